Context: an optimization exercise on an open-source flow, tuned for small area and a short achievable clock period. The choices shown serve that exercise and are no tape-out recipe. At most, simulation tests tie the RTL to the original design; equivalence was not proved. The runs stand in the order in which they began. Some may have run side by side, so a run need not build on the results above it, and the first need not be the original design. Not every run is shown, and edits may drop behaviour that the tests do not exercise. For runs 2 to 9, 11, 13, 15 to 18, 21, 22, 36, 41 and 42, only the layout was checked, not whether the RTL still works.

--- run.sh ---
#!/bin/bash
# synth_recipe.tcl (not shown) runs the flow's synth.tcl, then flattens the netlist and writes it again
# the make line also repeats each setting of config.mk as NAME=value (left out here)
make -C /OpenROAD-flow-scripts/flow DESIGN_CONFIG=/design/flow/config.mk WORK_HOME=/design/flow/orfs CLKGATE_MAP_FILE= SYNTH_SCRIPT=/design/flow/synth_recipe.tcl finish
--- config.mk ---
export PLATFORM = sky130hd
export DESIGN_NAME = top
export DESIGN_NICKNAME = top
export VERILOG_FILES = /design/flow/design.v
export SDC_FILE = /design/flow/constraint.sdc
export NUM_CORES = 4
export LEC_CHECK = 0
export CAP_MARGIN = 20
export CORE_MARGIN = 2
export CORE_UTILIZATION = 40
export SLEW_MARGIN = 20
--- constraint.sdc ---
create_clock -name core_clock -period 10.0 [get_ports {clk}]
set_input_delay 2.0000 -clock core_clock [delete_from_list [all_inputs] [get_ports {clk}]]
set_output_delay 2.0000 -clock core_clock [all_outputs]
set_load 0.01 [all_outputs]
--- design.v ---
module top#(parameter m = 7)(
    input clk,
    input signed [m-1:0]noise_in,
    output reg signed [2*m-1:0]filter_out
);
    localparam signed [m-1:0] tap0 = 5;
    localparam signed [m-1:0] tap1 = 8;
    localparam signed [m-1:0] tap2 = 11;
    localparam signed [m-1:0] tap3 = 15;
    localparam signed [m-1:0] tap4 = 17;
    localparam signed [m-1:0] tap5 = 18;
    localparam signed [m-1:0] tap6 = 17;
    localparam signed [m-1:0] tap7 = 15;
    localparam signed [m-1:0] tap8 = 11;
    localparam signed [m-1:0] tap9 = 8;
    localparam signed [m-1:0] tap10 = 5;
    reg signed [m-1:0] register_0;
    reg signed [m-1:0] register_1;
    reg signed [m-1:0] register_2;
    reg signed [m-1:0] register_3;
    reg signed [m-1:0] register_4;
    reg signed [m-1:0] register_5;
    reg signed [m-1:0] register_6;
    reg signed [m-1:0] register_7;
    reg signed [m-1:0] register_8;
    reg signed [m-1:0] register_9;
    always@(posedge clk) begin
        register_0 <= noise_in;
        register_1 <= register_0;
        register_2 <= register_1;
        register_3 <= register_2;
        register_4 <= register_3;
        register_5 <= register_4;
        register_6 <= register_5;
        register_7 <= register_6;
        register_8 <= register_7;
        register_9 <= register_8;  
        filter_out <=  noise_in * tap0 +
                            register_0 * tap1 +
                            register_1 * tap2 +
                            register_2 * tap3 +
                            register_3 * tap4 +
                            register_4 * tap5 +
                            register_5 * tap6 +
                            register_6 * tap7 +
                            register_7 * tap8 +
                            register_8 * tap9 +
                            register_9 * tap10;
    end
endmodule
==> results of run 1 <==
-- synth_stat cells (all sizes together) --
master   number
nand3b        2
o21bai        1
inv         311
a211oi        2
nor2          8
and2          4
nand3         1
o21a          2
or2           4
nor2b         2
dfxtp        84
a2111o        1
o211ai        1
xnor2        25
a21o          3
fa          186
a2111oi       1
o21ai         9
ha          163
nand2         4
a21oi        11
a31oi         1
xnor3         1
xor2          7
o2111ai       1
clkbuf        2
-- sequential cells by signal (all words and copies together) (netlist names) --
register / flops
register_2: 7
register_4: 7
register_7: 7
filter_out: 14
register_1: 7
register_0: 7
register_8: 7
register_5: 7
register_9: 7
register_3: 7
register_6: 7
-- area by class of cell --
type                            count  area [um^2]
Fill cell                        2137        12500
Multi-Input combinational cell    440         6400
Sequential cell                    84         1680
Inverter                          311         1170
Tap cell                          285          357
Clock buffer                       12          246
Timing Repair Buffer               21          210
Clock inverter                      4         72.6
-- through the flow --
| stage | util | cells | worst slack (ns) | hold WS, ns | instance area (um^2) |
|---|---|---|---|---|---|
| global placement | 0.433 | 1141 | 1.15 | 0.336 | 9810 |
| floorplan | - | 837 | 2.11 | 0.331 | 9250 |
| detailed placement | 0.433 | 1141 | 1.06 | 0.338 | 9810 |
| CTS | 0.447 | 1157 | 1.40 | 0.352 | 10100 |
| global route | 0.447 | 1157 | 1.10 | 0.359 | 10100 |
| finish | 0.447 | 1157 | 1.46 | 0.350 | 10100 |
-- logic make-up after synthesis --
group,Yosys count
xor gates and xnor gates,33
adders and majority gates,349
buffers and inverters,313
DFF,84
AOI/OAI and AO/OA,33
and+or+nand+nor,25
-- worst max-delay path, stage by stage --
cell	delay [ns]
clkdlybuf4s50_1	0.58
inv_1	0.17
fa_1	0.56
inv_1	0.04
ha_1	0.29
fa_1	0.48
fa_1	0.51
inv_1	0.05
fa_1	0.47
inv_1	0.05
fa_1	0.53
fa_1	0.45
fa_1	0.59
inv_1	0.07
fa_1	0.52
inv_1	0.04
ha_1	0.33
and2_1	0.17
o21ai_0	0.24
nand3b_1	0.15
a21o_1	0.20
a21oi_1	0.18
xnor2_1	0.13
-- worst min-delay path by stage --
| stage | start | end | slack, ns | depth (start not counted) |
|---|---|---|---|---|
| 6_report | register_8[5]$_DFF_P_ | register_9[5]$_DFF_P_ | 0.35 | 0 |
| 5_1_grt | register_8[3]$_DFF_P_ | register_9[3]$_DFF_P_ | 0.36 | 0 |
| 4_1_cts | register_8[5]$_DFF_P_ | register_9[5]$_DFF_P_ | 0.35 | 0 |
| 3_5_place_dp | register_8[5]$_DFF_P_ | register_9[5]$_DFF_P_ | 0.34 | 0 |
| 3_3_place_gp | register_8[4]$_DFF_P_ | register_9[4]$_DFF_P_ | 0.34 | 0 |
| 2_1_floorplan | register_0[1]$_DFF_P_ | register_1[1]$_DFF_P_ | 0.33 | 0 |
-- per-layer routing --
metal  vias up  track usage  routed length (um)
met5         -            0                   0
met4         0       0.0467                 330
met3        21       0.0208                 304
met2        44        0.268                8180
met1      2479        0.204                7370
li1       2474            -                   -
-- placed cells by master (no fill, tap or decap), types with 2 or more instances in the layout --
| cell type | count |
|---|---|
| nor2_1 | 8 |
| nor2b_1 | 2 |
| inv_1 | 311 |
| dfxtp_1 | 84 |
| a211oi_1 | 2 |
| ha_1 | 163 |
| a21oi_1 | 11 |
| bufinv_16 | 2 |
| nand3b_1 | 2 |
| clkbuf_1 | 2 |
| o21ai_0 | 9 |
| xor2_1 | 7 |
| o21a_1 | 2 |
| xnor2_1 | 25 |
| fa_1 | 186 |
| or2_2 | 4 |
| and2_1 | 4 |
| clkdlybuf4s50_1 | 21 |
| a21o_1 | 3 |
| clkbuf_16 | 9 |
| nand2_1 | 4 |
==> out/summary.txt, run 1 <==
STATUS
---------------------------------------------------------------------------------
Status .............................................................  timing/DRC/antenna clean

CRITICAL PATH
---------------------------------------------------------------------------------
Class of the most critical setup path .............................. input port to register
Req. time, crit path ...............................................     10.28 ns
Source of the critical timing path .................................  noise_in[6]
Critical Path Source Type ..........................................   input port
Arrival time at the worst endpoint .................................      8.82 ns
Worst r2r path cells ...............................................           20
Critical Path Fanout Max ...........................................            5
Worst reg2reg path endpoint ........................................ filter_out[11]$_DFF_P_
Worst reg2reg path startpoint ...................................... register_2[6]$_DFF_P_
Type of element capturing the critical path ........................     register
Worst-case register-to-register setup slack ........................      3.06 ns
End point of the critical path ..................................... filter_out[11]$_DFF_P_

DETAILED ROUTING
---------------------------------------------------------------------------------
Routed wire per std cell ...........................................      14.0 um
Initial DRT Pass Iterations ........................................            4
Remaining DRCs .....................................................            0
Total via count after detailed routing .............................         5018
Via density ........................................................         4.34
Post-detailed-routing wire length ..................................      16.2 mm
DR iter-0 viols ....................................................          123
Final ANT Viol Nets ................................................            0

CLOCKING
---------------------------------------------------------------------------------
Hold buffer count at CTS ...........................................            0
Clock buffer count from CTS ........................................            9
Clock Pin Slew Worst Setup and Hold Paths ..........................      0.06 ns
Post-cts resize count ..............................................            0
CTS root buffer ....................................................    clkbuf_16
Post-CTS Setup Bufs ................................................            0
TritonCTS Sinks ....................................................           84
CTS tree ...........................................................         done
Number of buffers on the longest clock path ........................            2
Source-to-sink clock delay at the later pin of the worst-skew pair .      0.35 ns
Number of H-tree branching levels ..................................            3

CELLS AND AREA
---------------------------------------------------------------------------------
Count of nets after finishing ......................................         1224
Proportion of layout cells with a drive suffix above 1 .............       0.0206
Inserted Diodes ....................................................            0
Area growth from synthesis to layout ...............................        9.49%

SYNTH
---------------------------------------------------------------------------------
Cells after synthesis ..............................................          837
Fraction of the mapped netlist area in compound gates ..............       0.0219
Share of cell area taken by muxes after synthesis ..................            0
Fraction of synthesized cell area taken by the top area cell type ..        0.402
Portion of the post-synthesis area used by sequential elements .....        0.182
Synth top area cells ............................................... fa_1 (40%), ha_1 (22%), dfxtp_1 (18%), inv_1 (13%), xnor2_1 (2.4%)
Post-synthesis adder-cell area fraction ............................        0.623
Post-synthesis cell area ...........................................    9250 um^2
Total number of yosys warnings .....................................            1
Dominant combinational cell family by area after synthesis .........  adder cells
Total of flip-flops plus latches after synthesis ...................           84
Synth area leader ..................................................         fa_1
Avg Cell Area, Syn .................................................    11.1 um^2
Synth Area in XOR/XNOR .............................................       0.0327
Distinct cell type count after synthesis ...........................           26
Simple-gate share of the synthesized area ..........................       0.0138

STA
---------------------------------------------------------------------------------
Largest clock skew in the final design .............................   0.00951 ns
Actual transition at the worst max-transition pin ..................     0.521 ns
Number of failing setup endpoints in the final timing report .......            0
Count of endpoints failing hold in the final timing report .........            0
Minimum clock period after layout ..................................      8.54 ns
Post-route clock period utilization ................................        0.854
F_max ..............................................................      117 MHz
Setup TNS ..........................................................         0 ns
Number of pins with negative max-slew slack in the final report ....            0
Unrepaired setup endpoints after global routing ....................           no
Rel. slew slack ....................................................        0.650

GRT
---------------------------------------------------------------------------------
Antenna violations before repair ...................................            0
First-pass GRT wire length .........................................      28.9 mm
GRT overflow .......................................................            0
Pin count of the biggest net entering global routing ...............           14
Tot GR Track Use ...................................................        0.155
Vias in the first global route .....................................         5794

DIE
---------------------------------------------------------------------------------
Full die area ......................................................   24400 um^2
Top-Level Pins .....................................................           22
Die Span X .........................................................       156 um
Chip Height ........................................................       156 um
Effective utilization at floorplan .................................        0.409
Floorplan Core Area ................................................   22600 um^2
Row count ..........................................................           55

HOLD PATH
---------------------------------------------------------------------------------
Worst hold path type ............................................... register to register

PLACED DESIGN
---------------------------------------------------------------------------------
Half-perimeter wire length of the detailed placement result ........      14.4 mm
Number of port buffers .............................................           21
Placer congestion estimate .........................................        0.821

FLOW RUN
---------------------------------------------------------------------------------
Max-capacitance violation count ....................................            0

Power of run 1 is left out: the tool's default activity adds up to more than one toggle a clock period on the data nets, which glitch-free logic cannot reach.
==> inputs of run 2 (changes only) <==
==> design.v (replaced) <==
module fa (input a, input b, input c, output s, output co);
    assign s = a ^ b ^ c;
    assign co = (a & b) | (c & (a ^ b));
endmodule
module ha (input a, input b, output s, output co);
    assign s = a ^ b;
    assign co = a & b;
endmodule
module top #(parameter m = 7) (
    input clk,
    input signed [m-1:0] noise_in,
    output reg signed [2*m-1:0] filter_out
);
    reg [6:0] d0, d1, d2, d3, d4, d5, d6, d7, d8;
    reg [12:0] ps;
    reg [12:0] pc;
    wire n1, n2, n3, n4, n5, n6, n7, n8, n9, n10, n11, n12;
    wire n13, n14, n15, n16, n17, n18, n19, n20, n21, n22, n23, n24;
    wire n25, n26, n27, n28, n29, n30, n31, n32, n33, n34, n35, n36;
    wire n37, n38, n39, n40, n41, n42, n43, n44, n45, n46, n47, n48;
    wire n49, n50, n51, n52, n53, n54, n55, n56, n57, n58, n59, n60;
    wire n61, n62, n63, n64, n65, n66, n67, n68, n69, n70, n71, n72;
    wire n73, n74, n75, n76, n77, n78, n79, n80, n81, n82, n83, n84;
    wire n85, n86, n87, n88, n89, n90, n91, n92, n93, n94, n95, n96;
    wire n97, n98, n99, n100, n101, n102, n103, n104, n105, n106, n107, n108;
    wire n109, n110, n111, n112, n113, n114, n115, n116, n117, n118, n119, n120;
    wire n121, n122, n123, n124, n125, n126, n127, n128, n129, n130, n131, n132;
    wire n133, n134, n135, n136, n137, n138, n139, n140, n141, n142, n143, n144;
    wire n145, n146, n147, n148, n149, n150, n151, n152, n153, n154, n155, n156;
    wire n157, n158, n159, n160, n161, n162, n163, n164, n165, n166, n167, n168;
    wire n169, n170, n171, n172, n173, n174, n175, n176, n177, n178, n179, n180;
    wire n181, n182, n183, n184, n185, n186, n187, n188, n189, n190, n191, n192;
    wire n193, n194, n195, n196, n197, n198, n199, n200, n201, n202, n203, n204;
    wire n205, n206, n207, n208, n209, n210, n211, n212, n213, n214, n215, n216;
    wire n217, n218, n219, n220, n221, n222, n223, n224, n225, n226, n227, n228;
    wire n229, n230, n231, n232, n233, n234, n235, n236, n237, n238, n239, n240;
    wire n241, n242, n243, n244, n245, n246, n247, n248, n249, n250, n251, n252;
    wire n253, n254, n255, n256, n257, n258, n259, n260, n261, n262, n263, n264;
    wire n265, n266, n267, n268, n269, n270, n271, n272, n273, n274, n275, n276;
    wire n277, n278, n279, n280, n281, n282, n283, n284, n285, n286, n287, n288;
    wire n289, n290, n291, n292;
    ha u2 (d0[0], d0[2], n1, n2);
    fa u4 (d0[1], d0[3], d0[4], n3, n4);
    fa u6 (d1[0], ~d1[4], d2[0], n5, n6);
    fa u8 (d2[4], d3[0], d3[3], n7, n8);
    ha u10 (d4[0], d4[4], n9, n10);
    fa u12 (d0[2], d0[4], d0[5], n11, n12);
    fa u14 (d1[1], ~d1[5], d2[1], n13, n14);
    fa u16 (d2[5], d3[1], d3[4], n15, n16);
    fa u18 (d4[1], d4[5], d5[1], n17, n18);
    fa u20 (~d5[5], d6[2], d6[4], n19, n20);
    fa u22 (d0[3], d0[5], ~d0[6], n21, n22);
    fa u24 (d1[2], d1[6], d2[2], n23, n24);
    fa u26 (~d2[6], d3[2], d3[5], n25, n26);
    fa u28 (d4[2], ~d4[6], d5[2], n27, n28);
    fa u30 (d5[6], d6[3], d6[5], n29, n30);
    ha u32 (~d6[6], d7[3], n31, n32);
    fa u34 (d0[4], ~d0[6], d1[3], n33, n34);
    fa u36 (d2[3], d3[3], ~d3[6], n35, n36);
    ha u38 (d4[3], d5[3], n37, n38);
    ha u40 (d0[0], d0[1], n39, n40);
    fa u42 (d0[1], d0[2], ~d1[2], n41, n42);
    ha u44 (d2[2], d3[1], n43, n44);
    fa u46 (d0[3], ~d1[3], d2[3], n45, n46);
    fa u48 (d3[2], d4[3], ~d5[3], n47, n48);
    fa u50 (d6[0], d6[2], d6[3], n49, n50);
    fa u52 (d5[0], ~d5[4], d6[1], n51, n52);
    fa u54 (d6[3], d6[4], d7[1], n53, n54);
    fa u56 (d8[2], d8[4], n2, n55, n56);
    ha u58 (n9, n3, n57, n58);
    fa u60 (d6[5], d7[2], d8[3], n59, n60);
    fa u62 (d8[5], n10, n4, n61, n62);
    fa u64 (n6, n8, n11, n63, n64);
    fa u66 (n13, n15, n17, n65, n66);
    fa u68 (d8[4], ~d8[6], n31, n67, n68);
    fa u70 (n12, n14, n16, n69, n70);
    fa u72 (n18, n20, n21, n71, n72);
    fa u74 (n23, n25, n27, n73, n74);
    fa u76 (d6[4], ~d6[6], d7[4], n75, n76);
    fa u78 (d8[5], n32, n37, n77, n78);
    fa u80 (n22, n24, n26, n79, n80);
    fa u82 (n28, n30, n33, n81, n82);
    fa u84 (d0[5], d1[4], d2[4], n83, n84);
    fa u86 (d3[4], d4[4], d5[4], n85, n86);
    fa u88 (d6[5], d7[5], ~d8[6], n87, n88);
    ha u90 (n38, n34, n89, n90);
    fa u92 (~d0[6], d1[5], d2[5], n91, n92);
    ha u94 (d3[5], d4[5], n93, n94);
    ha u96 (d0[0], ~d1[0], n95, n96);
    fa u98 (~d1[1], d2[1], d3[0], n97, n98);
    fa u100 (d4[1], ~d5[1], d6[0], n99, n100);
    fa u102 (d4[2], ~d5[2], d6[1], n101, n102);
    fa u104 (d6[2], d8[0], d8[2], n103, n104);
    ha u106 (n40, n43, n105, n106);
    fa u108 (d7[0], d8[1], d8[3], n107, n108);
    fa u110 (n44, n1, n42, n109, n110);
    fa u112 (n45, n47, n49, n111, n112);
    fa u114 (n46, n48, n50, n113, n114);
    fa u116 (n5, n7, n51, n115, n116);
    fa u118 (n53, n55, n57, n117, n118);
    fa u120 (n52, n54, n19, n119, n120);
    fa u122 (n59, n56, n58, n121, n122);
    fa u124 (n61, n63, n65, n123, n124);
    fa u126 (n60, n29, n67, n125, n126);
    fa u128 (n62, n64, n66, n127, n128);
    fa u130 (n69, n71, n73, n129, n130);
    fa u132 (n35, n75, n68, n131, n132);
    fa u134 (n77, n70, n72, n133, n134);
    fa u136 (n74, n79, n81, n135, n136);
    fa u138 (n76, n36, n83, n137, n138);
    fa u140 (n85, n87, n78, n139, n140);
    fa u142 (n89, n80, n82, n141, n142);
    fa u144 (d5[5], ~d6[6], ~d7[6], n143, n144);
    fa u146 (n93, n84, n86, n145, n146);
    fa u148 (n88, n91, n90, n147, n148);
    fa u150 (~d1[6], ~d2[6], ~d3[6], n149, n150);
    fa u152 (~d4[6], ~d5[6], n94, n151, n152);
    fa u154 (d2[0], d4[0], ~d5[0], n153, n154);
    fa u156 (d6[1], d8[1], n96, n155, n156);
    ha u158 (n39, n97, n157, n158);
    fa u160 (n98, n100, n41, n159, n160);
    fa u162 (n101, n103, n105, n161, n162);
    fa u164 (n102, n104, n106, n163, n164);
    fa u166 (n107, n109, n111, n165, n166);
    fa u168 (n108, n110, n112, n167, n168);
    fa u170 (n113, n115, n117, n169, n170);
    fa u172 (n114, n116, n119, n171, n172);
    fa u174 (n118, n121, n123, n173, n174);
    fa u176 (n120, n122, n125, n175, n176);
    fa u178 (n124, n127, n129, n177, n178);
    fa u180 (n126, n131, n128, n179, n180);
    fa u182 (n130, n133, n135, n181, n182);
    fa u184 (n137, n132, n139, n183, n184);
    fa u186 (n134, n136, n141, n185, n186);
    fa u188 (n143, n138, n145, n187, n188);
    fa u190 (n140, n147, n142, n189, n190);
    fa u192 (n144, n92, n149, n191, n192);
    fa u194 (n151, n146, n148, n193, n194);
    ha u196 (d6[0], d8[0], n195, n196);
    fa u198 (n154, n99, n155, n197, n198);
    fa u200 (n156, n158, n159, n199, n200);
    fa u202 (n160, n162, n163, n201, n202);
    fa u204 (n164, n166, n167, n203, n204);
    fa u206 (n168, n171, n170, n205, n206);
    fa u208 (n172, n175, n174, n207, n208);
    fa u210 (n176, n179, n178, n209, n210);
    fa u212 (n183, n180, n182, n211, n212);
    fa u214 (n187, n184, n189, n213, n214);
    fa u216 (n191, n188, n193, n215, n216);
    fa u218 (n150, n152, n192, n217, n218);
    ha u220 (n95, n195, n219, n220);
    fa u222 (n196, n157, n197, n221, n222);
    fa u224 (n161, n198, n199, n223, n224);
    fa u226 (n200, n201, n165, n225, n226);
    fa u228 (n202, n169, n203, n227, n228);
    fa u230 (n204, n173, n205, n229, n230);
    fa u232 (n177, n206, n207, n231, n232);
    fa u234 (n181, n208, n209, n233, n234);
    fa u236 (n185, n210, n211, n235, n236);
    fa u238 (n186, n213, n212, n237, n238);
    fa u240 (n190, n215, n214, n239, n240);
    fa u242 (n217, n194, n216, n241, n242);
    ha u244 (ps[7], pc[7], n243, n244);
    ha u246 (ps[8], pc[8], n245, n246);
    fa u248 (ps[9], pc[9], ~d0[6], n247, n248);
    ha u250 (ps[10], pc[10], n249, n250);
    ha u252 (ps[11], pc[11], n251, n252);
    ha u254 (ps[12], pc[12], n253, n254);
    ha u256 (ps[1], pc[1], n255, n256);
    ha u258 (ps[2], pc[2], n257, n258);
    fa u260 (ps[3], pc[3], d0[0], n259, n260);
    fa u262 (ps[4], pc[4], d0[1], n261, n262);
    fa u264 (ps[5], pc[5], d0[2], n263, n264);
    fa u266 (ps[6], pc[6], d0[3], n265, n266);
    fa u268 (d0[4], n243, 1'b1, n267, n268);
    fa u270 (d0[5], n244, n245, n269, n270);
    fa u272 (n246, n247, 1'b1, n271, n272);
    fa u274 (n249, n248, 1'b1, n273, n274);
    fa u276 (n250, n251, 1'b1, n275, n276);
    fa u278 (n252, n253, 1'b1, n277, n278);
    wire [13:0] ea = {n278, n276, n274, n272, n270, n268, n266, n264, n262, n260, n258, n256, n255, ps[0]};
    wire [13:0] eb = {n254, n277, n275, n273, n271, n269, n267, n265, n263, n261, n259, n257, 1'b0, pc[0]};
    wire [13:0] pb = ea + eb + 14'd2;
    wire [6:0] xi = {~noise_in[6], noise_in[5:0]};
    ha u280 (pb[2], xi[0], n279, n280);
    fa u282 (pb[3], xi[1], xi[3], n281, n282);
    fa u284 (pb[4], xi[2], xi[4], n283, n284);
    fa u286 (pb[5], xi[3], xi[5], n285, n286);
    fa u288 (pb[6], xi[4], xi[6], n287, n288);
    ha u290 (pb[7], xi[5], n289, n290);
    ha u292 (pb[8], xi[6], n291, n292);
    wire [13:0] la = {pb[13], pb[12], pb[11], pb[10], n292, n290, n288, n286, n284, n282, n280, xi[2], pb[1], pb[0]};
    wire [13:0] lb = {1'b0, 1'b0, 1'b0, 1'b0, pb[9], n291, n289, n287, n285, n283, n281, n279, xi[1], xi[0]};
    always @(posedge clk) begin
        d0 <= noise_in; d1 <= d0; d2 <= d1; d3 <= d2; d4 <= d3;
        d5 <= d4; d6 <= d5; d7 <= d6; d8 <= d7;
        ps <= {n242, n240, n238, n236, n234, n232, n230, n228, n226, n224, n222, n220, n153};
        pc <= {n218, n241, n239, n237, n235, n233, n231, n229, n227, n225, n223, n221, n219};
        filter_out <= la + lb;
    end
endmodule
--- a/config.mk
+++ b/config.mk
@@ -9,3 +9,4 @@
 export CORE_MARGIN = 2
 export CORE_UTILIZATION = 40
 export SLEW_MARGIN = 20
+export SYNTH_HIERARCHICAL = 1
==> run 2 against run 1 <==
Still clean; critical path depth down 14; worst hold slack gained 0.0012 ns; clock-buffer cell count fell by 2; global-route usage down 0.35 points; cell area is 34% lower; clock skew down 0.0020 ns; cell count decreased by 44%; sequential cell count is 19 higher; routed wire length decreased by 34%; core utilization rose by 1.5 points; critical endpoint is now filter_out[12]$_DFF_P_; highest routed layer unchanged.
==> out/summary.txt, run 2 <==
STATUS
-------------------------------------------------------------------------------------
Status .................................................................  timing/DRC/antenna clean

CELLS AND AREA
-------------------------------------------------------------------------------------
Proportion of layout cells with a drive suffix above 1 .................       0.0436   +0.0229
Area growth from synthesis to layout ...................................        12.6%
Count of nets after finishing ..........................................          633   -48%
Highest-count cells in the layout ignoring fill and taps ............... fa_1 (123), dfxtp_1 (103), ha_1 (48)
Core utilization of the finished layout ................................        0.462   +0.0150
Post-layout instance area ..............................................    6720 um^2   -34%
Number of fill cells in the layout .....................................         1321   -38%
Sequential standard cell area ..........................................    2060 um^2   +23%
Most frequent standard cell in the layout excluding fill and tap cells .         fa_1
Number of flip-flops in the largest register ...........................           14   unchanged
Biggest registers after layout ......................................... filter_out (14), pc (13), ps (13)
Inserted Diodes ........................................................            0   unchanged
Multi-input logic area .................................................    3810 um^2   -40%
Most flop-heavy register ...............................................   filter_out

SYNTH
-------------------------------------------------------------------------------------
Cells after synthesis ..................................................          418   -50%
Total number of yosys warnings .........................................            7   +6
Portion of the post-synthesis area used by sequential elements .........        0.346   +0.164
Distinct cell type count after synthesis ...............................           39   +50%
Fraction of synthesized cell area taken by the top area cell type ......        0.413   +0.0102
Prevailing post-synth register cell ....................................      dfxtp_1
Most frequent cells after synthesis .................................... fa_1 (123), dfxtp_1 (103), ha_1 (48)
Avg Cell Area, Syn .....................................................    14.3 um^2   +29%
Most frequently used cell type in the post-synthesis netlist ...........         fa_1
Synth area leader ......................................................         fa_1
Post-synthesis cell area ...............................................    5970 um^2   -36%
Synth top area cells ................................................... fa_1 (41%), dfxtp_1 (35%), ha_1 (10%), inv_1 (1.8%), xnor2_1 (1.8%)
Number of flops mapped to enable cells by yosys ........................            0   unchanged
Total of flip-flops plus latches after synthesis .......................          103   +23%
Share of async-settable or async-resettable flops after synthesis ......            0   unchanged

DETAILED ROUTING
-------------------------------------------------------------------------------------
Remaining DRCs .........................................................            0   unchanged
Total via count after detailed routing .................................         3092   -38%
Via density ............................................................         4.81   +11%
Initial DRT Pass Iterations ............................................            4   unchanged
Routed wire per std cell ...............................................      16.5 um   +18%
DR iter-0 viols ........................................................          158   +28%
Final ANT Viol Nets ....................................................            0   unchanged
Post-detailed-routing wire length ......................................      10.6 mm   -34%

CRITICAL PATH
-------------------------------------------------------------------------------------
Class of the most critical setup path .................................. input port to register
Critical Path Source Type ..............................................   input port
Type of element capturing the critical path ............................     register
Arrival time at the worst endpoint .....................................      4.67 ns   -4.15 ns
Critical Path Fanout Max ...............................................            4   -1
Req. time, crit path ...................................................     10.23 ns   -0.05 ns

CLOCKING
-------------------------------------------------------------------------------------
CTS root buffer ........................................................    clkbuf_16
Clock buffer count from CTS ............................................            9   unchanged
Source-to-sink clock delay at the later pin of the worst-skew pair .....      0.35 ns   about the same
Clock Pin Slew Worst Setup and Hold Paths ..............................      0.07 ns   about the same
Post-CTS Setup Bufs ....................................................            0   unchanged
Number of H-tree branching levels ......................................            3   unchanged
Hold buffer count at CTS ...............................................            0   unchanged
Number of buffers on the longest clock path ............................            2   unchanged
Post-cts resize count ..................................................            0   unchanged
TritonCTS Sinks ........................................................          103   +23%
CTS tree ...............................................................         done

FLOW RUN
-------------------------------------------------------------------------------------
Max-capacitance violation count ........................................            0   unchanged

PLACED DESIGN
-------------------------------------------------------------------------------------
Placer congestion estimate .............................................        0.862   +5.0%
Post-Place Cell Area ...................................................    6420 um^2   -35%
Pre-CTS setup slack ....................................................      5.17 ns   +4.11 ns
Half-perimeter wire length of the detailed placement result ............      9.15 mm   -36%
Number of port buffers .................................................           21   unchanged

STA
-------------------------------------------------------------------------------------
Count of endpoints failing hold in the final timing report .............            0   unchanged
F_max ..................................................................      225 MHz   +92%
Rel. slew slack ........................................................        0.629   -0.0212
Number of failing setup endpoints in the final timing report ...........            0   unchanged
Number of pins with negative max-slew slack in the final report ........            0   unchanged
Largest clock skew in the final design .................................   0.00749 ns   -0.00202 ns
Setup TNS ..............................................................         0 ns   unchanged
Post-route setup slack .................................................      5.56 ns   +4.10 ns
Actual transition at the worst max-transition pin ......................     0.549 ns   +0.0283 ns
Unrepaired setup endpoints after global routing ........................           no
Post-route clock period utilization ....................................        0.444   -0.410
Minimum clock period after layout ......................................      4.44 ns   -4.10 ns

GRT
-------------------------------------------------------------------------------------
GRT overflow ...........................................................            0   unchanged
Pin count of the biggest net entering global routing ...................           18   +4
Tot GR Track Use .......................................................        0.152   -0.00346
First-pass GRT wire length .............................................      18.2 mm   -37%
Vias in the first global route .........................................         3424   -41%
Antenna violations before repair .......................................            0   unchanged

DIE
-------------------------------------------------------------------------------------
Full die area ..........................................................   15900 um^2   -35%
Die Span X .............................................................       126 um   -19%
Row count ..............................................................           44   -20%
Effective utilization at floorplan .....................................        0.411   +0.00188
Chip Height ............................................................       126 um   -19%
Top-Level Pins .........................................................           22   unchanged
Floorplan Core Area ....................................................   14500 um^2   -36%

HOLD PATH
-------------------------------------------------------------------------------------
Worst hold path type ................................................... register to register

run 2: changes by cell type after synthesis, sizes merged, moves of 6 or more:
cell / change
nor2: +7
nor3: +6
ha: -115
dfxtp: +19
inv: -282
fa: -63
xnor2: -13
a21oi: +6
run 2: final cells by class:
class                   count  area share
clock buffers              10      0.0341
well taps                 184      0.0343
clock inverters             6      0.0104
repair buffers             21      0.0313
flip-flops and latches    103       0.307
multi-input cells         290       0.567
inverters                  29      0.0162
run 2: worst paths after layout:
kind | start | endpoint | slack, ns | depth (start not counted)
worst min register to register | d4[6]$_DFF_P_ | d5[6]$_DFF_P_ | 0.35 | 0
worst max register to register | d0[1]$_DFF_P_ | filter_out[12]$_DFF_P_ | 5.72 | 14
worst max-delay path | noise_in[1] | filter_out[12]$_DFF_P_ | 5.56 | 9
worst min-delay path | d4[6]$_DFF_P_ | d5[6]$_DFF_P_ | 0.35 | 0
run 2: layer usage:
metal  track usage  share of wire  vias up
met5             0              0        -
met4        0.0368         0.0090        0
met3        0.0433          0.041        6
met2         0.233           0.49       52
met1         0.215           0.46     1596
li1              -              -     1438
run 2: modules after synthesis, one instance, submodules excluded:
module | flip-flops and latches | cells | copies in the design
top | 103 | 272 | 1
fa | 0 | 1 | 122
ha | 0 | 1 | 24
run 2: cells by family after synthesis:
logic type | count (synthesis) | share of synthesized area
simple gates | 49 | 0.0463
buf+inv | 29 | 0.0182
xor+xnor | 19 | 0.0279
flops | 103 | 0.346
compound gates | 46 | 0.0480
fa+ha+maj | 171 | 0.513
other cells | 1 | 0.000628
run 2: worst max-delay path, cell delays in order:
cell	delay, ns
clkdlybuf4s50_1	0.58
fa_1	0.45
ha_1	0.34
a21oi_1	0.11
nor2b_1	0.17
o31ai_1	0.12
a21boi_0	0.34
or3b_1	0.41
xor2_1	0.15
run 2: metrics by stage:
stage,hold slack (ns),cells
2_1_floorplan,0.331,422
3_3_place_gp,0.336,627
3_5_place_dp,0.336,627
4_1_cts,0.351,643
5_1_grt,0.359,643
6_report,0.351,643
Power of run 2 is left out for the same reason.
==> inputs of run 3 (changes only) <==
==> design.v (replaced) <==
module fa (input a, input b, input c, output s, output co);
    assign s = a ^ b ^ c;
    assign co = (a & b) | (c & (a ^ b));
endmodule
module ha (input a, input b, output s, output co);
    assign s = a ^ b;
    assign co = a & b;
endmodule
module g_inv (input a, output y);
    assign y = ~a;
endmodule
module g_nand2 (input a, input b, output y);
    assign y = ~(a & b);
endmodule
module g_nor2 (input a, input b, output y);
    assign y = ~(a | b);
endmodule
module g_xor2 (input a, input b, output y);
    assign y = a ^ b;
endmodule
module g_xnor2 (input a, input b, output y);
    assign y = ~(a ^ b);
endmodule
module g_o21ai (input a1, input a2, input b1, output y);
    assign y = ~((a1 | a2) & b1);
endmodule
module g_a21oi (input a1, input a2, input b1, output y);
    assign y = ~((a1 & a2) | b1);
endmodule
module late (input [13:0] pb, input [6:0] xi, output [13:0] y);
    wire w1, w2, w3, w4, w5, w6, w7, w8, w9, w10, w11, w12;
    wire w13, w14, w15, w16, w17, w18, w19, w20, w21, w22, w23, w24;
    wire w25, w26, w27, w28, w29, w30, w31, w32, w33, w34, w35, w36;
    wire w37, w38, w39, w40, w41, w42, w43, w44, w45, w46, w47, w48;
    wire w49, w50, w51, w52, w53, w54, w55, w56, w57, w58, w59, w60;
    wire w61, w62, w63, w64, w65, w66, w67, w68, w69, w70, w71, w72;
    wire w73, w74, w75, w76, w77, w78, w79, w80, w81, w82, w83, w84;
    wire w85, w86, w87, w88, w89, w90, w91, w92, w93, w94, w95, w96;
    wire w97, w98, w99, w100, w101, w102, w103, w104, w105, w106, w107, w108;
    wire w109, w110, w111, w112, w113, w114, w115, w116, w117, w118, w119, w120;
    wire w121, w122, w123, w124, w125, w126, w127, w128, w129, w130, w131, w132;
    wire w133, w134, w135, w136, w137, w138, w139, w140, w141, w142, w143, w144;
    wire w145, w146, w147, w148, w149;
    g_xor2 i1 (xi[2], xi[0], w1);
    g_xor2 i2 (pb[2], w1, w2);
    g_nand2 i3 (xi[2], xi[0], w3);
    g_nor2 i4 (xi[2], xi[0], w4);
    g_inv i5 (pb[2], w5);
    g_o21ai i6 (w5, w4, w3, w6);
    g_xor2 i7 (xi[3], xi[1], w7);
    g_xor2 i8 (pb[3], w7, w8);
    g_nand2 i9 (xi[3], xi[1], w9);
    g_nor2 i10 (xi[3], xi[1], w10);
    g_inv i11 (pb[3], w11);
    g_o21ai i12 (w11, w10, w9, w12);
    g_xor2 i13 (xi[4], xi[2], w13);
    g_xor2 i14 (pb[4], w13, w14);
    g_nand2 i15 (xi[4], xi[2], w15);
    g_nor2 i16 (xi[4], xi[2], w16);
    g_inv i17 (pb[4], w17);
    g_o21ai i18 (w17, w16, w15, w18);
    g_xor2 i19 (xi[5], xi[3], w19);
    g_xor2 i20 (pb[5], w19, w20);
    g_nand2 i21 (xi[5], xi[3], w21);
    g_nor2 i22 (xi[5], xi[3], w22);
    g_inv i23 (pb[5], w23);
    g_o21ai i24 (w23, w22, w21, w24);
    g_xor2 i25 (xi[6], xi[4], w25);
    g_xor2 i26 (pb[6], w25, w26);
    g_nand2 i27 (xi[6], xi[4], w27);
    g_nor2 i28 (xi[6], xi[4], w28);
    g_inv i29 (pb[6], w29);
    g_o21ai i30 (w29, w28, w27, w30);
    g_xor2 i31 (pb[7], xi[5], w31);
    g_xor2 i32 (pb[8], xi[6], w32);
    g_nand2 i33 (pb[7], xi[5], w33);
    g_nand2 i34 (pb[8], xi[6], w34);
    g_nand2 i35 (pb[0], xi[0], w35);
    g_nand2 i36 (pb[1], xi[1], w36);
    g_nand2 i37 (w8, w6, w37);
    g_nand2 i38 (w14, w12, w38);
    g_nand2 i39 (w20, w18, w39);
    g_nand2 i40 (w26, w24, w40);
    g_nand2 i41 (w31, w30, w41);
    g_inv i42 (w32, w42);
    g_nor2 i43 (w42, w33, w43);
    g_inv i44 (pb[9], w44);
    g_nor2 i45 (w44, w34, w45);
    g_nor2 i46 (pb[0], xi[0], w46);
    g_nor2 i47 (pb[1], xi[1], w47);
    g_nor2 i48 (w8, w6, w48);
    g_nor2 i49 (w14, w12, w49);
    g_nor2 i50 (w20, w18, w50);
    g_nor2 i51 (w26, w24, w51);
    g_nor2 i52 (w31, w30, w52);
    g_inv i53 (w32, w53);
    g_nand2 i54 (w53, w33, w54);
    g_inv i55 (pb[9], w55);
    g_nand2 i56 (w55, w34, w56);
    g_xor2 i57 (pb[0], xi[0], w57);
    g_xor2 i58 (pb[1], xi[1], w58);
    g_xor2 i59 (w8, w6, w59);
    g_xor2 i60 (w14, w12, w60);
    g_xor2 i61 (w20, w18, w61);
    g_xor2 i62 (w26, w24, w62);
    g_xor2 i63 (w31, w30, w63);
    g_xnor2 i64 (w32, w33, w64);
    g_xnor2 i65 (pb[9], w34, w65);
    g_xnor2 i66 (pb[2], w1, w66);
    g_inv i67 (w54, w67);
    g_inv i68 (w56, w68);
    g_inv i69 (pb[10], w69);
    g_inv i70 (pb[11], w70);
    g_inv i71 (pb[12], w71);
    g_inv i72 (pb[13], w72);
    g_o21ai i73 (w47, w35, w36, w73);
    g_nor2 i74 (w66, w36, w74);
    g_nor2 i75 (w66, w47, w75);
    g_nor2 i76 (w48, w66, w76);
    g_o21ai i77 (w49, w37, w38, w77);
    g_nor2 i78 (w49, w48, w78);
    g_o21ai i79 (w50, w38, w39, w79);
    g_nor2 i80 (w50, w49, w80);
    g_o21ai i81 (w51, w39, w40, w81);
    g_nor2 i82 (w51, w50, w82);
    g_o21ai i83 (w52, w40, w41, w83);
    g_nor2 i84 (w52, w51, w84);
    g_inv i85 (w43, w85);
    g_o21ai i86 (w67, w41, w85, w86);
    g_nor2 i87 (w67, w52, w87);
    g_inv i88 (w68, w88);
    g_a21oi i89 (w88, w43, w45, w89);
    g_nor2 i90 (w68, w67, w90);
    g_inv i91 (w45, w91);
    g_nor2 i92 (w69, w91, w92);
    g_nor2 i93 (w69, w68, w93);
    g_nor2 i94 (w70, w69, w94);
    g_nor2 i95 (w71, w70, w95);
    g_nor2 i96 (w72, w71, w96);
    g_inv i97 (w35, w97);
    g_a21oi i98 (w75, w97, w74, w98);
    g_inv i99 (w37, w99);
    g_a21oi i100 (w76, w73, w99, w100);
    g_a21oi i101 (w78, w74, w77, w101);
    g_nand2 i102 (w78, w75, w102);
    g_inv i103 (w37, w103);
    g_a21oi i104 (w80, w103, w79, w104);
    g_nand2 i105 (w80, w76, w105);
    g_a21oi i106 (w82, w77, w81, w106);
    g_nand2 i107 (w82, w78, w107);
    g_a21oi i108 (w84, w79, w83, w108);
    g_nand2 i109 (w84, w80, w109);
    g_a21oi i110 (w87, w81, w86, w110);
    g_nand2 i111 (w87, w82, w111);
    g_inv i112 (w89, w112);
    g_a21oi i113 (w90, w83, w112, w113);
    g_nand2 i114 (w90, w84, w114);
    g_a21oi i115 (w93, w86, w92, w115);
    g_nand2 i116 (w93, w87, w116);
    g_inv i117 (w94, w117);
    g_nor2 i118 (w117, w89, w118);
    g_nand2 i119 (w94, w90, w119);
    g_nand2 i120 (w95, w92, w120);
    g_nand2 i121 (w95, w93, w121);
    g_nand2 i122 (w96, w94, w122);
    g_o21ai i123 (w102, w35, w101, w123);
    g_inv i124 (w73, w124);
    g_o21ai i125 (w105, w124, w104, w125);
    g_o21ai i126 (w107, w98, w106, w126);
    g_o21ai i127 (w109, w100, w108, w127);
    g_o21ai i128 (w111, w101, w110, w128);
    g_nor2 i129 (w111, w102, w129);
    g_o21ai i130 (w114, w104, w113, w130);
    g_nor2 i131 (w114, w105, w131);
    g_o21ai i132 (w116, w106, w115, w132);
    g_nor2 i133 (w116, w107, w133);
    g_inv i134 (w118, w134);
    g_o21ai i135 (w119, w108, w134, w135);
    g_nor2 i136 (w119, w109, w136);
    g_o21ai i137 (w121, w110, w120, w137);
    g_nor2 i138 (w121, w111, w138);
    g_nor2 i139 (w122, w113, w139);
    g_nor2 i140 (w122, w114, w140);
    g_inv i141 (w35, w141);
    g_a21oi i142 (w129, w141, w128, w142);
    g_a21oi i143 (w131, w73, w130, w143);
    g_inv i144 (w98, w144);
    g_a21oi i145 (w133, w144, w132, w145);
    g_inv i146 (w100, w146);
    g_a21oi i147 (w136, w146, w135, w147);
    g_a21oi i148 (w138, w123, w137, w148);
    g_a21oi i149 (w140, w125, w139, w149);
    g_xor2 o0 (w57, 1'b0, y[0]);
    g_xnor2 o1 (w58, w35, y[1]);
    g_xor2 o2 (w2, w73, y[2]);
    g_xnor2 o3 (w59, w98, y[3]);
    g_xnor2 o4 (w60, w100, y[4]);
    g_xor2 o5 (w61, w123, y[5]);
    g_xor2 o6 (w62, w125, y[6]);
    g_xor2 o7 (w63, w126, y[7]);
    g_xor2 o8 (w64, w127, y[8]);
    g_xnor2 o9 (w65, w142, y[9]);
    g_xnor2 o10 (pb[10], w143, y[10]);
    g_xnor2 o11 (pb[11], w145, y[11]);
    g_xnor2 o12 (pb[12], w147, y[12]);
    g_xnor2 o13 (pb[13], w148, y[13]);
endmodule
module top #(parameter m = 7) (
    input clk,
    input signed [m-1:0] noise_in,
    output reg signed [2*m-1:0] filter_out
);
    reg [6:0] d0, d1, d2, d3, d4, d5, d6, d7;
    reg [13:0] s2;
    reg [12:0] c2;
    reg [13:0] s1;
    reg [12:0] c1;
    wire n1, n2, n3, n4, n5, n6, n7, n8, n9, n10, n11, n12;
    wire n13, n14, n15, n16, n17, n18, n19, n20, n21, n22, n23, n24;
    wire n25, n26, n27, n28, n29, n30, n31, n32, n33, n34, n35, n36;
    wire n37, n38, n39, n40, n41, n42, n43, n44, n45, n46, n47, n48;
    wire n49, n50, n51, n52, n53, n54, n55, n56, n57, n58, n59, n60;
    wire n61, n62, n63, n64, n65, n66, n67, n68, n69, n70, n71, n72;
    wire n73, n74, n75, n76, n77, n78, n79, n80, n81, n82, n83, n84;
    wire n85, n86, n87, n88, n89, n90, n91, n92, n93, n94, n95, n96;
    wire n97, n98, n99, n100, n101, n102, n103, n104, n105, n106, n107, n108;
    wire n109, n110, n111, n112, n113, n114, n115, n116, n117, n118, n119, n120;
    wire n121, n122, n123, n124, n125, n126, n127, n128, n129, n130, n131, n132;
    wire n133, n134, n135, n136, n137, n138, n139, n140, n141, n142, n143, n144;
    wire n145, n146, n147, n148, n149, n150, n151, n152, n153, n154, n155, n156;
    wire n157, n158, n159, n160, n161, n162, n163, n164, n165, n166, n167, n168;
    wire n169, n170, n171, n172, n173, n174, n175, n176, n177, n178, n179, n180;
    wire n181, n182, n183, n184, n185, n186, n187, n188, n189, n190, n191, n192;
    wire n193, n194, n195, n196, n197, n198, n199, n200, n201, n202, n203, n204;
    wire n205, n206, n207, n208, n209, n210, n211, n212, n213, n214, n215, n216;
    wire n217, n218, n219, n220, n221, n222, n223, n224, n225, n226, n227, n228;
    wire n229, n230, n231, n232, n233, n234, n235, n236, n237, n238, n239, n240;
    wire n241, n242, n243, n244, n245, n246, n247, n248, n249, n250, n251, n252;
    wire n253, n254, n255, n256, n257, n258, n259, n260, n261, n262, n263, n264;
    wire n265, n266, n267, n268, n269, n270, n271, n272, n273, n274, n275, n276;
    wire n277, n278, n279, n280, n281, n282, n283, n284, n285, n286;
    fa u1 (d2[0], d2[3], d3[0], n1, n2);
    ha u2 (d3[4], d4[0], n3, n4);
    fa u3 (d2[1], d2[4], d3[1], n5, n6);
    fa u4 (d3[5], d4[1], ~d4[5], n7, n8);
    ha u5 (d5[2], d5[4], n9, n10);
    fa u6 (d2[2], d2[5], d3[2], n11, n12);
    fa u7 (~d3[6], d4[2], d4[6], n13, n14);
    fa u8 (d5[3], d5[5], ~d5[6], n15, n16);
    fa u9 (d2[3], ~d2[6], d3[3], n17, n18);
    ha u10 (d4[3], d5[4], n19, n20);
    ha u11 (d2[0], d3[1], n21, n22);
    fa u12 (d2[1], d3[2], ~d4[2], n23, n24);
    fa u13 (d2[2], d3[3], ~d4[3], n25, n26);
    fa u14 (d5[0], d5[2], d5[3], n27, n28);
    fa u15 (~d4[4], d5[1], d5[3], n29, n30);
    fa u16 (d5[4], d6[1], d7[2], n31, n32);
    ha u17 (d7[4], n3, n33, n34);
    fa u18 (d5[5], d6[2], d7[3], n35, n36);
    fa u19 (d7[5], n4, n9, n37, n38);
    fa u20 (n2, n5, n7, n39, n40);
    fa u21 (d6[3], d7[4], ~d7[6], n41, n42);
    fa u22 (n10, n6, n8, n43, n44);
    fa u23 (n11, n13, n15, n45, n46);
    fa u24 (~d5[6], d6[4], d7[5], n47, n48);
    fa u25 (n19, n12, n14, n49, n50);
    fa u26 (n16, n17, 1'b1, n51, n52);
    fa u27 (d2[4], d3[4], d4[4], n53, n54);
    fa u28 (d5[5], d6[5], ~d7[6], n55, n56);
    ha u29 (n20, n18, n57, n58);
    fa u30 (d2[5], d3[5], d4[5], n59, n60);
    ha u31 (~d5[6], ~d6[6], n61, n62);
    fa u32 (~d4[1], d5[0], d5[1], n63, n64);
    fa u33 (d5[1], d5[2], d7[0], n65, n66);
    ha u34 (d7[2], n22, n67, n68);
    fa u35 (d6[0], d7[1], d7[3], n69, n70);
    fa u36 (n24, n25, n27, n71, n72);
    fa u37 (n26, n28, n1, n73, n74);
    fa u38 (n29, n31, n33, n75, n76);
    fa u39 (n30, n32, n35, n77, n78);
    fa u40 (n34, n37, n39, n79, n80);
    fa u41 (n36, n41, n38, n81, n82);
    fa u42 (n40, n43, n45, n83, n84);
    fa u43 (n42, n47, n44, n85, n86);
    fa u44 (n46, n49, n51, n87, n88);
    fa u45 (n48, n53, n55, n89, n90);
    fa u46 (n57, n50, n52, n91, n92);
    fa u47 (n61, n54, n56, n93, n94);
    fa u48 (n59, n58, 1'b1, n95, n96);
    fa u49 (~d2[6], ~d3[6], ~d4[6], n97, n98);
    fa u50 (n62, n60, 1'b1, n99, n100);
    ha u51 (d3[0], ~d4[0], n101, n102);
    fa u52 (d7[1], n21, n63, n103, n104);
    fa u53 (n64, n23, n65, n105, n106);
    fa u54 (n66, n68, n69, n107, n108);
    fa u55 (n70, n72, n73, n109, n110);
    fa u56 (n74, n77, n76, n111, n112);
    fa u57 (n78, n81, n80, n113, n114);
    fa u58 (n82, n85, n84, n115, n116);
    fa u59 (n89, n86, n88, n117, n118);
    fa u60 (n90, n93, n95, n119, n120);
    fa u61 (n97, n94, n99, n121, n122);
    ha u62 (n98, n100, n123, n124);
    ha u63 (d5[0], d7[0], n125, n126);
    fa u64 (n102, n103, 1'b1, n127, n128);
    fa u65 (n67, n104, n105, n129, n130);
    fa u66 (n106, n71, n107, n131, n132);
    fa u67 (n108, n75, n109, n133, n134);
    fa u68 (n110, n79, n111, n135, n136);
    fa u69 (n112, n83, n113, n137, n138);
    fa u70 (n87, n114, n115, n139, n140);
    fa u71 (n91, n116, n117, n141, n142);
    fa u72 (n92, n119, n118, n143, n144);
    fa u73 (n96, n121, n120, n145, n146);
    fa u74 (n123, n122, 1'b1, n147, n148);
    ha u75 (n124, 1'b1, n149, n150);
    ha u76 (s2[3], c2[3], n151, n152);
    fa u77 (s2[4], c2[4], d0[1], n153, n154);
    fa u78 (d0[3], d0[4], d1[0], n155, n156);
    fa u79 (s2[5], c2[5], d0[2], n157, n158);
    fa u80 (d0[4], d0[5], d1[1], n159, n160);
    ha u81 (~d1[5], d2[1], n161, n162);
    fa u82 (s2[6], c2[6], d0[3], n163, n164);
    fa u83 (d0[5], ~d0[6], d1[2], n165, n166);
    fa u84 (d1[6], d2[2], ~d2[6], n167, n168);
    fa u85 (s2[7], c2[7], d0[4], n169, n170);
    ha u86 (~d0[6], d1[3], n171, n172);
    ha u87 (s2[8], c2[8], n173, n174);
    ha u88 (s2[0], c2[0], n175, n176);
    fa u89 (s2[1], c2[1], d0[0], n177, n178);
    ha u90 (d0[1], ~d1[1], n179, n180);
    fa u91 (s2[2], c2[2], d0[1], n181, n182);
    fa u92 (d0[2], ~d1[2], d2[2], n183, n184);
    fa u93 (d0[0], d0[2], d0[3], n185, n186);
    fa u94 (~d1[3], d2[3], n151, n187, n188);
    fa u95 (~d1[4], d2[0], d2[4], n189, n190);
    fa u96 (n152, n153, n155, n191, n192);
    fa u97 (d2[5], n161, n154, n193, n194);
    fa u98 (n156, n157, n159, n195, n196);
    fa u99 (n162, n158, n160, n197, n198);
    fa u100 (n163, n165, n167, n199, n200);
    fa u101 (d2[3], n171, n164, n201, n202);
    fa u102 (n166, n168, n169, n203, n204);
    fa u103 (d0[5], d1[4], d2[4], n205, n206);
    fa u104 (n172, n173, n170, n207, n208);
    fa u105 (s2[9], c2[9], ~d0[6], n209, n210);
    fa u106 (d1[5], d2[5], n174, n211, n212);
    fa u107 (s2[10], c2[10], ~d1[6], n213, n214);
    ha u108 (d0[0], ~d1[0], n215, n216);
    fa u109 (d2[1], n176, n179, n217, n218);
    fa u110 (n180, n178, n181, n219, n220);
    fa u111 (n182, n184, n185, n221, n222);
    fa u112 (n186, n189, n188, n223, n224);
    fa u113 (n190, n192, n193, n225, n226);
    fa u114 (n194, n196, n197, n227, n228);
    fa u115 (n198, n200, n201, n229, n230);
    fa u116 (n205, n202, n204, n231, n232);
    fa u117 (n206, n209, n211, n233, n234);
    fa u118 (~d2[6], n210, n213, n235, n236);
    ha u119 (s2[11], c2[11], n237, n238);
    ha u120 (d2[0], n175, n239, n240);
    fa u121 (n216, n177, n217, n241, n242);
    fa u122 (n183, n218, n219, n243, n244);
    fa u123 (n187, n220, n221, n245, n246);
    fa u124 (n222, n191, n223, n247, n248);
    fa u125 (n195, n224, n225, n249, n250);
    fa u126 (n199, n226, n227, n251, n252);
    fa u127 (n203, n228, n229, n253, n254);
    fa u128 (n207, n230, n231, n255, n256);
    fa u129 (n208, n233, n232, n257, n258);
    fa u130 (n212, n235, n234, n259, n260);
    fa u131 (n237, n214, n236, n261, n262);
    fa u132 (s2[12], c2[12], n238, n263, n264);
    fa u133 (n244, n245, noise_in[0], n265, n266);
    fa u134 (n246, n247, noise_in[1], n267, n268);
    fa u135 (n248, noise_in[2], n249, n269, n270);
    fa u136 (n250, noise_in[3], n251, n271, n272);
    fa u137 (n252, noise_in[4], n253, n273, n274);
    fa u138 (n254, noise_in[5], n255, n275, n276);
    fa u139 (n257, n256, ~noise_in[6], n277, n278);
    ha u140 (n259, n258, n279, n280);
    ha u141 (n261, n260, n281, n282);
    ha u142 (n263, n262, n283, n284);
    ha u143 (s2[13], n264, n285, n286);
    wire [13:0] ea = {s1[13], s1[12], s1[11], s1[10], s1[9], s1[8], s1[7], s1[6], s1[5], s1[4], s1[3], s1[2], s1[1], s1[0]};
    wire [13:0] eb = {c1[12], c1[11], c1[10], c1[9], c1[8], c1[7], c1[6], c1[5], c1[4], c1[3], 1'b0, c1[2], c1[1], c1[0]};
    wire [13:0] pb = ea + eb + 14'd0;
    wire [13:0] y;
    late u_late (pb, {~noise_in[6], noise_in[5:0]}, y);
    always @(posedge clk) begin
        d0 <= noise_in;
        d1 <= d0;
        d2 <= d1;
        d3 <= d2;
        d4 <= d3;
        d5 <= d4;
        d6 <= d5;
        d7 <= d6;
        s2 <= {n150, n148, n146, n144, n142, n140, n138, n136, n134, n132, n130, n128, n126, n101};
        c2 <= {n149, n147, n145, n143, n141, n139, n137, n135, n133, n131, n129, n127, n125};
        s1 <= {n284, n282, n280, n278, n276, n274, n272, n270, n268, n266, n265, n242, n240, n215};
        c1 <= {n285, n283, n281, n279, n277, n275, n273, n271, n269, n267, n243, n241, n239};
        filter_out <= y;
    end
endmodule
==> flow/run.sh (new file) <==
#!/bin/bash
# The standard ORFS layout, with one change: the port buffers are buf_4
# cells instead of the delay buffer that buffer_ports picks by default, which
# puts about half a nanosecond on every path from an input.
set -euo pipefail
export BUFFER_PORTS_ARGS="-buffer_cell sky130_fd_sc_hd__buf_4"
bash standard.sh finish > standard.log 2>&1
==> standard.sh (new file) <==
#!/bin/bash
# synth_recipe.tcl (not shown) runs the flow's synth.tcl, then flattens the netlist and writes it again
# the make line also repeats each setting of config.mk as NAME=value (left out here)
make -C /OpenROAD-flow-scripts/flow DESIGN_CONFIG=/design/flow/config.mk WORK_HOME=/design/flow/orfs CLKGATE_MAP_FILE= SYNTH_SCRIPT=/design/flow/synth_recipe.tcl "${@:-finish}"
removed: run.sh
==> run 3 against run 2 <==
Critical path depth increased by 1; non-clock buffer count unchanged; via count increased by 22%; highest routed layer unchanged.
==> out/summary.txt, run 3 <==
STATUS
-------------------------------------------------------------------------------------
Status .................................................................  timing/DRC/antenna clean

GRT
-------------------------------------------------------------------------------------
Pin count of the biggest net entering global routing ...................           17   -1
Vias in the first global route .........................................         4103   +20%
Met2 demand-to-capacity share in global routing ........................        0.253   +0.0198
Antenna violations before repair .......................................            0   unchanged
GRT overflow ...........................................................            0   unchanged
Global-route met3 utilization ..........................................       0.0393   -0.00403
First-pass GRT wire length .............................................      20.1 mm   +11%
Tot GR Track Use .......................................................        0.149   -0.00332
Met1 Usage GRT .........................................................        0.182   -0.0330
Most heavily used metal layer in global routing ........................         met2

STA
-------------------------------------------------------------------------------------
Number of pins with negative max-slew slack in the final report ........            0   unchanged
F_max ..................................................................      301 MHz   +33%
Post-route clock period utilization ....................................        0.333   -0.111
Largest clock skew in the final design .................................   0.00957 ns   +0.00208 ns
Unrepaired setup endpoints after global routing ........................           no
Setup TNS ..............................................................         0 ns   unchanged
Minimum clock period after layout ......................................      3.33 ns   -1.11 ns
Count of endpoints failing hold in the final timing report .............            0   unchanged
Number of failing setup endpoints in the final timing report ...........            0   unchanged

SYNTH
-------------------------------------------------------------------------------------
Distinct cell type count after synthesis ...............................           37   -5.1%
Prevailing post-synth register cell ....................................      dfxtp_1
Synth top area cells ................................................... dfxtp_1 (37%), fa_1 (35%), ha_1 (6.8%), xor2_1 (3.7%), inv_1 (3.1%)
Post-synthesis cell area ...............................................    6800 um^2   +14%
Total of flip-flops plus latches after synthesis .......................          124   +20%
Fraction of synthesized cell area taken by the top area cell type ......        0.365   -0.0475
Total number of yosys warnings .........................................            7   unchanged
Share of async-settable or async-resettable flops after synthesis ......            0   unchanged
Synth area leader ......................................................      dfxtp_1
Portion of the post-synthesis area used by sequential elements .........        0.365   +0.0196
Number of flops mapped to enable cells by yosys ........................            0   unchanged
Most frequently used cell type in the post-synthesis netlist ...........      dfxtp_1
Avg Cell Area, Syn .....................................................    12.7 um^2   -11%
Cells after synthesis ..................................................          536   +28%
Most frequent cells after synthesis .................................... dfxtp_1 (124), fa_1 (119), inv_1 (56)

CRITICAL PATH
-------------------------------------------------------------------------------------
Req. time, crit path ...................................................     10.30 ns   +0.07 ns
Maximum cell stage delay along the critical path .......................      0.28 ns   -0.30 ns
Critical Path Fanout Max ...............................................            6   +2
Worst r2r path cells ...................................................           16   +2
Cell with the largest stage delay on the worst path ....................       xor2_1
Arrival time at the worst endpoint .....................................      3.63 ns   -1.04 ns
Cell mode on critical path .............................................       nor2_1
Worst reg2reg path startpoint .......................................... c1[0]$_DFF_P_
Worst reg2reg path endpoint ............................................ filter_out[10]$_DFF_P_
Critical Path Source Type ..............................................   input port
Type of element capturing the critical path ............................     register
Worst-case register-to-register setup slack ............................      6.92 ns   +1.20 ns
Class of the most critical setup path .................................. input port to register
Crit-path cells ........................................................ buf_4 > inv_1 > xor2_1 > xor2_1 > nor2_1 > nor2_1 > nand2_1 > nor2_1 > a21oi_2 > xnor2_1

CELLS AND AREA
-------------------------------------------------------------------------------------
Inserted Diodes ........................................................            0   unchanged
Number of fill cells in the layout .....................................         1502   +14%
Sequential standard cell area ..........................................    2480 um^2   +20%
Multi-input logic area .................................................    4110 um^2   +7.9%
Highest-count cells in the layout ignoring fill and taps ............... dfxtp_1 (124), fa_1 (119), inv_1 (56)
Count of nets after finishing ..........................................          743   +17%
Most frequent standard cell in the layout excluding fill and tap cells .      dfxtp_1
Post-layout instance area ..............................................    7850 um^2   +17%
Biggest registers after layout ......................................... filter_out (14), s1 (14), s2 (14)
Proportion of layout cells with a drive suffix above 1 .................        0.127   +0.0831
Area growth from synthesis to layout ...................................        15.5%

DETAILED ROUTING
-------------------------------------------------------------------------------------
Post-detailed-routing wire length ......................................      11.9 mm   +13%
Final ANT Viol Nets ....................................................            0   unchanged
Via density ............................................................         4.63   -3.6%
Routed wire per std cell ...............................................      14.7 um   -11%
Total via count after detailed routing .................................         3763   +22%
Initial DRT Pass Iterations ............................................            4   unchanged
DR iter-0 viols ........................................................          144   -8.9%
Remaining DRCs .........................................................            0   unchanged

CLOCKING
-------------------------------------------------------------------------------------
Clock Pin Slew Worst Setup and Hold Paths ..............................      0.06 ns   about the same
Post-CTS Setup Bufs ....................................................            0   unchanged
CTS root buffer ........................................................    clkbuf_16
Hold buffer count at CTS ...............................................            0   unchanged
Clock buffer count from CTS ............................................           17   +8
Source-to-sink clock delay at the later pin of the worst-skew pair .....      0.42 ns   +0.07 ns
CTS tree ...............................................................         done
Number of buffers on the longest clock path ............................            2   unchanged
TritonCTS Sinks ........................................................          124   +20%
Post-cts resize count ..................................................            0   unchanged
Number of H-tree branching levels ......................................            4   +1

DIE
-------------------------------------------------------------------------------------
Effective utilization at floorplan .....................................        0.410   -0.000640
Chip Height ............................................................       134 um   +6.5%
Top-Level Pins .........................................................           22   unchanged
Die Span X .............................................................       134 um   +6.5%
Row count ..............................................................           47   +6.8%
Floorplan Core Area ....................................................   16600 um^2   +14%
Full die area ..........................................................   18100 um^2   +13%

PLACED DESIGN
-------------------------------------------------------------------------------------
Number of port buffers .................................................           21   unchanged
Post-Place Cell Area ...................................................    7240 um^2   +13%
Placer congestion estimate .............................................        0.809   -6.1%
Half-perimeter wire length of the detailed placement result ............      9.83 mm   +7.5%

HOLD PATH
-------------------------------------------------------------------------------------
Worst hold path type ................................................... register to register
Sink of the worst hold path ............................................ d1[6]$_DFF_P_
Min-Delay Startpoint ................................................... d0[6]$_DFF_P_
Hold path cells ........................................................            0   unchanged

FLOW RUN
-------------------------------------------------------------------------------------
Max-capacitance violation count ........................................            0   unchanged

==> run 3: logic make-up (layout without fill, tap and decap cells) <==
logic type,after synthesis,after routing,share of synthesized area
adder cells (fa/ha/maj),156,156,0.419
buffers and inverters,58,109,0.0324
other,2,7,0.00110
multiplexers,1,1,0.00147
AO/OA/AOI/OAI,64,64,0.0674
XOR/XNOR,46,46,0.0593
flip-flops,124,124,0.365
AND/OR/NAND/NOR,85,85,0.0547
==> run 3: per-module statistics from Yosys, one instance, submodules excluded, excerpt <==
module / times used / area (um^2)
g_xnor2: 11 / 8.76
g_xor2: 25 / 8.76
late: 1 / 3.75
g_nor2: 32 / 3.75
g_nand2: 26 / 3.75
fa: 118 / 20.0
g_a21oi: 15 / 8.76
ha: 25 / 12.5
g_inv: 27 / 3.75
==> run 3: critical path: cells and delay by family <==
family          cells  cell delay [ns]
simple gates        4             0.60
xor+xnor            3             0.61
compound gates      1             0.08
buf+inv             2             0.34
==> run 3: area by class of cell <==
| cell class | instances | area share |
|---|---|---|
| tap | 220 | 0.0351 |
| clock buffer | 19 | 0.0564 |
| sequential | 124 | 0.316 |
| timing repair buffer | 21 | 0.0201 |
| inverter | 56 | 0.0268 |
| clock inverter | 13 | 0.0212 |
| multi-input combinational | 359 | 0.524 |
==> run 3: metal layers <==
metal | up-vias | part of all wire | wire length (um)
met3 | 17 | 0.030 | 358
met4 | 0 | 0.014 | 166
met1 | 1901 | 0.45 | 5370
met2 | 52 | 0.51 | 6050
li1 | 1793 | - | -
met5 | - | 0 | 0
==> run 3: worst max-delay path by stage <==
stage	slack (ns)	cells after the start	endpoint	from
floorplan	6.61	9	filter_out[13]$_DFF_P_	noise_in[6]
global placement	6.28	10	filter_out[10]$_DFF_P_	noise_in[6]
detailed placement	6.25	10	filter_out[10]$_DFF_P_	noise_in[6]
CTS	6.70	10	filter_out[10]$_DFF_P_	noise_in[6]
global route	6.48	10	filter_out[12]$_DFF_P_	noise_in[6]
finish	6.67	10	filter_out[13]$_DFF_P_	noise_in[6]
==> run 3: per-stage QoR <==
step | hold WS [ns] | util | setup WS [ns] | instances
finish | 0.351 | 0.473 | 6.67 | 812
global route | 0.360 | 0.473 | 6.48 | 812
CTS | 0.352 | 0.473 | 6.70 | 812
detailed placement | 0.340 | 0.437 | 6.25 | 780
global placement | 0.337 | 0.437 | 6.28 | 780
floorplan | 0.331 | - | 6.61 | 541
Power of run 3 is left out for the same reason.
==> inputs of run 4 (changes only) <==
==> run.sh (new file) <==
#!/bin/bash
# synth_recipe.tcl (not shown) runs the flow's synth.tcl, then flattens the netlist and writes it again
# the make line also repeats each setting of config.mk as NAME=value (left out here)
make -C /OpenROAD-flow-scripts/flow DESIGN_CONFIG=/design/flow/config.mk WORK_HOME=/design/flow/orfs CLKGATE_MAP_FILE= SYNTH_SCRIPT=/design/flow/synth_recipe.tcl finish
removed: flow/run.sh
removed: standard.sh
==> run 4 against run 3 <==
Sequential share of layout area increased by 0.081 points; global-route usage rose by 0.12 points; routed wire length is 0.23% lower; critical path depth down 1.
==> out/summary.txt, run 4 <==
STA
-------------------------------------------------------------------------------------
Minimum clock period after layout ......................................      3.77 ns   +0.445 ns
Actual transition at the worst max-transition pin ......................     0.529 ns
Hold slack final .......................................................     0.350 ns   -0.000704 ns
Largest clock skew in the final design .................................   0.00889 ns   -0.000679 ns
Rel. slew slack ........................................................        0.645
Post-route clock period utilization ....................................        0.377   +0.0445
Number of failing setup endpoints in the final timing report ...........            0   unchanged
Number of pins with negative max-slew slack in the final report ........            0   unchanged
Setup TNS ..............................................................         0 ns   unchanged
Unrepaired setup endpoints after global routing ........................           no
Count of endpoints failing hold in the final timing report .............            0   unchanged
F_max ..................................................................      265 MHz   -12%

DETAILED ROUTING
-------------------------------------------------------------------------------------
Post-detailed-routing wire length ......................................      11.9 mm   -0.23%
Via density ............................................................         4.61   -0.43%
Remaining DRCs .........................................................            0   unchanged
Initial DRT Pass Iterations ............................................            4   unchanged
Total via count after detailed routing .................................         3747   -0.43%
Final ANT Viol Nets ....................................................            0   unchanged
Routed wire per std cell ...............................................      14.7 um   -0.23%
DR iter-0 viols ........................................................          117   -19%

CLOCKING
-------------------------------------------------------------------------------------
TritonCTS Sinks ........................................................          124   unchanged
Post-CTS Setup Bufs ....................................................            0   unchanged
Post-cts resize count ..................................................            0   unchanged
Source-to-sink clock delay at the later pin of the worst-skew pair .....      0.41 ns   about the same
CTS root buffer ........................................................    clkbuf_16
Number of H-tree branching levels ......................................            4   unchanged
Clock buffer count from CTS ............................................           17   unchanged
Number of buffers on the longest clock path ............................            2   unchanged
Clock Pin Slew Worst Setup and Hold Paths ..............................      0.05 ns   about the same
Hold buffer count at CTS ...............................................            0   unchanged
CTS tree ...............................................................         done

FLOW RUN
-------------------------------------------------------------------------------------
Max-capacitance violation count ........................................            0   unchanged

SYNTH
-------------------------------------------------------------------------------------
Share of async-settable or async-resettable flops after synthesis ......            0   unchanged
Prevailing post-synth register cell ....................................      dfxtp_1
Distinct cell type count after synthesis ...............................           37   unchanged
Cells after synthesis ..................................................          536   unchanged
Total number of yosys warnings .........................................            7   unchanged
Post-synthesis cell area ...............................................    6800 um^2   unchanged
Fraction of synthesized cell area taken by the top area cell type ......        0.365   unchanged
Portion of the post-synthesis area used by sequential elements .........        0.365   unchanged
Most frequent cells after synthesis .................................... dfxtp_1 (124), fa_1 (119), inv_1 (56)
Avg Cell Area, Syn .....................................................    12.7 um^2   unchanged
Number of flops mapped to enable cells by yosys ........................            0   unchanged
Most frequently used cell type in the post-synthesis netlist ...........      dfxtp_1
Total of flip-flops plus latches after synthesis .......................          124   unchanged
Synth area leader ......................................................      dfxtp_1
Synth top area cells ................................................... dfxtp_1 (37%), fa_1 (35%), ha_1 (6.8%), xor2_1 (3.7%), inv_1 (3.1%)

GRT
-------------------------------------------------------------------------------------
Vias in the first global route .........................................         4305   +4.9%
Pin count of the biggest net entering global routing ...................           17   unchanged
GRT overflow ...........................................................            0   unchanged
First-pass GRT wire length .............................................      20.5 mm   +1.9%
Tot GR Track Use .......................................................        0.150   +0.00123
Antenna violations before repair .......................................            0   unchanged

CELLS AND AREA
-------------------------------------------------------------------------------------
Most frequent standard cell in the layout excluding fill and tap cells .      dfxtp_1
Highest-count cells in the layout ignoring fill and taps ............... dfxtp_1 (124), fa_1 (119), inv_1 (56)
Core utilization of the finished layout ................................        0.472   -0.00121
Proportion of layout cells with a drive suffix above 1 .................       0.0878   -0.0389
Final cell count without fillers .......................................          812   unchanged
Biggest registers after layout ......................................... filter_out (14), s1 (14), s2 (14)
Count of nets after finishing ..........................................          743   unchanged
Inserted Diodes ........................................................            0   unchanged
Area growth from synthesis to layout ...................................        15.2%

DIE
-------------------------------------------------------------------------------------
Die Span X .............................................................       134 um   unchanged
Top-Level Pins .........................................................           22   unchanged
Full die area ..........................................................   18100 um^2   unchanged
Floorplan Core Area ....................................................   16600 um^2   unchanged
Row count ..............................................................           47   unchanged
Effective utilization at floorplan .....................................        0.410   unchanged
Chip Height ............................................................       134 um   unchanged

CRITICAL PATH
-------------------------------------------------------------------------------------
Req. time, crit path ...................................................     10.29 ns   about the same
Critical Path Source Type ..............................................   input port
Arrival time at the worst endpoint .....................................      4.06 ns   +0.43 ns
Class of the most critical setup path .................................. input port to register
Critical Path Fanout Max ...............................................            8   +2
Type of element capturing the critical path ............................     register

PLACED DESIGN
-------------------------------------------------------------------------------------
Placer congestion estimate .............................................        0.873   +7.9%
Number of port buffers .................................................           21   unchanged
Half-perimeter wire length of the detailed placement result ............      9.89 mm   +0.60%
Placed instance count ..................................................          780   unchanged

HOLD PATH
-------------------------------------------------------------------------------------
Worst hold path type ................................................... register to register

STATUS
-------------------------------------------------------------------------------------
Status .................................................................  timing/DRC/antenna clean

run 4: cell counts after synthesis:
No cell type changed its count.
run 4: Yosys stat by module, one instance, submodules excluded, a selection:
module   times used  cell area, um^2
ha               25             12.5
g_a21oi          15             8.76
g_inv            27             3.75
g_nand2          26             3.75
late              1             3.75
g_xor2           25             8.76
g_o21ai          20             5.00
g_xnor2          11             8.76
g_nor2           32             3.75
top               1             3250
run 4: worst paths after layout:
path	depth (start not counted)	startpoint	end	slack, ns
hold reg to reg	0	d0[6]$_DFF_P_	d1[6]$_DFF_P_	0.35
hold / removal	0	d0[6]$_DFF_P_	d1[6]$_DFF_P_	0.35
setup / recovery	9	noise_in[4]	filter_out[13]$_DFF_P_	6.23
setup reg to reg	16	c1[0]$_DFF_P_	filter_out[13]$_DFF_P_	6.83
run 4: routing by layer:
layer	part of all wire	wire length, um	track usage
met5	0	0	0
met4	0.013	153	0.0509
met3	0.036	428	0.0461
met2	0.51	6020	0.248
met1	0.45	5310	0.187
run 4: worst max-delay path: stages:
cell             delay, ns
clkdlybuf4s50_1       0.71
xor2_1                0.21
xor2_1                0.27
nor2_1                0.11
nor2_1                0.21
nand2_1               0.11
o21ai_1               0.23
a21oi_2               0.09
xnor2_1               0.13
run 4: metrics by stage:
| stage | worst slack (ns) | instance area, um^2 |
|---|---|---|
| floorplan | 6.61 | 6820 |
| global placement | 5.86 | 7290 |
| detailed placement | 5.81 | 7290 |
| CTS | 6.24 | 7830 |
| global route | 6.02 | 7830 |
| finish | 6.23 | 7830 |
run 4: cell type report:
type	count	area [um^2]
clock inverter	12	100
tap	220	275
fill	1482	8750
clock buffer	20	437
timing repair buffer	21	210
sequential	124	2480
inverter	56	210
multi-input combinational	359	4110
run 4: kinds of logic after synthesis:
family / count (synthesis) / synth area share
muxes: 1 / 0.00147
AOI/OAI and AO/OA: 64 / 0.0674
xor gates and xnor gates: 46 / 0.0593
DFF: 124 / 0.365
buffers and inverters: 58 / 0.0324
and+or+nand+nor: 85 / 0.0547
other: 2 / 0.00110
adders and majority gates: 156 / 0.419
Power of run 4 is left out for the same reason.
--- run 5: outline of the changes from run 4 ---
design.v: 405 -> 398 lines; modules unchanged: 9
  g_nand2b: new, 3 lines, not shown
  g_nor2b: new, 3 lines
  late: edited, 178 -> 165 lines, shown in part
  top: edited, 198 -> 198 lines, not shown
==> module g_nor2b as of run 5 <==
module g_nor2b (input a, input bn, output y);
    assign y = ~(a | ~bn);
endmodule
==> module late, changes in run 5, first 3 of 308 lines <==
@@ -1,4 +1,4 @@
-module late (input [13:0] pb, input [6:0] xi, output [13:0] y);
+module late (input [13:0] pb, input [6:0] xr, output [13:0] y);
removed: run.sh
==> flow/run.sh (new file) <==
#!/bin/bash
# The standard ORFS layout, with one change: the port buffers are buf_4
# cells instead of the delay buffer that buffer_ports picks by default, which
# puts about half a nanosecond on every path from an input.
set -euo pipefail
export BUFFER_PORTS_ARGS="-buffer_cell sky130_fd_sc_hd__buf_4"
export SETUP_SLACK_MARGIN=7.0
bash standard.sh finish > standard.log 2>&1
==> standard.sh (new file) <==
#!/bin/bash
# synth_recipe.tcl (not shown) runs the flow's synth.tcl, then flattens the netlist and writes it again
# the make line also repeats each setting of config.mk as NAME=value (left out here)
make -C /OpenROAD-flow-scripts/flow DESIGN_CONFIG=/design/flow/config.mk WORK_HOME=/design/flow/orfs CLKGATE_MAP_FILE= SYNTH_SCRIPT=/design/flow/synth_recipe.tcl "${@:-finish}"
--- a/config.mk
+++ b/config.mk
@@ -7,6 +7,7 @@
 export LEC_CHECK = 0
 export CAP_MARGIN = 20
 export CORE_MARGIN = 2
-export CORE_UTILIZATION = 40
+export CORE_UTILIZATION = 60
+export CTS_BUF_LIST = sky130_fd_sc_hd__clkbuf_4
 export SLEW_MARGIN = 20
 export SYNTH_HIERARCHICAL = 1
==> run 5 against run 4 <==
Synthesized cell count is 2.2% lower; still clean on timing, DRC and antenna; critical path depth stayed put; die area down 33%; clock skew grew 0.0080 ns; worst hold slack improved by 0.0097 ns.
==> out/summary.txt, run 5 <==
GRT
-------------------------------------------------------------------------------------
Tot GR Track Use .......................................................        0.227   +0.0771
Antenna violations before repair .......................................            0   unchanged
Vias in the first global route .........................................         4124   -4.2%
GRT overflow ...........................................................            0   unchanged
First-pass GRT wire length .............................................      19.8 mm   -3.7%
Pin count of the biggest net entering global routing ...................           17   unchanged

DIE
-------------------------------------------------------------------------------------
Top-Level Pins .........................................................           22   unchanged
Row count ..............................................................           38   -19%
Effective utilization at floorplan .....................................        0.621   +0.211
Chip Height ............................................................       110 um   -18%
Floorplan Core Area ....................................................   10900 um^2   -34%
Die Span X .............................................................       110 um   -18%
Full die area ..........................................................   12200 um^2   -33%

STA
-------------------------------------------------------------------------------------
Number of pins with negative max-slew slack in the final report ........            0   unchanged
Number of failing setup endpoints in the final timing report ...........            0   unchanged
Post-route setup slack .................................................      7.00 ns   +0.773 ns
Minimum clock period after layout ......................................      3.00 ns   -0.773 ns
Unrepaired setup endpoints after global routing ........................          yes
Setup TNS ..............................................................         0 ns   unchanged
Largest clock skew in the final design .................................    0.0169 ns   +0.00798 ns
Post-route clock period utilization ....................................        0.300   -0.0773
Count of endpoints failing hold in the final timing report .............            0   unchanged
F_max ..................................................................      334 MHz   +26%

CELLS AND AREA
-------------------------------------------------------------------------------------
Post-layout instance area ..............................................    7670 um^2   -2.0%
Area growth from synthesis to layout ...................................        13.0%
Inserted Diodes ........................................................            0   unchanged
Highest-count cells in the layout ignoring fill and taps ............... fa_1 (118), dfxtp_1 (99), inv_1 (42)
Multi-input logic area .................................................    4280 um^2   +4.1%
Sequential standard cell area ..........................................    2510 um^2   +1.3%
Number of fill cells in the layout .....................................          810   -45%
Proportion of layout cells with a drive suffix above 1 .................        0.229   +0.141
Biggest registers after layout ......................................... filter_out (14), s1 (14), s2 (14)
Count of nets after finishing ..........................................          737   -0.81%
Most frequent standard cell in the layout excluding fill and tap cells .         fa_1

SYNTH
-------------------------------------------------------------------------------------
Portion of the post-synthesis area used by sequential elements .........        0.366   +0.000471
Prevailing post-synth register cell ....................................      dfxtp_1
Synth area leader ......................................................      dfxtp_1
Post-synthesis cell area ...............................................    6790 um^2   -0.13%
Synth top area cells ................................................... dfxtp_1 (37%), fa_1 (35%), ha_1 (6.8%), xor2_1 (3.5%), xnor2_1 (2.5%)
Distinct cell type count after synthesis ...............................           38   +2.7%
Avg Cell Area, Syn .....................................................    13.0 um^2   +2.2%
Most frequently used cell type in the post-synthesis netlist ...........      dfxtp_1
Number of flops mapped to enable cells by yosys ........................            0   unchanged
Fraction of synthesized cell area taken by the top area cell type ......        0.366   +0.000471
Cells after synthesis ..................................................          524   -2.2%
Total number of yosys warnings .........................................            7   unchanged
Total of flip-flops plus latches after synthesis .......................          124   unchanged
Share of async-settable or async-resettable flops after synthesis ......            0   unchanged
Most frequent cells after synthesis .................................... dfxtp_1 (124), fa_1 (119), inv_1 (44)

CLOCKING
-------------------------------------------------------------------------------------
Source-to-sink clock delay at the later pin of the worst-skew pair .....      0.53 ns   +0.12 ns
CTS tree ...............................................................         done
TritonCTS Sinks ........................................................          124   unchanged
Number of buffers on the longest clock path ............................            2   unchanged
Clock Pin Slew Worst Setup and Hold Paths ..............................      0.11 ns   +0.06 ns
Number of H-tree branching levels ......................................            4   unchanged
Clock buffer count from CTS ............................................           17   unchanged
CTS root buffer ........................................................     clkbuf_4

CRITICAL PATH
-------------------------------------------------------------------------------------
Worst r2r path cells ...................................................            5   -11
Worst-case register-to-register setup slack ............................      7.10 ns   +0.27 ns
Worst reg2reg path endpoint ............................................ c2[8]$_DFF_P_
Critical Path Source Type ..............................................   input port
Class of the most critical setup path .................................. input port to register
Arrival time at the worst endpoint .....................................      3.41 ns   -0.65 ns
Critical Path Fanout Max ...............................................            8   unchanged
Req. time, crit path ...................................................     10.42 ns   +0.13 ns
Worst reg2reg path startpoint .......................................... d5[3]$_DFF_P_
Type of element capturing the critical path ............................     register

HOLD PATH
-------------------------------------------------------------------------------------
Sink of the worst hold path ............................................ d6[6]$_DFF_P_
Worst hold path type ................................................... register to register
Min-Delay Startpoint ................................................... d5[6]$_DFF_P_
Hold path cells ........................................................            0   unchanged

PLACED DESIGN
-------------------------------------------------------------------------------------
Placer congestion estimate .............................................        0.844   -3.3%
Post-Place Cell Area ...................................................    7160 um^2   -1.8%
Half-perimeter wire length of the detailed placement result ............      9.89 mm   about the same
Pre-CTS setup slack ....................................................      6.38 ns   +0.572 ns
Number of port buffers .................................................           21   unchanged

STATUS
-------------------------------------------------------------------------------------
Status .................................................................  timing/DRC/antenna clean

DETAILED ROUTING
-------------------------------------------------------------------------------------
Routed wire per std cell ...............................................      16.4 um   +12%
Total via count after detailed routing .................................         3779   +0.85%
Post-detailed-routing wire length ......................................      11.9 mm   about the same
Initial DRT Pass Iterations ............................................            4   unchanged
DR iter-0 viols ........................................................          149   +27%
Final ANT Viol Nets ....................................................            0   unchanged
Remaining DRCs .........................................................            0   unchanged
Via density ............................................................         5.21   +13%

FLOW RUN
-------------------------------------------------------------------------------------
Max-capacitance violation count ........................................            0   unchanged

[run 5: changes by cell type after synthesis, sizes merged, moves of 2 or more]
| cell | previous run | this run |
|---|---|---|
| inv | 56 | 44 |
| nor2b | 1 | 4 |
| nand2 | 33 | 30 |
| xnor2 | 17 | 19 |
| nand2b | 1 | 5 |
| nor2 | 35 | 31 |
| xor2 | 29 | 27 |
[run 5: per-module statistics from Yosys (local to each module, per instance), excerpt]
module / copies in the design / area [um^2]
g_inv: 15 / 3.75
g_nand2: 23 / 3.75
g_nand2b: 4 / 6.26
g_nor2: 28 / 3.75
g_nor2b: 3 / 13.8
g_o21ai: 21 / 5.00
g_xor2: 23 / 8.76
ha: 25 / 12.5
late: 1 / 3.75
top: 1 / 3250
[run 5: cell type report]
cell class	count	area share
Multi-Input combinational cell	359	0.558
Sequential cell	124	0.328
Timing Repair Buffer	27	0.0342
Tap cell	140	0.0228
Inverter	44	0.0215
Clock inverter	15	0.0191
Clock buffer	17	0.0166
[run 5: worst max path at each step]
| stage | startpoint | end | slack [ns] | depth (start not counted) |
|---|---|---|---|---|
| finish | noise_in[2] | filter_out[13]$_DFF_P_ | 7.00 | 9 |
| CTS | filter_out[13]$_DFF_P_ | filter_out[13] | 6.95 | 1 |
| global route | c1[0]$_DFF_P_ | filter_out[12]$_DFF_P_ | 6.95 | 15 |
| global placement | noise_in[4] | filter_out[10]$_DFF_P_ | 6.43 | 9 |
| floorplan | noise_in[2] | filter_out[13]$_DFF_P_ | 6.77 | 8 |
| detailed placement | noise_in[4] | filter_out[13]$_DFF_P_ | 6.38 | 9 |
[run 5: per-stage QoR]
step           hold slack [ns]   util  cells
2_1_floorplan            0.331      -    529
3_3_place_gp             0.338  0.655    688
3_5_place_dp             0.338  0.655    688
4_1_cts                  0.362  0.689    722
5_1_grt                  0.368  0.702    726
6_report                 0.360  0.702    726
[run 5: logic make-up after synthesis]
group,share of synthesized area
buffers and inverters,0.0258
adder cells (fa/ha/maj),0.419
AO/OA/AOI/OAI,0.0669
flip-flops,0.366
AND/OR/NAND/NOR,0.0606
XOR/XNOR,0.0593
multiplexers,0.00147
other,0.00111
[run 5: timing repair]
action                                  4_1_cts  5_1_grt
endpoints found under the hold margin         0        0
pin swaps                                     0       14
buffers inserted                              2        4
endpoints found under the setup margin       22       30
hold buffers                                  0        0
gates resized for setup                      26       36
[run 5: critical path: stages]
cell and delay (ns):
buf_4 0.16, xor2_2 0.19, xor2_2 0.20, nor2_2 0.21, o21ai_2 0.12, a21oi_2 0.20, o21ai_4 0.10, a21oi_2 0.15
xnor2_1 0.08
[run 5: per-layer routing]
layer | up-vias | track usage | share of wire
li1 | 1786 | - | -
met1 | 1927 | 0.276 | 0.42
met2 | 48 | 0.397 | 0.54
met3 | 18 | 0.0441 | 0.025
met4 | 0 | 0.0920 | 0.018
met5 | - | 0 | 0
Power of run 5 is left out for the same reason.
==> inputs of run 6 (changes only) <==
--- a/flow/run.sh
+++ b/flow/run.sh
@@ -4,5 +4,4 @@
 # puts about half a nanosecond on every path from an input.
 set -euo pipefail
 export BUFFER_PORTS_ARGS="-buffer_cell sky130_fd_sc_hd__buf_4"
-export SETUP_SLACK_MARGIN=7.0
 bash standard.sh finish > standard.log 2>&1
==> run 6 against run 5 <==
Cell count down 0.69%; area after synthesis stayed put; clock skew barely moved; first-iteration DRC count up 28%; highest routed layer unchanged.
==> out/summary.txt, run 6 <==
DIE
-------------------------------------------------------------------------------------
Effective utilization at floorplan .....................................        0.621   unchanged
Die Span X .............................................................       110 um   unchanged
Chip Height ............................................................       110 um   unchanged
Floorplan Core Area ....................................................   10900 um^2   unchanged
Top-Level Pins .........................................................           22   unchanged
Row count ..............................................................           38   unchanged
Full die area ..........................................................   12200 um^2   unchanged

CRITICAL PATH
-------------------------------------------------------------------------------------
Worst r2r path cells ...................................................            5   unchanged
Cell with the largest stage delay on the worst path ....................       xor2_1
Critical Path Source Type ..............................................   input port
Arrival time at the worst endpoint .....................................      3.52 ns   +0.11 ns
Req. time, crit path ...................................................     10.43 ns   about the same
Worst-case register-to-register setup slack ............................      6.97 ns   -0.13 ns
Type of element capturing the critical path ............................     register
Depth of the critical timing path with buffers and inverters included ..            9   unchanged
Critical Path Fanout Max ...............................................            8   unchanged
Worst reg2reg path startpoint .......................................... d2[5]$_DFF_P_
Maximum cell stage delay along the critical path .......................      0.30 ns   +0.09 ns
Family with the most delay on the worst path ........................... XOR/XNOR gates
Worst reg2reg path endpoint ............................................ c2[7]$_DFF_P_
Class of the most critical setup path .................................. input port to register
Crit-path cells ........................................................ buf_4 > xor2_1 > xor2_1 > nor2_1 > nor2_1 > nand2_1 > o21ai_1 > a21oi_2 > xnor2_1
Critical path buffer and inverter count ................................            1   unchanged

CELLS AND AREA
-------------------------------------------------------------------------------------
Count of nets after finishing ..........................................          731   -0.81%
Proportion of layout cells with a drive suffix above 1 .................        0.133   -0.0959
Most frequent standard cell in the layout excluding fill and tap cells .      dfxtp_1
Highest-count cells in the layout ignoring fill and taps ............... dfxtp_1 (124), fa_1 (119), inv_1 (44)
Core utilization of the finished layout ................................        0.680   -0.0214
Number of fill cells in the layout .....................................          820   +1.2%
Area growth from synthesis to layout ...................................        9.60%
Biggest registers after layout ......................................... filter_out (14), s1 (14), s2 (14)

STA
-------------------------------------------------------------------------------------
Setup TNS ..............................................................         0 ns   unchanged
Number of failing setup endpoints in the final timing report ...........            0   unchanged
Unrepaired setup endpoints after global routing ........................           no
Post-route clock period utilization ....................................        0.308   +0.00864
Minimum clock period after layout ......................................      3.08 ns   +0.0864 ns
Largest clock skew in the final design .................................    0.0167 ns   -0.000181 ns
Rel. slew slack ........................................................        0.650
Number of pins with negative max-slew slack in the final report ........            0   unchanged
Actual transition at the worst max-transition pin ......................     0.522 ns
F_max ..................................................................      324 MHz   -2.8%
Count of endpoints failing hold in the final timing report .............            0   unchanged

SYNTH
-------------------------------------------------------------------------------------
Total of flip-flops plus latches after synthesis .......................          124   unchanged
Distinct cell type count after synthesis ...............................           38   unchanged
Total number of yosys warnings .........................................            7   unchanged
Synth area leader ......................................................      dfxtp_1
Post-synthesis cell area ...............................................    6790 um^2   unchanged
Most frequently used cell type in the post-synthesis netlist ...........      dfxtp_1
Avg Cell Area, Syn .....................................................    13.0 um^2   unchanged
Number of flops mapped to enable cells by yosys ........................            0   unchanged
Synth top area cells ................................................... dfxtp_1 (37%), fa_1 (35%), ha_1 (6.8%), xor2_1 (3.5%), xnor2_1 (2.5%)
Share of async-settable or async-resettable flops after synthesis ......            0   unchanged
Most frequent cells after synthesis .................................... dfxtp_1 (124), fa_1 (119), inv_1 (44)
Cells after synthesis ..................................................          524   unchanged
Fraction of synthesized cell area taken by the top area cell type ......        0.366   unchanged
Portion of the post-synthesis area used by sequential elements .........        0.366   unchanged
Prevailing post-synth register cell ....................................      dfxtp_1

PLACED DESIGN
-------------------------------------------------------------------------------------
Half-perimeter wire length of the detailed placement result ............      9.68 mm   -2.0%
Number of port buffers .................................................           21   unchanged
Placer congestion estimate .............................................        0.842   -0.23%

GRT
-------------------------------------------------------------------------------------
GRT overflow ...........................................................            0   unchanged
Pin count of the biggest net entering global routing ...................           17   unchanged
Met1 Usage GRT .........................................................        0.287   +0.0104
Global-route met3 utilization ..........................................       0.0511   +0.00705
Met2 demand-to-capacity share in global routing ........................        0.389   -0.00833
Tot GR Track Use .......................................................        0.228   +0.00115
First-pass GRT wire length .............................................      19.7 mm   -0.35%
Antenna violations before repair .......................................            1   +1
Most heavily used metal layer in global routing ........................         met2
Vias in the first global route .........................................         4023   -2.4%

CLOCKING
-------------------------------------------------------------------------------------
Post-CTS Setup Bufs ....................................................            0   -2
Number of H-tree branching levels ......................................            4   unchanged
CTS root buffer ........................................................     clkbuf_4
Source-to-sink clock delay at the later pin of the worst-skew pair .....      0.55 ns   +0.02 ns
Number of buffers on the longest clock path ............................            2   unchanged
TritonCTS Sinks ........................................................          124   unchanged
Clock Pin Slew Worst Setup and Hold Paths ..............................      0.11 ns   about the same
Clock buffer count from CTS ............................................           17   unchanged
Hold buffer count at CTS ...............................................            0   unchanged
Post-cts resize count ..................................................            0   -100%
CTS tree ...............................................................         done

HOLD PATH
-------------------------------------------------------------------------------------
Hold path cells ........................................................            0   unchanged
Worst hold path type ................................................... register to register
Sink of the worst hold path ............................................ d6[6]$_DFF_P_
Min-Delay Startpoint ................................................... d5[6]$_DFF_P_

STATUS
-------------------------------------------------------------------------------------
Status .................................................................  timing/DRC/antenna clean

DETAILED ROUTING
-------------------------------------------------------------------------------------
Via density ............................................................         5.19   -0.21%
Final ANT Viol Nets ....................................................            0   unchanged
Remaining DRCs .........................................................            0   unchanged
Initial DRT Pass Iterations ............................................            4   unchanged
Routed wire per std cell ...............................................      16.2 um   -1.1%
Total via count after detailed routing .................................         3745   -0.90%
Post-detailed-routing wire length ......................................      11.7 mm   -1.8%
DR iter-0 viols ........................................................          190   +28%

FLOW RUN
-------------------------------------------------------------------------------------
Max-capacitance violation count ........................................            0   unchanged

run 6: layout make-up:
cell class	count	area, um^2	area share
Antenna cell	1	2.50	0.000336
Sequential cell	124	2480	0.334
Clock inverter	13	165	0.0222
Multi-Input combinational cell	359	4150	0.558
Timing Repair Buffer	21	158	0.0212
Inverter	44	165	0.0222
Clock buffer	19	143	0.0192
Tap cell	140	175	0.0235
run 6: worst max-delay path by stage:
stage / from / to
after floorplan: noise_in[2] / filter_out[13]$_DFF_P_
after global placement: noise_in[4] / filter_out[13]$_DFF_P_
after detailed placement: noise_in[3] / filter_out[13]$_DFF_P_
after CTS: filter_out[13]$_DFF_P_ / filter_out[13]
after global routing: c1[0]$_DFF_P_ / filter_out[10]$_DFF_P_
final: noise_in[3] / filter_out[13]$_DFF_P_
run 6: modules after synthesis (local to each module, per instance):
module	cell area, um^2	flops+latches	times used
g_nor2	3.75	0	28
g_nand2	3.75	0	23
fa	20.0	0	118
ha	12.5	0	25
late	3.75	0	1
top	3250	124	1
g_o21ai	5.00	0	21
g_inv	3.75	0	15
g_nand2b	6.26	0	4
g_xnor2	8.76	0	13
g_nor2b	13.8	0	3
g_xor2	8.76	0	23
g_a21oi	8.76	0	14
run 6: stage by stage:
stage          hold WS, ns  setup slack (ns)  std cells  cell area (um^2)
6_report             0.362              6.92        721              7440
5_1_grt              0.371              6.72        721              7440
4_1_cts              0.364              6.93        720              7440
3_5_place_dp         0.337              6.35        688              7130
3_3_place_gp         0.337              6.41        688              7130
2_1_floorplan        0.331              6.72        529              6810
run 6: layer usage:
| layer | share of wire | wire length [um] | vias to the layer above |
|---|---|---|---|
| li1 | - | - | 1778 |
| met1 | 0.43 | 4990 | 1893 |
| met2 | 0.53 | 6140 | 58 |
| met3 | 0.030 | 345 | 16 |
| met4 | 0.018 | 206 | 0 |
| met5 | 0 | 0 | - |
run 6: cells by family (layout without fill, tap and decap cells):
kind of cell             after synthesis  count (layout)  share of synthesized area
adder cells (fa/ha/maj)              156             156                      0.419
buffers and inverters                 46              97                     0.0258
multiplexers                           1               1                    0.00147
XOR/XNOR                              46              46                     0.0593
other                                  2               8                    0.00111
AO/OA/AOI/OAI                         64              64                     0.0669
AND/OR/NAND/NOR                       85              85                     0.0606
flip-flops                           124             124                      0.366
Power of run 6 is left out for the same reason.
==> inputs of run 7 (changes only) <==
--- a/config.mk
+++ b/config.mk
@@ -8,6 +8,6 @@
 export CAP_MARGIN = 20
 export CORE_MARGIN = 2
 export CORE_UTILIZATION = 60
-export CTS_BUF_LIST = sky130_fd_sc_hd__clkbuf_4
+export CTS_BUF_LIST = sky130_fd_sc_hd__clkbuf_8
 export SLEW_MARGIN = 20
 export SYNTH_HIERARCHICAL = 1
==> run 7 against run 6 <==
Cell area up 1.4%; largest cell class unchanged; first-iteration DRC count up 11%; core utilization up 0.97 points; clock-buffer cell count down 1; critical endpoint unchanged.
==> out/summary.txt, run 7 <==
DETAILED ROUTING
-------------------------------------------------------------------------------------
Routed wire per std cell ...............................................      16.7 um   +2.9%
Post-detailed-routing wire length ......................................      12.0 mm   +2.7%
Initial DRT Pass Iterations ............................................            5   +1
Final ANT Viol Nets ....................................................            0   unchanged
DR iter-0 viols ........................................................          211   +11%
Remaining DRCs .........................................................            0   unchanged
DRT met1 WL ............................................................      5.05 mm   +1.1%
Via density ............................................................         5.23   +0.59%
Total via count after detailed routing .................................         3762   +0.45%
Highest metal layer used by the detailed router ........................         met4
Routed length on met2 ..................................................      6.37 mm   +3.6%
Total length of routed met3 wires ......................................       418 um   +21%

GRT
-------------------------------------------------------------------------------------
Antenna violations before repair .......................................            0   -1
First-pass GRT wire length .............................................      20.1 mm   +2.0%
GRT overflow ...........................................................            0   unchanged
Vias in the first global route .........................................         4082   +1.5%
Tot GR Track Use .......................................................        0.233   +0.00503
Pin count of the biggest net entering global routing ...................           17   unchanged

DIE
-------------------------------------------------------------------------------------
Die Span X .............................................................       110 um   unchanged
Chip Height ............................................................       110 um   unchanged
Effective utilization at floorplan .....................................        0.621   unchanged
Floorplan Core Area ....................................................   10900 um^2   unchanged
Full die area ..........................................................   12200 um^2   unchanged
Row count ..............................................................           38   unchanged
Top-Level Pins .........................................................           22   unchanged

SYNTH
-------------------------------------------------------------------------------------
Prevailing post-synth register cell ....................................      dfxtp_1
Share of async-settable or async-resettable flops after synthesis ......            0   unchanged
Synth area leader ......................................................      dfxtp_1
Number of flops mapped to enable cells by yosys ........................            0   unchanged
Portion of the post-synthesis area used by sequential elements .........        0.366   unchanged
Total of flip-flops plus latches after synthesis .......................          124   unchanged
Post-synthesis cell area ...............................................    6790 um^2   unchanged
Most frequently used cell type in the post-synthesis netlist ...........      dfxtp_1
Distinct cell type count after synthesis ...............................           38   unchanged
Most frequent cells after synthesis .................................... dfxtp_1 (124), fa_1 (119), inv_1 (44)
Cells after synthesis ..................................................          524   unchanged
Fraction of synthesized cell area taken by the top area cell type ......        0.366   unchanged
Avg Cell Area, Syn .....................................................    13.0 um^2   unchanged
Total number of yosys warnings .........................................            7   unchanged
Synth top area cells ................................................... dfxtp_1 (37%), fa_1 (35%), ha_1 (6.8%), xor2_1 (3.5%), xnor2_1 (2.5%)

CELLS AND AREA
-------------------------------------------------------------------------------------
Area growth from synthesis to layout ...................................        11.2%
Highest-count cells in the layout ignoring fill and taps ............... dfxtp_1 (124), fa_1 (119), inv_1 (46)
Number of fill cells in the layout .....................................          810   -1.2%
Biggest registers after layout ......................................... filter_out (14), s1 (14), s2 (14)
Sequential standard cell area ..........................................    2480 um^2   unchanged
Multi-input logic area .................................................    4150 um^2   unchanged
Core utilization of the finished layout ................................        0.690   +0.00972
Inserted Diodes ........................................................            0   -1
Most frequent standard cell in the layout excluding fill and tap cells .      dfxtp_1
Count of nets after finishing ..........................................          731   unchanged
Proportion of layout cells with a drive suffix above 1 .................        0.131   -0.00172

STA
-------------------------------------------------------------------------------------
Minimum clock period after layout ......................................      3.17 ns   +0.0905 ns
Hold slack final .......................................................     0.358 ns   -0.00334 ns
Setup TNS ..............................................................         0 ns   unchanged
Rel. slew slack ........................................................        0.640   -0.0101
F_max ..................................................................      315 MHz   -2.9%
Number of failing setup endpoints in the final timing report ...........            0   unchanged
Number of pins with negative max-slew slack in the final report ........            0   unchanged
Unrepaired setup endpoints after global routing ........................           no
Count of endpoints failing hold in the final timing report .............            0   unchanged
Post-route clock period utilization ....................................        0.317   +0.00905
Largest clock skew in the final design .................................   0.00693 ns   -0.00975 ns
Actual transition at the worst max-transition pin ......................     0.537 ns   +0.0151 ns

CRITICAL PATH
-------------------------------------------------------------------------------------
Critical Path Fanout Max ...............................................            8   unchanged
Arrival time at the worst endpoint .....................................      3.50 ns   -0.02 ns
Class of the most critical setup path .................................. input port to register
Type of element capturing the critical path ............................     register
Critical Path Source Type ..............................................   input port
Req. time, crit path ...................................................     10.33 ns   -0.10 ns

STATUS
-------------------------------------------------------------------------------------
Status .................................................................  timing/DRC/antenna clean

HOLD PATH
-------------------------------------------------------------------------------------
Worst hold path type ................................................... register to register

PLACED DESIGN
-------------------------------------------------------------------------------------
Half-perimeter wire length of the detailed placement result ............      9.68 mm   unchanged
Placer congestion estimate .............................................        0.842   unchanged
Number of port buffers .................................................           21   unchanged

CLOCKING
-------------------------------------------------------------------------------------
Post-cts resize count ..................................................            0   unchanged
Number of buffers on the longest clock path ............................            2   unchanged
Number of H-tree branching levels ......................................            4   unchanged
Hold buffer count at CTS ...............................................            0   unchanged
Clock buffer count from CTS ............................................           17   unchanged
TritonCTS Sinks ........................................................          124   unchanged
Post-CTS Setup Bufs ....................................................            0   unchanged
CTS tree ...............................................................         done
CTS root buffer ........................................................     clkbuf_8
Clock Pin Slew Worst Setup and Hold Paths ..............................      0.07 ns   -0.04 ns
Source-to-sink clock delay at the later pin of the worst-skew pair .....      0.45 ns   -0.10 ns

FLOW RUN
-------------------------------------------------------------------------------------
Max-capacitance violation count ........................................            0   unchanged

-- run 7: final timing paths --
kind	startpoint	end	slack, ns	depth (start not counted)
setup / recovery	noise_in[3]	filter_out[13]$_DFF_P_	6.83	9
hold / removal	d0[6]$_DFF_P_	d1[6]$_DFF_P_	0.36	0
setup reg to reg	d2[5]$_DFF_P_	c2[7]$_DFF_P_	6.96	5
hold reg to reg	d0[6]$_DFF_P_	d1[6]$_DFF_P_	0.36	0
-- run 7: cell type report --
cell class	count	area share
Inverter	44	0.0219
Timing Repair Buffer	21	0.0209
Sequential cell	124	0.329
Clock buffer	18	0.0328
Tap cell	140	0.0232
Multi-Input combinational cell	359	0.550
Clock inverter	14	0.0224
-- run 7: stage by stage --
step	setup WS, ns	instances	area (um^2)
after CTS	6.85	720	7550
after global placement	6.41	688	7130
after floorplan	6.72	529	6810
after global routing	6.67	720	7550
final	6.83	720	7550
after detailed placement	6.35	688	7130
-- run 7: Yosys stat by module, one instance, submodules excluded, a selection --
module / flip-flops and latches / cell area [um^2] / cells inside / times used
g_nand2: 0 / 3.75 / 1 / 23
g_nand2b: 0 / 6.26 / 1 / 4
g_nor2: 0 / 3.75 / 1 / 28
g_nor2b: 0 / 13.8 / 1 / 3
g_o21ai: 0 / 5.00 / 1 / 21
g_xnor2: 0 / 8.76 / 1 / 13
late: 0 / 3.75 / 1 / 1
top: 124 / 3250 / 236 / 1
-- run 7: cells by family after synthesis --
family,share of synthesized area
AO/OA/AOI/OAI,0.0669
XOR/XNOR,0.0593
adder cells (fa/ha/maj),0.419
buffers and inverters,0.0258
flip-flops,0.366
multiplexers,0.00147
other,0.00111
AND/OR/NAND/NOR,0.0606
-- run 7: per-layer routing --
layer / vias to the layer above / track usage
li1: 1773 / -
met1: 1906 / 0.285
met2: 66 / 0.408
met3: 17 / 0.0529
met4: 0 / 0.0804
met5: - / 0
-- run 7: worst max-delay path: stages --
cell and delay (ns):
buf_4 0.15, xor2_1 0.18, xor2_1 0.30, nor2_1 0.10
nor2_1 0.23, nand2_1 0.10, o21ai_1 0.23, a21oi_2 0.09
xnor2_1 0.13
Power of run 7 is left out for the same reason.
## Run 8: large edit since run 7, in outline
design.v: 398 -> 502 lines; modules unchanged: 11
  early: new, 104 lines, not shown
  late: edited, 165 -> 167 lines, shown in part
  top: edited, 198 -> 196 lines, not shown
==> module late as of run 8, first 12 of 167 lines <==
module late (input [13:0] pb, input [6:0] xr, output [13:0] y);
    wire w1, w2, w3, w4, w5, w6, w7, w8, w9, w10, w11, w12;
    wire w13, w14, w15, w16, w17, w18, w19, w20, w21, w22, w23, w24;
    wire w25, w26, w27, w28, w29, w30, w31, w32, w33, w34, w35, w36;
    wire w37, w38, w39, w40, w41, w42, w43, w44, w45, w46, w47, w48;
    wire w49, w50, w51, w52, w53, w54, w55, w56, w57, w58, w59, w60;
    wire w61, w62, w63, w64, w65, w66, w67, w68, w69, w70, w71, w72;
    wire w73, w74, w75, w76, w77, w78, w79, w80, w81, w82, w83, w84;
    wire w85, w86, w87, w88, w89, w90, w91, w92, w93, w94, w95, w96;
    wire w97, w98, w99, w100, w101, w102, w103, w104, w105, w106, w107, w108;
    wire w109, w110, w111, w112, w113, w114, w115, w116, w117, w118, w119, w120;
    wire w121, w122, w123, w124, w125, w126, w127, w128, w129, w130, w131, w132;
--- a/config.mk
+++ b/config.mk
@@ -8,6 +8,6 @@
 export CAP_MARGIN = 20
 export CORE_MARGIN = 2
 export CORE_UTILIZATION = 60
-export CTS_BUF_LIST = sky130_fd_sc_hd__clkbuf_8
+export CTS_BUF_LIST = sky130_fd_sc_hd__clkbuf_4
 export SLEW_MARGIN = 20
 export SYNTH_HIERARCHICAL = 1
==> run 8 against run 7 <==
Largest cell class unchanged; critical path depth did not move; setup slack worse by 0.036 ns; cell count grew 0.14%; sequential share of layout area rose by 1.2 points; sequential cell count is the same; register-to-register slack lost 0.12 ns; still clean; area after synthesis fell by 2.0%; via count decreased by 5.5%.
==> out/summary.txt, run 8 <==
SYNTH
-------------------------------------------------------------------------------------
Synth area leader ......................................................      dfxtp_1
Most frequently used cell type in the post-synthesis netlist ...........      dfxtp_1
Most frequent cells after synthesis .................................... dfxtp_1 (124), fa_1 (118), inv_1 (51)
Distinct cell type count after synthesis ...............................           13   -66%
Synth Area in XOR/XNOR .................................................       0.0817   +0.0223
Total number of yosys warnings .........................................            7   unchanged
Synth top area cells ................................................... dfxtp_1 (37%), fa_1 (36%), xor2_1 (5.9%), ha_1 (4.7%), inv_1 (2.9%)
Avg Cell Area, Syn .....................................................    12.7 um^2   -2.2%
Simple-gate share of the synthesized area ..............................       0.0611   +0.000514
Post-synthesis adder-cell area fraction ................................        0.402   -0.0168
Dominant combinational cell family by area after synthesis .............  adder cells
Share of cell area taken by muxes after synthesis ......................            0   -0.00147
Share of async-settable or async-resettable flops after synthesis ......            0   unchanged
Prevailing post-synth register cell ....................................      dfxtp_1
Cells after synthesis ..................................................          525   +0.19%
Fraction of the mapped netlist area in compound gates ..................       0.0512   -0.0157
Fraction of synthesized cell area taken by the top area cell type ......        0.373   +0.00764
Post-synthesis cell area ...............................................    6650 um^2   -2.0%
Number of flops mapped to enable cells by yosys ........................            0   unchanged
Portion of the post-synthesis area used by sequential elements .........        0.373   +0.00764
Total of flip-flops plus latches after synthesis .......................          124   unchanged

CLOCKING
-------------------------------------------------------------------------------------
Post-CTS Setup Bufs ....................................................            0   unchanged
Source-to-sink clock delay at the later pin of the worst-skew pair .....      0.52 ns   +0.07 ns
Number of buffers on the longest clock path ............................            2   unchanged
CTS tree ...............................................................         done
TritonCTS Sinks ........................................................          124   unchanged
Number of H-tree branching levels ......................................            4   unchanged
Post-cts resize count ..................................................            0   unchanged
Clock Pin Slew Worst Setup and Hold Paths ..............................      0.09 ns   +0.02 ns
Clock buffer count from CTS ............................................           17   unchanged
Hold buffer count at CTS ...............................................            0   unchanged
CTS root buffer ........................................................     clkbuf_4

DIE
-------------------------------------------------------------------------------------
Effective utilization at floorplan .....................................        0.613   -0.00737
Full die area ..........................................................   11900 um^2   -2.0%
Chip Height ............................................................       109 um   -0.99%
Top-Level Pins .........................................................           22   unchanged
Floorplan Core Area ....................................................   10800 um^2   -0.87%
Die Span X .............................................................       109 um   -0.99%
Row count ..............................................................           38   unchanged

STA
-------------------------------------------------------------------------------------
Largest clock skew in the final design .................................    0.0157 ns   +0.00877 ns
Number of failing setup endpoints in the final timing report ...........            0   unchanged
Setup TNS ..............................................................         0 ns   unchanged
Hold slack final .......................................................     0.359 ns   +0.000439 ns
Number of pins with negative max-slew slack in the final report ........            0   unchanged
Actual transition at the worst max-transition pin ......................     0.504 ns   -0.0323 ns
Minimum clock period after layout ......................................      3.21 ns   +0.0363 ns
F_max ..................................................................      311 MHz   -1.1%
Count of endpoints failing hold in the final timing report .............            0   unchanged
Unrepaired setup endpoints after global routing ........................           no
Post-route clock period utilization ....................................        0.321   +0.00363
Rel. slew slack ........................................................        0.661   +0.0217

CRITICAL PATH
-------------------------------------------------------------------------------------
Critical Path Fanout Max ...............................................            8   unchanged
Req. time, crit path ...................................................     10.40 ns   +0.07 ns
Worst r2r path cells ...................................................           15   +10
Critical Path Source Type ..............................................   input port
Type of element capturing the critical path ............................     register
Worst-case register-to-register setup slack ............................      6.84 ns   -0.12 ns
Worst reg2reg path endpoint ............................................ filter_out[13]$_DFF_P_
Arrival time at the worst endpoint .....................................      3.61 ns   +0.11 ns
Worst reg2reg path startpoint .......................................... c1[0]$_DFF_P_
Class of the most critical setup path .................................. input port to register

CELLS AND AREA
-------------------------------------------------------------------------------------
Highest-count cells in the layout ignoring fill and taps ............... dfxtp_1 (124), fa_1 (118), inv_1 (51)
Biggest registers after layout ......................................... filter_out (14), s1 (14), s2 (14)
Inserted Diodes ........................................................            0   unchanged
Most frequent standard cell in the layout excluding fill and tap cells .      dfxtp_1
Sequential standard cell area ..........................................    2480 um^2   unchanged
Core utilization of the finished layout ................................        0.671   -0.0193
Area growth from synthesis to layout ...................................        9.35%
Multi-input logic area .................................................    4000 um^2   -3.7%
Count of nets after finishing ..........................................          721   -1.4%
Number of fill cells in the layout .....................................          822   +1.5%
Proportion of layout cells with a drive suffix above 1 .................        0.120   -0.0106

PLACED DESIGN
-------------------------------------------------------------------------------------
Number of port buffers .................................................           21   unchanged
Placer congestion estimate .............................................        0.839   -0.30%
Half-perimeter wire length of the detailed placement result ............      9.56 mm   -1.2%

DETAILED ROUTING
-------------------------------------------------------------------------------------
Via density ............................................................         4.93   -5.7%
Routed wire per std cell ...............................................      15.8 um   -5.1%
Final ANT Viol Nets ....................................................            0   unchanged
Remaining DRCs .........................................................            0   unchanged
DR iter-0 viols ........................................................          146   -31%
Initial DRT Pass Iterations ............................................            5   unchanged
Post-detailed-routing wire length ......................................      11.4 mm   -4.9%
Total via count after detailed routing .................................         3554   -5.5%

HOLD PATH
-------------------------------------------------------------------------------------
Hold path cells ........................................................            0   unchanged
Min-Delay Startpoint ................................................... d2[6]$_DFF_P_
Worst hold path type ................................................... register to register
Sink of the worst hold path ............................................ d3[6]$_DFF_P_

GRT
-------------------------------------------------------------------------------------
Pin count of the biggest net entering global routing ...................           17   unchanged
Tot GR Track Use .......................................................        0.223   -0.0104
First-pass GRT wire length .............................................      19.0 mm   -5.5%
Vias in the first global route .........................................         3988   -2.3%
GRT overflow ...........................................................            0   unchanged
Antenna violations before repair .......................................            0   unchanged

FLOW RUN
-------------------------------------------------------------------------------------
Max-capacitance violation count ........................................            0   unchanged

STATUS
-------------------------------------------------------------------------------------
Status .................................................................  timing/DRC/antenna clean

==> run 8: cell families (layout without fill, tap and decap cells) <==
kind of cell,after synthesis,after routing
AO/OA/AOI/OAI,53,53
XOR/XNOR,62,62
adder cells (fa/ha/maj),143,143
buffers and inverters,51,102
flip-flops,124,124
other,3,8
AND/OR/NAND/NOR,89,89
==> run 8: Yosys stat by module, one instance, submodules excluded, a selection <==
module	cells	cell area (um^2)
g_nor2	1	3.75
fa	1	20.0
late	1	3.75
g_xnor2	1	8.76
g_o21ai	1	5.00
g_nor2b	1	13.8
g_nand2b	1	6.26
ha	1	12.5
early	1	3.75
g_nand2	1	3.75
==> run 8: layer usage <==
layer,wire length (um),global-route usage
met1,4890,0.264
met2,5980,0.395
met3,386,0.0604
met4,169,0.0696
met5,0,0
==> run 8: area by class of cell <==
type	instances	area share
Clock inverter	11	0.0175
Clock buffer	19	0.0196
Sequential cell	124	0.341
Multi-Input combinational cell	355	0.549
Tap cell	140	0.0241
Inverter	51	0.0263
Timing Repair Buffer	21	0.0217
==> run 8: worst max-delay path, stage by stage <==
cell      delay (ns)
buf_4           0.15
xor2_1          0.18
xor2_1          0.29
nor2_1          0.13
nor2_1          0.22
nand2b_1        0.12
o21ai_1         0.26
a21oi_2         0.09
xnor2_1         0.14
==> run 8: worst max path at each step <==
stage                       start                     end  slack, ns  cells after the start
finish                noise_in[4]  filter_out[13]$_DFF_P_       6.79                      9
global route        c1[0]$_DFF_P_  filter_out[13]$_DFF_P_       6.61                     15
CTS                   noise_in[4]  filter_out[13]$_DFF_P_       6.84                      9
detailed placement    noise_in[4]  filter_out[13]$_DFF_P_       6.31                      9
global placement      noise_in[0]   filter_out[8]$_DFF_P_       6.40                      8
floorplan             noise_in[2]  filter_out[13]$_DFF_P_       6.72                      8
==> run 8: stage by stage <==
step / setup WS (ns) / cell area (um^2) / cells
2_1_floorplan: 6.72 / 6670 / 530
3_3_place_gp: 6.40 / 7000 / 691
3_5_place_dp: 6.31 / 7000 / 691
4_1_cts: 6.84 / 7270 / 721
5_1_grt: 6.61 / 7270 / 721
6_report: 6.79 / 7270 / 721
Power of run 8 is left out for the same reason.
==> inputs of run 9 (changes only) <==
--- a/config.mk
+++ b/config.mk
@@ -9,5 +9,6 @@
 export CORE_MARGIN = 2
 export CORE_UTILIZATION = 60
 export CTS_BUF_LIST = sky130_fd_sc_hd__clkbuf_4
+export CTS_CLUSTER_SIZE = 8
 export SLEW_MARGIN = 20
 export SYNTH_HIERARCHICAL = 1
==> run 9 against run 8 <==
Worst hold slack unchanged; cell count unchanged; largest cell class unchanged; core utilization stayed put; sequential cell count is the same; routed wire length unchanged.
==> out/summary.txt, run 9 <==
STATUS
-------------------------------------------------------------------------------------
Status .................................................................  timing/DRC/antenna clean

STA
-------------------------------------------------------------------------------------
Minimum clock period after layout ......................................      3.21 ns   unchanged
Setup TNS ..............................................................         0 ns   unchanged
Largest clock skew in the final design .................................    0.0157 ns   unchanged
Number of pins with negative max-slew slack in the final report ........            0   unchanged
Post-route setup slack .................................................      6.79 ns   unchanged
F_max ..................................................................      311 MHz   unchanged
Count of endpoints failing hold in the final timing report .............            0   unchanged
Actual transition at the worst max-transition pin ......................     0.504 ns   unchanged
Unrepaired setup endpoints after global routing ........................           no
Rel. slew slack ........................................................        0.661   unchanged
Post-route clock period utilization ....................................        0.321   unchanged
Number of failing setup endpoints in the final timing report ...........            0   unchanged

CLOCKING
-------------------------------------------------------------------------------------
Number of H-tree branching levels ......................................            4   unchanged
Clock buffer count from CTS ............................................           17   unchanged
CTS root buffer ........................................................     clkbuf_4
Clock Pin Slew Worst Setup and Hold Paths ..............................      0.09 ns   about the same
Number of buffers on the longest clock path ............................            2   unchanged
TritonCTS Sinks ........................................................          124   unchanged
Post-CTS Setup Bufs ....................................................            0   unchanged
Source-to-sink clock delay at the later pin of the worst-skew pair .....      0.52 ns   about the same
CTS tree ...............................................................         done
Post-cts resize count ..................................................            0   unchanged
Hold buffer count at CTS ...............................................            0   unchanged

PLACED DESIGN
-------------------------------------------------------------------------------------
Number of port buffers .................................................           21   unchanged
Placed instance count ..................................................          691   unchanged
Pre-CTS setup slack ....................................................      6.31 ns   unchanged
Placer congestion estimate .............................................        0.839   unchanged
Half-perimeter wire length of the detailed placement result ............      9.56 mm   unchanged

SYNTH
-------------------------------------------------------------------------------------
Synth top area cells ................................................... dfxtp_1 (37%), fa_1 (36%), xor2_1 (5.9%), ha_1 (4.7%), inv_1 (2.9%)
Fraction of synthesized cell area taken by the top area cell type ......        0.373   unchanged
Distinct cell type count after synthesis ...............................           13   unchanged
Total number of yosys warnings .........................................            7   unchanged
Cells after synthesis ..................................................          525   unchanged
Prevailing post-synth register cell ....................................      dfxtp_1
Total of flip-flops plus latches after synthesis .......................          124   unchanged
Post-synthesis cell area ...............................................    6650 um^2   unchanged
Synth area leader ......................................................      dfxtp_1
Share of async-settable or async-resettable flops after synthesis ......            0   unchanged
Avg Cell Area, Syn .....................................................    12.7 um^2   unchanged
Number of flops mapped to enable cells by yosys ........................            0   unchanged
Most frequent cells after synthesis .................................... dfxtp_1 (124), fa_1 (118), inv_1 (51)
Most frequently used cell type in the post-synthesis netlist ...........      dfxtp_1
Portion of the post-synthesis area used by sequential elements .........        0.373   unchanged

CRITICAL PATH
-------------------------------------------------------------------------------------
Critical Path Fanout Max ...............................................            8   unchanged
Family with the most delay on the worst path ........................... XOR/XNOR gates
Crit-path cells ........................................................ buf_4 > xor2_1 > xor2_1 > nor2_1 > nor2_1 > nand2b_1 > o21ai_1 > a21oi_2 > xnor2_1
Req. time, crit path ...................................................     10.40 ns   about the same
Class of the most critical setup path .................................. input port to register
Maximum cell stage delay along the critical path .......................      0.29 ns   about the same
Type of element capturing the critical path ............................     register
Critical path buffer and inverter count ................................            1   unchanged
Cell with the largest stage delay on the worst path ....................       xor2_1
Arrival time at the worst endpoint .....................................      3.61 ns   about the same
Critical Path Source Type ..............................................   input port

DETAILED ROUTING
-------------------------------------------------------------------------------------
Remaining DRCs .........................................................            0   unchanged
Highest metal layer used by the detailed router ........................         met4
Final ANT Viol Nets ....................................................            0   unchanged
Routed wire per std cell ...............................................      15.8 um   unchanged
DR iter-0 viols ........................................................          146   unchanged
Routed length on met2 ..................................................      5.98 mm   unchanged
Via density ............................................................         4.93   unchanged
DRT met1 WL ............................................................      4.89 mm   unchanged
Initial DRT Pass Iterations ............................................            5   unchanged
Post-detailed-routing wire length ......................................      11.4 mm   unchanged
Total via count after detailed routing .................................         3554   unchanged
Total length of routed met3 wires ......................................       386 um   unchanged

CELLS AND AREA
-------------------------------------------------------------------------------------
Most frequent standard cell in the layout excluding fill and tap cells .      dfxtp_1
Core utilization of the finished layout ................................        0.671   unchanged
Number of fill cells in the layout .....................................          822   unchanged
Area growth from synthesis to layout ...................................        9.35%   unchanged
Count of nets after finishing ..........................................          721   unchanged
Final cell count without fillers .......................................          721   unchanged
Inserted Diodes ........................................................            0   unchanged
Proportion of layout cells with a drive suffix above 1 .................        0.120   unchanged
Highest-count cells in the layout ignoring fill and taps ............... dfxtp_1 (124), fa_1 (118), inv_1 (51)
Biggest registers after layout ......................................... filter_out (14), s1 (14), s2 (14)

GRT
-------------------------------------------------------------------------------------
Pin count of the biggest net entering global routing ...................           17   unchanged
Vias in the first global route .........................................         3988   unchanged
First-pass GRT wire length .............................................      19.0 mm   unchanged
Tot GR Track Use .......................................................        0.223   unchanged
GRT overflow ...........................................................            0   unchanged
Antenna violations before repair .......................................            0   unchanged

DIE
-------------------------------------------------------------------------------------
Die Span X .............................................................       109 um   unchanged
Floorplan Core Area ....................................................   10800 um^2   unchanged
Full die area ..........................................................   11900 um^2   unchanged
Top-Level Pins .........................................................           22   unchanged
Chip Height ............................................................       109 um   unchanged
Row count ..............................................................           38   unchanged
Effective utilization at floorplan .....................................        0.613   unchanged

HOLD PATH
-------------------------------------------------------------------------------------
Worst hold path type ................................................... register to register

FLOW RUN
-------------------------------------------------------------------------------------
Max-capacitance violation count ........................................            0   unchanged

==> run 9: cell counts in the layout (fill, tap and decap cells not counted) <==
Identical to the previous run, type by type.
==> run 9: through the flow <==
stage / instance area (um^2) / hold WS [ns]
6_report: 7270 / 0.359
5_1_grt: 7270 / 0.368
4_1_cts: 7270 / 0.361
3_5_place_dp: 7000 / 0.344
3_3_place_gp: 7000 / 0.334
2_1_floorplan: 6670 / 0.331
==> run 9: cells by family (layout without fill, tap and decap cells) <==
family	count (synthesis)	after routing	synth area share
other	3	8	0.00169
DFF	124	124	0.373
AOI/OAI and AO/OA	53	53	0.0512
adders and majority gates	143	143	0.402
buffers and inverters	51	102	0.0288
xor gates and xnor gates	62	62	0.0817
and+or+nand+nor	89	89	0.0611
==> run 9: area by class of cell <==
class | instances | area [um^2] | share of cell area
tap | 140 | 175 | 0.0241
multi-input combinational | 355 | 4000 | 0.549
clock inverter | 11 | 128 | 0.0175
inverter | 51 | 191 | 0.0263
timing repair buffer | 21 | 158 | 0.0217
clock buffer | 19 | 143 | 0.0196
sequential | 124 | 2480 | 0.341
==> run 9: modules after synthesis, one instance, submodules excluded, excerpt <==
module   cells  times used
g_xnor2      1          17
g_nor2b      1           3
early        1           1
g_a21oi      1          20
g_xor2       1          45
top        146           1
g_nand2      1          32
g_o21ai      1          33
fa           1         118
ha           1          25
==> run 9: final timing paths <==
| check | start | slack (ns) | endpoint | cells past startpoint |
|---|---|---|---|---|
| worst min register to register | d2[6]$_DFF_P_ | 0.36 | d3[6]$_DFF_P_ | 0 |
| worst max-delay path | noise_in[4] | 6.79 | filter_out[13]$_DFF_P_ | 9 |
| worst max register to register | c1[0]$_DFF_P_ | 6.84 | filter_out[13]$_DFF_P_ | 15 |
| worst min-delay path | d2[6]$_DFF_P_ | 0.36 | d3[6]$_DFF_P_ | 0 |
==> run 9: per-layer routing <==
layer  track usage  vias up
met1         0.264     1767
met3        0.0604       16
met5             0        -
li1              -     1710
met2         0.395       61
met4        0.0696        0
Power of run 9 is left out for the same reason.
==> run 10: too many edits to list; what changed since run 9 <==
design.v: 502 -> 484 lines; modules unchanged: 12
  early: edited, 104 -> 76 lines, not shown
  late: edited, 167 -> 177 lines, shown in part
==> module late as of run 10, first 14 of 177 lines <==
module late (input [13:0] pb, input [6:0] xr, output [13:0] y);
    wire w1, w2, w3, w4, w5, w6, w7, w8, w9, w10, w11, w12;
    wire w13, w14, w15, w16, w17, w18, w19, w20, w21, w22, w23, w24;
    wire w25, w26, w27, w28, w29, w30, w31, w32, w33, w34, w35, w36;
    wire w37, w38, w39, w40, w41, w42, w43, w44, w45, w46, w47, w48;
    wire w49, w50, w51, w52, w53, w54, w55, w56, w57, w58, w59, w60;
    wire w61, w62, w63, w64, w65, w66, w67, w68, w69, w70, w71, w72;
    wire w73, w74, w75, w76, w77, w78, w79, w80, w81, w82, w83, w84;
    wire w85, w86, w87, w88, w89, w90, w91, w92, w93, w94, w95, w96;
    wire w97, w98, w99, w100, w101, w102, w103, w104, w105, w106, w107, w108;
    wire w109, w110, w111, w112, w113, w114, w115, w116, w117, w118, w119, w120;
    wire w121, w122, w123, w124, w125, w126, w127, w128, w129, w130, w131, w132;
    wire w133, w134, w135, w136, w137, w138, w139, w140, w141, w142, w143, w144;
    wire w145, w146, w147, w148;
--- a/config.mk
+++ b/config.mk
@@ -9,6 +9,5 @@
 export CORE_MARGIN = 2
 export CORE_UTILIZATION = 60
 export CTS_BUF_LIST = sky130_fd_sc_hd__clkbuf_4
-export CTS_CLUSTER_SIZE = 8
 export SLEW_MARGIN = 20
 export SYNTH_HIERARCHICAL = 1
==> run 10 against run 9 <==
Cell count down 2.1%; via count down 3.3%; still clean; fmax up 1.3%; cell area down 0.33%.
==> out/summary.txt, run 10 <==
CELLS AND AREA
-------------------------------------------------------------------------------------
Area growth from synthesis to layout ...................................        9.49%
Biggest registers after layout ......................................... filter_out (14), s1 (14), s2 (14)
Count of nets after finishing ..........................................          717   -0.55%
Sequential standard cell area ..........................................    2480 um^2   unchanged
Inserted Diodes ........................................................            0   unchanged
Number of fill cells in the layout .....................................          811   -1.3%
Most frequent standard cell in the layout excluding fill and tap cells .      dfxtp_1
Multi-input logic area .................................................    3940 um^2   -1.3%
Highest-count cells in the layout ignoring fill and taps ............... dfxtp_1 (124), fa_1 (118), inv_1 (57)
Proportion of layout cells with a drive suffix above 1 .................        0.131   +0.0103
Final cell count without fillers .......................................          706   -2.1%
Post-layout instance area ..............................................    7250 um^2   -0.33%

SYNTH
-------------------------------------------------------------------------------------
Synth top area cells ................................................... dfxtp_1 (37%), fa_1 (36%), ha_1 (7.2%), xor2_1 (4.4%), inv_1 (3.2%)
Fraction of synthesized cell area taken by the top area cell type ......        0.375   +0.00169
Avg Cell Area, Syn .....................................................    13.0 um^2   +2.9%
Synth area leader ......................................................      dfxtp_1
Prevailing post-synth register cell ....................................      dfxtp_1
Portion of the post-synthesis area used by sequential elements .........        0.375   +0.00169
Cells after synthesis ..................................................          508   -3.2%
Most frequent cells after synthesis .................................... dfxtp_1 (124), fa_1 (118), inv_1 (57)
Post-synthesis cell area ...............................................    6620 um^2   -0.45%
Most frequently used cell type in the post-synthesis netlist ...........      dfxtp_1
Distinct cell type count after synthesis ...............................           12   -1
Share of async-settable or async-resettable flops after synthesis ......            0   unchanged
Total number of yosys warnings .........................................            7   unchanged
Total of flip-flops plus latches after synthesis .......................          124   unchanged
Number of flops mapped to enable cells by yosys ........................            0   unchanged

CRITICAL PATH
-------------------------------------------------------------------------------------
Req. time, crit path ...................................................     10.42 ns   +0.02 ns
Critical Path Source Type ..............................................   input port
Type of element capturing the critical path ............................     register
Arrival time at the worst endpoint .....................................      3.59 ns   -0.02 ns
Class of the most critical setup path .................................. input port to register
Critical Path Fanout Max ...............................................            8   unchanged

PLACED DESIGN
-------------------------------------------------------------------------------------
Post-Place Cell Area ...................................................    6970 um^2   -0.43%
Half-perimeter wire length of the detailed placement result ............      9.01 mm   -5.8%
Placer congestion estimate .............................................        0.825   -1.7%
Number of port buffers .................................................           21   unchanged
Placed instance count ..................................................          674   -2.5%

DIE
-------------------------------------------------------------------------------------
Floorplan Core Area ....................................................   10800 um^2   -0.44%
Row count ..............................................................           38   unchanged
Chip Height ............................................................       109 um   -0.22%
Effective utilization at floorplan .....................................        0.613   about the same
Full die area ..........................................................   11900 um^2   -0.44%
Die Span X .............................................................       109 um   -0.22%
Top-Level Pins .........................................................           22   unchanged

DETAILED ROUTING
-------------------------------------------------------------------------------------
Remaining DRCs .........................................................            0   unchanged
DR iter-0 viols ........................................................          149   +2.1%
Final ANT Viol Nets ....................................................            0   unchanged
Via density ............................................................         4.87   -1.3%
Routed wire per std cell ...............................................      15.5 um   -2.4%
Post-detailed-routing wire length ......................................      10.9 mm   -4.4%
Initial DRT Pass Iterations ............................................            4   -1
Total via count after detailed routing .................................         3436   -3.3%

GRT
-------------------------------------------------------------------------------------
Most heavily used metal layer in global routing ........................         met2
Global-route met3 utilization ..........................................       0.0634   +0.00299
Met2 demand-to-capacity share in global routing ........................        0.382   -0.0129
First-pass GRT wire length .............................................      18.5 mm   -2.7%
Met1 Usage GRT .........................................................        0.255   -0.00832
GRT overflow ...........................................................            0   unchanged
Vias in the first global route .........................................         3888   -2.5%
Tot GR Track Use .......................................................        0.217   -0.00575
Antenna violations before repair .......................................            0   unchanged
Pin count of the biggest net entering global routing ...................           17   unchanged

CLOCKING
-------------------------------------------------------------------------------------
Clock Pin Slew Worst Setup and Hold Paths ..............................      0.11 ns   +0.02 ns
Number of H-tree branching levels ......................................            4   unchanged
Hold buffer count at CTS ...............................................            0   unchanged
CTS tree ...............................................................         done
CTS root buffer ........................................................     clkbuf_4
Post-cts resize count ..................................................            0   unchanged
Number of buffers on the longest clock path ............................            2   unchanged
Clock buffer count from CTS ............................................           17   unchanged
TritonCTS Sinks ........................................................          124   unchanged
Source-to-sink clock delay at the later pin of the worst-skew pair .....      0.53 ns   about the same
Post-CTS Setup Bufs ....................................................            0   unchanged

HOLD PATH
-------------------------------------------------------------------------------------
Worst hold path type ................................................... register to register

STA
-------------------------------------------------------------------------------------
Unrepaired setup endpoints after global routing ........................           no
F_max ..................................................................      315 MHz   +1.3%
Number of pins with negative max-slew slack in the final report ........            0   unchanged
Hold slack final .......................................................     0.358 ns   -0.000186 ns
Number of failing setup endpoints in the final timing report ...........            0   unchanged
Setup TNS ..............................................................         0 ns   unchanged
Post-route clock period utilization ....................................        0.317   -0.00405
Count of endpoints failing hold in the final timing report .............            0   unchanged
Largest clock skew in the final design .................................   0.00968 ns   -0.00602 ns
Minimum clock period after layout ......................................      3.17 ns   -0.0405 ns

STATUS
-------------------------------------------------------------------------------------
Status .................................................................  timing/DRC/antenna clean

FLOW RUN
-------------------------------------------------------------------------------------
Max-capacitance violation count ........................................            0   unchanged

## run 10: cell types whose count changed after synthesis, sizes merged, moves of 3 or more
cell / change
ha: +13
inv: +6
nand2: -8
nand2b: +3
nor2: -15
nor2b: -3
xor2: -12
## run 10: per-module statistics from Yosys (local to each module, per instance), a selection
module | area [um^2] | flops+latches | cells
g_xor2 | 8.76 | 0 | 1
g_xnor2 | 8.76 | 0 | 1
top | 2560 | 124 | 146
late | 3.75 | 0 | 1
g_o21ai | 5.00 | 0 | 1
g_nand2 | 3.75 | 0 | 1
g_a21oi | 8.76 | 0 | 1
early | 3.75 | 0 | 1
fa | 20.0 | 0 | 1
g_nor2 | 3.75 | 0 | 1
ha | 12.5 | 0 | 1
## run 10: per-layer routing
layer / wire, um / part of all wire / vias to the layer above
li1: - / - / 1671
met1: 4710 / 0.43 / 1712
met2: 5740 / 0.53 / 43
met3: 343 / 0.031 / 10
met4: 125 / 0.011 / 0
met5: 0 / 0 / -
## run 10: stage by stage
stage	setup WS [ns]	utilization
finish	6.83	0.672
floorplan	6.72	-
global placement	6.40	0.646
detailed placement	6.36	0.646
CTS	6.91	0.672
global route	6.70	0.672
## run 10: logic make-up (layout without fill, tap and decap cells)
family,after synthesis,in the layout,synth area share
AND/OR/NAND/NOR,66,66,0.0450
buffers and inverters,57,110,0.0323
AO/OA/AOI/OAI,53,53,0.0525
flip-flops,124,124,0.375
other,3,8,0.00170
adder cells (fa/ha/maj),156,156,0.429
XOR/XNOR,49,49,0.0648
## run 10: final timing paths
kind                 start                     end  slack, ns  cells past startpoint
max            noise_in[4]  filter_out[13]$_DFF_P_       6.83                      9
min          d0[6]$_DFF_P_           d1[6]$_DFF_P_       0.36                      0
min reg2reg  d0[6]$_DFF_P_           d1[6]$_DFF_P_       0.36                      0
max reg2reg  s1[1]$_DFF_P_  filter_out[13]$_DFF_P_       6.96                     14
## run 10: critical path, cell delays in order
cell and delay [ns]:
buf_4 0.14, xor2_1 0.18, xor2_1 0.28, nor2_1 0.12, nor2_1 0.24, nand2b_1 0.14
o21ai_1 0.26, a21oi_2 0.10, xnor2_1 0.13
## run 10: cell type report
type	count	area share
flip-flops and latches	124	0.342
repair buffers	21	0.0218
multi-input cells	332	0.544
well taps	140	0.0242
clock buffers	17	0.0176
clock inverters	15	0.0205
inverters	57	0.0295
Power of run 10 is left out for the same reason.
==> inputs of run 11 (changes only) <==
--- a/design.v
+++ b/design.v
@@ -119,10 +119,7 @@
     wire w73, w74, w75, w76, w77, w78, w79, w80, w81, w82, w83, w84;
     wire w85, w86, w87, w88, w89, w90, w91, w92, w93, w94, w95, w96;
     wire w97, w98, w99, w100, w101, w102, w103, w104, w105, w106, w107, w108;
-    wire w109, w110, w111, w112, w113, w114, w115, w116, w117, w118, w119, w120;
-    wire w121, w122, w123, w124, w125, w126, w127, w128, w129, w130, w131, w132;
-    wire w133, w134, w135, w136, w137, w138, w139, w140, w141, w142, w143, w144;
-    wire w145, w146, w147, w148;
+    wire w109, w110, w111, w112, w113, w125, w127, w128, w130, w131, w133;
     g_xor2 i1 (xr[2], xr[0], w1);
     g_xor2 i2 (pb[2], w1, w2);
     g_nand2 i3 (xr[2], xr[0], w3);
@@ -203,88 +200,59 @@
     g_inv i78 (w61, w78);
     g_o21ai i79 (w78, w57, w60, w79);
     g_nand2 i80 (w61, w58, w80);
-    g_nand2b i81 (w60, pb[10], w81);
-    g_nand2 i82 (pb[10], w61, w82);
-    g_nand2 i83 (pb[11], pb[10], w83);
-    g_nand2 i84 (pb[12], pb[11], w84);
-    g_nand2 i85 (pb[13], pb[12], w85);
-    g_o21ai i86 (w65, w36, w64, w86);
-    g_inv i87 (w63, w87);
-    g_o21ai i88 (w66, w87, w42, w88);
-    g_inv i89 (w64, w89);
-    g_a21oi i90 (w68, w89, w67, w90);
-    g_nand2b i91 (w65, w68, w91);
-    g_inv i92 (w42, w92);
-    g_a21oi i93 (w70, w92, w69, w93);
-    g_nand2b i94 (w66, w70, w94);
-    g_a21oi i95 (w72, w67, w71, w95);
-    g_nand2 i96 (w72, w68, w96);
-    g_a21oi i97 (w74, w69, w73, w97);
-    g_nand2 i98 (w74, w70, w98);
-    g_inv i99 (w77, w99);
-    g_a21oi i100 (w99, w71, w76, w100);
-    g_nand2b i101 (w77, w72, w101);
-    g_inv i102 (w80, w102);
-    g_a21oi i103 (w102, w73, w79, w103);
-    g_nand2b i104 (w80, w74, w104);
-    g_inv i105 (w82, w105);
-    g_inv i106 (w81, w106);
-    g_a21oi i107 (w105, w76, w106, w107);
-    g_nor2 i108 (w82, w77, w108);
-    g_nand2b i109 (w83, w79, w109);
-    g_nor2 i110 (w83, w80, w110);
-    g_nor2 i111 (w84, w81, w111);
-    g_nor2 i112 (w84, w82, w112);
-    g_nor2 i113 (w85, w83, w113);
-    g_o21ai i114 (w91, w36, w90, w114);
-    g_inv i115 (w63, w115);
-    g_o21ai i116 (w94, w115, w93, w116);
-    g_inv i117 (w86, w117);
-    g_o21ai i118 (w96, w117, w95, w118);
-    g_inv i119 (w88, w119);
-    g_o21ai i120 (w98, w119, w97, w120);
-    g_o21ai i121 (w101, w90, w100, w121);
-    g_nor2 i122 (w101, w91, w122);
-    g_o21ai i123 (w104, w93, w103, w123);
-    g_nor2 i124 (w104, w94, w124);
-    g_inv i125 (w108, w125);
-    g_o21ai i126 (w125, w95, w107, w126);
-    g_nand2b i127 (w96, w108, w127);
-    g_inv i128 (w110, w128);
-    g_o21ai i129 (w128, w97, w109, w129);
-    g_nand2b i130 (w98, w110, w130);
-    g_inv i131 (w112, w131);
-    g_inv i132 (w111, w132);
-    g_o21ai i133 (w131, w100, w132, w133);
-    g_nand2b i134 (w101, w112, w134);
-    g_nand2b i135 (w103, w113, w135);
-    g_nand2b i136 (w104, w113, w136);
-    g_inv i137 (w36, w137);
-    g_a21oi i138 (w122, w137, w121, w138);
-    g_a21oi i139 (w124, w63, w123, w139);
-    g_inv i140 (w127, w140);
-    g_a21oi i141 (w140, w86, w126, w141);
-    g_inv i142 (w130, w142);
-    g_a21oi i143 (w142, w88, w129, w143);
-    g_inv i144 (w134, w144);
-    g_a21oi i145 (w144, w114, w133, w145);
-    g_inv i146 (w136, w146);
-    g_inv i147 (w135, w147);
-    g_a21oi i148 (w146, w116, w147, w148);
-    g_xor2 i149 (w38, 1'b0, y[0]);
-    g_xnor2 i150 (w41, w36, y[1]);
-    g_xor2 i151 (w2, w63, y[2]);
-    g_xor2 i152 (w44, w86, y[3]);
-    g_xor2 i153 (w47, w88, y[4]);
-    g_xor2 i154 (w50, w114, y[5]);
-    g_xor2 i155 (w53, w116, y[6]);
-    g_xor2 i156 (w56, w118, y[7]);
-    g_xor2 i157 (w59, w120, y[8]);
-    g_xnor2 i158 (w62, w138, y[9]);
-    g_xnor2 i159 (pb[10], w139, y[10]);
-    g_xnor2 i160 (pb[11], w141, y[11]);
-    g_xnor2 i161 (pb[12], w143, y[12]);
-    g_xnor2 i162 (pb[13], w145, y[13]);
+    g_o21ai i81 (w65, w36, w64, w81);
+    g_inv i82 (w63, w82);
+    g_o21ai i83 (w66, w82, w42, w83);
+    g_inv i84 (w64, w84);
+    g_a21oi i85 (w68, w84, w67, w85);
+    g_nand2b i86 (w65, w68, w86);
+    g_inv i87 (w42, w87);
+    g_a21oi i88 (w70, w87, w69, w88);
+    g_nand2b i89 (w66, w70, w89);
+    g_a21oi i90 (w72, w67, w71, w90);
+    g_nand2 i91 (w72, w68, w91);
+    g_a21oi i92 (w74, w69, w73, w92);
+    g_nand2 i93 (w74, w70, w93);
+    g_inv i94 (w77, w94);
+    g_a21oi i95 (w94, w71, w76, w95);
+    g_nand2b i96 (w77, w72, w96);
+    g_inv i97 (w80, w97);
+    g_a21oi i98 (w97, w73, w79, w98);
+    g_nand2b i99 (w80, w74, w99);
+    g_o21ai i100 (w86, w36, w85, w100);
+    g_inv i101 (w63, w101);
+    g_o21ai i102 (w89, w101, w88, w102);
+    g_inv i103 (w81, w103);
+    g_o21ai i104 (w91, w103, w90, w104);
+    g_inv i105 (w83, w105);
+    g_o21ai i106 (w93, w105, w92, w106);
+    g_o21ai i107 (w96, w85, w95, w107);
+    g_nor2 i108 (w96, w86, w108);
+    g_o21ai i109 (w99, w88, w98, w109);
+    g_nor2 i110 (w99, w89, w110);
+    g_inv i111 (w36, w111);
+    g_a21oi i112 (w108, w111, w107, w112);
+    g_a21oi i113 (w110, w63, w109, w113);
+    g_xor2 i114 (w38, 1'b0, y[0]);
+    g_xnor2 i115 (w41, w36, y[1]);
+    g_xor2 i116 (w2, w63, y[2]);
+    g_xor2 i117 (w44, w81, y[3]);
+    g_xor2 i118 (w47, w83, y[4]);
+    g_xor2 i119 (w50, w100, y[5]);
+    g_xor2 i120 (w53, w102, y[6]);
+    g_xor2 i121 (w56, w104, y[7]);
+    g_xor2 i122 (w59, w106, y[8]);
+    g_xnor2 i123 (w62, w112, y[9]);
+    g_xnor2 i124 (pb[10], w113, y[10]);
+    g_nand2b i125 (w113, pb[10], w125);
+    g_xnor2 i126 (pb[11], w125, y[11]);
+    g_nand2 i127 (pb[10], pb[11], w127);
+    g_nor2 i128 (w113, w127, w128);
+    g_xor2 i129 (pb[12], w128, y[12]);
+    g_nand2b i130 (w127, pb[12], w130);
+    g_nor2 i131 (w113, w130, w131);
+    g_xor2 i132 (pb[13], w131, y[13]);
+    g_nand2b i133 (w130, pb[13], w133);
 endmodule
 module top #(parameter m = 7) (
     input clk,
==> run 11 against run 10 <==
Critical path depth is 1 higher; worst hold slack about the same; die area down 1.7%; global-route usage is 0.14 points lower; cell area down 0.95%; largest cell class unchanged; cell count shrank 3.3%; first-iteration DRC count shrank 23%.
==> out/summary.txt, run 11 <==
SYNTH
-------------------------------------------------------------------------------------
Prevailing post-synth register cell ....................................      dfxtp_1
Synth area leader ......................................................      dfxtp_1
Most frequent cells after synthesis .................................... dfxtp_1 (124), fa_1 (118), inv_1 (48)
Post-synthesis cell area ...............................................    6500 um^2   -1.8%
Cells after synthesis ..................................................          485   -4.5%
Avg Cell Area, Syn .....................................................    13.4 um^2   +2.9%
Number of flops mapped to enable cells by yosys ........................            0   unchanged
Total number of yosys warnings .........................................            7   unchanged
Most frequently used cell type in the post-synthesis netlist ...........      dfxtp_1
Total of flip-flops plus latches after synthesis .......................          124   unchanged
Synth top area cells ................................................... dfxtp_1 (38%), fa_1 (36%), ha_1 (7.3%), xor2_1 (4.7%), inv_1 (2.8%)
Fraction of synthesized cell area taken by the top area cell type ......        0.382   +0.00678
Portion of the post-synthesis area used by sequential elements .........        0.382   +0.00678
Distinct cell type count after synthesis ...............................           12   unchanged
Share of async-settable or async-resettable flops after synthesis ......            0   unchanged

DIE
-------------------------------------------------------------------------------------
Effective utilization at floorplan .....................................        0.608   -0.00554
Die Span X .............................................................       108 um   -0.86%
Chip Height ............................................................       108 um   -0.86%
Floorplan Core Area ....................................................   10700 um^2   -0.88%
Top-Level Pins .........................................................           22   unchanged
Row count ..............................................................           38   unchanged
Full die area ..........................................................   11700 um^2   -1.7%

CELLS AND AREA
-------------------------------------------------------------------------------------
Most frequent standard cell in the layout excluding fill and tap cells .      dfxtp_1
Proportion of layout cells with a drive suffix above 1 .................        0.129   -0.00183
Count of nets after finishing ..........................................          694   -3.2%
Biggest registers after layout ......................................... filter_out (14), s1 (14), s2 (14)
Inserted Diodes ........................................................            0   unchanged
Core utilization of the finished layout ................................        0.671   about the same
Area growth from synthesis to layout ...................................        10.4%
Post-layout instance area ..............................................    7180 um^2   -0.95%
Highest-count cells in the layout ignoring fill and taps ............... dfxtp_1 (124), fa_1 (118), inv_1 (48)

CLOCKING
-------------------------------------------------------------------------------------
CTS tree ...............................................................         done
Hold buffer count at CTS ...............................................            0   unchanged
Number of H-tree branching levels ......................................            4   unchanged
Post-CTS Setup Bufs ....................................................            0   unchanged
Post-cts resize count ..................................................            0   unchanged
Number of buffers on the longest clock path ............................            2   unchanged
CTS root buffer ........................................................     clkbuf_4
Clock buffer count from CTS ............................................           17   unchanged
TritonCTS Sinks ........................................................          124   unchanged
Source-to-sink clock delay at the later pin of the worst-skew pair .....      0.53 ns   about the same
Clock Pin Slew Worst Setup and Hold Paths ..............................      0.10 ns   about the same

FLOW RUN
-------------------------------------------------------------------------------------
Max-capacitance violation count ........................................            0   unchanged

DETAILED ROUTING
-------------------------------------------------------------------------------------
Post-detailed-routing wire length ......................................      10.6 mm   -2.5%
Initial DRT Pass Iterations ............................................            4   unchanged
Remaining DRCs .........................................................            0   unchanged
Final ANT Viol Nets ....................................................            0   unchanged
Via density ............................................................         5.00   +2.8%
Total via count after detailed routing .................................         3416   -0.58%
Routed wire per std cell ...............................................      15.6 um   +0.78%
DR iter-0 viols ........................................................          115   -23%

STA
-------------------------------------------------------------------------------------
Largest clock skew in the final design .................................    0.0155 ns   +0.00583 ns
F_max ..................................................................      305 MHz   -3.3%
Number of failing setup endpoints in the final timing report ...........            0   unchanged
Count of endpoints failing hold in the final timing report .............            0   unchanged
Rel. slew slack ........................................................        0.644
Minimum clock period after layout ......................................      3.28 ns   +0.108 ns
Actual transition at the worst max-transition pin ......................     0.530 ns
Unrepaired setup endpoints after global routing ........................           no
Post-route clock period utilization ....................................        0.328   +0.0108
Number of pins with negative max-slew slack in the final report ........            0   unchanged
Setup TNS ..............................................................         0 ns   unchanged

GRT
-------------------------------------------------------------------------------------
Pin count of the biggest net entering global routing ...................           17   unchanged
Tot GR Track Use .......................................................        0.215   -0.00138
Vias in the first global route .........................................         3747   -3.6%
First-pass GRT wire length .............................................      18.0 mm   -2.6%
Antenna violations before repair .......................................            0   unchanged
GRT overflow ...........................................................            0   unchanged

CRITICAL PATH
-------------------------------------------------------------------------------------
Arrival time at the worst endpoint .....................................      3.70 ns   +0.11 ns
Critical Path Fanout Max ...............................................            8   unchanged
Crit-path cells ........................................................ buf_4 > xor2_1 > xor2_1 > nand2_1 > o21ai_1 > a21oi_2 > o21ai_1 > a21oi_2 > nand2b_1 > xnor2_1
Class of the most critical setup path .................................. input port to register
Req. time, crit path ...................................................     10.42 ns   about the same
Family with the most delay on the worst path ........................... compound AO/OA/AOI/OAI gates
Maximum cell stage delay along the critical path .......................      0.29 ns   about the same
Critical Path Source Type ..............................................   input port
Type of element capturing the critical path ............................     register
Critical path buffer and inverter count ................................            1   unchanged
Cell with the largest stage delay on the worst path ....................      o21ai_1

PLACED DESIGN
-------------------------------------------------------------------------------------
Placer congestion estimate .............................................        0.832   +0.91%
Number of port buffers .................................................           21   unchanged
Half-perimeter wire length of the detailed placement result ............      8.83 mm   -1.9%
Post-Place Cell Area ...................................................    6850 um^2   -1.7%

STATUS
-------------------------------------------------------------------------------------
Status .................................................................  timing/DRC/antenna clean

HOLD PATH
-------------------------------------------------------------------------------------
Worst hold path type ................................................... register to register

[run 11: changes by cell type after synthesis]
cell      previous run  this run
a21oi_2             22        18
inv_1               57        48
nand2_1             24        22
nand2b_1            20        17
nor2_1              22        20
o21ai_1             31        28
xnor2_1             16        14
xor2_1              33        35
[run 11: per-layer routing]
layer | GRT usage | part of all wire | vias to the layer above
met2 | 0.374 | 0.54 | 48
met3 | 0.0615 | 0.031 | 15
li1 | - | - | 1605
met4 | 0.0687 | 0.015 | 0
met5 | 0 | 0 | -
met1 | 0.261 | 0.41 | 1748
[run 11: stage by stage]
stage,worst slack (ns),std cells,hold WS (ns)
2_1_floorplan,6.60,490,0.331
3_3_place_gp,6.30,651,0.338
3_5_place_dp,6.25,651,0.345
4_1_cts,6.79,683,0.359
5_1_grt,6.50,683,0.372
6_report,6.72,683,0.359
[run 11: cell families (layout without fill, tap and decap cells)]
group	Yosys count	count (layout)	share of synthesized area
AOI/OAI and AO/OA	46	46	0.0458
xor gates and xnor gates	49	49	0.0660
adders and majority gates	156	156	0.436
buffers and inverters	48	101	0.0277
DFF	124	124	0.382
other	3	8	0.00173
and+or+nand+nor	59	59	0.0406
[run 11: path summary, 6_finish.rpt]
path                            depth (start not counted)     startpoint                     end  slack (ns)
worst min register to register                          0  d2[6]$_DFF_P_           d3[6]$_DFF_P_        0.36
worst min-delay path                                    0  d2[6]$_DFF_P_           d3[6]$_DFF_P_        0.36
worst max register to register                         14  s1[1]$_DFF_P_  filter_out[11]$_DFF_P_        6.76
worst max-delay path                                   10    noise_in[2]  filter_out[11]$_DFF_P_        6.72
[run 11: cell type report]
| class | count | area (um^2) |
|---|---|---|
| Multi-Input combinational cell | 318 | 3860 |
| Fill cell | 819 | 3520 |
| Sequential cell | 124 | 2480 |
| Clock inverter | 15 | 198 |
| Inverter | 48 | 180 |
| Tap cell | 140 | 175 |
| Timing Repair Buffer | 21 | 158 |
| Clock buffer | 17 | 128 |
[run 11: worst reg2reg max path, stage by stage, from the launching register on]
cell	delay (ns)
dfxtp_1	0.32
ha_1	0.32
a21oi_2	0.09
o21ai_1	0.45
a21oi_2	0.14
o21ai_1	0.21
xor2_1	0.32
xor2_1	0.29
nor2_1	0.11
nor2_1	0.20
nand2b_1	0.10
o21ai_1	0.17
a21oi_2	0.10
nand2b_1	0.20
xnor2_1	0.13
[run 11: Yosys stat by module (local to each module, per instance), a selection]
module / area, um^2 / cells / flops+latches
g_o21ai: 5.00 / 1 / 0
g_nand2b: 6.26 / 1 / 0
g_nand2: 3.75 / 1 / 0
g_xor2: 8.76 / 1 / 0
top: 2560 / 146 / 124
g_xnor2: 8.76 / 1 / 0
g_inv: 3.75 / 1 / 0
fa: 20.0 / 1 / 0
late: 3.75 / 1 / 0
ha: 12.5 / 1 / 0
early: 3.75 / 1 / 0
g_a21oi: 8.76 / 1 / 0
Power of run 11 is left out for the same reason.
==> inputs of run 12 (changes only) <==
==> design.v: back to that of run 10 <==
--- a/flow/run.sh
+++ b/flow/run.sh
@@ -4,4 +4,6 @@
 # puts about half a nanosecond on every path from an input.
 set -euo pipefail
 export BUFFER_PORTS_ARGS="-buffer_cell sky130_fd_sc_hd__buf_4"
+export SETUP_SLACK_MARGIN=6.9
+export SETUP_MOVE_SEQUENCE=sizeup,swap
 bash standard.sh finish > standard.log 2>&1
==> run 12 against run 11 <==
Core utilization is 1.4 points higher; cell area rose by 2.9%; clock skew increased by 0.0049 ns; still clean on timing, DRC and antenna; fmax is 7.6% higher; largest cell class unchanged; synthesized cell count increased by 4.7%.
==> out/summary.txt, run 12 <==
DETAILED ROUTING
-------------------------------------------------------------------------------------
Final ANT Viol Nets ....................................................            0   unchanged
DR iter-0 viols ........................................................          168   +46%
Post-detailed-routing wire length ......................................      11.0 mm   +3.6%
Remaining DRCs .........................................................            0   unchanged
Initial DRT Pass Iterations ............................................            4   unchanged
Total via count after detailed routing .................................         3469   +1.6%
Routed wire per std cell ...............................................      15.6 um   +0.18%
Via density ............................................................         4.91   -1.8%

STA
-------------------------------------------------------------------------------------
Setup TNS ..............................................................         0 ns   unchanged
Number of failing setup endpoints in the final timing report ...........            0   unchanged
Largest clock skew in the final design .................................    0.0204 ns   +0.00494 ns
F_max ..................................................................      328 MHz   +7.6%
Post-route clock period utilization ....................................        0.305   -0.0232
Unrepaired setup endpoints after global routing ........................           no
Number of pins with negative max-slew slack in the final report ........            0   unchanged
Count of endpoints failing hold in the final timing report .............            0   unchanged
Minimum clock period after layout ......................................      3.05 ns   -0.232 ns

SYNTH
-------------------------------------------------------------------------------------
Dominant combinational cell family by area after synthesis .............  adder cells
Portion of the post-synthesis area used by sequential elements .........        0.375   -0.00678
Total of flip-flops plus latches after synthesis .......................          124   unchanged
Synth area leader ......................................................      dfxtp_1
Most frequently used cell type in the post-synthesis netlist ...........      dfxtp_1
Simple-gate share of the synthesized area ..............................       0.0450   +0.00438
Post-synthesis cell area ...............................................    6620 um^2   +1.8%
Most frequent cells after synthesis .................................... dfxtp_1 (124), fa_1 (118), inv_1 (57)
Fraction of synthesized cell area taken by the top area cell type ......        0.375   -0.00678
Share of async-settable or async-resettable flops after synthesis ......            0   unchanged
Synth top area cells ................................................... dfxtp_1 (37%), fa_1 (36%), ha_1 (7.2%), xor2_1 (4.4%), inv_1 (3.2%)
Cells after synthesis ..................................................          508   +4.7%
Number of flops mapped to enable cells by yosys ........................            0   unchanged
Fraction of the mapped netlist area in compound gates ..................       0.0525   +0.00675
Share of cell area taken by muxes after synthesis ......................            0   unchanged
Distinct cell type count after synthesis ...............................           12   unchanged
Post-synthesis adder-cell area fraction ................................        0.429   -0.00775
Avg Cell Area, Syn .....................................................    13.0 um^2   -2.8%
Prevailing post-synth register cell ....................................      dfxtp_1
Synth Area in XOR/XNOR .................................................       0.0648   -0.00117
Total number of yosys warnings .........................................            7   unchanged

CRITICAL PATH
-------------------------------------------------------------------------------------
Arrival time at the worst endpoint .....................................      3.53 ns   -0.17 ns
Critical Path Source Type ..............................................   input port
Req. time, crit path ...................................................     10.48 ns   +0.06 ns
Class of the most critical setup path .................................. input port to register
Critical Path Fanout Max ...............................................            8   unchanged
Worst-case register-to-register setup slack ............................      7.00 ns   +0.24 ns
Type of element capturing the critical path ............................     register

CLOCKING
-------------------------------------------------------------------------------------
Clock buffer count from CTS ............................................           17   unchanged
CTS tree ...............................................................         done
Number of buffers on the longest clock path ............................            2   unchanged
Number of H-tree branching levels ......................................            4   unchanged
Hold buffer count at CTS ...............................................            0   unchanged
CTS root buffer ........................................................     clkbuf_4
TritonCTS Sinks ........................................................          124   unchanged
Clock Pin Slew Worst Setup and Hold Paths ..............................      0.12 ns   +0.02 ns
Source-to-sink clock delay at the later pin of the worst-skew pair .....      0.54 ns   about the same

DIE
-------------------------------------------------------------------------------------
Full die area ..........................................................   11900 um^2   +1.7%
Effective utilization at floorplan .....................................        0.613   +0.00554
Die Span X .............................................................       109 um   +0.86%
Row count ..............................................................           38   unchanged
Top-Level Pins .........................................................           22   unchanged
Chip Height ............................................................       109 um   +0.86%
Floorplan Core Area ....................................................   10800 um^2   +0.89%

CELLS AND AREA
-------------------------------------------------------------------------------------
Proportion of layout cells with a drive suffix above 1 .................        0.177   +0.0478
Number of fill cells in the layout .....................................          809   -1.2%
Count of nets after finishing ..........................................          717   +3.3%
Biggest registers after layout ......................................... filter_out (14), s1 (14), s2 (14)
Core utilization of the finished layout ................................        0.685   +0.0137
Inserted Diodes ........................................................            0   unchanged
Area growth from synthesis to layout ...................................        11.6%
Highest-count cells in the layout ignoring fill and taps ............... dfxtp_1 (120), fa_1 (118), inv_1 (56)
Most frequent standard cell in the layout excluding fill and tap cells .      dfxtp_1

STATUS
-------------------------------------------------------------------------------------
Status .................................................................  timing/DRC/antenna clean

GRT
-------------------------------------------------------------------------------------
Antenna violations before repair .......................................            0   unchanged
First-pass GRT wire length .............................................      18.8 mm   +4.8%
GRT overflow ...........................................................            0   unchanged
Vias in the first global route .........................................         3905   +4.2%
Pin count of the biggest net entering global routing ...................           17   unchanged
Tot GR Track Use .......................................................        0.222   +0.00639

PLACED DESIGN
-------------------------------------------------------------------------------------
Placer congestion estimate .............................................        0.843   +1.2%
Number of port buffers .................................................           21   unchanged
Half-perimeter wire length of the detailed placement result ............      9.12 mm   +3.2%

FLOW RUN
-------------------------------------------------------------------------------------
Max-capacitance violation count ........................................            0   unchanged

HOLD PATH
-------------------------------------------------------------------------------------
Worst hold path type ................................................... register to register

-- run 12: changes by cell type in the layout (fill, tap and decap cells not counted), moves of 4 or more --
cell     change
a21oi_2      +4
dfxtp_1      -4
dfxtp_2      +4
inv_1        +8
nor2_1       -6
nor2_2       +6
o21ai_1      -7
o21ai_2      +9
-- run 12: worst paths after layout --
check                start                    end  cells after the start
max            noise_in[3]  filter_out[8]$_DFF_P_                      9
min          d5[6]$_DFF_P_          d6[6]$_DFF_P_                      0
max reg2reg  d2[3]$_DFF_P_          c2[8]$_DFF_P_                      5
min reg2reg  d5[6]$_DFF_P_          d6[6]$_DFF_P_                      0
-- run 12: logic make-up after synthesis --
group,after synthesis
AOI/OAI and AO/OA,53
xor gates and xnor gates,49
adders and majority gates,156
buffers and inverters,57
DFF,124
other,3
and+or+nand+nor,66
-- run 12: area by class of cell --
cell class              instances  area (um^2)  share of cell area
inverters                      57          214              0.0289
flip-flops and latches        124         2490               0.337
well taps                     140          175              0.0237
clock buffers                  19          143              0.0193
multi-input cells             332         4060               0.550
repair buffers                 21          161              0.0218
clock inverters                13          149              0.0201
-- run 12: worst max-delay path, cell delays in order --
cell and delay (ns):
buf_4 0.15, xor2_1 0.18, xor2_1 0.29, nor2_1 0.15, nand2b_4 0.18, o21ai_4 0.18, inv_1 0.06, o21ai_1 0.18
xor2_1 0.15
-- run 12: modules after synthesis, one instance, submodules excluded, a selection --
module | flops+latches | copies in the design | cell area, um^2 | cells
late | 0 | 1 | 3.75 | 1
g_a21oi | 0 | 22 | 8.76 | 1
g_o21ai | 0 | 31 | 5.00 | 1
g_xor2 | 0 | 33 | 8.76 | 1
g_xnor2 | 0 | 16 | 8.76 | 1
g_nand2 | 0 | 24 | 3.75 | 1
early | 0 | 1 | 3.75 | 1
-- run 12: per-layer routing --
metal,global-route usage,vias up,share of wire
met5,0,-,0
met4,0.0815,0,0.013
met1,0.278,1751,0.43
met3,0.0550,14,0.028
met2,0.375,44,0.53
li1,-,1660,-
-- run 12: timing repair --
action                                  in CTS  in global routing
resized for setup                            0                 15
endpoints found under the setup margin       0                  9
setup buffers                                0                  0
-- run 12: metrics by stage --
stage	worst slack [ns]	std cells	cell area [um^2]	hold WS [ns]
2_1_floorplan	6.76	513	6710	0.331
3_3_place_gp	6.41	674	7040	0.339
3_5_place_dp	6.36	674	7040	0.335
4_1_cts	6.92	706	7330	0.361
5_1_grt	6.90	706	7390	0.367
6_report	6.95	706	7390	0.358
Power of run 12 is left out for the same reason.
## Run 13: large edit since run 12, in outline
design.v: 484 -> 477 lines; modules unchanged: 13
  late: edited, 177 -> 170 lines, shown in part
==> module late as of run 13, first 23 of 170 lines <==
module late (input [13:0] pb, input [6:0] xr, output [13:0] y);
    wire w1, w2, w3, w4, w5, w6, w7, w8, w9, w10, w11, w12;
    wire w13, w14, w15, w16, w17, w18, w19, w20, w21, w22, w23, w24;
    wire w25, w26, w27, w28, w29, w30, w31, w32, w33, w34, w35, w36;
    wire w37, w38, w39, w40, w41, w42, w43, w44, w45, w46, w47, w48;
    wire w49, w50, w51, w52, w53, w54, w55, w56, w57, w58, w59, w60;
    wire w61, w62, w63, w64, w65, w66, w67, w68, w69, w70, w71, w72;
    wire w73, w74, w75, w76, w77, w78, w79, w80, w81, w82, w83, w84;
    wire w85, w86, w87, w88, w89, w90, w91, w92, w93, w94, w95, w96;
    wire w97, w98, w99, w100, w101, w102, w103, w104, w105, w106, w107, w108;
    wire w109, w110, w111, w112, w113, w114, w115, w116, w117, w118, w119, w120;
    wire w121, w122, w123, w124, w125, w126, w127, w128, w129, w130, w131, w132;
    wire w133, w134, w135, w136, w137, w138, w139, w140, w141, w142;
    g_xnor2 i1 (xr[2], xr[0], w1);
    g_xnor2 i2 (pb[2], w1, w2);
    g_nand2 i3 (xr[2], xr[0], w3);
    g_inv i4 (pb[2], w4);
    g_o21ai i5 (w4, w1, w3, w5);
    g_xnor2 i6 (xr[3], xr[1], w6);
    g_xnor2 i7 (pb[3], w6, w7);
    g_nand2 i8 (xr[3], xr[1], w8);
    g_inv i9 (pb[3], w9);
    g_o21ai i10 (w9, w6, w8, w10);
==> run 13 against run 12 <==
Still clean; core utilization up 0.058 points; via count down 0.40%; synthesized cell count down 1.2%; critical path type unchanged; highest routed layer unchanged.
==> out/summary.txt, run 13 <==
STA
-------------------------------------------------------------------------------------
F_max ..................................................................      331 MHz   +0.91%
Post-route clock period utilization ....................................        0.302   -0.00276
Setup TNS ..............................................................         0 ns   unchanged
Number of pins with negative max-slew slack in the final report ........            0   unchanged
Number of failing setup endpoints in the final timing report ...........            0   unchanged
Unrepaired setup endpoints after global routing ........................           no
Count of endpoints failing hold in the final timing report .............            0   unchanged
Minimum clock period after layout ......................................      3.02 ns   -0.0276 ns
Largest clock skew in the final design .................................   0.00975 ns   -0.0107 ns

CLOCKING
-------------------------------------------------------------------------------------
Post-cts resize count ..................................................            0   unchanged
Post-CTS Setup Bufs ....................................................            0   unchanged
TritonCTS Sinks ........................................................          124   unchanged
Clock buffer count from CTS ............................................           17   unchanged
Number of buffers on the longest clock path ............................            2   unchanged
Source-to-sink clock delay at the later pin of the worst-skew pair .....      0.53 ns   about the same
CTS root buffer ........................................................     clkbuf_4
Number of H-tree branching levels ......................................            4   unchanged
CTS tree ...............................................................         done
Hold buffer count at CTS ...............................................            0   unchanged
Clock Pin Slew Worst Setup and Hold Paths ..............................      0.10 ns   -0.02 ns

SYNTH
-------------------------------------------------------------------------------------
Prevailing post-synth register cell ....................................      dfxtp_1
Share of async-settable or async-resettable flops after synthesis ......            0   unchanged
Total of flip-flops plus latches after synthesis .......................          124   unchanged
Avg Cell Area, Syn .....................................................    13.1 um^2   +0.81%
Synth top area cells ................................................... dfxtp_1 (38%), fa_1 (36%), ha_1 (7.2%), xor2_1 (3.3%), inv_1 (3.2%)
Fraction of synthesized cell area taken by the top area cell type ......        0.376   +0.00142
Distinct cell type count after synthesis ...............................           12   unchanged
Synth area leader ......................................................      dfxtp_1
Most frequent cells after synthesis .................................... dfxtp_1 (124), fa_1 (118), inv_1 (56)
Post-synthesis cell area ...............................................    6600 um^2   -0.38%
Total number of yosys warnings .........................................            7   unchanged
Number of flops mapped to enable cells by yosys ........................            0   unchanged
Portion of the post-synthesis area used by sequential elements .........        0.376   +0.00142
Cells after synthesis ..................................................          502   -1.2%
Most frequently used cell type in the post-synthesis netlist ...........      dfxtp_1

PLACED DESIGN
-------------------------------------------------------------------------------------
Number of port buffers .................................................           21   unchanged
Placer congestion estimate .............................................        0.917   +8.9%
Half-perimeter wire length of the detailed placement result ............      9.29 mm   +1.9%

DETAILED ROUTING
-------------------------------------------------------------------------------------
Post-detailed-routing wire length ......................................      11.2 mm   +1.2%
Routed length on met2 ..................................................      5.93 mm   +0.99%
Routed wire per std cell ...............................................      15.9 um   +2.1%
Via density ............................................................         4.94   +0.45%
Remaining DRCs .........................................................            0   unchanged
Total length of routed met3 wires ......................................       346 um   +11%
Highest metal layer used by the detailed router ........................         met4
DR iter-0 viols ........................................................          118   -30%
Initial DRT Pass Iterations ............................................            4   unchanged
Total via count after detailed routing .................................         3455   -0.40%
DRT met1 WL ............................................................      4.68 mm   -0.32%
Final ANT Viol Nets ....................................................            0   unchanged

CELLS AND AREA
-------------------------------------------------------------------------------------
Most frequent standard cell in the layout excluding fill and tap cells .      dfxtp_1
Biggest registers after layout ......................................... filter_out (14), s1 (14), s2 (14)
Area growth from synthesis to layout ...................................        12.2%
Multi-input logic area .................................................    4160 um^2   +2.3%
Count of nets after finishing ..........................................          711   -0.84%
Highest-count cells in the layout ignoring fill and taps ............... dfxtp_1 (121), fa_1 (118), inv_1 (55)
Sequential standard cell area ..........................................    2490 um^2   about the same
Inserted Diodes ........................................................            0   unchanged
Proportion of layout cells with a drive suffix above 1 .................        0.195   +0.0180
Number of fill cells in the layout .....................................          779   -3.7%

CRITICAL PATH
-------------------------------------------------------------------------------------
Worst reg2reg path endpoint ............................................ c2[7]$_DFF_P_
Type of element capturing the critical path ............................     register
Worst-case register-to-register setup slack ............................      7.01 ns   about the same
Worst reg2reg path startpoint .......................................... d2[1]$_DFF_P_
Worst r2r path cells ...................................................            5   unchanged
Arrival time at the worst endpoint .....................................      3.48 ns   -0.05 ns
Class of the most critical setup path .................................. input port to register
Critical Path Source Type ..............................................   input port
Req. time, crit path ...................................................     10.46 ns   -0.02 ns
Critical Path Fanout Max ...............................................            6   -2

DIE
-------------------------------------------------------------------------------------
Top-Level Pins .........................................................           22   unchanged
Die Span X .............................................................       109 um   -0.18%
Effective utilization at floorplan .....................................        0.611   -0.00232
Floorplan Core Area ....................................................   10800 um^2   unchanged
Full die area ..........................................................   11800 um^2   -0.37%
Chip Height ............................................................       109 um   -0.18%
Row count ..............................................................           38   unchanged

GRT
-------------------------------------------------------------------------------------
Tot GR Track Use .......................................................        0.227   +0.00554
Vias in the first global route .........................................         3954   +1.3%
First-pass GRT wire length .............................................      19.2 mm   +1.8%
Pin count of the biggest net entering global routing ...................           17   unchanged
GRT overflow ...........................................................            0   unchanged
Antenna violations before repair .......................................            0   unchanged

STATUS
-------------------------------------------------------------------------------------
Status .................................................................  timing/DRC/antenna clean

HOLD PATH
-------------------------------------------------------------------------------------
Hold path cells ........................................................            0   unchanged
Sink of the worst hold path ............................................ d1[6]$_DFF_P_
Worst hold path type ................................................... register to register
Min-Delay Startpoint ................................................... d0[6]$_DFF_P_

FLOW RUN
-------------------------------------------------------------------------------------
Max-capacitance violation count ........................................            0   unchanged

==> run 13: cell type report <==
class                           count  share of cell area
Multi-Input combinational cell    327               0.562
Clock buffer                       21              0.0213
Inverter                           56              0.0284
Tap cell                          140              0.0237
Timing Repair Buffer               21              0.0213
Sequential cell                   124               0.336
Clock inverter                     11             0.00727
==> run 13: stage by stage <==
step	std cells	setup slack (ns)	utilization	hold WS, ns	cell area (um^2)
after floorplan	507	6.81	-	0.331	6850
after global placement	668	6.49	0.665	0.333	7180
after detailed placement	668	6.45	0.665	0.340	7180
after CTS	700	6.93	0.685	0.354	7390
after global routing	700	6.90	0.685	0.365	7400
final	700	6.98	0.685	0.353	7400
==> run 13: how the worst max path moves through the flow <==
stage                             start                      to  slack (ns)  cells after the start
after floorplan             noise_in[4]  filter_out[11]$_DFF_P_        6.81                      9
final                       noise_in[2]   filter_out[7]$_DFF_P_        6.98                      8
after global placement      noise_in[2]   filter_out[7]$_DFF_P_        6.49                      8
after global routing      d2[1]$_DFF_P_           c2[7]$_DFF_P_        6.90                      5
after CTS                 d2[5]$_DFF_P_           c2[8]$_DFF_P_        6.93                      5
after detailed placement    noise_in[2]   filter_out[7]$_DFF_P_        6.45                      8
==> run 13: worst max-delay path, stage by stage <==
cell      delay, ns
buf_4          0.16
xnor2_2        0.18
xnor2_2        0.31
nand2b_1       0.14
o21ai_2        0.25
inv_1          0.08
o21ai_1        0.20
xor2_1         0.17
==> run 13: per-module statistics from Yosys, one instance, submodules excluded <==
module,area [um^2],flops+latches,cells inside,times used
g_nor2,3.75,0,1,18
g_nand2,3.75,0,1,24
late,3.75,0,1,1
g_xor2,8.76,0,1,25
early,3.75,0,1,1
ha,12.5,0,1,38
g_nand2b,6.26,0,1,19
g_xnor2,8.76,0,1,24
top,2560,124,146,1
fa,20.0,0,1,118
g_inv,3.75,0,1,35
g_o21ai,5.00,0,1,31
g_a21oi,8.76,0,1,22
==> run 13: cell families after synthesis <==
group,share of synthesized area
AO/OA/AOI/OAI,0.0527
XOR/XNOR,0.0651
adder cells (fa/ha/maj),0.430
buffers and inverters,0.0319
flip-flops,0.376
other,0.00171
AND/OR/NAND/NOR,0.0419
==> run 13: metal layers <==
layer | GRT usage | vias to the layer above
li1 | - | 1653
met1 | 0.272 | 1732
met2 | 0.397 | 49
met3 | 0.0616 | 21
met4 | 0.0806 | 0
met5 | 0 | -
Power of run 13 is left out for the same reason.
==> inputs of run 14 (changes only) <==
==> design.v: back to that of run 10 <==
--- a/flow/run.sh
+++ b/flow/run.sh
@@ -4,6 +4,6 @@
 # puts about half a nanosecond on every path from an input.
 set -euo pipefail
 export BUFFER_PORTS_ARGS="-buffer_cell sky130_fd_sc_hd__buf_4"
-export SETUP_SLACK_MARGIN=6.9
+export SETUP_SLACK_MARGIN=7.1
 export SETUP_MOVE_SEQUENCE=sizeup,swap
 bash standard.sh finish > standard.log 2>&1
==> run 14 against run 13 <==
Still clean; via count increased by 3.7%; cell count grew 0.86%; area after synthesis up 0.38%; register-to-register slack improved by 0.14 ns; first-iteration DRC count is 3.4% higher; critical path depth rose by 1; synthesized cell count rose by 1.2%; fmax up 0.39%; setup slack better by 0.012 ns; core utilization is 5.0 points higher; routed wire length rose by 4.2%; clock skew rose by 0.0049 ns.
==> out/summary.txt, run 14 <==
STA
-------------------------------------------------------------------------------------
Count of endpoints failing hold in the final timing report .............            0   unchanged
Actual transition at the worst max-transition pin ......................     0.511 ns
Number of failing setup endpoints in the final timing report ...........            0   unchanged
Largest clock skew in the final design .................................    0.0146 ns   +0.00489 ns
Unrepaired setup endpoints after global routing ........................          yes
Hold slack final .......................................................     0.363 ns   +0.00995 ns
Number of pins with negative max-slew slack in the final report ........            0   unchanged
Rel. slew slack ........................................................        0.657
F_max ..................................................................      333 MHz   +0.39%
Minimum clock period after layout ......................................      3.01 ns   -0.0118 ns
Post-route clock period utilization ....................................        0.301   -0.00118
Setup TNS ..............................................................         0 ns   unchanged

DETAILED ROUTING
-------------------------------------------------------------------------------------
Post-detailed-routing wire length ......................................      11.6 mm   +4.2%
Remaining DRCs .........................................................            0   unchanged
Final ANT Viol Nets ....................................................            0   unchanged
DR iter-0 viols ........................................................          122   +3.4%
Via density ............................................................         5.08   +2.8%
Total via count after detailed routing .................................         3583   +3.7%
Initial DRT Pass Iterations ............................................            4   unchanged
Routed wire per std cell ...............................................      16.5 um   +3.3%

CLOCKING
-------------------------------------------------------------------------------------
CTS root buffer ........................................................     clkbuf_4
Clock Pin Slew Worst Setup and Hold Paths ..............................      0.09 ns   about the same
Number of H-tree branching levels ......................................            4   unchanged
CTS tree ...............................................................         done
Number of buffers on the longest clock path ............................            2   unchanged
Post-CTS Setup Bufs ....................................................            0   unchanged
Hold buffer count at CTS ...............................................            0   unchanged
Source-to-sink clock delay at the later pin of the worst-skew pair .....      0.53 ns   about the same
TritonCTS Sinks ........................................................          124   unchanged
Clock buffer count from CTS ............................................           17   unchanged

SYNTH
-------------------------------------------------------------------------------------
Post-synthesis cell area ...............................................    6620 um^2   +0.38%
Synth area leader ......................................................      dfxtp_1
Most frequently used cell type in the post-synthesis netlist ...........      dfxtp_1
Dominant combinational cell family by area after synthesis .............  adder cells
Distinct cell type count after synthesis ...............................           12   unchanged
Fraction of the mapped netlist area in compound gates ..................       0.0525   -0.000199
Share of async-settable or async-resettable flops after synthesis ......            0   unchanged
Simple-gate share of the synthesized area ..............................       0.0450   +0.00305
Fraction of synthesized cell area taken by the top area cell type ......        0.375   -0.00142
Synth Area in XOR/XNOR .................................................       0.0648   -0.000246
Total of flip-flops plus latches after synthesis .......................          124   unchanged
Total number of yosys warnings .........................................            7   unchanged
Number of flops mapped to enable cells by yosys ........................            0   unchanged
Share of cell area taken by muxes after synthesis ......................            0   unchanged
Prevailing post-synth register cell ....................................      dfxtp_1
Most frequent cells after synthesis .................................... dfxtp_1 (124), fa_1 (118), inv_1 (57)
Avg Cell Area, Syn .....................................................    13.0 um^2   -0.81%
Synth top area cells ................................................... dfxtp_1 (37%), fa_1 (36%), ha_1 (7.2%), xor2_1 (4.4%), inv_1 (3.2%)
Portion of the post-synthesis area used by sequential elements .........        0.375   -0.00142
Cells after synthesis ..................................................          508   +1.2%
Post-synthesis adder-cell area fraction ................................        0.429   -0.00163

DIE
-------------------------------------------------------------------------------------
Top-Level Pins .........................................................           22   unchanged
Chip Height ............................................................       109 um   +0.18%
Full die area ..........................................................   11900 um^2   +0.37%
Row count ..............................................................           38   unchanged
Effective utilization at floorplan .....................................        0.613   +0.00232
Die Span X .............................................................       109 um   +0.18%
Floorplan Core Area ....................................................   10800 um^2   unchanged

GRT
-------------------------------------------------------------------------------------
Pin count of the biggest net entering global routing ...................           17   unchanged
Antenna violations before repair .......................................            0   unchanged
GRT overflow ...........................................................            0   unchanged
Vias in the first global route .........................................         3988   +0.86%
First-pass GRT wire length .............................................      18.9 mm   -1.4%
Tot GR Track Use .......................................................        0.224   -0.00380

CRITICAL PATH
-------------------------------------------------------------------------------------
Class of the most critical setup path .................................. input port to register
Worst-case register-to-register setup slack ............................      7.15 ns   +0.14 ns
Type of element capturing the critical path ............................     register
Req. time, crit path ...................................................     10.46 ns   about the same
Critical Path Fanout Max ...............................................            8   +2
Arrival time at the worst endpoint .....................................      3.46 ns   -0.02 ns
Critical Path Source Type ..............................................   input port

STATUS
-------------------------------------------------------------------------------------
Status .................................................................  timing/DRC/antenna clean

CELLS AND AREA
-------------------------------------------------------------------------------------
Proportion of layout cells with a drive suffix above 1 .................        0.295   +0.100
Final cell count without fillers .......................................          706   +0.86%
Area growth from synthesis to layout ...................................        19.8%
Most frequent standard cell in the layout excluding fill and tap cells .         fa_1
Highest-count cells in the layout ignoring fill and taps ............... fa_1 (113), dfxtp_1 (94), inv_1 (53)
Count of nets after finishing ..........................................          717   +0.84%
Inserted Diodes ........................................................            0   unchanged
Core utilization of the finished layout ................................        0.735   +0.0497
Biggest registers after layout ......................................... filter_out (14), s1 (14), s2 (14)

PLACED DESIGN
-------------------------------------------------------------------------------------
Placed instance count ..................................................          674   +0.90%
Number of port buffers .................................................           21   unchanged
Half-perimeter wire length of the detailed placement result ............      9.33 mm   +0.40%
Placer congestion estimate .............................................        0.867   -5.4%

FLOW RUN
-------------------------------------------------------------------------------------
Max-capacitance violation count ........................................            0   unchanged

HOLD PATH
-------------------------------------------------------------------------------------
Worst hold path type ................................................... register to register

## run 14: changes by cell type after synthesis, sizes merged
cell	before	now
xor2	25	33
xnor2	24	16
nor2	18	22
inv	56	57
nand2b	19	20
## run 14: cell families after synthesis
group,count (synthesis)
simple gates,66
flops,124
xor+xnor,49
other cells,3
compound gates,53
fa+ha+maj,156
buf+inv,57
## run 14: final timing paths
path                      start                endpoint  depth (start not counted)
hold reg to reg   d6[6]$_DFF_P_           d7[6]$_DFF_P_                          0
hold / removal    d6[6]$_DFF_P_           d7[6]$_DFF_P_                          0
setup / recovery    noise_in[4]  filter_out[13]$_DFF_P_                          9
setup reg to reg  d2[1]$_DFF_P_           c2[6]$_DFF_P_                          5
## run 14: metal layers
metal | GRT usage | share of wire | vias to the layer above
met5 | 0 | 0 | -
met3 | 0.0574 | 0.033 | 24
met1 | 0.270 | 0.40 | 1852
li1 | - | - | 1654
met2 | 0.388 | 0.54 | 53
met4 | 0.0806 | 0.018 | 0
## run 14: cell type report
cell class,count,area (um^2)
clock buffers,24,180
clock inverters,8,141
fillers,722,2860
inverters,57,216
multi-input cells,332,4410
flip-flops and latches,124,2530
well taps,140,175
repair buffers,21,273
## run 14: worst max-delay path, cell delays in order
cell,delay (ns)
buf_12,0.13
xor2_4,0.19
xor2_4,0.21
nor2_4,0.22
nor2_4,0.08
a21oi_2,0.22
o21ai_2,0.12
a21oi_2,0.16
xnor2_1,0.12
## run 14: metrics by stage
| step | instance area (um^2) | worst slack, ns |
|---|---|---|
| final | 7930 | 6.99 |
| after detailed placement | 7040 | 6.40 |
| after global routing | 7930 | 6.95 |
| after global placement | 7040 | 6.42 |
| after floorplan | 6710 | 6.76 |
| after CTS | 7540 | 6.97 |
## run 14: timing repair
item                       in CTS  in global routing
pin swaps                      17                 29
gates resized for setup        53                 84
setup endpoints to repair      38                 29
gates cloned                    0                  0
## run 14: modules after synthesis (local to each module, per instance)
module,cell area (um^2),copies in the design,flip-flops and latches
early,3.75,1,0
fa,20.0,118,0
g_a21oi,8.76,22,0
g_inv,3.75,36,0
g_nand2,3.75,24,0
g_nand2b,6.26,20,0
g_nor2,3.75,22,0
g_o21ai,5.00,31,0
g_xnor2,8.76,16,0
g_xor2,8.76,33,0
ha,12.5,38,0
late,3.75,1,0
top,2560,1,124
Power of run 14 is left out for the same reason.
## Run 15: large edit since run 14, in outline
design.v: 484 -> 474 lines; modules unchanged: 12
  g_or2: new, 3 lines
  late: edited, 177 -> 164 lines, not shown
  top: edited, 196 -> 196 lines, shown in part
==> module g_or2 as of run 15 <==
module g_or2 (input a, input b, output y);
    assign y = a | b;
endmodule
==> module top, changes in run 15, first 21 of 227 lines <==
@@ -4,8 +4,8 @@
     output reg signed [2*m-1:0] filter_out
 );
     reg [6:0] d0, d1, d2, d3, d4, d5, d6, d7;
-    reg [13:0] s2;
-    reg [12:0] c2;
+    reg [12:0] s2;
+    reg [11:0] c2;
     reg [13:0] s1;
     reg [12:0] c1;
     wire n1, n2, n3, n4, n5, n6, n7, n8, n9, n10, n11, n12;
@@ -31,7 +31,7 @@
     wire n241, n242, n243, n244, n245, n246, n247, n248, n249, n250, n251, n252;
     wire n253, n254, n255, n256, n257, n258, n259, n260, n261, n262, n263, n264;
     wire n265, n266, n267, n268, n269, n270, n271, n272, n273, n274, n275, n276;
-    wire n277, n278, n279, n280, n281, n282, n283, n284, n285, n286;
+    wire n277, n278, n279, n280;
     fa u1 (d2[0], d2[3], d3[0], n1, n2);
     ha u2 (d3[4], d4[0], n3, n4);
     fa u3 (d2[1], d2[4], d3[1], n5, n6);
@@ -57,7 +57,8 @@
--- a/flow/run.sh
+++ b/flow/run.sh
@@ -4,6 +4,4 @@
 # puts about half a nanosecond on every path from an input.
 set -euo pipefail
 export BUFFER_PORTS_ARGS="-buffer_cell sky130_fd_sc_hd__buf_4"
-export SETUP_SLACK_MARGIN=7.1
-export SETUP_MOVE_SEQUENCE=sizeup,swap
 bash standard.sh finish > standard.log 2>&1
==> run 15 against run 14 <==
Via count shrank 6.2%; first-iteration DRC count decreased by 22%; sequential cell count down 2; worst hold slack lost 0.0026 ns; still clean on timing, DRC and antenna; area after synthesis shrank 2.5%; setup slack got worse by 0.16 ns; cell count down 3.5%; routed wire length fell by 7.9%.
==> out/summary.txt, run 15 <==
DETAILED ROUTING
-------------------------------------------------------------------------------------
Post-detailed-routing wire length ......................................      10.7 mm   -7.9%
Via density ............................................................         4.93   -2.8%
Remaining DRCs .........................................................            0   unchanged
Initial DRT Pass Iterations ............................................            4   unchanged
Routed wire per std cell ...............................................      15.7 um   -4.5%
DR iter-0 viols ........................................................           95   -22%
Final ANT Viol Nets ....................................................            0   unchanged
Total via count after detailed routing .................................         3360   -6.2%

SYNTH
-------------------------------------------------------------------------------------
Post-synthesis cell area ...............................................    6450 um^2   -2.5%
Synth area leader ......................................................      dfxtp_1
Cells after synthesis ..................................................          491   -3.3%
Most frequent cells after synthesis .................................... dfxtp_1 (122), fa_1 (113), inv_1 (51)
Most frequently used cell type in the post-synthesis netlist ...........      dfxtp_1
Synth top area cells ................................................... dfxtp_1 (38%), fa_1 (35%), ha_1 (7.2%), xor2_1 (3.8%), xnor2_1 (3.3%)
Fraction of synthesized cell area taken by the top area cell type ......        0.378   +0.00346
Number of flops mapped to enable cells by yosys ........................            0   unchanged
Portion of the post-synthesis area used by sequential elements .........        0.378   +0.00346
Total number of yosys warnings .........................................            7   unchanged
Prevailing post-synth register cell ....................................      dfxtp_1
Total of flip-flops plus latches after synthesis .......................          122   -1.6%
Avg Cell Area, Syn .....................................................    13.1 um^2   +0.86%
Distinct cell type count after synthesis ...............................           13   +1
Share of async-settable or async-resettable flops after synthesis ......            0   unchanged

GRT
-------------------------------------------------------------------------------------
Tot GR Track Use .......................................................        0.222   -0.00200
Antenna violations before repair .......................................            1   +1
Pin count of the biggest net entering global routing ...................           17   unchanged
GRT overflow ...........................................................            0   unchanged
Vias in the first global route .........................................         3890   -2.5%
First-pass GRT wire length .............................................      18.5 mm   -2.2%

CLOCKING
-------------------------------------------------------------------------------------
Clock buffer count from CTS ............................................           17   unchanged
Post-CTS Setup Bufs ....................................................            0   unchanged
Clock Pin Slew Worst Setup and Hold Paths ..............................      0.11 ns   +0.02 ns
Number of H-tree branching levels ......................................            4   unchanged
Source-to-sink clock delay at the later pin of the worst-skew pair .....      0.52 ns   about the same
Number of buffers on the longest clock path ............................            2   unchanged
Post-cts resize count ..................................................            0   -100%
CTS tree ...............................................................         done
TritonCTS Sinks ........................................................          122   -1.6%
CTS root buffer ........................................................     clkbuf_4
Hold buffer count at CTS ...............................................            0   unchanged

CRITICAL PATH
-------------------------------------------------------------------------------------
Req. time, crit path ...................................................     10.42 ns   -0.04 ns
Type of element capturing the critical path ............................     register
Critical Path Source Type ..............................................   input port
Class of the most critical setup path .................................. input port to register
Arrival time at the worst endpoint .....................................      3.59 ns   +0.13 ns
Critical Path Fanout Max ...............................................            6   -2

DIE
-------------------------------------------------------------------------------------
Effective utilization at floorplan .....................................        0.622   +0.00897
Die Span X .............................................................       108 um   -1.2%
Floorplan Core Area ....................................................   10400 um^2   -3.9%
Top-Level Pins .........................................................           22   unchanged
Chip Height ............................................................       108 um   -1.2%
Row count ..............................................................           37   -2.6%
Full die area ..........................................................   11600 um^2   -2.4%

CELLS AND AREA
-------------------------------------------------------------------------------------
Proportion of layout cells with a drive suffix above 1 .................        0.134   -0.161
Biggest registers after layout ......................................... filter_out (14), s1 (14)
Area growth from synthesis to layout ...................................        9.44%
Post-layout instance area ..............................................    7060 um^2   -11%
Core utilization of the finished layout ................................        0.681   -0.0540
Final cell count without fillers .......................................          681   -3.5%
Count of nets after finishing ..........................................          689   -3.9%
Number of fill cells in the layout .....................................          805   +11%
Sequential standard cell area ..........................................    2440 um^2   -3.7%
Multi-input logic area .................................................    3820 um^2   -13%
Highest-count cells in the layout ignoring fill and taps ............... dfxtp_1 (122), fa_1 (113), inv_1 (51)
Most frequent standard cell in the layout excluding fill and tap cells .      dfxtp_1

STATUS
-------------------------------------------------------------------------------------
Status .................................................................  timing/DRC/antenna clean

PLACED DESIGN
-------------------------------------------------------------------------------------
Placed instance count ..................................................          648   -3.9%
Post-Place Cell Area ...................................................    6780 um^2   -3.7%
Placer congestion estimate .............................................        0.892   +2.8%
Number of port buffers .................................................           21   unchanged
Half-perimeter wire length of the detailed placement result ............      8.92 mm   -4.4%

STA
-------------------------------------------------------------------------------------
Setup TNS ..............................................................         0 ns   unchanged
Minimum clock period after layout ......................................      3.17 ns   +0.161 ns
Unrepaired setup endpoints after global routing ........................           no
Actual transition at the worst max-transition pin ......................     0.490 ns   -0.0209 ns
Largest clock skew in the final design .................................   0.00663 ns   -0.00800 ns
Rel. slew slack ........................................................        0.671   +0.0140
Number of failing setup endpoints in the final timing report ...........            0   unchanged
F_max ..................................................................      316 MHz   -5.1%
Post-route clock period utilization ....................................        0.317   +0.0161
Count of endpoints failing hold in the final timing report .............            0   unchanged
Number of pins with negative max-slew slack in the final report ........            0   unchanged

FLOW RUN
-------------------------------------------------------------------------------------
Max-capacitance violation count ........................................            0   unchanged

HOLD PATH
-------------------------------------------------------------------------------------
Worst hold path type ................................................... register to register

-- run 15: cell types whose count changed after synthesis --
cell	previous run	this run
nand2_1	24	21
inv_1	57	51
nand2b_1	20	19
ha_1	38	37
conb_1	3	2
dfxtp_1	124	122
fa_1	118	113
xor2_1	33	28
or2_1	0	3
xnor2_1	16	24
nor2_1	22	18
-- run 15: path summary, 6_finish.rpt --
check / depth (start not counted) / end / slack (ns) / start
hold / removal: 0 / d4[6]$_DFF_P_ / 0.36 / d3[6]$_DFF_P_
hold reg to reg: 0 / d4[6]$_DFF_P_ / 0.36 / d3[6]$_DFF_P_
setup reg to reg: 5 / c2[7]$_DFF_P_ / 6.93 / d2[5]$_DFF_P_
setup / recovery: 9 / filter_out[13]$_DFF_P_ / 6.83 / noise_in[2]
-- run 15: per-module statistics from Yosys (local to each module, per instance) --
module | cells inside | times used | flip-flops and latches
early | 1 | 1 | 0
fa | 1 | 113 | 0
g_a21oi | 1 | 22 | 0
g_inv | 1 | 30 | 0
g_nand2 | 1 | 21 | 0
g_nand2b | 1 | 19 | 0
g_nor2 | 1 | 18 | 0
g_o21ai | 1 | 31 | 0
g_or2 | 1 | 3 | 0
g_xnor2 | 1 | 24 | 0
g_xor2 | 1 | 28 | 0
ha | 1 | 37 | 0
late | 1 | 1 | 0
top | 143 | 1 | 122
-- run 15: critical path, cell delays in order --
cell	delay, ns
buf_4	0.14
xnor2_1	0.23
xnor2_1	0.21
nor2_1	0.12
nor2_1	0.23
nand2b_1	0.15
o21ai_1	0.26
a21oi_2	0.11
xnor2_1	0.14
-- run 15: cells by family after synthesis --
logic type	after synthesis	synth area share
AOI/OAI and AO/OA	53	0.0539
buffers and inverters	51	0.0297
other	2	0.00116
xor gates and xnor gates	52	0.0706
and+or+nand+nor	61	0.0440
DFF	122	0.378
adders and majority gates	150	0.422
-- run 15: metal layers --
layer	global-route usage	routed length (um)
met5	0	0
met3	0.0630	298
met4	0.0797	121
met1	0.263	4550
met2	0.385	5730
-- run 15: stage by stage --
stage | worst slack, ns | hold WS [ns]
floorplan | 6.71 | 0.331
global placement | 6.31 | 0.336
detailed placement | 6.29 | 0.338
CTS | 6.90 | 0.362
global route | 6.70 | 0.369
finish | 6.83 | 0.360
-- run 15: layout make-up --
class                           count  area share
Multi-Input combinational cell    318       0.541
Sequential cell                   122       0.346
Inverter                           51      0.0271
Tap cell                          136      0.0241
Timing Repair Buffer               21      0.0223
Clock inverter                     15      0.0214
Clock buffer                       17      0.0181
Antenna cell                        1    0.000354
Power of run 15 is left out for the same reason.
==> inputs of run 16 (changes only) <==
--- a/flow/run.sh
+++ b/flow/run.sh
@@ -4,4 +4,6 @@
 # puts about half a nanosecond on every path from an input.
 set -euo pipefail
 export BUFFER_PORTS_ARGS="-buffer_cell sky130_fd_sc_hd__buf_4"
+export SETUP_SLACK_MARGIN=6.9
+export SETUP_MOVE_SEQUENCE=sizeup,swap
 bash standard.sh finish > standard.log 2>&1
==> run 16 against run 15 <==
Still clean; synthesized cell count unchanged; cell area increased by 4.4%; sequential share of layout area decreased by 1.4 points; routed wire length increased by 2.6%; sequential cell count unchanged; worst hold slack got worse by 0.0033 ns; non-clock buffer count unchanged; first-iteration DRC count increased by 3.2%; cell count decreased by 0.29%; global-route usage increased by 0.46 points; via count increased by 0.71%.
==> out/summary.txt, run 16 <==
CRITICAL PATH
-------------------------------------------------------------------------------------
Maximum cell stage delay along the critical path .......................      0.27 ns   about the same
Family with the most delay on the worst path ........................... XOR/XNOR gates
Critical path buffer and inverter count ................................            1   unchanged
Req. time, crit path ...................................................     10.39 ns   -0.03 ns
Type of element capturing the critical path ............................     register
Arrival time at the worst endpoint .....................................      3.45 ns   -0.14 ns
Cell with the largest stage delay on the worst path ....................      xnor2_4
Cell mode on critical path .............................................      xnor2_4
Critical Path Fanout Max ...............................................            6   unchanged
Critical Path Source Type ..............................................   input port
Crit-path cells ........................................................ buf_4 > xnor2_4 > xnor2_4 > nor2_4 > nor2_2 > nand2b_1 > o21ai_2 > a21oi_2 > xnor2_1
Class of the most critical setup path .................................. input port to register

CELLS AND AREA
-------------------------------------------------------------------------------------
Count of nets after finishing ..........................................          689   unchanged
Multi-input logic area .................................................    4130 um^2   +8.1%
Highest-count cells in the layout ignoring fill and taps ............... dfxtp_1 (119), fa_1 (113), inv_1 (50)
Core utilization of the finished layout ................................        0.711   +0.0298
Most frequent standard cell in the layout excluding fill and tap cells .      dfxtp_1
Inserted Diodes ........................................................            0   -1
Number of fill cells in the layout .....................................          749   -7.0%
Biggest registers after layout ......................................... filter_out (14), s1 (14)
Area growth from synthesis to layout ...................................        14.2%
Proportion of layout cells with a drive suffix above 1 .................        0.215   +0.0813
Final cell count without fillers .......................................          679   -0.29%
Sequential standard cell area ..........................................    2450 um^2   +0.15%

SYNTH
-------------------------------------------------------------------------------------
Post-synthesis cell area ...............................................    6450 um^2   unchanged
Most frequently used cell type in the post-synthesis netlist ...........      dfxtp_1
Synth top area cells ................................................... dfxtp_1 (38%), fa_1 (35%), ha_1 (7.2%), xor2_1 (3.8%), xnor2_1 (3.3%)
Fraction of synthesized cell area taken by the top area cell type ......        0.378   unchanged
Portion of the post-synthesis area used by sequential elements .........        0.378   unchanged
Most frequent cells after synthesis .................................... dfxtp_1 (122), fa_1 (113), inv_1 (51)
Number of flops mapped to enable cells by yosys ........................            0   unchanged
Share of async-settable or async-resettable flops after synthesis ......            0   unchanged
Synth area leader ......................................................      dfxtp_1
Prevailing post-synth register cell ....................................      dfxtp_1
Total of flip-flops plus latches after synthesis .......................          122   unchanged
Distinct cell type count after synthesis ...............................           13   unchanged
Cells after synthesis ..................................................          491   unchanged
Total number of yosys warnings .........................................            7   unchanged
Avg Cell Area, Syn .....................................................    13.1 um^2   unchanged

DETAILED ROUTING
-------------------------------------------------------------------------------------
Via density ............................................................         4.98   +1.0%
Post-detailed-routing wire length ......................................      11.0 mm   +2.6%
Final ANT Viol Nets ....................................................            0   unchanged
Initial DRT Pass Iterations ............................................            6   +2
DR iter-0 viols ........................................................           98   +3.2%
Routed wire per std cell ...............................................      16.2 um   +2.9%
Total via count after detailed routing .................................         3384   +0.71%
Remaining DRCs .........................................................            0   unchanged

STATUS
-------------------------------------------------------------------------------------
Status .................................................................  timing/DRC/antenna clean

DIE
-------------------------------------------------------------------------------------
Floorplan Core Area ....................................................   10400 um^2   unchanged
Effective utilization at floorplan .....................................        0.622   unchanged
Row count ..............................................................           37   unchanged
Chip Height ............................................................       108 um   unchanged
Top-Level Pins .........................................................           22   unchanged
Die Span X .............................................................       108 um   unchanged
Full die area ..........................................................   11600 um^2   unchanged

GRT
-------------------------------------------------------------------------------------
Pin count of the biggest net entering global routing ...................           17   unchanged
Vias in the first global route .........................................         4042   +3.9%
GRT overflow ...........................................................            0   unchanged
First-pass GRT wire length .............................................      19.2 mm   +4.1%
Tot GR Track Use .......................................................        0.226   +0.00455
Antenna violations before repair .......................................            0   -1

FLOW RUN
-------------------------------------------------------------------------------------
Max-capacitance violation count ........................................            0   unchanged

STA
-------------------------------------------------------------------------------------
Post-route clock period utilization ....................................        0.306   -0.0111
Number of failing setup endpoints in the final timing report ...........            0   unchanged
Unrepaired setup endpoints after global routing ........................           no
Number of pins with negative max-slew slack in the final report ........            0   unchanged
Count of endpoints failing hold in the final timing report .............            0   unchanged
Minimum clock period after layout ......................................      3.06 ns   -0.111 ns
Largest clock skew in the final design .................................    0.0181 ns   +0.0115 ns
F_max ..................................................................      327 MHz   +3.6%
Setup TNS ..............................................................         0 ns   unchanged

CLOCKING
-------------------------------------------------------------------------------------
TritonCTS Sinks ........................................................          122   unchanged
CTS root buffer ........................................................     clkbuf_4
Number of H-tree branching levels ......................................            4   unchanged
Number of buffers on the longest clock path ............................            2   unchanged
Clock Pin Slew Worst Setup and Hold Paths ..............................      0.10 ns   about the same
Clock buffer count from CTS ............................................           17   unchanged
Source-to-sink clock delay at the later pin of the worst-skew pair .....      0.50 ns   -0.02 ns
CTS tree ...............................................................         done
Hold buffer count at CTS ...............................................            0   unchanged

HOLD PATH
-------------------------------------------------------------------------------------
Worst hold path type ................................................... register to register

PLACED DESIGN
-------------------------------------------------------------------------------------
Number of port buffers .................................................           21   unchanged
Half-perimeter wire length of the detailed placement result ............      9.05 mm   +1.5%
Placed instance count ..................................................          648   unchanged
Placer congestion estimate .............................................        0.858   -3.7%

[run 16: metrics by stage]
step | area [um^2] | worst slack (ns) | hold WS (ns)
2_1_floorplan | 6700 | 6.83 | 0.331
3_3_place_gp | 7030 | 6.41 | 0.337
3_5_place_dp | 7030 | 6.38 | 0.337
4_1_cts | 7300 | 6.92 | 0.354
5_1_grt | 7370 | 6.90 | 0.356
6_report | 7370 | 6.94 | 0.357
[run 16: cell type report]
| type | count | area share |
|---|---|---|
| Sequential cell | 122 | 0.332 |
| Timing Repair Buffer | 21 | 0.0214 |
| Multi-Input combinational cell | 318 | 0.560 |
| Clock buffer | 17 | 0.0173 |
| Inverter | 51 | 0.0260 |
| Clock inverter | 14 | 0.0202 |
| Tap cell | 136 | 0.0231 |
[run 16: modules after synthesis, one instance, submodules excluded, excerpt]
module,cells,area [um^2],flip-flops and latches
top,143,2520,122
g_xor2,1,8.76,0
g_a21oi,1,8.76,0
g_o21ai,1,5.00,0
early,1,3.75,0
late,1,3.75,0
g_inv,1,3.75,0
[run 16: worst register-to-register path: stages (launching register included)]
cell	delay [ns]
dfxtp_1	0.33
inv_1	0.23
fa_1	0.50
fa_1	0.40
fa_1	0.48
fa_1	0.51
fa_1	0.40
[run 16: path summary, 6_finish.rpt]
path | start | endpoint | slack (ns) | cells after the start
hold / removal | d0[6]$_DFF_P_ | d1[6]$_DFF_P_ | 0.36 | 0
setup reg to reg | d2[6]$_DFF_P_ | c1[6]$_DFF_P_ | 7.04 | 6
setup / recovery | noise_in[2] | filter_out[13]$_DFF_P_ | 6.94 | 9
hold reg to reg | d0[6]$_DFF_P_ | d1[6]$_DFF_P_ | 0.36 | 0
[run 16: cell families after synthesis]
family / count (synthesis) / synth area share
AOI/OAI and AO/OA: 53 / 0.0539
xor gates and xnor gates: 52 / 0.0706
adders and majority gates: 150 / 0.422
buffers and inverters: 51 / 0.0297
DFF: 122 / 0.378
other: 2 / 0.00116
and+or+nand+nor: 61 / 0.0440
[run 16: timing repair]
item / CTS / global route
resized for setup: 0 / 13
setup endpoints to repair: 0 / 7
buffers inserted: 0 / 0
[run 16: per-layer routing]
layer  vias to the layer above  share of wire  track usage
li1                       1623              -            -
met1                      1717           0.42        0.266
met2                        34           0.55        0.413
met3                        10          0.023       0.0466
met4                         0          0.011       0.0733
met5                         -              0            0
Power of run 16 is left out for the same reason.
--- run 17: outline of the changes from run 16 ---
design.v: 474 -> 468 lines; modules unchanged: 12
  early: edited, 76 -> 76 lines, not shown
  late: edited, 164 -> 158 lines, shown in part
  top: edited, 196 -> 196 lines, not shown
==> module late as of run 17, first 13 of 158 lines <==
module late (input [13:0] pb, input [6:0] xr, output [13:0] y);
    wire w1, w2, w3, w4, w5, w6, w7, w8, w9, w10, w11, w12;
    wire w13, w14, w15, w16, w17, w18, w19, w20, w21, w22, w23, w24;
    wire w25, w26, w27, w28, w29, w30, w31, w32, w33, w34, w35, w36;
    wire w37, w38, w39, w40, w41, w42, w43, w44, w45, w46, w47, w48;
    wire w49, w50, w51, w52, w53, w54, w55, w56, w57, w58, w59, w60;
    wire w61, w62, w63, w64, w65, w66, w67, w68, w69, w70, w71, w72;
    wire w73, w74, w75, w76, w77, w78, w79, w80, w81, w82, w83, w84;
    wire w85, w86, w87, w88, w89, w90, w91, w92, w93, w94, w95, w96;
    wire w97, w98, w99, w100, w101, w102, w103, w104, w105, w106, w107, w108;
    wire w109, w110, w111, w112, w113, w114, w115, w116, w117, w118, w119, w120;
    wire w121, w122, w123, w124, w125, w126, w127, w128, w129, w130, w131;
    g_xnor2 i1 (xr[2], xr[0], w1);
--- a/flow/run.sh
+++ b/flow/run.sh
@@ -4,6 +4,4 @@
 # puts about half a nanosecond on every path from an input.
 set -euo pipefail
 export BUFFER_PORTS_ARGS="-buffer_cell sky130_fd_sc_hd__buf_4"
-export SETUP_SLACK_MARGIN=6.9
-export SETUP_MOVE_SEQUENCE=sizeup,swap
 bash standard.sh finish > standard.log 2>&1
==> run 17 against run 16 <==
Register-to-register slack lost 0.09 ns; global-route usage decreased by 2.0 points; largest cell class unchanged; core utilization fell by 3.6 points; sequential share of layout area is 1.7 points higher; routed wire length is 5.4% lower; critical path type unchanged; cell count decreased by 1.6%; first-iteration DRC count is 16% lower.
==> out/summary.txt, run 17 <==
STA
-------------------------------------------------------------------------------------
Count of endpoints failing hold in the final timing report .............            0   unchanged
Actual transition at the worst max-transition pin ......................     0.514 ns
Largest clock skew in the final design .................................    0.0216 ns   +0.00350 ns
F_max ..................................................................      308 MHz   -5.9%
Unrepaired setup endpoints after global routing ........................           no
Rel. slew slack ........................................................        0.655
Setup TNS ..............................................................         0 ns   unchanged
Minimum clock period after layout ......................................      3.25 ns   +0.192 ns
Number of pins with negative max-slew slack in the final report ........            0   unchanged
Number of failing setup endpoints in the final timing report ...........            0   unchanged
Post-route clock period utilization ....................................        0.325   +0.0192

SYNTH
-------------------------------------------------------------------------------------
Cells after synthesis ..................................................          480   -2.2%
Most frequently used cell type in the post-synthesis netlist ...........      dfxtp_1
Synth top area cells ................................................... dfxtp_1 (38%), fa_1 (35%), ha_1 (7.2%), xor2_1 (4.6%), a21oi_2 (3.0%)
Avg Cell Area, Syn .....................................................    13.4 um^2   +1.6%
Most frequent cells after synthesis .................................... dfxtp_1 (122), fa_1 (113), inv_1 (40)
Share of async-settable or async-resettable flops after synthesis ......            0   unchanged
Portion of the post-synthesis area used by sequential elements .........        0.381   +0.00244
Synth area leader ......................................................      dfxtp_1
Post-synthesis cell area ...............................................    6410 um^2   -0.64%
Prevailing post-synth register cell ....................................      dfxtp_1
Distinct cell type count after synthesis ...............................           13   unchanged
Total of flip-flops plus latches after synthesis .......................          122   unchanged
Total number of yosys warnings .........................................            7   unchanged
Fraction of synthesized cell area taken by the top area cell type ......        0.381   +0.00244
Number of flops mapped to enable cells by yosys ........................            0   unchanged

CLOCKING
-------------------------------------------------------------------------------------
Source-to-sink clock delay at the later pin of the worst-skew pair .....      0.49 ns   about the same
Post-CTS Setup Bufs ....................................................            0   unchanged
Number of buffers on the longest clock path ............................            2   unchanged
CTS root buffer ........................................................     clkbuf_4
Post-cts resize count ..................................................            0   unchanged
Hold buffer count at CTS ...............................................            0   unchanged
Clock Pin Slew Worst Setup and Hold Paths ..............................      0.12 ns   +0.02 ns
Clock buffer count from CTS ............................................           17   unchanged
TritonCTS Sinks ........................................................          122   unchanged
Number of H-tree branching levels ......................................            4   unchanged
CTS tree ...............................................................         done

CRITICAL PATH
-------------------------------------------------------------------------------------
Critical Path Source Type ..............................................   input port
Worst reg2reg path startpoint .......................................... c1[1]$_DFF_P_
Arrival time at the worst endpoint .....................................      3.63 ns   +0.18 ns
Worst r2r path cells ...................................................           14   +8
Worst reg2reg path endpoint ............................................ filter_out[13]$_DFF_P_
Req. time, crit path ...................................................     10.38 ns   about the same
Critical path buffer and inverter count ................................            1   unchanged
Type of element capturing the critical path ............................     register
Cell with the largest stage delay on the worst path ....................       xor2_1
Critical Path Fanout Max ...............................................            7   +1
Family with the most delay on the worst path ........................... XOR/XNOR gates
Crit-path cells ........................................................ buf_4 > xnor2_1 > xor2_1 > nor2_1 > nor2_1 > nand2b_1 > o21ai_1 > a21oi_2 > xnor2_1
Depth of the critical timing path with buffers and inverters included ..            9   unchanged
Worst-case register-to-register setup slack ............................      6.95 ns   -0.09 ns
Class of the most critical setup path .................................. input port to register
Maximum cell stage delay along the critical path .......................      0.29 ns   +0.02 ns

CELLS AND AREA
-------------------------------------------------------------------------------------
Proportion of layout cells with a drive suffix above 1 .................        0.137   -0.0780
Post-layout instance area ..............................................    6990 um^2   -5.1%
Final cell count without fillers .......................................          668   -1.6%
Most frequent standard cell in the layout excluding fill and tap cells .      dfxtp_1
Count of nets after finishing ..........................................          678   -1.6%
Highest-count cells in the layout ignoring fill and taps ............... dfxtp_1 (122), fa_1 (113), inv_1 (40)
Area growth from synthesis to layout ...................................        9.07%
Biggest registers after layout ......................................... filter_out (14), s1 (14)
Number of fill cells in the layout .....................................          795   +6.1%

PLACED DESIGN
-------------------------------------------------------------------------------------
Half-perimeter wire length of the detailed placement result ............      8.64 mm   -4.5%
Placed instance count ..................................................          637   -1.7%
Placer congestion estimate .............................................        0.862   +0.43%
Number of port buffers .................................................           21   unchanged
Post-Place Cell Area ...................................................    6740 um^2   -4.1%

GRT
-------------------------------------------------------------------------------------
Vias in the first global route .........................................         3750   -7.2%
Pin count of the biggest net entering global routing ...................           17   unchanged
First-pass GRT wire length .............................................      17.6 mm   -8.5%
GRT overflow ...........................................................            0   unchanged
Tot GR Track Use .......................................................        0.207   -0.0197
Antenna violations before repair .......................................            1   +1

FLOW RUN
-------------------------------------------------------------------------------------
Max-capacitance violation count ........................................            0   unchanged

DETAILED ROUTING
-------------------------------------------------------------------------------------
Routed wire per std cell ...............................................      15.6 um   -3.8%
Remaining DRCs .........................................................            0   unchanged
Total via count after detailed routing .................................         3317   -2.0%
Final ANT Viol Nets ....................................................            0   unchanged
DR iter-0 viols ........................................................           82   -16%
Via density ............................................................         4.97   -0.37%
Post-detailed-routing wire length ......................................      10.4 mm   -5.4%
Initial DRT Pass Iterations ............................................            4   -2

HOLD PATH
-------------------------------------------------------------------------------------
Hold path cells ........................................................            0   unchanged
Min-Delay Startpoint ................................................... d6[4]$_DFF_P_
Sink of the worst hold path ............................................ d7[4]$_DFF_P_
Worst hold path type ................................................... register to register

DIE
-------------------------------------------------------------------------------------
Effective utilization at floorplan .....................................        0.618   -0.00398
Die Span X .............................................................       107 um   -0.31%
Chip Height ............................................................       107 um   -0.31%
Top-Level Pins .........................................................           22   unchanged
Row count ..............................................................           37   unchanged
Full die area ..........................................................   11500 um^2   -0.61%
Floorplan Core Area ....................................................   10400 um^2   unchanged

STATUS
-------------------------------------------------------------------------------------
Status .................................................................  timing/DRC/antenna clean

-- run 17: changes by cell type in the layout (fill, tap and decap cells not counted), moves of 4 or more --
| cell | change |
|---|---|
| inv_1 | -10 |
| nand2b_1 | +7 |
| nand2b_4 | -6 |
| nor2_1 | +9 |
| nor2_4 | -6 |
| o21ai_1 | +13 |
| o21ai_2 | -11 |
| xnor2_2 | -5 |
| xnor2_4 | -4 |
| xor2_1 | +8 |
-- run 17: how the worst max path moves through the flow --
stage                 from                endpoint  slack (ns)
6_report       noise_in[1]  filter_out[13]$_DFF_P_        6.75
5_1_grt        noise_in[2]  filter_out[13]$_DFF_P_        6.66
4_1_cts        noise_in[2]  filter_out[13]$_DFF_P_        6.81
3_5_place_dp   noise_in[2]  filter_out[13]$_DFF_P_        6.26
3_3_place_gp   noise_in[2]  filter_out[13]$_DFF_P_        6.32
2_1_floorplan  noise_in[1]  filter_out[11]$_DFF_P_        6.65
-- run 17: final cells by class --
class	instances	area [um^2]	area share
multi-input cells	318	3820	0.546
well taps	136	170	0.0243
clock buffers	17	128	0.0182
inverters	40	150	0.0215
diodes	1	2.50	0.000358
repair buffers	21	158	0.0225
flip-flops and latches	122	2440	0.349
clock inverters	13	124	0.0177
-- run 17: kinds of logic after synthesis --
family / Yosys count / synth area share
other cells: 2 / 0.00117
xor+xnor: 52 / 0.0710
compound gates: 53 / 0.0542
fa+ha+maj: 150 / 0.425
simple gates: 61 / 0.0443
buf+inv: 40 / 0.0234
flops: 122 / 0.381
-- run 17: metal layers --
metal | vias to the layer above | track usage | routed length, um
li1 | 1596 | - | -
met1 | 1667 | 0.263 | 4640
met2 | 41 | 0.349 | 5360
met3 | 13 | 0.0502 | 256
met4 | 0 | 0.0705 | 142
met5 | - | 0 | 0
-- run 17: per-stage QoR --
| step | worst slack [ns] | hold WS, ns | util |
|---|---|---|---|
| after global placement | 6.32 | 0.354 | 0.650 |
| final | 6.75 | 0.380 | 0.674 |
| after CTS | 6.81 | 0.374 | 0.674 |
| after floorplan | 6.65 | 0.334 | - |
| after detailed placement | 6.26 | 0.347 | 0.650 |
| after global routing | 6.66 | 0.393 | 0.674 |
-- run 17: Yosys stat by module (local to each module, per instance), a selection --
module / area, um^2 / copies in the design
g_nor2: 3.75 / 18
g_or2: 6.26 / 3
g_o21ai: 5.00 / 31
ha: 12.5 / 37
g_xnor2: 8.76 / 18
g_nand2b: 6.26 / 19
g_a21oi: 8.76 / 22
Power of run 17 is left out for the same reason.
==> inputs of run 18 (changes only) <==
--- a/config.mk
+++ b/config.mk
@@ -8,6 +8,6 @@
 export CAP_MARGIN = 20
 export CORE_MARGIN = 2
 export CORE_UTILIZATION = 60
-export CTS_BUF_LIST = sky130_fd_sc_hd__clkbuf_4
+export CTS_BUF_LIST = sky130_fd_sc_hd__clkbuf_4 sky130_fd_sc_hd__clkbuf_8
 export SLEW_MARGIN = 20
 export SYNTH_HIERARCHICAL = 1
==> run 18 against run 17 <==
Largest cell class unchanged; routed wire length up 0.82%; sequential share of layout area down 0.51 points; setup slack worse by 0.087 ns.
==> out/summary.txt, run 18 <==
DETAILED ROUTING
-------------------------------------------------------------------------------------
Initial DRT Pass Iterations ............................................            4   unchanged
Remaining DRCs .........................................................            0   unchanged
DR iter-0 viols ........................................................           84   +2.4%
Routed wire per std cell ...............................................      15.7 um   +0.97%
Total via count after detailed routing .................................         3329   +0.36%
Post-detailed-routing wire length ......................................      10.5 mm   +0.82%
Via density ............................................................         4.99   +0.51%
Final ANT Viol Nets ....................................................            0   unchanged

CELLS AND AREA
-------------------------------------------------------------------------------------
Biggest registers after layout ......................................... filter_out (14), s1 (14)
Area growth from synthesis to layout ...................................        10.7%
Multi-input logic area .................................................    3820 um^2   unchanged
Sequential standard cell area ..........................................    2440 um^2   unchanged
Number of fill cells in the layout .....................................          768   -3.4%
Count of nets after finishing ..........................................          678   unchanged
Inserted Diodes ........................................................            0   -1
Highest-count cells in the layout ignoring fill and taps ............... dfxtp_1 (122), fa_1 (113), inv_1 (40)
Most frequent standard cell in the layout excluding fill and tap cells .      dfxtp_1
Proportion of layout cells with a drive suffix above 1 .................        0.137   unchanged

DIE
-------------------------------------------------------------------------------------
Effective utilization at floorplan .....................................        0.618   unchanged
Die Span X .............................................................       107 um   unchanged
Floorplan Core Area ....................................................   10400 um^2   unchanged
Chip Height ............................................................       107 um   unchanged
Top-Level Pins .........................................................           22   unchanged
Full die area ..........................................................   11500 um^2   unchanged
Row count ..............................................................           37   unchanged

STA
-------------------------------------------------------------------------------------
Largest clock skew in the final design .................................    0.0143 ns   -0.00732 ns
Count of endpoints failing hold in the final timing report .............            0   unchanged
Setup TNS ..............................................................         0 ns   unchanged
Minimum clock period after layout ......................................      3.34 ns   +0.0870 ns
Number of pins with negative max-slew slack in the final report ........            0   unchanged
Rel. slew slack ........................................................        0.651   -0.00363
Unrepaired setup endpoints after global routing ........................           no
Post-route clock period utilization ....................................        0.334   +0.00870
Actual transition at the worst max-transition pin ......................     0.520 ns   +0.00541 ns
Number of failing setup endpoints in the final timing report ...........            0   unchanged
F_max ..................................................................      300 MHz   -2.6%

PLACED DESIGN
-------------------------------------------------------------------------------------
Number of port buffers .................................................           21   unchanged
Half-perimeter wire length of the detailed placement result ............      8.64 mm   unchanged
Placer congestion estimate .............................................        0.862   unchanged

GRT
-------------------------------------------------------------------------------------
Vias in the first global route .........................................         3774   +0.64%
Pin count of the biggest net entering global routing ...................           17   unchanged
Antenna violations before repair .......................................            0   -1
First-pass GRT wire length .............................................      17.7 mm   +0.63%
Tot GR Track Use .......................................................        0.208   +0.00174
GRT overflow ...........................................................            0   unchanged

CRITICAL PATH
-------------------------------------------------------------------------------------
Crit-path cells ........................................................ buf_4 > xnor2_1 > xor2_1 > nor2_1 > nor2_1 > nand2b_1 > o21ai_1 > a21oi_2 > xnor2_1
Cell with the largest stage delay on the worst path ....................       xor2_1
Maximum cell stage delay along the critical path .......................      0.29 ns   about the same
Class of the most critical setup path .................................. input port to register
Critical Path Fanout Max ...............................................            7   unchanged
Critical Path Source Type ..............................................   input port
Arrival time at the worst endpoint .....................................      3.64 ns   about the same
Req. time, crit path ...................................................     10.31 ns   -0.07 ns
Type of element capturing the critical path ............................     register

SYNTH
-------------------------------------------------------------------------------------
Most frequent cells after synthesis .................................... dfxtp_1 (122), fa_1 (113), inv_1 (40)
Post-synthesis cell area ...............................................    6410 um^2   unchanged
Distinct cell type count after synthesis ...............................           13   unchanged
Total of flip-flops plus latches after synthesis .......................          122   unchanged
Cells after synthesis ..................................................          480   unchanged
Total number of yosys warnings .........................................            7   unchanged
Prevailing post-synth register cell ....................................      dfxtp_1
Fraction of synthesized cell area taken by the top area cell type ......        0.381   unchanged
Number of flops mapped to enable cells by yosys ........................            0   unchanged
Avg Cell Area, Syn .....................................................    13.4 um^2   unchanged
Synth top area cells ................................................... dfxtp_1 (38%), fa_1 (35%), ha_1 (7.2%), xor2_1 (4.6%), a21oi_2 (3.0%)
Synth area leader ......................................................      dfxtp_1
Most frequently used cell type in the post-synthesis netlist ...........      dfxtp_1
Portion of the post-synthesis area used by sequential elements .........        0.381   unchanged
Share of async-settable or async-resettable flops after synthesis ......            0   unchanged

CLOCKING
-------------------------------------------------------------------------------------
Hold buffer count at CTS ...............................................            0   unchanged
Source-to-sink clock delay at the later pin of the worst-skew pair .....      0.42 ns   -0.07 ns
Post-cts resize count ..................................................            0   unchanged
CTS tree ...............................................................         done
Clock buffer count from CTS ............................................           17   unchanged
Number of H-tree branching levels ......................................            4   unchanged
Number of buffers on the longest clock path ............................            2   unchanged
TritonCTS Sinks ........................................................          122   unchanged
Clock Pin Slew Worst Setup and Hold Paths ..............................      0.07 ns   -0.05 ns
Post-CTS Setup Bufs ....................................................            0   unchanged
CTS root buffer ........................................................     clkbuf_8

FLOW RUN
-------------------------------------------------------------------------------------
Max-capacitance violation count ........................................            0   unchanged

HOLD PATH
-------------------------------------------------------------------------------------
Worst hold path type ................................................... register to register

STATUS
-------------------------------------------------------------------------------------
Status .................................................................  timing/DRC/antenna clean

==> run 18: final timing paths <==
kind	start	to	slack [ns]	cells after the start
hold / removal	d6[6]$_DFF_P_	d7[6]$_DFF_P_	0.36	0
setup reg to reg	d2[5]$_DFF_P_	c2[8]$_DFF_P_	6.95	5
setup / recovery	noise_in[1]	filter_out[13]$_DFF_P_	6.66	9
hold reg to reg	d6[6]$_DFF_P_	d7[6]$_DFF_P_	0.36	0
==> run 18: worst max-delay path, delay by kind of cell <==
family                    cells  cell delay, ns
buffers and inverters         1            0.14
and+or+nand+nor               3            0.44
xor gates and xnor gates      3            0.67
AOI/OAI and AO/OA             2            0.39
==> run 18: per-layer routing <==
metal  track usage  share of wire  vias to the layer above
met1         0.264           0.44                     1691
met4        0.0668          0.010                        0
met5             0              0                        -
met3        0.0478          0.026                        9
li1              -              -                     1589
met2         0.357           0.53                       40
==> run 18: metrics by stage <==
step	area, um^2	hold slack [ns]	setup WS (ns)	instances	utilization
6_report	7100	0.363	6.66	667	0.684
5_1_grt	7100	0.382	6.57	667	0.684
4_1_cts	7100	0.365	6.71	667	0.684
3_5_place_dp	6740	0.347	6.26	637	0.650
3_3_place_gp	6740	0.354	6.32	637	0.650
2_1_floorplan	6410	0.334	6.65	480	-
==> run 18: area by class of cell <==
class | count | share of cell area
Clock buffer | 17 | 0.0330
Clock inverter | 13 | 0.0175
Inverter | 40 | 0.0212
Multi-Input combinational cell | 318 | 0.538
Sequential cell | 122 | 0.344
Tap cell | 136 | 0.0240
Timing Repair Buffer | 21 | 0.0222
==> run 18: logic make-up (layout without fill, tap and decap cells) <==
logic type               Yosys count  in the layout  synth area share
other                              2              2           0.00117
adder cells (fa/ha/maj)          150            150             0.425
AND/OR/NAND/NOR                   61             61            0.0443
flip-flops                       122            122             0.381
buffers and inverters             40             91            0.0234
AO/OA/AOI/OAI                     53             53            0.0542
XOR/XNOR                          52             52            0.0710
==> run 18: Yosys stat by module, one instance, submodules excluded, excerpt <==
module | times used | flops+latches | cells inside
fa | 113 | 0 | 1
g_xor2 | 34 | 0 | 1
g_nand2b | 19 | 0 | 1
g_inv | 25 | 0 | 1
g_nand2 | 21 | 0 | 1
g_a21oi | 22 | 0 | 1
early | 1 | 0 | 1
late | 1 | 0 | 1
g_o21ai | 31 | 0 | 1
ha | 37 | 0 | 1
Power of run 18 is left out for the same reason.
--- run 19: outline of the changes from run 18 ---
design.v: 468 -> 445 lines; modules unchanged: 13
  early: edited, 76 -> 69 lines, not shown
  top: edited, 196 -> 180 lines, shown in part
==> module top as of run 19, first 18 of 180 lines <==
module top #(parameter m = 7) (
    input clk,
    input signed [m-1:0] noise_in,
    output reg signed [2*m-1:0] filter_out
);
    reg [6:0] d0, d1, d2, d3, d4, d5, d6, d7;
    reg [21:0] r2;
    reg [13:0] s1;
    reg [11:0] c1;
    wire n1, n2, n3, n4, n5, n6, n7, n8, n9, n10, n11, n12;
    wire n13, n14, n15, n16, n17, n18, n19, n20, n21, n22, n23, n24;
    wire n25, n26, n27, n28, n29, n30, n31, n32, n33, n34, n35, n36;
    wire n37, n38, n39, n40, n41, n42, n43, n44, n45, n46, n47, n48;
    wire n49, n50, n51, n52, n53, n54, n55, n56, n57, n58, n59, n60;
    wire n61, n62, n63, n64, n65, n66, n67, n68, n69, n70, n71, n72;
    wire n73, n74, n75, n76, n77, n78, n79, n80, n81, n82, n83, n84;
    wire n85, n86, n87, n88, n89, n90, n91, n92, n93, n94, n95, n96;
    wire n97, n98, n99, n100, n101, n102, n103, n104, n105, n106, n107, n108;
--- a/config.mk
+++ b/config.mk
@@ -8,6 +8,7 @@
 export CAP_MARGIN = 20
 export CORE_MARGIN = 2
 export CORE_UTILIZATION = 60
-export CTS_BUF_LIST = sky130_fd_sc_hd__clkbuf_4 sky130_fd_sc_hd__clkbuf_8
+export CTS_BUF_LIST = sky130_fd_sc_hd__clkbuf_4
+export CTS_CLUSTER_DIAMETER = 20
 export SLEW_MARGIN = 20
 export SYNTH_HIERARCHICAL = 1
==> run 19 against run 18 <==
Still clean on timing, DRC and antenna; sequential cell count is 4 lower; first-iteration DRC count is 33% higher; area after synthesis is 3.7% lower; critical path depth stayed put; cell area is 4.2% lower; critical endpoint unchanged.
==> out/summary.txt, run 19 <==
SYNTH
-------------------------------------------------------------------------------------
Fraction of the mapped netlist area in compound gates ..................       0.0563   +0.00207
Synth top area cells ................................................... dfxtp_1 (38%), fa_1 (37%), xor2_1 (4.8%), ha_1 (4.7%), a21oi_2 (3.1%)
Cells after synthesis ..................................................          463   -3.5%
Dominant combinational cell family by area after synthesis .............  adder cells
Simple-gate share of the synthesized area ..............................       0.0460   +0.00169
Post-synthesis cell area ...............................................    6180 um^2   -3.7%
Prevailing post-synth register cell ....................................      dfxtp_1
Most frequently used cell type in the post-synthesis netlist ...........      dfxtp_1
Total number of yosys warnings .........................................            7   unchanged
Total of flip-flops plus latches after synthesis .......................          118   -3.3%
Portion of the post-synthesis area used by sequential elements .........        0.382   +0.00154
Share of cell area taken by muxes after synthesis ......................            0   unchanged
Synth area leader ......................................................      dfxtp_1
Distinct cell type count after synthesis ...............................           13   unchanged
Avg Cell Area, Syn .....................................................    13.3 um^2   -0.13%
Share of async-settable or async-resettable flops after synthesis ......            0   unchanged
Most frequent cells after synthesis .................................... dfxtp_1 (118), fa_1 (114), inv_1 (40)
Synth Area in XOR/XNOR .................................................       0.0737   +0.00270
Post-synthesis adder-cell area fraction ................................        0.416   -0.00893
Fraction of synthesized cell area taken by the top area cell type ......        0.382   +0.00154
Number of flops mapped to enable cells by yosys ........................            0   unchanged

CLOCKING
-------------------------------------------------------------------------------------
Clock Pin Slew Worst Setup and Hold Paths ..............................      0.11 ns   +0.04 ns
TritonCTS Sinks ........................................................          118   -3.3%
Post-CTS Setup Bufs ....................................................            0   unchanged
Post-cts resize count ..................................................            0   unchanged
CTS root buffer ........................................................     clkbuf_4
Number of H-tree branching levels ......................................            4   unchanged
Clock buffer count from CTS ............................................           17   unchanged
Number of buffers on the longest clock path ............................            2   unchanged
CTS tree ...............................................................         done
Source-to-sink clock delay at the later pin of the worst-skew pair .....      0.52 ns   +0.10 ns
Hold buffer count at CTS ...............................................            0   unchanged

DETAILED ROUTING
-------------------------------------------------------------------------------------
DR iter-0 viols ........................................................          112   +33%
Total via count after detailed routing .................................         3265   -1.9%
Post-detailed-routing wire length ......................................      10.3 mm   -1.3%
Via density ............................................................         5.00   +0.18%
Routed wire per std cell ...............................................      15.8 um   +0.84%
Initial DRT Pass Iterations ............................................            4   unchanged
Final ANT Viol Nets ....................................................            0   unchanged
Remaining DRCs .........................................................            0   unchanged

CRITICAL PATH
-------------------------------------------------------------------------------------
Maximum cell stage delay along the critical path .......................      0.27 ns   -0.02 ns
Critical Path Source Type ..............................................   input port
Cell with the largest stage delay on the worst path ....................       xor2_1
Crit-path cells ........................................................ buf_4 > xnor2_1 > xor2_1 > nor2_1 > nor2_1 > nand2b_1 > o21ai_1 > a21oi_2 > xnor2_1
Type of element capturing the critical path ............................     register
Critical Path Fanout Max ...............................................            7   unchanged
Arrival time at the worst endpoint .....................................      3.62 ns   -0.02 ns
Class of the most critical setup path .................................. input port to register
Req. time, crit path ...................................................     10.41 ns   +0.10 ns

CELLS AND AREA
-------------------------------------------------------------------------------------
Area growth from synthesis to layout ...................................        10.0%
Number of flip-flops in the largest register ...........................           22
Count of nets after finishing ..........................................          648   -4.4%
Highest-count cells in the layout ignoring fill and taps ............... dfxtp_1 (118), fa_1 (114), inv_1 (40)
Proportion of layout cells with a drive suffix above 1 .................        0.145   +0.00787
Biggest registers after layout ......................................... r2 (22), filter_out (14), s1 (14)
Post-layout instance area ..............................................    6800 um^2   -4.2%
Most frequent standard cell in the layout excluding fill and tap cells .      dfxtp_1
Most flop-heavy register ...............................................           r2

HOLD PATH
-------------------------------------------------------------------------------------
Worst hold path type ................................................... register to register

STA
-------------------------------------------------------------------------------------
Minimum clock period after layout ......................................      3.20 ns   -0.131 ns
Post-route clock period utilization ....................................        0.320   -0.0131
Unrepaired setup endpoints after global routing ........................           no
Number of pins with negative max-slew slack in the final report ........            0   unchanged
Number of failing setup endpoints in the final timing report ...........            0   unchanged
F_max ..................................................................      312 MHz   +4.1%
Setup TNS ..............................................................         0 ns   unchanged
Largest clock skew in the final design .................................    0.0166 ns   +0.00235 ns
Count of endpoints failing hold in the final timing report .............            0   unchanged

GRT
-------------------------------------------------------------------------------------
Pin count of the biggest net entering global routing ...................           17   unchanged
Antenna violations before repair .......................................            1   +1
Tot GR Track Use .......................................................        0.219   +0.0104
First-pass GRT wire length .............................................      17.8 mm   +0.58%
Vias in the first global route .........................................         3753   -0.56%
GRT overflow ...........................................................            0   unchanged

DIE
-------------------------------------------------------------------------------------
Row count ..............................................................           37   unchanged
Top-Level Pins .........................................................           22   unchanged
Die Span X .............................................................       105 um   -1.8%
Chip Height ............................................................       105 um   -1.8%
Full die area ..........................................................   11100 um^2   -3.5%
Effective utilization at floorplan .....................................        0.609   -0.00908
Floorplan Core Area ....................................................   10100 um^2   -2.2%

PLACED DESIGN
-------------------------------------------------------------------------------------
Number of port buffers .................................................           21   unchanged
Post-Place Cell Area ...................................................    6500 um^2   -3.5%
Placer congestion estimate .............................................        0.828   -4.0%
Half-perimeter wire length of the detailed placement result ............      8.53 mm   -1.3%

FLOW RUN
-------------------------------------------------------------------------------------
Max-capacitance violation count ........................................            0   unchanged

STATUS
-------------------------------------------------------------------------------------
Status .................................................................  timing/DRC/antenna clean

## run 19: cell count changes after synthesis
cell     previous run  this run
dfxtp_1           122       118
ha_1               37        23
fa_1              113       114
## run 19: path summary, 6_finish.rpt
path | startpoint | end | slack, ns | cells after the start
setup reg to reg | d2[3]$_DFF_P_ | r2[10]$_DFF_P_ | 6.91 | 5
hold / removal | d7[0]$_DFF_P_ | r2[0]$_DFF_P_ | 0.38 | 0
setup / recovery | noise_in[1] | filter_out[13]$_DFF_P_ | 6.80 | 9
hold reg to reg | d7[0]$_DFF_P_ | r2[0]$_DFF_P_ | 0.38 | 0
## run 19: area by class of cell
cell class,instances,area (um^2)
timing repair buffer,21,158
inverter,40,150
antenna,1,2.50
clock inverter,14,155
tap,136,170
fill,751,3340
sequential,118,2360
clock buffer,18,135
multi-input combinational,305,3660
## run 19: Yosys stat by module (local to each module, per instance), a selection
module	flip-flops and latches	times used
g_xnor2	0	18
top	118	1
early	0	1
g_nand2b	0	19
late	0	1
g_a21oi	0	22
## run 19: critical path: cells and delay by family
kind                   cells  cell delay [ns]
XOR/XNOR                   3             0.63
AND/OR/NAND/NOR            3             0.45
buffers and inverters      1             0.14
AO/OA/AOI/OAI              2             0.38
## run 19: through the flow
stage               hold slack (ns)  worst slack (ns)  instances  utilization
finish                        0.381              6.80        653        0.670
global route                  0.388              6.69        653        0.670
CTS                           0.382              6.85        652        0.670
detailed placement            0.366              6.27        620        0.642
global placement              0.363              6.27        620        0.642
floorplan                     0.349              6.65        463            -
## run 19: logic make-up (layout without fill, tap and decap cells)
family,Yosys count,in the layout
flops,118,118
xor+xnor,52,52
simple gates,61,61
other cells,2,3
fa+ha+maj,137,137
buf+inv,40,93
compound gates,53,53
## run 19: per-layer routing
layer / track usage / part of all wire
met4: 0.0743 / 0.017
met3: 0.0668 / 0.035
met1: 0.247 / 0.40
met2: 0.392 / 0.54
met5: 0 / 0
Power of run 19 is left out for the same reason.
==> inputs of run 20 (changes only) <==
--- a/config.mk
+++ b/config.mk
@@ -9,6 +9,5 @@
 export CORE_MARGIN = 2
 export CORE_UTILIZATION = 60
 export CTS_BUF_LIST = sky130_fd_sc_hd__clkbuf_4
-export CTS_CLUSTER_DIAMETER = 20
 export SLEW_MARGIN = 20
 export SYNTH_HIERARCHICAL = 1
==> run 20 against run 19 <==
Clock-buffer cell count unchanged; first-iteration DRC count unchanged; non-clock buffer count unchanged; die area unchanged; cell count unchanged; global-route usage unchanged; synthesized cell count unchanged; core utilization unchanged.
==> out/summary.txt, run 20 <==
STATUS
-------------------------------------------------------------------------------------
Status .................................................................  timing/DRC/antenna clean

CELLS AND AREA
-------------------------------------------------------------------------------------
Count of nets after finishing ..........................................          648   unchanged
Most frequent standard cell in the layout excluding fill and tap cells .      dfxtp_1
Most flop-heavy register ...............................................           r2
Area growth from synthesis to layout ...................................        10.0%   unchanged
Biggest registers after layout ......................................... r2 (22), filter_out (14), s1 (14)
Highest-count cells in the layout ignoring fill and taps ............... dfxtp_1 (118), fa_1 (114), inv_1 (40)
Number of fill cells in the layout .....................................          751   unchanged
Post-layout instance area ..............................................    6800 um^2   unchanged
Number of flip-flops in the largest register ...........................           22   unchanged
Proportion of layout cells with a drive suffix above 1 .................        0.145   unchanged

SYNTH
-------------------------------------------------------------------------------------
Distinct cell type count after synthesis ...............................           13   unchanged
Number of flops mapped to enable cells by yosys ........................            0   unchanged
Synth area leader ......................................................      dfxtp_1
Most frequently used cell type in the post-synthesis netlist ...........      dfxtp_1
Total of flip-flops plus latches after synthesis .......................          118   unchanged
Post-synthesis cell area ...............................................    6180 um^2   unchanged
Fraction of synthesized cell area taken by the top area cell type ......        0.382   unchanged
Total number of yosys warnings .........................................            7   unchanged
Share of async-settable or async-resettable flops after synthesis ......            0   unchanged
Portion of the post-synthesis area used by sequential elements .........        0.382   unchanged
Synth top area cells ................................................... dfxtp_1 (38%), fa_1 (37%), xor2_1 (4.8%), ha_1 (4.7%), a21oi_2 (3.1%)
Cells after synthesis ..................................................          463   unchanged
Avg Cell Area, Syn .....................................................    13.3 um^2   unchanged
Most frequent cells after synthesis .................................... dfxtp_1 (118), fa_1 (114), inv_1 (40)
Prevailing post-synth register cell ....................................      dfxtp_1

DETAILED ROUTING
-------------------------------------------------------------------------------------
Post-detailed-routing wire length ......................................      10.3 mm   unchanged
Routed wire per std cell ...............................................      15.8 um   unchanged
Final ANT Viol Nets ....................................................            0   unchanged
DR iter-0 viols ........................................................          112   unchanged
Total via count after detailed routing .................................         3265   unchanged
Via density ............................................................         5.00   unchanged
Remaining DRCs .........................................................            0   unchanged
Initial DRT Pass Iterations ............................................            4   unchanged

GRT
-------------------------------------------------------------------------------------
First-pass GRT wire length .............................................      17.8 mm   unchanged
Vias in the first global route .........................................         3753   unchanged
Tot GR Track Use .......................................................        0.219   unchanged
Pin count of the biggest net entering global routing ...................           17   unchanged
GRT overflow ...........................................................            0   unchanged
Antenna violations before repair .......................................            1   unchanged

DIE
-------------------------------------------------------------------------------------
Full die area ..........................................................   11100 um^2   unchanged
Top-Level Pins .........................................................           22   unchanged
Row count ..............................................................           37   unchanged
Die Span X .............................................................       105 um   unchanged
Chip Height ............................................................       105 um   unchanged
Floorplan Core Area ....................................................   10100 um^2   unchanged
Effective utilization at floorplan .....................................        0.609   unchanged

CRITICAL PATH
-------------------------------------------------------------------------------------
Critical Path Fanout Max ...............................................            7   unchanged
Worst reg2reg path startpoint .......................................... d2[3]$_DFF_P_
Source of the critical timing path .....................................  noise_in[1]
Type of element capturing the critical path ............................     register
Critical Path Source Type ..............................................   input port
Maximum cell stage delay along the critical path .......................      0.27 ns   about the same
Crit-path cells ........................................................ buf_4 > xnor2_1 > xor2_1 > nor2_1 > nor2_1 > nand2b_1 > o21ai_1 > a21oi_2 > xnor2_1
Arrival time at the worst endpoint .....................................      3.62 ns   about the same
Cell with the largest stage delay on the worst path ....................       xor2_1
Critical path buffer and inverter count ................................            1   unchanged
Class of the most critical setup path .................................. input port to register
Family with the most delay on the worst path ........................... XOR/XNOR gates
Req. time, crit path ...................................................     10.41 ns   about the same

PLACED DESIGN
-------------------------------------------------------------------------------------
Pre-CTS setup slack ....................................................      6.27 ns   unchanged
Number of port buffers .................................................           21   unchanged
Half-perimeter wire length of the detailed placement result ............      8.53 mm   unchanged
Placer congestion estimate .............................................        0.828   unchanged
Post-Place Cell Area ...................................................    6500 um^2   unchanged

STA
-------------------------------------------------------------------------------------
Minimum clock period after layout ......................................      3.20 ns   unchanged
Setup TNS ..............................................................         0 ns   unchanged
Unrepaired setup endpoints after global routing ........................           no
Count of endpoints failing hold in the final timing report .............            0   unchanged
F_max ..................................................................      312 MHz   unchanged
Number of pins with negative max-slew slack in the final report ........            0   unchanged
Post-route clock period utilization ....................................        0.320   unchanged
Number of failing setup endpoints in the final timing report ...........            0   unchanged
Largest clock skew in the final design .................................    0.0166 ns   unchanged
Post-route setup slack .................................................      6.80 ns   unchanged
Hold slack final .......................................................     0.381 ns   unchanged

FLOW RUN
-------------------------------------------------------------------------------------
Max-capacitance violation count ........................................            0   unchanged

HOLD PATH
-------------------------------------------------------------------------------------
Min-Delay Startpoint ................................................... d7[0]$_DFF_P_
Worst hold path type ................................................... register to register

CLOCKING
-------------------------------------------------------------------------------------
CTS tree ...............................................................         done
TritonCTS Sinks ........................................................          118   unchanged
CTS root buffer ........................................................     clkbuf_4
Number of H-tree branching levels ......................................            4   unchanged
Post-CTS Setup Bufs ....................................................            0   unchanged
Clock buffer count from CTS ............................................           17   unchanged
Number of buffers on the longest clock path ............................            2   unchanged
Source-to-sink clock delay at the later pin of the worst-skew pair .....      0.52 ns   about the same
Clock Pin Slew Worst Setup and Hold Paths ..............................      0.11 ns   about the same
Hold buffer count at CTS ...............................................            0   unchanged
Post-cts resize count ..................................................            0   unchanged

-- run 20: cell counts after synthesis --
No cell type changed its count.
-- run 20: modules after synthesis (local to each module, per instance), a selection --
module	cells	area, um^2	flip-flops and latches
fa	1	20.0	0
g_inv	1	3.75	0
g_nand2	1	3.75	0
g_nand2b	1	6.26	0
g_nor2	1	3.75	0
g_o21ai	1	5.00	0
g_or2	1	6.26	0
g_xnor2	1	8.76	0
g_xor2	1	8.76	0
late	1	3.75	0
top	133	2420	118
-- run 20: per-stage QoR --
step / std cells / util
final: 653 / 0.670
after global routing: 653 / 0.670
after CTS: 652 / 0.670
after detailed placement: 620 / 0.642
after global placement: 620 / 0.642
after floorplan: 463 / -
-- run 20: area by class of cell --
class | count | area [um^2] | share of cell area
Tap cell | 136 | 170 | 0.0250
Clock inverter | 14 | 155 | 0.0228
Sequential cell | 118 | 2360 | 0.348
Antenna cell | 1 | 2.50 | 0.000368
Inverter | 40 | 150 | 0.0221
Multi-Input combinational cell | 305 | 3660 | 0.539
Timing Repair Buffer | 21 | 158 | 0.0232
Clock buffer | 18 | 135 | 0.0199
-- run 20: kinds of logic (layout without fill, tap and decap cells) --
logic type | after synthesis | in the layout | synth area share
buffers and inverters | 40 | 93 | 0.0243
XOR/XNOR | 52 | 52 | 0.0737
AND/OR/NAND/NOR | 61 | 61 | 0.0460
AO/OA/AOI/OAI | 53 | 53 | 0.0563
other | 2 | 3 | 0.00122
flip-flops | 118 | 118 | 0.382
adder cells (fa/ha/maj) | 137 | 137 | 0.416
-- run 20: path summary, 6_finish.rpt --
| kind | cells past startpoint | slack [ns] | end |
|---|---|---|---|
| worst max-delay path | 9 | 6.80 | filter_out[13]$_DFF_P_ |
| worst min register to register | 0 | 0.38 | r2[0]$_DFF_P_ |
| worst min-delay path | 0 | 0.38 | r2[0]$_DFF_P_ |
| worst max register to register | 5 | 6.91 | r2[10]$_DFF_P_ |
-- run 20: metal layers --
metal	GRT usage	wire length, um	up-vias
met4	0.0743	176	0
met1	0.247	4180	1664
met3	0.0668	366	13
met5	0	0	-
met2	0.392	5620	55
li1	-	-	1533
Power of run 20 is left out for the same reason.
==> inputs of run 21 (changes only) <==
--- a/design.v
+++ b/design.v
@@ -100,9 +100,9 @@
     g_xor2 i56 (e7s, e43, pb[7]);
     g_xnor2 i57 (e8s, e29, pb[8]);
     g_xor2 i58 (e9s, e46, pb[9]);
-    g_xor2 i59 (e10s, e36, pb[10]);
-    g_xnor2 i60 (e11s, e47, pb[11]);
-    g_xor2 i61 (e12s, e32, pb[12]);
+    g_xnor2 i59 (e10s, e36, pb[10]);
+    g_xor2 i60 (e11s, e47, pb[11]);
+    g_xnor2 i61 (e12s, e32, pb[12]);
     g_xnor2 i62 (s[13], e48, pb[13]);
 endmodule
 module late (input [13:0] pb, input [6:0] xr, output [13:0] y);
@@ -116,9 +116,9 @@
     wire w85, w86, w87, w88, w89, w90, w91, w92, w93, w94, w95, w96;
     wire w97, w98, w99, w100, w101, w102, w103, w104, w105, w106, w107, w108;
     wire w109, w110, w111, w112, w113, w114, w115, w116, w117, w118, w119, w120;
-    wire w121, w122, w123, w124, w125, w126, w127, w128, w129, w130, w131;
+    wire w121, w122, w123, w124, w125, w126;
     g_xnor2 i1 (xr[2], xr[0], w1);
-    g_xor2 i2 (pb[2], w1, w2);
+    g_xnor2 i2 (pb[2], w1, w2);
     g_nand2 i3 (xr[2], xr[0], w3);
     g_o21ai i4 (pb[2], w1, w3, w4);
     g_xnor2 i5 (xr[3], xr[1], w5);
@@ -169,9 +169,9 @@
     g_nand2b i50 (pb[9], w24, w50);
     g_xnor2 i51 (pb[9], w24, w51);
     g_o21ai i52 (w29, w25, w28, w52);
-    g_nand2b i53 (w28, w2, w53);
-    g_nand2b i54 (w29, w2, w54);
-    g_nand2b i55 (w32, w2, w55);
+    g_nor2 i53 (w2, w28, w53);
+    g_nor2 i54 (w2, w29, w54);
+    g_nor2 i55 (w32, w2, w55);
     g_o21ai i56 (w35, w31, w34, w56);
     g_nor2 i57 (w35, w32, w57);
     g_o21ai i58 (w38, w34, w37, w58);
@@ -186,82 +186,77 @@
     g_inv i67 (w50, w67);
     g_o21ai i68 (w67, w46, w49, w68);
     g_nand2 i69 (w50, w47, w69);
-    g_nand2b i70 (pb[10], w49, w70);
-    g_nor2 i71 (pb[11], pb[10], w71);
-    g_nor2 i72 (pb[12], pb[11], w72);
-    g_nand2 i73 (pb[13], pb[12], w73);
-    g_o21ai i74 (w54, w25, w53, w74);
-    g_inv i75 (w52, w75);
-    g_o21ai i76 (w55, w75, w31, w76);
-    g_inv i77 (w53, w77);
-    g_a21oi i78 (w57, w77, w56, w78);
-    g_nand2b i79 (w54, w57, w79);
-    g_inv i80 (w31, w80);
-    g_a21oi i81 (w59, w80, w58, w81);
-    g_nand2b i82 (w55, w59, w82);
-    g_a21oi i83 (w61, w56, w60, w83);
-    g_nand2 i84 (w61, w57, w84);
-    g_a21oi i85 (w63, w58, w62, w85);
-    g_nand2 i86 (w63, w59, w86);
-    g_inv i87 (w66, w87);
-    g_a21oi i88 (w87, w60, w65, w88);
-    g_nand2b i89 (w66, w61, w89);
-    g_inv i90 (w69, w90);
-    g_a21oi i91 (w90, w62, w68, w91);
-    g_nand2b i92 (w69, w63, w92);
-    g_a21oi i93 (w50, w65, w70, w93);
-    g_nand2b i94 (w66, w50, w94);
-    g_nand2b i95 (w68, w71, w95);
-    g_nand2b i96 (w70, w72, w96);
-    g_inv i97 (pb[13], w97);
-    g_o21ai i98 (w97, w71, w73, w98);
+    g_nand2 i70 (pb[10], w49, w70);
+    g_nand2 i71 (pb[11], pb[10], w71);
+    g_nand2 i72 (pb[12], pb[11], w72);
+    g_nand2b i73 (pb[12], pb[13], w73);
+    g_inv i74 (w25, w74);
+    g_a21oi i75 (w54, w74, w53, w75);
+    g_inv i76 (w31, w76);
+    g_a21oi i77 (w55, w52, w76, w77);
+    g_a21oi i78 (w57, w53, w56, w78);
+    g_nand2 i79 (w57, w54, w79);
+    g_a21oi i80 (w59, w76, w58, w80);
+    g_nand2 i81 (w59, w55, w81);
+    g_a21oi i82 (w61, w56, w60, w82);
+    g_nand2 i83 (w61, w57, w83);
+    g_a21oi i84 (w63, w58, w62, w84);
+    g_nand2 i85 (w63, w59, w85);
+    g_inv i86 (w66, w86);
+    g_a21oi i87 (w86, w60, w65, w87);
+    g_nand2b i88 (w66, w61, w88);
+    g_inv i89 (w69, w89);
+    g_a21oi i90 (w89, w62, w68, w90);
+    g_nand2b i91 (w69, w63, w91);
+    g_a21oi i92 (w50, w65, w70, w92);
+    g_nand2b i93 (w66, w50, w93);
+    g_nor2 i94 (w71, w68, w94);
+    g_nor2 i95 (w72, w70, w95);
+    g_inv i96 (pb[13], w96);
+    g_inv i97 (w71, w97);
+    g_o21ai i98 (w96, w97, w73, w98);
     g_o21ai i99 (w79, w25, w78, w99);
     g_inv i100 (w52, w100);
-    g_o21ai i101 (w82, w100, w81, w101);
-    g_inv i102 (w74, w102);
-    g_o21ai i103 (w84, w102, w83, w103);
-    g_inv i104 (w76, w104);
-    g_o21ai i105 (w86, w104, w85, w105);
-    g_o21ai i106 (w89, w78, w88, w106);
-    g_nor2 i107 (w89, w79, w107);
-    g_o21ai i108 (w92, w81, w91, w108);
-    g_nor2 i109 (w92, w82, w109);
-    g_o21ai i110 (w94, w83, w93, w110);
-    g_nor2 i111 (w94, w84, w111);
-    g_inv i112 (w95, w112);
-    g_o21ai i113 (w69, w85, w112, w113);
-    g_nor2 i114 (w69, w86, w114);
-    g_inv i115 (w50, w115);
-    g_inv i116 (w96, w116);
-    g_o21ai i117 (w115, w88, w116, w117);
-    g_nand2b i118 (w89, w50, w118);
-    g_inv i119 (pb[13], w119);
-    g_inv i120 (w98, w120);
-    g_o21ai i121 (w119, w91, w120, w121);
-    g_nand2b i122 (w92, pb[13], w122);
-    g_inv i123 (w25, w123);
-    g_a21oi i124 (w107, w123, w106, w124);
-    g_a21oi i125 (w109, w52, w108, w125);
-    g_a21oi i126 (w111, w74, w110, w126);
-    g_a21oi i127 (w114, w76, w113, w127);
-    g_inv i128 (w118, w128);
-    g_a21oi i129 (w128, w99, w117, w129);
-    g_inv i130 (w122, w130);
-    g_a21oi i131 (w130, w101, w121, w131);
-    g_xor2 i132 (w27, 1'b0, y[0]);
-    g_xnor2 i133 (w30, w25, y[1]);
-    g_xor2 i134 (w2, w52, y[2]);
-    g_xor2 i135 (w33, w74, y[3]);
-    g_xor2 i136 (w36, w76, y[4]);
-    g_xor2 i137 (w39, w99, y[5]);
-    g_xor2 i138 (w42, w101, y[6]);
-    g_xor2 i139 (w45, w103, y[7]);
-    g_xor2 i140 (w48, w105, y[8]);
-    g_xnor2 i141 (w51, w124, y[9]);
-    g_xor2 i142 (pb[10], w125, y[10]);
-    g_xor2 i143 (pb[11], w126, y[11]);
-    g_xor2 i144 (pb[12], w127, y[12]);
-    g_xnor2 i145 (pb[13], w129, y[13]);
+    g_o21ai i101 (w81, w100, w80, w101);
+    g_o21ai i102 (w83, w75, w82, w102);
+    g_o21ai i103 (w85, w77, w84, w103);
+    g_o21ai i104 (w88, w78, w87, w104);
+    g_nor2 i105 (w88, w79, w105);
+    g_o21ai i106 (w91, w80, w90, w106);
+    g_nor2 i107 (w91, w81, w107);
+    g_o21ai i108 (w93, w82, w92, w108);
+    g_nor2 i109 (w93, w83, w109);
+    g_o21ai i110 (w69, w84, w94, w110);
+    g_nor2 i111 (w69, w85, w111);
+    g_o21ai i112 (w67, w87, w95, w112);
+    g_nand2b i113 (w88, w50, w113);
+    g_inv i114 (w98, w114);
+    g_o21ai i115 (w96, w90, w114, w115);
+    g_nand2b i116 (w91, pb[13], w116);
+    g_a21oi i117 (w105, w74, w104, w117);
+    g_a21oi i118 (w107, w52, w106, w118);
+    g_inv i119 (w75, w119);
+    g_a21oi i120 (w109, w119, w108, w120);
+    g_inv i121 (w77, w121);
+    g_a21oi i122 (w111, w121, w110, w122);
+    g_inv i123 (w113, w123);
+    g_a21oi i124 (w123, w99, w112, w124);
+    g_inv i125 (w116, w125);
+    g_a21oi i126 (w125, w101, w115, w126);
+    g_xor2 i127 (w27, 1'b0, y[0]);
+    g_xnor2 i128 (w30, w25, y[1]);
+    g_xnor2 i129 (w2, w52, y[2]);
+    g_xnor2 i130 (w33, w75, y[3]);
+    g_xnor2 i131 (w36, w77, y[4]);
+    g_xor2 i132 (w39, w99, y[5]);
+    g_xor2 i133 (w42, w101, y[6]);
+    g_xor2 i134 (w45, w102, y[7]);
+    g_xor2 i135 (w48, w103, y[8]);
+    g_xnor2 i136 (w51, w117, y[9]);
+    g_xnor2 i137 (pb[10], w118, y[10]);
+    g_xnor2 i138 (pb[11], w120, y[11]);
+    g_xnor2 i139 (pb[12], w122, y[12]);
+    g_xnor2 i140 (pb[13], w124, y[13]);
 endmodule
 module top #(parameter m = 7) (
     input clk,
==> run 21 against run 20 <==
Clock skew rose by 0.0050 ns; setup slack worse by 0.0071 ns; sequential cell count unchanged; clock-buffer cell count down 1; cell count shrank 1.4%; fmax decreased by 0.22%; critical path depth stayed put; highest routed layer unchanged.
==> out/summary.txt, run 21 <==
FLOW RUN
-------------------------------------------------------------------------------------
Max-capacitance violation count ........................................            0   unchanged

SYNTH
-------------------------------------------------------------------------------------
Most frequently used cell type in the post-synthesis netlist ...........      dfxtp_1
Total number of yosys warnings .........................................            7   unchanged
Post-synthesis cell area ...............................................    6150 um^2   -0.51%
Share of async-settable or async-resettable flops after synthesis ......            0   unchanged
Most frequent cells after synthesis .................................... dfxtp_1 (118), fa_1 (114), inv_1 (35)
Distinct cell type count after synthesis ...............................           13   unchanged
Cells after synthesis ..................................................          458   -1.1%
Synth area leader ......................................................      dfxtp_1
Number of flops mapped to enable cells by yosys ........................            0   unchanged
Prevailing post-synth register cell ....................................      dfxtp_1
Synth top area cells ................................................... dfxtp_1 (38%), fa_1 (37%), ha_1 (4.7%), xnor2_1 (3.7%), xor2_1 (3.7%)
Avg Cell Area, Syn .....................................................    13.4 um^2   +0.58%
Fraction of synthesized cell area taken by the top area cell type ......        0.384   +0.00195
Portion of the post-synthesis area used by sequential elements .........        0.384   +0.00195
Total of flip-flops plus latches after synthesis .......................          118   unchanged

DETAILED ROUTING
-------------------------------------------------------------------------------------
Post-detailed-routing wire length ......................................      10.8 mm   +4.4%
Initial DRT Pass Iterations ............................................            4   unchanged
Total via count after detailed routing .................................         3224   -1.3%
Remaining DRCs .........................................................            0   unchanged
Routed wire per std cell ...............................................      16.8 um   +5.9%
Via density ............................................................         5.01   +0.12%
Final ANT Viol Nets ....................................................            0   unchanged
DR iter-0 viols ........................................................           85   -24%

CRITICAL PATH
-------------------------------------------------------------------------------------
Source of the critical timing path .....................................  noise_in[2]
End point of the critical path ......................................... filter_out[12]$_DFF_P_
Class of the most critical setup path .................................. input port to register
Maximum cell stage delay along the critical path .......................      0.35 ns   +0.08 ns
Crit-path cells ........................................................ buf_4 > xnor2_1 > xor2_1 > nand2_1 > o21ai_1 > a21oi_2 > o21ai_1 > a21oi_2 > xnor2_1
Worst reg2reg path endpoint ............................................ r2[10]$_DFF_P_
Type of element capturing the critical path ............................     register
Arrival time at the worst endpoint .....................................      3.62 ns   about the same
Worst-case register-to-register setup slack ............................      6.89 ns   -0.02 ns
Critical Path Source Type ..............................................   input port
Cell with the largest stage delay on the worst path ....................      o21ai_1
Worst reg2reg path startpoint .......................................... d2[3]$_DFF_P_
Req. time, crit path ...................................................     10.41 ns   about the same
Critical Path Fanout Max ...............................................            6   -1
Worst r2r path cells ...................................................            5   unchanged

STA
-------------------------------------------------------------------------------------
Number of pins with negative max-slew slack in the final report ........            0   unchanged
Minimum clock period after layout ......................................      3.21 ns   +0.00709 ns
Setup TNS ..............................................................         0 ns   unchanged
F_max ..................................................................      311 MHz   -0.22%
Hold slack final .......................................................     0.373 ns   -0.00747 ns
Post-route clock period utilization ....................................        0.321   +0.000709
Number of failing setup endpoints in the final timing report ...........            0   unchanged
Count of endpoints failing hold in the final timing report .............            0   unchanged
Unrepaired setup endpoints after global routing ........................           no
Largest clock skew in the final design .................................    0.0217 ns   +0.00501 ns

CLOCKING
-------------------------------------------------------------------------------------
Clock Pin Slew Worst Setup and Hold Paths ..............................      0.12 ns   about the same
Post-CTS Setup Bufs ....................................................            0   unchanged
CTS root buffer ........................................................     clkbuf_4
Clock buffer count from CTS ............................................           17   unchanged
CTS tree ...............................................................         done
Number of buffers on the longest clock path ............................            2   unchanged
TritonCTS Sinks ........................................................          118   unchanged
Post-cts resize count ..................................................            0   unchanged
Source-to-sink clock delay at the later pin of the worst-skew pair .....      0.51 ns   about the same
Hold buffer count at CTS ...............................................            0   unchanged
Number of H-tree branching levels ......................................            4   unchanged

CELLS AND AREA
-------------------------------------------------------------------------------------
Sequential standard cell area ..........................................    2360 um^2   unchanged
Most flop-heavy register ...............................................           r2
Area growth from synthesis to layout ...................................        10.2%
Count of nets after finishing ..........................................          643   -0.77%
Most frequent standard cell in the layout excluding fill and tap cells .      dfxtp_1
Inserted Diodes ........................................................            0   -1
Multi-input logic area .................................................    3650 um^2   -0.34%
Highest-count cells in the layout ignoring fill and taps ............... dfxtp_1 (118), fa_1 (114), inv_1 (35)
Number of flip-flops in the largest register ...........................           22   unchanged
Biggest registers after layout ......................................... r2 (22), filter_out (14), s1 (14)
Number of fill cells in the layout .....................................          705   -6.1%
Proportion of layout cells with a drive suffix above 1 .................        0.149   +0.00338
Post-layout instance area ..............................................    6780 um^2   -0.33%

PLACED DESIGN
-------------------------------------------------------------------------------------
Post-Place Cell Area ...................................................    6470 um^2   -0.54%
Number of port buffers .................................................           21   unchanged
Half-perimeter wire length of the detailed placement result ............      8.65 mm   +1.4%
Placer congestion estimate .............................................        0.890   +7.5%

DIE
-------------------------------------------------------------------------------------
Full die area ..........................................................   11100 um^2   -0.48%
Die Span X .............................................................       105 um   -0.24%
Top-Level Pins .........................................................           22   unchanged
Chip Height ............................................................       105 um   -0.24%
Row count ..............................................................           36   -2.7%
Effective utilization at floorplan .....................................        0.623   +0.0138
Floorplan Core Area ....................................................    9860 um^2   -2.7%

STATUS
-------------------------------------------------------------------------------------
Status .................................................................  timing/DRC/antenna clean

GRT
-------------------------------------------------------------------------------------
Pin count of the biggest net entering global routing ...................           17   unchanged
Tot GR Track Use .......................................................        0.227   +0.00844
Vias in the first global route .........................................         3822   +1.8%
GRT overflow ...........................................................            0   unchanged
First-pass GRT wire length .............................................      18.7 mm   +4.8%
Antenna violations before repair .......................................            0   -1

HOLD PATH
-------------------------------------------------------------------------------------
Worst hold path type ................................................... register to register

[run 21: changes by cell type after synthesis]
cell,previous run,this run
nand2b_1,19,11
xnor2_1,18,26
xor2_1,34,26
inv_1,40,35
nand2_1,21,26
nor2_1,18,21
a21oi_2,22,24
o21ai_1,31,29
[run 21: worst min-delay path by stage]
stage,start,endpoint,slack [ns],cells past startpoint
floorplan,d7[0]$_DFF_P_,r2[0]$_DFF_P_,0.35,0
global placement,d6[5]$_DFF_P_,d7[5]$_DFF_P_,0.36,0
detailed placement,d7[0]$_DFF_P_,r2[0]$_DFF_P_,0.36,0
CTS,d7[0]$_DFF_P_,r2[0]$_DFF_P_,0.38,0
global route,d4[4]$_DFF_P_,d5[4]$_DFF_P_,0.38,0
finish,d7[0]$_DFF_P_,r2[0]$_DFF_P_,0.37,0
[run 21: cell type report]
class,instances,area share
multi-input cells,305,0.539
flip-flops and latches,118,0.349
repair buffers,21,0.0233
clock inverters,15,0.0262
well taps,133,0.0246
inverters,35,0.0194
clock buffers,17,0.0188
[run 21: critical path: cells and delay by family]
kind	cells	cell delay, ns
xor gates and xnor gates	3	0.64
buffers and inverters	1	0.14
AOI/OAI and AO/OA	4	0.69
and+or+nand+nor	1	0.14
[run 21: layer usage]
metal  global-route usage  part of all wire  vias to the layer above
met5                    0                 0                        -
met4               0.0495            0.0084                        0
met3               0.0550             0.028                       11
met2                0.422              0.55                       53
met1                0.265              0.42                     1647
li1                     -                 -                     1513
[run 21: Yosys stat by module, one instance, submodules excluded]
module,cells inside,times used,flops+latches,cell area (um^2)
g_xnor2,1,26,0,8.76
g_o21ai,1,29,0,5.00
g_nor2,1,21,0,3.75
g_nand2b,1,11,0,6.26
g_a21oi,1,24,0,8.76
ha,1,23,0,12.5
early,1,1,0,3.75
top,133,1,118,2420
fa,1,114,0,20.0
g_or2,1,3,0,6.26
late,1,1,0,3.75
g_xor2,1,26,0,8.76
g_nand2,1,26,0,3.75
g_inv,1,20,0,3.75
[run 21: per-stage QoR]
| stage | worst slack [ns] | cells | utilization |
|---|---|---|---|
| 2_1_floorplan | 6.67 | 458 | - |
| 3_3_place_gp | 6.41 | 612 | 0.656 |
| 3_5_place_dp | 6.33 | 612 | 0.656 |
| 6_report | 6.79 | 644 | 0.687 |
| 4_1_cts | 6.85 | 644 | 0.687 |
| 5_1_grt | 6.67 | 644 | 0.687 |
[run 21: kinds of logic (layout without fill, tap and decap cells)]
| kind of cell | after synthesis | after routing | share of synthesized area |
|---|---|---|---|
| adder cells (fa/ha/maj) | 137 | 137 | 0.418 |
| flip-flops | 118 | 118 | 0.384 |
| AND/OR/NAND/NOR | 61 | 61 | 0.0430 |
| AO/OA/AOI/OAI | 53 | 53 | 0.0578 |
| XOR/XNOR | 52 | 52 | 0.0741 |
| buffers and inverters | 35 | 88 | 0.0214 |
| other | 2 | 2 | 0.00122 |
Power of run 21 is left out for the same reason.
==> inputs of run 22 (changes only) <==
==> flow/run.sh (replaced) <==
#!/bin/bash
# The standard ORFS layout with two changes:
# * the port buffers are buf_4 cells instead of the delay buffer that
#   buffer_ports picks by default (about half a nanosecond on every input);
# * from clock-tree synthesis on, the standard repair_timing steps aim for
#   6.95 ns of setup slack, resizing and swapping pins only, so that the few
#   paths from the input port get larger gates; the constraints (10 ns clock,
#   2 ns input and output delays) are unchanged.
set -euo pipefail
export BUFFER_PORTS_ARGS="-buffer_cell sky130_fd_sc_hd__buf_4"
bash standard.sh place > standard_place.log 2>&1
export SETUP_SLACK_MARGIN=6.95
export SETUP_MOVE_SEQUENCE=sizeup,swap
bash standard.sh finish > standard_finish.log 2>&1
==> run 22 against run 21 <==
Clock skew about the same; still clean on timing, DRC and antenna; global-route usage shrank 0.054 points; first-iteration DRC count is the same; setup slack better by 0.15 ns; critical endpoint is now filter_out[13]$_DFF_P_; critical path type unchanged; routed wire length is 2.6% higher.
==> out/summary.txt, run 22 <==
SYNTH
-------------------------------------------------------------------------------------
Fraction of synthesized cell area taken by the top area cell type ......        0.384   unchanged
Total of flip-flops plus latches after synthesis .......................          118   unchanged
Most frequent cells after synthesis .................................... dfxtp_1 (118), fa_1 (114), inv_1 (35)
Portion of the post-synthesis area used by sequential elements .........        0.384   unchanged
Most frequently used cell type in the post-synthesis netlist ...........      dfxtp_1
Synth top area cells ................................................... dfxtp_1 (38%), fa_1 (37%), ha_1 (4.7%), xnor2_1 (3.7%), xor2_1 (3.7%)
Synth area leader ......................................................      dfxtp_1
Cells after synthesis ..................................................          458   unchanged
Avg Cell Area, Syn .....................................................    13.4 um^2   unchanged
Distinct cell type count after synthesis ...............................           13   unchanged
Share of async-settable or async-resettable flops after synthesis ......            0   unchanged
Post-synthesis cell area ...............................................    6150 um^2   unchanged
Number of flops mapped to enable cells by yosys ........................            0   unchanged
Total number of yosys warnings .........................................            7   unchanged
Prevailing post-synth register cell ....................................      dfxtp_1

DETAILED ROUTING
-------------------------------------------------------------------------------------
Total via count after detailed routing .................................         3256   +0.99%
Via density ............................................................         5.06   +0.99%
DR iter-0 viols ........................................................           85   unchanged
Remaining DRCs .........................................................            0   unchanged
Routed wire per std cell ...............................................      17.2 um   +2.6%
Initial DRT Pass Iterations ............................................            4   unchanged
Post-detailed-routing wire length ......................................      11.1 mm   +2.6%
Final ANT Viol Nets ....................................................            0   unchanged

STA
-------------------------------------------------------------------------------------
Count of endpoints failing hold in the final timing report .............            0   unchanged
Actual transition at the worst max-transition pin ......................     0.511 ns
Post-route clock period utilization ....................................        0.306   -0.0148
Number of pins with negative max-slew slack in the final report ........            0   unchanged
Number of failing setup endpoints in the final timing report ...........            0   unchanged
Hold slack final .......................................................     0.373 ns   -0.00000800 ns
Unrepaired setup endpoints after global routing ........................          yes
Setup TNS ..............................................................         0 ns   unchanged
Largest clock skew in the final design .................................    0.0215 ns   -0.000169 ns
Rel. slew slack ........................................................        0.657
Minimum clock period after layout ......................................      3.06 ns   -0.148 ns
F_max ..................................................................      326 MHz   +4.8%

PLACED DESIGN
-------------------------------------------------------------------------------------
Placer congestion estimate .............................................        0.890   unchanged
Number of port buffers .................................................           21   unchanged
Half-perimeter wire length of the detailed placement result ............      8.65 mm   unchanged

CRITICAL PATH
-------------------------------------------------------------------------------------
Worst r2r path cells ...................................................            5   unchanged
Type of element capturing the critical path ............................     register
Critical path buffer and inverter count ................................            2   +1
Cell mode on critical path .............................................     nand2b_1
Critical Path Fanout Max ...............................................            6   unchanged
Cell with the largest stage delay on the worst path ....................      o21ai_2
Req. time, crit path ...................................................     10.39 ns   -0.02 ns
Critical Path Source Type ..............................................   input port
Arrival time at the worst endpoint .....................................      3.45 ns   -0.17 ns
Worst reg2reg path startpoint .......................................... d0[2]$_DFF_P_
Crit-path cells ........................................................ buf_4 > xor2_4 > o21ai_2 > nor2_2 > nand2b_1 > nand2b_1 > nand2b_1 > inv_1 > a21oi_2 > xnor2_1
Worst reg2reg path endpoint ............................................ c1[5]$_DFF_P_
Worst-case register-to-register setup slack ............................      7.05 ns   +0.16 ns
Maximum cell stage delay along the critical path .......................      0.23 ns   -0.12 ns
Class of the most critical setup path .................................. input port to register
Family with the most delay on the worst path ........................... simple AND/OR/NAND/NOR gates

CELLS AND AREA
-------------------------------------------------------------------------------------
Most flop-heavy register ...............................................           r2
Biggest registers after layout ......................................... r2 (22), filter_out (14), s1 (14)
Proportion of layout cells with a drive suffix above 1 .................        0.229   +0.0802
Most frequent standard cell in the layout excluding fill and tap cells .         fa_1
Number of flip-flops in the largest register ...........................           22   unchanged
Core utilization of the finished layout ................................        0.708   +0.0214
Inserted Diodes ........................................................            0   unchanged
Area growth from synthesis to layout ...................................        13.7%
Count of nets after finishing ..........................................          643   unchanged
Highest-count cells in the layout ignoring fill and taps ............... fa_1 (114), dfxtp_1 (111), inv_1 (35)

HOLD PATH
-------------------------------------------------------------------------------------
Min-Delay Startpoint ................................................... d7[0]$_DFF_P_
Worst hold path type ................................................... register to register
Sink of the worst hold path ............................................ r2[0]$_DFF_P_
Hold path cells ........................................................            0   unchanged

DIE
-------------------------------------------------------------------------------------
Chip Height ............................................................       105 um   unchanged
Die Span X .............................................................       105 um   unchanged
Effective utilization at floorplan .....................................        0.623   unchanged
Row count ..............................................................           36   unchanged
Top-Level Pins .........................................................           22   unchanged
Full die area ..........................................................   11100 um^2   unchanged
Floorplan Core Area ....................................................    9860 um^2   unchanged

STATUS
-------------------------------------------------------------------------------------
Status .................................................................  timing/DRC/antenna clean

CLOCKING
-------------------------------------------------------------------------------------
CTS tree ...............................................................         done
Number of H-tree branching levels ......................................            4   unchanged
Number of buffers on the longest clock path ............................            2   unchanged
CTS root buffer ........................................................     clkbuf_4
Clock buffer count from CTS ............................................           17   unchanged
TritonCTS Sinks ........................................................          118   unchanged
Post-CTS Setup Bufs ....................................................            0   unchanged
Source-to-sink clock delay at the later pin of the worst-skew pair .....      0.51 ns   about the same
Hold buffer count at CTS ...............................................            0   unchanged
Clock Pin Slew Worst Setup and Hold Paths ..............................      0.11 ns   about the same

GRT
-------------------------------------------------------------------------------------
Antenna violations before repair .......................................            0   unchanged
GRT overflow ...........................................................            0   unchanged
First-pass GRT wire length .............................................      18.6 mm   -0.22%
Tot GR Track Use .......................................................        0.227   -0.000542
Vias in the first global route .........................................         3811   -0.29%
Pin count of the biggest net entering global routing ...................           17   unchanged

FLOW RUN
-------------------------------------------------------------------------------------
Max-capacitance violation count ........................................            0   unchanged

-- run 22: per-layer routing --
metal  vias to the layer above  GRT usage  share of wire
li1                       1507          -              -
met4                         0     0.0495          0.012
met3                        15     0.0550          0.026
met1                      1677      0.265           0.41
met5                         -          0              0
met2                        57      0.420           0.56
-- run 22: what timing repair did --
action,in CTS,in global routing
pin swaps,0,5
resized for setup,7,39
endpoints found under the setup margin,9,13
-- run 22: cell type report --
class | instances | area, um^2
Multi-Input combinational cell | 305 | 3850
Fill cell | 681 | 2880
Sequential cell | 118 | 2370
Clock inverter | 15 | 178
Tap cell | 133 | 166
Timing Repair Buffer | 21 | 161
Inverter | 35 | 131
Clock buffer | 17 | 128
-- run 22: worst max-delay path by stage --
| stage | startpoint | to | slack [ns] | cells past startpoint |
|---|---|---|---|---|
| floorplan | noise_in[3] | filter_out[13]$_DFF_P_ | 6.67 | 9 |
| global placement | noise_in[1] | filter_out[13]$_DFF_P_ | 6.41 | 9 |
| detailed placement | noise_in[1] | filter_out[13]$_DFF_P_ | 6.33 | 9 |
| CTS | filter_out[13]$_DFF_P_ | filter_out[13] | 6.92 | 1 |
| global route | noise_in[3] | filter_out[13]$_DFF_P_ | 6.90 | 10 |
| finish | noise_in[4] | filter_out[13]$_DFF_P_ | 6.94 | 10 |
-- run 22: worst register-to-register path, cell delays in order, from the launching register on --
cell	delay, ns
dfxtp_1	0.50
fa_1	0.50
fa_1	0.43
fa_1	0.48
fa_1	0.53
fa_1	0.41
-- run 22: stage by stage --
step / setup slack [ns] / cell area (um^2) / std cells
after floorplan: 6.67 / 6150 / 458
after global placement: 6.41 / 6470 / 612
after detailed placement: 6.33 / 6470 / 612
after CTS: 6.92 / 6790 / 644
after global routing: 6.90 / 6990 / 644
final: 6.94 / 6990 / 644
-- run 22: per-module statistics from Yosys (local to each module, per instance), a selection --
module | area (um^2) | flip-flops and latches | times used
top | 2420 | 118 | 1
fa | 20.0 | 0 | 114
ha | 12.5 | 0 | 23
g_a21oi | 8.76 | 0 | 24
g_xnor2 | 8.76 | 0 | 26
g_or2 | 6.26 | 0 | 3
g_nand2b | 6.26 | 0 | 11
late | 3.75 | 0 | 1
g_inv | 3.75 | 0 | 20
g_nor2 | 3.75 | 0 | 21
g_nand2 | 3.75 | 0 | 26
early | 3.75 | 0 | 1
-- run 22: kinds of logic (layout without fill, tap and decap cells) --
kind of cell,Yosys count,after routing,share of synthesized area
xor+xnor,52,52,0.0741
compound gates,53,53,0.0578
other cells,2,2,0.00122
flops,118,118,0.384
buf+inv,35,88,0.0214
fa+ha+maj,137,137,0.418
simple gates,61,61,0.0430
Power of run 22 is left out for the same reason.
==> inputs of run 23 (changes only) <==
--- a/design.v
+++ b/design.v
@@ -18,6 +18,12 @@
 module g_or2 (input a, input b, output y);
     assign y = a | b;
 endmodule
+module g_and2 (input a, input b, output y);
+    assign y = a & b;
+endmodule
+module g_and2b (input an, input b, output y);
+    assign y = ~an & b;
+endmodule
 module g_nand2b (input an, input b, output y);
     assign y = ~(~an & b);
 endmodule
@@ -103,7 +109,7 @@
     g_xnor2 i59 (e10s, e36, pb[10]);
     g_xor2 i60 (e11s, e47, pb[11]);
     g_xnor2 i61 (e12s, e32, pb[12]);
-    g_xnor2 i62 (s[13], e48, pb[13]);
+    g_xor2 i62 (s[13], e48, pb[13]);
 endmodule
 module late (input [13:0] pb, input [6:0] xr, output [13:0] y);
     wire w1, w2, w3, w4, w5, w6, w7, w8, w9, w10, w11, w12;
@@ -116,7 +122,7 @@
     wire w85, w86, w87, w88, w89, w90, w91, w92, w93, w94, w95, w96;
     wire w97, w98, w99, w100, w101, w102, w103, w104, w105, w106, w107, w108;
     wire w109, w110, w111, w112, w113, w114, w115, w116, w117, w118, w119, w120;
-    wire w121, w122, w123, w124, w125, w126;
+    wire w121;
     g_xnor2 i1 (xr[2], xr[0], w1);
     g_xnor2 i2 (pb[2], w1, w2);
     g_nand2 i3 (xr[2], xr[0], w3);
@@ -139,8 +145,8 @@
     g_o21ai i20 (pb[6], w17, w19, w20);
     g_xor2 i21 (pb[7], xr[5], w21);
     g_xnor2 i22 (pb[8], xr[6], w22);
-    g_nand2 i23 (pb[7], xr[5], w23);
-    g_nand2b i24 (xr[6], pb[8], w24);
+    g_and2 i23 (pb[7], xr[5], w23);
+    g_and2b i24 (xr[6], pb[8], w24);
     g_nand2 i25 (pb[0], xr[0], w25);
     g_nor2 i26 (pb[0], xr[0], w26);
     g_xor2 i27 (pb[0], xr[0], w27);
@@ -162,12 +168,12 @@
     g_nand2 i43 (w21, w20, w43);
     g_nor2 i44 (w21, w20, w44);
     g_xor2 i45 (w21, w20, w45);
-    g_nand2b i46 (w23, w22, w46);
-    g_nand2b i47 (w22, w23, w47);
-    g_xnor2 i48 (w22, w23, w48);
-    g_nand2b i49 (w24, pb[9], w49);
-    g_nand2b i50 (pb[9], w24, w50);
-    g_xnor2 i51 (pb[9], w24, w51);
+    g_nand2 i46 (w22, w23, w46);
+    g_nor2 i47 (w22, w23, w47);
+    g_xor2 i48 (w22, w23, w48);
+    g_nand2 i49 (pb[9], w24, w49);
+    g_nor2 i50 (pb[9], w24, w50);
+    g_xor2 i51 (pb[9], w24, w51);
     g_o21ai i52 (w29, w25, w28, w52);
     g_nor2 i53 (w2, w28, w53);
     g_nor2 i54 (w2, w29, w54);
@@ -180,83 +186,78 @@
     g_nor2 i61 (w41, w38, w61);
     g_o21ai i62 (w44, w40, w43, w62);
     g_nor2 i63 (w44, w41, w63);
-    g_inv i64 (w47, w64);
-    g_o21ai i65 (w64, w43, w46, w65);
-    g_nand2b i66 (w44, w47, w66);
-    g_inv i67 (w50, w67);
-    g_o21ai i68 (w67, w46, w49, w68);
-    g_nand2 i69 (w50, w47, w69);
-    g_nand2 i70 (pb[10], w49, w70);
-    g_nand2 i71 (pb[11], pb[10], w71);
-    g_nand2 i72 (pb[12], pb[11], w72);
-    g_nand2b i73 (pb[12], pb[13], w73);
-    g_inv i74 (w25, w74);
-    g_a21oi i75 (w54, w74, w53, w75);
-    g_inv i76 (w31, w76);
-    g_a21oi i77 (w55, w52, w76, w77);
-    g_a21oi i78 (w57, w53, w56, w78);
-    g_nand2 i79 (w57, w54, w79);
-    g_a21oi i80 (w59, w76, w58, w80);
-    g_nand2 i81 (w59, w55, w81);
-    g_a21oi i82 (w61, w56, w60, w82);
-    g_nand2 i83 (w61, w57, w83);
-    g_a21oi i84 (w63, w58, w62, w84);
-    g_nand2 i85 (w63, w59, w85);
-    g_inv i86 (w66, w86);
-    g_a21oi i87 (w86, w60, w65, w87);
-    g_nand2b i88 (w66, w61, w88);
-    g_inv i89 (w69, w89);
-    g_a21oi i90 (w89, w62, w68, w90);
-    g_nand2b i91 (w69, w63, w91);
-    g_a21oi i92 (w50, w65, w70, w92);
-    g_nand2b i93 (w66, w50, w93);
-    g_nor2 i94 (w71, w68, w94);
-    g_nor2 i95 (w72, w70, w95);
-    g_inv i96 (pb[13], w96);
-    g_inv i97 (w71, w97);
-    g_o21ai i98 (w96, w97, w73, w98);
-    g_o21ai i99 (w79, w25, w78, w99);
-    g_inv i100 (w52, w100);
-    g_o21ai i101 (w81, w100, w80, w101);
-    g_o21ai i102 (w83, w75, w82, w102);
-    g_o21ai i103 (w85, w77, w84, w103);
-    g_o21ai i104 (w88, w78, w87, w104);
-    g_nor2 i105 (w88, w79, w105);
-    g_o21ai i106 (w91, w80, w90, w106);
-    g_nor2 i107 (w91, w81, w107);
-    g_o21ai i108 (w93, w82, w92, w108);
-    g_nor2 i109 (w93, w83, w109);
-    g_o21ai i110 (w69, w84, w94, w110);
-    g_nor2 i111 (w69, w85, w111);
-    g_o21ai i112 (w67, w87, w95, w112);
-    g_nand2b i113 (w88, w50, w113);
-    g_inv i114 (w98, w114);
-    g_o21ai i115 (w96, w90, w114, w115);
-    g_nand2b i116 (w91, pb[13], w116);
-    g_a21oi i117 (w105, w74, w104, w117);
-    g_a21oi i118 (w107, w52, w106, w118);
-    g_inv i119 (w75, w119);
-    g_a21oi i120 (w109, w119, w108, w120);
-    g_inv i121 (w77, w121);
-    g_a21oi i122 (w111, w121, w110, w122);
-    g_inv i123 (w113, w123);
-    g_a21oi i124 (w123, w99, w112, w124);
-    g_inv i125 (w116, w125);
-    g_a21oi i126 (w125, w101, w115, w126);
-    g_xor2 i127 (w27, 1'b0, y[0]);
-    g_xnor2 i128 (w30, w25, y[1]);
-    g_xnor2 i129 (w2, w52, y[2]);
-    g_xnor2 i130 (w33, w75, y[3]);
-    g_xnor2 i131 (w36, w77, y[4]);
-    g_xor2 i132 (w39, w99, y[5]);
-    g_xor2 i133 (w42, w101, y[6]);
-    g_xor2 i134 (w45, w102, y[7]);
-    g_xor2 i135 (w48, w103, y[8]);
-    g_xnor2 i136 (w51, w117, y[9]);
-    g_xnor2 i137 (pb[10], w118, y[10]);
-    g_xnor2 i138 (pb[11], w120, y[11]);
-    g_xnor2 i139 (pb[12], w122, y[12]);
-    g_xnor2 i140 (pb[13], w124, y[13]);
+    g_o21ai i64 (w47, w43, w46, w64);
+    g_nor2 i65 (w47, w44, w65);
+    g_o21ai i66 (w50, w46, w49, w66);
+    g_nor2 i67 (w50, w47, w67);
+    g_nand2 i68 (pb[10], w49, w68);
+    g_nand2 i69 (pb[11], pb[10], w69);
+    g_nand2 i70 (pb[12], pb[11], w70);
+    g_nor2 i71 (pb[13], pb[12], w71);
+    g_inv i72 (w25, w72);
+    g_a21oi i73 (w54, w72, w53, w73);
+    g_inv i74 (w31, w74);
+    g_a21oi i75 (w55, w52, w74, w75);
+    g_a21oi i76 (w57, w53, w56, w76);
+    g_nand2 i77 (w57, w54, w77);
+    g_a21oi i78 (w59, w74, w58, w78);
+    g_nand2 i79 (w59, w55, w79);
+    g_a21oi i80 (w61, w56, w60, w80);
+    g_nand2 i81 (w61, w57, w81);
+    g_a21oi i82 (w63, w58, w62, w82);
+    g_nand2 i83 (w63, w59, w83);
+    g_a21oi i84 (w65, w60, w64, w84);
+    g_nand2 i85 (w65, w61, w85);
+    g_a21oi i86 (w67, w62, w66, w86);
+    g_nand2 i87 (w67, w63, w87);
+    g_inv i88 (w50, w88);
+    g_a21oi i89 (w88, w64, w68, w89);
+    g_nand2b i90 (w50, w65, w90);
+    g_nor2 i91 (w69, w66, w91);
+    g_nor2 i92 (w70, w68, w92);
+    g_inv i93 (pb[13], w93);
+    g_a21oi i94 (w93, w69, w71, w94);
+    g_o21ai i95 (w77, w25, w76, w95);
+    g_inv i96 (w52, w96);
+    g_o21ai i97 (w79, w96, w78, w97);
+    g_o21ai i98 (w81, w73, w80, w98);
+    g_o21ai i99 (w83, w75, w82, w99);
+    g_o21ai i100 (w85, w76, w84, w100);
+    g_nor2 i101 (w85, w77, w101);
+    g_o21ai i102 (w87, w78, w86, w102);
+    g_nor2 i103 (w87, w79, w103);
+    g_o21ai i104 (w90, w80, w89, w104);
+    g_nor2 i105 (w90, w81, w105);
+    g_inv i106 (w67, w106);
+    g_o21ai i107 (w106, w82, w91, w107);
+    g_nand2b i108 (w83, w67, w108);
+    g_o21ai i109 (w50, w84, w92, w109);
+    g_nor2 i110 (w50, w85, w110);
+    g_o21ai i111 (pb[13], w86, w94, w111);
+    g_nor2 i112 (pb[13], w87, w112);
+    g_a21oi i113 (w101, w72, w100, w113);
+    g_a21oi i114 (w103, w52, w102, w114);
+    g_inv i115 (w73, w115);
+    g_a21oi i116 (w105, w115, w104, w116);
+    g_inv i117 (w108, w117);
+    g_inv i118 (w75, w118);
+    g_a21oi i119 (w117, w118, w107, w119);
+    g_a21oi i120 (w110, w95, w109, w120);
+    g_a21oi i121 (w112, w97, w111, w121);
+    g_xor2 i122 (w27, 1'b0, y[0]);
+    g_xnor2 i123 (w30, w25, y[1]);
+    g_xnor2 i124 (w2, w52, y[2]);
+    g_xnor2 i125 (w33, w73, y[3]);
+    g_xnor2 i126 (w36, w75, y[4]);
+    g_xor2 i127 (w39, w95, y[5]);
+    g_xor2 i128 (w42, w97, y[6]);
+    g_xor2 i129 (w45, w98, y[7]);
+    g_xor2 i130 (w48, w99, y[8]);
+    g_xnor2 i131 (w51, w113, y[9]);
+    g_xnor2 i132 (pb[10], w114, y[10]);
+    g_xnor2 i133 (pb[11], w116, y[11]);
+    g_xnor2 i134 (pb[12], w119, y[12]);
+    g_xor2 i135 (pb[13], w120, y[13]);
 endmodule
 module top #(parameter m = 7) (
     input clk,
==> flow/run.sh (replaced) <==
#!/bin/bash
# The standard ORFS layout with two changes:
# * the port buffers are buf_4 cells instead of the delay buffer that
#   buffer_ports picks by default (about half a nanosecond on every input);
# * from clock-tree synthesis on, the standard repair_timing steps aim for
#   7.05 ns of setup slack, resizing and swapping pins only, so that the few
#   paths from the input port get larger gates; the constraints (10 ns clock,
#   2 ns input and output delays) are unchanged.
set -euo pipefail
export BUFFER_PORTS_ARGS="-buffer_cell sky130_fd_sc_hd__buf_4"
bash standard.sh place > standard_place.log 2>&1
export SETUP_SLACK_MARGIN=7.05
export SETUP_MOVE_SEQUENCE=sizeup,swap
bash standard.sh finish > standard_finish.log 2>&1
==> run 23 against run 22 <==
Register-to-register slack improved by 0.07 ns; still clean on timing, DRC and antenna; routed wire length decreased by 1.7%; global-route usage decreased by 0.15 points; via count increased by 0.71%; die area decreased by 0.24%; sequential cell count unchanged; synthesized cell count decreased by 0.44%.
==> out/summary.txt, run 23 <==
DIE
-------------------------------------------------------------------------------------
Chip Height ............................................................       105 um   -0.12%
Full die area ..........................................................   11000 um^2   -0.24%
Die Span X .............................................................       105 um   -0.12%
Effective utilization at floorplan .....................................        0.622   -0.00152
Floorplan Core Area ....................................................    9860 um^2   unchanged
Row count ..............................................................           36   unchanged
Top-Level Pins .........................................................           22   unchanged

SYNTH
-------------------------------------------------------------------------------------
Prevailing post-synth register cell ....................................      dfxtp_1
Portion of the post-synthesis area used by sequential elements .........        0.385   +0.000941
Share of async-settable or async-resettable flops after synthesis ......            0   unchanged
Synth top area cells ................................................... dfxtp_1 (39%), fa_1 (37%), ha_1 (4.7%), xor2_1 (4.3%), a21oi_2 (3.4%)
Synth area leader ......................................................      dfxtp_1
Fraction of synthesized cell area taken by the top area cell type ......        0.385   +0.000941
Number of flops mapped to enable cells by yosys ........................            0   unchanged
Post-synthesis cell area ...............................................    6130 um^2   -0.24%
Total of flip-flops plus latches after synthesis .......................          118   unchanged
Most frequent cells after synthesis .................................... dfxtp_1 (118), fa_1 (114), inv_1 (33)
Total number of yosys warnings .........................................            7   unchanged
Avg Cell Area, Syn .....................................................    13.4 um^2   +0.19%
Cells after synthesis ..................................................          456   -0.44%
Most frequently used cell type in the post-synthesis netlist ...........      dfxtp_1
Distinct cell type count after synthesis ...............................           15   +2

CELLS AND AREA
-------------------------------------------------------------------------------------
Post-layout instance area ..............................................    7120 um^2   +1.8%
Number of fill cells in the layout .....................................          694   +1.9%
Most frequent standard cell in the layout excluding fill and tap cells .         fa_1
Proportion of layout cells with a drive suffix above 1 .................        0.281   +0.0520
Count of nets after finishing ..........................................          641   -0.31%
Highest-count cells in the layout ignoring fill and taps ............... fa_1 (114), dfxtp_1 (85), inv_1 (33)
Inserted Diodes ........................................................            0   unchanged
Biggest registers after layout ......................................... r2 (22), filter_out (14), s1 (14)
Area growth from synthesis to layout ...................................        16.1%
Most flop-heavy register ...............................................           r2
Final cell count without fillers .......................................          642   -0.31%
Number of flip-flops in the largest register ...........................           22   unchanged

CLOCKING
-------------------------------------------------------------------------------------
Clock Pin Slew Worst Setup and Hold Paths ..............................      0.11 ns   about the same
TritonCTS Sinks ........................................................          118   unchanged
Source-to-sink clock delay at the later pin of the worst-skew pair .....      0.53 ns   +0.02 ns
Clock buffer count from CTS ............................................           17   unchanged
CTS tree ...............................................................         done
CTS root buffer ........................................................     clkbuf_4
Hold buffer count at CTS ...............................................            0   unchanged
Post-CTS Setup Bufs ....................................................            0   unchanged
Number of H-tree branching levels ......................................            4   unchanged
Number of buffers on the longest clock path ............................            2   unchanged

DETAILED ROUTING
-------------------------------------------------------------------------------------
Post-detailed-routing wire length ......................................      10.9 mm   -1.7%
Remaining DRCs .........................................................            0   unchanged
DR iter-0 viols ........................................................          104   +22%
Initial DRT Pass Iterations ............................................            4   unchanged
Total via count after detailed routing .................................         3279   +0.71%
Via density ............................................................         5.11   +1.0%
Final ANT Viol Nets ....................................................            0   unchanged
Routed wire per std cell ...............................................      17.0 um   -1.4%

CRITICAL PATH
-------------------------------------------------------------------------------------
Maximum cell stage delay along the critical path .......................      0.24 ns   about the same
Req. time, crit path ...................................................     10.41 ns   +0.02 ns
Type of element capturing the critical path ............................     register
Class of the most critical setup path .................................. input port to register
Cell mode on critical path .............................................      a21oi_2
Crit-path cells ........................................................ buf_4 > xnor2_4 > xor2_2 > nand2_1 > o21ai_2 > a21oi_2 > o21ai_1 > a21oi_2 > xor2_1
Critical Path Fanout Max ...............................................            6   unchanged
Cell with the largest stage delay on the worst path ....................       xor2_2
Arrival time at the worst endpoint .....................................      3.44 ns   about the same
Critical Path Source Type ..............................................   input port

STA
-------------------------------------------------------------------------------------
F_max ..................................................................      330 MHz   +1.1%
Unrepaired setup endpoints after global routing ........................          yes
Number of failing setup endpoints in the final timing report ...........            0   unchanged
Count of endpoints failing hold in the final timing report .............            0   unchanged
Largest clock skew in the final design .................................    0.0182 ns   -0.00326 ns
Actual transition at the worst max-transition pin ......................     0.532 ns   +0.0209 ns
Setup TNS ..............................................................         0 ns   unchanged
Number of pins with negative max-slew slack in the final report ........            0   unchanged
Post-route clock period utilization ....................................        0.303   -0.00325
Rel. slew slack ........................................................        0.643   -0.0142
Hold slack final .......................................................     0.381 ns   +0.00804 ns
Minimum clock period after layout ......................................      3.03 ns   -0.0325 ns

GRT
-------------------------------------------------------------------------------------
Pin count of the biggest net entering global routing ...................           17   unchanged
Tot GR Track Use .......................................................        0.225   -0.00148
Vias in the first global route .........................................         3749   -1.6%
First-pass GRT wire length .............................................      18.1 mm   -3.0%
GRT overflow ...........................................................            0   unchanged
Antenna violations before repair .......................................            0   unchanged

PLACED DESIGN
-------------------------------------------------------------------------------------
Number of port buffers .................................................           21   unchanged
Half-perimeter wire length of the detailed placement result ............      8.64 mm   -0.11%
Placer congestion estimate .............................................        0.865   -2.9%
Placed instance count ..................................................          610   -0.33%
Post-Place Cell Area ...................................................    6450 um^2   -0.23%

HOLD PATH
-------------------------------------------------------------------------------------
Worst hold path type ................................................... register to register

FLOW RUN
-------------------------------------------------------------------------------------
Max-capacitance violation count ........................................            0   unchanged

STATUS
-------------------------------------------------------------------------------------
Status .................................................................  timing/DRC/antenna clean

-- run 23: cell type report --
type                       instances  area (um^2)  share of cell area
tap                              133          166              0.0234
inverter                          33          124              0.0174
multi-input combinational        305         3870               0.544
clock buffer                      17          128              0.0179
sequential                       118         2420               0.340
timing repair buffer              21          210              0.0295
clock inverter                    15          203              0.0285
-- run 23: cells by family (layout without fill, tap and decap cells) --
family / after synthesis / count (layout) / share of synthesized area
XOR/XNOR: 52 / 52 / 0.0743
buffers and inverters: 33 / 86 / 0.0202
AO/OA/AOI/OAI: 53 / 53 / 0.0580
flip-flops: 118 / 118 / 0.385
adder cells (fa/ha/maj): 137 / 137 / 0.419
AND/OR/NAND/NOR: 61 / 61 / 0.0418
other: 2 / 2 / 0.00122
-- run 23: Yosys stat by module (local to each module, per instance), excerpt --
| module | cell area [um^2] | flip-flops and latches | cells inside |
|---|---|---|---|
| g_nor2 | 3.75 | 0 | 1 |
| g_xor2 | 8.76 | 0 | 1 |
| g_xnor2 | 8.76 | 0 | 1 |
| g_or2 | 6.26 | 0 | 1 |
| g_nand2 | 3.75 | 0 | 1 |
| g_inv | 3.75 | 0 | 1 |
| top | 2420 | 118 | 133 |
| early | 3.75 | 0 | 1 |
-- run 23: critical path: cells and delay by family --
| family | cells | cell delay (ns) |
|---|---|---|
| XOR/XNOR | 3 | 0.60 |
| buffers and inverters | 1 | 0.17 |
| AND/OR/NAND/NOR | 1 | 0.17 |
| AO/OA/AOI/OAI | 4 | 0.50 |
-- run 23: routing by layer --
metal  wire (um)  up-vias  GRT usage
li1            -     1516          -
met3         353       28     0.0605
met2        5770       65      0.393
met5           0        -          0
met1        4430     1670      0.259
met4         329        0      0.101
-- run 23: path summary, 6_finish.rpt --
check	startpoint	to	slack, ns	depth (start not counted)
max	noise_in[3]	filter_out[13]$_DFF_P_	6.97	9
min	d4[4]$_DFF_P_	d5[4]$_DFF_P_	0.38	0
max reg2reg	d0[1]$_DFF_P_	c1[4]$_DFF_P_	7.12	5
min reg2reg	d4[4]$_DFF_P_	d5[4]$_DFF_P_	0.38	0
-- run 23: through the flow --
| step | util | setup slack [ns] |
|---|---|---|
| final | 0.721 | 6.97 |
| after global routing | 0.721 | 6.88 |
| after CTS | 0.703 | 6.93 |
| after detailed placement | 0.654 | 6.32 |
| after global placement | 0.654 | 6.37 |
| after floorplan | - | 6.63 |
-- run 23: timing repair --
item,CTS,global route
resized for setup,43,51
setup endpoints to repair,25,30
gates cloned,0,0
pin swaps,2,8
Power of run 23 is left out for the same reason.
==> inputs of run 24 (changes only) <==
==> flow/run.sh (replaced) <==
#!/bin/bash
# The standard ORFS layout with two changes:
# * the port buffers are buf_4 cells instead of the delay buffer that
#   buffer_ports picks by default (about half a nanosecond on every input);
# * from clock-tree synthesis on, the standard repair_timing steps aim for
#   6.95 ns of setup slack, resizing and swapping pins only, so that the few
#   paths from the input port get larger gates; the constraints (10 ns clock,
#   2 ns input and output delays) are unchanged.
set -euo pipefail
export BUFFER_PORTS_ARGS="-buffer_cell sky130_fd_sc_hd__buf_4"
bash standard.sh place > standard_place.log 2>&1
export SETUP_SLACK_MARGIN=6.95
export SETUP_MOVE_SEQUENCE=sizeup,swap
bash standard.sh finish > standard_finish.log 2>&1
==> run 24 against run 23 <==
Fmax shrank 1.2%; global-route usage shrank 0.57 points; worst hold slack lost 0.00067 ns; setup slack lost 0.037 ns; synthesized cell count is the same; non-clock buffer count is the same; core utilization shrank 1.6 points; first-iteration DRC count shrank 16%; routed wire length shrank 1.7%; clock skew is essentially flat; cell count is the same; register-to-register slack lost 0.04 ns.
==> out/summary.txt, run 24 <==
STATUS
-------------------------------------------------------------------------------------
Status .................................................................  timing/DRC/antenna clean

CRITICAL PATH
-------------------------------------------------------------------------------------
Class of the most critical setup path .................................. input port to register
Worst reg2reg path endpoint ............................................ c1[5]$_DFF_P_
Critical Path Fanout Max ...............................................            6   unchanged
Type of element capturing the critical path ............................     register
Req. time, crit path ...................................................     10.45 ns   +0.04 ns
Arrival time at the worst endpoint .....................................      3.52 ns   +0.08 ns
Worst reg2reg path startpoint .......................................... d0[2]$_DFF_P_
Critical Path Source Type ..............................................   input port
Worst-case register-to-register setup slack ............................      7.08 ns   -0.04 ns
Source of the critical timing path .....................................  noise_in[2]
Worst r2r path cells ...................................................            5   unchanged

DETAILED ROUTING
-------------------------------------------------------------------------------------
Remaining DRCs .........................................................            0   unchanged
DR iter-0 viols ........................................................           87   -16%
Routed wire per std cell ...............................................      16.7 um   -1.7%
Final ANT Viol Nets ....................................................            0   unchanged
Via density ............................................................         5.10   -0.18%
Post-detailed-routing wire length ......................................      10.7 mm   -1.7%
Total via count after detailed routing .................................         3273   -0.18%
Initial DRT Pass Iterations ............................................            4   unchanged

STA
-------------------------------------------------------------------------------------
Unrepaired setup endpoints after global routing ........................          yes
Setup TNS ..............................................................         0 ns   unchanged
F_max ..................................................................      326 MHz   -1.2%
Number of failing setup endpoints in the final timing report ...........            0   unchanged
Number of pins with negative max-slew slack in the final report ........            0   unchanged
Hold slack final .......................................................     0.380 ns   -0.000671 ns
Count of endpoints failing hold in the final timing report .............            0   unchanged
Post-route clock period utilization ....................................        0.307   +0.00374
Largest clock skew in the final design .................................    0.0182 ns   -0.0000377 ns
Minimum clock period after layout ......................................      3.07 ns   +0.0374 ns

CELLS AND AREA
-------------------------------------------------------------------------------------
Most frequent standard cell in the layout excluding fill and tap cells .         fa_1
Number of flip-flops in the largest register ...........................           22   unchanged
Proportion of layout cells with a drive suffix above 1 .................        0.220   -0.0609
Count of nets after finishing ..........................................          641   unchanged
Highest-count cells in the layout ignoring fill and taps ............... fa_1 (114), dfxtp_1 (109), inv_1 (33)
Inserted Diodes ........................................................            0   unchanged
Biggest registers after layout ......................................... r2 (22), filter_out (14), s1 (14)
Most flop-heavy register ...............................................           r2
Area growth from synthesis to layout ...................................        13.4%

DIE
-------------------------------------------------------------------------------------
Row count ..............................................................           36   unchanged
Die Span X .............................................................       105 um   unchanged
Full die area ..........................................................   11000 um^2   unchanged
Effective utilization at floorplan .....................................        0.622   unchanged
Top-Level Pins .........................................................           22   unchanged
Floorplan Core Area ....................................................    9860 um^2   unchanged
Chip Height ............................................................       105 um   unchanged

GRT
-------------------------------------------------------------------------------------
First-pass GRT wire length .............................................      17.6 mm   -2.8%
Pin count of the biggest net entering global routing ...................           17   unchanged
Antenna violations before repair .......................................            0   unchanged
GRT overflow ...........................................................            0   unchanged
Tot GR Track Use .......................................................        0.219   -0.00575
Vias in the first global route .........................................         3666   -2.2%

SYNTH
-------------------------------------------------------------------------------------
Prevailing post-synth register cell ....................................      dfxtp_1
Cells after synthesis ..................................................          456   unchanged
Portion of the post-synthesis area used by sequential elements .........        0.385   unchanged
Synth top area cells ................................................... dfxtp_1 (39%), fa_1 (37%), ha_1 (4.7%), xor2_1 (4.3%), a21oi_2 (3.4%)
Total number of yosys warnings .........................................            7   unchanged
Total of flip-flops plus latches after synthesis .......................          118   unchanged
Fraction of synthesized cell area taken by the top area cell type ......        0.385   unchanged
Most frequently used cell type in the post-synthesis netlist ...........      dfxtp_1
Distinct cell type count after synthesis ...............................           15   unchanged
Most frequent cells after synthesis .................................... dfxtp_1 (118), fa_1 (114), inv_1 (33)
Synth area leader ......................................................      dfxtp_1
Avg Cell Area, Syn .....................................................    13.4 um^2   unchanged
Number of flops mapped to enable cells by yosys ........................            0   unchanged
Share of async-settable or async-resettable flops after synthesis ......            0   unchanged
Post-synthesis cell area ...............................................    6130 um^2   unchanged

FLOW RUN
-------------------------------------------------------------------------------------
Max-capacitance violation count ........................................            0   unchanged

CLOCKING
-------------------------------------------------------------------------------------
Number of buffers on the longest clock path ............................            2   unchanged
Hold buffer count at CTS ...............................................            0   unchanged
Clock buffer count from CTS ............................................           17   unchanged
Post-CTS Setup Bufs ....................................................            0   unchanged
TritonCTS Sinks ........................................................          118   unchanged
CTS root buffer ........................................................     clkbuf_4
Number of H-tree branching levels ......................................            4   unchanged
Clock Pin Slew Worst Setup and Hold Paths ..............................      0.11 ns   about the same
CTS tree ...............................................................         done
Source-to-sink clock delay at the later pin of the worst-skew pair .....      0.53 ns   about the same

HOLD PATH
-------------------------------------------------------------------------------------
Hold path cells ........................................................            0   unchanged
Min-Delay Startpoint ................................................... d6[5]$_DFF_P_
Worst hold path type ................................................... register to register
Sink of the worst hold path ............................................ d7[5]$_DFF_P_

PLACED DESIGN
-------------------------------------------------------------------------------------
Number of port buffers .................................................           21   unchanged
Placer congestion estimate .............................................        0.865   unchanged
Half-perimeter wire length of the detailed placement result ............      8.64 mm   unchanged

-- run 24: cell type report --
cell class              count  area [um^2]
inverters                  33          124
repair buffers             21          169
multi-input cells         305         3790
flip-flops and latches    118         2370
well taps                 133          166
fillers                   728         2910
clock inverters            15          203
clock buffers              17          128
-- run 24: timing repair --
action / in CTS / in global routing
endpoints found under the setup margin: 4 / 15
pin swaps: 0 / 8
resized for setup: 5 / 37
-- run 24: modules after synthesis (local to each module, per instance), a selection --
module / times used / cell area, um^2 / cells inside / flops+latches
top: 1 / 2420 / 133 / 118
fa: 114 / 20.0 / 1 / 0
ha: 23 / 12.5 / 1 / 0
g_xnor2: 22 / 8.76 / 1 / 0
g_xor2: 30 / 8.76 / 1 / 0
g_a21oi: 24 / 8.76 / 1 / 0
g_nand2b: 3 / 6.26 / 1 / 0
g_or2: 3 / 6.26 / 1 / 0
g_and2: 1 / 6.26 / 1 / 0
g_o21ai: 29 / 5.00 / 1 / 0
early: 1 / 3.75 / 1 / 0
late: 1 / 3.75 / 1 / 0
g_nand2: 28 / 3.75 / 1 / 0
-- run 24: worst max path at each step --
stage	end	slack, ns	cells past startpoint
after floorplan	filter_out[13]$_DFF_P_	6.63	8
after global placement	filter_out[13]$_DFF_P_	6.37	9
after detailed placement	filter_out[13]$_DFF_P_	6.32	9
after CTS	filter_out[13]	6.92	1
after global routing	filter_out[12]$_DFF_P_	6.85	9
final	filter_out[12]$_DFF_P_	6.93	9
-- run 24: logic make-up (layout without fill, tap and decap cells) --
| family | count (synthesis) | after routing | synth area share |
|---|---|---|---|
| AOI/OAI and AO/OA | 53 | 53 | 0.0580 |
| xor gates and xnor gates | 52 | 52 | 0.0743 |
| adders and majority gates | 137 | 137 | 0.419 |
| buffers and inverters | 33 | 86 | 0.0202 |
| DFF | 118 | 118 | 0.385 |
| other | 2 | 2 | 0.00122 |
| and+or+nand+nor | 61 | 61 | 0.0418 |
-- run 24: worst max-delay path, stage by stage --
cell     delay [ns]
buf_4          0.15
xnor2_2        0.25
xor2_2         0.24
nand2_1        0.14
o21ai_2        0.25
a21oi_2        0.09
o21ai_1        0.17
a21oi_2        0.05
xnor2_1        0.17
-- run 24: per-stage QoR --
step           worst slack (ns)  instance area, um^2  cells   util
4_1_cts                    6.92                 6800    642  0.689
6_report                   6.93                 6960    642  0.705
3_3_place_gp               6.37                 6450    610  0.654
5_1_grt                    6.85                 6960    642  0.705
2_1_floorplan              6.63                 6130    456      -
3_5_place_dp               6.32                 6450    610  0.654
-- run 24: metal layers --
layer	vias to the layer above	routed length, um	track usage
met3	27	314	0.0605
met2	58	5650	0.380
met5	-	0	0
met4	0	314	0.101
met1	1673	4420	0.253
li1	1515	-	-
Power of run 24 is left out for the same reason.
==> inputs of run 25 (changes only) <==
--- a/flow/run.sh
+++ b/flow/run.sh
@@ -5,9 +5,12 @@
 # * from clock-tree synthesis on, the standard repair_timing steps aim for
 #   6.95 ns of setup slack, resizing and swapping pins only, so that the few
 #   paths from the input port get larger gates; the constraints (10 ns clock,
-#   2 ns input and output delays) are unchanged.
+#   2 ns input and output delays) are unchanged;
+# * clock-tree synthesis inserts no dummy loads (cells that only add load to
+#   balance the tree: about 200 um2 of this small design's area).
 set -euo pipefail
 export BUFFER_PORTS_ARGS="-buffer_cell sky130_fd_sc_hd__buf_4"
+export CTS_ARGS="-sink_clustering_enable -repair_clock_nets -buf_list sky130_fd_sc_hd__clkbuf_4 -dont_use_dummy_load"
 bash standard.sh place > standard_place.log 2>&1
 export SETUP_SLACK_MARGIN=6.95
 export SETUP_MOVE_SEQUENCE=sizeup,swap
==> run 25 against run 24 <==
Global-route usage fell by 0.22 points; fmax is 1.6% higher; core utilization fell by 1.7 points; still clean on timing, DRC and antenna; setup slack gained 0.050 ns; area after synthesis unchanged; sequential cell count unchanged; largest cell class unchanged.
==> out/summary.txt, run 25 <==
PLACED DESIGN
-------------------------------------------------------------------------------------
Half-perimeter wire length of the detailed placement result ............      8.64 mm   unchanged
Number of port buffers .................................................           21   unchanged
Placer congestion estimate .............................................        0.865   unchanged
Placed instance count ..................................................          610   unchanged

CELLS AND AREA
-------------------------------------------------------------------------------------
Count of nets after finishing ..........................................          641   unchanged
Final cell count without fillers .......................................          627   -2.3%
Multi-input logic area .................................................    3840 um^2   +1.2%
Number of fill cells in the layout .....................................          747   +2.6%
Proportion of layout cells with a drive suffix above 1 .................        0.202   -0.0176
Most frequent standard cell in the layout excluding fill and tap cells .         fa_1
Most flop-heavy register ...............................................           r2
Biggest registers after layout ......................................... r2 (22), filter_out (14), s1 (14)
Highest-count cells in the layout ignoring fill and taps ............... fa_1 (114), dfxtp_1 (113), inv_1 (33)
Area growth from synthesis to layout ...................................        10.7%
Sequential standard cell area ..........................................    2370 um^2   -0.21%
Number of flip-flops in the largest register ...........................           22   unchanged
Inserted Diodes ........................................................            0   unchanged

SYNTH
-------------------------------------------------------------------------------------
Post-synthesis cell area ...............................................    6130 um^2   unchanged
Total of flip-flops plus latches after synthesis .......................          118   unchanged
Avg Cell Area, Syn .....................................................    13.4 um^2   unchanged
Fraction of synthesized cell area taken by the top area cell type ......        0.385   unchanged
Most frequently used cell type in the post-synthesis netlist ...........      dfxtp_1
Cells after synthesis ..................................................          456   unchanged
Total number of yosys warnings .........................................            7   unchanged
Synth top area cells ................................................... dfxtp_1 (39%), fa_1 (37%), ha_1 (4.7%), xor2_1 (4.3%), a21oi_2 (3.4%)
Synth area leader ......................................................      dfxtp_1
Most frequent cells after synthesis .................................... dfxtp_1 (118), fa_1 (114), inv_1 (33)
Distinct cell type count after synthesis ...............................           15   unchanged
Share of async-settable or async-resettable flops after synthesis ......            0   unchanged
Prevailing post-synth register cell ....................................      dfxtp_1
Portion of the post-synthesis area used by sequential elements .........        0.385   unchanged
Number of flops mapped to enable cells by yosys ........................            0   unchanged

GRT
-------------------------------------------------------------------------------------
Antenna violations before repair .......................................            0   unchanged
Global-route met3 utilization ..........................................       0.0580   -0.00250
Tot GR Track Use .......................................................        0.217   -0.00222
First-pass GRT wire length .............................................      17.5 mm   -0.28%
Met1 Usage GRT .........................................................        0.251   -0.00181
Met2 demand-to-capacity share in global routing ........................        0.382   +0.00186
Vias in the first global route .........................................         3661   -0.14%
GRT overflow ...........................................................            0   unchanged
Pin count of the biggest net entering global routing ...................           17   unchanged
Most heavily used metal layer in global routing ........................         met2

HOLD PATH
-------------------------------------------------------------------------------------
Worst hold path type ................................................... register to register

CRITICAL PATH
-------------------------------------------------------------------------------------
Depth of the critical timing path with buffers and inverters included ..            9   unchanged
Family with the most delay on the worst path ........................... compound AO/OA/AOI/OAI gates
Req. time, crit path ...................................................     10.37 ns   -0.08 ns
Arrival time at the worst endpoint .....................................      3.39 ns   -0.13 ns
Worst-case register-to-register setup slack ............................      7.07 ns   about the same
Worst reg2reg path endpoint ............................................ r2[10]$_DFF_P_
Critical Path Fanout Max ...............................................            6   unchanged
Critical path buffer and inverter count ................................            1   unchanged
Critical Path Source Type ..............................................   input port
Worst r2r path cells ...................................................            5   unchanged
Class of the most critical setup path .................................. input port to register
Crit-path cells ........................................................ buf_4 > xnor2_2 > o21ai_1 > nand2_1 > o21ai_2 > a21oi_2 > o21ai_1 > a21oi_2 > xnor2_1
Worst reg2reg path startpoint .......................................... d2[1]$_DFF_P_
Type of element capturing the critical path ............................     register
Cell with the largest stage delay on the worst path ....................      o21ai_1
Source of the critical timing path .....................................  noise_in[2]
Maximum cell stage delay along the critical path .......................      0.28 ns   +0.03 ns
End point of the critical path ......................................... filter_out[11]$_DFF_P_

DETAILED ROUTING
-------------------------------------------------------------------------------------
Remaining DRCs .........................................................            0   unchanged
Final ANT Viol Nets ....................................................            0   unchanged
Via density ............................................................         5.11   +0.17%
Routed wire per std cell ...............................................      16.6 um   -0.46%
DR iter-0 viols ........................................................           80   -8.0%
Post-detailed-routing wire length ......................................      10.4 mm   -2.8%
Initial DRT Pass Iterations ............................................            4   unchanged
Total via count after detailed routing .................................         3202   -2.2%

CLOCKING
-------------------------------------------------------------------------------------
Clock buffer count from CTS ............................................           17   unchanged
TritonCTS Sinks ........................................................          118   unchanged
Number of H-tree branching levels ......................................            4   unchanged
Clock Pin Slew Worst Setup and Hold Paths ..............................      0.11 ns   about the same
CTS root buffer ........................................................     clkbuf_4
Source-to-sink clock delay at the later pin of the worst-skew pair .....      0.52 ns   about the same
CTS tree ...............................................................         done
Hold buffer count at CTS ...............................................            0   unchanged
Number of buffers on the longest clock path ............................            2   unchanged
Post-CTS Setup Bufs ....................................................            0   unchanged

STA
-------------------------------------------------------------------------------------
Count of endpoints failing hold in the final timing report .............            0   unchanged
Setup TNS ..............................................................         0 ns   unchanged
Number of failing setup endpoints in the final timing report ...........            0   unchanged
Hold slack final .......................................................     0.379 ns   -0.00158 ns
Number of pins with negative max-slew slack in the final report ........            0   unchanged
Minimum clock period after layout ......................................      3.02 ns   -0.0495 ns
Largest clock skew in the final design .................................    0.0354 ns   +0.0173 ns
F_max ..................................................................      331 MHz   +1.6%
Unrepaired setup endpoints after global routing ........................          yes
Post-route clock period utilization ....................................        0.302   -0.00495

DIE
-------------------------------------------------------------------------------------
Floorplan Core Area ....................................................    9860 um^2   unchanged
Row count ..............................................................           36   unchanged
Effective utilization at floorplan .....................................        0.622   unchanged
Chip Height ............................................................       105 um   unchanged
Die Span X .............................................................       105 um   unchanged
Top-Level Pins .........................................................           22   unchanged
Full die area ..........................................................   11000 um^2   unchanged

STATUS
-------------------------------------------------------------------------------------
Status .................................................................  timing/DRC/antenna clean

FLOW RUN
-------------------------------------------------------------------------------------
Max-capacitance violation count ........................................            0   unchanged

[run 25: metal layers]
metal	vias to the layer above	share of wire	wire [um]
met1	1628	0.41	4260
met2	49	0.54	5570
met3	22	0.030	313
met4	0	0.024	254
li1	1503	-	-
met5	-	0	0
[run 25: how the worst min path moves through the flow]
stage                             start             to  slack [ns]  depth (start not counted)
after detailed placement  d6[6]$_DFF_P_  d7[6]$_DFF_P_        0.37                          0
after global routing      d4[6]$_DFF_P_  d5[6]$_DFF_P_        0.38                          0
after global placement    d6[5]$_DFF_P_  d7[5]$_DFF_P_        0.36                          0
after CTS                 d6[2]$_DFF_P_  d7[2]$_DFF_P_        0.38                          0
after floorplan           d7[0]$_DFF_P_  r2[0]$_DFF_P_        0.35                          0
final                     d6[5]$_DFF_P_  d7[5]$_DFF_P_        0.38                          0
[run 25: worst register-to-register path: stages, from the launching register on]
cell	delay, ns
dfxtp_1	0.54
fa_1	0.48
fa_1	0.48
fa_1	0.40
fa_1	0.51
fa_1	0.41
[run 25: area by class of cell]
class | count | area share
Inverter | 33 | 0.0183
Clock buffer | 17 | 0.0188
Timing Repair Buffer | 21 | 0.0238
Tap cell | 133 | 0.0245
Multi-Input combinational cell | 305 | 0.566
Sequential cell | 118 | 0.349
[run 25: what timing repair did]
action                                 CTS  global route
endpoints found under the hold margin    0             0
setup endpoints to repair                6            12
pin swaps                                0             7
gates resized for setup                  8            34
[run 25: stage by stage]
step	setup WS, ns	utilization	instance area [um^2]
after CTS	6.93	0.669	6600
after global placement	6.37	0.654	6450
after detailed placement	6.32	0.654	6450
after floorplan	6.63	-	6130
after global routing	6.92	0.688	6790
final	6.98	0.688	6790
[run 25: Yosys stat by module, one instance, submodules excluded, excerpt]
| module | cell area [um^2] | cells inside | times used |
|---|---|---|---|
| late | 3.75 | 1 | 1 |
| g_inv | 3.75 | 1 | 18 |
| g_or2 | 6.26 | 1 | 3 |
| ha | 12.5 | 1 | 23 |
| g_nand2 | 3.75 | 1 | 28 |
| g_and2 | 6.26 | 1 | 1 |
| fa | 20.0 | 1 | 114 |
[run 25: kinds of logic (layout without fill, tap and decap cells)]
family                     count (synthesis)  in the layout  synth area share
AOI/OAI and AO/OA                         53             53            0.0580
xor gates and xnor gates                  52             52            0.0743
adders and majority gates                137            137             0.419
buffers and inverters                     33             71            0.0202
DFF                                      118            118             0.385
other                                      2              2           0.00122
and+or+nand+nor                           61             61            0.0418
Power of run 25 is left out for the same reason.
==> inputs of run 26 (changes only) <==
==> flow/run.sh (replaced) <==
#!/bin/bash
# The standard ORFS layout with two changes:
# * the port buffers are buf_4 cells instead of the delay buffer that
#   buffer_ports picks by default (about half a nanosecond on every input);
# * from clock-tree synthesis on, the standard repair_timing steps aim for
#   6.9 ns of setup slack, resizing and swapping pins only, so that the few
#   paths from the input port get larger gates; the constraints (10 ns clock,
#   2 ns input and output delays) are unchanged;
# * clock-tree synthesis inserts no dummy loads (cells that only add load to
#   balance the tree: about 200 um2 of this small design's area).
set -euo pipefail
export BUFFER_PORTS_ARGS="-buffer_cell sky130_fd_sc_hd__buf_4"
export CTS_ARGS="-sink_clustering_enable -repair_clock_nets -buf_list sky130_fd_sc_hd__clkbuf_4 -dont_use_dummy_load"
bash standard.sh place > standard_place.log 2>&1
export SETUP_SLACK_MARGIN=6.9
export SETUP_MOVE_SEQUENCE=sizeup,swap
bash standard.sh finish > standard_finish.log 2>&1
==> run 26 against run 25 <==
Sequential cell count is the same; clock skew about the same; largest cell class unchanged; critical path type unchanged; non-clock buffer count unchanged; cell count stayed put; via count decreased by 0.28%; routed wire length fell by 0.31%.
==> out/summary.txt, run 26 <==
STATUS
---------------------------------------------------------------------------------
Status .............................................................  timing/DRC/antenna clean

CLOCKING
---------------------------------------------------------------------------------
Clock Pin Slew Worst Setup and Hold Paths ..........................      0.11 ns   about the same
TritonCTS Sinks ....................................................          118   unchanged
Number of buffers on the longest clock path ........................            2   unchanged
Hold buffer count at CTS ...........................................            0   unchanged
Number of H-tree branching levels ..................................            4   unchanged
CTS tree ...........................................................         done
CTS root buffer ....................................................     clkbuf_4
Source-to-sink clock delay at the later pin of the worst-skew pair .      0.52 ns   about the same
Clock buffer count from CTS ........................................           17   unchanged

STA
---------------------------------------------------------------------------------
Number of pins with negative max-slew slack in the final report ....            0   unchanged
Setup TNS ..........................................................         0 ns   unchanged
Count of endpoints failing hold in the final timing report .........            0   unchanged
F_max ..............................................................      326 MHz   -1.5%
Post-route clock period utilization ................................        0.307   +0.00475
Unrepaired setup endpoints after global routing ....................          yes
Minimum clock period after layout ..................................      3.07 ns   +0.0475 ns
Largest clock skew in the final design .............................    0.0357 ns   +0.000209 ns
Number of failing setup endpoints in the final timing report .......            0   unchanged
Hold slack final ...................................................     0.380 ns   +0.00142 ns

SYNTH
---------------------------------------------------------------------------------
Post-synthesis cell area ...........................................    6130 um^2   unchanged
Total of flip-flops plus latches after synthesis ...................          118   unchanged
Most frequent cells after synthesis ................................ dfxtp_1 (118), fa_1 (114), inv_1 (33)
Most frequently used cell type in the post-synthesis netlist .......      dfxtp_1
Share of async-settable or async-resettable flops after synthesis ..            0   unchanged
Synth top area cells ............................................... dfxtp_1 (39%), fa_1 (37%), ha_1 (4.7%), xor2_1 (4.3%), a21oi_2 (3.4%)
Prevailing post-synth register cell ................................      dfxtp_1
Avg Cell Area, Syn .................................................    13.4 um^2   unchanged
Fraction of synthesized cell area taken by the top area cell type ..        0.385   unchanged
Cells after synthesis ..............................................          456   unchanged
Total number of yosys warnings .....................................            7   unchanged
Synth area leader ..................................................      dfxtp_1
Number of flops mapped to enable cells by yosys ....................            0   unchanged
Distinct cell type count after synthesis ...........................           15   unchanged
Portion of the post-synthesis area used by sequential elements .....        0.385   unchanged

CELLS AND AREA
---------------------------------------------------------------------------------
Post-layout instance area ..........................................    6700 um^2   -1.3%
Proportion of layout cells with a drive suffix above 1 .............        0.178   -0.0243
Inserted Diodes ....................................................            0   unchanged
Sequential standard cell area ......................................    2370 um^2   about the same
Count of nets after finishing ......................................          641   unchanged
Number of flip-flops in the largest register .......................           22   unchanged
Highest-count cells in the layout ignoring fill and taps ........... fa_1 (114), dfxtp_1 (114), inv_1 (33)
Area growth from synthesis to layout ...............................        9.20%
Biggest registers after layout ..................................... r2 (22), filter_out (14), s1 (14)
Number of fill cells in the layout .................................          759   +1.6%
Multi-input logic area .............................................    3750 um^2   -2.2%
Final cell count without fillers ...................................          627   unchanged
Most flop-heavy register ...........................................           r2

GRT
---------------------------------------------------------------------------------
Met2 demand-to-capacity share in global routing ....................        0.383   +0.000928
Antenna violations before repair ...................................            0   unchanged
Vias in the first global route .....................................         3633   -0.76%
GRT overflow .......................................................            0   unchanged
First-pass GRT wire length .........................................      17.5 mm   -0.15%
Pin count of the biggest net entering global routing ...............           17   unchanged
Global-route met3 utilization ......................................       0.0618   +0.00374
Tot GR Track Use ...................................................        0.217   unchanged
Most heavily used metal layer in global routing ....................         met2
Met1 Usage GRT .....................................................        0.251   unchanged

HOLD PATH
---------------------------------------------------------------------------------
Sink of the worst hold path ........................................ d7[5]$_DFF_P_
Min-Delay Startpoint ............................................... d6[5]$_DFF_P_
Worst hold path type ............................................... register to register
Hold path cells ....................................................            0   unchanged

PLACED DESIGN
---------------------------------------------------------------------------------
Placer congestion estimate .........................................        0.865   unchanged
Placed instance count ..............................................          610   unchanged
Number of port buffers .............................................           21   unchanged
Post-Place Cell Area ...............................................    6450 um^2   unchanged
Half-perimeter wire length of the detailed placement result ........      8.64 mm   unchanged

CRITICAL PATH
---------------------------------------------------------------------------------
Worst reg2reg path startpoint ...................................... d2[5]$_DFF_P_
Critical Path Fanout Max ...........................................            6   unchanged
Cell with the largest stage delay on the worst path ................      o21ai_2
Req. time, crit path ...............................................     10.39 ns   +0.02 ns
Arrival time at the worst endpoint .................................      3.46 ns   +0.07 ns
Type of element capturing the critical path ........................     register
Critical Path Source Type ..........................................   input port
Cell mode on critical path .........................................      a21oi_2
Worst-case register-to-register setup slack ........................      7.03 ns   -0.04 ns
Crit-path cells .................................................... buf_4 > xnor2_2 > xor2_2 > nand2_1 > o21ai_2 > a21oi_2 > o21ai_1 > a21oi_2 > xnor2_1
Class of the most critical setup path .............................. input port to register
Maximum cell stage delay along the critical path ...................      0.26 ns   -0.02 ns
Worst r2r path cells ...............................................            5   unchanged
Worst reg2reg path endpoint ........................................ r2[12]$_DFF_P_

FLOW RUN
---------------------------------------------------------------------------------
Max-capacitance violation count ....................................            0   unchanged

DETAILED ROUTING
---------------------------------------------------------------------------------
DR iter-0 viols ....................................................           56   -30%
Routed wire per std cell ...........................................      16.5 um   -0.31%
Remaining DRCs .....................................................            0   unchanged
Initial DRT Pass Iterations ........................................            4   unchanged
Via density ........................................................         5.09   -0.28%
Final ANT Viol Nets ................................................            0   unchanged
Total via count after detailed routing .............................         3193   -0.28%
Post-detailed-routing wire length ..................................      10.4 mm   -0.31%

DIE
---------------------------------------------------------------------------------
Top-Level Pins .....................................................           22   unchanged
Row count ..........................................................           36   unchanged
Effective utilization at floorplan .................................        0.622   unchanged
Chip Height ........................................................       105 um   unchanged
Die Span X .........................................................       105 um   unchanged
Floorplan Core Area ................................................    9860 um^2   unchanged
Full die area ......................................................   11000 um^2   unchanged

[run 26: cell counts after synthesis]
Identical to the previous run, type by type.
[run 26: area by class of cell]
| type | count | share of cell area |
|---|---|---|
| Timing Repair Buffer | 21 | 0.0235 |
| Sequential cell | 118 | 0.354 |
| Tap cell | 133 | 0.0249 |
| Multi-Input combinational cell | 305 | 0.560 |
| Inverter | 33 | 0.0185 |
| Clock buffer | 17 | 0.0191 |
[run 26: logic make-up (layout without fill, tap and decap cells)]
group / count (synthesis) / in the layout / synth area share
buf+inv: 33 / 71 / 0.0202
simple gates: 61 / 61 / 0.0418
xor+xnor: 52 / 52 / 0.0743
other cells: 2 / 2 / 0.00122
flops: 118 / 118 / 0.385
compound gates: 53 / 53 / 0.0580
fa+ha+maj: 137 / 137 / 0.419
[run 26: layer usage]
layer / vias up / part of all wire
met4: 0 / 0.026
met2: 53 / 0.53
met3: 26 / 0.029
met5: - / 0
li1: 1501 / -
met1: 1613 / 0.41
[run 26: critical path: cells and delay by family]
kind                      cells  cell delay [ns]
buffers and inverters         1             0.15
xor gates and xnor gates      3             0.61
AOI/OAI and AO/OA             4             0.57
and+or+nand+nor               1             0.14
[run 26: how the worst max path moves through the flow]
stage | startpoint | endpoint | cells after the start
after global placement | noise_in[1] | filter_out[13]$_DFF_P_ | 9
after CTS | filter_out[13]$_DFF_P_ | filter_out[13] | 1
after detailed placement | noise_in[1] | filter_out[13]$_DFF_P_ | 9
final | noise_in[2] | filter_out[12]$_DFF_P_ | 9
after floorplan | noise_in[2] | filter_out[13]$_DFF_P_ | 8
after global routing | noise_in[2] | filter_out[12]$_DFF_P_ | 9
[run 26: modules after synthesis (local to each module, per instance)]
module | cell area [um^2] | cells inside | flip-flops and latches | copies in the design
g_and2 | 6.26 | 1 | 0 | 1
g_and2b | 13.8 | 1 | 0 | 1
late | 3.75 | 1 | 0 | 1
top | 2420 | 133 | 118 | 1
fa | 20.0 | 1 | 0 | 114
g_xor2 | 8.76 | 1 | 0 | 30
early | 3.75 | 1 | 0 | 1
g_o21ai | 5.00 | 1 | 0 | 29
g_nand2 | 3.75 | 1 | 0 | 28
g_nor2 | 3.75 | 1 | 0 | 25
g_nand2b | 6.26 | 1 | 0 | 3
g_or2 | 6.26 | 1 | 0 | 3
ha | 12.5 | 1 | 0 | 23
g_a21oi | 8.76 | 1 | 0 | 24
g_inv | 3.75 | 1 | 0 | 18
g_xnor2 | 8.76 | 1 | 0 | 22
[run 26: per-stage QoR]
step	util	setup slack (ns)
6_report	0.679	6.93
5_1_grt	0.679	6.87
4_1_cts	0.668	6.91
3_5_place_dp	0.654	6.32
3_3_place_gp	0.654	6.37
2_1_floorplan	-	6.63
[run 26: what timing repair did]
action                                  in CTS  in global routing
resized for setup                            1                 26
pin swaps                                    0                  4
gates cloned                                 0                  0
setup buffers                                0                  0
endpoints found under the setup margin       1                 11
Power of run 26 is left out for the same reason.
==> inputs of run 27 (changes only) <==
==> flow/run.sh (replaced) <==
#!/bin/bash
# The standard ORFS layout with these changes:
# * the port buffers are buf_4 cells instead of the delay buffer that
#   buffer_ports picks by default (about half a nanosecond on every input);
# * from clock-tree synthesis on, the standard repair_timing steps aim for
#   6.95 ns of setup slack, resizing and swapping pins only, so that the few
#   paths from the input port get larger gates; the constraints (10 ns clock,
#   2 ns input and output delays) are unchanged;
# * clock-tree synthesis inserts no dummy loads (cells that only add load to
#   balance the tree: about 200 um2 of this small design's area);
# * after floorplanning, logic cells that synthesis gave a drive strength
#   above 1 are set back to drive 1 (flow/downsize.tcl); repair upsizes them
#   again where needed.
set -euo pipefail
export BUFFER_PORTS_ARGS="-buffer_cell sky130_fd_sc_hd__buf_4"
export CTS_ARGS="-sink_clustering_enable -repair_clock_nets -buf_list sky130_fd_sc_hd__clkbuf_4 -dont_use_dummy_load"
bash standard.sh floorplan > standard_floorplan.log 2>&1
ODB=orfs/results/sky130hd/top/base/2_floorplan.odb openroad -no_init -exit flow/downsize.tcl > downsize.log 2>&1
bash standard.sh place > standard_place.log 2>&1
export SETUP_SLACK_MARGIN=6.95
export SETUP_MOVE_SEQUENCE=sizeup,swap
bash standard.sh finish > standard_finish.log 2>&1
==> flow/downsize.tcl (new file) <==
# After floorplanning: every logic cell that synthesis mapped to a drive
# strength above 1 becomes the drive-1 cell of the same function; the later
# repair steps upsize again wherever slew, load or timing call for it.
set odb $::env(ODB)
read_db $odb
set db [ord::get_db]
set n 0
foreach inst [[ord::get_db_block] getInsts] {
  set m [[$inst getMaster] getName]
  if {[regexp {^(sky130_fd_sc_hd__(a21oi|o21ai|nor2b|nand2b|nor2|nand2|xor2|xnor2|inv|a21o|o21a|and2|or2|and2b))_([2-9]|1[0-9])$} $m -> base]} {
    set small [$db findMaster ${base}_1]
    if {$small ne "NULL" && $small ne ""} {
      if {[$inst swapMaster $small]} { incr n }
    }
  }
}
puts "downsized $n cells"
write_db $odb
==> run 27 against run 26 <==
Register-to-register slack better by 0.05 ns; first-iteration DRC count up 5.4%; cell count unchanged; critical path type unchanged; highest routed layer unchanged; critical path depth unchanged; global-route usage down 0.38 points; core utilization up 0.089 points; critical endpoint is now filter_out[13]$_DFF_P_; synthesized cell count unchanged; still clean on timing, DRC and antenna.
==> out/summary.txt, run 27 <==
GRT
-------------------------------------------------------------------------------------
Tot GR Track Use .......................................................        0.213   -0.00376
Antenna violations before repair .......................................            0   unchanged
Pin count of the biggest net entering global routing ...................           17   unchanged
Vias in the first global route .........................................         3556   -2.1%
First-pass GRT wire length .............................................      17.2 mm   -1.9%
GRT overflow ...........................................................            0   unchanged

SYNTH
-------------------------------------------------------------------------------------
Post-synthesis cell area ...............................................    6130 um^2   unchanged
Synth area leader ......................................................      dfxtp_1
Cells after synthesis ..................................................          456   unchanged
Total of flip-flops plus latches after synthesis .......................          118   unchanged
Synth top area cells ................................................... dfxtp_1 (39%), fa_1 (37%), ha_1 (4.7%), xor2_1 (4.3%), a21oi_2 (3.4%)
Prevailing post-synth register cell ....................................      dfxtp_1
Avg Cell Area, Syn .....................................................    13.4 um^2   unchanged
Share of async-settable or async-resettable flops after synthesis ......            0   unchanged
Total number of yosys warnings .........................................            7   unchanged
Most frequently used cell type in the post-synthesis netlist ...........      dfxtp_1
Fraction of synthesized cell area taken by the top area cell type ......        0.385   unchanged
Portion of the post-synthesis area used by sequential elements .........        0.385   unchanged
Most frequent cells after synthesis .................................... dfxtp_1 (118), fa_1 (114), inv_1 (33)
Number of flops mapped to enable cells by yosys ........................            0   unchanged
Distinct cell type count after synthesis ...............................           15   unchanged

STA
-------------------------------------------------------------------------------------
Number of pins with negative max-slew slack in the final report ........            0   unchanged
Number of failing setup endpoints in the final timing report ...........            0   unchanged
F_max ..................................................................      323 MHz   -0.94%
Count of endpoints failing hold in the final timing report .............            0   unchanged
Setup TNS ..............................................................         0 ns   unchanged
Unrepaired setup endpoints after global routing ........................          yes
Post-route clock period utilization ....................................        0.309   +0.00291
Largest clock skew in the final design .................................    0.0277 ns   -0.00795 ns
Hold slack final .......................................................     0.372 ns   -0.00837 ns
Minimum clock period after layout ......................................      3.09 ns   +0.0291 ns

CRITICAL PATH
-------------------------------------------------------------------------------------
Worst-case register-to-register setup slack ............................      7.08 ns   +0.05 ns
Arrival time at the worst endpoint .....................................      3.46 ns   about the same
Type of element capturing the critical path ............................     register
Req. time, crit path ...................................................     10.37 ns   -0.02 ns
Critical Path Fanout Max ...............................................            6   unchanged
Critical Path Source Type ..............................................   input port
Class of the most critical setup path .................................. input port to register

CELLS AND AREA
-------------------------------------------------------------------------------------
Biggest registers after layout ......................................... r2 (22), filter_out (14), s1 (14)
Area growth from synthesis to layout ...................................        9.35%
Count of nets after finishing ..........................................          641   unchanged
Most flop-heavy register ...............................................           r2
Sequential standard cell area ..........................................    2370 um^2   +0.11%
Proportion of layout cells with a drive suffix above 1 .................        0.170   -0.00810
Multi-input logic area .................................................    3760 um^2   +0.17%
Highest-count cells in the layout ignoring fill and taps ............... fa_1 (114), dfxtp_1 (112), inv_1 (33)
Most frequent standard cell in the layout excluding fill and tap cells .         fa_1
Number of fill cells in the layout .....................................          723   -4.7%
Number of flip-flops in the largest register ...........................           22   unchanged
Inserted Diodes ........................................................            0   unchanged

STATUS
-------------------------------------------------------------------------------------
Status .................................................................  timing/DRC/antenna clean

DIE
-------------------------------------------------------------------------------------
Full die area ..........................................................   11000 um^2   unchanged
Effective utilization at floorplan .....................................        0.622   unchanged
Floorplan Core Area ....................................................    9860 um^2   unchanged
Top-Level Pins .........................................................           22   unchanged
Row count ..............................................................           36   unchanged
Die Span X .............................................................       105 um   unchanged
Chip Height ............................................................       105 um   unchanged

DETAILED ROUTING
-------------------------------------------------------------------------------------
Via density ............................................................         5.01   -1.6%
Remaining DRCs .........................................................            0   unchanged
Total via count after detailed routing .................................         3141   -1.6%
Final ANT Viol Nets ....................................................            0   unchanged
Post-detailed-routing wire length ......................................      10.3 mm   -0.81%
DR iter-0 viols ........................................................           59   +5.4%
Initial DRT Pass Iterations ............................................            4   unchanged
Routed wire per std cell ...............................................      16.4 um   -0.81%

CLOCKING
-------------------------------------------------------------------------------------
Number of buffers on the longest clock path ............................            2   unchanged
CTS root buffer ........................................................     clkbuf_4
Post-CTS Setup Bufs ....................................................            0   unchanged
CTS tree ...............................................................         done
Hold buffer count at CTS ...............................................            0   unchanged
Clock Pin Slew Worst Setup and Hold Paths ..............................      0.08 ns   -0.03 ns
Number of H-tree branching levels ......................................            4   unchanged
Clock buffer count from CTS ............................................           17   unchanged
TritonCTS Sinks ........................................................          118   unchanged
Source-to-sink clock delay at the later pin of the worst-skew pair .....      0.52 ns   about the same

HOLD PATH
-------------------------------------------------------------------------------------
Worst hold path type ................................................... register to register

FLOW RUN
-------------------------------------------------------------------------------------
Max-capacitance violation count ........................................            0   unchanged

PLACED DESIGN
-------------------------------------------------------------------------------------
Number of port buffers .................................................           21   unchanged
Half-perimeter wire length of the detailed placement result ............      8.30 mm   -4.0%
Placer congestion estimate .............................................        0.877   +1.4%

-- run 27: metal layers --
layer  vias to the layer above  wire (um)  track usage
met5                         -          0            0
met4                         0        191       0.0743
met3                        16        311       0.0630
met2                        39       5420        0.370
met1                      1580       4360        0.254
li1                       1506          -            -
-- run 27: critical path: stages --
cell	delay, ns
buf_4	0.16
xnor2_2	0.27
xor2_2	0.24
nand2_1	0.14
o21ai_2	0.19
a21oi_2	0.09
o21ai_1	0.14
a21oi_1	0.07
xor2_1	0.16
-- run 27: per-module statistics from Yosys, one instance, submodules excluded, a selection --
module	copies in the design	area [um^2]
top	1	2420
ha	23	12.5
g_xor2	30	8.76
g_and2	1	6.26
g_inv	18	3.75
early	1	3.75
g_nor2	25	3.75
-- run 27: kinds of logic (layout without fill, tap and decap cells) --
group                      count (synthesis)  in the layout  share of synthesized area
adders and majority gates                137            137                      0.419
DFF                                      118            118                      0.385
and+or+nand+nor                           61             61                     0.0418
AOI/OAI and AO/OA                         53             53                     0.0580
xor gates and xnor gates                  52             52                     0.0743
buffers and inverters                     33             71                     0.0202
other                                      2              2                    0.00122
-- run 27: final timing paths --
check / start / end / cells after the start
worst max-delay path: noise_in[3] / filter_out[13]$_DFF_P_ / 9
worst min-delay path: d7[0]$_DFF_P_ / r2[0]$_DFF_P_ / 0
worst max register to register: d2[2]$_DFF_P_ / r2[12]$_DFF_P_ / 5
worst min register to register: d7[0]$_DFF_P_ / r2[0]$_DFF_P_ / 0
-- run 27: repair_timing --
item,CTS,global route
resized for setup,3,47
pin swaps,0,6
setup endpoints to repair,3,10
-- run 27: cell type report --
class | instances | share of cell area
clock buffer | 17 | 0.0190
inverter | 33 | 0.0185
multi-input combinational | 305 | 0.561
sequential | 118 | 0.353
tap | 133 | 0.0248
timing repair buffer | 21 | 0.0235
-- run 27: per-stage QoR --
stage,cell area (um^2),utilization,instances,setup WS (ns)
global placement,6360,0.644,610,6.42
CTS,6490,0.658,627,6.95
finish,6700,0.680,627,6.91
floorplan,6130,-,456,6.63
detailed placement,6360,0.644,610,6.38
global route,6700,0.680,627,6.81
Power of run 27 is left out for the same reason.
==> inputs of run 28 (changes only) <==
--- a/config.mk
+++ b/config.mk
@@ -7,7 +7,7 @@
 export LEC_CHECK = 0
 export CAP_MARGIN = 20
 export CORE_MARGIN = 2
-export CORE_UTILIZATION = 60
+export CORE_UTILIZATION = 65
 export CTS_BUF_LIST = sky130_fd_sc_hd__clkbuf_4
 export SLEW_MARGIN = 20
 export SYNTH_HIERARCHICAL = 1
==> run 28 against run 27 <==
Critical path depth is the same; still clean; core utilization is 5.1 points higher; cell count down 3.5%; first-iteration DRC count up 78%; setup slack barely moved; register-to-register slack got worse by 0.03 ns; cell area rose by 0.28%; routed wire length increased by 4.8%; synthesized cell count unchanged; clock skew increased by 0.019 ns; worst hold slack worse by 0.015 ns.
==> out/summary.txt, run 28 <==
STATUS
-------------------------------------------------------------------------------------
Status .................................................................  timing/DRC/antenna clean

DETAILED ROUTING
-------------------------------------------------------------------------------------
Final ANT Viol Nets ....................................................            0   unchanged
Total via count after detailed routing .................................         3224   +2.6%
Routed wire per std cell ...............................................      17.8 um   +8.7%
Initial DRT Pass Iterations ............................................            4   unchanged
Post-detailed-routing wire length ......................................      10.8 mm   +4.8%
Via density ............................................................         5.33   +6.4%
Remaining DRCs .........................................................            0   unchanged
DR iter-0 viols ........................................................          105   +78%

SYNTH
-------------------------------------------------------------------------------------
Most frequently used cell type in the post-synthesis netlist ...........      dfxtp_1
Portion of the post-synthesis area used by sequential elements .........        0.385   unchanged
Number of flops mapped to enable cells by yosys ........................            0   unchanged
Avg Cell Area, Syn .....................................................    13.4 um^2   unchanged
Distinct cell type count after synthesis ...............................           15   unchanged
Most frequent cells after synthesis .................................... dfxtp_1 (118), fa_1 (114), inv_1 (33)
Post-synthesis cell area ...............................................    6130 um^2   unchanged
Synth area leader ......................................................      dfxtp_1
Share of async-settable or async-resettable flops after synthesis ......            0   unchanged
Synth top area cells ................................................... dfxtp_1 (39%), fa_1 (37%), ha_1 (4.7%), xor2_1 (4.3%), a21oi_2 (3.4%)
Cells after synthesis ..................................................          456   unchanged
Total of flip-flops plus latches after synthesis .......................          118   unchanged
Total number of yosys warnings .........................................            7   unchanged
Fraction of synthesized cell area taken by the top area cell type ......        0.385   unchanged
Prevailing post-synth register cell ....................................      dfxtp_1

CELLS AND AREA
-------------------------------------------------------------------------------------
Proportion of layout cells with a drive suffix above 1 .................        0.168   -0.00202
Number of flip-flops in the largest register ...........................           22   unchanged
Area growth from synthesis to layout ...................................        9.65%
Count of nets after finishing ..........................................          641   unchanged
Post-layout instance area ..............................................    6720 um^2   +0.28%
Number of fill cells in the layout .....................................          634   -12%
Biggest registers after layout ......................................... r2 (22), filter_out (14), s1 (14)
Highest-count cells in the layout ignoring fill and taps ............... fa_1 (114), dfxtp_1 (112), inv_1 (33)
Core utilization of the finished layout ................................        0.731   +0.0514
Most frequent standard cell in the layout excluding fill and tap cells .         fa_1
Inserted Diodes ........................................................            0   unchanged
Most flop-heavy register ...............................................           r2

CRITICAL PATH
-------------------------------------------------------------------------------------
Crit-path cells ........................................................ buf_4 > xor2_4 > xor2_2 > nor2_4 > nor2_2 > a21oi_1 > o21ai_1 > a21oi_2 > xnor2_1
Arrival time at the worst endpoint .....................................      3.49 ns   +0.03 ns
Class of the most critical setup path .................................. input port to register
Type of element capturing the critical path ............................     register
Cell with the largest stage delay on the worst path ....................       xor2_2
Critical path buffer and inverter count ................................            1   unchanged
Maximum cell stage delay along the critical path .......................      0.22 ns   -0.05 ns
Family with the most delay on the worst path ........................... XOR/XNOR gates
Critical Path Fanout Max ...............................................            5   -1
Critical Path Source Type ..............................................   input port
Req. time, crit path ...................................................     10.39 ns   +0.02 ns

DIE
-------------------------------------------------------------------------------------
Row count ..............................................................           35   -2.8%
Floorplan Core Area ....................................................    9200 um^2   -6.8%
Chip Height ............................................................       101 um   -3.8%
Die Span X .............................................................       101 um   -3.8%
Effective utilization at floorplan .....................................        0.667   +0.0452
Full die area ..........................................................   10200 um^2   -7.4%
Top-Level Pins .........................................................           22   unchanged

STA
-------------------------------------------------------------------------------------
Count of endpoints failing hold in the final timing report .............            0   unchanged
Number of pins with negative max-slew slack in the final report ........            0   unchanged
Number of failing setup endpoints in the final timing report ...........            0   unchanged
Post-route clock period utilization ....................................        0.310   about the same
Post-route setup slack .................................................      6.90 ns   -0.000440 ns
Setup TNS ..............................................................         0 ns   unchanged
Unrepaired setup endpoints after global routing ........................          yes
F_max ..................................................................      323 MHz   about the same
Largest clock skew in the final design .................................    0.0469 ns   +0.0192 ns
Minimum clock period after layout ......................................      3.10 ns   +0.000440 ns

CLOCKING
-------------------------------------------------------------------------------------
Clock buffer count from CTS ............................................           17   unchanged
CTS tree ...............................................................         done
TritonCTS Sinks ........................................................          118   unchanged
Post-CTS Setup Bufs ....................................................            0   unchanged
Source-to-sink clock delay at the later pin of the worst-skew pair .....      0.49 ns   -0.03 ns
Number of buffers on the longest clock path ............................            2   unchanged
Number of H-tree branching levels ......................................            4   unchanged
CTS root buffer ........................................................     clkbuf_4
Clock Pin Slew Worst Setup and Hold Paths ..............................      0.12 ns   +0.04 ns

PLACED DESIGN
-------------------------------------------------------------------------------------
Pre-CTS setup slack ....................................................      6.34 ns   -0.0422 ns
Placer congestion estimate .............................................        0.902   +2.8%
Half-perimeter wire length of the detailed placement result ............      8.52 mm   +2.7%
Number of port buffers .................................................           21   unchanged
Post-Place Cell Area ...................................................    6330 um^2   -0.43%

GRT
-------------------------------------------------------------------------------------
Most heavily used metal layer in global routing ........................         met2
Global-route met3 utilization ..........................................       0.0527   -0.0103
GRT overflow ...........................................................            0   unchanged
Antenna violations before repair .......................................            0   unchanged
Met1 Usage GRT .........................................................        0.277   +0.0230
Pin count of the biggest net entering global routing ...................           17   unchanged
Vias in the first global route .........................................         3550   -0.17%
Tot GR Track Use .......................................................        0.237   +0.0234
First-pass GRT wire length .............................................      17.3 mm   +0.80%
Met2 demand-to-capacity share in global routing ........................        0.441   +0.0705

HOLD PATH
-------------------------------------------------------------------------------------
Worst hold path type ................................................... register to register

FLOW RUN
-------------------------------------------------------------------------------------
Max-capacitance violation count ........................................            0   unchanged

run 28: final timing paths:
path,cells after the start,to,slack (ns),start
worst min register to register,0,d7[5]$_DFF_P_,0.36,d6[5]$_DFF_P_
worst max-delay path,9,filter_out[11]$_DFF_P_,6.90,noise_in[6]
worst max register to register,5,c1[6]$_DFF_P_,7.05,d0[2]$_DFF_P_
worst min-delay path,0,d7[5]$_DFF_P_,0.36,d6[5]$_DFF_P_
run 28: area by class of cell:
cell class	count	area [um^2]	share of cell area
sequential	118	2370	0.353
clock buffer	17	128	0.0190
inverter	33	124	0.0184
multi-input combinational	305	3800	0.565
timing repair buffer	21	161	0.0240
tap	111	139	0.0207
run 28: what timing repair did:
| action | in CTS | in global routing |
|---|---|---|
| pin swaps | 1 | 11 |
| resized for setup | 5 | 50 |
| setup endpoints to repair | 5 | 12 |
| hold buffers | 0 | 0 |
run 28: Yosys stat by module (local to each module, per instance), a selection:
| module | area [um^2] | flops+latches | cells inside |
|---|---|---|---|
| late | 3.75 | 0 | 1 |
| g_and2b | 13.8 | 0 | 1 |
| top | 2420 | 118 | 133 |
| g_and2 | 6.26 | 0 | 1 |
| g_xnor2 | 8.76 | 0 | 1 |
| g_a21oi | 8.76 | 0 | 1 |
| g_nor2 | 3.75 | 0 | 1 |
| g_nand2b | 6.26 | 0 | 1 |
| fa | 20.0 | 0 | 1 |
| early | 3.75 | 0 | 1 |
| ha | 12.5 | 0 | 1 |
| g_xor2 | 8.76 | 0 | 1 |
| g_o21ai | 5.00 | 0 | 1 |
| g_inv | 3.75 | 0 | 1 |
| g_nand2 | 3.75 | 0 | 1 |
run 28: kinds of logic after synthesis:
logic type,after synthesis,synth area share
DFF,118,0.385
and+or+nand+nor,61,0.0418
adders and majority gates,137,0.419
buffers and inverters,33,0.0202
xor gates and xnor gates,52,0.0743
AOI/OAI and AO/OA,53,0.0580
other,2,0.00122
run 28: through the flow:
| stage | hold WS (ns) | std cells |
|---|---|---|
| global placement | 0.362 | 588 |
| global route | 0.367 | 605 |
| floorplan | 0.349 | 456 |
| detailed placement | 0.368 | 588 |
| finish | 0.357 | 605 |
| CTS | 0.361 | 605 |
run 28: routing by layer:
layer  share of wire  up-vias
met4           0.018        0
met3           0.024       17
met5               0        -
met2            0.56       61
li1                -     1499
met1            0.40     1647
Power of run 28 is left out for the same reason.
==> inputs of run 29 (changes only) <==
--- a/design.v
+++ b/design.v
@@ -47,7 +47,7 @@
     wire e7s, e7c, e8s, e8c, e9s, e9c, e10s, e10c, e11s, e11c, e12s, e12c;
     wire e13, e14, e15, e16, e17, e18, e19, e20, e21, e22, e23, e24;
     wire e25, e26, e27, e28, e29, e30, e31, e32, e33, e34, e35, e36;
-    wire e37, e38, e39, e40, e41, e42, e43, e44, e45, e46, e47, e48;
+    wire e37, e38, e39, e40, e41, e42;
     ha i1 (s[0], c[0], e1s, e1c);
     ha i2 (s[1], c[1], e2s, e2c);
     ha i3 (s[2], c[2], e3s, e3c);
@@ -77,39 +77,33 @@
     g_o21ai i27 (e23, e20, e22, e27);
     g_nor2 i28 (e23, e21, e28);
     g_a21oi i29 (e26, e24, e25, e29);
-    g_inv i30 (e28, e30);
-    g_inv i31 (e27, e31);
-    g_o21ai i32 (e30, e29, e31, e32);
-    g_inv i33 (e17, e33);
-    g_inv i34 (e16, e34);
-    g_a21oi i35 (e33, e24, e34, e35);
-    g_o21ai i36 (e21, e29, e20, e36);
-    g_inv i37 (e3s, e37);
-    g_inv i38 (e3c, e38);
-    g_o21ai i39 (e37, e13, e38, e39);
-    g_a21oi i40 (e4s, e24, e4c, e40);
-    g_inv i41 (e6s, e41);
-    g_inv i42 (e6c, e42);
-    g_o21ai i43 (e41, e35, e42, e43);
-    g_inv i44 (e8s, e44);
-    g_inv i45 (e8c, e45);
-    g_o21ai i46 (e44, e29, e45, e46);
-    g_a21oi i47 (e10s, e36, e10c, e47);
-    g_a21oi i48 (e12s, e32, e12c, e48);
-    g_xor2 i49 (e1s, 1'b0, pb[0]);
-    g_xor2 i50 (e2s, e1c, pb[1]);
-    g_xor2 i51 (e3s, e13, pb[2]);
-    g_xnor2 i52 (s[3], e39, pb[3]);
-    g_xnor2 i53 (e4s, e24, pb[4]);
-    g_xor2 i54 (e5s, e40, pb[5]);
-    g_xor2 i55 (e6s, e35, pb[6]);
-    g_xor2 i56 (e7s, e43, pb[7]);
-    g_xnor2 i57 (e8s, e29, pb[8]);
-    g_xor2 i58 (e9s, e46, pb[9]);
-    g_xnor2 i59 (e10s, e36, pb[10]);
-    g_xor2 i60 (e11s, e47, pb[11]);
-    g_xnor2 i61 (e12s, e32, pb[12]);
-    g_xor2 i62 (s[13], e48, pb[13]);
+    g_inv i30 (e29, e30);
+    g_a21oi i31 (e28, e30, e27, e31);
+    g_inv i32 (e24, e32);
+    g_o21ai i33 (e17, e32, e16, e33);
+    g_o21ai i34 (e21, e29, e20, e34);
+    g_inv i35 (e13, e35);
+    g_a21oi i36 (e3s, e35, e3c, e36);
+    g_a21oi i37 (e4s, e24, e4c, e37);
+    g_a21oi i38 (e6s, e33, e6c, e38);
+    g_a21oi i39 (e8s, e30, e8c, e39);
+    g_a21oi i40 (e10s, e34, e10c, e40);
+    g_inv i41 (e31, e41);
+    g_a21oi i42 (e12s, e41, e12c, e42);
+    g_xor2 i43 (e1s, 1'b0, pb[0]);
+    g_xor2 i44 (e2s, e1c, pb[1]);
+    g_xor2 i45 (e3s, e13, pb[2]);
+    g_xor2 i46 (s[3], e36, pb[3]);
+    g_xnor2 i47 (e4s, e24, pb[4]);
+    g_xor2 i48 (e5s, e37, pb[5]);
+    g_xnor2 i49 (e6s, e33, pb[6]);
+    g_xnor2 i50 (e7s, e38, pb[7]);
+    g_xnor2 i51 (e8s, e29, pb[8]);
+    g_xnor2 i52 (e9s, e39, pb[9]);
+    g_xnor2 i53 (e10s, e34, pb[10]);
+    g_xor2 i54 (e11s, e40, pb[11]);
+    g_xor2 i55 (e12s, e31, pb[12]);
+    g_xor2 i56 (s[13], e42, pb[13]);
 endmodule
 module late (input [13:0] pb, input [6:0] xr, output [13:0] y);
     wire w1, w2, w3, w4, w5, w6, w7, w8, w9, w10, w11, w12;
--- a/flow/run.sh
+++ b/flow/run.sh
@@ -3,7 +3,7 @@
 # * the port buffers are buf_4 cells instead of the delay buffer that
 #   buffer_ports picks by default (about half a nanosecond on every input);
 # * from clock-tree synthesis on, the standard repair_timing steps aim for
-#   6.95 ns of setup slack, resizing and swapping pins only, so that the few
+#   7.0 ns of setup slack, resizing and swapping pins only, so that the few
 #   paths from the input port get larger gates; the constraints (10 ns clock,
 #   2 ns input and output delays) are unchanged;
 # * clock-tree synthesis inserts no dummy loads (cells that only add load to
@@ -17,6 +17,6 @@
 bash standard.sh floorplan > standard_floorplan.log 2>&1
 ODB=orfs/results/sky130hd/top/base/2_floorplan.odb openroad -no_init -exit flow/downsize.tcl > downsize.log 2>&1
 bash standard.sh place > standard_place.log 2>&1
-export SETUP_SLACK_MARGIN=6.95
+export SETUP_SLACK_MARGIN=7.0
 export SETUP_MOVE_SEQUENCE=sizeup,swap
 bash standard.sh finish > standard_finish.log 2>&1
--- a/config.mk
+++ b/config.mk
@@ -7,7 +7,7 @@
 export LEC_CHECK = 0
 export CAP_MARGIN = 20
 export CORE_MARGIN = 2
-export CORE_UTILIZATION = 65
+export CORE_UTILIZATION = 60
 export CTS_BUF_LIST = sky130_fd_sc_hd__clkbuf_4
 export SLEW_MARGIN = 20
 export SYNTH_HIERARCHICAL = 1
==> run 29 against run 28 <==
Synthesized cell count fell by 1.3%; clock skew decreased by 0.013 ns; die area grew 7.8%; clock-buffer cell count unchanged; worst hold slack improved by 0.018 ns; fmax up 2.5%; sequential share of layout area down 0.15 points; register-to-register slack improved by 0.04 ns; via count shrank 2.3%; cell count increased by 2.6%; area after synthesis down 0.18%.
==> out/summary.txt, run 29 <==
DIE
-------------------------------------------------------------------------------------
Full die area ..........................................................   11000 um^2   +7.8%
Chip Height ............................................................       105 um   +3.8%
Die Span X .............................................................       105 um   +3.8%
Top-Level Pins .........................................................           22   unchanged
Row count ..............................................................           36   +2.9%
Floorplan Core Area ....................................................    9820 um^2   +6.8%
Effective utilization at floorplan .....................................        0.623   -0.0435

SYNTH
-------------------------------------------------------------------------------------
Post-synthesis cell area ...............................................    6120 um^2   -0.18%
Distinct cell type count after synthesis ...............................           15   unchanged
Synth top area cells ................................................... dfxtp_1 (39%), fa_1 (37%), ha_1 (4.7%), xor2_1 (4.2%), a21oi_2 (3.9%)
Most frequently used cell type in the post-synthesis netlist ...........      dfxtp_1
Fraction of synthesized cell area taken by the top area cell type ......        0.386   +0.000709
Avg Cell Area, Syn .....................................................    13.6 um^2   +1.1%
Share of async-settable or async-resettable flops after synthesis ......            0   unchanged
Cells after synthesis ..................................................          450   -1.3%
Synth area leader ......................................................      dfxtp_1
Total number of yosys warnings .........................................            7   unchanged
Total of flip-flops plus latches after synthesis .......................          118   unchanged
Portion of the post-synthesis area used by sequential elements .........        0.386   +0.000709
Number of flops mapped to enable cells by yosys ........................            0   unchanged
Most frequent cells after synthesis .................................... dfxtp_1 (118), fa_1 (114), xor2_1 (29)
Prevailing post-synth register cell ....................................      dfxtp_1

GRT
-------------------------------------------------------------------------------------
Pin count of the biggest net entering global routing ...................           17   unchanged
Tot GR Track Use .......................................................        0.214   -0.0231
Antenna violations before repair .......................................            0   unchanged
GRT overflow ...........................................................            0   unchanged
First-pass GRT wire length .............................................      17.2 mm   -0.80%
Vias in the first global route .........................................         3505   -1.3%

STA
-------------------------------------------------------------------------------------
Count of endpoints failing hold in the final timing report .............            0   unchanged
Largest clock skew in the final design .................................    0.0336 ns   -0.0133 ns
Unrepaired setup endpoints after global routing ........................          yes
Number of failing setup endpoints in the final timing report ...........            0   unchanged
Setup TNS ..............................................................         0 ns   unchanged
Minimum clock period after layout ......................................      3.02 ns   -0.0751 ns
Number of pins with negative max-slew slack in the final report ........            0   unchanged
Hold slack final .......................................................     0.375 ns   +0.0181 ns
F_max ..................................................................      331 MHz   +2.5%
Post-route clock period utilization ....................................        0.302   -0.00751

CELLS AND AREA
-------------------------------------------------------------------------------------
Number of flip-flops in the largest register ...........................           22   unchanged
Highest-count cells in the layout ignoring fill and taps ............... fa_1 (113), dfxtp_1 (100), inv_1 (27)
Biggest registers after layout ......................................... r2 (22), filter_out (14), s1 (14)
Inserted Diodes ........................................................            0   unchanged
Number of fill cells in the layout .....................................          735   +16%
Most flop-heavy register ...............................................           r2
Core utilization of the finished layout ................................        0.692   -0.0391
Proportion of layout cells with a drive suffix above 1 .................        0.209   +0.0410
Count of nets after finishing ..........................................          635   -0.94%
Area growth from synthesis to layout ...................................        11.0%
Most frequent standard cell in the layout excluding fill and tap cells .         fa_1

CLOCKING
-------------------------------------------------------------------------------------
Number of H-tree branching levels ......................................            4   unchanged
CTS root buffer ........................................................     clkbuf_4
CTS tree ...............................................................         done
TritonCTS Sinks ........................................................          118   unchanged
Clock Pin Slew Worst Setup and Hold Paths ..............................      0.09 ns   -0.03 ns
Hold buffer count at CTS ...............................................            0   unchanged
Source-to-sink clock delay at the later pin of the worst-skew pair .....      0.50 ns   about the same
Clock buffer count from CTS ............................................           17   unchanged
Number of buffers on the longest clock path ............................            2   unchanged

DETAILED ROUTING
-------------------------------------------------------------------------------------
Post-detailed-routing wire length ......................................      10.3 mm   -4.5%
Via density ............................................................         5.07   -4.8%
Routed length on met2 ..................................................      5.45 mm   -9.7%
DRT met1 WL ............................................................      4.31 mm   +0.28%
DR iter-0 viols ........................................................           57   -46%
Initial DRT Pass Iterations ............................................            4   unchanged
Final ANT Viol Nets ....................................................            0   unchanged
Total via count after detailed routing .................................         3151   -2.3%
Remaining DRCs .........................................................            0   unchanged
Total length of routed met3 wires ......................................       304 um   +19%
Routed wire per std cell ...............................................      16.6 um   -7.0%
Highest metal layer used by the detailed router ........................         met4

CRITICAL PATH
-------------------------------------------------------------------------------------
End point of the critical path ......................................... filter_out[11]$_DFF_P_
Req. time, crit path ...................................................     10.37 ns   -0.02 ns
Worst reg2reg path endpoint ............................................ r2[10]$_DFF_P_
Type of element capturing the critical path ............................     register
Critical Path Source Type ..............................................   input port
Worst r2r path cells ...................................................            5   unchanged
Worst reg2reg path startpoint .......................................... d2[0]$_DFF_P_
Cell with the largest stage delay on the worst path ....................       nor2_2
Family with the most delay on the worst path ........................... compound AO/OA/AOI/OAI gates
Source of the critical timing path .....................................  noise_in[4]
Arrival time at the worst endpoint .....................................      3.39 ns   -0.10 ns
Critical path buffer and inverter count ................................            1   unchanged
Crit-path cells ........................................................ buf_12 > xor2_4 > xor2_2 > nor2_2 > o21ai_2 > a21oi_1 > o21ai_1 > a21oi_2 > xnor2_1
Class of the most critical setup path .................................. input port to register
Critical Path Fanout Max ...............................................            6   +1
Depth of the critical timing path with buffers and inverters included ..            9   unchanged
Worst-case register-to-register setup slack ............................      7.09 ns   +0.04 ns
Maximum cell stage delay along the critical path .......................      0.22 ns   about the same

PLACED DESIGN
-------------------------------------------------------------------------------------
Half-perimeter wire length of the detailed placement result ............      8.34 mm   -2.2%
Placer congestion estimate .............................................        0.909   +0.87%
Number of port buffers .................................................           21   unchanged

HOLD PATH
-------------------------------------------------------------------------------------
Worst hold path type ................................................... register to register

STATUS
-------------------------------------------------------------------------------------
Status .................................................................  timing/DRC/antenna clean

FLOW RUN
-------------------------------------------------------------------------------------
Max-capacitance violation count ........................................            0   unchanged

## run 29: cell types whose count changed in the layout (fill, tap and decap cells not counted), sizes merged
| cell | previous run | this run |
|---|---|---|
| a21oi | 24 | 27 |
| o21ai | 29 | 26 |
| xnor2 | 22 | 23 |
| xor2 | 30 | 29 |
| inv | 33 | 27 |
## run 29: cells by family after synthesis
| group | after synthesis | share of synthesized area |
|---|---|---|
| compound gates | 53 | 0.0599 |
| xor+xnor | 52 | 0.0744 |
| fa+ha+maj | 137 | 0.420 |
| buf+inv | 27 | 0.0166 |
| flops | 118 | 0.386 |
| other cells | 2 | 0.00123 |
| simple gates | 61 | 0.0419 |
## run 29: per-module statistics from Yosys (local to each module, per instance), excerpt
| module | copies in the design | flip-flops and latches |
|---|---|---|
| top | 1 | 118 |
| g_xor2 | 29 | 0 |
| g_a21oi | 27 | 0 |
| g_xnor2 | 23 | 0 |
| g_or2 | 3 | 0 |
| g_o21ai | 26 | 0 |
| late | 1 | 0 |
## run 29: worst min path at each step
| stage | start | endpoint | slack (ns) | cells past startpoint |
|---|---|---|---|---|
| 2_1_floorplan | d7[0]$_DFF_P_ | r2[0]$_DFF_P_ | 0.35 | 0 |
| 3_3_place_gp | d6[5]$_DFF_P_ | d7[5]$_DFF_P_ | 0.36 | 0 |
| 3_5_place_dp | d6[6]$_DFF_P_ | d7[6]$_DFF_P_ | 0.37 | 0 |
| 4_1_cts | d7[0]$_DFF_P_ | r2[0]$_DFF_P_ | 0.38 | 0 |
| 5_1_grt | d1[6]$_DFF_P_ | d2[6]$_DFF_P_ | 0.38 | 0 |
| 6_report | d1[6]$_DFF_P_ | d2[6]$_DFF_P_ | 0.38 | 0 |
## run 29: worst register-to-register path, cell delays in order, from the launching register on
cell and delay [ns]:
dfxtp_2 0.39, fa_1 0.46, fa_1 0.54, fa_1 0.48, fa_1 0.52, fa_1 0.42
## run 29: through the flow
step,cell area [um^2],worst slack [ns],cells
global route,6790,6.92,621
detailed placement,6330,6.36,604
global placement,6330,6.42,604
finish,6790,6.98,621
CTS,6500,6.99,621
floorplan,6120,6.63,450
## run 29: routing by layer
metal / track usage / vias up
li1: - / 1487
met2: 0.367 / 53
met1: 0.257 / 1591
met3: 0.0655 / 20
met4: 0.0705 / 0
met5: 0 / -
## run 29: final cells by class
type                            count  area, um^2  area share
Sequential cell                   118        2380       0.351
Tap cell                          133         166      0.0245
Multi-Input combinational cell    305        3820       0.562
Timing Repair Buffer               21         196      0.0289
Clock buffer                       17         128      0.0188
Inverter                           27         101      0.0149
## run 29: repair_timing
item                                   CTS  global route
gates resized for setup                 11            72
buffers inserted                         0             0
setup endpoints to repair                7            20
endpoints found under the hold margin    0             0
pin swaps                                0            16
Power of run 29 is left out for the same reason.
==> inputs of run 30 (changes only) <==
--- a/flow/run.sh
+++ b/flow/run.sh
@@ -3,7 +3,7 @@
 # * the port buffers are buf_4 cells instead of the delay buffer that
 #   buffer_ports picks by default (about half a nanosecond on every input);
 # * from clock-tree synthesis on, the standard repair_timing steps aim for
-#   7.0 ns of setup slack, resizing and swapping pins only, so that the few
+#   6.95 ns of setup slack, resizing and swapping pins only, so that the few
 #   paths from the input port get larger gates; the constraints (10 ns clock,
 #   2 ns input and output delays) are unchanged;
 # * clock-tree synthesis inserts no dummy loads (cells that only add load to
@@ -17,6 +17,6 @@
 bash standard.sh floorplan > standard_floorplan.log 2>&1
 ODB=orfs/results/sky130hd/top/base/2_floorplan.odb openroad -no_init -exit flow/downsize.tcl > downsize.log 2>&1
 bash standard.sh place > standard_place.log 2>&1
-export SETUP_SLACK_MARGIN=7.0
+export SETUP_SLACK_MARGIN=6.95
 export SETUP_MOVE_SEQUENCE=sizeup,swap
 bash standard.sh finish > standard_finish.log 2>&1
==> run 30 against run 29 <==
Still clean on timing, DRC and antenna; register-to-register slack hardly changed; core utilization decreased by 0.71 points; critical path depth unchanged; sequential share of layout area increased by 0.16 points; routed wire length is 0.13% higher; via count about the same; cell area decreased by 1.0%; non-clock buffer count unchanged; setup slack got worse by 0.025 ns; global-route usage is essentially flat; cell count unchanged.
==> out/summary.txt, run 30 <==
STATUS
-------------------------------------------------------------------------------------
Status .................................................................  timing/DRC/antenna clean

SYNTH
-------------------------------------------------------------------------------------
Post-synthesis cell area ...............................................    6120 um^2   unchanged
Share of cell area taken by muxes after synthesis ......................            0   unchanged
Prevailing post-synth register cell ....................................      dfxtp_1
Fraction of the mapped netlist area in compound gates ..................       0.0599   unchanged
Dominant combinational cell family by area after synthesis .............  adder cells
Synth Area in XOR/XNOR .................................................       0.0744   unchanged
Total number of yosys warnings .........................................            7   unchanged
Total of flip-flops plus latches after synthesis .......................          118   unchanged
Most frequent cells after synthesis .................................... dfxtp_1 (118), fa_1 (114), xor2_1 (29)
Portion of the post-synthesis area used by sequential elements .........        0.386   unchanged
Synth area leader ......................................................      dfxtp_1
Most frequently used cell type in the post-synthesis netlist ...........      dfxtp_1
Distinct cell type count after synthesis ...............................           15   unchanged
Post-synthesis adder-cell area fraction ................................        0.420   unchanged
Share of async-settable or async-resettable flops after synthesis ......            0   unchanged
Avg Cell Area, Syn .....................................................    13.6 um^2   unchanged
Synth top area cells ................................................... dfxtp_1 (39%), fa_1 (37%), ha_1 (4.7%), xor2_1 (4.2%), a21oi_2 (3.9%)
Cells after synthesis ..................................................          450   unchanged
Number of flops mapped to enable cells by yosys ........................            0   unchanged
Fraction of synthesized cell area taken by the top area cell type ......        0.386   unchanged
Simple-gate share of the synthesized area ..............................       0.0419   unchanged

DETAILED ROUTING
-------------------------------------------------------------------------------------
Total via count after detailed routing .................................         3152   +0.032%
Routed wire per std cell ...............................................      16.6 um   +0.13%
Initial DRT Pass Iterations ............................................            4   unchanged
Final ANT Viol Nets ....................................................            0   unchanged
Remaining DRCs .........................................................            0   unchanged
Post-detailed-routing wire length ......................................      10.3 mm   +0.13%
DR iter-0 viols ........................................................           63   +11%
Via density ............................................................         5.08   about the same

STA
-------------------------------------------------------------------------------------
Hold slack final .......................................................     0.376 ns   +0.000890 ns
Post-route clock period utilization ....................................        0.304   +0.00246
F_max ..................................................................      328 MHz   -0.81%
Largest clock skew in the final design .................................    0.0335 ns   -0.0000783 ns
Unrepaired setup endpoints after global routing ........................          yes
Number of pins with negative max-slew slack in the final report ........            0   unchanged
Number of failing setup endpoints in the final timing report ...........            0   unchanged
Count of endpoints failing hold in the final timing report .............            0   unchanged
Post-route setup slack .................................................      6.96 ns   -0.0246 ns
Minimum clock period after layout ......................................      3.04 ns   +0.0246 ns
Setup TNS ..............................................................         0 ns   unchanged

DIE
-------------------------------------------------------------------------------------
Floorplan Core Area ....................................................    9820 um^2   unchanged
Effective utilization at floorplan .....................................        0.623   unchanged
Row count ..............................................................           36   unchanged
Chip Height ............................................................       105 um   unchanged
Top-Level Pins .........................................................           22   unchanged
Full die area ..........................................................   11000 um^2   unchanged
Die Span X .............................................................       105 um   unchanged

FLOW RUN
-------------------------------------------------------------------------------------
Max-capacitance violation count ........................................            0   unchanged

CRITICAL PATH
-------------------------------------------------------------------------------------
Cell with the largest stage delay on the worst path ....................       xor2_2
Type of element capturing the critical path ............................     register
Critical Path Source Type ..............................................   input port
Worst-case register-to-register setup slack ............................      7.08 ns   about the same
Class of the most critical setup path .................................. input port to register
Maximum cell stage delay along the critical path .......................      0.27 ns   +0.05 ns
Req. time, crit path ...................................................     10.38 ns   about the same
Cell mode on critical path .............................................      a21oi_1
Crit-path cells ........................................................ buf_4 > xnor2_4 > xor2_2 > nand2_1 > o21ai_2 > a21oi_1 > o21ai_1 > a21oi_1 > xnor2_1
Critical Path Fanout Max ...............................................            6   unchanged
Arrival time at the worst endpoint .....................................      3.42 ns   +0.03 ns

CLOCKING
-------------------------------------------------------------------------------------
Number of buffers on the longest clock path ............................            2   unchanged
Source-to-sink clock delay at the later pin of the worst-skew pair .....      0.50 ns   about the same
CTS tree ...............................................................         done
Post-CTS Setup Bufs ....................................................            0   unchanged
CTS root buffer ........................................................     clkbuf_4
Number of H-tree branching levels ......................................            4   unchanged
TritonCTS Sinks ........................................................          118   unchanged
Clock buffer count from CTS ............................................           17   unchanged
Clock Pin Slew Worst Setup and Hold Paths ..............................      0.08 ns   about the same

CELLS AND AREA
-------------------------------------------------------------------------------------
Proportion of layout cells with a drive suffix above 1 .................        0.178   -0.0307
Core utilization of the finished layout ................................        0.685   -0.00714
Most frequent standard cell in the layout excluding fill and tap cells .         fa_1
Count of nets after finishing ..........................................          635   unchanged
Biggest registers after layout ......................................... r2 (22), filter_out (14), s1 (14)
Inserted Diodes ........................................................            0   unchanged
Area growth from synthesis to layout ...................................        9.88%
Highest-count cells in the layout ignoring fill and taps ............... fa_1 (114), dfxtp_1 (111), inv_1 (27)
Most flop-heavy register ...............................................           r2
Number of flip-flops in the largest register ...........................           22   unchanged

GRT
-------------------------------------------------------------------------------------
First-pass GRT wire length .............................................      17.2 mm   -0.12%
Vias in the first global route .........................................         3505   unchanged
Antenna violations before repair .......................................            0   unchanged
Pin count of the biggest net entering global routing ...................           17   unchanged
Tot GR Track Use .......................................................        0.213   -0.000271
GRT overflow ...........................................................            0   unchanged

PLACED DESIGN
-------------------------------------------------------------------------------------
Number of port buffers .................................................           21   unchanged
Half-perimeter wire length of the detailed placement result ............      8.34 mm   unchanged
Placer congestion estimate .............................................        0.909   unchanged
Pre-CTS setup slack ....................................................      6.36 ns   unchanged

HOLD PATH
-------------------------------------------------------------------------------------
Worst hold path type ................................................... register to register

[run 30: cell counts after synthesis]
No cell type changed its count.
[run 30: layer usage]
metal / up-vias / share of wire / track usage
met5: - / 0 / 0
met4: 0 / 0.021 / 0.0705
met3: 20 / 0.029 / 0.0655
met2: 49 / 0.53 / 0.367
met1: 1595 / 0.42 / 0.256
li1: 1488 / - / -
[run 30: path summary, 6_finish.rpt]
kind	startpoint	endpoint	depth (start not counted)
worst min-delay path	d7[0]$_DFF_P_	r2[0]$_DFF_P_	0
worst max register to register	d2[6]$_DFF_P_	c1[5]$_DFF_P_	5
worst min register to register	d7[0]$_DFF_P_	r2[0]$_DFF_P_	0
worst max-delay path	noise_in[2]	filter_out[12]$_DFF_P_	9
[run 30: per-module statistics from Yosys, one instance, submodules excluded, excerpt]
module | area, um^2 | flip-flops and latches
early | 3.75 | 0
top | 2420 | 118
g_nand2b | 6.26 | 0
g_xor2 | 8.76 | 0
late | 3.75 | 0
g_nand2 | 3.75 | 0
g_and2b | 13.8 | 0
ha | 12.5 | 0
g_xnor2 | 8.76 | 0
g_and2 | 6.26 | 0
g_or2 | 6.26 | 0
g_inv | 3.75 | 0
g_o21ai | 5.00 | 0
[run 30: per-stage QoR]
step | instance area [um^2] | cells
floorplan | 6120 | 450
global placement | 6330 | 604
detailed placement | 6330 | 604
CTS | 6480 | 621
global route | 6720 | 621
finish | 6720 | 621
[run 30: cells by family (layout without fill, tap and decap cells)]
logic type	after synthesis	count (layout)
adders and majority gates	137	137
DFF	118	118
and+or+nand+nor	61	61
AOI/OAI and AO/OA	53	53
xor gates and xnor gates	52	52
buffers and inverters	27	65
other	2	2
[run 30: repair_timing]
item                                   in CTS  in global routing
pin swaps                                   0                 12
setup endpoints to repair                   3                 15
resized for setup                           5                 53
hold buffers                                0                  0
endpoints found under the hold margin       0                  0
[run 30: layout make-up]
class	count	area, um^2
Multi-Input combinational cell	305	3800
Fill cell	748	3100
Sequential cell	118	2370
Tap cell	133	166
Timing Repair Buffer	21	161
Clock buffer	17	128
Inverter	27	101
[run 30: worst max-delay path, delay by kind of cell]
family	cells	cell delay (ns)
xor gates and xnor gates	3	0.58
and+or+nand+nor	1	0.15
AOI/OAI and AO/OA	4	0.52
buffers and inverters	1	0.16
Power of run 30 is left out for the same reason.
==> inputs of run 31 (changes only) <==
--- a/config.mk
+++ b/config.mk
@@ -9,5 +9,6 @@
 export CORE_MARGIN = 2
 export CORE_UTILIZATION = 60
 export CTS_BUF_LIST = sky130_fd_sc_hd__clkbuf_4
+export PLACE_DENSITY = 0.8
 export SLEW_MARGIN = 20
 export SYNTH_HIERARCHICAL = 1
==> run 31 against run 30 <==
Sequential share of layout area grew 0.13 points; first-iteration DRC count is 140% higher; global-route usage increased by 0.073 points; die area unchanged; worst hold slack got worse by 0.022 ns; fmax shrank 2.9%; cell count is the same; synthesized cell count is the same; setup slack got worse by 0.092 ns; sequential cell count stayed put; clock skew increased by 0.022 ns.
==> out/summary.txt, run 31 <==
HOLD PATH
------------------------------------------------------------------------------------
Hold path cells .......................................................            0   unchanged
Min-Delay Startpoint .................................................. d6[5]$_DFF_P_
Sink of the worst hold path ........................................... d7[5]$_DFF_P_
Worst hold path type .................................................. register to register

CRITICAL PATH
------------------------------------------------------------------------------------
Type of element capturing the critical path ...........................     register
Critical path buffer and inverter count ...............................            1   unchanged
Worst reg2reg path startpoint ......................................... d4[6]$_DFF_P_
Worst reg2reg path endpoint ........................................... r2[13]$_DFF_P_
Critical Path Fanout Max ..............................................            6   unchanged
Family with the most delay on the worst path .......................... XOR/XNOR gates
Cell with the largest stage delay on the worst path ...................      xnor2_2
Depth of the critical timing path with buffers and inverters included .            9   unchanged
Cell mode on critical path ............................................      o21ai_1
Crit-path cells ....................................................... buf_4 > xnor2_2 > xor2_2 > nand2_1 > o21ai_1 > a21oi_2 > o21ai_1 > a21oi_1 > xor2_1
Worst r2r path cells ..................................................            6   +1
Maximum cell stage delay along the critical path ......................      0.26 ns   about the same
Req. time, crit path ..................................................     10.37 ns   about the same
Arrival time at the worst endpoint ....................................      3.50 ns   +0.08 ns
Class of the most critical setup path ................................. input port to register
Worst-case register-to-register setup slack ...........................      7.02 ns   -0.06 ns
Critical Path Source Type .............................................   input port

CELLS AND AREA
------------------------------------------------------------------------------------
Area growth from synthesis to layout ..................................        9.30%
Count of nets after finishing .........................................          635   unchanged
Number of flip-flops in the largest register ..........................           22   unchanged
Biggest registers after layout ........................................ r2 (22), filter_out (14), s1 (14)
Highest-count cells in the layout ignoring fill and taps .............. fa_1 (114), dfxtp_1 (114), nand2_1 (28)
Most flop-heavy register ..............................................           r2
Proportion of layout cells with a drive suffix above 1 ................        0.160   -0.0184
Inserted Diodes .......................................................            0   unchanged
Core utilization of the finished layout ...............................        0.681   -0.00357

DIE
------------------------------------------------------------------------------------
Effective utilization at floorplan ....................................        0.623   unchanged
Top-Level Pins ........................................................           22   unchanged
Chip Height ...........................................................       105 um   unchanged
Row count .............................................................           36   unchanged
Full die area .........................................................   11000 um^2   unchanged
Floorplan Core Area ...................................................    9820 um^2   unchanged
Die Span X ............................................................       105 um   unchanged

CLOCKING
------------------------------------------------------------------------------------
TritonCTS Sinks .......................................................          118   unchanged
Post-CTS Setup Bufs ...................................................            0   unchanged
CTS root buffer .......................................................     clkbuf_4
Hold buffer count at CTS ..............................................            0   unchanged
Source-to-sink clock delay at the later pin of the worst-skew pair ....      0.51 ns   about the same
Clock Pin Slew Worst Setup and Hold Paths .............................      0.12 ns   +0.04 ns
Number of H-tree branching levels .....................................            4   unchanged
CTS tree ..............................................................         done
Clock buffer count from CTS ...........................................           17   unchanged
Number of buffers on the longest clock path ...........................            2   unchanged

STA
------------------------------------------------------------------------------------
Minimum clock period after layout .....................................      3.14 ns   +0.0920 ns
Unrepaired setup endpoints after global routing .......................          yes
Number of failing setup endpoints in the final timing report ..........            0   unchanged
F_max .................................................................      319 MHz   -2.9%
Count of endpoints failing hold in the final timing report ............            0   unchanged
Largest clock skew in the final design ................................    0.0558 ns   +0.0223 ns
Setup TNS .............................................................         0 ns   unchanged
Hold slack final ......................................................     0.354 ns   -0.0219 ns
Number of pins with negative max-slew slack in the final report .......            0   unchanged
Post-route clock period utilization ...................................        0.314   +0.00920
Post-route setup slack ................................................      6.86 ns   -0.0920 ns

GRT
------------------------------------------------------------------------------------
Tot GR Track Use ......................................................        0.214   +0.000727
First-pass GRT wire length ............................................      17.5 mm   +2.1%
GRT overflow ..........................................................            0   unchanged
Antenna violations before repair ......................................            0   unchanged
Pin count of the biggest net entering global routing ..................           17   unchanged
Vias in the first global route ........................................         3654   +4.3%

SYNTH
------------------------------------------------------------------------------------
Total number of yosys warnings ........................................            7   unchanged
Distinct cell type count after synthesis ..............................           15   unchanged
Synth area leader .....................................................      dfxtp_1
Most frequently used cell type in the post-synthesis netlist ..........      dfxtp_1
Fraction of synthesized cell area taken by the top area cell type .....        0.386   unchanged
Synth top area cells .................................................. dfxtp_1 (39%), fa_1 (37%), ha_1 (4.7%), xor2_1 (4.2%), a21oi_2 (3.9%)
Portion of the post-synthesis area used by sequential elements ........        0.386   unchanged
Avg Cell Area, Syn ....................................................    13.6 um^2   unchanged
Post-synthesis cell area ..............................................    6120 um^2   unchanged
Number of flops mapped to enable cells by yosys .......................            0   unchanged
Share of async-settable or async-resettable flops after synthesis .....            0   unchanged
Cells after synthesis .................................................          450   unchanged
Prevailing post-synth register cell ...................................      dfxtp_1
Total of flip-flops plus latches after synthesis ......................          118   unchanged
Most frequent cells after synthesis ................................... dfxtp_1 (118), fa_1 (114), xor2_1 (29)

DETAILED ROUTING
------------------------------------------------------------------------------------
Total via count after detailed routing ................................         3238   +2.7%
Post-detailed-routing wire length .....................................      10.7 mm   +4.3%
Initial DRT Pass Iterations ...........................................            4   unchanged
DR iter-0 viols .......................................................          149   +140%
Remaining DRCs ........................................................            0   unchanged
Routed wire per std cell ..............................................      17.3 um   +4.3%
Final ANT Viol Nets ...................................................            0   unchanged
Via density ...........................................................         5.21   +2.7%

PLACED DESIGN
------------------------------------------------------------------------------------
Number of port buffers ................................................           21   unchanged
Placer congestion estimate ............................................        0.863   -5.1%
Pre-CTS setup slack ...................................................      6.34 ns   -0.0184 ns
Half-perimeter wire length of the detailed placement result ...........      8.72 mm   +4.6%

FLOW RUN
------------------------------------------------------------------------------------
Max-capacitance violation count .......................................            0   unchanged

STATUS
------------------------------------------------------------------------------------
Status ................................................................  timing/DRC/antenna clean

run 31: metal layers:
metal  part of all wire  vias to the layer above  global-route usage
li1                   -                     1489                   -
met3              0.036                       19              0.0618
met4              0.017                        0              0.0533
met1               0.41                     1658               0.258
met5                  0                        -                   0
met2               0.54                       72               0.378
run 31: timing repair:
item	4_1_cts	5_1_grt
setup endpoints to repair	3	12
pin swaps	0	9
resized for setup	7	40
run 31: worst reg2reg max path, delay by kind of cell, from the launching register on:
kind       cells  cell delay (ns)
fa+ha+maj      5             2.31
buf+inv        1             0.10
flops          1             0.42
run 31: kinds of logic (layout without fill, tap and decap cells):
| family | count (synthesis) | after routing | share of synthesized area |
|---|---|---|---|
| AO/OA/AOI/OAI | 53 | 53 | 0.0599 |
| XOR/XNOR | 52 | 52 | 0.0744 |
| adder cells (fa/ha/maj) | 137 | 137 | 0.420 |
| buffers and inverters | 27 | 65 | 0.0166 |
| flip-flops | 118 | 118 | 0.386 |
| other | 2 | 2 | 0.00123 |
| AND/OR/NAND/NOR | 61 | 61 | 0.0419 |
run 31: modules after synthesis (local to each module, per instance), excerpt:
module	cells inside	flip-flops and latches
g_or2	1	0
g_nor2	1	0
g_and2	1	0
early	1	0
g_and2b	1	0
g_xnor2	1	0
g_o21ai	1	0
g_nand2b	1	0
g_nand2	1	0
g_a21oi	1	0
late	1	0
g_inv	1	0
top	133	118
run 31: area by class of cell:
class	count	area [um^2]
multi-input combinational	305	3760
fill	716	3130
sequential	118	2370
tap	133	166
timing repair buffer	21	161
clock buffer	17	128
inverter	27	101
run 31: worst max-delay path by stage:
| stage | end | slack, ns | from |
|---|---|---|---|
| after global placement | filter_out[13]$_DFF_P_ | 6.40 | noise_in[1] |
| after floorplan | filter_out[13]$_DFF_P_ | 6.63 | noise_in[2] |
| after CTS | filter_out[13]$_DFF_P_ | 6.94 | s1[1]$_DFF_P_ |
| after global routing | filter_out[11]$_DFF_P_ | 6.87 | noise_in[3] |
| final | filter_out[13]$_DFF_P_ | 6.86 | noise_in[3] |
| after detailed placement | filter_out[13]$_DFF_P_ | 6.34 | noise_in[1] |
run 31: stage by stage:
stage	area, um^2	std cells
5_1_grt	6690	621
3_3_place_gp	6330	604
3_5_place_dp	6330	604
6_report	6690	621
4_1_cts	6490	621
2_1_floorplan	6120	450
Power of run 31 is left out for the same reason.
==> inputs of run 32 (changes only) <==
--- a/flow/run.sh
+++ b/flow/run.sh
@@ -18,5 +18,5 @@
 ODB=orfs/results/sky130hd/top/base/2_floorplan.odb openroad -no_init -exit flow/downsize.tcl > downsize.log 2>&1
 bash standard.sh place > standard_place.log 2>&1
 export SETUP_SLACK_MARGIN=6.95
-export SETUP_MOVE_SEQUENCE=sizeup,swap
+export SETUP_MOVE_SEQUENCE=sizeup,swap,split
 bash standard.sh finish > standard_finish.log 2>&1
--- a/config.mk
+++ b/config.mk
@@ -9,6 +9,5 @@
 export CORE_MARGIN = 2
 export CORE_UTILIZATION = 60
 export CTS_BUF_LIST = sky130_fd_sc_hd__clkbuf_4
-export PLACE_DENSITY = 0.8
 export SLEW_MARGIN = 20
 export SYNTH_HIERARCHICAL = 1
==> run 32 against run 31 <==
Synthesized cell count is the same; cell count is the same; routed wire length shrank 4.2%; setup slack gained 0.092 ns; die area is the same; register-to-register slack gained 0.06 ns; non-clock buffer count is the same; fmax grew 3.0%; global-route usage shrank 0.073 points; worst hold slack gained 0.022 ns; area after synthesis is the same; sequential cell count is the same.
==> out/summary.txt, run 32 <==
CRITICAL PATH
-------------------------------------------------------------------------------------
Req. time, crit path ...................................................     10.38 ns   about the same
Class of the most critical setup path .................................. input port to register
Family with the most delay on the worst path ........................... XOR/XNOR gates
Maximum cell stage delay along the critical path .......................      0.27 ns   about the same
Critical path buffer and inverter count ................................            1   unchanged
Type of element capturing the critical path ............................     register
Arrival time at the worst endpoint .....................................      3.42 ns   -0.08 ns
Critical Path Fanout Max ...............................................            6   unchanged
Worst r2r path cells ...................................................            5   -1
Critical Path Source Type ..............................................   input port
Cell with the largest stage delay on the worst path ....................       xor2_2
Cell mode on critical path .............................................      a21oi_1
Crit-path cells ........................................................ buf_4 > xnor2_4 > xor2_2 > nand2_1 > o21ai_2 > a21oi_1 > o21ai_1 > a21oi_1 > xnor2_1
Depth of the critical timing path with buffers and inverters included ..            9   unchanged

DETAILED ROUTING
-------------------------------------------------------------------------------------
Final ANT Viol Nets ....................................................            0   unchanged
Post-detailed-routing wire length ......................................      10.3 mm   -4.2%
Routed wire per std cell ...............................................      16.6 um   -4.2%
DR iter-0 viols ........................................................           63   -58%
Total via count after detailed routing .................................         3152   -2.7%
Remaining DRCs .........................................................            0   unchanged
Via density ............................................................         5.08   -2.7%
Initial DRT Pass Iterations ............................................            4   unchanged

CLOCKING
-------------------------------------------------------------------------------------
TritonCTS Sinks ........................................................          118   unchanged
Number of buffers on the longest clock path ............................            2   unchanged
Clock buffer count from CTS ............................................           17   unchanged
Source-to-sink clock delay at the later pin of the worst-skew pair .....      0.50 ns   about the same
Post-CTS Setup Bufs ....................................................            0   unchanged
CTS root buffer ........................................................     clkbuf_4
Number of H-tree branching levels ......................................            4   unchanged
Hold buffer count at CTS ...............................................            0   unchanged
Clock Pin Slew Worst Setup and Hold Paths ..............................      0.08 ns   -0.04 ns
CTS tree ...............................................................         done

STA
-------------------------------------------------------------------------------------
Minimum clock period after layout ......................................      3.04 ns   -0.0920 ns
Unrepaired setup endpoints after global routing ........................          yes
Number of pins with negative max-slew slack in the final report ........            0   unchanged
Largest clock skew in the final design .................................    0.0335 ns   -0.0223 ns
Setup TNS ..............................................................         0 ns   unchanged
F_max ..................................................................      328 MHz   +3.0%
Post-route clock period utilization ....................................        0.304   -0.00920
Count of endpoints failing hold in the final timing report .............            0   unchanged
Number of failing setup endpoints in the final timing report ...........            0   unchanged

SYNTH
-------------------------------------------------------------------------------------
Distinct cell type count after synthesis ...............................           15   unchanged
Share of async-settable or async-resettable flops after synthesis ......            0   unchanged
Portion of the post-synthesis area used by sequential elements .........        0.386   unchanged
Most frequent cells after synthesis .................................... dfxtp_1 (118), fa_1 (114), xor2_1 (29)
Fraction of synthesized cell area taken by the top area cell type ......        0.386   unchanged
Total of flip-flops plus latches after synthesis .......................          118   unchanged
Number of flops mapped to enable cells by yosys ........................            0   unchanged
Synth area leader ......................................................      dfxtp_1
Synth top area cells ................................................... dfxtp_1 (39%), fa_1 (37%), ha_1 (4.7%), xor2_1 (4.2%), a21oi_2 (3.9%)
Total number of yosys warnings .........................................            7   unchanged
Most frequently used cell type in the post-synthesis netlist ...........      dfxtp_1
Avg Cell Area, Syn .....................................................    13.6 um^2   unchanged
Post-synthesis cell area ...............................................    6120 um^2   unchanged
Prevailing post-synth register cell ....................................      dfxtp_1
Cells after synthesis ..................................................          450   unchanged

GRT
-------------------------------------------------------------------------------------
Pin count of the biggest net entering global routing ...................           17   unchanged
GRT overflow ...........................................................            0   unchanged
Tot GR Track Use .......................................................        0.213   -0.000727
First-pass GRT wire length .............................................      17.2 mm   -2.0%
Antenna violations before repair .......................................            0   unchanged
Vias in the first global route .........................................         3505   -4.1%

HOLD PATH
-------------------------------------------------------------------------------------
Hold path cells ........................................................            0   unchanged
Worst hold path type ................................................... register to register

CELLS AND AREA
-------------------------------------------------------------------------------------
Inserted Diodes ........................................................            0   unchanged
Area growth from synthesis to layout ...................................        9.88%
Biggest registers after layout ......................................... r2 (22), filter_out (14), s1 (14)
Proportion of layout cells with a drive suffix above 1 .................        0.178   +0.0184
Most frequent standard cell in the layout excluding fill and tap cells .         fa_1
Highest-count cells in the layout ignoring fill and taps ............... fa_1 (114), dfxtp_1 (111), inv_1 (27)
Number of flip-flops in the largest register ...........................           22   unchanged
Most flop-heavy register ...............................................           r2
Count of nets after finishing ..........................................          635   unchanged

FLOW RUN
-------------------------------------------------------------------------------------
Max-capacitance violation count ........................................            0   unchanged

DIE
-------------------------------------------------------------------------------------
Die Span X .............................................................       105 um   unchanged
Top-Level Pins .........................................................           22   unchanged
Floorplan Core Area ....................................................    9820 um^2   unchanged
Effective utilization at floorplan .....................................        0.623   unchanged
Chip Height ............................................................       105 um   unchanged
Full die area ..........................................................   11000 um^2   unchanged
Row count ..............................................................           36   unchanged

PLACED DESIGN
-------------------------------------------------------------------------------------
Number of port buffers .................................................           21   unchanged
Half-perimeter wire length of the detailed placement result ............      8.34 mm   -4.4%
Placer congestion estimate .............................................        0.909   +5.4%

STATUS
-------------------------------------------------------------------------------------
Status .................................................................  timing/DRC/antenna clean

-- run 32: cell count changes in the layout (fill, tap and decap cells not counted), moves of 2 or more --
cell / delta
nand2_1: -2
dfxtp_2: +3
nand2_2: +2
o21ai_2: +5
dfxtp_1: -3
o21ai_1: -5
-- run 32: path summary, 6_finish.rpt --
kind / to / startpoint / slack (ns)
max: filter_out[12]$_DFF_P_ / noise_in[2] / 6.96
min: r2[0]$_DFF_P_ / d7[0]$_DFF_P_ / 0.38
max reg2reg: c1[5]$_DFF_P_ / d2[6]$_DFF_P_ / 7.08
min reg2reg: r2[0]$_DFF_P_ / d7[0]$_DFF_P_ / 0.38
-- run 32: worst reg2reg max path, stage by stage (launching register included) --
cell,delay (ns)
dfxtp_1,0.56
ha_1,0.33
fa_1,0.53
fa_1,0.44
fa_1,0.52
fa_1,0.41
-- run 32: cell families (layout without fill, tap and decap cells) --
family          after synthesis  after routing  share of synthesized area
fa+ha+maj                   137            137                      0.420
flops                       118            118                      0.386
simple gates                 61             61                     0.0419
compound gates               53             53                     0.0599
xor+xnor                     52             52                     0.0744
buf+inv                      27             65                     0.0166
other cells                   2              2                    0.00123
-- run 32: repair_timing --
action                     in CTS  in global routing
setup endpoints to repair       3                 15
pin swaps                       0                 12
resized for setup               5                 53
-- run 32: routing by layer --
metal	up-vias	routed length, um	GRT usage	part of all wire
li1	1488	-	-	-
met1	1595	4360	0.256	0.42
met3	20	294	0.0655	0.029
met2	49	5430	0.367	0.53
met5	-	0	0	0
met4	0	220	0.0705	0.021
-- run 32: final cells by class --
cell class                 instances  area, um^2
tap                              133         166
inverter                          27         101
fill                             748        3100
sequential                       118        2370
clock buffer                      17         128
timing repair buffer              21         161
multi-input combinational        305        3800
-- run 32: through the flow --
stage          hold WS, ns  setup WS, ns  std cells   util  instance area (um^2)
2_1_floorplan        0.349          6.63        450      -                  6120
3_3_place_gp         0.363          6.42        604  0.645                  6330
3_5_place_dp         0.368          6.36        604  0.645                  6330
4_1_cts              0.382          6.95        621  0.660                  6480
5_1_grt              0.390          6.90        621  0.685                  6720
6_report             0.376          6.96        621  0.685                  6720
-- run 32: per-module statistics from Yosys, one instance, submodules excluded, excerpt --
module,cell area (um^2),cells,flip-flops and latches
top,2420,133,118
g_and2b,13.8,1,0
ha,12.5,1,0
g_xnor2,8.76,1,0
g_xor2,8.76,1,0
g_a21oi,8.76,1,0
g_nand2b,6.26,1,0
g_and2,6.26,1,0
g_or2,6.26,1,0
g_o21ai,5.00,1,0
g_inv,3.75,1,0
g_nor2,3.75,1,0
late,3.75,1,0
g_nand2,3.75,1,0
early,3.75,1,0
Power of run 32 is left out for the same reason.
==> inputs of run 33 (changes only) <==
--- a/flow/run.sh
+++ b/flow/run.sh
@@ -18,5 +18,5 @@
 ODB=orfs/results/sky130hd/top/base/2_floorplan.odb openroad -no_init -exit flow/downsize.tcl > downsize.log 2>&1
 bash standard.sh place > standard_place.log 2>&1
 export SETUP_SLACK_MARGIN=6.95
-export SETUP_MOVE_SEQUENCE=sizeup,swap,split
+export SETUP_MOVE_SEQUENCE=sizeup,swap,buffer,clone,split
 bash standard.sh finish > standard_finish.log 2>&1
==> run 33 against run 32 <==
Cell count grew 0.81%; area after synthesis unchanged; critical path type unchanged; routed wire length increased by 0.57%; largest cell class unchanged; core utilization shrank 0.13 points; first-iteration DRC count rose by 13%; clock-buffer cell count unchanged; critical path depth stayed put; cell area decreased by 0.19%; fmax fell by 0.84%.
==> out/summary.txt, run 33 <==
SYNTH
-------------------------------------------------------------------------------------
Number of flops mapped to enable cells by yosys ........................            0   unchanged
Post-synthesis cell area ...............................................    6120 um^2   unchanged
Most frequently used cell type in the post-synthesis netlist ...........      dfxtp_1
Total number of yosys warnings .........................................            7   unchanged
Cells after synthesis ..................................................          450   unchanged
Avg Cell Area, Syn .....................................................    13.6 um^2   unchanged
Distinct cell type count after synthesis ...............................           15   unchanged
Portion of the post-synthesis area used by sequential elements .........        0.386   unchanged
Prevailing post-synth register cell ....................................      dfxtp_1
Share of async-settable or async-resettable flops after synthesis ......            0   unchanged
Most frequent cells after synthesis .................................... dfxtp_1 (118), fa_1 (114), xor2_1 (29)
Fraction of synthesized cell area taken by the top area cell type ......        0.386   unchanged
Synth area leader ......................................................      dfxtp_1
Total of flip-flops plus latches after synthesis .......................          118   unchanged
Synth top area cells ................................................... dfxtp_1 (39%), fa_1 (37%), ha_1 (4.7%), xor2_1 (4.2%), a21oi_2 (3.9%)

CELLS AND AREA
-------------------------------------------------------------------------------------
Most flop-heavy register ...............................................           r2
Biggest registers after layout ......................................... r2 (22), filter_out (14), s1 (14)
Area growth from synthesis to layout ...................................        9.67%
Most frequent standard cell in the layout excluding fill and tap cells .         fa_1
Inserted Diodes ........................................................            0   unchanged
Number of flip-flops in the largest register ...........................           22   unchanged
Proportion of layout cells with a drive suffix above 1 .................        0.174   -0.00384
Highest-count cells in the layout ignoring fill and taps ............... fa_1 (114), dfxtp_1 (111), inv_1 (27), nand2_1 (27)
Count of nets after finishing ..........................................          640   +0.79%

STA
-------------------------------------------------------------------------------------
Count of endpoints failing hold in the final timing report .............            0   unchanged
Minimum clock period after layout ......................................      3.07 ns   +0.0257 ns
Number of failing setup endpoints in the final timing report ...........            0   unchanged
Post-route clock period utilization ....................................        0.307   +0.00257
Largest clock skew in the final design .................................    0.0335 ns   -0.0000524 ns
Number of pins with negative max-slew slack in the final report ........            0   unchanged
F_max ..................................................................      326 MHz   -0.84%
Unrepaired setup endpoints after global routing ........................          yes
Setup TNS ..............................................................         0 ns   unchanged

PLACED DESIGN
-------------------------------------------------------------------------------------
Placer congestion estimate .............................................        0.909   unchanged
Half-perimeter wire length of the detailed placement result ............      8.34 mm   unchanged
Number of port buffers .................................................           21   unchanged

DETAILED ROUTING
-------------------------------------------------------------------------------------
Total via count after detailed routing .................................         3193   +1.3%
Routed wire per std cell ...............................................      16.6 um   -0.23%
Final ANT Viol Nets ....................................................            0   unchanged
Initial DRT Pass Iterations ............................................            4   unchanged
Remaining DRCs .........................................................            0   unchanged
Via density ............................................................         5.10   +0.49%
Post-detailed-routing wire length ......................................      10.4 mm   +0.57%
DR iter-0 viols ........................................................           71   +13%

CRITICAL PATH
-------------------------------------------------------------------------------------
Type of element capturing the critical path ............................     register
Req. time, crit path ...................................................     10.37 ns   about the same
Critical Path Source Type ..............................................   input port
Worst-case register-to-register setup slack ............................      7.09 ns   about the same
Arrival time at the worst endpoint .....................................      3.44 ns   +0.02 ns
Class of the most critical setup path .................................. input port to register
Critical Path Fanout Max ...............................................            6   unchanged

DIE
-------------------------------------------------------------------------------------
Die Span X .............................................................       105 um   unchanged
Chip Height ............................................................       105 um   unchanged
Top-Level Pins .........................................................           22   unchanged
Effective utilization at floorplan .....................................        0.623   unchanged
Row count ..............................................................           36   unchanged
Full die area ..........................................................   11000 um^2   unchanged
Floorplan Core Area ....................................................    9820 um^2   unchanged

HOLD PATH
-------------------------------------------------------------------------------------
Worst hold path type ................................................... register to register

GRT
-------------------------------------------------------------------------------------
GRT overflow ...........................................................            0   unchanged
First-pass GRT wire length .............................................      17.2 mm   unchanged
Vias in the first global route .........................................         3504   -0.029%
Antenna violations before repair .......................................            0   unchanged
Pin count of the biggest net entering global routing ...................           17   unchanged
Tot GR Track Use .......................................................        0.213   unchanged

FLOW RUN
-------------------------------------------------------------------------------------
Max-capacitance violation count ........................................            0   unchanged

CLOCKING
-------------------------------------------------------------------------------------
Number of H-tree branching levels ......................................            4   unchanged
CTS root buffer ........................................................     clkbuf_4
Source-to-sink clock delay at the later pin of the worst-skew pair .....      0.50 ns   about the same
TritonCTS Sinks ........................................................          118   unchanged
Number of buffers on the longest clock path ............................            2   unchanged
CTS tree ...............................................................         done
Clock Pin Slew Worst Setup and Hold Paths ..............................      0.08 ns   about the same
Hold buffer count at CTS ...............................................            0   unchanged
Clock buffer count from CTS ............................................           17   unchanged

STATUS
-------------------------------------------------------------------------------------
Status .................................................................  timing/DRC/antenna clean

-- run 33: cell counts after synthesis --
No cell type changed its count.
-- run 33: cells by family (layout without fill, tap and decap cells) --
family / after synthesis / after routing / synth area share
other cells: 2 / 2 / 0.00123
compound gates: 53 / 53 / 0.0599
fa+ha+maj: 137 / 137 / 0.420
xor+xnor: 52 / 52 / 0.0744
simple gates: 61 / 61 / 0.0419
flops: 118 / 118 / 0.386
buf+inv: 27 / 70 / 0.0166
-- run 33: worst max-delay path: stages --
cell     delay (ns)
buf_4          0.16
xnor2_4        0.14
xor2_2         0.20
nor2_2         0.28
o21ai_2        0.11
a21oi_1        0.19
o21ai_1        0.11
a21oi_2        0.16
xnor2_1        0.09
-- run 33: worst paths after layout --
path                               startpoint                      to  cells after the start
worst max-delay path              noise_in[2]  filter_out[11]$_DFF_P_                      9
worst max register to register  d4[4]$_DFF_P_          r2[10]$_DFF_P_                      6
worst min register to register  d7[0]$_DFF_P_           r2[0]$_DFF_P_                      0
worst min-delay path            d7[0]$_DFF_P_           r2[0]$_DFF_P_                      0
-- run 33: per-module statistics from Yosys, one instance, submodules excluded, excerpt --
module / copies in the design / cells inside / flip-flops and latches / area, um^2
fa: 114 / 1 / 0 / 20.0
g_a21oi: 27 / 1 / 0 / 8.76
g_nand2: 28 / 1 / 0 / 3.75
g_nor2: 25 / 1 / 0 / 3.75
g_or2: 3 / 1 / 0 / 6.26
g_xnor2: 23 / 1 / 0 / 8.76
top: 1 / 133 / 118 / 2420
-- run 33: stage by stage --
| stage | util | worst slack, ns | std cells | area (um^2) | hold slack [ns] |
|---|---|---|---|---|---|
| floorplan | - | 6.63 | 450 | 6120 | 0.349 |
| global route | 0.683 | 6.87 | 626 | 6710 | 0.390 |
| global placement | 0.645 | 6.42 | 604 | 6330 | 0.363 |
| detailed placement | 0.645 | 6.36 | 604 | 6330 | 0.368 |
| finish | 0.683 | 6.93 | 626 | 6710 | 0.376 |
| CTS | 0.661 | 6.95 | 622 | 6490 | 0.382 |
-- run 33: final cells by class --
type / count / area (um^2)
clock buffers: 17 / 128
multi-input cells: 305 / 3750
well taps: 133 / 166
flip-flops and latches: 118 / 2370
repair buffers: 26 / 199
inverters: 27 / 101
fillers: 762 / 3110
-- run 33: routing by layer --
layer / global-route usage / up-vias / share of wire
met5: 0 / - / 0
met4: 0.0705 / 0 / 0.020
met3: 0.0655 / 18 / 0.028
met2: 0.367 / 50 / 0.53
met1: 0.256 / 1625 / 0.42
li1: - / 1500 / -
-- run 33: what timing repair did --
action / CTS / global route
setup endpoints to repair: 3 / 15
pin swaps: 0 / 14
setup buffers: 1 / 4
resized for setup: 4 / 45
Power of run 33 is left out for the same reason.
==> inputs of run 34 (changes only) <==
--- a/design.v
+++ b/design.v
@@ -116,7 +116,7 @@
     wire w85, w86, w87, w88, w89, w90, w91, w92, w93, w94, w95, w96;
     wire w97, w98, w99, w100, w101, w102, w103, w104, w105, w106, w107, w108;
     wire w109, w110, w111, w112, w113, w114, w115, w116, w117, w118, w119, w120;
-    wire w121;
+    wire w121, w122, w123, w124, w125;
     g_xnor2 i1 (xr[2], xr[0], w1);
     g_xnor2 i2 (pb[2], w1, w2);
     g_nand2 i3 (xr[2], xr[0], w3);
@@ -149,109 +149,113 @@
     g_xor2 i30 (pb[1], xr[1], w30);
     g_nand2 i31 (w6, w4, w31);
     g_nor2 i32 (w6, w4, w32);
-    g_xor2 i33 (w6, w4, w33);
-    g_nand2 i34 (w10, w8, w34);
-    g_nor2 i35 (w10, w8, w35);
-    g_xor2 i36 (w10, w8, w36);
-    g_nand2 i37 (w14, w12, w37);
-    g_nor2 i38 (w14, w12, w38);
-    g_xor2 i39 (w14, w12, w39);
-    g_nand2 i40 (w18, w16, w40);
-    g_nor2 i41 (w18, w16, w41);
-    g_xor2 i42 (w18, w16, w42);
-    g_nand2 i43 (w21, w20, w43);
-    g_nor2 i44 (w21, w20, w44);
-    g_xor2 i45 (w21, w20, w45);
-    g_nand2 i46 (w22, w23, w46);
-    g_nor2 i47 (w22, w23, w47);
-    g_xor2 i48 (w22, w23, w48);
-    g_nand2 i49 (pb[9], w24, w49);
-    g_nor2 i50 (pb[9], w24, w50);
-    g_xor2 i51 (pb[9], w24, w51);
-    g_o21ai i52 (w29, w25, w28, w52);
-    g_nor2 i53 (w2, w28, w53);
-    g_nor2 i54 (w2, w29, w54);
-    g_nor2 i55 (w32, w2, w55);
-    g_o21ai i56 (w35, w31, w34, w56);
-    g_nor2 i57 (w35, w32, w57);
-    g_o21ai i58 (w38, w34, w37, w58);
-    g_nor2 i59 (w38, w35, w59);
-    g_o21ai i60 (w41, w37, w40, w60);
-    g_nor2 i61 (w41, w38, w61);
-    g_o21ai i62 (w44, w40, w43, w62);
-    g_nor2 i63 (w44, w41, w63);
-    g_o21ai i64 (w47, w43, w46, w64);
-    g_nor2 i65 (w47, w44, w65);
-    g_o21ai i66 (w50, w46, w49, w66);
-    g_nor2 i67 (w50, w47, w67);
-    g_nand2 i68 (pb[10], w49, w68);
-    g_nand2 i69 (pb[11], pb[10], w69);
-    g_nand2 i70 (pb[12], pb[11], w70);
-    g_nor2 i71 (pb[13], pb[12], w71);
-    g_inv i72 (w25, w72);
-    g_a21oi i73 (w54, w72, w53, w73);
-    g_inv i74 (w31, w74);
-    g_a21oi i75 (w55, w52, w74, w75);
-    g_a21oi i76 (w57, w53, w56, w76);
-    g_nand2 i77 (w57, w54, w77);
-    g_a21oi i78 (w59, w74, w58, w78);
-    g_nand2 i79 (w59, w55, w79);
-    g_a21oi i80 (w61, w56, w60, w80);
-    g_nand2 i81 (w61, w57, w81);
-    g_a21oi i82 (w63, w58, w62, w82);
+    g_xnor2 i33 (pb[3], w4, w33);
+    g_xnor2 i34 (w33, w5, w34);
+    g_nand2 i35 (w10, w8, w35);
+    g_nor2 i36 (w10, w8, w36);
+    g_xnor2 i37 (pb[4], w8, w37);
+    g_xnor2 i38 (w37, w9, w38);
+    g_nand2 i39 (w14, w12, w39);
+    g_nor2 i40 (w14, w12, w40);
+    g_xnor2 i41 (pb[5], w12, w41);
+    g_xnor2 i42 (w41, w13, w42);
+    g_nand2 i43 (w18, w16, w43);
+    g_nor2 i44 (w18, w16, w44);
+    g_xnor2 i45 (pb[6], w16, w45);
+    g_xnor2 i46 (w45, w17, w46);
+    g_nand2 i47 (w21, w20, w47);
+    g_nor2 i48 (w21, w20, w48);
+    g_xor2 i49 (w21, w20, w49);
+    g_nand2 i50 (w22, w23, w50);
+    g_nor2 i51 (w22, w23, w51);
+    g_xor2 i52 (w22, w23, w52);
+    g_nand2 i53 (pb[9], w24, w53);
+    g_nor2 i54 (pb[9], w24, w54);
+    g_xor2 i55 (pb[9], w24, w55);
+    g_o21ai i56 (w29, w25, w28, w56);
+    g_nor2 i57 (w2, w28, w57);
+    g_nor2 i58 (w2, w29, w58);
+    g_nor2 i59 (w32, w2, w59);
+    g_o21ai i60 (w36, w31, w35, w60);
+    g_nor2 i61 (w36, w32, w61);
+    g_o21ai i62 (w40, w35, w39, w62);
+    g_nor2 i63 (w40, w36, w63);
+    g_o21ai i64 (w44, w39, w43, w64);
+    g_nor2 i65 (w44, w40, w65);
+    g_o21ai i66 (w48, w43, w47, w66);
+    g_nor2 i67 (w48, w44, w67);
+    g_o21ai i68 (w51, w47, w50, w68);
+    g_nor2 i69 (w51, w48, w69);
+    g_o21ai i70 (w54, w50, w53, w70);
+    g_nor2 i71 (w54, w51, w71);
+    g_nand2 i72 (pb[10], w53, w72);
+    g_nand2 i73 (pb[11], pb[10], w73);
+    g_nand2 i74 (pb[12], pb[11], w74);
+    g_nor2 i75 (pb[13], pb[12], w75);
+    g_inv i76 (w25, w76);
+    g_a21oi i77 (w58, w76, w57, w77);
+    g_inv i78 (w31, w78);
+    g_a21oi i79 (w59, w56, w78, w79);
+    g_a21oi i80 (w61, w57, w60, w80);
+    g_nand2 i81 (w61, w58, w81);
+    g_a21oi i82 (w63, w78, w62, w82);
     g_nand2 i83 (w63, w59, w83);
     g_a21oi i84 (w65, w60, w64, w84);
     g_nand2 i85 (w65, w61, w85);
     g_a21oi i86 (w67, w62, w66, w86);
     g_nand2 i87 (w67, w63, w87);
-    g_inv i88 (w50, w88);
-    g_a21oi i89 (w88, w64, w68, w89);
-    g_nand2b i90 (w50, w65, w90);
-    g_nor2 i91 (w69, w66, w91);
-    g_nor2 i92 (w70, w68, w92);
-    g_inv i93 (pb[13], w93);
-    g_a21oi i94 (w93, w69, w71, w94);
-    g_o21ai i95 (w77, w25, w76, w95);
-    g_inv i96 (w52, w96);
-    g_o21ai i97 (w79, w96, w78, w97);
-    g_o21ai i98 (w81, w73, w80, w98);
-    g_o21ai i99 (w83, w75, w82, w99);
-    g_o21ai i100 (w85, w76, w84, w100);
-    g_nor2 i101 (w85, w77, w101);
-    g_o21ai i102 (w87, w78, w86, w102);
-    g_nor2 i103 (w87, w79, w103);
-    g_o21ai i104 (w90, w80, w89, w104);
-    g_nor2 i105 (w90, w81, w105);
-    g_inv i106 (w67, w106);
-    g_o21ai i107 (w106, w82, w91, w107);
-    g_nand2b i108 (w83, w67, w108);
-    g_o21ai i109 (w50, w84, w92, w109);
-    g_nor2 i110 (w50, w85, w110);
-    g_o21ai i111 (pb[13], w86, w94, w111);
-    g_nor2 i112 (pb[13], w87, w112);
-    g_a21oi i113 (w101, w72, w100, w113);
-    g_a21oi i114 (w103, w52, w102, w114);
-    g_inv i115 (w73, w115);
-    g_a21oi i116 (w105, w115, w104, w116);
-    g_inv i117 (w108, w117);
-    g_inv i118 (w75, w118);
-    g_a21oi i119 (w117, w118, w107, w119);
-    g_a21oi i120 (w110, w95, w109, w120);
-    g_a21oi i121 (w112, w97, w111, w121);
-    g_xor2 i122 (w27, 1'b0, y[0]);
-    g_xnor2 i123 (w30, w25, y[1]);
-    g_xnor2 i124 (w2, w52, y[2]);
-    g_xnor2 i125 (w33, w73, y[3]);
-    g_xnor2 i126 (w36, w75, y[4]);
-    g_xor2 i127 (w39, w95, y[5]);
-    g_xor2 i128 (w42, w97, y[6]);
-    g_xor2 i129 (w45, w98, y[7]);
-    g_xor2 i130 (w48, w99, y[8]);
-    g_xnor2 i131 (w51, w113, y[9]);
-    g_xnor2 i132 (pb[10], w114, y[10]);
-    g_xnor2 i133 (pb[11], w116, y[11]);
-    g_xnor2 i134 (pb[12], w119, y[12]);
-    g_xor2 i135 (pb[13], w120, y[13]);
+    g_a21oi i88 (w69, w64, w68, w88);
+    g_nand2 i89 (w69, w65, w89);
+    g_a21oi i90 (w71, w66, w70, w90);
+    g_nand2 i91 (w71, w67, w91);
+    g_inv i92 (w54, w92);
+    g_a21oi i93 (w92, w68, w72, w93);
+    g_nand2b i94 (w54, w69, w94);
+    g_nor2 i95 (w73, w70, w95);
+    g_nor2 i96 (w74, w72, w96);
+    g_inv i97 (pb[13], w97);
+    g_a21oi i98 (w97, w73, w75, w98);
+    g_o21ai i99 (w81, w25, w80, w99);
+    g_inv i100 (w56, w100);
+    g_o21ai i101 (w83, w100, w82, w101);
+    g_o21ai i102 (w85, w77, w84, w102);
+    g_o21ai i103 (w87, w79, w86, w103);
+    g_o21ai i104 (w89, w80, w88, w104);
+    g_nor2 i105 (w89, w81, w105);
+    g_o21ai i106 (w91, w82, w90, w106);
+    g_nor2 i107 (w91, w83, w107);
+    g_o21ai i108 (w94, w84, w93, w108);
+    g_nor2 i109 (w94, w85, w109);
+    g_inv i110 (w71, w110);
+    g_o21ai i111 (w110, w86, w95, w111);
+    g_nand2b i112 (w87, w71, w112);
+    g_o21ai i113 (w54, w88, w96, w113);
+    g_nor2 i114 (w54, w89, w114);
+    g_o21ai i115 (pb[13], w90, w98, w115);
+    g_nor2 i116 (pb[13], w91, w116);
+    g_a21oi i117 (w105, w76, w104, w117);
+    g_a21oi i118 (w107, w56, w106, w118);
+    g_inv i119 (w77, w119);
+    g_a21oi i120 (w109, w119, w108, w120);
+    g_inv i121 (w112, w121);
+    g_inv i122 (w79, w122);
+    g_a21oi i123 (w121, w122, w111, w123);
+    g_a21oi i124 (w114, w99, w113, w124);
+    g_a21oi i125 (w116, w101, w115, w125);
+    g_xor2 i126 (w27, 1'b0, y[0]);
+    g_xnor2 i127 (w30, w25, y[1]);
+    g_xnor2 i128 (w2, w56, y[2]);
+    g_xnor2 i129 (w34, w77, y[3]);
+    g_xnor2 i130 (w38, w79, y[4]);
+    g_xor2 i131 (w42, w99, y[5]);
+    g_xor2 i132 (w46, w101, y[6]);
+    g_xor2 i133 (w49, w102, y[7]);
+    g_xor2 i134 (w52, w103, y[8]);
+    g_xnor2 i135 (w55, w117, y[9]);
+    g_xnor2 i136 (pb[10], w118, y[10]);
+    g_xnor2 i137 (pb[11], w120, y[11]);
+    g_xnor2 i138 (pb[12], w123, y[12]);
+    g_xor2 i139 (pb[13], w124, y[13]);
 endmodule
 module top #(parameter m = 7) (
     input clk,
--- a/flow/run.sh
+++ b/flow/run.sh
@@ -18,5 +18,5 @@
 ODB=orfs/results/sky130hd/top/base/2_floorplan.odb openroad -no_init -exit flow/downsize.tcl > downsize.log 2>&1
 bash standard.sh place > standard_place.log 2>&1
 export SETUP_SLACK_MARGIN=6.95
-export SETUP_MOVE_SEQUENCE=sizeup,swap,buffer,clone,split
+export SETUP_MOVE_SEQUENCE=sizeup,swap
 bash standard.sh finish > standard_finish.log 2>&1
==> run 34 against run 33 <==
Via count decreased by 0.63%; sequential cell count unchanged; clock skew increased by 0.0069 ns; cell count decreased by 0.16%; worst hold slack got worse by 0.0056 ns; area after synthesis increased by 0.57%; critical path depth unchanged; fmax increased by 1.3%; critical path type unchanged; critical endpoint is now filter_out[9]$_DFF_P_; highest routed layer unchanged.
==> out/summary.txt, run 34 <==
SYNTH
------------------------------------------------------------------------------------
Distinct cell type count after synthesis ..............................           15   unchanged
Portion of the post-synthesis area used by sequential elements ........        0.384   -0.00220
Share of async-settable or async-resettable flops after synthesis .....            0   unchanged
Avg Cell Area, Syn ....................................................    13.6 um^2   -0.31%
Most frequent cells after synthesis ................................... dfxtp_1 (118), fa_1 (114), xnor2_1 (31)
Fraction of synthesized cell area taken by the top area cell type .....        0.384   -0.00220
Synth top area cells .................................................. dfxtp_1 (38%), fa_1 (37%), ha_1 (4.7%), xnor2_1 (4.4%), a21oi_2 (3.8%)
Number of flops mapped to enable cells by yosys .......................            0   unchanged
Synth area leader .....................................................      dfxtp_1
Prevailing post-synth register cell ...................................      dfxtp_1
Post-synthesis cell area ..............................................    6150 um^2   +0.57%
Total number of yosys warnings ........................................            7   unchanged
Total of flip-flops plus latches after synthesis ......................          118   unchanged
Most frequently used cell type in the post-synthesis netlist ..........      dfxtp_1
Cells after synthesis .................................................          454   +0.89%

CRITICAL PATH
------------------------------------------------------------------------------------
Maximum cell stage delay along the critical path ......................      0.21 ns   -0.07 ns
Depth of the critical timing path with buffers and inverters included .            9   unchanged
Critical Path Fanout Max ..............................................            6   unchanged
Worst-case register-to-register setup slack ...........................      7.05 ns   -0.04 ns
Source of the critical timing path ....................................  noise_in[4]
Family with the most delay on the worst path .......................... XOR/XNOR gates
Req. time, crit path ..................................................     10.41 ns   +0.04 ns
End point of the critical path ........................................ filter_out[9]$_DFF_P_
Critical path buffer and inverter count ...............................            1   unchanged
Crit-path cells ....................................................... buf_4 > xor2_4 > xor2_2 > nor2_2 > o21ai_2 > a21oi_2 > o21ai_1 > a21oi_1 > xnor2_1
Type of element capturing the critical path ...........................     register
Worst reg2reg path endpoint ........................................... r2[12]$_DFF_P_
Critical Path Source Type .............................................   input port
Cell with the largest stage delay on the worst path ...................       xor2_4
Class of the most critical setup path ................................. input port to register
Arrival time at the worst endpoint ....................................      3.44 ns   about the same
Worst reg2reg path startpoint ......................................... d2[2]$_DFF_P_
Worst r2r path cells ..................................................            5   -1

CELLS AND AREA
------------------------------------------------------------------------------------
Sequential standard cell area .........................................    2370 um^2   -0.16%
Final cell count without fillers ......................................          625   -0.16%
Biggest registers after layout ........................................ r2 (22), filter_out (14), s1 (14)
Highest-count cells in the layout ignoring fill and taps .............. fa_1 (114), dfxtp_1 (114), nand2_1 (28)
Number of fill cells in the layout ....................................          713   -6.4%
Multi-input logic area ................................................    3780 um^2   +0.97%
Core utilization of the finished layout ...............................        0.679   -0.00401
Inserted Diodes .......................................................            0   unchanged
Proportion of layout cells with a drive suffix above 1 ................        0.154   -0.0200
Area growth from synthesis to layout ..................................        8.90%
Number of flip-flops in the largest register ..........................           22   unchanged
Count of nets after finishing .........................................          639   -0.16%
Most flop-heavy register ..............................................           r2

PLACED DESIGN
------------------------------------------------------------------------------------
Placed instance count .................................................          608   +0.66%
Placer congestion estimate ............................................        0.845   -7.1%
Half-perimeter wire length of the detailed placement result ...........      8.67 mm   +3.9%
Number of port buffers ................................................           21   unchanged

DETAILED ROUTING
------------------------------------------------------------------------------------
Via density ...........................................................         5.08   -0.47%
DR iter-0 viols .......................................................           84   +18%
Final ANT Viol Nets ...................................................            0   unchanged
Initial DRT Pass Iterations ...........................................            4   unchanged
Post-detailed-routing wire length .....................................      10.4 mm   +0.55%
Remaining DRCs ........................................................            0   unchanged
Total via count after detailed routing ................................         3173   -0.63%
Routed wire per std cell ..............................................      16.7 um   +0.71%

HOLD PATH
------------------------------------------------------------------------------------
Hold path cells .......................................................            0   unchanged
Min-Delay Startpoint .................................................. d6[4]$_DFF_P_
Worst hold path type .................................................. register to register

STATUS
------------------------------------------------------------------------------------
Status ................................................................  timing/DRC/antenna clean

STA
------------------------------------------------------------------------------------
Unrepaired setup endpoints after global routing .......................          yes
Post-route clock period utilization ...................................        0.303   -0.00396
Hold slack final ......................................................     0.370 ns   -0.00559 ns
Minimum clock period after layout .....................................      3.03 ns   -0.0396 ns
Largest clock skew in the final design ................................    0.0404 ns   +0.00694 ns
Number of pins with negative max-slew slack in the final report .......            0   unchanged
Number of failing setup endpoints in the final timing report ..........            0   unchanged
Actual transition at the worst max-transition pin .....................     0.505 ns
Setup TNS .............................................................         0 ns   unchanged
F_max .................................................................      330 MHz   +1.3%
Count of endpoints failing hold in the final timing report ............            0   unchanged
Rel. slew slack .......................................................        0.662

CLOCKING
------------------------------------------------------------------------------------
TritonCTS Sinks .......................................................          118   unchanged
Number of buffers on the longest clock path ...........................            2   unchanged
CTS root buffer .......................................................     clkbuf_4
CTS tree ..............................................................         done
Number of H-tree branching levels .....................................            4   unchanged
Source-to-sink clock delay at the later pin of the worst-skew pair ....      0.50 ns   about the same
Post-CTS Setup Bufs ...................................................            0   -1
Clock buffer count from CTS ...........................................           17   unchanged
Clock Pin Slew Worst Setup and Hold Paths .............................      0.09 ns   about the same

DIE
------------------------------------------------------------------------------------
Chip Height ...........................................................       105 um   +0.28%
Full die area .........................................................   11100 um^2   +0.55%
Row count .............................................................           36   unchanged
Die Span X ............................................................       105 um   +0.28%
Floorplan Core Area ...................................................    9860 um^2   +0.46%
Effective utilization at floorplan ....................................        0.624   +0.000706
Top-Level Pins ........................................................           22   unchanged

GRT
------------------------------------------------------------------------------------
Vias in the first global route ........................................         3684   +5.1%
Pin count of the biggest net entering global routing ..................           17   unchanged
Tot GR Track Use ......................................................        0.216   +0.00287
GRT overflow ..........................................................            0   unchanged
First-pass GRT wire length ............................................      17.8 mm   +3.9%
Antenna violations before repair ......................................            0   unchanged

FLOW RUN
------------------------------------------------------------------------------------
Max-capacitance violation count .......................................            0   unchanged

[run 34: cell count changes after synthesis]
cell / delta
xnor2_1: +8
xor2_1: -4
[run 34: how the worst min path moves through the flow]
stage                               end  slack (ns)
final                     d7[4]$_DFF_P_        0.37
after global placement    d7[6]$_DFF_P_        0.36
after detailed placement  d7[6]$_DFF_P_        0.37
after global routing      d7[4]$_DFF_P_        0.38
after floorplan           r2[0]$_DFF_P_        0.35
after CTS                 d7[4]$_DFF_P_        0.37
[run 34: worst reg2reg max path: cells and delay by family, from the launching register on]
kind                     cells  cell delay [ns]
flip-flops                   1             0.53
adder cells (fa/ha/maj)      5             2.31
[run 34: timing repair]
item / in CTS / in global routing
pin swaps: 1 / 3
resized for setup: 8 / 34
hold buffers: 0 / 0
endpoints found under the hold margin: 0 / 0
endpoints found under the setup margin: 6 / 11
[run 34: per-stage QoR]
| step | cell area (um^2) | worst slack [ns] |
|---|---|---|
| 6_report | 6700 | 6.97 |
| 5_1_grt | 6700 | 6.90 |
| 4_1_cts | 6540 | 6.93 |
| 3_5_place_dp | 6370 | 6.27 |
| 3_3_place_gp | 6370 | 6.31 |
| 2_1_floorplan | 6150 | 6.63 |
[run 34: logic make-up (layout without fill, tap and decap cells)]
family                   count (synthesis)  in the layout  synth area share
flip-flops                             118            118             0.384
adder cells (fa/ha/maj)                137            137             0.418
other                                    2              2           0.00122
AO/OA/AOI/OAI                           53             53            0.0596
buffers and inverters                   27             65            0.0165
XOR/XNOR                                56             56            0.0797
AND/OR/NAND/NOR                         61             61            0.0417
[run 34: modules after synthesis (local to each module, per instance), a selection]
module,copies in the design,cells
g_o21ai,26,1
g_nand2b,3,1
late,1,1
fa,114,1
g_or2,3,1
g_a21oi,27,1
[run 34: layer usage]
layer	vias to the layer above	global-route usage	part of all wire
li1	1500	-	-
met1	1596	0.258	0.41
met2	59	0.374	0.53
met3	18	0.0637	0.040
met4	0	0.0752	0.019
met5	-	0	0
[run 34: cell type report]
| type | count | area share |
|---|---|---|
| Sequential cell | 118 | 0.353 |
| Tap cell | 133 | 0.0248 |
| Clock buffer | 17 | 0.0190 |
| Multi-Input combinational cell | 309 | 0.564 |
| Inverter | 27 | 0.0151 |
| Timing Repair Buffer | 21 | 0.0235 |
Power of run 34 is left out for the same reason.
==> inputs of run 35 (changes only) <==
--- a/flow/run.sh
+++ b/flow/run.sh
@@ -3,7 +3,7 @@
 # * the port buffers are buf_4 cells instead of the delay buffer that
 #   buffer_ports picks by default (about half a nanosecond on every input);
 # * from clock-tree synthesis on, the standard repair_timing steps aim for
-#   6.95 ns of setup slack, resizing and swapping pins only, so that the few
+#   7.0 ns of setup slack, resizing and swapping pins only, so that the few
 #   paths from the input port get larger gates; the constraints (10 ns clock,
 #   2 ns input and output delays) are unchanged;
 # * clock-tree synthesis inserts no dummy loads (cells that only add load to
@@ -17,6 +17,6 @@
 bash standard.sh floorplan > standard_floorplan.log 2>&1
 ODB=orfs/results/sky130hd/top/base/2_floorplan.odb openroad -no_init -exit flow/downsize.tcl > downsize.log 2>&1
 bash standard.sh place > standard_place.log 2>&1
-export SETUP_SLACK_MARGIN=6.95
+export SETUP_SLACK_MARGIN=7.0
 export SETUP_MOVE_SEQUENCE=sizeup,swap
 bash standard.sh finish > standard_finish.log 2>&1
==> run 35 against run 34 <==
Cell count stayed put; critical path depth is the same; core utilization is 2.2 points higher; synthesized cell count is the same; sequential cell count unchanged; worst hold slack about the same; still clean.
==> out/summary.txt, run 35 <==
STA
-------------------------------------------------------------------------------------
Number of pins with negative max-slew slack in the final report ........            0   unchanged
Unrepaired setup endpoints after global routing ........................          yes
Count of endpoints failing hold in the final timing report .............            0   unchanged
F_max ..................................................................      328 MHz   -0.49%
Post-route clock period utilization ....................................        0.305   +0.00150
Minimum clock period after layout ......................................      3.05 ns   +0.0150 ns
Number of failing setup endpoints in the final timing report ...........            0   unchanged
Setup TNS ..............................................................         0 ns   unchanged
Rel. slew slack ........................................................        0.600   -0.0618
Actual transition at the worst max-transition pin ......................     0.598 ns   +0.0924 ns
Largest clock skew in the final design .................................    0.0404 ns   +0.00000220 ns

CLOCKING
-------------------------------------------------------------------------------------
CTS tree ...............................................................         done
Clock Pin Slew Worst Setup and Hold Paths ..............................      0.09 ns   about the same
Number of H-tree branching levels ......................................            4   unchanged
Post-CTS Setup Bufs ....................................................            0   unchanged
TritonCTS Sinks ........................................................          118   unchanged
CTS root buffer ........................................................     clkbuf_4
Source-to-sink clock delay at the later pin of the worst-skew pair .....      0.50 ns   about the same
Number of buffers on the longest clock path ............................            2   unchanged
Clock buffer count from CTS ............................................           17   unchanged

CRITICAL PATH
-------------------------------------------------------------------------------------
Type of element capturing the critical path ............................     register
Crit-path cells ........................................................ buf_4 > xnor2_4 > xor2_2 > nand2_2 > o21ai_2 > a21oi_1 > o21ai_1 > a21oi_1 > xnor2_1
Critical path buffer and inverter count ................................            1   unchanged
Cell with the largest stage delay on the worst path ....................       xor2_2
Req. time, crit path ...................................................     10.38 ns   -0.03 ns
Critical Path Source Type ..............................................   input port
Cell mode on critical path .............................................      a21oi_1
Arrival time at the worst endpoint .....................................      3.42 ns   -0.02 ns
Class of the most critical setup path .................................. input port to register
Maximum cell stage delay along the critical path .......................      0.28 ns   +0.07 ns
Family with the most delay on the worst path ........................... XOR/XNOR gates
Critical Path Fanout Max ...............................................            6   unchanged

GRT
-------------------------------------------------------------------------------------
Pin count of the biggest net entering global routing ...................           17   unchanged
Antenna violations before repair .......................................            0   unchanged
Tot GR Track Use .......................................................        0.217   +0.000870
Vias in the first global route .........................................         3699   +0.41%
GRT overflow ...........................................................            0   unchanged
First-pass GRT wire length .............................................      17.9 mm   +0.62%

PLACED DESIGN
-------------------------------------------------------------------------------------
Placer congestion estimate .............................................        0.845   unchanged
Number of port buffers .................................................           21   unchanged
Half-perimeter wire length of the detailed placement result ............      8.67 mm   unchanged

SYNTH
-------------------------------------------------------------------------------------
Synth area leader ......................................................      dfxtp_1
Post-synthesis adder-cell area fraction ................................        0.418   unchanged
Most frequent cells after synthesis .................................... dfxtp_1 (118), fa_1 (114), xnor2_1 (31)
Avg Cell Area, Syn .....................................................    13.6 um^2   unchanged
Share of cell area taken by muxes after synthesis ......................            0   unchanged
Share of async-settable or async-resettable flops after synthesis ......            0   unchanged
Simple-gate share of the synthesized area ..............................       0.0417   unchanged
Cells after synthesis ..................................................          454   unchanged
Fraction of synthesized cell area taken by the top area cell type ......        0.384   unchanged
Post-synthesis cell area ...............................................    6150 um^2   unchanged
Most frequently used cell type in the post-synthesis netlist ...........      dfxtp_1
Number of flops mapped to enable cells by yosys ........................            0   unchanged
Portion of the post-synthesis area used by sequential elements .........        0.384   unchanged
Fraction of the mapped netlist area in compound gates ..................       0.0596   unchanged
Distinct cell type count after synthesis ...............................           15   unchanged
Prevailing post-synth register cell ....................................      dfxtp_1
Synth Area in XOR/XNOR .................................................       0.0797   unchanged
Total of flip-flops plus latches after synthesis .......................          118   unchanged
Dominant combinational cell family by area after synthesis .............  adder cells
Total number of yosys warnings .........................................            7   unchanged
Synth top area cells ................................................... dfxtp_1 (38%), fa_1 (37%), ha_1 (4.7%), xnor2_1 (4.4%), a21oi_2 (3.8%)

CELLS AND AREA
-------------------------------------------------------------------------------------
Area growth from synthesis to layout ...................................        12.5%
Biggest registers after layout ......................................... r2 (22), filter_out (14), s1 (14)
Highest-count cells in the layout ignoring fill and taps ............... fa_1 (114), dfxtp_1 (104), inv_1 (27)
Most frequent standard cell in the layout excluding fill and tap cells .         fa_1
Number of fill cells in the layout .....................................          683   -4.2%
Proportion of layout cells with a drive suffix above 1 .................        0.215   +0.0610
Count of nets after finishing ..........................................          639   unchanged
Most flop-heavy register ...............................................           r2
Number of flip-flops in the largest register ...........................           22   unchanged
Inserted Diodes ........................................................            0   unchanged

DIE
-------------------------------------------------------------------------------------
Floorplan Core Area ....................................................    9860 um^2   unchanged
Full die area ..........................................................   11100 um^2   unchanged
Row count ..............................................................           36   unchanged
Effective utilization at floorplan .....................................        0.624   unchanged
Chip Height ............................................................       105 um   unchanged
Die Span X .............................................................       105 um   unchanged
Top-Level Pins .........................................................           22   unchanged

DETAILED ROUTING
-------------------------------------------------------------------------------------
Via density ............................................................         5.17   +1.8%
Remaining DRCs .........................................................            0   unchanged
Routed wire per std cell ...............................................      17.3 um   +3.7%
Initial DRT Pass Iterations ............................................            4   unchanged
Post-detailed-routing wire length ......................................      10.8 mm   +3.7%
Final ANT Viol Nets ....................................................            0   unchanged
Total via count after detailed routing .................................         3230   +1.8%
DR iter-0 viols ........................................................           60   -29%

FLOW RUN
-------------------------------------------------------------------------------------
Max-capacitance violation count ........................................            0   unchanged

HOLD PATH
-------------------------------------------------------------------------------------
Worst hold path type ................................................... register to register

STATUS
-------------------------------------------------------------------------------------
Status .................................................................  timing/DRC/antenna clean

run 35: path summary, 6_finish.rpt:
check                              startpoint                endpoint  slack (ns)  depth (start not counted)
worst min-delay path            d6[4]$_DFF_P_           d7[4]$_DFF_P_        0.37                          0
worst max register to register  d2[3]$_DFF_P_          r2[10]$_DFF_P_        7.09                          5
worst min register to register  d6[4]$_DFF_P_           d7[4]$_DFF_P_        0.37                          0
worst max-delay path              noise_in[2]  filter_out[10]$_DFF_P_        6.95                          9
run 35: cell type report:
class                           count  area, um^2  share of cell area
Tap cell                          133         166              0.0240
Multi-Input combinational cell    309        3940               0.569
Inverter                           27         101              0.0146
Sequential cell                   118        2380               0.344
Timing Repair Buffer               21         205              0.0296
Clock buffer                       17         128              0.0184
run 35: worst reg2reg max path, stage by stage (launching register included):
cell	delay, ns
dfxtp_2	0.47
fa_1	0.48
fa_1	0.47
fa_1	0.44
fa_1	0.52
fa_1	0.41
run 35: kinds of logic after synthesis:
group	Yosys count
flops	118
fa+ha+maj	137
simple gates	61
xor+xnor	56
compound gates	53
other cells	2
buf+inv	27
run 35: per-module statistics from Yosys, one instance, submodules excluded, a selection:
module / copies in the design / flip-flops and latches
fa: 114 / 0
g_inv: 12 / 0
early: 1 / 0
g_and2: 1 / 0
g_nand2b: 3 / 0
g_o21ai: 26 / 0
run 35: per-layer routing:
layer	vias to the layer above	share of wire	track usage
met3	30	0.039	0.0612
li1	1501	-	-
met4	0	0.029	0.0743
met1	1628	0.40	0.261
met5	-	0	0
met2	71	0.53	0.376
run 35: repair_timing:
item | in CTS | in global routing
pin swaps | 3 | 19
hold buffers | 0 | 0
resized for setup | 25 | 72
hold endpoints to repair | 0 | 0
endpoints found under the setup margin | 13 | 19
run 35: stage by stage:
step | worst slack, ns | cell area (um^2) | utilization | std cells | hold slack [ns]
floorplan | 6.63 | 6150 | - | 454 | 0.349
finish | 6.95 | 6920 | 0.702 | 625 | 0.370
CTS | 7.00 | 6610 | 0.670 | 625 | 0.375
global route | 6.89 | 6920 | 0.702 | 625 | 0.383
global placement | 6.31 | 6370 | 0.646 | 608 | 0.362
detailed placement | 6.27 | 6370 | 0.646 | 608 | 0.369
Power of run 35 is left out for the same reason.
==> inputs of run 36 (changes only) <==
--- a/design.v
+++ b/design.v
@@ -18,6 +18,9 @@
 module g_or2 (input a, input b, output y);
     assign y = a | b;
 endmodule
+module g_mux2i (input a0, input a1, input s, output y);
+    assign y = ~(s ? a1 : a0);
+endmodule
 module g_and2 (input a, input b, output y);
     assign y = a & b;
 endmodule
@@ -106,156 +109,127 @@
     g_xor2 i56 (s[13], e42, pb[13]);
 endmodule
 module late (input [13:0] pb, input [6:0] xr, output [13:0] y);
-    wire w1, w2, w3, w4, w5, w6, w7, w8, w9, w10, w11, w12;
-    wire w13, w14, w15, w16, w17, w18, w19, w20, w21, w22, w23, w24;
-    wire w25, w26, w27, w28, w29, w30, w31, w32, w33, w34, w35, w36;
-    wire w37, w38, w39, w40, w41, w42, w43, w44, w45, w46, w47, w48;
-    wire w49, w50, w51, w52, w53, w54, w55, w56, w57, w58, w59, w60;
-    wire w61, w62, w63, w64, w65, w66, w67, w68, w69, w70, w71, w72;
-    wire w73, w74, w75, w76, w77, w78, w79, w80, w81, w82, w83, w84;
-    wire w85, w86, w87, w88, w89, w90, w91, w92, w93, w94, w95, w96;
-    wire w97, w98, w99, w100, w101, w102, w103, w104, w105, w106, w107, w108;
-    wire w109, w110, w111, w112, w113, w114, w115, w116, w117, w118, w119, w120;
-    wire w121, w122, w123, w124, w125;
-    g_xnor2 i1 (xr[2], xr[0], w1);
-    g_xnor2 i2 (pb[2], w1, w2);
-    g_nand2 i3 (xr[2], xr[0], w3);
-    g_o21ai i4 (pb[2], w1, w3, w4);
-    g_xnor2 i5 (xr[3], xr[1], w5);
-    g_xor2 i6 (pb[3], w5, w6);
-    g_nand2 i7 (xr[3], xr[1], w7);
-    g_o21ai i8 (pb[3], w5, w7, w8);
-    g_xnor2 i9 (xr[4], xr[2], w9);
-    g_xor2 i10 (pb[4], w9, w10);
-    g_nand2 i11 (xr[4], xr[2], w11);
-    g_o21ai i12 (pb[4], w9, w11, w12);
-    g_xnor2 i13 (xr[5], xr[3], w13);
-    g_xor2 i14 (pb[5], w13, w14);
-    g_nand2 i15 (xr[5], xr[3], w15);
-    g_o21ai i16 (pb[5], w13, w15, w16);
-    g_xor2 i17 (xr[6], xr[4], w17);
-    g_xor2 i18 (pb[6], w17, w18);
-    g_nand2b i19 (xr[6], xr[4], w19);
-    g_o21ai i20 (pb[6], w17, w19, w20);
-    g_xor2 i21 (pb[7], xr[5], w21);
-    g_xnor2 i22 (pb[8], xr[6], w22);
-    g_and2 i23 (pb[7], xr[5], w23);
-    g_and2b i24 (xr[6], pb[8], w24);
-    g_nand2 i25 (pb[0], xr[0], w25);
-    g_nor2 i26 (pb[0], xr[0], w26);
-    g_xor2 i27 (pb[0], xr[0], w27);
-    g_nand2 i28 (pb[1], xr[1], w28);
-    g_nor2 i29 (pb[1], xr[1], w29);
-    g_xor2 i30 (pb[1], xr[1], w30);
-    g_nand2 i31 (w6, w4, w31);
-    g_nor2 i32 (w6, w4, w32);
-    g_xnor2 i33 (pb[3], w4, w33);
-    g_xnor2 i34 (w33, w5, w34);
-    g_nand2 i35 (w10, w8, w35);
-    g_nor2 i36 (w10, w8, w36);
-    g_xnor2 i37 (pb[4], w8, w37);
-    g_xnor2 i38 (w37, w9, w38);
-    g_nand2 i39 (w14, w12, w39);
-    g_nor2 i40 (w14, w12, w40);
-    g_xnor2 i41 (pb[5], w12, w41);
-    g_xnor2 i42 (w41, w13, w42);
-    g_nand2 i43 (w18, w16, w43);
-    g_nor2 i44 (w18, w16, w44);
-    g_xnor2 i45 (pb[6], w16, w45);
-    g_xnor2 i46 (w45, w17, w46);
-    g_nand2 i47 (w21, w20, w47);
-    g_nor2 i48 (w21, w20, w48);
-    g_xor2 i49 (w21, w20, w49);
-    g_nand2 i50 (w22, w23, w50);
-    g_nor2 i51 (w22, w23, w51);
-    g_xor2 i52 (w22, w23, w52);
-    g_nand2 i53 (pb[9], w24, w53);
-    g_nor2 i54 (pb[9], w24, w54);
-    g_xor2 i55 (pb[9], w24, w55);
-    g_o21ai i56 (w29, w25, w28, w56);
-    g_nor2 i57 (w2, w28, w57);
-    g_nor2 i58 (w2, w29, w58);
-    g_nor2 i59 (w32, w2, w59);
-    g_o21ai i60 (w36, w31, w35, w60);
-    g_nor2 i61 (w36, w32, w61);
-    g_o21ai i62 (w40, w35, w39, w62);
-    g_nor2 i63 (w40, w36, w63);
-    g_o21ai i64 (w44, w39, w43, w64);
-    g_nor2 i65 (w44, w40, w65);
-    g_o21ai i66 (w48, w43, w47, w66);
-    g_nor2 i67 (w48, w44, w67);
-    g_o21ai i68 (w51, w47, w50, w68);
-    g_nor2 i69 (w51, w48, w69);
-    g_o21ai i70 (w54, w50, w53, w70);
-    g_nor2 i71 (w54, w51, w71);
-    g_nand2 i72 (pb[10], w53, w72);
-    g_nand2 i73 (pb[11], pb[10], w73);
-    g_nand2 i74 (pb[12], pb[11], w74);
-    g_nor2 i75 (pb[13], pb[12], w75);
-    g_inv i76 (w25, w76);
-    g_a21oi i77 (w58, w76, w57, w77);
-    g_inv i78 (w31, w78);
-    g_a21oi i79 (w59, w56, w78, w79);
-    g_a21oi i80 (w61, w57, w60, w80);
-    g_nand2 i81 (w61, w58, w81);
-    g_a21oi i82 (w63, w78, w62, w82);
-    g_nand2 i83 (w63, w59, w83);
-    g_a21oi i84 (w65, w60, w64, w84);
-    g_nand2 i85 (w65, w61, w85);
-    g_a21oi i86 (w67, w62, w66, w86);
-    g_nand2 i87 (w67, w63, w87);
-    g_a21oi i88 (w69, w64, w68, w88);
-    g_nand2 i89 (w69, w65, w89);
-    g_a21oi i90 (w71, w66, w70, w90);
-    g_nand2 i91 (w71, w67, w91);
-    g_inv i92 (w54, w92);
-    g_a21oi i93 (w92, w68, w72, w93);
-    g_nand2b i94 (w54, w69, w94);
-    g_nor2 i95 (w73, w70, w95);
-    g_nor2 i96 (w74, w72, w96);
-    g_inv i97 (pb[13], w97);
-    g_a21oi i98 (w97, w73, w75, w98);
-    g_o21ai i99 (w81, w25, w80, w99);
-    g_inv i100 (w56, w100);
-    g_o21ai i101 (w83, w100, w82, w101);
-    g_o21ai i102 (w85, w77, w84, w102);
-    g_o21ai i103 (w87, w79, w86, w103);
-    g_o21ai i104 (w89, w80, w88, w104);
-    g_nor2 i105 (w89, w81, w105);
-    g_o21ai i106 (w91, w82, w90, w106);
-    g_nor2 i107 (w91, w83, w107);
-    g_o21ai i108 (w94, w84, w93, w108);
-    g_nor2 i109 (w94, w85, w109);
-    g_inv i110 (w71, w110);
-    g_o21ai i111 (w110, w86, w95, w111);
-    g_nand2b i112 (w87, w71, w112);
-    g_o21ai i113 (w54, w88, w96, w113);
-    g_nor2 i114 (w54, w89, w114);
-    g_o21ai i115 (pb[13], w90, w98, w115);
-    g_nor2 i116 (pb[13], w91, w116);
-    g_a21oi i117 (w105, w76, w104, w117);
-    g_a21oi i118 (w107, w56, w106, w118);
-    g_inv i119 (w77, w119);
-    g_a21oi i120 (w109, w119, w108, w120);
-    g_inv i121 (w112, w121);
-    g_inv i122 (w79, w122);
-    g_a21oi i123 (w121, w122, w111, w123);
-    g_a21oi i124 (w114, w99, w113, w124);
-    g_a21oi i125 (w116, w101, w115, w125);
-    g_xor2 i126 (w27, 1'b0, y[0]);
-    g_xnor2 i127 (w30, w25, y[1]);
-    g_xnor2 i128 (w2, w56, y[2]);
-    g_xnor2 i129 (w34, w77, y[3]);
-    g_xnor2 i130 (w38, w79, y[4]);
-    g_xor2 i131 (w42, w99, y[5]);
-    g_xor2 i132 (w46, w101, y[6]);
-    g_xor2 i133 (w49, w102, y[7]);
-    g_xor2 i134 (w52, w103, y[8]);
-    g_xnor2 i135 (w55, w117, y[9]);
-    g_xnor2 i136 (pb[10], w118, y[10]);
-    g_xnor2 i137 (pb[11], w120, y[11]);
-    g_xnor2 i138 (pb[12], w123, y[12]);
-    g_xor2 i139 (pb[13], w124, y[13]);
+    wire w1, w3, w4, w5, w7, w8, w9, w10, w11, w12, w13, w14;
+    wire w15, w16, w17, w18, w19, w20, w21, w22, w23, w24, w25, w26;
+    wire w27, w28, w29, w30, w31, w32, w33, w34, w35, w36, w37, w38;
+    wire w39, w40, w41, w42, w43, w44, w45, w46, w47, w48, w49, w50;
+    wire w51, w52, w53, w54, w55, w56, w57, w58, w59, w60, w61, w62;
+    wire w63, w64, w65, w66, w67, w68, w69, w70, w71, w72, w73, w74;
+    wire w75, w76, w77, w78, w79, w80, w81, w82, w83, w84, w85, w86;
+    wire w87, w88, w89, w98, w100, w101, w103, w104, w105, w107, w108, w109;
+    wire w110, w112;
+    g_nand2 i1 (pb[0], xr[0], w1);
+    g_xor2 i2 (pb[0], xr[0], y[0]);
+    g_nand2 i3 (pb[1], xr[1], w3);
+    g_nor2 i4 (pb[1], xr[1], w4);
+    g_xor2 i5 (pb[1], xr[1], w5);
+    g_xnor2 i6 (w5, w1, y[1]);
+    g_o21ai i7 (w4, w1, w3, w7);
+    g_xnor2 i8 (xr[2], xr[0], w8);
+    g_xor2 i9 (pb[2], w8, w9);
+    g_nand2 i10 (xr[2], xr[0], w10);
+    g_o21ai i11 (pb[2], w8, w10, w11);
+    g_xnor2 i12 (xr[3], xr[1], w12);
+    g_xor2 i13 (pb[3], w12, w13);
+    g_nand2 i14 (xr[3], xr[1], w14);
+    g_o21ai i15 (pb[3], w12, w14, w15);
+    g_xnor2 i16 (xr[4], xr[2], w16);
+    g_xor2 i17 (pb[4], w16, w17);
+    g_nand2 i18 (xr[4], xr[2], w18);
+    g_o21ai i19 (pb[4], w16, w18, w19);
+    g_xnor2 i20 (xr[5], xr[3], w20);
+    g_xor2 i21 (pb[5], w20, w21);
+    g_nand2 i22 (xr[5], xr[3], w22);
+    g_o21ai i23 (pb[5], w20, w22, w23);
+    g_xor2 i24 (xr[6], xr[4], w24);
+    g_xor2 i25 (pb[6], w24, w25);
+    g_nand2b i26 (xr[6], xr[4], w26);
+    g_o21ai i27 (pb[6], w24, w26, w27);
+    g_xor2 i28 (pb[7], xr[5], w28);
+    g_xnor2 i29 (pb[8], xr[6], w29);
+    g_and2 i30 (pb[7], xr[5], w30);
+    g_and2b i31 (xr[6], pb[8], w31);
+    g_nand2 i32 (w9, w7, w32);
+    g_nor2 i33 (w9, w7, w33);
+    g_xnor2 i34 (pb[2], w7, w34);
+    g_xnor2 i35 (w34, w8, w35);
+    g_nand2 i36 (w13, w11, w36);
+    g_nor2 i37 (w13, w11, w37);
+    g_xnor2 i38 (pb[3], w11, w38);
+    g_xnor2 i39 (w38, w12, w39);
+    g_nand2 i40 (w17, w15, w40);
+    g_nor2 i41 (w17, w15, w41);
+    g_xnor2 i42 (pb[4], w15, w42);
+    g_xnor2 i43 (w42, w16, w43);
+    g_nand2 i44 (w21, w19, w44);
+    g_nor2 i45 (w21, w19, w45);
+    g_xnor2 i46 (pb[5], w19, w46);
+    g_xnor2 i47 (w46, w20, w47);
+    g_nand2 i48 (w25, w23, w48);
+    g_nor2 i49 (w25, w23, w49);
+    g_xnor2 i50 (pb[6], w23, w50);
+    g_xnor2 i51 (w50, w24, w51);
+    g_nand2 i52 (w28, w27, w52);
+    g_nor2 i53 (w28, w27, w53);
+    g_xor2 i54 (w28, w27, w54);
+    g_nand2 i55 (w29, w30, w55);
+    g_nor2 i56 (w29, w30, w56);
+    g_xor2 i57 (w29, w30, w57);
+    g_nand2 i58 (pb[9], w31, w58);
+    g_nor2 i59 (pb[9], w31, w59);
+    g_xor2 i60 (pb[9], w31, w60);
+    g_o21ai i61 (w37, w32, w36, w61);
+    g_o21ai i62 (w41, w36, w40, w62);
+    g_nor2 i63 (w41, w37, w63);
+    g_o21ai i64 (w45, w40, w44, w64);
+    g_nor2 i65 (w45, w41, w65);
+    g_o21ai i66 (w49, w44, w48, w66);
+    g_nor2 i67 (w49, w45, w67);
+    g_o21ai i68 (w53, w48, w52, w68);
+    g_nor2 i69 (w53, w49, w69);
+    g_o21ai i70 (w56, w52, w55, w70);
+    g_nor2 i71 (w56, w53, w71);
+    g_o21ai i72 (w59, w55, w58, w72);
+    g_nor2 i73 (w59, w56, w73);
+    g_inv i74 (w32, w74);
+    g_a21oi i75 (w63, w74, w62, w75);
+    g_a21oi i76 (w65, w61, w64, w76);
+    g_a21oi i77 (w67, w62, w66, w77);
+    g_nand2 i78 (w67, w63, w78);
+    g_a21oi i79 (w69, w64, w68, w79);
+    g_nand2 i80 (w69, w65, w80);
+    g_a21oi i81 (w71, w66, w70, w81);
+    g_nand2 i82 (w71, w67, w82);
+    g_a21oi i83 (w73, w68, w72, w83);
+    g_nand2 i84 (w73, w69, w84);
+    g_o21ai i85 (w78, w32, w77, w85);
+    g_inv i86 (w61, w86);
+    g_o21ai i87 (w80, w86, w79, w87);
+    g_o21ai i88 (w82, w75, w81, w88);
+    g_o21ai i89 (w84, w76, w83, w89);
+    g_xor2 i90 (w35, 1'b0, y[2]);
+    g_xnor2 i91 (w39, w32, y[3]);
+    g_xor2 i92 (w43, w61, y[4]);
+    g_xnor2 i93 (w47, w75, y[5]);
+    g_xnor2 i94 (w51, w76, y[6]);
+    g_xor2 i95 (w54, w85, y[7]);
+    g_xor2 i96 (w57, w87, y[8]);
+    g_xor2 i97 (w60, w88, y[9]);
+    g_inv i98 (pb[10], w98);
+    g_mux2i i99 (w98, pb[10], w89, y[10]);
+    g_xnor2 i100 (pb[11], pb[10], w100);
+    g_inv i101 (w100, w101);
+    g_mux2i i102 (w101, pb[11], w89, y[11]);
+    g_nand2 i103 (pb[11], pb[10], w103);
+    g_xor2 i104 (pb[12], w103, w104);
+    g_inv i105 (w104, w105);
+    g_mux2i i106 (w105, pb[12], w89, y[12]);
+    g_nand2b i107 (w103, pb[12], w107);
+    g_xnor2 i108 (pb[13], w107, w108);
+    g_inv i109 (w108, w109);
+    g_inv i110 (pb[13], w110);
+    g_mux2i i111 (w109, w110, w89, y[13]);
+    g_nand2b i112 (pb[13], w107, w112);
 endmodule
 module top #(parameter m = 7) (
     input clk,
--- a/flow/run.sh
+++ b/flow/run.sh
@@ -3,7 +3,7 @@
 # * the port buffers are buf_4 cells instead of the delay buffer that
 #   buffer_ports picks by default (about half a nanosecond on every input);
 # * from clock-tree synthesis on, the standard repair_timing steps aim for
-#   7.0 ns of setup slack, resizing and swapping pins only, so that the few
+#   6.95 ns of setup slack, resizing and swapping pins only, so that the few
 #   paths from the input port get larger gates; the constraints (10 ns clock,
 #   2 ns input and output delays) are unchanged;
 # * clock-tree synthesis inserts no dummy loads (cells that only add load to
@@ -17,6 +17,6 @@
 bash standard.sh floorplan > standard_floorplan.log 2>&1
 ODB=orfs/results/sky130hd/top/base/2_floorplan.odb openroad -no_init -exit flow/downsize.tcl > downsize.log 2>&1
 bash standard.sh place > standard_place.log 2>&1
-export SETUP_SLACK_MARGIN=7.0
+export SETUP_SLACK_MARGIN=6.95
 export SETUP_MOVE_SEQUENCE=sizeup,swap
 bash standard.sh finish > standard_finish.log 2>&1
==> run 36 against run 35 <==
Register-to-register slack lost 0.03 ns; sequential share of layout area increased by 1.2 points; still clean on timing, DRC and antenna; critical path depth fell by 1; core utilization fell by 2.1 points; non-clock buffer count unchanged; first-iteration DRC count rose by 63%; clock skew fell by 0.010 ns; clock-buffer cell count unchanged; routed wire length is 10% lower; via count fell by 4.8%; sequential cell count stayed put; critical endpoint is now filter_out[13]$_DFF_P_.
==> out/summary.txt, run 36 <==
STATUS
------------------------------------------------------------------------------------
Status ................................................................  timing/DRC/antenna clean

CRITICAL PATH
------------------------------------------------------------------------------------
Req. time, crit path ..................................................     10.42 ns   +0.04 ns
Worst r2r path cells ..................................................            5   unchanged
Type of element capturing the critical path ...........................     register
Critical Path Source Type .............................................   input port
Critical Path Fanout Max ..............................................            6   unchanged
Class of the most critical setup path ................................. input port to register
Arrival time at the worst endpoint ....................................      3.47 ns   +0.05 ns
Maximum cell stage delay along the critical path ......................      0.28 ns   about the same
Depth of the critical timing path with buffers and inverters included .            8   -1
Crit-path cells ....................................................... buf_12 > xnor2_4 > xor2_1 > nand2_2 > o21ai_4 > a21oi_4 > o21ai_4 > mux2i_1
Cell with the largest stage delay on the worst path ...................      o21ai_4
Critical path buffer and inverter count ...............................            1   unchanged
Cell mode on critical path ............................................      o21ai_4
Family with the most delay on the worst path .......................... compound AO/OA/AOI/OAI gates

SYNTH
------------------------------------------------------------------------------------
Number of flops mapped to enable cells by yosys .......................            0   unchanged
Share of async-settable or async-resettable flops after synthesis .....            0   unchanged
Portion of the post-synthesis area used by sequential elements ........        0.390   +0.00667
Avg Cell Area, Syn ....................................................    14.0 um^2   +3.3%
Most frequently used cell type in the post-synthesis netlist ..........      dfxtp_1
Cells after synthesis .................................................          432   -4.8%
Prevailing post-synth register cell ...................................      dfxtp_1
Distinct cell type count after synthesis ..............................           16   +1
Synth top area cells .................................................. dfxtp_1 (39%), fa_1 (38%), ha_1 (4.8%), xnor2_1 (4.3%), xor2_1 (3.8%)
Total of flip-flops plus latches after synthesis ......................          118   unchanged
Most frequent cells after synthesis ................................... dfxtp_1 (118), fa_1 (114), xnor2_1 (30)
Fraction of synthesized cell area taken by the top area cell type .....        0.390   +0.00667
Post-synthesis cell area ..............................................    6050 um^2   -1.7%
Synth area leader .....................................................      dfxtp_1
Total number of yosys warnings ........................................            7   unchanged

CLOCKING
------------------------------------------------------------------------------------
Source-to-sink clock delay at the later pin of the worst-skew pair ....      0.49 ns   about the same
CTS tree ..............................................................         done
Number of buffers on the longest clock path ...........................            2   unchanged
CTS root buffer .......................................................     clkbuf_4
Clock Pin Slew Worst Setup and Hold Paths .............................      0.10 ns   about the same
Hold buffer count at CTS ..............................................            0   unchanged
Number of H-tree branching levels .....................................            4   unchanged
Clock buffer count from CTS ...........................................           17   unchanged
TritonCTS Sinks .......................................................          118   unchanged

PLACED DESIGN
------------------------------------------------------------------------------------
Placer congestion estimate ............................................        0.812   -3.9%
Post-Place Cell Area ..................................................    6290 um^2   -1.2%
Half-perimeter wire length of the detailed placement result ...........      7.76 mm   -10%
Number of port buffers ................................................           21   unchanged

CELLS AND AREA
------------------------------------------------------------------------------------
Multi-input logic area ................................................    3710 um^2   -5.8%
Count of nets after finishing .........................................          617   -3.4%
Number of fill cells in the layout ....................................          734   +7.5%
Proportion of layout cells with a drive suffix above 1 ................        0.147   -0.0686
Number of flip-flops in the largest register ..........................           22   unchanged
Most flop-heavy register ..............................................           r2
Highest-count cells in the layout ignoring fill and taps .............. fa_1 (114), dfxtp_1 (114), inv_1 (26)
Biggest registers after layout ........................................ r2 (22), filter_out (14), s1 (14)
Post-layout instance area .............................................    6650 um^2   -3.9%
Sequential standard cell area .........................................    2370 um^2   -0.53%
Area growth from synthesis to layout ..................................        9.93%
Inserted Diodes .......................................................            0   unchanged
Core utilization of the finished layout ...............................        0.680   -0.0213

GRT
------------------------------------------------------------------------------------
GRT overflow ..........................................................            0   unchanged
Tot GR Track Use ......................................................        0.206   -0.0110
Vias in the first global route ........................................         3518   -4.9%
First-pass GRT wire length ............................................      16.7 mm   -6.8%
Antenna violations before repair ......................................            0   unchanged
Pin count of the biggest net entering global routing ..................           17   unchanged

DETAILED ROUTING
------------------------------------------------------------------------------------
Final ANT Viol Nets ...................................................            0   unchanged
Highest metal layer used by the detailed router .......................         met4
Routed wire per std cell ..............................................      16.1 um   -6.7%
DRT met1 WL ...........................................................      4.01 mm   -8.3%
Via density ...........................................................         5.10   -1.4%
Total via count after detailed routing ................................         3074   -4.8%
Total length of routed met3 wires .....................................       351 um   -16%
DR iter-0 viols .......................................................           98   +63%
Post-detailed-routing wire length .....................................      9.72 mm   -10%
Routed length on met2 .................................................      5.26 mm   -7.8%
Remaining DRCs ........................................................            0   unchanged
Initial DRT Pass Iterations ...........................................            5   +1

DIE
------------------------------------------------------------------------------------
Die Span X ............................................................       104 um   -0.83%
Effective utilization at floorplan ....................................        0.619   -0.00500
Floorplan Core Area ...................................................    9770 um^2   -0.91%
Row count .............................................................           36   unchanged
Chip Height ...........................................................       104 um   -0.83%
Full die area .........................................................   10900 um^2   -1.6%
Top-Level Pins ........................................................           22   unchanged

FLOW RUN
------------------------------------------------------------------------------------
Max-capacitance violation count .......................................            0   unchanged

HOLD PATH
------------------------------------------------------------------------------------
Worst hold path type .................................................. register to register
Hold path cells .......................................................            0   unchanged

STA
------------------------------------------------------------------------------------
Hold slack final ......................................................     0.342 ns   -0.0282 ns
Number of pins with negative max-slew slack in the final report .......            0   unchanged
Rel. slew slack .......................................................        0.633   +0.0325
Minimum clock period after layout .....................................      3.05 ns   +0.00165 ns
Post-route clock period utilization ...................................        0.305   about the same
Number of failing setup endpoints in the final timing report ..........            0   unchanged
Setup TNS .............................................................         0 ns   unchanged
Largest clock skew in the final design ................................    0.0302 ns   -0.0103 ns
F_max .................................................................      328 MHz   about the same
Unrepaired setup endpoints after global routing .......................          yes
Count of endpoints failing hold in the final timing report ............            0   unchanged
Actual transition at the worst max-transition pin .....................     0.547 ns   -0.0506 ns

run 36: cell count changes after synthesis, sizes merged, moves of 3 or more:
cell and change:
a21oi -8, mux2i +4, nand2 -3, nor2 -9, o21ai -4
run 36: final cells by class:
class / instances / share of cell area
clock buffers: 17 / 0.0192
flip-flops and latches: 118 / 0.356
well taps: 133 / 0.0250
multi-input cells: 288 / 0.558
repair buffers: 21 / 0.0267
inverters: 26 / 0.0147
run 36: through the flow:
stage	setup slack [ns]	std cells
3_3_place_gp	6.04	586
6_report	6.95	603
2_1_floorplan	6.48	432
3_5_place_dp	5.97	586
5_1_grt	6.93	603
4_1_cts	6.95	603
run 36: layer usage:
| metal | track usage | up-vias |
|---|---|---|
| met1 | 0.247 | 1579 |
| li1 | - | 1437 |
| met5 | 0 | - |
| met2 | 0.359 | 49 |
| met4 | 0.0676 | 0 |
| met3 | 0.0589 | 9 |
run 36: path summary, 6_finish.rpt:
path                                     from                endpoint  slack (ns)
worst max-delay path              noise_in[2]  filter_out[13]$_DFF_P_        6.95
worst min-delay path            d6[5]$_DFF_P_           d7[5]$_DFF_P_        0.34
worst min register to register  d6[5]$_DFF_P_           d7[5]$_DFF_P_        0.34
worst max register to register  d2[2]$_DFF_P_          r2[12]$_DFF_P_        7.06
run 36: cells by family after synthesis:
family,synth area share
flip-flops,0.390
buffers and inverters,0.0161
AND/OR/NAND/NOR,0.0339
XOR/XNOR,0.0811
other,0.00124
multiplexers,0.00662
adder cells (fa/ha/maj),0.425
AO/OA/AOI/OAI,0.0457
run 36: timing repair:
item | 4_1_cts | 5_1_grt
pin swaps | 3 | 9
endpoints found under the setup margin | 7 | 10
buffers inserted | 0 | 0
resized for setup | 11 | 33
run 36: per-module statistics from Yosys (local to each module, per instance), excerpt:
| module | cells inside | flops+latches | times used | cell area, um^2 |
|---|---|---|---|---|
| g_xor2 | 1 | 0 | 26 | 8.76 |
| g_nand2b | 1 | 0 | 2 | 6.26 |
| late | 1 | 0 | 1 | 3.75 |
| g_nor2 | 1 | 0 | 16 | 3.75 |
| g_or2 | 1 | 0 | 3 | 6.26 |
| fa | 1 | 0 | 114 | 20.0 |
| g_xnor2 | 1 | 0 | 30 | 8.76 |
Power of run 36 is left out for the same reason.
==> inputs of run 37 (changes only) <==
--- a/design.v
+++ b/design.v
@@ -116,8 +116,8 @@
     wire w51, w52, w53, w54, w55, w56, w57, w58, w59, w60, w61, w62;
     wire w63, w64, w65, w66, w67, w68, w69, w70, w71, w72, w73, w74;
     wire w75, w76, w77, w78, w79, w80, w81, w82, w83, w84, w85, w86;
-    wire w87, w88, w89, w98, w100, w101, w103, w104, w105, w107, w108, w109;
-    wire w110, w112;
+    wire w87, w88, w89, w89d, w99, w101, w102, w104, w105, w106, w108, w109;
+    wire w110, w111, w113;
     g_nand2 i1 (pb[0], xr[0], w1);
     g_xor2 i2 (pb[0], xr[0], y[0]);
     g_nand2 i3 (pb[1], xr[1], w3);
@@ -215,21 +215,22 @@
     g_xor2 i95 (w54, w85, y[7]);
     g_xor2 i96 (w57, w87, y[8]);
     g_xor2 i97 (w60, w88, y[9]);
-    g_inv i98 (pb[10], w98);
-    g_mux2i i99 (w98, pb[10], w89, y[10]);
-    g_xnor2 i100 (pb[11], pb[10], w100);
-    g_inv i101 (w100, w101);
-    g_mux2i i102 (w101, pb[11], w89, y[11]);
-    g_nand2 i103 (pb[11], pb[10], w103);
-    g_xor2 i104 (pb[12], w103, w104);
-    g_inv i105 (w104, w105);
-    g_mux2i i106 (w105, pb[12], w89, y[12]);
-    g_nand2b i107 (w103, pb[12], w107);
-    g_xnor2 i108 (pb[13], w107, w108);
-    g_inv i109 (w108, w109);
-    g_inv i110 (pb[13], w110);
-    g_mux2i i111 (w109, w110, w89, y[13]);
-    g_nand2b i112 (pb[13], w107, w112);
+    g_o21ai id89 (w84, w76, w83, w89d);
+    g_inv i99 (pb[10], w99);
+    g_mux2i i100 (w99, pb[10], w89, y[10]);
+    g_xnor2 i101 (pb[11], pb[10], w101);
+    g_inv i102 (w101, w102);
+    g_mux2i i103 (w102, pb[11], w89, y[11]);
+    g_nand2 i104 (pb[11], pb[10], w104);
+    g_xor2 i105 (pb[12], w104, w105);
+    g_inv i106 (w105, w106);
+    g_mux2i i107 (w106, pb[12], w89d, y[12]);
+    g_nand2b i108 (w104, pb[12], w108);
+    g_xnor2 i109 (pb[13], w108, w109);
+    g_inv i110 (w109, w110);
+    g_inv i111 (pb[13], w111);
+    g_mux2i i112 (w110, w111, w89d, y[13]);
+    g_nand2b i113 (pb[13], w108, w113);
 endmodule
 module top #(parameter m = 7) (
     input clk,
==> run 37 against run 36 <==
Still clean; clock skew up 0.015 ns; cell area down 0.45%; largest cell class unchanged; register-to-register slack about the same.
==> out/summary.txt, run 37 <==
STATUS
-------------------------------------------------------------------------------------
Status .................................................................  timing/DRC/antenna clean

CLOCKING
-------------------------------------------------------------------------------------
TritonCTS Sinks ........................................................          118   unchanged
Post-CTS Setup Bufs ....................................................            0   unchanged
CTS root buffer ........................................................     clkbuf_4
Number of buffers on the longest clock path ............................            2   unchanged
Hold buffer count at CTS ...............................................            0   unchanged
Clock Pin Slew Worst Setup and Hold Paths ..............................      0.12 ns   +0.02 ns
Clock buffer count from CTS ............................................           17   unchanged
Number of H-tree branching levels ......................................            4   unchanged
CTS tree ...............................................................         done
Source-to-sink clock delay at the later pin of the worst-skew pair .....      0.53 ns   +0.04 ns

SYNTH
-------------------------------------------------------------------------------------
Fraction of the mapped netlist area in compound gates ..................       0.0465   +0.000789
Prevailing post-synth register cell ....................................      dfxtp_1
Total of flip-flops plus latches after synthesis .......................          118   unchanged
Most frequent cells after synthesis .................................... dfxtp_1 (118), fa_1 (114), xnor2_1 (30)
Share of async-settable or async-resettable flops after synthesis ......            0   unchanged
Post-synthesis cell area ...............................................    6050 um^2   about the same
Fraction of synthesized cell area taken by the top area cell type ......        0.390   about the same
Total number of yosys warnings .........................................            7   unchanged
Synth Area in XOR/XNOR .................................................       0.0810   about the same
Number of flops mapped to enable cells by yosys ........................            0   unchanged
Cells after synthesis ..................................................          433   +0.23%
Synth top area cells ................................................... dfxtp_1 (39%), fa_1 (38%), ha_1 (4.8%), xnor2_1 (4.3%), xor2_1 (3.8%)
Share of cell area taken by muxes after synthesis ......................      0.00661   about the same
Simple-gate share of the synthesized area ..............................       0.0339   about the same
Most frequently used cell type in the post-synthesis netlist ...........      dfxtp_1
Avg Cell Area, Syn .....................................................    14.0 um^2   -0.15%
Dominant combinational cell family by area after synthesis .............  adder cells
Post-synthesis adder-cell area fraction ................................        0.424   about the same
Portion of the post-synthesis area used by sequential elements .........        0.390   about the same
Synth area leader ......................................................      dfxtp_1
Distinct cell type count after synthesis ...............................           16   unchanged

STA
-------------------------------------------------------------------------------------
Actual transition at the worst max-transition pin ......................     0.508 ns   -0.0394 ns
Post-route clock period utilization ....................................        0.300   -0.00513
Count of endpoints failing hold in the final timing report .............            0   unchanged
Number of failing setup endpoints in the final timing report ...........            0   unchanged
Rel. slew slack ........................................................        0.659   +0.0265
Largest clock skew in the final design .................................    0.0452 ns   +0.0151 ns
Minimum clock period after layout ......................................      3.00 ns   -0.0513 ns
Number of pins with negative max-slew slack in the final report ........            0   unchanged
Setup TNS ..............................................................         0 ns   unchanged
F_max ..................................................................      334 MHz   +1.7%
Post-route setup slack .................................................      7.00 ns   +0.0513 ns
Unrepaired setup endpoints after global routing ........................          yes

GRT
-------------------------------------------------------------------------------------
Antenna violations before repair .......................................            0   unchanged
Vias in the first global route .........................................         3627   +3.1%
Tot GR Track Use .......................................................        0.213   +0.00681
Pin count of the biggest net entering global routing ...................           17   unchanged
GRT overflow ...........................................................            0   unchanged
First-pass GRT wire length .............................................      17.3 mm   +3.2%

CRITICAL PATH
-------------------------------------------------------------------------------------
Source of the critical timing path .....................................  noise_in[3]
Worst-case register-to-register setup slack ............................      7.07 ns   about the same
Req. time, crit path ...................................................     10.43 ns   about the same
Worst reg2reg path startpoint .......................................... d3[1]$_DFF_P_
Arrival time at the worst endpoint .....................................      3.42 ns   -0.05 ns
Critical Path Source Type ..............................................   input port
Worst reg2reg path endpoint ............................................ r2[10]$_DFF_P_
Critical Path Fanout Max ...............................................            6   unchanged
Class of the most critical setup path .................................. input port to register
Type of element capturing the critical path ............................     register
Worst r2r path cells ...................................................            5   unchanged

DIE
-------------------------------------------------------------------------------------
Full die area ..........................................................   10900 um^2   about the same
Effective utilization at floorplan .....................................        0.619   about the same
Chip Height ............................................................       104 um   about the same
Die Span X .............................................................       104 um   about the same
Top-Level Pins .........................................................           22   unchanged
Row count ..............................................................           36   unchanged
Floorplan Core Area ....................................................    9770 um^2   unchanged

CELLS AND AREA
-------------------------------------------------------------------------------------
Most flop-heavy register ...............................................           r2
Number of fill cells in the layout .....................................          758   +3.3%
Biggest registers after layout ......................................... r2 (22), filter_out (14), s1 (14)
Sequential standard cell area ..........................................    2370 um^2   +0.11%
Multi-input logic area .................................................    3700 um^2   -0.44%
Number of flip-flops in the largest register ...........................           22   unchanged
Inserted Diodes ........................................................            0   unchanged
Proportion of layout cells with a drive suffix above 1 .................        0.151   +0.00393
Final cell count without fillers .......................................          604   +0.17%
Most frequent standard cell in the layout excluding fill and tap cells .         fa_1
Highest-count cells in the layout ignoring fill and taps ............... fa_1 (114), dfxtp_1 (112), inv_1 (26), xnor2_1 (26), xor2_1 (24)
Count of nets after finishing ..........................................          618   +0.16%
Area growth from synthesis to layout ...................................        9.34%

DETAILED ROUTING
-------------------------------------------------------------------------------------
Post-detailed-routing wire length ......................................      9.95 mm   +2.4%
Total via count after detailed routing .................................         3036   -1.2%
Final ANT Viol Nets ....................................................            0   unchanged
Routed wire per std cell ...............................................      16.5 um   +2.2%
Initial DRT Pass Iterations ............................................            4   -1
Remaining DRCs .........................................................            0   unchanged
Via density ............................................................         5.03   -1.4%
DR iter-0 viols ........................................................           74   -24%

HOLD PATH
-------------------------------------------------------------------------------------
Worst hold path type ................................................... register to register
Hold path cells ........................................................            0   unchanged
Min-Delay Startpoint ................................................... d1[1]$_DFF_P_
Sink of the worst hold path ............................................ d2[1]$_DFF_P_

PLACED DESIGN
-------------------------------------------------------------------------------------
Number of port buffers .................................................           21   unchanged
Half-perimeter wire length of the detailed placement result ............      8.15 mm   +5.1%
Placed instance count ..................................................          587   +0.17%
Pre-CTS setup slack ....................................................      6.11 ns   +0.137 ns
Placer congestion estimate .............................................        0.835   +2.9%

FLOW RUN
-------------------------------------------------------------------------------------
Max-capacitance violation count ........................................            0   unchanged

-- run 37: cell types whose count changed after synthesis --
cell	delta
o21ai_1	+1
-- run 37: worst max-delay path by stage --
stage	to	slack, ns	cells after the start
detailed placement	filter_out[13]$_DFF_P_	6.11	8
global route	filter_out[10]$_DFF_P_	6.92	8
global placement	filter_out[13]$_DFF_P_	6.23	8
CTS	filter_out[12]$_DFF_P_	6.94	8
finish	filter_out[10]$_DFF_P_	7.00	8
floorplan	filter_out[10]$_DFF_P_	6.61	7
-- run 37: stage by stage --
stage	cell area (um^2)	utilization	hold WS, ns
after floorplan	6050	-	0.349
after global placement	6300	0.645	0.370
after detailed placement	6300	0.645	0.366
after CTS	6460	0.661	0.379
after global routing	6620	0.677	0.377
final	6620	0.677	0.362
-- run 37: cells by family (layout without fill, tap and decap cells) --
kind of cell / Yosys count / count (layout)
flops: 118 / 118
other cells: 2 / 2
mux: 4 / 4
fa+ha+maj: 137 / 137
simple gates: 48 / 48
xor+xnor: 56 / 56
compound gates: 42 / 42
buf+inv: 26 / 64
-- run 37: layout make-up --
| cell class | count | share of cell area |
|---|---|---|
| Inverter | 26 | 0.0147 |
| Clock buffer | 17 | 0.0193 |
| Sequential cell | 118 | 0.358 |
| Tap cell | 133 | 0.0251 |
| Timing Repair Buffer | 21 | 0.0244 |
| Multi-Input combinational cell | 289 | 0.558 |
-- run 37: critical path, cell delays in order --
cell	delay, ns
buf_4	0.16
xnor2_2	0.26
xor2_1	0.24
nor2_2	0.09
nor2_2	0.19
a21oi_4	0.11
o21ai_2	0.18
mux2i_1	0.20
-- run 37: Yosys stat by module (local to each module, per instance), a selection --
| module | copies in the design | flops+latches |
|---|---|---|
| g_and2b | 1 | 0 |
| ha | 23 | 0 |
| fa | 114 | 0 |
| g_a21oi | 19 | 0 |
| late | 1 | 0 |
| early | 1 | 0 |
| g_and2 | 1 | 0 |
| g_mux2i | 4 | 0 |
| top | 1 | 118 |
| g_nor2 | 16 | 0 |
| g_or2 | 3 | 0 |
| g_nand2b | 2 | 0 |
-- run 37: repair_timing --
| item | CTS | global route |
|---|---|---|
| resized for setup | 8 | 33 |
| endpoints found under the setup margin | 5 | 10 |
| cloned | 0 | 0 |
| pin swaps | 1 | 8 |
-- run 37: per-layer routing --
metal	routed length, um	GRT usage	vias up	part of all wire
met2	5320	0.367	42	0.53
li1	-	-	1437	-
met1	4130	0.257	1543	0.42
met3	326	0.0602	14	0.033
met4	173	0.0734	0	0.017
met5	0	0	-	0
Power of run 37 is left out for the same reason.
==> inputs of run 38 (changes only) <==
--- a/flow/run.sh
+++ b/flow/run.sh
@@ -13,7 +13,7 @@
 #   again where needed.
 set -euo pipefail
 export BUFFER_PORTS_ARGS="-buffer_cell sky130_fd_sc_hd__buf_4"
-export CTS_ARGS="-sink_clustering_enable -repair_clock_nets -buf_list sky130_fd_sc_hd__clkbuf_4 -dont_use_dummy_load"
+export CTS_ARGS="-sink_clustering_enable -sink_clustering_size 10 -sink_clustering_max_diameter 30 -repair_clock_nets -buf_list sky130_fd_sc_hd__clkbuf_4 -dont_use_dummy_load"
 bash standard.sh floorplan > standard_floorplan.log 2>&1
 ODB=orfs/results/sky130hd/top/base/2_floorplan.odb openroad -no_init -exit flow/downsize.tcl > downsize.log 2>&1
 bash standard.sh place > standard_place.log 2>&1
==> run 38 against run 37 <==
Still clean on timing, DRC and antenna; synthesized cell count unchanged; core utilization unchanged; critical path depth unchanged; critical path type unchanged.
==> out/summary.txt, run 38 <==
STATUS
-------------------------------------------------------------------------------------
Status .................................................................  timing/DRC/antenna clean

SYNTH
-------------------------------------------------------------------------------------
Avg Cell Area, Syn .....................................................    14.0 um^2   unchanged
Number of flops mapped to enable cells by yosys ........................            0   unchanged
Portion of the post-synthesis area used by sequential elements .........        0.390   unchanged
Synth Area in XOR/XNOR .................................................       0.0810   unchanged
Simple-gate share of the synthesized area ..............................       0.0339   unchanged
Total number of yosys warnings .........................................            7   unchanged
Most frequently used cell type in the post-synthesis netlist ...........      dfxtp_1
Distinct cell type count after synthesis ...............................           16   unchanged
Fraction of the mapped netlist area in compound gates ..................       0.0465   unchanged
Share of cell area taken by muxes after synthesis ......................      0.00661   unchanged
Post-synthesis adder-cell area fraction ................................        0.424   unchanged
Share of async-settable or async-resettable flops after synthesis ......            0   unchanged
Most frequent cells after synthesis .................................... dfxtp_1 (118), fa_1 (114), xnor2_1 (30)
Dominant combinational cell family by area after synthesis .............  adder cells
Post-synthesis cell area ...............................................    6050 um^2   unchanged
Cells after synthesis ..................................................          433   unchanged
Synth top area cells ................................................... dfxtp_1 (39%), fa_1 (38%), ha_1 (4.8%), xnor2_1 (4.3%), xor2_1 (3.8%)
Synth area leader ......................................................      dfxtp_1
Total of flip-flops plus latches after synthesis .......................          118   unchanged
Prevailing post-synth register cell ....................................      dfxtp_1
Fraction of synthesized cell area taken by the top area cell type ......        0.390   unchanged

DETAILED ROUTING
-------------------------------------------------------------------------------------
Via density ............................................................         5.03   unchanged
Remaining DRCs .........................................................            0   unchanged
Post-detailed-routing wire length ......................................      9.95 mm   unchanged
Initial DRT Pass Iterations ............................................            4   unchanged
DR iter-0 viols ........................................................           74   unchanged
Total via count after detailed routing .................................         3036   unchanged
Final ANT Viol Nets ....................................................            0   unchanged
Routed wire per std cell ...............................................      16.5 um   unchanged

GRT
-------------------------------------------------------------------------------------
GRT overflow ...........................................................            0   unchanged
Pin count of the biggest net entering global routing ...................           17   unchanged
Antenna violations before repair .......................................            0   unchanged
Tot GR Track Use .......................................................        0.213   unchanged
First-pass GRT wire length .............................................      17.3 mm   unchanged
Vias in the first global route .........................................         3627   unchanged

STA
-------------------------------------------------------------------------------------
Setup TNS ..............................................................         0 ns   unchanged
F_max ..................................................................      334 MHz   unchanged
Rel. slew slack ........................................................        0.659   unchanged
Minimum clock period after layout ......................................      3.00 ns   unchanged
Unrepaired setup endpoints after global routing ........................          yes
Post-route setup slack .................................................      7.00 ns   unchanged
Count of endpoints failing hold in the final timing report .............            0   unchanged
Number of failing setup endpoints in the final timing report ...........            0   unchanged
Post-route clock period utilization ....................................        0.300   unchanged
Largest clock skew in the final design .................................    0.0452 ns   unchanged
Actual transition at the worst max-transition pin ......................     0.508 ns   unchanged
Number of pins with negative max-slew slack in the final report ........            0   unchanged

PLACED DESIGN
-------------------------------------------------------------------------------------
Pre-CTS setup slack ....................................................      6.11 ns   unchanged
Half-perimeter wire length of the detailed placement result ............      8.15 mm   unchanged
Placer congestion estimate .............................................        0.835   unchanged
Placed instance count ..................................................          587   unchanged
Number of port buffers .................................................           21   unchanged

CELLS AND AREA
-------------------------------------------------------------------------------------
Number of fill cells in the layout .....................................          758   unchanged
Inserted Diodes ........................................................            0   unchanged
Number of flip-flops in the largest register ...........................           22   unchanged
Most flop-heavy register ...............................................           r2
Proportion of layout cells with a drive suffix above 1 .................        0.151   unchanged
Most frequent standard cell in the layout excluding fill and tap cells .         fa_1
Count of nets after finishing ..........................................          618   unchanged
Highest-count cells in the layout ignoring fill and taps ............... fa_1 (114), dfxtp_1 (112), inv_1 (26), xnor2_1 (26), xor2_1 (24)
Area growth from synthesis to layout ...................................        9.34%   unchanged
Biggest registers after layout ......................................... r2 (22), filter_out (14), s1 (14)
Sequential standard cell area ..........................................    2370 um^2   unchanged
Final cell count without fillers .......................................          604   unchanged
Multi-input logic area .................................................    3700 um^2   unchanged

HOLD PATH
-------------------------------------------------------------------------------------
Min-Delay Startpoint ................................................... d1[1]$_DFF_P_
Worst hold path type ................................................... register to register

CRITICAL PATH
-------------------------------------------------------------------------------------
Type of element capturing the critical path ............................     register
Req. time, crit path ...................................................     10.43 ns   about the same
Critical Path Source Type ..............................................   input port
Worst reg2reg path endpoint ............................................ r2[10]$_DFF_P_
End point of the critical path ......................................... filter_out[10]$_DFF_P_
Worst r2r path cells ...................................................            5   unchanged
Class of the most critical setup path .................................. input port to register
Source of the critical timing path .....................................  noise_in[3]
Worst-case register-to-register setup slack ............................      7.07 ns   about the same
Worst reg2reg path startpoint .......................................... d3[1]$_DFF_P_
Critical Path Fanout Max ...............................................            6   unchanged
Arrival time at the worst endpoint .....................................      3.42 ns   about the same

DIE
-------------------------------------------------------------------------------------
Floorplan Core Area ....................................................    9770 um^2   unchanged
Die Span X .............................................................       104 um   unchanged
Effective utilization at floorplan .....................................        0.619   unchanged
Row count ..............................................................           36   unchanged
Chip Height ............................................................       104 um   unchanged
Top-Level Pins .........................................................           22   unchanged
Full die area ..........................................................   10900 um^2   unchanged

CLOCKING
-------------------------------------------------------------------------------------
CTS tree ...............................................................         done
Clock buffer count from CTS ............................................           17   unchanged
Number of H-tree branching levels ......................................            4   unchanged
Hold buffer count at CTS ...............................................            0   unchanged
Number of buffers on the longest clock path ............................            2   unchanged
Post-CTS Setup Bufs ....................................................            0   unchanged
Clock Pin Slew Worst Setup and Hold Paths ..............................      0.12 ns   about the same
Source-to-sink clock delay at the later pin of the worst-skew pair .....      0.53 ns   about the same
TritonCTS Sinks ........................................................          118   unchanged
CTS root buffer ........................................................     clkbuf_4

FLOW RUN
-------------------------------------------------------------------------------------
Max-capacitance violation count ........................................            0   unchanged

-- run 38: how the worst min path moves through the flow --
stage	slack [ns]	cells after the start	endpoint
6_report	0.36	0	d2[1]$_DFF_P_
5_1_grt	0.38	0	d2[1]$_DFF_P_
4_1_cts	0.38	0	d7[1]$_DFF_P_
3_5_place_dp	0.37	0	d7[6]$_DFF_P_
3_3_place_gp	0.37	0	d7[1]$_DFF_P_
2_1_floorplan	0.35	0	r2[0]$_DFF_P_
-- run 38: cell type report --
type                    count  area share
clock buffers              17      0.0193
inverters                  26      0.0147
multi-input cells         289       0.558
flip-flops and latches    118       0.358
well taps                 133      0.0251
repair buffers             21      0.0244
-- run 38: logic make-up (layout without fill, tap and decap cells) --
logic type | after synthesis | after routing
AO/OA/AOI/OAI | 42 | 42
XOR/XNOR | 56 | 56
adder cells (fa/ha/maj) | 137 | 137
buffers and inverters | 26 | 64
flip-flops | 118 | 118
multiplexers | 4 | 4
other | 2 | 2
AND/OR/NAND/NOR | 48 | 48
-- run 38: metrics by stage --
stage,cell area [um^2],hold WS (ns),utilization
floorplan,6050,0.349,-
global placement,6300,0.370,0.645
detailed placement,6300,0.366,0.645
CTS,6460,0.379,0.661
global route,6620,0.377,0.677
finish,6620,0.362,0.677
-- run 38: critical path, cell delays in order --
cell     delay [ns]
buf_4          0.16
xnor2_2        0.26
xor2_1         0.24
nor2_2         0.09
nor2_2         0.19
a21oi_4        0.11
o21ai_2        0.18
mux2i_1        0.20
-- run 38: repair_timing --
action	CTS	global route
gates resized for setup	8	33
setup endpoints to repair	5	10
pin swaps	1	8
endpoints found under the hold margin	0	0
-- run 38: metal layers --
layer  track usage  share of wire  up-vias
li1              -              -     1437
met1         0.257           0.42     1543
met3        0.0602          0.033       14
met4        0.0734          0.017        0
met2         0.367           0.53       42
met5             0              0        -
-- run 38: per-module statistics from Yosys (local to each module, per instance), a selection --
module	area [um^2]	flip-flops and latches	times used
g_a21oi	8.76	0	19
g_xor2	8.76	0	26
g_and2b	13.8	0	1
g_inv	3.75	0	11
fa	20.0	0	114
g_nand2	3.75	0	25
g_xnor2	8.76	0	30
g_or2	6.26	0	3
top	2420	118	1
early	3.75	0	1
late	3.75	0	1
g_nand2b	6.26	0	2
g_o21ai	5.00	0	23
ha	12.5	0	23
g_nor2	3.75	0	16
g_and2	6.26	0	1
Power of run 38 is left out for the same reason.
==> inputs of run 39 (changes only) <==
--- a/flow/run.sh
+++ b/flow/run.sh
@@ -13,7 +13,7 @@
 #   again where needed.
 set -euo pipefail
 export BUFFER_PORTS_ARGS="-buffer_cell sky130_fd_sc_hd__buf_4"
-export CTS_ARGS="-sink_clustering_enable -sink_clustering_size 10 -sink_clustering_max_diameter 30 -repair_clock_nets -buf_list sky130_fd_sc_hd__clkbuf_4 -dont_use_dummy_load"
+export CTS_ARGS="-sink_clustering_enable -repair_clock_nets -buf_list sky130_fd_sc_hd__clkbuf_4 -dont_use_dummy_load -sink_buffer_max_cap_derate 0.5"
 bash standard.sh floorplan > standard_floorplan.log 2>&1
 ODB=orfs/results/sky130hd/top/base/2_floorplan.odb openroad -no_init -exit flow/downsize.tcl > downsize.log 2>&1
 bash standard.sh place > standard_place.log 2>&1
==> run 39 against run 38 <==
Setup slack did not move; routed wire length did not move; still clean; core utilization did not move; sequential cell count did not move.
==> out/summary.txt, run 39 <==
HOLD PATH
-------------------------------------------------------------------------------------
Min-Delay Startpoint ................................................... d1[1]$_DFF_P_
Sink of the worst hold path ............................................ d2[1]$_DFF_P_
Hold path cells ........................................................            0   unchanged
Worst hold path type ................................................... register to register

CELLS AND AREA
-------------------------------------------------------------------------------------
Area growth from synthesis to layout ...................................        9.34%   unchanged
Most frequent standard cell in the layout excluding fill and tap cells .         fa_1
Number of flip-flops in the largest register ...........................           22   unchanged
Post-layout instance area ..............................................    6620 um^2   unchanged
Final cell count without fillers .......................................          604   unchanged
Most flop-heavy register ...............................................           r2
Highest-count cells in the layout ignoring fill and taps ............... fa_1 (114), dfxtp_1 (112), inv_1 (26), xnor2_1 (26), xor2_1 (24)
Count of nets after finishing ..........................................          618   unchanged
Inserted Diodes ........................................................            0   unchanged
Proportion of layout cells with a drive suffix above 1 .................        0.151   unchanged
Biggest registers after layout ......................................... r2 (22), filter_out (14), s1 (14)

SYNTH
-------------------------------------------------------------------------------------
Synth area leader ......................................................      dfxtp_1
Synth top area cells ................................................... dfxtp_1 (39%), fa_1 (38%), ha_1 (4.8%), xnor2_1 (4.3%), xor2_1 (3.8%)
Share of async-settable or async-resettable flops after synthesis ......            0   unchanged
Most frequently used cell type in the post-synthesis netlist ...........      dfxtp_1
Distinct cell type count after synthesis ...............................           16   unchanged
Most frequent cells after synthesis .................................... dfxtp_1 (118), fa_1 (114), xnor2_1 (30)
Cells after synthesis ..................................................          433   unchanged
Fraction of synthesized cell area taken by the top area cell type ......        0.390   unchanged
Total of flip-flops plus latches after synthesis .......................          118   unchanged
Avg Cell Area, Syn .....................................................    14.0 um^2   unchanged
Prevailing post-synth register cell ....................................      dfxtp_1
Number of flops mapped to enable cells by yosys ........................            0   unchanged
Portion of the post-synthesis area used by sequential elements .........        0.390   unchanged
Total number of yosys warnings .........................................            7   unchanged
Post-synthesis cell area ...............................................    6050 um^2   unchanged

PLACED DESIGN
-------------------------------------------------------------------------------------
Number of port buffers .................................................           21   unchanged
Half-perimeter wire length of the detailed placement result ............      8.15 mm   unchanged
Post-Place Cell Area ...................................................    6300 um^2   unchanged
Placer congestion estimate .............................................        0.835   unchanged
Placed instance count ..................................................          587   unchanged

CRITICAL PATH
-------------------------------------------------------------------------------------
Critical Path Source Type ..............................................   input port
Family with the most delay on the worst path ........................... XOR/XNOR gates
Maximum cell stage delay along the critical path .......................      0.26 ns   about the same
Class of the most critical setup path .................................. input port to register
Worst r2r path cells ...................................................            5   unchanged
Worst-case register-to-register setup slack ............................      7.07 ns   about the same
Critical path buffer and inverter count ................................            1   unchanged
Cell with the largest stage delay on the worst path ....................      xnor2_2
Req. time, crit path ...................................................     10.43 ns   about the same
Worst reg2reg path startpoint .......................................... d3[1]$_DFF_P_
Worst reg2reg path endpoint ............................................ r2[10]$_DFF_P_
Crit-path cells ........................................................ buf_4 > xnor2_2 > xor2_1 > nor2_2 > nor2_2 > a21oi_4 > o21ai_2 > mux2i_1
Cell mode on critical path .............................................       nor2_2
Arrival time at the worst endpoint .....................................      3.42 ns   about the same
Type of element capturing the critical path ............................     register
Critical Path Fanout Max ...............................................            6   unchanged

CLOCKING
-------------------------------------------------------------------------------------
Number of buffers on the longest clock path ............................            2   unchanged
Number of H-tree branching levels ......................................            4   unchanged
CTS tree ...............................................................         done
CTS root buffer ........................................................     clkbuf_4
Source-to-sink clock delay at the later pin of the worst-skew pair .....      0.53 ns   about the same
TritonCTS Sinks ........................................................          118   unchanged
Clock Pin Slew Worst Setup and Hold Paths ..............................      0.12 ns   about the same
Clock buffer count from CTS ............................................           17   unchanged
Post-CTS Setup Bufs ....................................................            0   unchanged

GRT
-------------------------------------------------------------------------------------
First-pass GRT wire length .............................................      17.3 mm   unchanged
Pin count of the biggest net entering global routing ...................           17   unchanged
Vias in the first global route .........................................         3627   unchanged
GRT overflow ...........................................................            0   unchanged
Tot GR Track Use .......................................................        0.213   unchanged
Antenna violations before repair .......................................            0   unchanged

DETAILED ROUTING
-------------------------------------------------------------------------------------
Total via count after detailed routing .................................         3036   unchanged
Initial DRT Pass Iterations ............................................            4   unchanged
DR iter-0 viols ........................................................           74   unchanged
Final ANT Viol Nets ....................................................            0   unchanged
Remaining DRCs .........................................................            0   unchanged
Routed wire per std cell ...............................................      16.5 um   unchanged
Post-detailed-routing wire length ......................................      9.95 mm   unchanged
Via density ............................................................         5.03   unchanged

DIE
-------------------------------------------------------------------------------------
Chip Height ............................................................       104 um   unchanged
Full die area ..........................................................   10900 um^2   unchanged
Floorplan Core Area ....................................................    9770 um^2   unchanged
Top-Level Pins .........................................................           22   unchanged
Effective utilization at floorplan .....................................        0.619   unchanged
Die Span X .............................................................       104 um   unchanged
Row count ..............................................................           36   unchanged

STA
-------------------------------------------------------------------------------------
Setup TNS ..............................................................         0 ns   unchanged
Post-route clock period utilization ....................................        0.300   unchanged
Minimum clock period after layout ......................................      3.00 ns   unchanged
Rel. slew slack ........................................................        0.659   unchanged
Count of endpoints failing hold in the final timing report .............            0   unchanged
Actual transition at the worst max-transition pin ......................     0.508 ns   unchanged
Largest clock skew in the final design .................................    0.0452 ns   unchanged
Number of failing setup endpoints in the final timing report ...........            0   unchanged
Number of pins with negative max-slew slack in the final report ........            0   unchanged
Unrepaired setup endpoints after global routing ........................          yes
F_max ..................................................................      334 MHz   unchanged

STATUS
-------------------------------------------------------------------------------------
Status .................................................................  timing/DRC/antenna clean

FLOW RUN
-------------------------------------------------------------------------------------
Max-capacitance violation count ........................................            0   unchanged

## run 39: cell counts in the layout (fill, tap and decap cells not counted)
No cell type changed its count.
## run 39: area by class of cell
cell class                      count  area, um^2
Fill cell                         758        3150
Tap cell                          133         166
Multi-Input combinational cell    289        3700
Inverter                           26        97.6
Timing Repair Buffer               21         161
Clock buffer                       17         128
Sequential cell                   118        2370
## run 39: through the flow
stage               hold slack, ns  utilization  worst slack, ns
floorplan                    0.349            -             6.61
global placement             0.370        0.645             6.23
detailed placement           0.366        0.645             6.11
CTS                          0.379        0.661             6.94
global route                 0.377        0.677             6.92
finish                       0.362        0.677             7.00
## run 39: worst max path at each step
stage	from	to	slack [ns]	depth (start not counted)
floorplan	noise_in[0]	filter_out[10]$_DFF_P_	6.61	7
global route	noise_in[0]	filter_out[10]$_DFF_P_	6.92	8
finish	noise_in[3]	filter_out[10]$_DFF_P_	7.00	8
CTS	noise_in[0]	filter_out[12]$_DFF_P_	6.94	8
detailed placement	noise_in[0]	filter_out[13]$_DFF_P_	6.11	8
global placement	noise_in[0]	filter_out[13]$_DFF_P_	6.23	8
## run 39: Yosys stat by module (local to each module, per instance), a selection
module    flops+latches  cells
g_nor2                0      1
g_nand2b              0      1
fa                    0      1
g_nand2               0      1
g_xnor2               0      1
g_and2b               0      1
g_a21oi               0      1
top                 118    133
## run 39: cells by family after synthesis
family / count (synthesis) / share of synthesized area
AOI/OAI and AO/OA: 42 / 0.0465
xor gates and xnor gates: 56 / 0.0810
adders and majority gates: 137 / 0.424
buffers and inverters: 26 / 0.0161
DFF: 118 / 0.390
muxes: 4 / 0.00661
other: 2 / 0.00124
and+or+nand+nor: 48 / 0.0339
## run 39: layer usage
metal / vias to the layer above / global-route usage / part of all wire
met5: - / 0 / 0
met2: 42 / 0.367 / 0.53
met1: 1543 / 0.257 / 0.42
met3: 14 / 0.0602 / 0.033
met4: 0 / 0.0734 / 0.017
li1: 1437 / - / -
## run 39: what timing repair did
| item | CTS | global route |
|---|---|---|
| pin swaps | 1 | 8 |
| endpoints found under the setup margin | 5 | 10 |
| hold buffers | 0 | 0 |
| gates resized for setup | 8 | 33 |
## run 39: worst register-to-register path, delay by kind of cell (launching register included)
kind / cells / cell delay [ns]
adder cells (fa/ha/maj): 5 / 2.31
flip-flops: 1 / 0.46
Power of run 39 is left out for the same reason.
==> inputs of run 40 (changes only) <==
--- a/design.v
+++ b/design.v
@@ -115,9 +115,8 @@
     wire w39, w40, w41, w42, w43, w44, w45, w46, w47, w48, w49, w50;
     wire w51, w52, w53, w54, w55, w56, w57, w58, w59, w60, w61, w62;
     wire w63, w64, w65, w66, w67, w68, w69, w70, w71, w72, w73, w74;
-    wire w75, w76, w77, w78, w79, w80, w81, w82, w83, w84, w85, w86;
-    wire w87, w88, w89, w89d, w99, w101, w102, w104, w105, w106, w108, w109;
-    wire w110, w111, w113;
+    wire w75, w76, w77, w78, w79, w80, w81, w82, w83, w83d, w93, w95;
+    wire w96, w98, w99, w100, w102, w103, w104, w105, w107;
     g_nand2 i1 (pb[0], xr[0], w1);
     g_xor2 i2 (pb[0], xr[0], y[0]);
     g_nand2 i3 (pb[1], xr[1], w3);
@@ -179,58 +178,52 @@
     g_nor2 i59 (pb[9], w31, w59);
     g_xor2 i60 (pb[9], w31, w60);
     g_o21ai i61 (w37, w32, w36, w61);
-    g_o21ai i62 (w41, w36, w40, w62);
-    g_nor2 i63 (w41, w37, w63);
-    g_o21ai i64 (w45, w40, w44, w64);
-    g_nor2 i65 (w45, w41, w65);
-    g_o21ai i66 (w49, w44, w48, w66);
-    g_nor2 i67 (w49, w45, w67);
-    g_o21ai i68 (w53, w48, w52, w68);
-    g_nor2 i69 (w53, w49, w69);
-    g_o21ai i70 (w56, w52, w55, w70);
-    g_nor2 i71 (w56, w53, w71);
-    g_o21ai i72 (w59, w55, w58, w72);
-    g_nor2 i73 (w59, w56, w73);
-    g_inv i74 (w32, w74);
-    g_a21oi i75 (w63, w74, w62, w75);
-    g_a21oi i76 (w65, w61, w64, w76);
-    g_a21oi i77 (w67, w62, w66, w77);
-    g_nand2 i78 (w67, w63, w78);
-    g_a21oi i79 (w69, w64, w68, w79);
-    g_nand2 i80 (w69, w65, w80);
-    g_a21oi i81 (w71, w66, w70, w81);
-    g_nand2 i82 (w71, w67, w82);
-    g_a21oi i83 (w73, w68, w72, w83);
-    g_nand2 i84 (w73, w69, w84);
-    g_o21ai i85 (w78, w32, w77, w85);
-    g_inv i86 (w61, w86);
-    g_o21ai i87 (w80, w86, w79, w87);
-    g_o21ai i88 (w82, w75, w81, w88);
-    g_o21ai i89 (w84, w76, w83, w89);
-    g_xor2 i90 (w35, 1'b0, y[2]);
-    g_xnor2 i91 (w39, w32, y[3]);
-    g_xor2 i92 (w43, w61, y[4]);
-    g_xnor2 i93 (w47, w75, y[5]);
-    g_xnor2 i94 (w51, w76, y[6]);
-    g_xor2 i95 (w54, w85, y[7]);
-    g_xor2 i96 (w57, w87, y[8]);
-    g_xor2 i97 (w60, w88, y[9]);
-    g_o21ai id89 (w84, w76, w83, w89d);
-    g_inv i99 (pb[10], w99);
-    g_mux2i i100 (w99, pb[10], w89, y[10]);
-    g_xnor2 i101 (pb[11], pb[10], w101);
-    g_inv i102 (w101, w102);
-    g_mux2i i103 (w102, pb[11], w89, y[11]);
-    g_nand2 i104 (pb[11], pb[10], w104);
-    g_xor2 i105 (pb[12], w104, w105);
-    g_inv i106 (w105, w106);
-    g_mux2i i107 (w106, pb[12], w89d, y[12]);
-    g_nand2b i108 (w104, pb[12], w108);
-    g_xnor2 i109 (pb[13], w108, w109);
-    g_inv i110 (w109, w110);
-    g_inv i111 (pb[13], w111);
-    g_mux2i i112 (w110, w111, w89d, y[13]);
-    g_nand2b i113 (pb[13], w108, w113);
+    g_o21ai i62 (w45, w40, w44, w62);
+    g_nor2 i63 (w45, w41, w63);
+    g_o21ai i64 (w53, w48, w52, w64);
+    g_nor2 i65 (w53, w49, w65);
+    g_o21ai i66 (w59, w55, w58, w66);
+    g_nor2 i67 (w59, w56, w67);
+    g_inv i68 (w41, w68);
+    g_inv i69 (w40, w69);
+    g_a21oi i70 (w68, w61, w69, w70);
+    g_a21oi i71 (w63, w61, w62, w71);
+    g_inv i72 (w56, w72);
+    g_inv i73 (w55, w73);
+    g_a21oi i74 (w72, w64, w73, w74);
+    g_nand2b i75 (w56, w65, w75);
+    g_a21oi i76 (w67, w64, w66, w76);
+    g_nand2 i77 (w67, w65, w77);
+    g_o21ai i78 (w49, w71, w48, w78);
+    g_inv i79 (w65, w79);
+    g_inv i80 (w64, w80);
+    g_o21ai i81 (w79, w71, w80, w81);
+    g_o21ai i82 (w75, w71, w74, w82);
+    g_o21ai i83 (w77, w71, w76, w83);
+    g_xor2 i84 (w35, 1'b0, y[2]);
+    g_xnor2 i85 (w39, w32, y[3]);
+    g_xor2 i86 (w43, w61, y[4]);
+    g_xnor2 i87 (w47, w70, y[5]);
+    g_xnor2 i88 (w51, w71, y[6]);
+    g_xor2 i89 (w54, w78, y[7]);
+    g_xor2 i90 (w57, w81, y[8]);
+    g_xor2 i91 (w60, w82, y[9]);
+    g_o21ai id83 (w77, w71, w76, w83d);
+    g_inv i93 (pb[10], w93);
+    g_mux2i i94 (w93, pb[10], w83, y[10]);
+    g_xnor2 i95 (pb[11], pb[10], w95);
+    g_inv i96 (w95, w96);
+    g_mux2i i97 (w96, pb[11], w83, y[11]);
+    g_nand2 i98 (pb[11], pb[10], w98);
+    g_xor2 i99 (pb[12], w98, w99);
+    g_inv i100 (w99, w100);
+    g_mux2i i101 (w100, pb[12], w83d, y[12]);
+    g_nand2b i102 (w98, pb[12], w102);
+    g_xnor2 i103 (pb[13], w102, w103);
+    g_inv i104 (w103, w104);
+    g_inv i105 (pb[13], w105);
+    g_mux2i i106 (w104, w105, w83d, y[13]);
+    g_nand2b i107 (pb[13], w102, w107);
 endmodule
 module top #(parameter m = 7) (
     input clk,
--- a/flow/run.sh
+++ b/flow/run.sh
@@ -13,7 +13,7 @@
 #   again where needed.
 set -euo pipefail
 export BUFFER_PORTS_ARGS="-buffer_cell sky130_fd_sc_hd__buf_4"
-export CTS_ARGS="-sink_clustering_enable -repair_clock_nets -buf_list sky130_fd_sc_hd__clkbuf_4 -dont_use_dummy_load -sink_buffer_max_cap_derate 0.5"
+export CTS_ARGS="-sink_clustering_enable -repair_clock_nets -buf_list sky130_fd_sc_hd__clkbuf_4 -dont_use_dummy_load"
 bash standard.sh floorplan > standard_floorplan.log 2>&1
 ODB=orfs/results/sky130hd/top/base/2_floorplan.odb openroad -no_init -exit flow/downsize.tcl > downsize.log 2>&1
 bash standard.sh place > standard_place.log 2>&1
==> run 40 against run 39 <==
Fmax fell by 0.90%; worst hold slack gained 0.0088 ns; register-to-register slack hardly changed; cell count down 0.99%; highest routed layer unchanged.
==> out/summary.txt, run 40 <==
STATUS
-------------------------------------------------------------------------------------
Status .................................................................  timing/DRC/antenna clean

SYNTH
-------------------------------------------------------------------------------------
Distinct cell type count after synthesis ...............................           16   unchanged
Post-synthesis cell area ...............................................    6020 um^2   -0.56%
Fraction of synthesized cell area taken by the top area cell type ......        0.392   +0.00219
Cells after synthesis ..................................................          427   -1.4%
Share of async-settable or async-resettable flops after synthesis ......            0   unchanged
Synth top area cells ................................................... dfxtp_1 (39%), fa_1 (38%), ha_1 (4.8%), xnor2_1 (4.4%), xor2_1 (3.8%)
Total number of yosys warnings .........................................            7   unchanged
Synth area leader ......................................................      dfxtp_1
Total of flip-flops plus latches after synthesis .......................          118   unchanged
Portion of the post-synthesis area used by sequential elements .........        0.392   +0.00219
Most frequent cells after synthesis .................................... dfxtp_1 (118), fa_1 (114), inv_1 (30), xnor2_1 (30), xor2_1 (26)
Avg Cell Area, Syn .....................................................    14.1 um^2   +0.84%
Most frequently used cell type in the post-synthesis netlist ...........      dfxtp_1
Prevailing post-synth register cell ....................................      dfxtp_1
Number of flops mapped to enable cells by yosys ........................            0   unchanged

CRITICAL PATH
-------------------------------------------------------------------------------------
Req. time, crit path ...................................................     10.35 ns   -0.08 ns
Critical Path Fanout Max ...............................................            6   unchanged
Class of the most critical setup path .................................. input port to register
Critical Path Source Type ..............................................   input port
Type of element capturing the critical path ............................     register
Arrival time at the worst endpoint .....................................      3.38 ns   -0.04 ns

GRT
-------------------------------------------------------------------------------------
Antenna violations before repair .......................................            0   unchanged
Tot GR Track Use .......................................................        0.200   -0.0128
Vias in the first global route .........................................         3394   -6.4%
First-pass GRT wire length .............................................      16.2 mm   -6.2%
GRT overflow ...........................................................            0   unchanged
Pin count of the biggest net entering global routing ...................           17   unchanged

DIE
-------------------------------------------------------------------------------------
Chip Height ............................................................       104 um   -0.27%
Full die area ..........................................................   10900 um^2   -0.54%
Effective utilization at floorplan .....................................        0.616   -0.00346
Die Span X .............................................................       104 um   -0.27%
Top-Level Pins .........................................................           22   unchanged
Floorplan Core Area ....................................................    9770 um^2   unchanged
Row count ..............................................................           36   unchanged

STA
-------------------------------------------------------------------------------------
Number of pins with negative max-slew slack in the final report ........            0   unchanged
F_max ..................................................................      331 MHz   -0.90%
Minimum clock period after layout ......................................      3.02 ns   +0.0272 ns
Largest clock skew in the final design .................................    0.0319 ns   -0.0134 ns
Unrepaired setup endpoints after global routing ........................           no
Count of endpoints failing hold in the final timing report .............            0   unchanged
Number of failing setup endpoints in the final timing report ...........            0   unchanged
Post-route clock period utilization ....................................        0.302   +0.00272
Setup TNS ..............................................................         0 ns   unchanged

CELLS AND AREA
-------------------------------------------------------------------------------------
Proportion of layout cells with a drive suffix above 1 .................        0.142   -0.00881
Biggest registers after layout ......................................... r2 (22), filter_out (14), s1 (14)
Most frequent standard cell in the layout excluding fill and tap cells .         fa_1
Highest-count cells in the layout ignoring fill and taps ............... fa_1 (114), dfxtp_1 (112), inv_1 (30)
Number of flip-flops in the largest register ...........................           22   unchanged
Inserted Diodes ........................................................            0   unchanged
Count of nets after finishing ..........................................          612   -0.97%
Most flop-heavy register ...............................................           r2
Area growth from synthesis to layout ...................................        9.31%   about the same

DETAILED ROUTING
-------------------------------------------------------------------------------------
DR iter-0 viols ........................................................           56   -24%
Final ANT Viol Nets ....................................................            0   unchanged
Via density ............................................................         4.91   -2.3%
Initial DRT Pass Iterations ............................................            4   unchanged
Routed wire per std cell ...............................................      15.0 um   -8.9%
Post-detailed-routing wire length ......................................      8.98 mm   -9.8%
Total via count after detailed routing .................................         2937   -3.3%
Remaining DRCs .........................................................            0   unchanged

CLOCKING
-------------------------------------------------------------------------------------
Source-to-sink clock delay at the later pin of the worst-skew pair .....      0.49 ns   -0.04 ns
Clock Pin Slew Worst Setup and Hold Paths ..............................      0.10 ns   -0.02 ns
CTS root buffer ........................................................     clkbuf_4
Number of H-tree branching levels ......................................            4   unchanged
TritonCTS Sinks ........................................................          118   unchanged
CTS tree ...............................................................         done
Number of buffers on the longest clock path ............................            2   unchanged
Clock buffer count from CTS ............................................           17   unchanged

FLOW RUN
-------------------------------------------------------------------------------------
Max-capacitance violation count ........................................            0   unchanged

PLACED DESIGN
-------------------------------------------------------------------------------------
Number of port buffers .................................................           21   unchanged
Placer congestion estimate .............................................        0.816   -2.3%
Half-perimeter wire length of the detailed placement result ............      7.44 mm   -8.7%

HOLD PATH
-------------------------------------------------------------------------------------
Worst hold path type ................................................... register to register

[run 40: cell count changes in the layout (fill, tap and decap cells not counted), moves of 2 or more]
cell     change
inv_1        +4
a21oi_2      -2
o21ai_4      -2
o21ai_1      -2
xnor2_4      +2
nor2_1       -3
nand2_2      -2
[run 40: final cells by class]
class | count | area (um^2)
multi-input combinational | 279 | 3650
fill | 754 | 3190
sequential | 118 | 2370
tap | 133 | 166
timing repair buffer | 21 | 158
clock buffer | 17 | 128
inverter | 30 | 113
[run 40: timing repair]
| action | CTS | global route |
|---|---|---|
| hold buffers | 0 | 0 |
| gates cloned | 0 | 0 |
| setup buffers | 0 | 0 |
| setup endpoints to repair | 9 | 9 |
| pin swaps | 0 | 1 |
| resized for setup | 11 | 24 |
[run 40: per-layer routing]
layer / up-vias / global-route usage / wire length (um)
met3: 9 / 0.0514 / 193
met1: 1499 / 0.252 / 3980
li1: 1405 / - / -
met4: 0 / 0.0666 / 102
met5: - / 0 / 0
met2: 24 / 0.340 / 4710
[run 40: stage by stage]
stage / util / setup slack (ns) / std cells / cell area (um^2) / hold slack [ns]
floorplan: - / 6.57 / 427 / 6020 / 0.349
global placement: 0.642 / 6.13 / 581 / 6270 / 0.363
detailed placement: 0.642 / 6.09 / 581 / 6270 / 0.367
CTS: 0.661 / 6.94 / 598 / 6460 / 0.376
global route: 0.673 / 6.96 / 598 / 6580 / 0.382
finish: 0.673 / 6.98 / 598 / 6580 / 0.371
[run 40: worst paths after layout]
kind                            slack [ns]                    end  cells after the start     startpoint
worst min-delay path                  0.37          r2[0]$_DFF_P_                      0  d7[0]$_DFF_P_
worst max register to register        7.08         r2[10]$_DFF_P_                      5  d2[0]$_DFF_P_
worst min register to register        0.37          r2[0]$_DFF_P_                      0  d7[0]$_DFF_P_
worst max-delay path                  6.98  filter_out[9]$_DFF_P_                      8    noise_in[0]
[run 40: logic make-up (layout without fill, tap and decap cells)]
kind of cell,Yosys count,count (layout),synth area share
buffers and inverters,30,68,0.0187
AO/OA/AOI/OAI,37,37,0.0414
XOR/XNOR,56,56,0.0815
adder cells (fa/ha/maj),137,137,0.427
other,2,2,0.00125
AND/OR/NAND/NOR,43,43,0.0314
flip-flops,118,118,0.392
multiplexers,4,4,0.00665
[run 40: critical path, cell delays in order]
cell     delay, ns
buf_4         0.15
xnor2_4       0.20
o21ai_1       0.15
nor2_1        0.21
o21ai_4       0.09
a21oi_4       0.28
o21ai_1       0.13
xor2_1        0.16
[run 40: per-module statistics from Yosys (local to each module, per instance), excerpt]
module | cell area [um^2] | flip-flops and latches | times used | cells
g_inv | 3.75 | 0 | 15 | 1
ha | 12.5 | 0 | 23 | 1
g_nor2 | 3.75 | 0 | 13 | 1
g_a21oi | 8.76 | 0 | 17 | 1
g_mux2i | 10.0 | 0 | 4 | 1
g_or2 | 6.26 | 0 | 3 | 1
early | 3.75 | 0 | 1 | 1
fa | 20.0 | 0 | 114 | 1
g_xor2 | 8.76 | 0 | 26 | 1
g_xnor2 | 8.76 | 0 | 30 | 1
g_and2 | 6.26 | 0 | 1 | 1
top | 2420 | 118 | 1 | 133
late | 3.75 | 0 | 1 | 1
g_and2b | 13.8 | 0 | 1 | 1
Power of run 40 is not shown: the default activity estimate is doubtful for this run.
==> inputs of run 41 (changes only) <==
--- a/design.v
+++ b/design.v
@@ -46,12 +46,12 @@
     assign y = ~((a1 | a2) & b1);
 endmodule
 module early (input [13:0] s, input [11:0] c, output [13:0] pb);
-    wire e1s, e1c, e2s, e2c, e3s, e3c, e4s, e4c, e5s, e5c, e6s, e6c;
-    wire e7s, e7c, e8s, e8c, e9s, e9c, e10s, e10c, e11s, e11c, e12s, e12c;
-    wire e13, e14, e15, e16, e17, e18, e19, e20, e21, e22, e23, e24;
-    wire e25, e26, e27, e28, e29, e30, e31, e32, e33, e34, e35, e36;
-    wire e37, e38, e39, e40, e41, e42;
-    ha i1 (s[0], c[0], e1s, e1c);
+    wire e1c, e2s, e2c, e3s, e3c, e4s, e4c, e5s, e5c, e6s, e6c, e7s;
+    wire e7c, e8s, e8c, e9s, e9c, e10s, e10c, e11s, e11c, e12s, e12c, e13;
+    wire e14, e15, e16, e17, e18, e19, e20, e21, e22, e23, e24, e25;
+    wire e26, e27, e28, e29, e30, e31, e32, e33, e34, e35, e36, e37;
+    wire e38, e39, e40, e41, e42;
+    ha i1 (s[0], c[0], pb[0], e1c);
     ha i2 (s[1], c[1], e2s, e2c);
     ha i3 (s[2], c[2], e3s, e3c);
     ha i4 (s[4], c[3], e4s, e4c);
@@ -93,7 +93,6 @@
     g_a21oi i40 (e10s, e34, e10c, e40);
     g_inv i41 (e31, e41);
     g_a21oi i42 (e12s, e41, e12c, e42);
-    g_xor2 i43 (e1s, 1'b0, pb[0]);
     g_xor2 i44 (e2s, e1c, pb[1]);
     g_xor2 i45 (e3s, e13, pb[2]);
     g_xor2 i46 (s[3], e36, pb[3]);
@@ -111,12 +110,13 @@
 module late (input [13:0] pb, input [6:0] xr, output [13:0] y);
     wire w1, w3, w4, w5, w7, w8, w9, w10, w11, w12, w13, w14;
     wire w15, w16, w17, w18, w19, w20, w21, w22, w23, w24, w25, w26;
-    wire w27, w28, w29, w30, w31, w32, w33, w34, w35, w36, w37, w38;
-    wire w39, w40, w41, w42, w43, w44, w45, w46, w47, w48, w49, w50;
-    wire w51, w52, w53, w54, w55, w56, w57, w58, w59, w60, w61, w62;
-    wire w63, w64, w65, w66, w67, w68, w69, w70, w71, w72, w73, w74;
-    wire w75, w76, w77, w78, w79, w80, w81, w82, w83, w83d, w93, w95;
-    wire w96, w98, w99, w100, w102, w103, w104, w105, w107;
+    wire w27, w28, w29, w30, w31, w32, w33, w34, w36, w37, w38, w39;
+    wire w40, w41, w42, w43, w44, w45, w46, w47, w48, w49, w50, w51;
+    wire w52, w53, w54, w55, w56, w57, w58, w59, w60, w61, w62, w63;
+    wire w64, w65, w66, w67, w68, w69, w70, w71, w72, w73, w74, w75;
+    wire w76, w77, w78, w79, w80, w81, w82, w83, w84, w85, w86, w87;
+    wire w88, w89, w89d, w99, w101, w102, w104, w105, w106, w108, w109, w110;
+    wire w111, w113;
     g_nand2 i1 (pb[0], xr[0], w1);
     g_xor2 i2 (pb[0], xr[0], y[0]);
     g_nand2 i3 (pb[1], xr[1], w3);
@@ -151,7 +151,7 @@
     g_nand2 i32 (w9, w7, w32);
     g_nor2 i33 (w9, w7, w33);
     g_xnor2 i34 (pb[2], w7, w34);
-    g_xnor2 i35 (w34, w8, w35);
+    g_xnor2 i35 (w34, w8, y[2]);
     g_nand2 i36 (w13, w11, w36);
     g_nor2 i37 (w13, w11, w37);
     g_xnor2 i38 (pb[3], w11, w38);
@@ -178,52 +178,57 @@
     g_nor2 i59 (pb[9], w31, w59);
     g_xor2 i60 (pb[9], w31, w60);
     g_o21ai i61 (w37, w32, w36, w61);
-    g_o21ai i62 (w45, w40, w44, w62);
-    g_nor2 i63 (w45, w41, w63);
-    g_o21ai i64 (w53, w48, w52, w64);
-    g_nor2 i65 (w53, w49, w65);
-    g_o21ai i66 (w59, w55, w58, w66);
-    g_nor2 i67 (w59, w56, w67);
-    g_inv i68 (w41, w68);
-    g_inv i69 (w40, w69);
-    g_a21oi i70 (w68, w61, w69, w70);
-    g_a21oi i71 (w63, w61, w62, w71);
-    g_inv i72 (w56, w72);
-    g_inv i73 (w55, w73);
-    g_a21oi i74 (w72, w64, w73, w74);
-    g_nand2b i75 (w56, w65, w75);
-    g_a21oi i76 (w67, w64, w66, w76);
-    g_nand2 i77 (w67, w65, w77);
-    g_o21ai i78 (w49, w71, w48, w78);
-    g_inv i79 (w65, w79);
-    g_inv i80 (w64, w80);
-    g_o21ai i81 (w79, w71, w80, w81);
-    g_o21ai i82 (w75, w71, w74, w82);
-    g_o21ai i83 (w77, w71, w76, w83);
-    g_xor2 i84 (w35, 1'b0, y[2]);
-    g_xnor2 i85 (w39, w32, y[3]);
-    g_xor2 i86 (w43, w61, y[4]);
-    g_xnor2 i87 (w47, w70, y[5]);
-    g_xnor2 i88 (w51, w71, y[6]);
-    g_xor2 i89 (w54, w78, y[7]);
-    g_xor2 i90 (w57, w81, y[8]);
-    g_xor2 i91 (w60, w82, y[9]);
-    g_o21ai id83 (w77, w71, w76, w83d);
-    g_inv i93 (pb[10], w93);
-    g_mux2i i94 (w93, pb[10], w83, y[10]);
-    g_xnor2 i95 (pb[11], pb[10], w95);
-    g_inv i96 (w95, w96);
-    g_mux2i i97 (w96, pb[11], w83, y[11]);
-    g_nand2 i98 (pb[11], pb[10], w98);
-    g_xor2 i99 (pb[12], w98, w99);
-    g_inv i100 (w99, w100);
-    g_mux2i i101 (w100, pb[12], w83d, y[12]);
-    g_nand2b i102 (w98, pb[12], w102);
-    g_xnor2 i103 (pb[13], w102, w103);
-    g_inv i104 (w103, w104);
-    g_inv i105 (pb[13], w105);
-    g_mux2i i106 (w104, w105, w83d, y[13]);
-    g_nand2b i107 (pb[13], w102, w107);
+    g_o21ai i62 (w41, w36, w40, w62);
+    g_nor2 i63 (w41, w37, w63);
+    g_o21ai i64 (w45, w40, w44, w64);
+    g_nor2 i65 (w45, w41, w65);
+    g_o21ai i66 (w49, w44, w48, w66);
+    g_nor2 i67 (w49, w45, w67);
+    g_o21ai i68 (w53, w48, w52, w68);
+    g_nor2 i69 (w53, w49, w69);
+    g_o21ai i70 (w56, w52, w55, w70);
+    g_nor2 i71 (w56, w53, w71);
+    g_o21ai i72 (w59, w55, w58, w72);
+    g_nor2 i73 (w59, w56, w73);
+    g_inv i74 (w32, w74);
+    g_a21oi i75 (w63, w74, w62, w75);
+    g_a21oi i76 (w65, w61, w64, w76);
+    g_a21oi i77 (w67, w62, w66, w77);
+    g_nand2 i78 (w67, w63, w78);
+    g_a21oi i79 (w69, w64, w68, w79);
+    g_nand2 i80 (w69, w65, w80);
+    g_a21oi i81 (w71, w66, w70, w81);
+    g_nand2 i82 (w71, w67, w82);
+    g_a21oi i83 (w73, w68, w72, w83);
+    g_nand2 i84 (w73, w69, w84);
+    g_o21ai i85 (w78, w32, w77, w85);
+    g_inv i86 (w61, w86);
+    g_o21ai i87 (w80, w86, w79, w87);
+    g_o21ai i88 (w82, w75, w81, w88);
+    g_o21ai i89 (w84, w76, w83, w89);
+    g_xnor2 i91 (w39, w32, y[3]);
+    g_xor2 i92 (w43, w61, y[4]);
+    g_xnor2 i93 (w47, w75, y[5]);
+    g_xnor2 i94 (w51, w76, y[6]);
+    g_xor2 i95 (w54, w85, y[7]);
+    g_xor2 i96 (w57, w87, y[8]);
+    g_xor2 i97 (w60, w88, y[9]);
+    g_o21ai id89 (w84, w76, w83, w89d);
+    g_inv i99 (pb[10], w99);
+    g_mux2i i100 (w99, pb[10], w89, y[10]);
+    g_xnor2 i101 (pb[11], pb[10], w101);
+    g_inv i102 (w101, w102);
+    g_mux2i i103 (w102, pb[11], w89, y[11]);
+    g_nand2 i104 (pb[11], pb[10], w104);
+    g_xor2 i105 (pb[12], w104, w105);
+    g_inv i106 (w105, w106);
+    g_mux2i i107 (w106, pb[12], w89d, y[12]);
+    g_nand2b i108 (w104, pb[12], w108);
+    g_xnor2 i109 (pb[13], w108, w109);
+    g_inv i110 (w109, w110);
+    g_inv i111 (pb[13], w111);
+    g_mux2i i112 (w110, w111, w89d, y[13]);
+    g_nand2b i113 (pb[13], w108, w113);
 endmodule
 module top #(parameter m = 7) (
     input clk,
==> run 41 against run 40 <==
Still clean; register-to-register slack is essentially flat; cell area grew 0.46%; sequential share of layout area shrank 0.20 points; first-iteration DRC count grew 63%; core utilization grew 0.31 points; non-clock buffer count is the same; clock-buffer cell count is the same; critical path depth is the same; cell count grew 0.33%; routed wire length grew 6.2%; die area grew 0.14%; critical endpoint is now filter_out[13]$_DFF_P_.
==> out/summary.txt, run 41 <==
SYNTH
------------------------------------------------------------------------------------
Total number of yosys warnings ........................................            7   unchanged
Share of cell area taken by muxes after synthesis .....................      0.00664   -0.00000966
Most frequent cells after synthesis ................................... dfxtp_1 (118), fa_1 (114), xnor2_1 (30)
Total of flip-flops plus latches after synthesis ......................          118   unchanged
Portion of the post-synthesis area used by sequential elements ........        0.392   -0.000570
Avg Cell Area, Syn ....................................................    14.1 um^2   -0.32%
Number of flops mapped to enable cells by yosys .......................            0   unchanged
Distinct cell type count after synthesis ..............................           15   -1
Prevailing post-synth register cell ...................................      dfxtp_1
Post-synthesis cell area ..............................................    6030 um^2   +0.15%
Share of async-settable or async-resettable flops after synthesis .....            0   unchanged
Most frequently used cell type in the post-synthesis netlist ..........      dfxtp_1
Post-synthesis adder-cell area fraction ...............................        0.426   -0.000620
Synth top area cells .................................................. dfxtp_1 (39%), fa_1 (38%), ha_1 (4.8%), xnor2_1 (4.4%), xor2_1 (3.5%)
Synth Area in XOR/XNOR ................................................       0.0784   -0.00302
Dominant combinational cell family by area after synthesis ............  adder cells
Fraction of synthesized cell area taken by the top area cell type .....        0.392   -0.000570
Cells after synthesis .................................................          429   +0.47%
Simple-gate share of the synthesized area .............................       0.0340   +0.00265
Synth area leader .....................................................      dfxtp_1
Fraction of the mapped netlist area in compound gates .................       0.0467   +0.00534

CRITICAL PATH
------------------------------------------------------------------------------------
Req. time, crit path ..................................................     10.42 ns   +0.07 ns
Cell mode on critical path ............................................      o21ai_2
Critical Path Source Type .............................................   input port
Critical path buffer and inverter count ...............................            1   unchanged
Cell with the largest stage delay on the worst path ...................      xnor2_4
Depth of the critical timing path with buffers and inverters included .            8   unchanged
Class of the most critical setup path ................................. input port to register
Crit-path cells ....................................................... buf_4 > xnor2_4 > xor2_2 > nand2_1 > o21ai_2 > a21oi_2 > o21ai_2 > mux2i_1
Worst reg2reg path startpoint ......................................... d2[0]$_DFF_P_
Worst r2r path cells ..................................................            5   unchanged
Critical Path Fanout Max ..............................................            6   unchanged
Worst reg2reg path endpoint ........................................... r2[10]$_DFF_P_
Worst-case register-to-register setup slack ...........................      7.09 ns   about the same
Arrival time at the worst endpoint ....................................      3.45 ns   +0.07 ns
Maximum cell stage delay along the critical path ......................      0.24 ns   -0.04 ns
Family with the most delay on the worst path .......................... compound AO/OA/AOI/OAI gates
Type of element capturing the critical path ...........................     register

CLOCKING
------------------------------------------------------------------------------------
Clock buffer count from CTS ...........................................           17   unchanged
CTS tree ..............................................................         done
TritonCTS Sinks .......................................................          118   unchanged
Source-to-sink clock delay at the later pin of the worst-skew pair ....      0.50 ns   about the same
Number of buffers on the longest clock path ...........................            2   unchanged
Hold buffer count at CTS ..............................................            0   unchanged
CTS root buffer .......................................................     clkbuf_4
Number of H-tree branching levels .....................................            4   unchanged
Clock Pin Slew Worst Setup and Hold Paths .............................      0.10 ns   about the same

STA
------------------------------------------------------------------------------------
Number of pins with negative max-slew slack in the final report .......            0   unchanged
Post-route setup slack ................................................      6.96 ns   -0.0128 ns
Largest clock skew in the final design ................................    0.0387 ns   +0.00680 ns
Rel. slew slack .......................................................        0.654
Minimum clock period after layout .....................................      3.04 ns   +0.0128 ns
Setup TNS .............................................................         0 ns   unchanged
Actual transition at the worst max-transition pin .....................     0.517 ns
F_max .................................................................      329 MHz   -0.42%
Unrepaired setup endpoints after global routing .......................          yes
Count of endpoints failing hold in the final timing report ............            0   unchanged
Number of failing setup endpoints in the final timing report ..........            0   unchanged
Post-route clock period utilization ...................................        0.304   +0.00128

PLACED DESIGN
------------------------------------------------------------------------------------
Placed instance count .................................................          583   +0.34%
Half-perimeter wire length of the detailed placement result ...........      7.75 mm   +4.1%
Number of port buffers ................................................           21   unchanged
Pre-CTS setup slack ...................................................      6.13 ns   +0.0360 ns
Placer congestion estimate ............................................        0.815   about the same

FLOW RUN
------------------------------------------------------------------------------------
Max-capacitance violation count .......................................            0   unchanged

DIE
------------------------------------------------------------------------------------
Full die area .........................................................   10900 um^2   +0.14%
Floorplan Core Area ...................................................    9770 um^2   unchanged
Row count .............................................................           36   unchanged
Effective utilization at floorplan ....................................        0.617   +0.000896
Chip Height ...........................................................       104 um   about the same
Die Span X ............................................................       104 um   about the same
Top-Level Pins ........................................................           22   unchanged

HOLD PATH
------------------------------------------------------------------------------------
Sink of the worst hold path ........................................... r2[0]$_DFF_P_
Hold path cells .......................................................            0   unchanged
Min-Delay Startpoint .................................................. d7[0]$_DFF_P_
Worst hold path type .................................................. register to register

DETAILED ROUTING
------------------------------------------------------------------------------------
Post-detailed-routing wire length .....................................      9.53 mm   +6.2%
Remaining DRCs ........................................................            0   unchanged
DR iter-0 viols .......................................................           91   +63%
Via density ...........................................................         5.02   +2.2%
Total via count after detailed routing ................................         3012   +2.6%
Final ANT Viol Nets ...................................................            0   unchanged
Routed wire per std cell ..............................................      15.9 um   +5.8%
Initial DRT Pass Iterations ...........................................            4   unchanged

CELLS AND AREA
------------------------------------------------------------------------------------
Final cell count without fillers ......................................          600   +0.33%
Most flop-heavy register ..............................................           r2
Area growth from synthesis to layout ..................................        9.65%
Highest-count cells in the layout ignoring fill and taps .............. fa_1 (114), dfxtp_1 (114), inv_1 (26)
Biggest registers after layout ........................................ r2 (22), filter_out (14), s1 (14)
Number of fill cells in the layout ....................................          734   -2.7%
Number of flip-flops in the largest register ..........................           22   unchanged
Inserted Diodes .......................................................            0   unchanged
Count of nets after finishing .........................................          614   +0.33%
Proportion of layout cells with a drive suffix above 1 ................        0.152   +0.0101

GRT
------------------------------------------------------------------------------------
Tot GR Track Use ......................................................        0.206   +0.00624
Pin count of the biggest net entering global routing ..................           17   unchanged
Antenna violations before repair ......................................            0   unchanged
GRT overflow ..........................................................            0   unchanged
Vias in the first global route ........................................         3525   +3.9%
First-pass GRT wire length ............................................      16.6 mm   +2.8%

STATUS
------------------------------------------------------------------------------------
Status ................................................................  timing/DRC/antenna clean

run 41: changes by cell type after synthesis:
| cell | delta |
|---|---|
| a21oi_2 | +2 |
| conb_1 | -2 |
| inv_1 | -4 |
| nand2_1 | +3 |
| nand2b_1 | -1 |
| nor2_1 | +3 |
| o21ai_1 | +3 |
| xor2_1 | -2 |
run 41: final cells by class:
type / count / area [um^2] / share of cell area
Multi-Input combinational cell: 285 / 3690 / 0.559
Timing Repair Buffer: 21 / 158 / 0.0238
Tap cell: 133 / 166 / 0.0252
Sequential cell: 118 / 2370 / 0.358
Inverter: 26 / 97.6 / 0.0148
Clock buffer: 17 / 128 / 0.0193
run 41: per-layer routing:
| layer | track usage | vias to the layer above | part of all wire |
|---|---|---|---|
| li1 | - | 1423 | - |
| met1 | 0.249 | 1526 | 0.42 |
| met2 | 0.358 | 48 | 0.53 |
| met3 | 0.0457 | 15 | 0.034 |
| met4 | 0.0888 | 0 | 0.017 |
| met5 | 0 | - | 0 |
run 41: per-module statistics from Yosys, one instance, submodules excluded, a selection:
module | cells inside | times used | area, um^2 | flops+latches
fa | 1 | 114 | 20.0 | 0
g_and2b | 1 | 1 | 13.8 | 0
ha | 1 | 23 | 12.5 | 0
g_xnor2 | 1 | 30 | 8.76 | 0
g_a21oi | 1 | 19 | 8.76 | 0
g_xor2 | 1 | 24 | 8.76 | 0
g_or2 | 1 | 3 | 6.26 | 0
g_and2 | 1 | 1 | 6.26 | 0
g_o21ai | 1 | 23 | 5.00 | 0
g_nand2 | 1 | 25 | 3.75 | 0
run 41: what timing repair did:
item                                    CTS  global route
endpoints found under the setup margin    5             9
buffers inserted                          0             0
resized for setup                        12            27
pin swaps                                 1             3
run 41: worst max path at each step:
stage                startpoint                     end  slack [ns]
floorplan           noise_in[0]  filter_out[10]$_DFF_P_        6.61
global placement    noise_in[0]  filter_out[13]$_DFF_P_        6.22
detailed placement  noise_in[0]  filter_out[12]$_DFF_P_        6.13
CTS                 noise_in[0]  filter_out[13]$_DFF_P_        6.94
global route        noise_in[2]  filter_out[10]$_DFF_P_        6.88
finish              noise_in[2]  filter_out[13]$_DFF_P_        6.96
run 41: kinds of logic (layout without fill, tap and decap cells):
family / count (synthesis) / in the layout
mux: 4 / 4
compound gates: 42 / 42
simple gates: 48 / 48
buf+inv: 26 / 64
xor+xnor: 54 / 54
flops: 118 / 118
fa+ha+maj: 137 / 137
run 41: through the flow:
step / util / instance area [um^2] / hold slack [ns]
after global placement: 0.642 / 6270 / 0.370
after floorplan: - / 6030 / 0.349
after detailed placement: 0.642 / 6270 / 0.371
after global routing: 0.676 / 6610 / 0.380
after CTS: 0.661 / 6460 / 0.369
final: 0.676 / 6610 / 0.370
run 41: worst reg2reg max path: cells and delay by family, from the launching register on:
kind,cells,cell delay (ns)
fa+ha+maj,5,2.40
flops,1,0.39
Power of run 41 is not shown: the default activity estimate is doubtful for this run.
==> inputs of run 42 (changes only) <==
--- a/design.v
+++ b/design.v
@@ -114,9 +114,8 @@
     wire w40, w41, w42, w43, w44, w45, w46, w47, w48, w49, w50, w51;
     wire w52, w53, w54, w55, w56, w57, w58, w59, w60, w61, w62, w63;
     wire w64, w65, w66, w67, w68, w69, w70, w71, w72, w73, w74, w75;
-    wire w76, w77, w78, w79, w80, w81, w82, w83, w84, w85, w86, w87;
-    wire w88, w89, w89d, w99, w101, w102, w104, w105, w106, w108, w109, w110;
-    wire w111, w113;
+    wire w76, w77, w78, w79, w80, w81, w82, w83, w83d, w93, w95, w96;
+    wire w98, w99, w100, w102, w103, w104, w105, w107;
     g_nand2 i1 (pb[0], xr[0], w1);
     g_xor2 i2 (pb[0], xr[0], y[0]);
     g_nand2 i3 (pb[1], xr[1], w3);
@@ -178,57 +177,51 @@
     g_nor2 i59 (pb[9], w31, w59);
     g_xor2 i60 (pb[9], w31, w60);
     g_o21ai i61 (w37, w32, w36, w61);
-    g_o21ai i62 (w41, w36, w40, w62);
-    g_nor2 i63 (w41, w37, w63);
-    g_o21ai i64 (w45, w40, w44, w64);
-    g_nor2 i65 (w45, w41, w65);
-    g_o21ai i66 (w49, w44, w48, w66);
-    g_nor2 i67 (w49, w45, w67);
-    g_o21ai i68 (w53, w48, w52, w68);
-    g_nor2 i69 (w53, w49, w69);
-    g_o21ai i70 (w56, w52, w55, w70);
-    g_nor2 i71 (w56, w53, w71);
-    g_o21ai i72 (w59, w55, w58, w72);
-    g_nor2 i73 (w59, w56, w73);
-    g_inv i74 (w32, w74);
-    g_a21oi i75 (w63, w74, w62, w75);
-    g_a21oi i76 (w65, w61, w64, w76);
-    g_a21oi i77 (w67, w62, w66, w77);
-    g_nand2 i78 (w67, w63, w78);
-    g_a21oi i79 (w69, w64, w68, w79);
-    g_nand2 i80 (w69, w65, w80);
-    g_a21oi i81 (w71, w66, w70, w81);
-    g_nand2 i82 (w71, w67, w82);
-    g_a21oi i83 (w73, w68, w72, w83);
-    g_nand2 i84 (w73, w69, w84);
-    g_o21ai i85 (w78, w32, w77, w85);
-    g_inv i86 (w61, w86);
-    g_o21ai i87 (w80, w86, w79, w87);
-    g_o21ai i88 (w82, w75, w81, w88);
-    g_o21ai i89 (w84, w76, w83, w89);
-    g_xnor2 i91 (w39, w32, y[3]);
-    g_xor2 i92 (w43, w61, y[4]);
-    g_xnor2 i93 (w47, w75, y[5]);
-    g_xnor2 i94 (w51, w76, y[6]);
-    g_xor2 i95 (w54, w85, y[7]);
-    g_xor2 i96 (w57, w87, y[8]);
-    g_xor2 i97 (w60, w88, y[9]);
-    g_o21ai id89 (w84, w76, w83, w89d);
-    g_inv i99 (pb[10], w99);
-    g_mux2i i100 (w99, pb[10], w89, y[10]);
-    g_xnor2 i101 (pb[11], pb[10], w101);
-    g_inv i102 (w101, w102);
-    g_mux2i i103 (w102, pb[11], w89, y[11]);
-    g_nand2 i104 (pb[11], pb[10], w104);
-    g_xor2 i105 (pb[12], w104, w105);
-    g_inv i106 (w105, w106);
-    g_mux2i i107 (w106, pb[12], w89d, y[12]);
-    g_nand2b i108 (w104, pb[12], w108);
-    g_xnor2 i109 (pb[13], w108, w109);
-    g_inv i110 (w109, w110);
-    g_inv i111 (pb[13], w111);
-    g_mux2i i112 (w110, w111, w89d, y[13]);
-    g_nand2b i113 (pb[13], w108, w113);
+    g_o21ai i62 (w45, w40, w44, w62);
+    g_nor2 i63 (w45, w41, w63);
+    g_o21ai i64 (w53, w48, w52, w64);
+    g_nor2 i65 (w53, w49, w65);
+    g_o21ai i66 (w59, w55, w58, w66);
+    g_nor2 i67 (w59, w56, w67);
+    g_inv i68 (w41, w68);
+    g_inv i69 (w40, w69);
+    g_a21oi i70 (w68, w61, w69, w70);
+    g_a21oi i71 (w63, w61, w62, w71);
+    g_inv i72 (w56, w72);
+    g_inv i73 (w55, w73);
+    g_a21oi i74 (w72, w64, w73, w74);
+    g_nand2b i75 (w56, w65, w75);
+    g_a21oi i76 (w67, w64, w66, w76);
+    g_nand2 i77 (w67, w65, w77);
+    g_o21ai i78 (w49, w71, w48, w78);
+    g_inv i79 (w65, w79);
+    g_inv i80 (w64, w80);
+    g_o21ai i81 (w79, w71, w80, w81);
+    g_o21ai i82 (w75, w71, w74, w82);
+    g_o21ai i83 (w77, w71, w76, w83);
+    g_xnor2 i85 (w39, w32, y[3]);
+    g_xor2 i86 (w43, w61, y[4]);
+    g_xnor2 i87 (w47, w70, y[5]);
+    g_xnor2 i88 (w51, w71, y[6]);
+    g_xor2 i89 (w54, w78, y[7]);
+    g_xor2 i90 (w57, w81, y[8]);
+    g_xor2 i91 (w60, w82, y[9]);
+    g_o21ai id83 (w77, w71, w76, w83d);
+    g_inv i93 (pb[10], w93);
+    g_mux2i i94 (w93, pb[10], w83, y[10]);
+    g_xnor2 i95 (pb[11], pb[10], w95);
+    g_inv i96 (w95, w96);
+    g_mux2i i97 (w96, pb[11], w83, y[11]);
+    g_nand2 i98 (pb[11], pb[10], w98);
+    g_xor2 i99 (pb[12], w98, w99);
+    g_inv i100 (w99, w100);
+    g_mux2i i101 (w100, pb[12], w83d, y[12]);
+    g_nand2b i102 (w98, pb[12], w102);
+    g_xnor2 i103 (pb[13], w102, w103);
+    g_inv i104 (w103, w104);
+    g_inv i105 (pb[13], w105);
+    g_mux2i i106 (w104, w105, w83d, y[13]);
+    g_nand2b i107 (pb[13], w102, w107);
 endmodule
 module top #(parameter m = 7) (
     input clk,
==> run 42 against run 41 <==
Still clean on timing, DRC and antenna; sequential share of layout area up 0.39 points; cell count down 1.0%; clock skew up 0.012 ns; non-clock buffer count unchanged; global-route usage down 0.093 points; core utilization down 0.32 points; critical endpoint is now filter_out[9]$_DFF_P_; largest cell class unchanged.
==> out/summary.txt, run 42 <==
CRITICAL PATH
-------------------------------------------------------------------------------------
Critical path buffer and inverter count ................................            1   unchanged
Class of the most critical setup path .................................. input port to register
Critical Path Fanout Max ...............................................            6   unchanged
Critical Path Source Type ..............................................   input port
End point of the critical path ......................................... filter_out[9]$_DFF_P_
Arrival time at the worst endpoint .....................................      3.39 ns   -0.06 ns
Worst reg2reg path endpoint ............................................ r2[12]$_DFF_P_
Source of the critical timing path .....................................  noise_in[2]
Crit-path cells ........................................................ buf_4 > xnor2_4 > o21ai_1 > nor2_2 > nor2_2 > a21oi_4 > o21ai_1 > xor2_1
Depth of the critical timing path with buffers and inverters included ..            8   unchanged
Worst r2r path cells ...................................................            5   unchanged
Maximum cell stage delay along the critical path .......................      0.28 ns   +0.04 ns
Req. time, crit path ...................................................     10.36 ns   -0.06 ns
Worst-case register-to-register setup slack ............................      7.04 ns   -0.05 ns
Cell with the largest stage delay on the worst path ....................      a21oi_4
Family with the most delay on the worst path ........................... compound AO/OA/AOI/OAI gates
Type of element capturing the critical path ............................     register
Worst reg2reg path startpoint .......................................... d2[2]$_DFF_P_

STA
-------------------------------------------------------------------------------------
Setup TNS ..............................................................         0 ns   unchanged
Rel. slew slack ........................................................        0.730   +0.0758
Actual transition at the worst max-transition pin ......................     0.404 ns   -0.113 ns
Unrepaired setup endpoints after global routing ........................          yes
Largest clock skew in the final design .................................    0.0505 ns   +0.0118 ns
F_max ..................................................................      330 MHz   +0.27%
Post-route setup slack .................................................      6.97 ns   +0.00816 ns
Minimum clock period after layout ......................................      3.03 ns   -0.00816 ns
Post-route clock period utilization ....................................        0.303   -0.000816
Count of endpoints failing hold in the final timing report .............            0   unchanged
Number of failing setup endpoints in the final timing report ...........            0   unchanged
Number of pins with negative max-slew slack in the final report ........            0   unchanged

DIE
-------------------------------------------------------------------------------------
Effective utilization at floorplan .....................................        0.616   about the same
Chip Height ............................................................       104 um   -0.27%
Die Span X .............................................................       104 um   -0.27%
Floorplan Core Area ....................................................    9730 um^2   -0.46%
Full die area ..........................................................   10800 um^2   -0.54%
Top-Level Pins .........................................................           22   unchanged
Row count ..............................................................           36   unchanged

SYNTH
-------------------------------------------------------------------------------------
Avg Cell Area, Syn .....................................................    14.2 um^2   +0.85%
Synth area leader ......................................................      dfxtp_1
Distinct cell type count after synthesis ...............................           15   unchanged
Portion of the post-synthesis area used by sequential elements .........        0.394   +0.00221
Total of flip-flops plus latches after synthesis .......................          118   unchanged
Number of flops mapped to enable cells by yosys ........................            0   unchanged
Post-synthesis cell area ...............................................    6000 um^2   -0.56%
Prevailing post-synth register cell ....................................      dfxtp_1
Most frequent cells after synthesis .................................... dfxtp_1 (118), fa_1 (114), inv_1 (30), xnor2_1 (30), xor2_1 (24)
Synth top area cells ................................................... dfxtp_1 (39%), fa_1 (38%), ha_1 (4.8%), xnor2_1 (4.4%), xor2_1 (3.5%)
Cells after synthesis ..................................................          423   -1.4%
Share of async-settable or async-resettable flops after synthesis ......            0   unchanged
Total number of yosys warnings .........................................            7   unchanged
Fraction of synthesized cell area taken by the top area cell type ......        0.394   +0.00221
Most frequently used cell type in the post-synthesis netlist ...........      dfxtp_1

PLACED DESIGN
-------------------------------------------------------------------------------------
Pre-CTS setup slack ....................................................      6.07 ns   -0.0631 ns
Placer congestion estimate .............................................        0.802   -1.7%
Half-perimeter wire length of the detailed placement result ............      7.59 mm   -2.1%
Number of port buffers .................................................           21   unchanged

GRT
-------------------------------------------------------------------------------------
Tot GR Track Use .......................................................        0.205   -0.000934
Global-route met3 utilization ..........................................       0.0451   -0.000627
First-pass GRT wire length .............................................      16.8 mm   +0.71%
Met2 demand-to-capacity share in global routing ........................        0.350   -0.00799
Antenna violations before repair .......................................            0   unchanged
Pin count of the biggest net entering global routing ...................           17   unchanged
Most heavily used metal layer in global routing ........................         met2
Vias in the first global route .........................................         3527   +0.057%
Met1 Usage GRT .........................................................        0.259   +0.0105
GRT overflow ...........................................................            0   unchanged

CELLS AND AREA
-------------------------------------------------------------------------------------
Proportion of layout cells with a drive suffix above 1 .................        0.148   -0.00453
Number of fill cells in the layout .....................................          754   +2.7%
Number of flip-flops in the largest register ...........................           22   unchanged
Most flop-heavy register ...............................................           r2
Highest-count cells in the layout ignoring fill and taps ............... fa_1 (114), dfxtp_1 (111), inv_1 (30)
Biggest registers after layout ......................................... r2 (22), filter_out (14), s1 (14)
Count of nets after finishing ..........................................          608   -0.98%
Area growth from synthesis to layout ...................................        9.24%
Most frequent standard cell in the layout excluding fill and tap cells .         fa_1
Inserted Diodes ........................................................            0   unchanged

CLOCKING
-------------------------------------------------------------------------------------
TritonCTS Sinks ........................................................          118   unchanged
CTS tree ...............................................................         done
Clock Pin Slew Worst Setup and Hold Paths ..............................      0.12 ns   +0.02 ns
Number of H-tree branching levels ......................................            4   unchanged
Clock buffer count from CTS ............................................           17   unchanged
Source-to-sink clock delay at the later pin of the worst-skew pair .....      0.52 ns   +0.02 ns
Number of buffers on the longest clock path ............................            2   unchanged
Hold buffer count at CTS ...............................................            0   unchanged
Post-CTS Setup Bufs ....................................................            0   unchanged
CTS root buffer ........................................................     clkbuf_4

DETAILED ROUTING
-------------------------------------------------------------------------------------
Initial DRT Pass Iterations ............................................            4   unchanged
Final ANT Viol Nets ....................................................            0   unchanged
Routed wire per std cell ...............................................      15.6 um   -1.5%
DR iter-0 viols ........................................................           90   -1.1%
Via density ............................................................         5.01   -0.16%
Total via count after detailed routing .................................         2977   -1.2%
Remaining DRCs .........................................................            0   unchanged
Post-detailed-routing wire length ......................................      9.29 mm   -2.5%

STATUS
-------------------------------------------------------------------------------------
Status .................................................................  timing/DRC/antenna clean

FLOW RUN
-------------------------------------------------------------------------------------
Max-capacitance violation count ........................................            0   unchanged

HOLD PATH
-------------------------------------------------------------------------------------
Worst hold path type ................................................... register to register

-- run 42: changes by cell type in the layout (fill, tap and decap cells not counted), sizes merged --
cell / delta
nand2: -3
nor2: -3
inv: +4
nand2b: +1
a21oi: -2
o21ai: -3
-- run 42: how the worst min path moves through the flow --
stage	from	end	slack (ns)	cells past startpoint
2_1_floorplan	d7[0]$_DFF_P_	r2[0]$_DFF_P_	0.35	0
3_3_place_gp	d6[6]$_DFF_P_	d7[6]$_DFF_P_	0.36	0
3_5_place_dp	d6[5]$_DFF_P_	d7[5]$_DFF_P_	0.36	0
4_1_cts	d4[5]$_DFF_P_	d5[5]$_DFF_P_	0.36	0
5_1_grt	d4[5]$_DFF_P_	d5[5]$_DFF_P_	0.37	0
6_report	d4[5]$_DFF_P_	d5[5]$_DFF_P_	0.35	0
-- run 42: routing by layer --
metal	vias up	share of wire
met4	0	0.015
li1	1393	-
met5	-	0
met3	15	0.023
met1	1528	0.43
met2	41	0.53
-- run 42: cell type report --
cell class	count	area, um^2	area share
sequential	118	2370	0.362
timing repair buffer	21	158	0.0241
multi-input combinational	275	3610	0.552
tap	133	166	0.0254
clock buffer	17	128	0.0195
inverter	30	113	0.0172
-- run 42: logic make-up (layout without fill, tap and decap cells) --
kind of cell,Yosys count,count (layout),share of synthesized area
XOR/XNOR,54,54,0.0789
adder cells (fa/ha/maj),137,137,0.429
AND/OR/NAND/NOR,43,43,0.0315
AO/OA/AOI/OAI,37,37,0.0415
multiplexers,4,4,0.00668
flip-flops,118,118,0.394
buffers and inverters,30,68,0.0188
-- run 42: what timing repair did --
item / 4_1_cts / 5_1_grt
setup endpoints to repair: 9 / 10
pin swaps: 1 / 4
hold endpoints to repair: 0 / 0
gates resized for setup: 13 / 24
-- run 42: Yosys stat by module, one instance, submodules excluded, a selection --
module	flops+latches	area (um^2)	cells inside
fa	0	20.0	1
g_a21oi	0	8.76	1
g_and2	0	6.26	1
g_and2b	0	13.8	1
g_inv	0	3.75	1
g_mux2i	0	10.0	1
g_nor2	0	3.75	1
g_o21ai	0	5.00	1
g_xnor2	0	8.76	1
g_xor2	0	8.76	1
ha	0	12.5	1
top	118	2420	133
-- run 42: through the flow --
step / hold slack [ns] / util / cells / cell area, um^2
after floorplan: 0.349 / - / 423 / 6000
after global placement: 0.363 / 0.642 / 577 / 6250
after detailed placement: 0.365 / 0.642 / 577 / 6250
after CTS: 0.360 / 0.663 / 594 / 6450
after global routing: 0.365 / 0.673 / 594 / 6550
final: 0.350 / 0.673 / 594 / 6550
-- run 42: worst register-to-register path: stages, from the launching register on --
cell	delay (ns)
dfxtp_1	0.52
fa_1	0.50
fa_1	0.49
fa_1	0.39
fa_1	0.50
fa_1	0.41
Power of run 42 is not shown: the default activity estimate is doubtful for this run.

-- static timing again, ports no longer ideal --
No port has a modelled driver above. Below, the same layouts with a new extraction and two added sets of constraints.
Step 1: set_driving_cell puts a clkbuf_16 on clk and a buf_2 on each other input, an assumption about the parent block.
Step 2 adds t to the input delays and takes it off the output delays; t is the mean of the earliest and latest rising clock arrival at the registers after step 1. Input paths then give back, and output paths get back, about the clock's delay inside the block.
Slacks: ideal / step 1 / step 2; pairs: ideal / step 1.
run	t (ns)	setup WS [ns]	worst setup path after step 2
run 1	0.387	1.463 / 1.480 / 1.093	input to register
run 2	0.386	5.563 / 5.565 / 5.179	input to register
run 3	0.452	6.674 / 6.688 / 6.236	input to register
run 4	0.448	6.230 / 6.248 / 5.800	input to register
run 5	0.555	7.003 / 6.978 / 6.458	input to register
run 6	0.575	6.916 / 6.924 / 6.349	input to register
run 7	0.479	6.826 / 6.833 / 6.354	input to register
run 8	0.538	6.790 / 6.795 / 6.257	input to register
run 9	0.538	6.790 / 6.795 / 6.257	input to register
run 10	0.558	6.830 / 6.837 / 6.279	input to register
run 11	0.556	6.722 / 6.729 / 6.173	input to register
run 12	0.561	6.954 / 6.957 / 6.396	input to register
run 13	0.552	6.982 / 6.991 / 6.439	input to register
run 14	0.555	6.994 / 6.977 / 6.421	input to register
run 15	0.552	6.833 / 6.847 / 6.295	input to register
run 16	0.526	6.944 / 6.950 / 6.424	input to register
run 17	0.515	6.752 / 6.766 / 6.251	input to register
run 18	0.449	6.665 / 6.679 / 6.230	input to register
run 19	0.546	6.796 / 6.802 / 6.257	input to register
run 20	0.546	6.796 / 6.802 / 6.257	input to register
run 21	0.531	6.789 / 6.797 / 6.266	input to register
run 22	0.525	6.937 / 6.942 / 6.417	input to register
run 23	0.553	6.970 / 6.949 / 6.426	input to register
run 24	0.548	6.932 / 6.939 / 6.391	input to register
run 25	0.532	6.982 / 6.984 / 6.457	input to register
run 26	0.536	6.934 / 6.941 / 6.405	input to register
run 27	0.532	6.905 / 6.911 / 6.379	input to register
run 28	0.495	6.905 / 6.913 / 6.418	input to register
run 29	0.513	6.980 / 6.960 / 6.447	input to register
run 30	0.514	6.955 / 6.952 / 6.438	input to register
run 31	0.511	6.863 / 6.870 / 6.359	input to register
run 32	0.514	6.955 / 6.952 / 6.438	input to register
run 33	0.514	6.930 / 6.939 / 6.426	input to register
run 34	0.514	6.969 / 6.969 / 6.456	input to register
run 35	0.514	6.954 / 6.956 / 6.443	input to register
run 36	0.508	6.953 / 6.937 / 6.429	input to register
run 37	0.536	7.004 / 6.996 / 6.476	input to register
run 38	0.536	7.004 / 6.996 / 6.476	input to register
run 39	0.536	7.004 / 6.996 / 6.476	input to register
run 40	0.506	6.977 / 6.983 / 6.477	input to register
run 41	0.509	6.964 / 6.972 / 6.463	input to register
run 42	0.520	6.972 / 6.978 / 6.457	input to register
After both steps setup and hold are still met in every run listed. For run 14, which loses most, drivers alone change the setup slack by -0.017 ns; drivers and shift together by -0.573 ns.
